Background: an optimization exercise with open tools, aiming at small area and a short achievable clock period. Do not read the settings as production practice. RTL that was checked went through simulation tests only; none was proved equivalent to the original. Order is by start time. A run may have started before the one above it ended, and the first run may already hold edits. The series may have gaps, and a smaller design here may also do less where the tests do not look. The RTL of runs 2 to 5, 7, 8, 10, 11, 14 to 16, 18, 19, 25 and 30 was laid out without a check of its function. No driver is modelled on the clock port, so clocking that relies on it looks cheaper here than on a real chip. No activity file was given, so power comes from the tool's default toggle rates.

==> design/flow/design.v <==
`timescale 1ns / 1ps
module Parameterized_ALU#(parameter N = 16)(
    input clk,  
    input [N-1:0] A, 
    input [N-1:0] B,  
    input [3:0] ALU_Func,  
    output reg [N-1:0] ALU_out, 
    output reg Carry,  
    output  Arith, 
    output  Shift, 
    output  CMP, 
    output  Logic  
    );
    localparam [N-1:0] one = 1, two = 2,three = 3;  
    always@(posedge clk)
        begin
            Carry <= 1'b0;
            case(ALU_Func)
                4'b0000: {Carry,ALU_out} <= A + B;
                4'b0001: {Carry,ALU_out} <= A - B;
                4'b0010: ALU_out <= A * B;
                4'b0011: ALU_out <= (B == 0) ? {N{1'b1}} : A / B;  
                4'b0100: ALU_out <= A & B;
                4'b0101: ALU_out <= A | B;
                4'b0110: ALU_out <= ~(A & B);
                4'b0111: ALU_out <= ~(A | B);
                4'b1000: ALU_out <= A ^ B;
                4'b1001: ALU_out <= ~(A ^ B);
                4'b1010: begin
                            if (A == B) ALU_out <= one;
                            else ALU_out <= 'b0;
                         end
                4'b1011:  begin
                            if (A > B) ALU_out <= two;
                            else ALU_out <= 'b0;
                          end
                 4'b1100: begin
                            if (A < B) ALU_out <= three;
                            else ALU_out <= 'b0;
                          end
                 4'b1101: ALU_out <= A >> 1'b1;
                 4'b1110: ALU_out <= A << 1'b1;                               
                default: ALU_out <= 'b0;
            endcase
        end
    assign Arith = ({ALU_Func[3],ALU_Func[2]} == 2'b00 ); 
    assign Logic = ({ALU_Func[3],ALU_Func[2]} == 2'b01) || (ALU_Func == 4'b1000) || (ALU_Func == 4'b1001);
    assign CMP = (ALU_Func == 4'b1010) || (ALU_Func == 4'b1011) || (ALU_Func == 4'b1100);
    assign Shift = (ALU_Func == 4'b1101) || (ALU_Func == 4'b1110);
endmodule
==> design/flow/run.sh <==
#!/bin/bash
# synth_recipe.tcl (not shown) runs the flow's synth.tcl, then flattens the netlist and writes it again
# the make line also repeats each setting of config.mk as NAME=value (left out here)
make -C /OpenROAD-flow-scripts/flow DESIGN_CONFIG=/design/flow/config.mk WORK_HOME=/design/flow/orfs CLKGATE_MAP_FILE= SYNTH_SCRIPT=/design/flow/synth_recipe.tcl finish
==> design/flow/config.mk <==
export PLATFORM = sky130hd
export DESIGN_NAME = Parameterized_ALU
export DESIGN_NICKNAME = Parameterized_ALU
export VERILOG_FILES = /design/flow/design.v
export SDC_FILE = /design/flow/constraint.sdc
export NUM_CORES = 4
export LEC_CHECK = 0
export CAP_MARGIN = 20
export CORE_MARGIN = 2
export CORE_UTILIZATION = 40
export SLEW_MARGIN = 20
==> design/flow/constraint.sdc <==
create_clock -name core_clock -period 35.0 [get_ports {clk}]
set_input_delay 7.0000 -clock core_clock [delete_from_list [all_inputs] [get_ports {clk}]]
set_output_delay 7.0000 -clock core_clock [all_outputs]
set_load 0.01 [all_outputs]
==> metrics.csv, run 1 <==
stage,metric,value,unit
job,max cap viols,0,
logic_synthesis,synth cell count leaders,"ha_1 (236), nor2_1 (198), nand2_1 (192)",
logic_synthesis,sequential fraction of the synthesis area,0.0245,
logic_synthesis,share of the synthesized area in the top cell type,0.213,
worst_setup_path,Worst path most repeated cell,ha_1,
worst_setup_path,Worst setup SP type,input pin,
grt,largest net degree at the start of global routing,55,
floorplan,Starting Density,0.404,
drt,DRC,0,
clock_network,hold-fix buffers at CTS,0,
sta,Final Hold Fails,0,
placed_design,placed cell count,2409,
logic_synthesis,most common cell in the netlist,ha_1,
clock_network,Num Clock Sinks,17,
drt,routed length per placed instance,23.8,um
logic_synthesis,Mapped Cells,1922,
sta,Final period util,0.955,
logic_synthesis,Post-Syn Area,13900,um2
sta,sum of negative setup slack,0,ps
logic_synthesis,Seq cells post-synth,17,
sta,Worst-Margin Slew,1230,ps
grt,global route overflow,0,
grt,global route hottest layer,met2,
floorplan,die footprint,36200,um2
sta,Tmin final,33410,ps
logic_synthesis,syn nets,2277,
floorplan,die width,190,um
worst_setup_path,Crit path largest cell delay,570,ps
grt,met1 Usage GRT,0.398,
grt,global routing usage on met2,0.507,
drt,drt initial violations,1647,
grt,first-pass GRT wire length,87100,um
worst_setup_path,Slowest cell on crit path,or4_1,
floorplan,std cell rows,68,
clock_network,clock root buffer,clkbuf_16,
sta,Slew Limit Fails,0,
drt,Vias,14920,
logic_synthesis,Unique masters post-synth,84,
finish,layout cell share with drive strength beyond 1,0.0799,
drt,drt pass-1 iters,7,
sta,Max-slew headroom,0.175,
grt,met3 usage,0.0532,
finish,n_diodes,0,
logic_synthesis,fraction of registers with async set/reset,0,
power,maximum VDD drop,0.0000796,V
finish,"Core Util, Final",0.450,
placed_design,GPL Wtd Cong,1.02,
placed_design,post-DP HPWL,43400,um
sta,final worst slack,1590,ps
power,pwr dens,40.7,nW/um2
power,LEAKAGE,7.02,nW
finish,Finished Cell Area,15500,um2
placed_design,"Cell Area, Placed",15200,um2
sta,# setup viols final,0,
worst_setup_path,Worst setup EP type,flop,
finish,area delta synth->final,11.4,%
sta,top achievable clock speed,29.9,MHz
grt,vias in the first global route,14605,
clock_network,H-Tree Depth,1,
floorplan,overall die height,190,um
clock_network,TritonCTS clock tree,built,
drt,WL final,57500,um
placed_design,post-place setup slack,-387,ps
finish,final net count,2321,
logic_synthesis,leading area contributor after synthesis,ha_1,
worst_hold_path,min-delay worst type,in -> reg,
logic_synthesis,"EDFF count, synth",0,
run_status,run status,timing/DRC/antenna clean,
logic_synthesis,YS warnings,1,
drt,vias per std cell,6.17,
grt,gr usage total,0.315,
floorplan,IO Count,58,
sta,Fin Hold WS,7570,ps
logic_synthesis,Synth Flop Type,dfxtp_1,
worst_setup_path,critical path peak fanout,18,
clock_network,clock buffer depth,2,
placed_design,I/O Buffers,57,
logic_synthesis,largest cells by area after synthesis,"ha_1 (21%), fa_1 (12%), nor2_1 (5.4%)",
worst_setup_path,Crit Path Class,in -> reg,
drt,post-route ant nets,0,
power,total power draw,0.629,mW
floorplan,core area,34400,um2
finish,fin cells,2420,
clock_network,CTS buffer count,3,
grt,antenna violations before repair,1,
clock_network,"Reg clk slew, reported paths",70,ps
worst_setup_path,"Arr. time, crit path",33540,ps
worst_setup_path,Critical Path RT,35130,ps
logic_synthesis,"Avg Cell Area, Syn",7.22,um2
[per-layer routing]
metal,up-vias,part of all wire
met1,7047,0.41
met3,206,0.086
met2,718,0.44
met5,-,0.00028
li1,6947,-
met4,2,0.067
[registers in the layout, indices dropped and copies added, names as in the netlist]
name / cells
ALU_out: 16
Carry: 1
[area by class of cell]
| cell class | instances | area, um2 |
|---|---|---|
| Inverter | 189 | 712 |
| Sequential cell | 17 | 340 |
| Multi-Input combinational cell | 1626 | 12600 |
| Fill cell | 3580 | 18900 |
| Clock inverter | 1 | 5.00 |
| Tap cell | 455 | 569 |
| Timing Repair Buffer | 129 | 1110 |
| Clock buffer | 3 | 75.1 |
[cells by family (layout without fill, tap and decap cells)]
kind of cell,after synthesis,count (layout),synth area share
compound gates,547,547,0.261
xor+xnor,117,117,0.0739
fa+ha+maj,318,318,0.331
buf+inv,279,322,0.0763
simple gates,604,604,0.201
flops,17,17,0.0245
mux,40,40,0.0319
[path summary, 6_finish.rpt]
| path | cells after the start | end | from | slack (ps) |
|---|---|---|---|---|
| hold / removal | 5 | ALU_out[0] | ALU_Func[0] | 7570 |
| setup / recovery | 117 | ALU_out[0] | B[11] | 1590 |
[where the power goes]
part,internal [mW],switching [mW],leakage [nW]
Combinational,0.235,0.342,6.84
Sequential,0.0245,0.00160,0.143
Clock,0.0154,0.0102,0.0409
Total,0.275,0.354,7.02
[cell usage in the layout (no fill, tap or decap), types with 17 or more instances in the layout]
cell	instances
a21o_1	38
a21oi_1	138
a31oi_1	25
buf_4	71
clkdlybuf4s50_1	55
dfxtp_1	17
fa_1	82
ha_1	236
inv_1	182
mux2_2	29
nand2_1	192
nand2b_1	20
nand3_1	33
nor2_1	195
nor3_1	48
o211ai_1	23
o21a_1	24
o21ai_0	93
o21bai_1	18
xnor2_1	84
xor2_1	33
[repair_timing]
action                     4_1_cts  5_1_grt
setup buffers                    0        7
gates resized for setup          1       33
pin swaps                        0        4
setup endpoints to repair        1        2
[critical path, delay by kind of cell]
family          cells  cell delay, ps
compound gates     57           11420
fa+ha+maj          15            4680
buf+inv            12            2230
mux                 5            1940
simple gates       28            6170
==> inputs of run 2 (changes only) <==
==> design/flow/design.v (replaced) <==
`timescale 1ns / 1ps
module Parameterized_ALU#(parameter N = 16)(
    input clk,
    input [N-1:0] A,
    input [N-1:0] B,
    input [3:0] ALU_Func,
    output reg [N-1:0] ALU_out,
    output reg Carry,
    output  Arith,
    output  Shift,
    output  CMP,
    output  Logic
    );
    wire sub = ALU_Func[0] | ALU_Func[3];
    wire [15:0] bx = B ^ {16{sub}};
    wire [16:0] c;
    wire [15:0] s;
    assign c[0] = sub;
    genvar i;
    generate for (i = 0; i < 16; i = i + 1) begin : add
      assign s[i] = A[i] ^ bx[i] ^ c[i];
      assign c[i+1] = (A[i] & bx[i]) | (c[i] & (A[i] ^ bx[i]));
    end endgenerate
    wire lt = ~c[16];             
    wire eq = ~|(A ^ B);
    wire gt = ~lt & ~eq;
    wire [15:0] prod, quo;
    alu_mul u_mul(.A(A), .B(B), .P(prod));
    alu_div u_div(.A(A), .B(B), .Q(quo));
    always @(posedge clk) begin
        Carry <= 1'b0;
        case (ALU_Func)
            4'b0000: {Carry, ALU_out} <= {c[16], s};
            4'b0001: {Carry, ALU_out} <= {lt, s};
            4'b0010: ALU_out <= prod;
            4'b0011: ALU_out <= quo;
            4'b0100: ALU_out <= A & B;
            4'b0101: ALU_out <= A | B;
            4'b0110: ALU_out <= ~(A & B);
            4'b0111: ALU_out <= ~(A | B);
            4'b1000: ALU_out <= A ^ B;
            4'b1001: ALU_out <= ~(A ^ B);
            4'b1010: ALU_out <= {15'b0, eq};
            4'b1011: ALU_out <= {14'b0, gt, 1'b0};
            4'b1100: ALU_out <= {14'b0, lt, lt};
            4'b1101: ALU_out <= {1'b0, A[15:1]};
            4'b1110: ALU_out <= {A[14:0], 1'b0};
            default: ALU_out <= 16'b0;
        endcase
    end
    assign Arith = (ALU_Func[3:2] == 2'b00);
    assign Logic = (ALU_Func[3:2] == 2'b01) || (ALU_Func == 4'b1000) || (ALU_Func == 4'b1001);
    assign CMP   = (ALU_Func == 4'b1010) || (ALU_Func == 4'b1011) || (ALU_Func == 4'b1100);
    assign Shift = (ALU_Func == 4'b1101) || (ALU_Func == 4'b1110);
endmodule
module alu_mul(input [15:0] A, input [15:0] B, output [15:0] P);
  wire [15:0] acc [0:15];
  assign acc[0] = A & {16{B[0]}};
  genvar i, j;
  generate for (i = 1; i < 16; i = i + 1) begin : row
    wire [15:0] pp = (A & {16{B[i]}}) << i;
    wire [16:0] c;
    assign c[i] = 1'b0;
    assign acc[i][i-1:0] = acc[i-1][i-1:0];
    for (j = i; j < 16; j = j + 1) begin : col
      wire x = acc[i-1][j], y = pp[j];
      assign acc[i][j] = x ^ y ^ c[j];
      assign c[j+1] = (x & y) | (c[j] & (x ^ y));
    end
  end endgenerate
  assign P = acc[15];
endmodule
module alu_div(input [15:0] A, input [15:0] B, output [15:0] Q);
  wire [15:0] nB = ~B;
  wire [16:0] hiz;
  assign hiz[16] = 1'b1;
  assign hiz[15] = hiz[16] & nB[15];
  assign hiz[14] = hiz[15] & nB[14];
  assign hiz[13] = hiz[14] & nB[13];
  assign hiz[12] = hiz[13] & nB[12];
  assign hiz[11] = hiz[12] & nB[11];
  assign hiz[10] = hiz[11] & nB[10];
  assign hiz[9] = hiz[10] & nB[9];
  assign hiz[8] = hiz[9] & nB[8];
  assign hiz[7] = hiz[8] & nB[7];
  assign hiz[6] = hiz[7] & nB[6];
  assign hiz[5] = hiz[6] & nB[5];
  assign hiz[4] = hiz[5] & nB[4];
  assign hiz[3] = hiz[4] & nB[3];
  assign hiz[2] = hiz[3] & nB[2];
  assign hiz[1] = hiz[2] & nB[1];
  wire [0:0] s1_t, s1_d, s1_r, s1_g, s1_p;
  assign s1_t = A[15];
  assign s1_g = ~s1_t & B[0:0];
  assign s1_p = ~(s1_t ^ B[0:0]);
  wire [1:0] s1_c; assign s1_c[0] = 1'b0;
  assign s1_c[1] = s1_g[0];
  assign s1_d = s1_t ^ B[0:0] ^ s1_c[0:0];
  assign Q[15] = hiz[1] & ~s1_c[1];
  assign s1_r = Q[15] ? s1_d : s1_t;
  wire [1:0] s2_t, s2_d, s2_r, s2_g, s2_p;
  assign s2_t = {s1_r, A[14]};
  assign s2_g = ~s2_t & B[1:0];
  assign s2_p = ~(s2_t ^ B[1:0]);
  wire [2:0] s2_c; assign s2_c[0] = 1'b0;
  wire s2_n1_g = s2_g[1] | (s2_p[1] & s2_g[0]);
  wire s2_n1_p = s2_p[1] & s2_p[0];
  assign s2_c[1] = s2_g[0];
  assign s2_c[2] = s2_n1_g;
  assign s2_d = s2_t ^ B[1:0] ^ s2_c[1:0];
  assign Q[14] = hiz[2] & ~s2_c[2];
  assign s2_r = Q[14] ? s2_d : s2_t;
  wire [2:0] s3_t, s3_d, s3_r, s3_g, s3_p;
  assign s3_t = {s2_r, A[13]};
  assign s3_g = ~s3_t & B[2:0];
  assign s3_p = ~(s3_t ^ B[2:0]);
  wire [3:0] s3_c; assign s3_c[0] = 1'b0;
  wire s3_n1_g = s3_g[1] | (s3_p[1] & s3_g[0]);
  wire s3_n1_p = s3_p[1] & s3_p[0];
  wire s3_n2_g = s3_g[2] | (s3_p[2] & s3_n1_g);
  wire s3_n2_p = s3_p[2] & s3_n1_p;
  assign s3_c[1] = s3_g[0];
  assign s3_c[2] = s3_n1_g;
  assign s3_c[3] = s3_n2_g;
  assign s3_d = s3_t ^ B[2:0] ^ s3_c[2:0];
  assign Q[13] = hiz[3] & ~s3_c[3];
  assign s3_r = Q[13] ? s3_d : s3_t;
  wire [3:0] s4_t, s4_d, s4_r, s4_g, s4_p;
  assign s4_t = {s3_r, A[12]};
  assign s4_g = ~s4_t & B[3:0];
  assign s4_p = ~(s4_t ^ B[3:0]);
  wire [4:0] s4_c; assign s4_c[0] = 1'b0;
  wire s4_n1_g = s4_g[1] | (s4_p[1] & s4_g[0]);
  wire s4_n1_p = s4_p[1] & s4_p[0];
  wire s4_n2_g = s4_g[3] | (s4_p[3] & s4_g[2]);
  wire s4_n2_p = s4_p[3] & s4_p[2];
  wire s4_n3_g = s4_g[2] | (s4_p[2] & s4_n1_g);
  wire s4_n3_p = s4_p[2] & s4_n1_p;
  wire s4_n4_g = s4_n2_g | (s4_n2_p & s4_n1_g);
  wire s4_n4_p = s4_n2_p & s4_n1_p;
  assign s4_c[1] = s4_g[0];
  assign s4_c[2] = s4_n1_g;
  assign s4_c[3] = s4_n3_g;
  assign s4_c[4] = s4_n4_g;
  assign s4_d = s4_t ^ B[3:0] ^ s4_c[3:0];
  assign Q[12] = hiz[4] & ~s4_c[4];
  assign s4_r = Q[12] ? s4_d : s4_t;
  wire [4:0] s5_t, s5_d, s5_r, s5_g, s5_p;
  assign s5_t = {s4_r, A[11]};
  assign s5_g = ~s5_t & B[4:0];
  assign s5_p = ~(s5_t ^ B[4:0]);
  wire [5:0] s5_c; assign s5_c[0] = 1'b0;
  wire s5_n1_g = s5_g[1] | (s5_p[1] & s5_g[0]);
  wire s5_n1_p = s5_p[1] & s5_p[0];
  wire s5_n2_g = s5_g[3] | (s5_p[3] & s5_g[2]);
  wire s5_n2_p = s5_p[3] & s5_p[2];
  wire s5_n3_g = s5_g[2] | (s5_p[2] & s5_n1_g);
  wire s5_n3_p = s5_p[2] & s5_n1_p;
  wire s5_n4_g = s5_n2_g | (s5_n2_p & s5_n1_g);
  wire s5_n4_p = s5_n2_p & s5_n1_p;
  wire s5_n5_g = s5_g[4] | (s5_p[4] & s5_n4_g);
  wire s5_n5_p = s5_p[4] & s5_n4_p;
  assign s5_c[1] = s5_g[0];
  assign s5_c[2] = s5_n1_g;
  assign s5_c[3] = s5_n3_g;
  assign s5_c[4] = s5_n4_g;
  assign s5_c[5] = s5_n5_g;
  assign s5_d = s5_t ^ B[4:0] ^ s5_c[4:0];
  assign Q[11] = hiz[5] & ~s5_c[5];
  assign s5_r = Q[11] ? s5_d : s5_t;
  wire [5:0] s6_t, s6_d, s6_r, s6_g, s6_p;
  assign s6_t = {s5_r, A[10]};
  assign s6_g = ~s6_t & B[5:0];
  assign s6_p = ~(s6_t ^ B[5:0]);
  wire [6:0] s6_c; assign s6_c[0] = 1'b0;
  wire s6_n1_g = s6_g[1] | (s6_p[1] & s6_g[0]);
  wire s6_n1_p = s6_p[1] & s6_p[0];
  wire s6_n2_g = s6_g[3] | (s6_p[3] & s6_g[2]);
  wire s6_n2_p = s6_p[3] & s6_p[2];
  wire s6_n3_g = s6_g[5] | (s6_p[5] & s6_g[4]);
  wire s6_n3_p = s6_p[5] & s6_p[4];
  wire s6_n4_g = s6_g[2] | (s6_p[2] & s6_n1_g);
  wire s6_n4_p = s6_p[2] & s6_n1_p;
  wire s6_n5_g = s6_n2_g | (s6_n2_p & s6_n1_g);
  wire s6_n5_p = s6_n2_p & s6_n1_p;
  wire s6_n6_g = s6_g[4] | (s6_p[4] & s6_n5_g);
  wire s6_n6_p = s6_p[4] & s6_n5_p;
  wire s6_n7_g = s6_n3_g | (s6_n3_p & s6_n5_g);
  wire s6_n7_p = s6_n3_p & s6_n5_p;
  assign s6_c[1] = s6_g[0];
  assign s6_c[2] = s6_n1_g;
  assign s6_c[3] = s6_n4_g;
  assign s6_c[4] = s6_n5_g;
  assign s6_c[5] = s6_n6_g;
  assign s6_c[6] = s6_n7_g;
  assign s6_d = s6_t ^ B[5:0] ^ s6_c[5:0];
  assign Q[10] = hiz[6] & ~s6_c[6];
  assign s6_r = Q[10] ? s6_d : s6_t;
  wire [6:0] s7_t, s7_d, s7_r, s7_g, s7_p;
  assign s7_t = {s6_r, A[9]};
  assign s7_g = ~s7_t & B[6:0];
  assign s7_p = ~(s7_t ^ B[6:0]);
  wire [7:0] s7_c; assign s7_c[0] = 1'b0;
  wire s7_n1_g = s7_g[1] | (s7_p[1] & s7_g[0]);
  wire s7_n1_p = s7_p[1] & s7_p[0];
  wire s7_n2_g = s7_g[3] | (s7_p[3] & s7_g[2]);
  wire s7_n2_p = s7_p[3] & s7_p[2];
  wire s7_n3_g = s7_g[5] | (s7_p[5] & s7_g[4]);
  wire s7_n3_p = s7_p[5] & s7_p[4];
  wire s7_n4_g = s7_g[2] | (s7_p[2] & s7_n1_g);
  wire s7_n4_p = s7_p[2] & s7_n1_p;
  wire s7_n5_g = s7_n2_g | (s7_n2_p & s7_n1_g);
  wire s7_n5_p = s7_n2_p & s7_n1_p;
  wire s7_n6_g = s7_g[6] | (s7_p[6] & s7_n3_g);
  wire s7_n6_p = s7_p[6] & s7_n3_p;
  wire s7_n7_g = s7_g[4] | (s7_p[4] & s7_n5_g);
  wire s7_n7_p = s7_p[4] & s7_n5_p;
  wire s7_n8_g = s7_n3_g | (s7_n3_p & s7_n5_g);
  wire s7_n8_p = s7_n3_p & s7_n5_p;
  wire s7_n9_g = s7_n6_g | (s7_n6_p & s7_n5_g);
  wire s7_n9_p = s7_n6_p & s7_n5_p;
  assign s7_c[1] = s7_g[0];
  assign s7_c[2] = s7_n1_g;
  assign s7_c[3] = s7_n4_g;
  assign s7_c[4] = s7_n5_g;
  assign s7_c[5] = s7_n7_g;
  assign s7_c[6] = s7_n8_g;
  assign s7_c[7] = s7_n9_g;
  assign s7_d = s7_t ^ B[6:0] ^ s7_c[6:0];
  assign Q[9] = hiz[7] & ~s7_c[7];
  assign s7_r = Q[9] ? s7_d : s7_t;
  wire [7:0] s8_t, s8_d, s8_r, s8_g, s8_p;
  assign s8_t = {s7_r, A[8]};
  assign s8_g = ~s8_t & B[7:0];
  assign s8_p = ~(s8_t ^ B[7:0]);
  wire [8:0] s8_c; assign s8_c[0] = 1'b0;
  wire s8_n1_g = s8_g[1] | (s8_p[1] & s8_g[0]);
  wire s8_n1_p = s8_p[1] & s8_p[0];
  wire s8_n2_g = s8_g[3] | (s8_p[3] & s8_g[2]);
  wire s8_n2_p = s8_p[3] & s8_p[2];
  wire s8_n3_g = s8_g[5] | (s8_p[5] & s8_g[4]);
  wire s8_n3_p = s8_p[5] & s8_p[4];
  wire s8_n4_g = s8_g[7] | (s8_p[7] & s8_g[6]);
  wire s8_n4_p = s8_p[7] & s8_p[6];
  wire s8_n5_g = s8_g[2] | (s8_p[2] & s8_n1_g);
  wire s8_n5_p = s8_p[2] & s8_n1_p;
  wire s8_n6_g = s8_n2_g | (s8_n2_p & s8_n1_g);
  wire s8_n6_p = s8_n2_p & s8_n1_p;
  wire s8_n7_g = s8_g[6] | (s8_p[6] & s8_n3_g);
  wire s8_n7_p = s8_p[6] & s8_n3_p;
  wire s8_n8_g = s8_n4_g | (s8_n4_p & s8_n3_g);
  wire s8_n8_p = s8_n4_p & s8_n3_p;
  wire s8_n9_g = s8_g[4] | (s8_p[4] & s8_n6_g);
  wire s8_n9_p = s8_p[4] & s8_n6_p;
  wire s8_n10_g = s8_n3_g | (s8_n3_p & s8_n6_g);
  wire s8_n10_p = s8_n3_p & s8_n6_p;
  wire s8_n11_g = s8_n7_g | (s8_n7_p & s8_n6_g);
  wire s8_n11_p = s8_n7_p & s8_n6_p;
  wire s8_n12_g = s8_n8_g | (s8_n8_p & s8_n6_g);
  wire s8_n12_p = s8_n8_p & s8_n6_p;
  assign s8_c[1] = s8_g[0];
  assign s8_c[2] = s8_n1_g;
  assign s8_c[3] = s8_n5_g;
  assign s8_c[4] = s8_n6_g;
  assign s8_c[5] = s8_n9_g;
  assign s8_c[6] = s8_n10_g;
  assign s8_c[7] = s8_n11_g;
  assign s8_c[8] = s8_n12_g;
  assign s8_d = s8_t ^ B[7:0] ^ s8_c[7:0];
  assign Q[8] = hiz[8] & ~s8_c[8];
  assign s8_r = Q[8] ? s8_d : s8_t;
  wire [8:0] s9_t, s9_d, s9_r, s9_g, s9_p;
  assign s9_t = {s8_r, A[7]};
  assign s9_g = ~s9_t & B[8:0];
  assign s9_p = ~(s9_t ^ B[8:0]);
  wire [9:0] s9_c; assign s9_c[0] = 1'b0;
  wire s9_n1_g = s9_g[1] | (s9_p[1] & s9_g[0]);
  wire s9_n1_p = s9_p[1] & s9_p[0];
  wire s9_n2_g = s9_g[3] | (s9_p[3] & s9_g[2]);
  wire s9_n2_p = s9_p[3] & s9_p[2];
  wire s9_n3_g = s9_g[5] | (s9_p[5] & s9_g[4]);
  wire s9_n3_p = s9_p[5] & s9_p[4];
  wire s9_n4_g = s9_g[7] | (s9_p[7] & s9_g[6]);
  wire s9_n4_p = s9_p[7] & s9_p[6];
  wire s9_n5_g = s9_g[2] | (s9_p[2] & s9_n1_g);
  wire s9_n5_p = s9_p[2] & s9_n1_p;
  wire s9_n6_g = s9_n2_g | (s9_n2_p & s9_n1_g);
  wire s9_n6_p = s9_n2_p & s9_n1_p;
  wire s9_n7_g = s9_g[6] | (s9_p[6] & s9_n3_g);
  wire s9_n7_p = s9_p[6] & s9_n3_p;
  wire s9_n8_g = s9_n4_g | (s9_n4_p & s9_n3_g);
  wire s9_n8_p = s9_n4_p & s9_n3_p;
  wire s9_n9_g = s9_g[4] | (s9_p[4] & s9_n6_g);
  wire s9_n9_p = s9_p[4] & s9_n6_p;
  wire s9_n10_g = s9_n3_g | (s9_n3_p & s9_n6_g);
  wire s9_n10_p = s9_n3_p & s9_n6_p;
  wire s9_n11_g = s9_n7_g | (s9_n7_p & s9_n6_g);
  wire s9_n11_p = s9_n7_p & s9_n6_p;
  wire s9_n12_g = s9_n8_g | (s9_n8_p & s9_n6_g);
  wire s9_n12_p = s9_n8_p & s9_n6_p;
  wire s9_n13_g = s9_g[8] | (s9_p[8] & s9_n12_g);
  wire s9_n13_p = s9_p[8] & s9_n12_p;
  assign s9_c[1] = s9_g[0];
  assign s9_c[2] = s9_n1_g;
  assign s9_c[3] = s9_n5_g;
  assign s9_c[4] = s9_n6_g;
  assign s9_c[5] = s9_n9_g;
  assign s9_c[6] = s9_n10_g;
  assign s9_c[7] = s9_n11_g;
  assign s9_c[8] = s9_n12_g;
  assign s9_c[9] = s9_n13_g;
  assign s9_d = s9_t ^ B[8:0] ^ s9_c[8:0];
  assign Q[7] = hiz[9] & ~s9_c[9];
  assign s9_r = Q[7] ? s9_d : s9_t;
  wire [9:0] s10_t, s10_d, s10_r, s10_g, s10_p;
  assign s10_t = {s9_r, A[6]};
  assign s10_g = ~s10_t & B[9:0];
  assign s10_p = ~(s10_t ^ B[9:0]);
  wire [10:0] s10_c; assign s10_c[0] = 1'b0;
  wire s10_n1_g = s10_g[1] | (s10_p[1] & s10_g[0]);
  wire s10_n1_p = s10_p[1] & s10_p[0];
  wire s10_n2_g = s10_g[3] | (s10_p[3] & s10_g[2]);
  wire s10_n2_p = s10_p[3] & s10_p[2];
  wire s10_n3_g = s10_g[5] | (s10_p[5] & s10_g[4]);
  wire s10_n3_p = s10_p[5] & s10_p[4];
  wire s10_n4_g = s10_g[7] | (s10_p[7] & s10_g[6]);
  wire s10_n4_p = s10_p[7] & s10_p[6];
  wire s10_n5_g = s10_g[9] | (s10_p[9] & s10_g[8]);
  wire s10_n5_p = s10_p[9] & s10_p[8];
  wire s10_n6_g = s10_g[2] | (s10_p[2] & s10_n1_g);
  wire s10_n6_p = s10_p[2] & s10_n1_p;
  wire s10_n7_g = s10_n2_g | (s10_n2_p & s10_n1_g);
  wire s10_n7_p = s10_n2_p & s10_n1_p;
  wire s10_n8_g = s10_g[6] | (s10_p[6] & s10_n3_g);
  wire s10_n8_p = s10_p[6] & s10_n3_p;
  wire s10_n9_g = s10_n4_g | (s10_n4_p & s10_n3_g);
  wire s10_n9_p = s10_n4_p & s10_n3_p;
  wire s10_n10_g = s10_g[4] | (s10_p[4] & s10_n7_g);
  wire s10_n10_p = s10_p[4] & s10_n7_p;
  wire s10_n11_g = s10_n3_g | (s10_n3_p & s10_n7_g);
  wire s10_n11_p = s10_n3_p & s10_n7_p;
  wire s10_n12_g = s10_n8_g | (s10_n8_p & s10_n7_g);
  wire s10_n12_p = s10_n8_p & s10_n7_p;
  wire s10_n13_g = s10_n9_g | (s10_n9_p & s10_n7_g);
  wire s10_n13_p = s10_n9_p & s10_n7_p;
  wire s10_n14_g = s10_g[8] | (s10_p[8] & s10_n13_g);
  wire s10_n14_p = s10_p[8] & s10_n13_p;
  wire s10_n15_g = s10_n5_g | (s10_n5_p & s10_n13_g);
  wire s10_n15_p = s10_n5_p & s10_n13_p;
  assign s10_c[1] = s10_g[0];
  assign s10_c[2] = s10_n1_g;
  assign s10_c[3] = s10_n6_g;
  assign s10_c[4] = s10_n7_g;
  assign s10_c[5] = s10_n10_g;
  assign s10_c[6] = s10_n11_g;
  assign s10_c[7] = s10_n12_g;
  assign s10_c[8] = s10_n13_g;
  assign s10_c[9] = s10_n14_g;
  assign s10_c[10] = s10_n15_g;
  assign s10_d = s10_t ^ B[9:0] ^ s10_c[9:0];
  assign Q[6] = hiz[10] & ~s10_c[10];
  assign s10_r = Q[6] ? s10_d : s10_t;
  wire [10:0] s11_t, s11_d, s11_r, s11_g, s11_p;
  assign s11_t = {s10_r, A[5]};
  assign s11_g = ~s11_t & B[10:0];
  assign s11_p = ~(s11_t ^ B[10:0]);
  wire [11:0] s11_c; assign s11_c[0] = 1'b0;
  wire s11_n1_g = s11_g[1] | (s11_p[1] & s11_g[0]);
  wire s11_n1_p = s11_p[1] & s11_p[0];
  wire s11_n2_g = s11_g[3] | (s11_p[3] & s11_g[2]);
  wire s11_n2_p = s11_p[3] & s11_p[2];
  wire s11_n3_g = s11_g[5] | (s11_p[5] & s11_g[4]);
  wire s11_n3_p = s11_p[5] & s11_p[4];
  wire s11_n4_g = s11_g[7] | (s11_p[7] & s11_g[6]);
  wire s11_n4_p = s11_p[7] & s11_p[6];
  wire s11_n5_g = s11_g[9] | (s11_p[9] & s11_g[8]);
  wire s11_n5_p = s11_p[9] & s11_p[8];
  wire s11_n6_g = s11_g[2] | (s11_p[2] & s11_n1_g);
  wire s11_n6_p = s11_p[2] & s11_n1_p;
  wire s11_n7_g = s11_n2_g | (s11_n2_p & s11_n1_g);
  wire s11_n7_p = s11_n2_p & s11_n1_p;
  wire s11_n8_g = s11_g[6] | (s11_p[6] & s11_n3_g);
  wire s11_n8_p = s11_p[6] & s11_n3_p;
  wire s11_n9_g = s11_n4_g | (s11_n4_p & s11_n3_g);
  wire s11_n9_p = s11_n4_p & s11_n3_p;
  wire s11_n10_g = s11_g[10] | (s11_p[10] & s11_n5_g);
  wire s11_n10_p = s11_p[10] & s11_n5_p;
  wire s11_n11_g = s11_g[4] | (s11_p[4] & s11_n7_g);
  wire s11_n11_p = s11_p[4] & s11_n7_p;
  wire s11_n12_g = s11_n3_g | (s11_n3_p & s11_n7_g);
  wire s11_n12_p = s11_n3_p & s11_n7_p;
  wire s11_n13_g = s11_n8_g | (s11_n8_p & s11_n7_g);
  wire s11_n13_p = s11_n8_p & s11_n7_p;
  wire s11_n14_g = s11_n9_g | (s11_n9_p & s11_n7_g);
  wire s11_n14_p = s11_n9_p & s11_n7_p;
  wire s11_n15_g = s11_g[8] | (s11_p[8] & s11_n14_g);
  wire s11_n15_p = s11_p[8] & s11_n14_p;
  wire s11_n16_g = s11_n5_g | (s11_n5_p & s11_n14_g);
  wire s11_n16_p = s11_n5_p & s11_n14_p;
  wire s11_n17_g = s11_n10_g | (s11_n10_p & s11_n14_g);
  wire s11_n17_p = s11_n10_p & s11_n14_p;
  assign s11_c[1] = s11_g[0];
  assign s11_c[2] = s11_n1_g;
  assign s11_c[3] = s11_n6_g;
  assign s11_c[4] = s11_n7_g;
  assign s11_c[5] = s11_n11_g;
  assign s11_c[6] = s11_n12_g;
  assign s11_c[7] = s11_n13_g;
  assign s11_c[8] = s11_n14_g;
  assign s11_c[9] = s11_n15_g;
  assign s11_c[10] = s11_n16_g;
  assign s11_c[11] = s11_n17_g;
  assign s11_d = s11_t ^ B[10:0] ^ s11_c[10:0];
  assign Q[5] = hiz[11] & ~s11_c[11];
  assign s11_r = Q[5] ? s11_d : s11_t;
  wire [11:0] s12_t, s12_d, s12_r, s12_g, s12_p;
  assign s12_t = {s11_r, A[4]};
  assign s12_g = ~s12_t & B[11:0];
  assign s12_p = ~(s12_t ^ B[11:0]);
  wire [12:0] s12_c; assign s12_c[0] = 1'b0;
  wire s12_n1_g = s12_g[1] | (s12_p[1] & s12_g[0]);
  wire s12_n1_p = s12_p[1] & s12_p[0];
  wire s12_n2_g = s12_g[3] | (s12_p[3] & s12_g[2]);
  wire s12_n2_p = s12_p[3] & s12_p[2];
  wire s12_n3_g = s12_g[5] | (s12_p[5] & s12_g[4]);
  wire s12_n3_p = s12_p[5] & s12_p[4];
  wire s12_n4_g = s12_g[7] | (s12_p[7] & s12_g[6]);
  wire s12_n4_p = s12_p[7] & s12_p[6];
  wire s12_n5_g = s12_g[9] | (s12_p[9] & s12_g[8]);
  wire s12_n5_p = s12_p[9] & s12_p[8];
  wire s12_n6_g = s12_g[11] | (s12_p[11] & s12_g[10]);
  wire s12_n6_p = s12_p[11] & s12_p[10];
  wire s12_n7_g = s12_g[2] | (s12_p[2] & s12_n1_g);
  wire s12_n7_p = s12_p[2] & s12_n1_p;
  wire s12_n8_g = s12_n2_g | (s12_n2_p & s12_n1_g);
  wire s12_n8_p = s12_n2_p & s12_n1_p;
  wire s12_n9_g = s12_g[6] | (s12_p[6] & s12_n3_g);
  wire s12_n9_p = s12_p[6] & s12_n3_p;
  wire s12_n10_g = s12_n4_g | (s12_n4_p & s12_n3_g);
  wire s12_n10_p = s12_n4_p & s12_n3_p;
  wire s12_n11_g = s12_g[10] | (s12_p[10] & s12_n5_g);
  wire s12_n11_p = s12_p[10] & s12_n5_p;
  wire s12_n12_g = s12_n6_g | (s12_n6_p & s12_n5_g);
  wire s12_n12_p = s12_n6_p & s12_n5_p;
  wire s12_n13_g = s12_g[4] | (s12_p[4] & s12_n8_g);
  wire s12_n13_p = s12_p[4] & s12_n8_p;
  wire s12_n14_g = s12_n3_g | (s12_n3_p & s12_n8_g);
  wire s12_n14_p = s12_n3_p & s12_n8_p;
  wire s12_n15_g = s12_n9_g | (s12_n9_p & s12_n8_g);
  wire s12_n15_p = s12_n9_p & s12_n8_p;
  wire s12_n16_g = s12_n10_g | (s12_n10_p & s12_n8_g);
  wire s12_n16_p = s12_n10_p & s12_n8_p;
  wire s12_n17_g = s12_g[8] | (s12_p[8] & s12_n16_g);
  wire s12_n17_p = s12_p[8] & s12_n16_p;
  wire s12_n18_g = s12_n5_g | (s12_n5_p & s12_n16_g);
  wire s12_n18_p = s12_n5_p & s12_n16_p;
  wire s12_n19_g = s12_n11_g | (s12_n11_p & s12_n16_g);
  wire s12_n19_p = s12_n11_p & s12_n16_p;
  wire s12_n20_g = s12_n12_g | (s12_n12_p & s12_n16_g);
  wire s12_n20_p = s12_n12_p & s12_n16_p;
  assign s12_c[1] = s12_g[0];
  assign s12_c[2] = s12_n1_g;
  assign s12_c[3] = s12_n7_g;
  assign s12_c[4] = s12_n8_g;
  assign s12_c[5] = s12_n13_g;
  assign s12_c[6] = s12_n14_g;
  assign s12_c[7] = s12_n15_g;
  assign s12_c[8] = s12_n16_g;
  assign s12_c[9] = s12_n17_g;
  assign s12_c[10] = s12_n18_g;
  assign s12_c[11] = s12_n19_g;
  assign s12_c[12] = s12_n20_g;
  assign s12_d = s12_t ^ B[11:0] ^ s12_c[11:0];
  assign Q[4] = hiz[12] & ~s12_c[12];
  assign s12_r = Q[4] ? s12_d : s12_t;
  wire [12:0] s13_t, s13_d, s13_r, s13_g, s13_p;
  assign s13_t = {s12_r, A[3]};
  assign s13_g = ~s13_t & B[12:0];
  assign s13_p = ~(s13_t ^ B[12:0]);
  wire [13:0] s13_c; assign s13_c[0] = 1'b0;
  wire s13_n1_g = s13_g[1] | (s13_p[1] & s13_g[0]);
  wire s13_n1_p = s13_p[1] & s13_p[0];
  wire s13_n2_g = s13_g[3] | (s13_p[3] & s13_g[2]);
  wire s13_n2_p = s13_p[3] & s13_p[2];
  wire s13_n3_g = s13_g[5] | (s13_p[5] & s13_g[4]);
  wire s13_n3_p = s13_p[5] & s13_p[4];
  wire s13_n4_g = s13_g[7] | (s13_p[7] & s13_g[6]);
  wire s13_n4_p = s13_p[7] & s13_p[6];
  wire s13_n5_g = s13_g[9] | (s13_p[9] & s13_g[8]);
  wire s13_n5_p = s13_p[9] & s13_p[8];
  wire s13_n6_g = s13_g[11] | (s13_p[11] & s13_g[10]);
  wire s13_n6_p = s13_p[11] & s13_p[10];
  wire s13_n7_g = s13_g[2] | (s13_p[2] & s13_n1_g);
  wire s13_n7_p = s13_p[2] & s13_n1_p;
  wire s13_n8_g = s13_n2_g | (s13_n2_p & s13_n1_g);
  wire s13_n8_p = s13_n2_p & s13_n1_p;
  wire s13_n9_g = s13_g[6] | (s13_p[6] & s13_n3_g);
  wire s13_n9_p = s13_p[6] & s13_n3_p;
  wire s13_n10_g = s13_n4_g | (s13_n4_p & s13_n3_g);
  wire s13_n10_p = s13_n4_p & s13_n3_p;
  wire s13_n11_g = s13_g[10] | (s13_p[10] & s13_n5_g);
  wire s13_n11_p = s13_p[10] & s13_n5_p;
  wire s13_n12_g = s13_n6_g | (s13_n6_p & s13_n5_g);
  wire s13_n12_p = s13_n6_p & s13_n5_p;
  wire s13_n13_g = s13_g[4] | (s13_p[4] & s13_n8_g);
  wire s13_n13_p = s13_p[4] & s13_n8_p;
  wire s13_n14_g = s13_n3_g | (s13_n3_p & s13_n8_g);
  wire s13_n14_p = s13_n3_p & s13_n8_p;
  wire s13_n15_g = s13_n9_g | (s13_n9_p & s13_n8_g);
  wire s13_n15_p = s13_n9_p & s13_n8_p;
  wire s13_n16_g = s13_n10_g | (s13_n10_p & s13_n8_g);
  wire s13_n16_p = s13_n10_p & s13_n8_p;
  wire s13_n17_g = s13_g[12] | (s13_p[12] & s13_n12_g);
  wire s13_n17_p = s13_p[12] & s13_n12_p;
  wire s13_n18_g = s13_g[8] | (s13_p[8] & s13_n16_g);
  wire s13_n18_p = s13_p[8] & s13_n16_p;
  wire s13_n19_g = s13_n5_g | (s13_n5_p & s13_n16_g);
  wire s13_n19_p = s13_n5_p & s13_n16_p;
  wire s13_n20_g = s13_n11_g | (s13_n11_p & s13_n16_g);
  wire s13_n20_p = s13_n11_p & s13_n16_p;
  wire s13_n21_g = s13_n12_g | (s13_n12_p & s13_n16_g);
  wire s13_n21_p = s13_n12_p & s13_n16_p;
  wire s13_n22_g = s13_n17_g | (s13_n17_p & s13_n16_g);
  wire s13_n22_p = s13_n17_p & s13_n16_p;
  assign s13_c[1] = s13_g[0];
  assign s13_c[2] = s13_n1_g;
  assign s13_c[3] = s13_n7_g;
  assign s13_c[4] = s13_n8_g;
  assign s13_c[5] = s13_n13_g;
  assign s13_c[6] = s13_n14_g;
  assign s13_c[7] = s13_n15_g;
  assign s13_c[8] = s13_n16_g;
  assign s13_c[9] = s13_n18_g;
  assign s13_c[10] = s13_n19_g;
  assign s13_c[11] = s13_n20_g;
  assign s13_c[12] = s13_n21_g;
  assign s13_c[13] = s13_n22_g;
  assign s13_d = s13_t ^ B[12:0] ^ s13_c[12:0];
  assign Q[3] = hiz[13] & ~s13_c[13];
  assign s13_r = Q[3] ? s13_d : s13_t;
  wire [13:0] s14_t, s14_d, s14_r, s14_g, s14_p;
  assign s14_t = {s13_r, A[2]};
  assign s14_g = ~s14_t & B[13:0];
  assign s14_p = ~(s14_t ^ B[13:0]);
  wire [14:0] s14_c; assign s14_c[0] = 1'b0;
  wire s14_n1_g = s14_g[1] | (s14_p[1] & s14_g[0]);
  wire s14_n1_p = s14_p[1] & s14_p[0];
  wire s14_n2_g = s14_g[3] | (s14_p[3] & s14_g[2]);
  wire s14_n2_p = s14_p[3] & s14_p[2];
  wire s14_n3_g = s14_g[5] | (s14_p[5] & s14_g[4]);
  wire s14_n3_p = s14_p[5] & s14_p[4];
  wire s14_n4_g = s14_g[7] | (s14_p[7] & s14_g[6]);
  wire s14_n4_p = s14_p[7] & s14_p[6];
  wire s14_n5_g = s14_g[9] | (s14_p[9] & s14_g[8]);
  wire s14_n5_p = s14_p[9] & s14_p[8];
  wire s14_n6_g = s14_g[11] | (s14_p[11] & s14_g[10]);
  wire s14_n6_p = s14_p[11] & s14_p[10];
  wire s14_n7_g = s14_g[13] | (s14_p[13] & s14_g[12]);
  wire s14_n7_p = s14_p[13] & s14_p[12];
  wire s14_n8_g = s14_g[2] | (s14_p[2] & s14_n1_g);
  wire s14_n8_p = s14_p[2] & s14_n1_p;
  wire s14_n9_g = s14_n2_g | (s14_n2_p & s14_n1_g);
  wire s14_n9_p = s14_n2_p & s14_n1_p;
  wire s14_n10_g = s14_g[6] | (s14_p[6] & s14_n3_g);
  wire s14_n10_p = s14_p[6] & s14_n3_p;
  wire s14_n11_g = s14_n4_g | (s14_n4_p & s14_n3_g);
  wire s14_n11_p = s14_n4_p & s14_n3_p;
  wire s14_n12_g = s14_g[10] | (s14_p[10] & s14_n5_g);
  wire s14_n12_p = s14_p[10] & s14_n5_p;
  wire s14_n13_g = s14_n6_g | (s14_n6_p & s14_n5_g);
  wire s14_n13_p = s14_n6_p & s14_n5_p;
  wire s14_n14_g = s14_g[4] | (s14_p[4] & s14_n9_g);
  wire s14_n14_p = s14_p[4] & s14_n9_p;
  wire s14_n15_g = s14_n3_g | (s14_n3_p & s14_n9_g);
  wire s14_n15_p = s14_n3_p & s14_n9_p;
  wire s14_n16_g = s14_n10_g | (s14_n10_p & s14_n9_g);
  wire s14_n16_p = s14_n10_p & s14_n9_p;
  wire s14_n17_g = s14_n11_g | (s14_n11_p & s14_n9_g);
  wire s14_n17_p = s14_n11_p & s14_n9_p;
  wire s14_n18_g = s14_g[12] | (s14_p[12] & s14_n13_g);
  wire s14_n18_p = s14_p[12] & s14_n13_p;
  wire s14_n19_g = s14_n7_g | (s14_n7_p & s14_n13_g);
  wire s14_n19_p = s14_n7_p & s14_n13_p;
  wire s14_n20_g = s14_g[8] | (s14_p[8] & s14_n17_g);
  wire s14_n20_p = s14_p[8] & s14_n17_p;
  wire s14_n21_g = s14_n5_g | (s14_n5_p & s14_n17_g);
  wire s14_n21_p = s14_n5_p & s14_n17_p;
  wire s14_n22_g = s14_n12_g | (s14_n12_p & s14_n17_g);
  wire s14_n22_p = s14_n12_p & s14_n17_p;
  wire s14_n23_g = s14_n13_g | (s14_n13_p & s14_n17_g);
  wire s14_n23_p = s14_n13_p & s14_n17_p;
  wire s14_n24_g = s14_n18_g | (s14_n18_p & s14_n17_g);
  wire s14_n24_p = s14_n18_p & s14_n17_p;
  wire s14_n25_g = s14_n19_g | (s14_n19_p & s14_n17_g);
  wire s14_n25_p = s14_n19_p & s14_n17_p;
  assign s14_c[1] = s14_g[0];
  assign s14_c[2] = s14_n1_g;
  assign s14_c[3] = s14_n8_g;
  assign s14_c[4] = s14_n9_g;
  assign s14_c[5] = s14_n14_g;
  assign s14_c[6] = s14_n15_g;
  assign s14_c[7] = s14_n16_g;
  assign s14_c[8] = s14_n17_g;
  assign s14_c[9] = s14_n20_g;
  assign s14_c[10] = s14_n21_g;
  assign s14_c[11] = s14_n22_g;
  assign s14_c[12] = s14_n23_g;
  assign s14_c[13] = s14_n24_g;
  assign s14_c[14] = s14_n25_g;
  assign s14_d = s14_t ^ B[13:0] ^ s14_c[13:0];
  assign Q[2] = hiz[14] & ~s14_c[14];
  assign s14_r = Q[2] ? s14_d : s14_t;
  wire [14:0] s15_t, s15_d, s15_r, s15_g, s15_p;
  assign s15_t = {s14_r, A[1]};
  assign s15_g = ~s15_t & B[14:0];
  assign s15_p = ~(s15_t ^ B[14:0]);
  wire [15:0] s15_c; assign s15_c[0] = 1'b0;
  wire s15_n1_g = s15_g[1] | (s15_p[1] & s15_g[0]);
  wire s15_n1_p = s15_p[1] & s15_p[0];
  wire s15_n2_g = s15_g[3] | (s15_p[3] & s15_g[2]);
  wire s15_n2_p = s15_p[3] & s15_p[2];
  wire s15_n3_g = s15_g[5] | (s15_p[5] & s15_g[4]);
  wire s15_n3_p = s15_p[5] & s15_p[4];
  wire s15_n4_g = s15_g[7] | (s15_p[7] & s15_g[6]);
  wire s15_n4_p = s15_p[7] & s15_p[6];
  wire s15_n5_g = s15_g[9] | (s15_p[9] & s15_g[8]);
  wire s15_n5_p = s15_p[9] & s15_p[8];
  wire s15_n6_g = s15_g[11] | (s15_p[11] & s15_g[10]);
  wire s15_n6_p = s15_p[11] & s15_p[10];
  wire s15_n7_g = s15_g[13] | (s15_p[13] & s15_g[12]);
  wire s15_n7_p = s15_p[13] & s15_p[12];
  wire s15_n8_g = s15_g[2] | (s15_p[2] & s15_n1_g);
  wire s15_n8_p = s15_p[2] & s15_n1_p;
  wire s15_n9_g = s15_n2_g | (s15_n2_p & s15_n1_g);
  wire s15_n9_p = s15_n2_p & s15_n1_p;
  wire s15_n10_g = s15_g[6] | (s15_p[6] & s15_n3_g);
  wire s15_n10_p = s15_p[6] & s15_n3_p;
  wire s15_n11_g = s15_n4_g | (s15_n4_p & s15_n3_g);
  wire s15_n11_p = s15_n4_p & s15_n3_p;
  wire s15_n12_g = s15_g[10] | (s15_p[10] & s15_n5_g);
  wire s15_n12_p = s15_p[10] & s15_n5_p;
  wire s15_n13_g = s15_n6_g | (s15_n6_p & s15_n5_g);
  wire s15_n13_p = s15_n6_p & s15_n5_p;
  wire s15_n14_g = s15_g[14] | (s15_p[14] & s15_n7_g);
  wire s15_n14_p = s15_p[14] & s15_n7_p;
  wire s15_n15_g = s15_g[4] | (s15_p[4] & s15_n9_g);
  wire s15_n15_p = s15_p[4] & s15_n9_p;
  wire s15_n16_g = s15_n3_g | (s15_n3_p & s15_n9_g);
  wire s15_n16_p = s15_n3_p & s15_n9_p;
  wire s15_n17_g = s15_n10_g | (s15_n10_p & s15_n9_g);
  wire s15_n17_p = s15_n10_p & s15_n9_p;
  wire s15_n18_g = s15_n11_g | (s15_n11_p & s15_n9_g);
  wire s15_n18_p = s15_n11_p & s15_n9_p;
  wire s15_n19_g = s15_g[12] | (s15_p[12] & s15_n13_g);
  wire s15_n19_p = s15_p[12] & s15_n13_p;
  wire s15_n20_g = s15_n7_g | (s15_n7_p & s15_n13_g);
  wire s15_n20_p = s15_n7_p & s15_n13_p;
  wire s15_n21_g = s15_n14_g | (s15_n14_p & s15_n13_g);
  wire s15_n21_p = s15_n14_p & s15_n13_p;
  wire s15_n22_g = s15_g[8] | (s15_p[8] & s15_n18_g);
  wire s15_n22_p = s15_p[8] & s15_n18_p;
  wire s15_n23_g = s15_n5_g | (s15_n5_p & s15_n18_g);
  wire s15_n23_p = s15_n5_p & s15_n18_p;
  wire s15_n24_g = s15_n12_g | (s15_n12_p & s15_n18_g);
  wire s15_n24_p = s15_n12_p & s15_n18_p;
  wire s15_n25_g = s15_n13_g | (s15_n13_p & s15_n18_g);
  wire s15_n25_p = s15_n13_p & s15_n18_p;
  wire s15_n26_g = s15_n19_g | (s15_n19_p & s15_n18_g);
  wire s15_n26_p = s15_n19_p & s15_n18_p;
  wire s15_n27_g = s15_n20_g | (s15_n20_p & s15_n18_g);
  wire s15_n27_p = s15_n20_p & s15_n18_p;
  wire s15_n28_g = s15_n21_g | (s15_n21_p & s15_n18_g);
  wire s15_n28_p = s15_n21_p & s15_n18_p;
  assign s15_c[1] = s15_g[0];
  assign s15_c[2] = s15_n1_g;
  assign s15_c[3] = s15_n8_g;
  assign s15_c[4] = s15_n9_g;
  assign s15_c[5] = s15_n15_g;
  assign s15_c[6] = s15_n16_g;
  assign s15_c[7] = s15_n17_g;
  assign s15_c[8] = s15_n18_g;
  assign s15_c[9] = s15_n22_g;
  assign s15_c[10] = s15_n23_g;
  assign s15_c[11] = s15_n24_g;
  assign s15_c[12] = s15_n25_g;
  assign s15_c[13] = s15_n26_g;
  assign s15_c[14] = s15_n27_g;
  assign s15_c[15] = s15_n28_g;
  assign s15_d = s15_t ^ B[14:0] ^ s15_c[14:0];
  assign Q[1] = hiz[15] & ~s15_c[15];
  assign s15_r = Q[1] ? s15_d : s15_t;
  wire [15:0] s16_t, s16_d, s16_r, s16_g, s16_p;
  assign s16_t = {s15_r, A[0]};
  assign s16_g = ~s16_t & B[15:0];
  assign s16_p = ~(s16_t ^ B[15:0]);
  wire [16:0] s16_c; assign s16_c[0] = 1'b0;
  wire s16_n1_g = s16_g[1] | (s16_p[1] & s16_g[0]);
  wire s16_n1_p = s16_p[1] & s16_p[0];
  wire s16_n2_g = s16_g[3] | (s16_p[3] & s16_g[2]);
  wire s16_n2_p = s16_p[3] & s16_p[2];
  wire s16_n3_g = s16_g[5] | (s16_p[5] & s16_g[4]);
  wire s16_n3_p = s16_p[5] & s16_p[4];
  wire s16_n4_g = s16_g[7] | (s16_p[7] & s16_g[6]);
  wire s16_n4_p = s16_p[7] & s16_p[6];
  wire s16_n5_g = s16_g[9] | (s16_p[9] & s16_g[8]);
  wire s16_n5_p = s16_p[9] & s16_p[8];
  wire s16_n6_g = s16_g[11] | (s16_p[11] & s16_g[10]);
  wire s16_n6_p = s16_p[11] & s16_p[10];
  wire s16_n7_g = s16_g[13] | (s16_p[13] & s16_g[12]);
  wire s16_n7_p = s16_p[13] & s16_p[12];
  wire s16_n8_g = s16_g[15] | (s16_p[15] & s16_g[14]);
  wire s16_n8_p = s16_p[15] & s16_p[14];
  wire s16_n9_g = s16_g[2] | (s16_p[2] & s16_n1_g);
  wire s16_n9_p = s16_p[2] & s16_n1_p;
  wire s16_n10_g = s16_n2_g | (s16_n2_p & s16_n1_g);
  wire s16_n10_p = s16_n2_p & s16_n1_p;
  wire s16_n11_g = s16_g[6] | (s16_p[6] & s16_n3_g);
  wire s16_n11_p = s16_p[6] & s16_n3_p;
  wire s16_n12_g = s16_n4_g | (s16_n4_p & s16_n3_g);
  wire s16_n12_p = s16_n4_p & s16_n3_p;
  wire s16_n13_g = s16_g[10] | (s16_p[10] & s16_n5_g);
  wire s16_n13_p = s16_p[10] & s16_n5_p;
  wire s16_n14_g = s16_n6_g | (s16_n6_p & s16_n5_g);
  wire s16_n14_p = s16_n6_p & s16_n5_p;
  wire s16_n15_g = s16_g[14] | (s16_p[14] & s16_n7_g);
  wire s16_n15_p = s16_p[14] & s16_n7_p;
  wire s16_n16_g = s16_n8_g | (s16_n8_p & s16_n7_g);
  wire s16_n16_p = s16_n8_p & s16_n7_p;
  wire s16_n17_g = s16_g[4] | (s16_p[4] & s16_n10_g);
  wire s16_n17_p = s16_p[4] & s16_n10_p;
  wire s16_n18_g = s16_n3_g | (s16_n3_p & s16_n10_g);
  wire s16_n18_p = s16_n3_p & s16_n10_p;
  wire s16_n19_g = s16_n11_g | (s16_n11_p & s16_n10_g);
  wire s16_n19_p = s16_n11_p & s16_n10_p;
  wire s16_n20_g = s16_n12_g | (s16_n12_p & s16_n10_g);
  wire s16_n20_p = s16_n12_p & s16_n10_p;
  wire s16_n21_g = s16_g[12] | (s16_p[12] & s16_n14_g);
  wire s16_n21_p = s16_p[12] & s16_n14_p;
  wire s16_n22_g = s16_n7_g | (s16_n7_p & s16_n14_g);
  wire s16_n22_p = s16_n7_p & s16_n14_p;
  wire s16_n23_g = s16_n15_g | (s16_n15_p & s16_n14_g);
  wire s16_n23_p = s16_n15_p & s16_n14_p;
  wire s16_n24_g = s16_n16_g | (s16_n16_p & s16_n14_g);
  wire s16_n24_p = s16_n16_p & s16_n14_p;
  wire s16_n25_g = s16_g[8] | (s16_p[8] & s16_n20_g);
  wire s16_n25_p = s16_p[8] & s16_n20_p;
  wire s16_n26_g = s16_n5_g | (s16_n5_p & s16_n20_g);
  wire s16_n26_p = s16_n5_p & s16_n20_p;
  wire s16_n27_g = s16_n13_g | (s16_n13_p & s16_n20_g);
  wire s16_n27_p = s16_n13_p & s16_n20_p;
  wire s16_n28_g = s16_n14_g | (s16_n14_p & s16_n20_g);
  wire s16_n28_p = s16_n14_p & s16_n20_p;
  wire s16_n29_g = s16_n21_g | (s16_n21_p & s16_n20_g);
  wire s16_n29_p = s16_n21_p & s16_n20_p;
  wire s16_n30_g = s16_n22_g | (s16_n22_p & s16_n20_g);
  wire s16_n30_p = s16_n22_p & s16_n20_p;
  wire s16_n31_g = s16_n23_g | (s16_n23_p & s16_n20_g);
  wire s16_n31_p = s16_n23_p & s16_n20_p;
  wire s16_n32_g = s16_n24_g | (s16_n24_p & s16_n20_g);
  wire s16_n32_p = s16_n24_p & s16_n20_p;
  assign s16_c[1] = s16_g[0];
  assign s16_c[2] = s16_n1_g;
  assign s16_c[3] = s16_n9_g;
  assign s16_c[4] = s16_n10_g;
  assign s16_c[5] = s16_n17_g;
  assign s16_c[6] = s16_n18_g;
  assign s16_c[7] = s16_n19_g;
  assign s16_c[8] = s16_n20_g;
  assign s16_c[9] = s16_n25_g;
  assign s16_c[10] = s16_n26_g;
  assign s16_c[11] = s16_n27_g;
  assign s16_c[12] = s16_n28_g;
  assign s16_c[13] = s16_n29_g;
  assign s16_c[14] = s16_n30_g;
  assign s16_c[15] = s16_n31_g;
  assign s16_c[16] = s16_n32_g;
  assign s16_d = s16_t ^ B[15:0] ^ s16_c[15:0];
  assign Q[0] = hiz[16] & ~s16_c[16];
  assign s16_r = Q[0] ? s16_d : s16_t;
endmodule
--- a/design/flow/config.mk
+++ b/design/flow/config.mk
@@ -6,4 +6,5 @@
 export NUM_CORES = 4
 export LEC_CHECK = 0
+export ABC_AREA = 1
 export CAP_MARGIN = 20
 export CORE_MARGIN = 2
==> run 2 against run 1 <==
  * Die area down 15%
  * Worst hold slack worse by 150 ps
  * Setup slack better by 630 ps
  * Highest routed layer is now met4
  * Wire length down 35%
  * Critical path depth up 53
  * Fmax up 1.9%
  * Global-route usage down 6.9 points
  * Sequential share of layout area up 0.39 points
  * Non-clock buffer count down 25
  * Sequential cell count unchanged
==> metrics.csv, run 2 <==
stage,metric,value,unit,change
worst_setup_path,Slowest cell on crit path,clkdlybuf4s50_1,,
logic_synthesis,Seq cells post-synth,17,,unchanged
finish,"Core Util, Final",0.456,,+0.00664
worst_setup_path,critical path peak fanout,21,,+3
job,max cap viols,0,,unchanged
finish,layout cell share with drive strength beyond 1,0.105,,+0.0254
drt,vias per std cell,5.30,,-14%
finish,n_diodes,0,,unchanged
drt,WL final,37200,um,-35%
placed_design,post-place setup slack,-609,ps,-223 ps
worst_setup_path,Crit path largest cell delay,520,ps,-50 ps
floorplan,die width,175,um,-8.0%
sta,Tmin final,32780,ps,-627 ps
logic_synthesis,most common cell in the netlist,nand2_1,,
logic_synthesis,"EDFF count, synth",0,,unchanged
logic_synthesis,synth cell count leaders,"nand2_1 (353), inv_1 (259), ha_1 (180)",,
worst_setup_path,Crit Path Class,in -> reg,,
grt,largest net degree at the start of global routing,37,,-33%
logic_synthesis,Synth Flop Type,dfxtp_1,,
finish,fin cells,1999,,-17%
clock_network,"Reg clk slew, reported paths",60,ps,about the same
placed_design,GPL Wtd Cong,0.979,,-3.9%
clock_network,CTS buffer count,3,,unchanged
floorplan,overall die height,175,um,-8.0%
finish,most frequent cells in the layout,"nand2_1 (351), inv_1 (257), ha_1 (180), fa_1 (151), xor2_1 (58)",,
worst_setup_path,Critical Path RT,35180,ps,+50 ps
worst_setup_path,Worst setup SP type,input pin,,
logic_synthesis,syn nets,1920,,-16%
grt,first-pass GRT wire length,58700,um,-33%
run_status,run status,timing/DRC/antenna clean,,
worst_setup_path,"Buf+Inv Stages, Crit Path",24,,+12
finish,largest registers,"ALU_out: 16 flops, Carry: 1 flops",,
finish,"commonest non-fill, non-tap cell in the layout",nand2_1,,
floorplan,IO Count,58,,unchanged
worst_setup_path,"Arr. time, crit path",32960,ps,-580 ps
grt,gr usage total,0.246,,-0.0690
sta,Slew Limit Fails,0,,unchanged
logic_synthesis,YS warnings,2,,+1
logic_synthesis,"Avg Cell Area, Syn",7.55,um2,+4.5%
finish,Biggest register,ALU_out,,
floorplan,core area,28800,um2,-16%
sta,Worst-Margin Slew,891,ps,-338 ps
clock_network,Num Clock Sinks,17,,unchanged
drt,post-route ant nets,0,,unchanged
grt,antenna violations before repair,1,,unchanged
clock_network,H-Tree Depth,1,,unchanged
placed_design,placed cell count,1984,,-18%
logic_synthesis,Mapped Cells,1552,,-19%
drt,DRC,0,,unchanged
placed_design,post-DP HPWL,29600,um,-32%
logic_synthesis,Unique masters post-synth,54,,-36%
floorplan,Starting Density,0.407,,+0.00328
worst_setup_path,Worst path most repeated cell,nand2_1,,
finish,Finished Cell Area,13100,um2,-15%
sta,Final Hold Fails,0,,unchanged
logic_synthesis,sequential fraction of the synthesis area,0.0291,,+0.00453
floorplan,die footprint,30700,um2,-15%
grt,global route overflow,0,,unchanged
clock_network,TritonCTS clock tree,built,,
sta,# setup viols final,0,,unchanged
worst_setup_path,CP top delay family,compound AO/OA/AOI/OAI gates,,
drt,drt initial violations,892,,-46%
sta,top achievable clock speed,30.5,MHz,+1.9%
drt,drt pass-1 iters,5,,-2
finish,final net count,1984,,-15%
finish,# fillers,2965,,-17%
logic_synthesis,leading area contributor after synthesis,fa_1,,
drt,routed length per placed instance,18.6,um,-22%
sta,final worst slack,2220,ps,+627 ps
grt,vias in the first global route,10685,,-27%
drt,Vias,10587,,-29%
clock_network,clock root buffer,clkbuf_16,,
placed_design,"Cell Area, Placed",12800,um2,-16%
finish,max reg flops,16,,unchanged
logic_synthesis,largest cells by area after synthesis,"fa_1 (26%), ha_1 (19%), nand2_1 (11%)",,
finish,area delta synth->final,12.1,%,
worst_hold_path,min-delay worst type,in -> reg,,
floorplan,std cell rows,62,,-8.8%
sta,Final period util,0.937,,-0.0179
logic_synthesis,Post-Syn Area,11700,um2,-16%
placed_design,I/O Buffers,57,,unchanged
worst_setup_path,Worst setup EP type,flop,,
sta,Max-slew headroom,0.404,,+0.229
logic_synthesis,share of the synthesized area in the top cell type,0.258,,+0.0453
logic_synthesis,fraction of registers with async set/reset,0,,unchanged
clock_network,clock buffer depth,2,,unchanged
[run 2: logic make-up (layout without fill, tap and decap cells)]
family	after synthesis	in the layout	share of synthesized area
buffers and inverters	321	383	0.106
adders and majority gates	331	331	0.450
and+or+nand+nor	549	550	0.210
muxes	5	5	0.00427
DFF	17	17	0.0291
xor gates and xnor gates	98	98	0.0733
AOI/OAI and AO/OA	231	231	0.127
[run 2: metrics by stage]
step / setup TNS [ps] / hold slack (ps)
after detailed placement: -609 / 7690
after global routing: -38.2 / 7450
after CTS: 0 / 7420
final: 0 / 7420
after global placement: 0 / 7710
after floorplan: 0 / 7130
[run 2: worst paths after layout]
path / cells past startpoint / from / to / slack [ps]
setup / recovery: 170 / B[11] / ALU_out[0] / 2220
hold / removal: 5 / B[2] / ALU_out[15] / 7420
[run 2: cell type report]
type                    count  area [um2]  share of cell area
repair buffers            104         918              0.0699
clock buffers               4        78.8             0.00600
flip-flops and latches     17         340              0.0259
multi-input cells        1215       10300               0.782
inverters                 275        1050              0.0798
well taps                 384         480              0.0366
[run 2: routing by layer]
metal / global-route usage / vias to the layer above / wire [um]
li1: - / 5094 / -
met4: 0.0549 / 0 / 1160
met2: 0.401 / 344 / 16500
met1: 0.336 / 5085 / 16900
met3: 0.0466 / 64 / 2690
met5: 0 / - / 0
[run 2: repair_timing]
item                                    CTS  global route
gates cloned                              0             1
pin swaps                                 0             4
endpoints found under the setup margin    1             2
buffers inserted                          3             7
resized for setup                         4            34
hold buffers                              0             0
Power of run 2 is left out: the tool's default activity adds up to more than one toggle a clock period on the data nets, which glitch-free logic cannot reach.
--- run 3: outline of the changes from run 2 ---
design/flow/design.v: 780 -> 695 lines; modules unchanged: 1
  alu_mul: edited, 17 -> 356 lines, shown in part
  alu_div: edited, 708 -> 284 lines, not shown
==> module alu_mul, changes in run 3, first 57 of 371 lines <==
@@ -1,17 +1,356 @@
 module alu_mul(input [15:0] A, input [15:0] B, output [15:0] P);
-  wire [15:0] acc [0:15];
-  assign acc[0] = A & {16{B[0]}};
-  genvar i, j;
-  generate for (i = 1; i < 16; i = i + 1) begin : row
-    wire [15:0] pp = (A & {16{B[i]}}) << i;
-    wire [16:0] c;
-    assign c[i] = 1'b0;
-    assign acc[i][i-1:0] = acc[i-1][i-1:0];
-    for (j = i; j < 16; j = j + 1) begin : col
-      wire x = acc[i-1][j], y = pp[j];
-      assign acc[i][j] = x ^ y ^ c[j];
-      assign c[j+1] = (x & y) | (c[j] & (x ^ y));
-    end
+  wire pp0_0 = A[0] & B[0];
+  wire pp0_1 = A[1] & B[0];
+  wire pp0_2 = A[2] & B[0];
+  wire pp0_3 = A[3] & B[0];
+  wire pp0_4 = A[4] & B[0];
+  wire pp0_5 = A[5] & B[0];
+  wire pp0_6 = A[6] & B[0];
+  wire pp0_7 = A[7] & B[0];
+  wire pp0_8 = A[8] & B[0];
+  wire pp0_9 = A[9] & B[0];
+  wire pp0_10 = A[10] & B[0];
+  wire pp0_11 = A[11] & B[0];
+  wire pp0_12 = A[12] & B[0];
+  wire pp0_13 = A[13] & B[0];
+  wire pp0_14 = A[14] & B[0];
+  wire pp0_15 = A[15] & B[0];
+  wire pp1_0 = A[0] & B[1];
+  wire pp1_1 = A[1] & B[1];
+  wire pp1_2 = A[2] & B[1];
+  wire pp1_3 = A[3] & B[1];
+  wire pp1_4 = A[4] & B[1];
+  wire pp1_5 = A[5] & B[1];
+  wire pp1_6 = A[6] & B[1];
+  wire pp1_7 = A[7] & B[1];
+  wire pp1_8 = A[8] & B[1];
+  wire pp1_9 = A[9] & B[1];
+  wire pp1_10 = A[10] & B[1];
+  wire pp1_11 = A[11] & B[1];
+  wire pp1_12 = A[12] & B[1];
+  wire pp1_13 = A[13] & B[1];
+  wire pp1_14 = A[14] & B[1];
+  wire pp2_0 = A[0] & B[2];
+  wire pp2_1 = A[1] & B[2];
+  wire pp2_2 = A[2] & B[2];
+  wire pp2_3 = A[3] & B[2];
+  wire pp2_4 = A[4] & B[2];
+  wire pp2_5 = A[5] & B[2];
+  wire pp2_6 = A[6] & B[2];
+  wire pp2_7 = A[7] & B[2];
+  wire pp2_8 = A[8] & B[2];
+  wire pp2_9 = A[9] & B[2];
+  wire pp2_10 = A[10] & B[2];
==> run 3 against run 2 <==
  * Design area fell by 0.97%
  * Still clean
  * Critical path depth is 2 lower
  * Critical endpoint unchanged
  * Synthesized area rose by 3.0%
  * Sequential share of layout area is essentially flat
  * Critical path type unchanged
==> metrics.csv, run 3 <==
stage,metric,value,unit,change
placed_design,post-place setup slack,10140,ps,+10750 ps
floorplan,overall die height,178,um,+1.5%
drt,vias per std cell,5.25,,-0.92%
grt,antenna violations before repair,0,,-1
grt,global route overflow,0,,unchanged
drt,routed length per placed instance,17.0,um,-8.7%
logic_synthesis,Unique masters post-synth,54,,unchanged
finish,layout cell share with drive strength beyond 1,0.105,,-0.000482
sta,Final Hold Fails,0,,unchanged
floorplan,Starting Density,0.407,,about the same
run_status,run status,timing/DRC/antenna clean,,
sta,Worst-Margin Slew,1040,ps,+147 ps
clock_network,"Reg clk slew, reported paths",80,ps,+20 ps
worst_setup_path,Slowest cell on crit path,inv_1,,
floorplan,core area,29600,um2,+3.0%
finish,"commonest non-fill, non-tap cell in the layout",nand2_1,,
sta,top achievable clock speed,40.4,MHz,+32%
logic_synthesis,synth cell count leaders,"nand2_1 (605), inv_1 (320), nand3_1 (185)",,
logic_synthesis,largest cells by area after synthesis,"nand2_1 (19%), fa_1 (18%), inv_1 (10%)",,
drt,post-route ant nets,0,,unchanged
finish,max reg flops,16,,unchanged
clock_network,CTS buffer count,3,,unchanged
sta,Tmin final,24750,ps,-8040 ps
logic_synthesis,"EDFF count, synth",0,,unchanged
floorplan,IO Count,58,,unchanged
sta,sum of negative setup slack,0,ps,unchanged
sta,Max-slew headroom,0.290,,-0.113
placed_design,GPL Wtd Cong,0.976,,-0.32%
logic_synthesis,leading area contributor after synthesis,nand2_1,,
logic_synthesis,Mapped Cells,1954,,+26%
finish,Finished Cell Area,13000,um2,-0.97%
grt,gr usage total,0.260,,+0.0144
grt,vias in the first global route,11903,,+11%
power,LEAKAGE,6.96,nW,
drt,drt initial violations,754,,-15%
clock_network,TritonCTS clock tree,built,,
finish,n_diodes,0,,unchanged
drt,Vias,12363,,+17%
sta,Slew Limit Fails,0,,unchanged
placed_design,I/O Buffers,57,,unchanged
floorplan,die footprint,31600,um2,+3.0%
logic_synthesis,Synth Flop Type,dfxtp_1,,
finish,most frequent cells in the layout,"nand2_1 (605), inv_1 (320), nand3_1 (185), fa_1 (106), nor2_1 (105)",,
sta,unrepaired setup endpoints after global routing,false,,
finish,Biggest register,ALU_out,,
drt,WL final,40100,um,+7.7%
power,pwr dens,29.5,nW/um2,
worst_setup_path,"Arr. time, crit path",24870,ps,-8090 ps
power,total power draw,0.383,mW,
clock_network,post-cts sizing count,0,,-4
drt,DRC,0,,unchanged
worst_setup_path,worst setup path startpoint,B[9],,
clock_network,clock buffer depth,2,,unchanged
logic_synthesis,most common cell in the netlist,nand2_1,,
floorplan,die width,178,um,+1.5%
clock_network,Num Clock Sinks,17,,unchanged
finish,largest registers,"ALU_out: 16 flops, Carry: 1 flops",,
finish,final net count,2157,,+8.7%
grt,largest net degree at the start of global routing,45,,+22%
worst_hold_path,min-delay src,B[2],,
job,max cap viols,0,,unchanged
worst_setup_path,Crit Path Class,in -> reg,,
grt,first-pass GRT wire length,64600,um,+10%
clock_network,clock root buffer,clkbuf_16,,
logic_synthesis,"Avg Cell Area, Syn",6.18,um2,-18%
worst_setup_path,Worst setup EP type,flop,,
drt,drt pass-1 iters,5,,unchanged
clock_network,hold-fix buffers at CTS,0,,unchanged
worst_setup_path,Crit path largest cell delay,630,ps,+110 ps
worst_setup_path,Worst path most repeated cell,nand3_2,,
placed_design,"Cell Area, Placed",12900,um2,+0.74%
sta,# setup viols final,0,,unchanged
worst_setup_path,CP Capture Point,ALU_out[0],,
logic_synthesis,syn nets,2144,,+12%
worst_setup_path,critical path peak fanout,20,,-4.8%
logic_synthesis,sequential fraction of the synthesis area,0.0282,,-0.000859
worst_setup_path,Worst setup SP type,input pin,,
clock_network,"Setup Fix Bufs, Post-CTS",0,,-3
floorplan,std cell rows,63,,+1.6%
logic_synthesis,Seq cells post-synth,17,,unchanged
sta,Final period util,0.707,,-0.230
logic_synthesis,Post-Syn Area,12100,um2,+3.0%
logic_synthesis,share of the synthesized area in the top cell type,0.188,,-0.0699
sta,final worst slack,10250,ps,+8040 ps
power,maximum VDD drop,0.0000425,V,
worst_hold_path,min-delay worst type,in -> reg,,
logic_synthesis,YS warnings,1,,-1
clock_network,H-Tree Depth,1,,unchanged
logic_synthesis,fraction of registers with async set/reset,0,,unchanged
finish,area delta synth->final,7.73,%,
placed_design,post-DP HPWL,30100,um,+1.7%
worst_setup_path,Critical Path RT,35120,ps,-60 ps
-- run 3: cell count changes after synthesis, sizes merged, moves of 51 or more --
cell | previous run | this run
nor2 | 59 | 110
ha | 180 | 47
inv | 273 | 364
nand3 | 57 | 251
nand2 | 379 | 633
o21ai | 101 | 47
-- run 3: area by class of cell --
type	instances	area, um2
multi-input combinational	1483	9860
tap	390	488
timing repair buffer	94	833
fill	3152	16600
sequential	17	340
clock inverter	1	7.51
clock buffer	3	75.1
inverter	368	1400
-- run 3: cell families (layout without fill, tap and decap cells) --
group	count (synthesis)	after routing	synth area share
xor+xnor	140	140	0.105
fa+ha+maj	153	153	0.225
flops	17	17	0.0282
simple gates	1055	1055	0.413
buf+inv	454	466	0.155
compound gates	135	135	0.0733
-- run 3: worst min-delay path by stage --
stage	to	slack, ps	depth (start not counted)
after global routing	ALU_out[14]	7620	4
after detailed placement	ALU_out[12]	7740	1
final	ALU_out[14]	7590	4
after floorplan	ALU_out[14]	7150	2
after CTS	ALU_out[14]	7570	4
after global placement	ALU_out[2]	7740	1
-- run 3: where the power goes --
part / internal (mW) / total (mW) / switching (mW)
combinational: 0.133 / 0.329 / 0.196
clock: 0.0156 / 0.0282 / 0.0126
sequential: 0.0243 / 0.0262 / 0.00189
-- run 3: per-stage QoR --
step / std cells / utilization / hold WS, ps
final: 2356 / 0.439 / 7590
after global routing: 2356 / 0.439 / 7620
after CTS: 2356 / 0.439 / 7570
after detailed placement: 2352 / 0.436 / 7740
after global placement: 2352 / 0.436 / 7740
after floorplan: 1954 / - / 7150
-- run 3: metal layers --
metal | routed length, um | vias to the layer above | share of wire | track usage
li1 | - | 6075 | - | -
met1 | 17200 | 5747 | 0.43 | 0.345
met2 | 18800 | 468 | 0.47 | 0.449
met3 | 2870 | 73 | 0.072 | 0.0304
met4 | 1200 | 0 | 0.030 | 0.0618
met5 | 0 | - | 0 | 0
-- run 3: worst max-delay path, delay by kind of cell --
family	cells	cell delay, ps
XOR/XNOR	6	1360
buffers and inverters	11	2120
AO/OA/AOI/OAI	1	150
AND/OR/NAND/NOR	150	14190
==> run 4: too many edits to list; what changed since run 3 <==
design/flow/design.v: 695 -> 1119 lines; modules unchanged: 2
  alu_div: edited, 284 -> 708 lines, shown in part
==> module alu_div, changes in run 4, first 45 of 776 lines <==
@@ -23,5 +23,5 @@
   assign s1_p = ~s1_t | B[0:0];
   wire [1:0] s1_c; assign s1_c[0] = 1'b0;
-  assign s1_c[1] = s1_g[0] | (s1_p[0] & s1_c[0]);
+  assign s1_c[1] = s1_g[0];
   assign s1_d = s1_t ^ B[0:0] ^ s1_c[0:0];
   assign Q[15] = hiz[1] & ~s1_c[1];
@@ -32,6 +32,8 @@
   assign s2_p = ~s2_t | B[1:0];
   wire [2:0] s2_c; assign s2_c[0] = 1'b0;
-  assign s2_c[1] = s2_g[0] | (s2_p[0] & s2_c[0]);
-  assign s2_c[2] = s2_g[1] | (s2_p[1] & s2_c[1]);
+  wire s2_n1_g = s2_g[1] | (s2_p[1] & s2_g[0]);
+  wire s2_n1_p = s2_p[1] & s2_p[0];
+  assign s2_c[1] = s2_g[0];
+  assign s2_c[2] = s2_n1_g;
   assign s2_d = s2_t ^ B[1:0] ^ s2_c[1:0];
   assign Q[14] = hiz[2] & ~s2_c[2];
@@ -42,7 +44,11 @@
   assign s3_p = ~s3_t | B[2:0];
   wire [3:0] s3_c; assign s3_c[0] = 1'b0;
-  assign s3_c[1] = s3_g[0] | (s3_p[0] & s3_c[0]);
-  assign s3_c[2] = s3_g[1] | (s3_p[1] & s3_c[1]);
-  assign s3_c[3] = s3_g[2] | (s3_p[2] & s3_c[2]);
+  wire s3_n1_g = s3_g[1] | (s3_p[1] & s3_g[0]);
+  wire s3_n1_p = s3_p[1] & s3_p[0];
+  wire s3_n2_g = s3_g[2] | (s3_p[2] & s3_n1_g);
+  wire s3_n2_p = s3_p[2] & s3_n1_p;
+  assign s3_c[1] = s3_g[0];
+  assign s3_c[2] = s3_n1_g;
+  assign s3_c[3] = s3_n2_g;
   assign s3_d = s3_t ^ B[2:0] ^ s3_c[2:0];
   assign Q[13] = hiz[3] & ~s3_c[3];
@@ -53,8 +59,16 @@
   assign s4_p = ~s4_t | B[3:0];
   wire [4:0] s4_c; assign s4_c[0] = 1'b0;
-  assign s4_c[1] = s4_g[0] | (s4_p[0] & s4_c[0]);
-  assign s4_c[2] = s4_g[1] | (s4_p[1] & s4_c[1]);
-  assign s4_c[3] = s4_g[2] | (s4_p[2] & s4_c[2]);
-  assign s4_c[4] = s4_g[3] | (s4_p[3] & s4_c[3]);
+  wire s4_n1_g = s4_g[1] | (s4_p[1] & s4_g[0]);
+  wire s4_n1_p = s4_p[1] & s4_p[0];
+  wire s4_n2_g = s4_g[3] | (s4_p[3] & s4_g[2]);
+  wire s4_n2_p = s4_p[3] & s4_p[2];
+  wire s4_n3_g = s4_g[2] | (s4_p[2] & s4_n1_g);
==> run 4 against run 3 <==
  * Still clean
  * Die area grew 17%
  * Count of clock-buffer cells in the layout unchanged
  * Sequential share of layout area decreased by 0.37 points
  * Design area is 16% higher
  * Core utilization fell by 1.0 points
  * Fmax increased by 6.5%
  * Wire length increased by 30%
  * Synthesized cell count up 29%
  * First-iteration DRC count up 69%
  * Total power grew 12%
  * Highest routed layer unchanged
==> metrics.csv, run 4 <==
stage,metric,value,unit,change
logic_synthesis,Seq cells post-synth,17,,unchanged
floorplan,core area,35300,um2,+19%
worst_setup_path,CP Capture Point,ALU_out[0],,
job,max cap viols,0,,unchanged
logic_synthesis,Synth Flop Type,dfxtp_1,,
finish,final net count,2699,,+25%
worst_setup_path,"Arr. time, crit path",23370,ps,-1500 ps
clock_network,"Setup Fix Bufs, Post-CTS",0,,unchanged
worst_setup_path,Worst setup SP type,input pin,,
clock_network,H-Tree Depth,1,,unchanged
finish,max reg flops,16,,unchanged
clock_network,Num Clock Sinks,17,,unchanged
sta,Final Hold Fails,0,,unchanged
logic_synthesis,sequential fraction of the synthesis area,0.0239,,-0.00428
logic_synthesis,share of the synthesized area in the top cell type,0.230,,+0.0421
drt,vias per std cell,5.49,,+4.7%
sta,Fin Hold WS,7560,ps,-23.6 ps
finish,# fillers,3853,,+22%
clock_network,"Reg clk slew, reported paths",80,ps,about the same
logic_synthesis,"EDFF count, synth",0,,unchanged
clock_network,post-cts sizing count,0,,unchanged
logic_synthesis,synth cell count leaders,"nand2_1 (873), inv_1 (392), nand3_1 (354)",,
run_status,run status,timing/DRC/antenna clean,,
clock_network,CTS buffer count,3,,unchanged
finish,Multi-input gate area,11700,um2,+18%
grt,antenna violations before repair,0,,unchanged
sta,Final period util,0.664,,-0.0432
drt,post-route ant nets,0,,unchanged
grt,gr usage total,0.283,,+0.0233
grt,global route overflow,0,,unchanged
clock_network,TritonCTS clock tree,built,,
worst_setup_path,critical path peak fanout,22,,+10%
floorplan,overall die height,193,um,+8.4%
finish,FF/Latch Area,340,um2,unchanged
worst_setup_path,worst setup path startpoint,B[11],,
floorplan,Starting Density,0.403,,-0.00418
logic_synthesis,Post-Syn Area,14200,um2,+18%
logic_synthesis,YS warnings,1,,unchanged
worst_setup_path,Worst setup EP type,flop,,
finish,n_diodes,0,,unchanged
logic_synthesis,most common cell in the netlist,nand2_1,,
worst_setup_path,Crit path largest cell delay,760,ps,+130 ps
clock_network,clock root buffer,clkbuf_16,,
power,maximum VDD drop,0.0000288,V,-32%
sta,Max-slew headroom,0.287,,-0.00337
placed_design,GPL Wtd Cong,0.929,,-4.8%
sta,Tmin final,23230,ps,-1510 ps
power,LEAKAGE,8.45,nW,+21%
drt,Vias,16314,,+32%
logic_synthesis,syn nets,2704,,+26%
worst_setup_path,Critical Path RT,35140,ps,+20 ps
logic_synthesis,largest cells by area after synthesis,"nand2_1 (23%), fa_1 (15%), nand3_1 (12%)",,
drt,routed length per placed instance,17.6,um,+3.5%
sta,# setup viols final,0,,unchanged
finish,most frequent cells in the layout,"nand2_1 (873), inv_1 (392), nand3_1 (354), nor2_1 (126), fa_1 (106)",,
floorplan,die width,193,um,+8.4%
logic_synthesis,"Avg Cell Area, Syn",5.66,um2,-8.4%
clock_network,clock buffer depth,2,,unchanged
floorplan,std cell rows,69,,+9.5%
sta,top achievable clock speed,43.0,MHz,+6.5%
finish,"commonest non-fill, non-tap cell in the layout",nand2_1,,
logic_synthesis,Unique masters post-synth,55,,+1.9%
placed_design,post-DP HPWL,38300,um,+27%
worst_hold_path,min-delay worst type,in -> reg,,
worst_setup_path,Worst path most repeated cell,nand2_1,,
grt,first-pass GRT wire length,82600,um,+28%
grt,vias in the first global route,15298,,+29%
sta,sum of negative setup slack,0,ps,unchanged
drt,DRC,0,,unchanged
grt,largest net degree at the start of global routing,45,,unchanged
floorplan,IO Count,58,,unchanged
placed_design,I/O Buffers,57,,unchanged
finish,largest registers,"ALU_out: 16 flops, Carry: 1 flops",,
finish,layout cell share with drive strength beyond 1,0.0809,,-0.0238
finish,area delta synth->final,6.30,%,
logic_synthesis,fraction of registers with async set/reset,0,,unchanged
floorplan,die footprint,37100,um2,+17%
clock_network,hold-fix buffers at CTS,0,,unchanged
finish,Biggest register,ALU_out,,
drt,drt initial violations,1272,,+69%
sta,unrepaired setup endpoints after global routing,false,,
worst_setup_path,Slowest cell on crit path,clkdlybuf4s50_1,,
drt,WL final,52300,um,+30%
sta,Worst-Margin Slew,1040,ps,+4.92 ps
sta,Slew Limit Fails,0,,unchanged
worst_setup_path,Crit Path Class,in -> reg,,
logic_synthesis,Mapped Cells,2514,,+29%
logic_synthesis,leading area contributor after synthesis,nand2_1,,
power,pwr dens,28.4,nW/um2,-3.7%
drt,drt pass-1 iters,7,,+2
[run 4: kinds of logic (layout without fill, tap and decap cells)]
| kind of cell | Yosys count | count (layout) | share of synthesized area |
|---|---|---|---|
| adders and majority gates | 153 | 153 | 0.190 |
| AOI/OAI and AO/OA | 174 | 174 | 0.0860 |
| buffers and inverters | 536 | 530 | 0.156 |
| DFF | 17 | 17 | 0.0239 |
| xor gates and xnor gates | 63 | 63 | 0.0388 |
| and+or+nand+nor | 1571 | 1571 | 0.505 |
[run 4: worst max-delay path: cells and delay by family]
family,cells,cell delay (ps)
AO/OA/AOI/OAI,5,1950
buffers and inverters,9,1940
AND/OR/NAND/NOR,101,12400
[run 4: area by class of cell]
class | count | share of cell area
clock buffer | 3 | 0.00496
clock inverter | 1 | 0.000496
sequential | 17 | 0.0225
multi-input combinational | 1961 | 0.771
timing repair buffer | 91 | 0.0536
tap | 461 | 0.0381
inverter | 435 | 0.109
[run 4: power by group]
part           switching, mW  total [mW]  internal (mW)
clock network         0.0127      0.0283         0.0156
logic                  0.231       0.374          0.142
registers            0.00266      0.0270         0.0244
total                  0.247       0.429          0.182
[run 4: layer usage]
metal	share of wire	track usage	vias to the layer above
met5	0	0	-
met1	0.44	0.381	7594
met2	0.45	0.471	627
met4	0.031	0.0887	0
li1	-	-	7978
met3	0.076	0.0349	115
[run 4: worst min-delay path by stage]
stage           startpoint  slack [ps]           to  cells after the start
2_1_floorplan         A[4]        7210   ALU_out[5]                      4
3_3_place_gp   ALU_out[15]        7740  ALU_out[15]                      1
5_1_grt        ALU_Func[0]        7600        Carry                      3
4_1_cts        ALU_Func[0]        7540        Carry                      3
3_5_place_dp   ALU_out[12]        7740  ALU_out[12]                      1
6_report       ALU_Func[0]        7560        Carry                      3
[run 4: through the flow]
stage                     instance area [um2]  std cells  power, mW  setup WS (ps)   util
after floorplan                         14200       2514      0.289          16760      -
after global placement                  15000       2965      0.393          11940  0.426
after detailed placement                15000       2965      0.396          11570  0.426
after CTS                               15100       2969      0.428          11850  0.428
after global routing                    15100       2969      0.473           9760  0.428
final                                   15100       2969      0.429          11770  0.428
==> inputs of run 5 (changes only) <==
==> design/flow/design.v: back to that of run 3 <==
--- a/design/flow/config.mk
+++ b/design/flow/config.mk
@@ -9,4 +9,5 @@
 export CAP_MARGIN = 20
 export CORE_MARGIN = 2
-export CORE_UTILIZATION = 40
+export CORE_UTILIZATION = 65
+export PLACE_DENSITY = 0.8
 export SLEW_MARGIN = 20
==> run 5 against run 4 <==
  * Setup slack lost 1700 ps
  * Fmax shrank 6.8%
  * Still clean on timing, DRC and antenna
  * First-iteration DRC count shrank 11%
  * Die area shrank 47%
  * Synthesized area shrank 15%
  * Via count shrank 20%
  * Sequential share of layout area grew 0.42 points
  * Global-route usage grew 12 points
  * Cell count shrank 26%
  * Sequential power shrank 4%
  * Clock power shrank 7.1%
==> metrics.csv, run 5 <==
stage,metric,value,unit,change
sta,top achievable clock speed,40.1,MHz,-6.8%
finish,max reg flops,16,,unchanged
finish,most frequent cells in the layout,"nand2_1 (605), inv_1 (320), nand3_1 (185), fa_1 (106), nor2_1 (105)",,
logic_synthesis,share of the synthesized area in the top cell type,0.188,,-0.0421
logic_synthesis,Post-Syn Area,12100,um2,-15%
finish,"commonest non-fill, non-tap cell in the layout",nand2_1,,
clock_network,"Setup Fix Bufs, Post-CTS",0,,unchanged
drt,drt initial violations,1135,,-11%
grt,antenna violations before repair,0,,unchanged
power,pwr dens,30.3,nW/um2,+6.6%
drt,vias per std cell,5.96,,+8.4%
sta,# setup viols final,0,,unchanged
floorplan,die width,140,um,-27%
finish,layout cell share with drive strength beyond 1,0.102,,+0.0210
clock_network,post-cts sizing count,0,,unchanged
logic_synthesis,Seq cells post-synth,17,,unchanged
logic_synthesis,YS warnings,1,,unchanged
job,max cap viols,0,,unchanged
placed_design,I/O Buffers,57,,unchanged
worst_setup_path,Slowest cell on crit path,inv_1,,
grt,first-pass GRT wire length,63100,um,-24%
sta,sum of negative setup slack,0,ps,unchanged
floorplan,die footprint,19700,um2,-47%
drt,drt pass-1 iters,7,,unchanged
drt,WL final,39600,um,-24%
finish,final net count,2152,,-20%
floorplan,std cell rows,49,,-29%
finish,area delta synth->final,5.72,%,
grt,global route overflow,0,,unchanged
sta,Worst-Margin Slew,1030,ps,-8.04 ps
clock_network,Num Clock Sinks,17,,unchanged
worst_setup_path,Crit path largest cell delay,630,ps,-130 ps
clock_network,TritonCTS clock tree,built,,
worst_setup_path,"Arr. time, crit path",25060,ps,+1690 ps
worst_setup_path,Worst setup SP type,input pin,,
placed_design,GPL Wtd Cong,1.00,,+8.2%
logic_synthesis,most common cell in the netlist,nand2_1,,
sta,Final period util,0.713,,+0.0488
worst_setup_path,Worst setup EP type,flop,,
drt,Vias,13044,,-20%
worst_setup_path,Worst path most repeated cell,nand3_2,,
sta,Final Hold Fails,0,,unchanged
clock_network,clock buffer depth,2,,unchanged
logic_synthesis,synth cell count leaders,"nand2_1 (605), inv_1 (320), nand3_1 (185)",,
worst_setup_path,critical path peak fanout,29,,+32%
run_status,run status,timing/DRC/antenna clean,,
placed_design,"Cell Area, Placed",12700,um2,-16%
finish,n_diodes,0,,unchanged
worst_setup_path,Critical Path RT,35120,ps,-20 ps
logic_synthesis,syn nets,2144,,-21%
sta,Slew Limit Fails,0,,unchanged
drt,routed length per placed instance,18.1,um,+2.8%
placed_design,post-DP HPWL,28900,um,-25%
worst_setup_path,Crit Path Class,in -> reg,,
floorplan,IO Count,58,,unchanged
placed_design,placed cell count,2186,,-26%
logic_synthesis,"Avg Cell Area, Syn",6.18,um2,+9.1%
finish,largest registers,"ALU_out: 16 flops, Carry: 1 flops",,
power,maximum VDD drop,0.0000396,V,+37%
grt,vias in the first global route,12291,,-20%
grt,gr usage total,0.405,,+0.121
sta,unrepaired setup endpoints after global routing,false,,
finish,Finished Cell Area,12800,um2,-16%
logic_synthesis,Synth Flop Type,dfxtp_1,,
finish,fin cells,2190,,-26%
sta,Fin Hold WS,7310,ps,-251 ps
logic_synthesis,Mapped Cells,1954,,-22%
logic_synthesis,fraction of registers with async set/reset,0,,unchanged
power,LEAKAGE,6.94,nW,-18%
drt,post-route ant nets,0,,unchanged
clock_network,clock root buffer,clkbuf_16,,
logic_synthesis,leading area contributor after synthesis,nand2_1,,
sta,Max-slew headroom,0.308,,+0.0208
grt,largest net degree at the start of global routing,45,,unchanged
logic_synthesis,sequential fraction of the synthesis area,0.0282,,+0.00428
logic_synthesis,Unique masters post-synth,54,,-1.8%
clock_network,hold-fix buffers at CTS,0,,unchanged
power,total power draw,0.386,mW,-10%
clock_network,H-Tree Depth,1,,unchanged
sta,Tmin final,24940,ps,+1710 ps
clock_network,CTS buffer count,3,,unchanged
worst_hold_path,min-delay worst type,in -> reg,,
clock_network,"Reg clk slew, reported paths",60,ps,-20 ps
drt,DRC,0,,unchanged
floorplan,core area,18100,um2,-49%
floorplan,Starting Density,0.667,,+0.264
floorplan,overall die height,140,um,-27%
finish,Biggest register,ALU_out,,
logic_synthesis,"EDFF count, synth",0,,unchanged
logic_synthesis,largest cells by area after synthesis,"nand2_1 (19%), fa_1 (18%), inv_1 (10%)",,
## run 5: cell types whose count changed in the layout (fill, tap and decap cells not counted), sizes merged, moves of 7 or more
| cell | change |
|---|---|
| inv | -63 |
| nand3 | -139 |
| o21ai | -14 |
| xnor2 | +23 |
| o22ai | +16 |
| a21oi | -11 |
| o21bai | -13 |
| nor2 | -39 |
| a21boi | -7 |
| xor2 | +54 |
| nand4 | -65 |
| or2 | +13 |
| nand2 | -285 |
## run 5: worst paths after layout
| check | startpoint | end | slack (ps) | cells past startpoint |
|---|---|---|---|---|
| worst max-delay path | B[8] | ALU_out[0] | 10060 | 159 |
| worst min-delay path | B[2] | ALU_out[14] | 7310 | 4 |
## run 5: worst max-delay path: cells and delay by family
| kind | cells | cell delay, ps |
|---|---|---|
| and+or+nand+nor | 127 | 12110 |
| buffers and inverters | 19 | 2970 |
| AOI/OAI and AO/OA | 3 | 720 |
| xor gates and xnor gates | 10 | 2190 |
## run 5: cell families (layout without fill, tap and decap cells)
family	count (synthesis)	count (layout)	synth area share
flops	17	17	0.0282
xor+xnor	140	140	0.105
simple gates	1055	1055	0.413
compound gates	135	135	0.0733
buf+inv	454	461	0.155
fa+ha+maj	153	153	0.225
## run 5: routing by layer
metal | vias to the layer above | track usage | wire, um
met5 | - | 0 | 0
met2 | 822 | 0.669 | 17900
met1 | 5920 | 0.506 | 14700
li1 | 6069 | - | -
met4 | 0 | 0.232 | 2670
met3 | 233 | 0.0605 | 4260
## run 5: per-stage QoR
step	utilization	worst slack, ps
2_1_floorplan	-	13640
3_3_place_gp	0.701	10750
3_5_place_dp	0.701	10130
4_1_cts	0.706	10370
5_1_grt	0.706	7950
6_report	0.706	10060
## run 5: layout make-up
type	instances	area, um2
repair buffers	89	796
multi-input cells	1483	9860
well taps	229	287
fillers	1642	5330
inverters	368	1400
flip-flops and latches	17	340
clock buffers	4	78.8
## run 5: report_power, final
| part | switching (mW) | total [mW] | internal, mW |
|---|---|---|---|
| clock | 0.0107 | 0.0263 | 0.0156 |
| sequential | 0.00173 | 0.0260 | 0.0243 |
| combinational | 0.199 | 0.334 | 0.134 |
==> inputs of run 6 (changes only) <==
==> design/flow/design.v (replaced) <==
`timescale 1ns / 1ps
module Parameterized_ALU#(parameter N = 16)(
    input clk,
    input [N-1:0] A,
    input [N-1:0] B,
    input [3:0] ALU_Func,
    output reg [N-1:0] ALU_out,
    output reg Carry,
    output  Arith,
    output  Shift,
    output  CMP,
    output  Logic
    );
    wire sub = ALU_Func[0] | ALU_Func[3];
    wire [15:0] bx = B ^ {16{sub}};
    wire [16:0] c;
    wire [15:0] s;
    assign c[0] = sub;
    genvar i;
    generate for (i = 0; i < 16; i = i + 1) begin : add
      assign s[i] = A[i] ^ bx[i] ^ c[i];
      assign c[i+1] = (A[i] & bx[i]) | (c[i] & (A[i] ^ bx[i]));
    end endgenerate
    wire lt = ~c[16];             
    wire eq = ~|(A ^ B);
    wire gt = ~lt & ~eq;
    wire [15:0] md;
    alu_muldiv u_md(.A(A), .B(B), .div(ALU_Func[0]), .Y(md));
    always @(posedge clk) begin
        Carry <= 1'b0;
        case (ALU_Func)
            4'b0000: {Carry, ALU_out} <= {c[16], s};
            4'b0001: {Carry, ALU_out} <= {lt, s};
            4'b0010: ALU_out <= md;
            4'b0011: ALU_out <= md;
            4'b0100: ALU_out <= A & B;
            4'b0101: ALU_out <= A | B;
            4'b0110: ALU_out <= ~(A & B);
            4'b0111: ALU_out <= ~(A | B);
            4'b1000: ALU_out <= A ^ B;
            4'b1001: ALU_out <= ~(A ^ B);
            4'b1010: ALU_out <= {15'b0, eq};
            4'b1011: ALU_out <= {14'b0, gt, 1'b0};
            4'b1100: ALU_out <= {14'b0, lt, lt};
            4'b1101: ALU_out <= {1'b0, A[15:1]};
            4'b1110: ALU_out <= {A[14:0], 1'b0};
            default: ALU_out <= 16'b0;
        endcase
    end
    assign Arith = (ALU_Func[3:2] == 2'b00);
    assign Logic = (ALU_Func[3:2] == 2'b01) || (ALU_Func == 4'b1000) || (ALU_Func == 4'b1001);
    assign CMP   = (ALU_Func == 4'b1010) || (ALU_Func == 4'b1011) || (ALU_Func == 4'b1100);
    assign Shift = (ALU_Func == 4'b1101) || (ALU_Func == 4'b1110);
endmodule
module alu_muldiv(input [15:0] A, input [15:0] B, input div, output [15:0] Y);
  wire [15:0] y = div ? ~B : A;
  wire [15:0] q;
  wire [16:0] hiz;
  assign hiz[16] = 1'b1;
  genvar w;
  generate for (w = 15; w >= 1; w = w - 1) begin : hz
    assign hiz[w] = hiz[w+1] & ~B[w];
  end endgenerate
  wire [0:0] s1_t, s1_r;
  wire [1:0] s1_c;
  assign s1_c[0] = div;
  assign s1_t = div & A[15];
  generate for (w = 0; w < 1; w = w + 1) begin : c1
    assign s1_c[w+1] = (s1_t[w] & y[w]) | ((s1_t[w] | y[w]) & s1_c[w]);
  end endgenerate
  assign q[15] = hiz[1] & s1_c[1];
  wire ctl1 = div ? q[15] : B[15];
  assign s1_r = s1_t ^ ({1{ctl1}} & (y[0:0] ^ s1_c[0:0]));
  wire [1:0] s2_t, s2_r;
  wire [2:0] s2_c;
  assign s2_c[0] = div;
  assign s2_t = {s1_r, div & A[14]};
  generate for (w = 0; w < 2; w = w + 1) begin : c2
    assign s2_c[w+1] = (s2_t[w] & y[w]) | ((s2_t[w] | y[w]) & s2_c[w]);
  end endgenerate
  assign q[14] = hiz[2] & s2_c[2];
  wire ctl2 = div ? q[14] : B[14];
  assign s2_r = s2_t ^ ({2{ctl2}} & (y[1:0] ^ s2_c[1:0]));
  wire [2:0] s3_t, s3_r;
  wire [3:0] s3_c;
  assign s3_c[0] = div;
  assign s3_t = {s2_r, div & A[13]};
  generate for (w = 0; w < 3; w = w + 1) begin : c3
    assign s3_c[w+1] = (s3_t[w] & y[w]) | ((s3_t[w] | y[w]) & s3_c[w]);
  end endgenerate
  assign q[13] = hiz[3] & s3_c[3];
  wire ctl3 = div ? q[13] : B[13];
  assign s3_r = s3_t ^ ({3{ctl3}} & (y[2:0] ^ s3_c[2:0]));
  wire [3:0] s4_t, s4_r;
  wire [4:0] s4_c;
  assign s4_c[0] = div;
  assign s4_t = {s3_r, div & A[12]};
  generate for (w = 0; w < 4; w = w + 1) begin : c4
    assign s4_c[w+1] = (s4_t[w] & y[w]) | ((s4_t[w] | y[w]) & s4_c[w]);
  end endgenerate
  assign q[12] = hiz[4] & s4_c[4];
  wire ctl4 = div ? q[12] : B[12];
  assign s4_r = s4_t ^ ({4{ctl4}} & (y[3:0] ^ s4_c[3:0]));
  wire [4:0] s5_t, s5_r;
  wire [5:0] s5_c;
  assign s5_c[0] = div;
  assign s5_t = {s4_r, div & A[11]};
  generate for (w = 0; w < 5; w = w + 1) begin : c5
    assign s5_c[w+1] = (s5_t[w] & y[w]) | ((s5_t[w] | y[w]) & s5_c[w]);
  end endgenerate
  assign q[11] = hiz[5] & s5_c[5];
  wire ctl5 = div ? q[11] : B[11];
  assign s5_r = s5_t ^ ({5{ctl5}} & (y[4:0] ^ s5_c[4:0]));
  wire [5:0] s6_t, s6_r;
  wire [6:0] s6_c;
  assign s6_c[0] = div;
  assign s6_t = {s5_r, div & A[10]};
  generate for (w = 0; w < 6; w = w + 1) begin : c6
    assign s6_c[w+1] = (s6_t[w] & y[w]) | ((s6_t[w] | y[w]) & s6_c[w]);
  end endgenerate
  assign q[10] = hiz[6] & s6_c[6];
  wire ctl6 = div ? q[10] : B[10];
  assign s6_r = s6_t ^ ({6{ctl6}} & (y[5:0] ^ s6_c[5:0]));
  wire [6:0] s7_t, s7_r;
  wire [7:0] s7_c;
  assign s7_c[0] = div;
  assign s7_t = {s6_r, div & A[9]};
  generate for (w = 0; w < 7; w = w + 1) begin : c7
    assign s7_c[w+1] = (s7_t[w] & y[w]) | ((s7_t[w] | y[w]) & s7_c[w]);
  end endgenerate
  assign q[9] = hiz[7] & s7_c[7];
  wire ctl7 = div ? q[9] : B[9];
  assign s7_r = s7_t ^ ({7{ctl7}} & (y[6:0] ^ s7_c[6:0]));
  wire [7:0] s8_t, s8_r;
  wire [8:0] s8_c;
  assign s8_c[0] = div;
  assign s8_t = {s7_r, div & A[8]};
  generate for (w = 0; w < 8; w = w + 1) begin : c8
    assign s8_c[w+1] = (s8_t[w] & y[w]) | ((s8_t[w] | y[w]) & s8_c[w]);
  end endgenerate
  assign q[8] = hiz[8] & s8_c[8];
  wire ctl8 = div ? q[8] : B[8];
  assign s8_r = s8_t ^ ({8{ctl8}} & (y[7:0] ^ s8_c[7:0]));
  wire [8:0] s9_t, s9_r;
  wire [9:0] s9_c;
  assign s9_c[0] = div;
  assign s9_t = {s8_r, div & A[7]};
  generate for (w = 0; w < 9; w = w + 1) begin : c9
    assign s9_c[w+1] = (s9_t[w] & y[w]) | ((s9_t[w] | y[w]) & s9_c[w]);
  end endgenerate
  assign q[7] = hiz[9] & s9_c[9];
  wire ctl9 = div ? q[7] : B[7];
  assign s9_r = s9_t ^ ({9{ctl9}} & (y[8:0] ^ s9_c[8:0]));
  wire [9:0] s10_t, s10_r;
  wire [10:0] s10_c;
  assign s10_c[0] = div;
  assign s10_t = {s9_r, div & A[6]};
  generate for (w = 0; w < 10; w = w + 1) begin : c10
    assign s10_c[w+1] = (s10_t[w] & y[w]) | ((s10_t[w] | y[w]) & s10_c[w]);
  end endgenerate
  assign q[6] = hiz[10] & s10_c[10];
  wire ctl10 = div ? q[6] : B[6];
  assign s10_r = s10_t ^ ({10{ctl10}} & (y[9:0] ^ s10_c[9:0]));
  wire [10:0] s11_t, s11_r;
  wire [11:0] s11_c;
  assign s11_c[0] = div;
  assign s11_t = {s10_r, div & A[5]};
  generate for (w = 0; w < 11; w = w + 1) begin : c11
    assign s11_c[w+1] = (s11_t[w] & y[w]) | ((s11_t[w] | y[w]) & s11_c[w]);
  end endgenerate
  assign q[5] = hiz[11] & s11_c[11];
  wire ctl11 = div ? q[5] : B[5];
  assign s11_r = s11_t ^ ({11{ctl11}} & (y[10:0] ^ s11_c[10:0]));
  wire [11:0] s12_t, s12_r;
  wire [12:0] s12_c;
  assign s12_c[0] = div;
  assign s12_t = {s11_r, div & A[4]};
  generate for (w = 0; w < 12; w = w + 1) begin : c12
    assign s12_c[w+1] = (s12_t[w] & y[w]) | ((s12_t[w] | y[w]) & s12_c[w]);
  end endgenerate
  assign q[4] = hiz[12] & s12_c[12];
  wire ctl12 = div ? q[4] : B[4];
  assign s12_r = s12_t ^ ({12{ctl12}} & (y[11:0] ^ s12_c[11:0]));
  wire [12:0] s13_t, s13_r;
  wire [13:0] s13_c;
  assign s13_c[0] = div;
  assign s13_t = {s12_r, div & A[3]};
  generate for (w = 0; w < 13; w = w + 1) begin : c13
    assign s13_c[w+1] = (s13_t[w] & y[w]) | ((s13_t[w] | y[w]) & s13_c[w]);
  end endgenerate
  assign q[3] = hiz[13] & s13_c[13];
  wire ctl13 = div ? q[3] : B[3];
  assign s13_r = s13_t ^ ({13{ctl13}} & (y[12:0] ^ s13_c[12:0]));
  wire [13:0] s14_t, s14_r;
  wire [14:0] s14_c;
  assign s14_c[0] = div;
  assign s14_t = {s13_r, div & A[2]};
  generate for (w = 0; w < 14; w = w + 1) begin : c14
    assign s14_c[w+1] = (s14_t[w] & y[w]) | ((s14_t[w] | y[w]) & s14_c[w]);
  end endgenerate
  assign q[2] = hiz[14] & s14_c[14];
  wire ctl14 = div ? q[2] : B[2];
  assign s14_r = s14_t ^ ({14{ctl14}} & (y[13:0] ^ s14_c[13:0]));
  wire [14:0] s15_t, s15_r;
  wire [15:0] s15_c;
  assign s15_c[0] = div;
  assign s15_t = {s14_r, div & A[1]};
  generate for (w = 0; w < 15; w = w + 1) begin : c15
    assign s15_c[w+1] = (s15_t[w] & y[w]) | ((s15_t[w] | y[w]) & s15_c[w]);
  end endgenerate
  assign q[1] = hiz[15] & s15_c[15];
  wire ctl15 = div ? q[1] : B[1];
  assign s15_r = s15_t ^ ({15{ctl15}} & (y[14:0] ^ s15_c[14:0]));
  wire [15:0] s16_t, s16_r;
  wire [16:0] s16_c;
  assign s16_c[0] = div;
  assign s16_t = {s15_r, div & A[0]};
  generate for (w = 0; w < 16; w = w + 1) begin : c16
    assign s16_c[w+1] = (s16_t[w] & y[w]) | ((s16_t[w] | y[w]) & s16_c[w]);
  end endgenerate
  assign q[0] = hiz[16] & s16_c[16];
  wire ctl16 = div ? q[0] : B[0];
  assign s16_r = s16_t ^ ({16{ctl16}} & (y[15:0] ^ s16_c[15:0]));
  assign Y = div ? q : s16_r;
endmodule
--- a/design/flow/config.mk
+++ b/design/flow/config.mk
@@ -9,5 +9,4 @@
 export CAP_MARGIN = 20
 export CORE_MARGIN = 2
-export CORE_UTILIZATION = 65
-export PLACE_DENSITY = 0.8
+export CORE_UTILIZATION = 40
 export SLEW_MARGIN = 20
==> run 6 against run 5 <==
  * Still clean on timing, DRC and antenna
  * Global-route usage decreased by 17 points
  * Non-clock buffer count decreased by 13
  * Core utilization decreased by 28 points
  * Design area decreased by 13%
  * Die area increased by 41%
  * Sequential cell count unchanged
  * Wire length decreased by 15%
  * Critical endpoint is now ALU_out[7]
  * Largest power group unchanged
  * Highest routed layer unchanged
==> metrics.csv, run 6 <==
stage,metric,value,unit,change
logic_synthesis,most common cell in the netlist,nand2_1,,
sta,top achievable clock speed,35.7,MHz,-11%
clock_network,"Reg clk slew, reported paths",70,ps,about the same
logic_synthesis,Seq cells post-synth,17,,unchanged
worst_setup_path,Worst setup SP type,input pin,,
power,maximum VDD drop,0.0000261,V,-34%
logic_synthesis,synth cell count leaders,"nand2_1 (596), inv_1 (274), nor2_1 (188)",,
placed_design,GPL Wtd Cong,0.962,,-4.3%
logic_synthesis,"Avg Cell Area, Syn",5.67,um2,-8.2%
clock_network,post-cts sizing count,0,,unchanged
worst_setup_path,Crit path largest cell delay,530,ps,-100 ps
sta,Max-slew headroom,0.250,,-0.0572
sta,Tmin final,27990,ps,+3050 ps
logic_synthesis,sequential fraction of the synthesis area,0.0321,,+0.00391
clock_network,TritonCTS clock tree,built,,
clock_network,"Setup Fix Bufs, Post-CTS",0,,unchanged
placed_design,post-DP HPWL,26600,um,-7.8%
floorplan,Starting Density,0.407,,-0.261
logic_synthesis,Synth Flop Type,dfxtp_1,,
worst_setup_path,"Arr. time, crit path",28130,ps,+3070 ps
drt,drt pass-1 iters,6,,-1
worst_setup_path,Worst path most repeated cell,nand3_2,,
floorplan,die width,167,um,+19%
drt,WL final,33800,um,-15%
sta,Slew Limit Fails,0,,unchanged
logic_synthesis,Post-Syn Area,10600,um2,-12%
grt,antenna violations before repair,0,,unchanged
worst_setup_path,critical path peak fanout,58,,+100%
logic_synthesis,"EDFF count, synth",0,,unchanged
floorplan,die footprint,27800,um2,+41%
sta,Fin Hold WS,7670,ps,+363 ps
power,pwr dens,49.1,nW/um2,+62%
clock_network,clock root buffer,clkbuf_16,,
worst_setup_path,worst setup path startpoint,ALU_Func[0],,
logic_synthesis,leading area contributor after synthesis,nand2_1,,
finish,n_diodes,0,,unchanged
sta,Final Hold Fails,0,,unchanged
sta,unrepaired setup endpoints after global routing,false,,
worst_hold_path,min-delay worst type,in -> reg,,
finish,most frequent cells in the layout,"nand2_1 (596), inv_1 (274), nor2_1 (187), nand3_1 (161), xor2_1 (103)",,
grt,gr usage total,0.238,,-0.166
finish,area delta synth->final,5.28,%,
grt,vias in the first global route,10409,,-15%
logic_synthesis,Unique masters post-synth,53,,-1.9%
power,LEAKAGE,6.09,nW,-12%
sta,Worst-Margin Slew,1100,ps,+61.3 ps
clock_network,hold-fix buffers at CTS,0,,unchanged
clock_network,CTS buffer count,3,,unchanged
floorplan,IO Count,58,,unchanged
finish,Finished Cell Area,11200,um2,-13%
power,total power draw,0.548,mW,+42%
grt,largest net degree at the start of global routing,59,,+31%
finish,final net count,1976,,-8.2%
clock_network,clock buffer depth,2,,unchanged
sta,Final period util,0.800,,+0.0870
clock_network,H-Tree Depth,1,,unchanged
floorplan,std cell rows,59,,+20%
finish,# fillers,2844,,+73%
finish,"commonest non-fill, non-tap cell in the layout",nand2_1,,
worst_hold_path,min-delay src,A[0],,
worst_setup_path,Critical Path RT,35140,ps,+20 ps
finish,layout cell share with drive strength beyond 1,0.147,,+0.0450
worst_setup_path,Crit Path Class,in -> reg,,
sta,sum of negative setup slack,0,ps,unchanged
clock_network,Num Clock Sinks,17,,unchanged
sta,# setup viols final,0,,unchanged
drt,drt initial violations,1041,,-8.3%
worst_hold_path,WHS Endpoint,ALU_out[0],,
logic_synthesis,syn nets,1953,,-8.9%
finish,max reg flops,16,,unchanged
placed_design,I/O Buffers,57,,unchanged
grt,first-pass GRT wire length,54200,um,-14%
grt,global route overflow,0,,unchanged
logic_synthesis,Mapped Cells,1869,,-4.4%
logic_synthesis,share of the synthesized area in the top cell type,0.211,,+0.0229
drt,post-route ant nets,0,,unchanged
placed_design,placed cell count,2222,,+1.6%
job,max cap viols,0,,unchanged
logic_synthesis,largest cells by area after synthesis,"nand2_1 (21%), inv_1 (9.7%), nand3_2 (9.0%)",,
drt,vias per std cell,5.12,,-14%
finish,Biggest register,ALU_out,,
drt,Vias,11398,,-13%
placed_design,"Cell Area, Placed",11100,um2,-13%
logic_synthesis,YS warnings,1,,unchanged
worst_setup_path,Slowest cell on crit path,buf_4,,
finish,fin cells,2226,,+1.6%
floorplan,overall die height,167,um,+19%
drt,DRC,0,,unchanged
drt,routed length per placed instance,15.2,um,-16%
finish,largest registers,"ALU_out: 16 flops, Carry: 1 flops",,
run_status,run status,timing/DRC/antenna clean,,
worst_hold_path,worst hold stages,4,,unchanged
logic_synthesis,fraction of registers with async set/reset,0,,unchanged
floorplan,core area,26100,um2,+44%
worst_setup_path,Worst setup EP type,flop,,
## run 6: worst max path at each step
stage                       end  cells after the start
finish               ALU_out[7]                    212
floorplan           ALU_out[12]                    203
detailed placement   ALU_out[7]                    210
global route         ALU_out[7]                    206
CTS                  ALU_out[7]                    208
global placement     ALU_out[7]                    211
## run 6: area by class of cell
| class | instances | area [um2] | share of cell area |
|---|---|---|---|
| clock buffers | 3 | 75.1 | 0.00673 |
| clock inverters | 1 | 7.51 | 0.000673 |
| inverters | 304 | 1180 | 0.105 |
| multi-input cells | 1490 | 8430 | 0.755 |
| flip-flops and latches | 17 | 340 | 0.0305 |
| well taps | 335 | 419 | 0.0376 |
| repair buffers | 76 | 713 | 0.0639 |
## run 6: critical path: cells and delay by family
family                    cells  cell delay (ps)
and+or+nand+nor             192            16920
buffers and inverters        13             2360
xor gates and xnor gates      6             1670
AOI/OAI and AO/OA             1              120
## run 6: logic make-up after synthesis
| kind of cell | share of synthesized area |
|---|---|
| compound gates | 0.0728 |
| simple gates | 0.546 |
| fa+ha+maj | 0.0661 |
| buf+inv | 0.174 |
| flops | 0.0321 |
| xor+xnor | 0.109 |
## run 6: per-stage QoR
stage / worst slack, ps / util
5_1_grt: 4430 / 0.428
3_5_place_dp: 6830 / 0.425
2_1_floorplan: 11930 / -
6_report: 7010 / 0.428
3_3_place_gp: 7290 / 0.425
4_1_cts: 7060 / 0.428
## run 6: metal layers
metal	routed length [um]	vias to the layer above	part of all wire	global-route usage
li1	-	5839	-	-
met2	15300	342	0.45	0.404
met4	650	0	0.019	0.0513
met3	2110	50	0.063	0.0166
met1	15700	5167	0.47	0.331
met5	0	-	0	0
## run 6: power by group
part	internal (mW)	switching (mW)	total [mW]	leakage, nW
clock network	0.0156	0.0108	0.0263	0.0371
logic	0.168	0.327	0.496	5.91
registers	0.0236	0.00230	0.0259	0.142
total	0.207	0.340	0.548	6.09
==> inputs of run 7 (changes only) <==
--- a/design/flow/design.v
+++ b/design/flow/design.v
@@ -66,7 +66,7 @@
   assign s1_c[0] = div;
   assign s1_t = div & A[15];
-  generate for (w = 0; w < 1; w = w + 1) begin : c1
-    assign s1_c[w+1] = (s1_t[w] & y[w]) | ((s1_t[w] | y[w]) & s1_c[w]);
-  end endgenerate
+  wire [0:0] s1_g = s1_t & y[0:0];
+  wire [0:0] s1_p = s1_t | y[0:0];
+  assign s1_c[1] = (s1_g[0] | (s1_p[0] & div));
   assign q[15] = hiz[1] & s1_c[1];
   wire ctl1 = div ? q[15] : B[15];
@@ -76,7 +76,9 @@
   assign s2_c[0] = div;
   assign s2_t = {s1_r, div & A[14]};
-  generate for (w = 0; w < 2; w = w + 1) begin : c2
-    assign s2_c[w+1] = (s2_t[w] & y[w]) | ((s2_t[w] | y[w]) & s2_c[w]);
-  end endgenerate
+  wire [1:0] s2_g = s2_t & y[1:0];
+  wire [1:0] s2_p = s2_t | y[1:0];
+  wire s2_n1_g = s2_g[1] | (s2_p[1] & (s2_g[0] | (s2_p[0] & div)));
+  assign s2_c[1] = (s2_g[0] | (s2_p[0] & div));
+  assign s2_c[2] = s2_n1_g;
   assign q[14] = hiz[2] & s2_c[2];
   wire ctl2 = div ? q[14] : B[14];
@@ -86,7 +88,11 @@
   assign s3_c[0] = div;
   assign s3_t = {s2_r, div & A[13]};
-  generate for (w = 0; w < 3; w = w + 1) begin : c3
-    assign s3_c[w+1] = (s3_t[w] & y[w]) | ((s3_t[w] | y[w]) & s3_c[w]);
-  end endgenerate
+  wire [2:0] s3_g = s3_t & y[2:0];
+  wire [2:0] s3_p = s3_t | y[2:0];
+  wire s3_n1_g = s3_g[1] | (s3_p[1] & (s3_g[0] | (s3_p[0] & div)));
+  wire s3_n2_g = s3_g[2] | (s3_p[2] & s3_n1_g);
+  assign s3_c[1] = (s3_g[0] | (s3_p[0] & div));
+  assign s3_c[2] = s3_n1_g;
+  assign s3_c[3] = s3_n2_g;
   assign q[13] = hiz[3] & s3_c[3];
   wire ctl3 = div ? q[13] : B[13];
@@ -96,7 +102,15 @@
   assign s4_c[0] = div;
   assign s4_t = {s3_r, div & A[12]};
-  generate for (w = 0; w < 4; w = w + 1) begin : c4
-    assign s4_c[w+1] = (s4_t[w] & y[w]) | ((s4_t[w] | y[w]) & s4_c[w]);
-  end endgenerate
+  wire [3:0] s4_g = s4_t & y[3:0];
+  wire [3:0] s4_p = s4_t | y[3:0];
+  wire s4_n1_g = s4_g[1] | (s4_p[1] & (s4_g[0] | (s4_p[0] & div)));
+  wire s4_n2_g = s4_g[3] | (s4_p[3] & s4_g[2]);
+  wire s4_n2_p = s4_p[3] & s4_p[2];
+  wire s4_n3_g = s4_g[2] | (s4_p[2] & s4_n1_g);
+  wire s4_n4_g = s4_n2_g | (s4_n2_p & s4_n1_g);
+  assign s4_c[1] = (s4_g[0] | (s4_p[0] & div));
+  assign s4_c[2] = s4_n1_g;
+  assign s4_c[3] = s4_n3_g;
+  assign s4_c[4] = s4_n4_g;
   assign q[12] = hiz[4] & s4_c[4];
   wire ctl4 = div ? q[12] : B[12];
@@ -106,7 +120,17 @@
   assign s5_c[0] = div;
   assign s5_t = {s4_r, div & A[11]};
-  generate for (w = 0; w < 5; w = w + 1) begin : c5
-    assign s5_c[w+1] = (s5_t[w] & y[w]) | ((s5_t[w] | y[w]) & s5_c[w]);
-  end endgenerate
+  wire [4:0] s5_g = s5_t & y[4:0];
+  wire [4:0] s5_p = s5_t | y[4:0];
+  wire s5_n1_g = s5_g[1] | (s5_p[1] & (s5_g[0] | (s5_p[0] & div)));
+  wire s5_n2_g = s5_g[3] | (s5_p[3] & s5_g[2]);
+  wire s5_n2_p = s5_p[3] & s5_p[2];
+  wire s5_n3_g = s5_g[2] | (s5_p[2] & s5_n1_g);
+  wire s5_n4_g = s5_n2_g | (s5_n2_p & s5_n1_g);
+  wire s5_n5_g = s5_g[4] | (s5_p[4] & s5_n4_g);
+  assign s5_c[1] = (s5_g[0] | (s5_p[0] & div));
+  assign s5_c[2] = s5_n1_g;
+  assign s5_c[3] = s5_n3_g;
+  assign s5_c[4] = s5_n4_g;
+  assign s5_c[5] = s5_n5_g;
   assign q[11] = hiz[5] & s5_c[5];
   wire ctl5 = div ? q[11] : B[11];
@@ -116,7 +140,21 @@
   assign s6_c[0] = div;
   assign s6_t = {s5_r, div & A[10]};
-  generate for (w = 0; w < 6; w = w + 1) begin : c6
-    assign s6_c[w+1] = (s6_t[w] & y[w]) | ((s6_t[w] | y[w]) & s6_c[w]);
-  end endgenerate
+  wire [5:0] s6_g = s6_t & y[5:0];
+  wire [5:0] s6_p = s6_t | y[5:0];
+  wire s6_n1_g = s6_g[1] | (s6_p[1] & (s6_g[0] | (s6_p[0] & div)));
+  wire s6_n2_g = s6_g[3] | (s6_p[3] & s6_g[2]);
+  wire s6_n2_p = s6_p[3] & s6_p[2];
+  wire s6_n3_g = s6_g[5] | (s6_p[5] & s6_g[4]);
+  wire s6_n3_p = s6_p[5] & s6_p[4];
+  wire s6_n4_g = s6_g[2] | (s6_p[2] & s6_n1_g);
+  wire s6_n5_g = s6_n2_g | (s6_n2_p & s6_n1_g);
+  wire s6_n6_g = s6_g[4] | (s6_p[4] & s6_n5_g);
+  wire s6_n7_g = s6_n3_g | (s6_n3_p & s6_n5_g);
+  assign s6_c[1] = (s6_g[0] | (s6_p[0] & div));
+  assign s6_c[2] = s6_n1_g;
+  assign s6_c[3] = s6_n4_g;
+  assign s6_c[4] = s6_n5_g;
+  assign s6_c[5] = s6_n6_g;
+  assign s6_c[6] = s6_n7_g;
   assign q[10] = hiz[6] & s6_c[6];
   wire ctl6 = div ? q[10] : B[10];
@@ -126,7 +164,25 @@
   assign s7_c[0] = div;
   assign s7_t = {s6_r, div & A[9]};
-  generate for (w = 0; w < 7; w = w + 1) begin : c7
-    assign s7_c[w+1] = (s7_t[w] & y[w]) | ((s7_t[w] | y[w]) & s7_c[w]);
-  end endgenerate
+  wire [6:0] s7_g = s7_t & y[6:0];
+  wire [6:0] s7_p = s7_t | y[6:0];
+  wire s7_n1_g = s7_g[1] | (s7_p[1] & (s7_g[0] | (s7_p[0] & div)));
+  wire s7_n2_g = s7_g[3] | (s7_p[3] & s7_g[2]);
+  wire s7_n2_p = s7_p[3] & s7_p[2];
+  wire s7_n3_g = s7_g[5] | (s7_p[5] & s7_g[4]);
+  wire s7_n3_p = s7_p[5] & s7_p[4];
+  wire s7_n4_g = s7_g[2] | (s7_p[2] & s7_n1_g);
+  wire s7_n5_g = s7_n2_g | (s7_n2_p & s7_n1_g);
+  wire s7_n6_g = s7_g[6] | (s7_p[6] & s7_n3_g);
+  wire s7_n6_p = s7_p[6] & s7_n3_p;
+  wire s7_n7_g = s7_g[4] | (s7_p[4] & s7_n5_g);
+  wire s7_n8_g = s7_n3_g | (s7_n3_p & s7_n5_g);
+  wire s7_n9_g = s7_n6_g | (s7_n6_p & s7_n5_g);
+  assign s7_c[1] = (s7_g[0] | (s7_p[0] & div));
+  assign s7_c[2] = s7_n1_g;
+  assign s7_c[3] = s7_n4_g;
+  assign s7_c[4] = s7_n5_g;
+  assign s7_c[5] = s7_n7_g;
+  assign s7_c[6] = s7_n8_g;
+  assign s7_c[7] = s7_n9_g;
   assign q[9] = hiz[7] & s7_c[7];
   wire ctl7 = div ? q[9] : B[9];
@@ -136,7 +192,31 @@
   assign s8_c[0] = div;
   assign s8_t = {s7_r, div & A[8]};
-  generate for (w = 0; w < 8; w = w + 1) begin : c8
-    assign s8_c[w+1] = (s8_t[w] & y[w]) | ((s8_t[w] | y[w]) & s8_c[w]);
-  end endgenerate
+  wire [7:0] s8_g = s8_t & y[7:0];
+  wire [7:0] s8_p = s8_t | y[7:0];
+  wire s8_n1_g = s8_g[1] | (s8_p[1] & (s8_g[0] | (s8_p[0] & div)));
+  wire s8_n2_g = s8_g[3] | (s8_p[3] & s8_g[2]);
+  wire s8_n2_p = s8_p[3] & s8_p[2];
+  wire s8_n3_g = s8_g[5] | (s8_p[5] & s8_g[4]);
+  wire s8_n3_p = s8_p[5] & s8_p[4];
+  wire s8_n4_g = s8_g[7] | (s8_p[7] & s8_g[6]);
+  wire s8_n4_p = s8_p[7] & s8_p[6];
+  wire s8_n5_g = s8_g[2] | (s8_p[2] & s8_n1_g);
+  wire s8_n6_g = s8_n2_g | (s8_n2_p & s8_n1_g);
+  wire s8_n7_g = s8_g[6] | (s8_p[6] & s8_n3_g);
+  wire s8_n7_p = s8_p[6] & s8_n3_p;
+  wire s8_n8_g = s8_n4_g | (s8_n4_p & s8_n3_g);
+  wire s8_n8_p = s8_n4_p & s8_n3_p;
+  wire s8_n9_g = s8_g[4] | (s8_p[4] & s8_n6_g);
+  wire s8_n10_g = s8_n3_g | (s8_n3_p & s8_n6_g);
+  wire s8_n11_g = s8_n7_g | (s8_n7_p & s8_n6_g);
+  wire s8_n12_g = s8_n8_g | (s8_n8_p & s8_n6_g);
+  assign s8_c[1] = (s8_g[0] | (s8_p[0] & div));
+  assign s8_c[2] = s8_n1_g;
+  assign s8_c[3] = s8_n5_g;
+  assign s8_c[4] = s8_n6_g;
+  assign s8_c[5] = s8_n9_g;
+  assign s8_c[6] = s8_n10_g;
+  assign s8_c[7] = s8_n11_g;
+  assign s8_c[8] = s8_n12_g;
   assign q[8] = hiz[8] & s8_c[8];
   wire ctl8 = div ? q[8] : B[8];
@@ -146,7 +226,33 @@
   assign s9_c[0] = div;
   assign s9_t = {s8_r, div & A[7]};
-  generate for (w = 0; w < 9; w = w + 1) begin : c9
-    assign s9_c[w+1] = (s9_t[w] & y[w]) | ((s9_t[w] | y[w]) & s9_c[w]);
-  end endgenerate
+  wire [8:0] s9_g = s9_t & y[8:0];
+  wire [8:0] s9_p = s9_t | y[8:0];
+  wire s9_n1_g = s9_g[1] | (s9_p[1] & (s9_g[0] | (s9_p[0] & div)));
+  wire s9_n2_g = s9_g[3] | (s9_p[3] & s9_g[2]);
+  wire s9_n2_p = s9_p[3] & s9_p[2];
+  wire s9_n3_g = s9_g[5] | (s9_p[5] & s9_g[4]);
+  wire s9_n3_p = s9_p[5] & s9_p[4];
+  wire s9_n4_g = s9_g[7] | (s9_p[7] & s9_g[6]);
+  wire s9_n4_p = s9_p[7] & s9_p[6];
+  wire s9_n5_g = s9_g[2] | (s9_p[2] & s9_n1_g);
+  wire s9_n6_g = s9_n2_g | (s9_n2_p & s9_n1_g);
+  wire s9_n7_g = s9_g[6] | (s9_p[6] & s9_n3_g);
+  wire s9_n7_p = s9_p[6] & s9_n3_p;
+  wire s9_n8_g = s9_n4_g | (s9_n4_p & s9_n3_g);
+  wire s9_n8_p = s9_n4_p & s9_n3_p;
+  wire s9_n9_g = s9_g[4] | (s9_p[4] & s9_n6_g);
+  wire s9_n10_g = s9_n3_g | (s9_n3_p & s9_n6_g);
+  wire s9_n11_g = s9_n7_g | (s9_n7_p & s9_n6_g);
+  wire s9_n12_g = s9_n8_g | (s9_n8_p & s9_n6_g);
+  wire s9_n13_g = s9_g[8] | (s9_p[8] & s9_n12_g);
+  assign s9_c[1] = (s9_g[0] | (s9_p[0] & div));
+  assign s9_c[2] = s9_n1_g;
+  assign s9_c[3] = s9_n5_g;
+  assign s9_c[4] = s9_n6_g;
+  assign s9_c[5] = s9_n9_g;
+  assign s9_c[6] = s9_n10_g;
+  assign s9_c[7] = s9_n11_g;
+  assign s9_c[8] = s9_n12_g;
+  assign s9_c[9] = s9_n13_g;
   assign q[7] = hiz[9] & s9_c[9];
   wire ctl9 = div ? q[7] : B[7];
@@ -156,7 +262,37 @@
   assign s10_c[0] = div;
   assign s10_t = {s9_r, div & A[6]};
-  generate for (w = 0; w < 10; w = w + 1) begin : c10
-    assign s10_c[w+1] = (s10_t[w] & y[w]) | ((s10_t[w] | y[w]) & s10_c[w]);
-  end endgenerate
+  wire [9:0] s10_g = s10_t & y[9:0];
+  wire [9:0] s10_p = s10_t | y[9:0];
+  wire s10_n1_g = s10_g[1] | (s10_p[1] & (s10_g[0] | (s10_p[0] & div)));
+  wire s10_n2_g = s10_g[3] | (s10_p[3] & s10_g[2]);
+  wire s10_n2_p = s10_p[3] & s10_p[2];
+  wire s10_n3_g = s10_g[5] | (s10_p[5] & s10_g[4]);
+  wire s10_n3_p = s10_p[5] & s10_p[4];
+  wire s10_n4_g = s10_g[7] | (s10_p[7] & s10_g[6]);
+  wire s10_n4_p = s10_p[7] & s10_p[6];
+  wire s10_n5_g = s10_g[9] | (s10_p[9] & s10_g[8]);
+  wire s10_n5_p = s10_p[9] & s10_p[8];
+  wire s10_n6_g = s10_g[2] | (s10_p[2] & s10_n1_g);
+  wire s10_n7_g = s10_n2_g | (s10_n2_p & s10_n1_g);
+  wire s10_n8_g = s10_g[6] | (s10_p[6] & s10_n3_g);
+  wire s10_n8_p = s10_p[6] & s10_n3_p;
+  wire s10_n9_g = s10_n4_g | (s10_n4_p & s10_n3_g);
+  wire s10_n9_p = s10_n4_p & s10_n3_p;
+  wire s10_n10_g = s10_g[4] | (s10_p[4] & s10_n7_g);
+  wire s10_n11_g = s10_n3_g | (s10_n3_p & s10_n7_g);
+  wire s10_n12_g = s10_n8_g | (s10_n8_p & s10_n7_g);
+  wire s10_n13_g = s10_n9_g | (s10_n9_p & s10_n7_g);
+  wire s10_n14_g = s10_g[8] | (s10_p[8] & s10_n13_g);
+  wire s10_n15_g = s10_n5_g | (s10_n5_p & s10_n13_g);
+  assign s10_c[1] = (s10_g[0] | (s10_p[0] & div));
+  assign s10_c[2] = s10_n1_g;
+  assign s10_c[3] = s10_n6_g;
+  assign s10_c[4] = s10_n7_g;
+  assign s10_c[5] = s10_n10_g;
+  assign s10_c[6] = s10_n11_g;
+  assign s10_c[7] = s10_n12_g;
+  assign s10_c[8] = s10_n13_g;
+  assign s10_c[9] = s10_n14_g;
+  assign s10_c[10] = s10_n15_g;
   assign q[6] = hiz[10] & s10_c[10];
   wire ctl10 = div ? q[6] : B[6];
@@ -166,7 +302,41 @@
   assign s11_c[0] = div;
   assign s11_t = {s10_r, div & A[5]};
-  generate for (w = 0; w < 11; w = w + 1) begin : c11
-    assign s11_c[w+1] = (s11_t[w] & y[w]) | ((s11_t[w] | y[w]) & s11_c[w]);
-  end endgenerate
+  wire [10:0] s11_g = s11_t & y[10:0];
+  wire [10:0] s11_p = s11_t | y[10:0];
+  wire s11_n1_g = s11_g[1] | (s11_p[1] & (s11_g[0] | (s11_p[0] & div)));
+  wire s11_n2_g = s11_g[3] | (s11_p[3] & s11_g[2]);
+  wire s11_n2_p = s11_p[3] & s11_p[2];
+  wire s11_n3_g = s11_g[5] | (s11_p[5] & s11_g[4]);
+  wire s11_n3_p = s11_p[5] & s11_p[4];
+  wire s11_n4_g = s11_g[7] | (s11_p[7] & s11_g[6]);
+  wire s11_n4_p = s11_p[7] & s11_p[6];
+  wire s11_n5_g = s11_g[9] | (s11_p[9] & s11_g[8]);
+  wire s11_n5_p = s11_p[9] & s11_p[8];
+  wire s11_n6_g = s11_g[2] | (s11_p[2] & s11_n1_g);
+  wire s11_n7_g = s11_n2_g | (s11_n2_p & s11_n1_g);
+  wire s11_n8_g = s11_g[6] | (s11_p[6] & s11_n3_g);
+  wire s11_n8_p = s11_p[6] & s11_n3_p;
+  wire s11_n9_g = s11_n4_g | (s11_n4_p & s11_n3_g);
+  wire s11_n9_p = s11_n4_p & s11_n3_p;
+  wire s11_n10_g = s11_g[10] | (s11_p[10] & s11_n5_g);
+  wire s11_n10_p = s11_p[10] & s11_n5_p;
+  wire s11_n11_g = s11_g[4] | (s11_p[4] & s11_n7_g);
+  wire s11_n12_g = s11_n3_g | (s11_n3_p & s11_n7_g);
+  wire s11_n13_g = s11_n8_g | (s11_n8_p & s11_n7_g);
+  wire s11_n14_g = s11_n9_g | (s11_n9_p & s11_n7_g);
+  wire s11_n15_g = s11_g[8] | (s11_p[8] & s11_n14_g);
+  wire s11_n16_g = s11_n5_g | (s11_n5_p & s11_n14_g);
+  wire s11_n17_g = s11_n10_g | (s11_n10_p & s11_n14_g);
+  assign s11_c[1] = (s11_g[0] | (s11_p[0] & div));
+  assign s11_c[2] = s11_n1_g;
+  assign s11_c[3] = s11_n6_g;
+  assign s11_c[4] = s11_n7_g;
+  assign s11_c[5] = s11_n11_g;
+  assign s11_c[6] = s11_n12_g;
+  assign s11_c[7] = s11_n13_g;
+  assign s11_c[8] = s11_n14_g;
+  assign s11_c[9] = s11_n15_g;
+  assign s11_c[10] = s11_n16_g;
+  assign s11_c[11] = s11_n17_g;
   assign q[5] = hiz[11] & s11_c[11];
   wire ctl11 = div ? q[5] : B[5];
@@ -176,7 +346,47 @@
   assign s12_c[0] = div;
   assign s12_t = {s11_r, div & A[4]};
-  generate for (w = 0; w < 12; w = w + 1) begin : c12
-    assign s12_c[w+1] = (s12_t[w] & y[w]) | ((s12_t[w] | y[w]) & s12_c[w]);
-  end endgenerate
+  wire [11:0] s12_g = s12_t & y[11:0];
+  wire [11:0] s12_p = s12_t | y[11:0];
+  wire s12_n1_g = s12_g[1] | (s12_p[1] & (s12_g[0] | (s12_p[0] & div)));
+  wire s12_n2_g = s12_g[3] | (s12_p[3] & s12_g[2]);
+  wire s12_n2_p = s12_p[3] & s12_p[2];
+  wire s12_n3_g = s12_g[5] | (s12_p[5] & s12_g[4]);
+  wire s12_n3_p = s12_p[5] & s12_p[4];
+  wire s12_n4_g = s12_g[7] | (s12_p[7] & s12_g[6]);
+  wire s12_n4_p = s12_p[7] & s12_p[6];
+  wire s12_n5_g = s12_g[9] | (s12_p[9] & s12_g[8]);
+  wire s12_n5_p = s12_p[9] & s12_p[8];
+  wire s12_n6_g = s12_g[11] | (s12_p[11] & s12_g[10]);
+  wire s12_n6_p = s12_p[11] & s12_p[10];
+  wire s12_n7_g = s12_g[2] | (s12_p[2] & s12_n1_g);
+  wire s12_n8_g = s12_n2_g | (s12_n2_p & s12_n1_g);
+  wire s12_n9_g = s12_g[6] | (s12_p[6] & s12_n3_g);
+  wire s12_n9_p = s12_p[6] & s12_n3_p;
+  wire s12_n10_g = s12_n4_g | (s12_n4_p & s12_n3_g);
+  wire s12_n10_p = s12_n4_p & s12_n3_p;
+  wire s12_n11_g = s12_g[10] | (s12_p[10] & s12_n5_g);
+  wire s12_n11_p = s12_p[10] & s12_n5_p;
+  wire s12_n12_g = s12_n6_g | (s12_n6_p & s12_n5_g);
+  wire s12_n12_p = s12_n6_p & s12_n5_p;
+  wire s12_n13_g = s12_g[4] | (s12_p[4] & s12_n8_g);
+  wire s12_n14_g = s12_n3_g | (s12_n3_p & s12_n8_g);
+  wire s12_n15_g = s12_n9_g | (s12_n9_p & s12_n8_g);
+  wire s12_n16_g = s12_n10_g | (s12_n10_p & s12_n8_g);
+  wire s12_n17_g = s12_g[8] | (s12_p[8] & s12_n16_g);
+  wire s12_n18_g = s12_n5_g | (s12_n5_p & s12_n16_g);
+  wire s12_n19_g = s12_n11_g | (s12_n11_p & s12_n16_g);
+  wire s12_n20_g = s12_n12_g | (s12_n12_p & s12_n16_g);
+  assign s12_c[1] = (s12_g[0] | (s12_p[0] & div));
+  assign s12_c[2] = s12_n1_g;
+  assign s12_c[3] = s12_n7_g;
+  assign s12_c[4] = s12_n8_g;
+  assign s12_c[5] = s12_n13_g;
+  assign s12_c[6] = s12_n14_g;
+  assign s12_c[7] = s12_n15_g;
+  assign s12_c[8] = s12_n16_g;
+  assign s12_c[9] = s12_n17_g;
+  assign s12_c[10] = s12_n18_g;
+  assign s12_c[11] = s12_n19_g;
+  assign s12_c[12] = s12_n20_g;
   assign q[4] = hiz[12] & s12_c[12];
   wire ctl12 = div ? q[4] : B[4];
@@ -186,7 +396,51 @@
   assign s13_c[0] = div;
   assign s13_t = {s12_r, div & A[3]};
-  generate for (w = 0; w < 13; w = w + 1) begin : c13
-    assign s13_c[w+1] = (s13_t[w] & y[w]) | ((s13_t[w] | y[w]) & s13_c[w]);
-  end endgenerate
+  wire [12:0] s13_g = s13_t & y[12:0];
+  wire [12:0] s13_p = s13_t | y[12:0];
+  wire s13_n1_g = s13_g[1] | (s13_p[1] & (s13_g[0] | (s13_p[0] & div)));
+  wire s13_n2_g = s13_g[3] | (s13_p[3] & s13_g[2]);
+  wire s13_n2_p = s13_p[3] & s13_p[2];
+  wire s13_n3_g = s13_g[5] | (s13_p[5] & s13_g[4]);
+  wire s13_n3_p = s13_p[5] & s13_p[4];
+  wire s13_n4_g = s13_g[7] | (s13_p[7] & s13_g[6]);
+  wire s13_n4_p = s13_p[7] & s13_p[6];
+  wire s13_n5_g = s13_g[9] | (s13_p[9] & s13_g[8]);
+  wire s13_n5_p = s13_p[9] & s13_p[8];
+  wire s13_n6_g = s13_g[11] | (s13_p[11] & s13_g[10]);
+  wire s13_n6_p = s13_p[11] & s13_p[10];
+  wire s13_n7_g = s13_g[2] | (s13_p[2] & s13_n1_g);
+  wire s13_n8_g = s13_n2_g | (s13_n2_p & s13_n1_g);
+  wire s13_n9_g = s13_g[6] | (s13_p[6] & s13_n3_g);
+  wire s13_n9_p = s13_p[6] & s13_n3_p;
+  wire s13_n10_g = s13_n4_g | (s13_n4_p & s13_n3_g);
+  wire s13_n10_p = s13_n4_p & s13_n3_p;
+  wire s13_n11_g = s13_g[10] | (s13_p[10] & s13_n5_g);
+  wire s13_n11_p = s13_p[10] & s13_n5_p;
+  wire s13_n12_g = s13_n6_g | (s13_n6_p & s13_n5_g);
+  wire s13_n12_p = s13_n6_p & s13_n5_p;
+  wire s13_n13_g = s13_g[4] | (s13_p[4] & s13_n8_g);
+  wire s13_n14_g = s13_n3_g | (s13_n3_p & s13_n8_g);
+  wire s13_n15_g = s13_n9_g | (s13_n9_p & s13_n8_g);
+  wire s13_n16_g = s13_n10_g | (s13_n10_p & s13_n8_g);
+  wire s13_n17_g = s13_g[12] | (s13_p[12] & s13_n12_g);
+  wire s13_n17_p = s13_p[12] & s13_n12_p;
+  wire s13_n18_g = s13_g[8] | (s13_p[8] & s13_n16_g);
+  wire s13_n19_g = s13_n5_g | (s13_n5_p & s13_n16_g);
+  wire s13_n20_g = s13_n11_g | (s13_n11_p & s13_n16_g);
+  wire s13_n21_g = s13_n12_g | (s13_n12_p & s13_n16_g);
+  wire s13_n22_g = s13_n17_g | (s13_n17_p & s13_n16_g);
+  assign s13_c[1] = (s13_g[0] | (s13_p[0] & div));
+  assign s13_c[2] = s13_n1_g;
+  assign s13_c[3] = s13_n7_g;
+  assign s13_c[4] = s13_n8_g;
+  assign s13_c[5] = s13_n13_g;
+  assign s13_c[6] = s13_n14_g;
+  assign s13_c[7] = s13_n15_g;
+  assign s13_c[8] = s13_n16_g;
+  assign s13_c[9] = s13_n18_g;
+  assign s13_c[10] = s13_n19_g;
+  assign s13_c[11] = s13_n20_g;
+  assign s13_c[12] = s13_n21_g;
+  assign s13_c[13] = s13_n22_g;
   assign q[3] = hiz[13] & s13_c[13];
   wire ctl13 = div ? q[3] : B[3];
@@ -196,7 +450,57 @@
   assign s14_c[0] = div;
   assign s14_t = {s13_r, div & A[2]};
-  generate for (w = 0; w < 14; w = w + 1) begin : c14
-    assign s14_c[w+1] = (s14_t[w] & y[w]) | ((s14_t[w] | y[w]) & s14_c[w]);
-  end endgenerate
+  wire [13:0] s14_g = s14_t & y[13:0];
+  wire [13:0] s14_p = s14_t | y[13:0];
+  wire s14_n1_g = s14_g[1] | (s14_p[1] & (s14_g[0] | (s14_p[0] & div)));
+  wire s14_n2_g = s14_g[3] | (s14_p[3] & s14_g[2]);
+  wire s14_n2_p = s14_p[3] & s14_p[2];
+  wire s14_n3_g = s14_g[5] | (s14_p[5] & s14_g[4]);
+  wire s14_n3_p = s14_p[5] & s14_p[4];
+  wire s14_n4_g = s14_g[7] | (s14_p[7] & s14_g[6]);
+  wire s14_n4_p = s14_p[7] & s14_p[6];
+  wire s14_n5_g = s14_g[9] | (s14_p[9] & s14_g[8]);
+  wire s14_n5_p = s14_p[9] & s14_p[8];
+  wire s14_n6_g = s14_g[11] | (s14_p[11] & s14_g[10]);
+  wire s14_n6_p = s14_p[11] & s14_p[10];
+  wire s14_n7_g = s14_g[13] | (s14_p[13] & s14_g[12]);
+  wire s14_n7_p = s14_p[13] & s14_p[12];
+  wire s14_n8_g = s14_g[2] | (s14_p[2] & s14_n1_g);
+  wire s14_n9_g = s14_n2_g | (s14_n2_p & s14_n1_g);
+  wire s14_n10_g = s14_g[6] | (s14_p[6] & s14_n3_g);
+  wire s14_n10_p = s14_p[6] & s14_n3_p;
+  wire s14_n11_g = s14_n4_g | (s14_n4_p & s14_n3_g);
+  wire s14_n11_p = s14_n4_p & s14_n3_p;
+  wire s14_n12_g = s14_g[10] | (s14_p[10] & s14_n5_g);
+  wire s14_n12_p = s14_p[10] & s14_n5_p;
+  wire s14_n13_g = s14_n6_g | (s14_n6_p & s14_n5_g);
+  wire s14_n13_p = s14_n6_p & s14_n5_p;
+  wire s14_n14_g = s14_g[4] | (s14_p[4] & s14_n9_g);
+  wire s14_n15_g = s14_n3_g | (s14_n3_p & s14_n9_g);
+  wire s14_n16_g = s14_n10_g | (s14_n10_p & s14_n9_g);
+  wire s14_n17_g = s14_n11_g | (s14_n11_p & s14_n9_g);
+  wire s14_n18_g = s14_g[12] | (s14_p[12] & s14_n13_g);
+  wire s14_n18_p = s14_p[12] & s14_n13_p;
+  wire s14_n19_g = s14_n7_g | (s14_n7_p & s14_n13_g);
+  wire s14_n19_p = s14_n7_p & s14_n13_p;
+  wire s14_n20_g = s14_g[8] | (s14_p[8] & s14_n17_g);
+  wire s14_n21_g = s14_n5_g | (s14_n5_p & s14_n17_g);
+  wire s14_n22_g = s14_n12_g | (s14_n12_p & s14_n17_g);
+  wire s14_n23_g = s14_n13_g | (s14_n13_p & s14_n17_g);
+  wire s14_n24_g = s14_n18_g | (s14_n18_p & s14_n17_g);
+  wire s14_n25_g = s14_n19_g | (s14_n19_p & s14_n17_g);
+  assign s14_c[1] = (s14_g[0] | (s14_p[0] & div));
+  assign s14_c[2] = s14_n1_g;
+  assign s14_c[3] = s14_n8_g;
+  assign s14_c[4] = s14_n9_g;
+  assign s14_c[5] = s14_n14_g;
+  assign s14_c[6] = s14_n15_g;
+  assign s14_c[7] = s14_n16_g;
+  assign s14_c[8] = s14_n17_g;
+  assign s14_c[9] = s14_n20_g;
+  assign s14_c[10] = s14_n21_g;
+  assign s14_c[11] = s14_n22_g;
+  assign s14_c[12] = s14_n23_g;
+  assign s14_c[13] = s14_n24_g;
+  assign s14_c[14] = s14_n25_g;
   assign q[2] = hiz[14] & s14_c[14];
   wire ctl14 = div ? q[2] : B[2];
@@ -206,7 +510,63 @@
   assign s15_c[0] = div;
   assign s15_t = {s14_r, div & A[1]};
-  generate for (w = 0; w < 15; w = w + 1) begin : c15
-    assign s15_c[w+1] = (s15_t[w] & y[w]) | ((s15_t[w] | y[w]) & s15_c[w]);
-  end endgenerate
+  wire [14:0] s15_g = s15_t & y[14:0];
+  wire [14:0] s15_p = s15_t | y[14:0];
+  wire s15_n1_g = s15_g[1] | (s15_p[1] & (s15_g[0] | (s15_p[0] & div)));
+  wire s15_n2_g = s15_g[3] | (s15_p[3] & s15_g[2]);
+  wire s15_n2_p = s15_p[3] & s15_p[2];
+  wire s15_n3_g = s15_g[5] | (s15_p[5] & s15_g[4]);
+  wire s15_n3_p = s15_p[5] & s15_p[4];
+  wire s15_n4_g = s15_g[7] | (s15_p[7] & s15_g[6]);
+  wire s15_n4_p = s15_p[7] & s15_p[6];
+  wire s15_n5_g = s15_g[9] | (s15_p[9] & s15_g[8]);
+  wire s15_n5_p = s15_p[9] & s15_p[8];
+  wire s15_n6_g = s15_g[11] | (s15_p[11] & s15_g[10]);
+  wire s15_n6_p = s15_p[11] & s15_p[10];
+  wire s15_n7_g = s15_g[13] | (s15_p[13] & s15_g[12]);
+  wire s15_n7_p = s15_p[13] & s15_p[12];
+  wire s15_n8_g = s15_g[2] | (s15_p[2] & s15_n1_g);
+  wire s15_n9_g = s15_n2_g | (s15_n2_p & s15_n1_g);
+  wire s15_n10_g = s15_g[6] | (s15_p[6] & s15_n3_g);
+  wire s15_n10_p = s15_p[6] & s15_n3_p;
+  wire s15_n11_g = s15_n4_g | (s15_n4_p & s15_n3_g);
+  wire s15_n11_p = s15_n4_p & s15_n3_p;
+  wire s15_n12_g = s15_g[10] | (s15_p[10] & s15_n5_g);
+  wire s15_n12_p = s15_p[10] & s15_n5_p;
+  wire s15_n13_g = s15_n6_g | (s15_n6_p & s15_n5_g);
+  wire s15_n13_p = s15_n6_p & s15_n5_p;
+  wire s15_n14_g = s15_g[14] | (s15_p[14] & s15_n7_g);
+  wire s15_n14_p = s15_p[14] & s15_n7_p;
+  wire s15_n15_g = s15_g[4] | (s15_p[4] & s15_n9_g);
+  wire s15_n16_g = s15_n3_g | (s15_n3_p & s15_n9_g);
+  wire s15_n17_g = s15_n10_g | (s15_n10_p & s15_n9_g);
+  wire s15_n18_g = s15_n11_g | (s15_n11_p & s15_n9_g);
+  wire s15_n19_g = s15_g[12] | (s15_p[12] & s15_n13_g);
+  wire s15_n19_p = s15_p[12] & s15_n13_p;
+  wire s15_n20_g = s15_n7_g | (s15_n7_p & s15_n13_g);
+  wire s15_n20_p = s15_n7_p & s15_n13_p;
+  wire s15_n21_g = s15_n14_g | (s15_n14_p & s15_n13_g);
+  wire s15_n21_p = s15_n14_p & s15_n13_p;
+  wire s15_n22_g = s15_g[8] | (s15_p[8] & s15_n18_g);
+  wire s15_n23_g = s15_n5_g | (s15_n5_p & s15_n18_g);
+  wire s15_n24_g = s15_n12_g | (s15_n12_p & s15_n18_g);
+  wire s15_n25_g = s15_n13_g | (s15_n13_p & s15_n18_g);
+  wire s15_n26_g = s15_n19_g | (s15_n19_p & s15_n18_g);
+  wire s15_n27_g = s15_n20_g | (s15_n20_p & s15_n18_g);
+  wire s15_n28_g = s15_n21_g | (s15_n21_p & s15_n18_g);
+  assign s15_c[1] = (s15_g[0] | (s15_p[0] & div));
+  assign s15_c[2] = s15_n1_g;
+  assign s15_c[3] = s15_n8_g;
+  assign s15_c[4] = s15_n9_g;
+  assign s15_c[5] = s15_n15_g;
+  assign s15_c[6] = s15_n16_g;
+  assign s15_c[7] = s15_n17_g;
+  assign s15_c[8] = s15_n18_g;
+  assign s15_c[9] = s15_n22_g;
+  assign s15_c[10] = s15_n23_g;
+  assign s15_c[11] = s15_n24_g;
+  assign s15_c[12] = s15_n25_g;
+  assign s15_c[13] = s15_n26_g;
+  assign s15_c[14] = s15_n27_g;
+  assign s15_c[15] = s15_n28_g;
   assign q[1] = hiz[15] & s15_c[15];
   wire ctl15 = div ? q[1] : B[1];
@@ -216,7 +576,71 @@
   assign s16_c[0] = div;
   assign s16_t = {s15_r, div & A[0]};
-  generate for (w = 0; w < 16; w = w + 1) begin : c16
-    assign s16_c[w+1] = (s16_t[w] & y[w]) | ((s16_t[w] | y[w]) & s16_c[w]);
-  end endgenerate
+  wire [15:0] s16_g = s16_t & y[15:0];
+  wire [15:0] s16_p = s16_t | y[15:0];
+  wire s16_n1_g = s16_g[1] | (s16_p[1] & (s16_g[0] | (s16_p[0] & div)));
+  wire s16_n2_g = s16_g[3] | (s16_p[3] & s16_g[2]);
+  wire s16_n2_p = s16_p[3] & s16_p[2];
+  wire s16_n3_g = s16_g[5] | (s16_p[5] & s16_g[4]);
+  wire s16_n3_p = s16_p[5] & s16_p[4];
+  wire s16_n4_g = s16_g[7] | (s16_p[7] & s16_g[6]);
+  wire s16_n4_p = s16_p[7] & s16_p[6];
+  wire s16_n5_g = s16_g[9] | (s16_p[9] & s16_g[8]);
+  wire s16_n5_p = s16_p[9] & s16_p[8];
+  wire s16_n6_g = s16_g[11] | (s16_p[11] & s16_g[10]);
+  wire s16_n6_p = s16_p[11] & s16_p[10];
+  wire s16_n7_g = s16_g[13] | (s16_p[13] & s16_g[12]);
+  wire s16_n7_p = s16_p[13] & s16_p[12];
+  wire s16_n8_g = s16_g[15] | (s16_p[15] & s16_g[14]);
+  wire s16_n8_p = s16_p[15] & s16_p[14];
+  wire s16_n9_g = s16_g[2] | (s16_p[2] & s16_n1_g);
+  wire s16_n10_g = s16_n2_g | (s16_n2_p & s16_n1_g);
+  wire s16_n11_g = s16_g[6] | (s16_p[6] & s16_n3_g);
+  wire s16_n11_p = s16_p[6] & s16_n3_p;
+  wire s16_n12_g = s16_n4_g | (s16_n4_p & s16_n3_g);
+  wire s16_n12_p = s16_n4_p & s16_n3_p;
+  wire s16_n13_g = s16_g[10] | (s16_p[10] & s16_n5_g);
+  wire s16_n13_p = s16_p[10] & s16_n5_p;
+  wire s16_n14_g = s16_n6_g | (s16_n6_p & s16_n5_g);
+  wire s16_n14_p = s16_n6_p & s16_n5_p;
+  wire s16_n15_g = s16_g[14] | (s16_p[14] & s16_n7_g);
+  wire s16_n15_p = s16_p[14] & s16_n7_p;
+  wire s16_n16_g = s16_n8_g | (s16_n8_p & s16_n7_g);
+  wire s16_n16_p = s16_n8_p & s16_n7_p;
+  wire s16_n17_g = s16_g[4] | (s16_p[4] & s16_n10_g);
+  wire s16_n18_g = s16_n3_g | (s16_n3_p & s16_n10_g);
+  wire s16_n19_g = s16_n11_g | (s16_n11_p & s16_n10_g);
+  wire s16_n20_g = s16_n12_g | (s16_n12_p & s16_n10_g);
+  wire s16_n21_g = s16_g[12] | (s16_p[12] & s16_n14_g);
+  wire s16_n21_p = s16_p[12] & s16_n14_p;
+  wire s16_n22_g = s16_n7_g | (s16_n7_p & s16_n14_g);
+  wire s16_n22_p = s16_n7_p & s16_n14_p;
+  wire s16_n23_g = s16_n15_g | (s16_n15_p & s16_n14_g);
+  wire s16_n23_p = s16_n15_p & s16_n14_p;
+  wire s16_n24_g = s16_n16_g | (s16_n16_p & s16_n14_g);
+  wire s16_n24_p = s16_n16_p & s16_n14_p;
+  wire s16_n25_g = s16_g[8] | (s16_p[8] & s16_n20_g);
+  wire s16_n26_g = s16_n5_g | (s16_n5_p & s16_n20_g);
+  wire s16_n27_g = s16_n13_g | (s16_n13_p & s16_n20_g);
+  wire s16_n28_g = s16_n14_g | (s16_n14_p & s16_n20_g);
+  wire s16_n29_g = s16_n21_g | (s16_n21_p & s16_n20_g);
+  wire s16_n30_g = s16_n22_g | (s16_n22_p & s16_n20_g);
+  wire s16_n31_g = s16_n23_g | (s16_n23_p & s16_n20_g);
+  wire s16_n32_g = s16_n24_g | (s16_n24_p & s16_n20_g);
+  assign s16_c[1] = (s16_g[0] | (s16_p[0] & div));
+  assign s16_c[2] = s16_n1_g;
+  assign s16_c[3] = s16_n9_g;
+  assign s16_c[4] = s16_n10_g;
+  assign s16_c[5] = s16_n17_g;
+  assign s16_c[6] = s16_n18_g;
+  assign s16_c[7] = s16_n19_g;
+  assign s16_c[8] = s16_n20_g;
+  assign s16_c[9] = s16_n25_g;
+  assign s16_c[10] = s16_n26_g;
+  assign s16_c[11] = s16_n27_g;
+  assign s16_c[12] = s16_n28_g;
+  assign s16_c[13] = s16_n29_g;
+  assign s16_c[14] = s16_n30_g;
+  assign s16_c[15] = s16_n31_g;
+  assign s16_c[16] = s16_n32_g;
   assign q[0] = hiz[16] & s16_c[16];
   wire ctl16 = div ? q[0] : B[0];
==> run 7 against run 6 <==
  * Total power up 7.8%
  * Design area up 10%
  * Sequential cell count unchanged
  * Fmax up 12%
  * Clock power down 3%
  * Synthesized cell count up 24%
  * Critical endpoint is now ALU_out[8]
  * Critical path depth down 49
  * Non-clock buffer count up 8
  * Sequential power down 4%
==> metrics.csv, run 7 <==
stage,metric,value,unit,change
run_status,run status,timing/DRC/antenna clean,,
placed_design,GPL Wtd Cong,0.985,,+2.4%
placed_design,I/O Buffers,57,,unchanged
worst_setup_path,critical path peak fanout,60,,+3.4%
finish,Multi-input gate area,9250,um2,+9.8%
sta,Slew Limit Fails,0,,unchanged
logic_synthesis,Seq cells post-synth,17,,unchanged
drt,post-route ant nets,0,,unchanged
finish,largest registers,"ALU_out: 16 flops, Carry: 1 flops",,
clock_network,clock buffer depth,2,,unchanged
worst_setup_path,Crit Path Class,in -> reg,,
worst_setup_path,CP Capture Point,ALU_out[8],,
finish,area delta synth->final,6.53,%,
floorplan,die width,174,um,+4.4%
worst_setup_path,Levels on crit path,163,,-23%
finish,Biggest register,ALU_out,,
worst_setup_path,Worst setup SP type,input pin,,
finish,FF/Latch Area,340,um2,unchanged
grt,gr usage total,0.269,,+0.0307
floorplan,std cell rows,62,,+5.1%
logic_synthesis,Unique masters post-synth,57,,+7.5%
worst_setup_path,"Arr. time, crit path",25210,ps,-2920 ps
floorplan,core area,28600,um2,+9.8%
sta,Max-slew headroom,0.335,,+0.0850
drt,Vias,14347,,+26%
drt,drt initial violations,1199,,+15%
clock_network,hold-fix buffers at CTS,0,,unchanged
power,pwr dens,47.9,nW/um2,-2.4%
grt,first-pass GRT wire length,66500,um,+23%
logic_synthesis,"Avg Cell Area, Syn",5.00,um2,-12%
clock_network,CTS buffer count,3,,unchanged
sta,# setup viols final,0,,unchanged
logic_synthesis,most common cell in the netlist,nand2_1,,
logic_synthesis,synth cell count leaders,"nand2_1 (930), nand3_1 (347), inv_1 (337)",,
floorplan,die footprint,30300,um2,+8.9%
worst_setup_path,Critical Path RT,35190,ps,+50 ps
finish,Finished Cell Area,12300,um2,+10%
job,max cap viols,0,,unchanged
logic_synthesis,Post-Syn Area,11600,um2,+9.1%
floorplan,IO Count,58,,unchanged
placed_design,post-DP HPWL,32700,um,+23%
logic_synthesis,largest cells by area after synthesis,"nand2_1 (30%), nand3_1 (15%), inv_1 (11%)",,
clock_network,post-cts sizing count,0,,unchanged
sta,unrepaired setup endpoints after global routing,false,,
sta,Tmin final,25030,ps,-2960 ps
sta,sum of negative setup slack,0,ps,unchanged
floorplan,overall die height,174,um,+4.4%
worst_setup_path,"Buf+Inv Stages, Crit Path",11,,-2
finish,layout cell share with drive strength beyond 1,0.0688,,-0.0783
finish,"commonest non-fill, non-tap cell in the layout",nand2_1,,
finish,final net count,2412,,+22%
logic_synthesis,sequential fraction of the synthesis area,0.0294,,-0.00269
grt,largest net degree at the start of global routing,61,,+3.4%
finish,max reg flops,16,,unchanged
drt,routed length per placed instance,15.4,um,+1.7%
logic_synthesis,syn nets,2396,,+23%
logic_synthesis,leading area contributor after synthesis,nand2_1,,
grt,antenna violations before repair,2,,+2
finish,n_diodes,0,,unchanged
worst_setup_path,Slowest cell on crit path,nor2_4,,
placed_design,"Cell Area, Placed",12200,um2,+11%
sta,Final period util,0.715,,-0.0846
finish,# fillers,3190,,+12%
worst_hold_path,min-delay worst type,in -> reg,,
worst_setup_path,worst setup path startpoint,ALU_Func[0],,
power,maximum VDD drop,0.0000211,V,-19%
drt,drt pass-1 iters,6,,unchanged
clock_network,"Reg clk slew, reported paths",70,ps,about the same
sta,top achievable clock speed,40.0,MHz,+12%
logic_synthesis,Mapped Cells,2312,,+24%
drt,DRC,0,,unchanged
worst_setup_path,Crit path largest cell delay,540,ps,about the same
clock_network,H-Tree Depth,1,,unchanged
sta,Worst-Margin Slew,996,ps,-100 ps
finish,most frequent cells in the layout,"nand2_1 (930), nand3_1 (347), inv_1 (337), nor2_1 (158), xor2_1 (77)",,
logic_synthesis,Synth Flop Type,dfxtp_1,,
logic_synthesis,"EDFF count, synth",0,,unchanged
drt,WL final,41800,um,+24%
worst_setup_path,CP top delay family,simple AND/OR/NAND/NOR gates,,
drt,vias per std cell,5.29,,+3.4%
grt,vias in the first global route,12848,,+23%
logic_synthesis,fraction of registers with async set/reset,0,,unchanged
logic_synthesis,share of the synthesized area in the top cell type,0.302,,+0.0907
clock_network,TritonCTS clock tree,built,,
sta,Final Hold Fails,0,,unchanged
clock_network,clock root buffer,clkbuf_16,,
worst_setup_path,Worst setup EP type,flop,,
clock_network,"Setup Fix Bufs, Post-CTS",0,,unchanged
worst_setup_path,Worst path most repeated cell,nand2_1,,
power,LEAKAGE,7.40,nW,+21%
logic_synthesis,YS warnings,1,,unchanged
clock_network,Num Clock Sinks,17,,unchanged
grt,global route overflow,0,,unchanged
floorplan,Starting Density,0.404,,-0.00259
[run 7: cell types whose count changed after synthesis, sizes merged, moves of 13 or more]
cell,change
nor2,-21
nand3,+107
buf,+48
o21ai,-13
xor2,-34
nand2,+287
a21oi,+24
clkbuf,-33
inv,+71
[run 7: worst min path at each step]
| stage | startpoint | to | slack (ps) | depth (start not counted) |
|---|---|---|---|---|
| 3_5_place_dp | ALU_out[5] | ALU_out[5] | 7740 | 1 |
| 5_1_grt | ALU_Func[2] | ALU_out[0] | 7680 | 4 |
| 6_report | ALU_Func[2] | ALU_out[0] | 7630 | 4 |
| 3_3_place_gp | ALU_out[12] | ALU_out[12] | 7740 | 1 |
| 2_1_floorplan | A[7] | ALU_out[8] | 7220 | 4 |
| 4_1_cts | ALU_Func[2] | ALU_out[0] | 7630 | 4 |
[run 7: kinds of logic (layout without fill, tap and decap cells)]
kind of cell	count (synthesis)	count (layout)	synth area share
flops	17	17	0.0294
compound gates	158	158	0.0889
simple gates	1564	1564	0.584
buf+inv	444	459	0.172
fa+ha+maj	47	47	0.0606
xor+xnor	82	82	0.0647
[run 7: final cells by class]
type	instances	area share
Clock inverter	1	0.000609
Clock buffer	3	0.00609
Sequential cell	17	0.0276
Inverter	371	0.113
Tap cell	384	0.0390
Timing Repair Buffer	84	0.0627
Multi-Input combinational cell	1851	0.751
[run 7: metrics by stage]
| stage | total power [mW] | setup slack (ps) | cells | hold slack [ps] | util |
|---|---|---|---|---|---|
| after floorplan | 0.444 | 15030 | 2312 | 7220 | - |
| after global placement | 0.550 | 10370 | 2707 | 7740 | 0.428 |
| after detailed placement | 0.555 | 9920 | 2707 | 7740 | 0.428 |
| after CTS | 0.583 | 10160 | 2711 | 7630 | 0.431 |
| after global routing | 0.666 | 7490 | 2711 | 7680 | 0.431 |
| final | 0.591 | 9970 | 2711 | 7630 | 0.431 |
[run 7: report_power, final]
group | internal [mW] | switching, mW
Combinational | 0.170 | 0.370
Sequential | 0.0232 | 0.00157
Clock | 0.0155 | 0.0100
[run 7: layer usage]
metal / share of wire / track usage / wire [um]
met5: 0.00038 / 0 / 16
met4: 0.020 / 0.0564 / 848
met3: 0.084 / 0.0350 / 3500
met2: 0.44 / 0.446 / 18500
met1: 0.45 / 0.372 / 19000
==> inputs of run 8 (changes only) <==
==> design/flow/design.v (replaced) <==
`timescale 1ns / 1ps
module Parameterized_ALU#(parameter N = 16)(
    input clk,
    input [N-1:0] A,
    input [N-1:0] B,
    input [3:0] ALU_Func,
    output reg [N-1:0] ALU_out,
    output reg Carry,
    output  Arith,
    output  Shift,
    output  CMP,
    output  Logic
    );
    wire sub = ALU_Func[0] | ALU_Func[3];
    wire [15:0] bx = B ^ {16{sub}};
    wire [16:0] c;
    wire [15:0] s;
    assign c[0] = sub;
    genvar i;
    generate for (i = 0; i < 16; i = i + 1) begin : add
      assign s[i] = A[i] ^ bx[i] ^ c[i];
      assign c[i+1] = (A[i] & bx[i]) | (c[i] & (A[i] ^ bx[i]));
    end endgenerate
    wire lt = ~c[16];             
    wire eq = ~|(A ^ B);
    wire gt = ~lt & ~eq;
    wire [15:0] md;
    alu_muldiv u_md(.A(A), .B(B), .div(ALU_Func[0]), .Y(md));
    always @(posedge clk) begin
        Carry <= 1'b0;
        case (ALU_Func)
            4'b0000: {Carry, ALU_out} <= {c[16], s};
            4'b0001: {Carry, ALU_out} <= {lt, s};
            4'b0010: ALU_out <= md;
            4'b0011: ALU_out <= md;
            4'b0100: ALU_out <= A & B;
            4'b0101: ALU_out <= A | B;
            4'b0110: ALU_out <= ~(A & B);
            4'b0111: ALU_out <= ~(A | B);
            4'b1000: ALU_out <= A ^ B;
            4'b1001: ALU_out <= ~(A ^ B);
            4'b1010: ALU_out <= {15'b0, eq};
            4'b1011: ALU_out <= {14'b0, gt, 1'b0};
            4'b1100: ALU_out <= {14'b0, lt, lt};
            4'b1101: ALU_out <= {1'b0, A[15:1]};
            4'b1110: ALU_out <= {A[14:0], 1'b0};
            default: ALU_out <= 16'b0;
        endcase
    end
    assign Arith = (ALU_Func[3:2] == 2'b00);
    assign Logic = (ALU_Func[3:2] == 2'b01) || (ALU_Func == 4'b1000) || (ALU_Func == 4'b1001);
    assign CMP   = (ALU_Func == 4'b1010) || (ALU_Func == 4'b1011) || (ALU_Func == 4'b1100);
    assign Shift = (ALU_Func == 4'b1101) || (ALU_Func == 4'b1110);
endmodule
module alu_muldiv(input [15:0] A, input [15:0] B, input div, output [15:0] Y);
  wire [15:0] y = div ? ~B : A;
  wire [15:0] q;
  wire [16:0] hiz;
  assign hiz[16] = 1'b1;
  genvar w;
  generate for (w = 15; w >= 1; w = w - 1) begin : hz
    assign hiz[w] = hiz[w+1] & ~B[w];
  end endgenerate
  wire [0:0] s1_t, s1_r;
  wire [1:0] s1_c;
  assign s1_c[0] = div;
  assign s1_t = div & A[15];
  wire [0:0] s1_g = s1_t & y[0:0];
  wire [0:0] s1_p = s1_t | y[0:0];
  assign s1_c[1] = (s1_g[0] | (s1_p[0] & div));
  assign q[15] = hiz[1] & s1_c[1];
  wire ctl1 = div ? q[15] : B[15];
  assign s1_r = s1_t ^ ({1{ctl1}} & (y[0:0] ^ s1_c[0:0]));
  wire [1:0] s2_t, s2_r;
  wire [2:0] s2_c;
  assign s2_c[0] = div;
  assign s2_t = {s1_r, div & A[14]};
  wire [1:0] s2_g = s2_t & y[1:0];
  wire [1:0] s2_p = s2_t | y[1:0];
  wire s2_n1_g = s2_g[1] | (s2_p[1] & (s2_g[0] | (s2_p[0] & div)));
  assign s2_c[1] = (s2_g[0] | (s2_p[0] & div));
  assign s2_c[2] = s2_n1_g;
  assign q[14] = hiz[2] & s2_c[2];
  wire ctl2 = div ? q[14] : B[14];
  assign s2_r = s2_t ^ ({2{ctl2}} & (y[1:0] ^ s2_c[1:0]));
  wire [2:0] s3_t, s3_r;
  wire [3:0] s3_c;
  assign s3_c[0] = div;
  assign s3_t = {s2_r, div & A[13]};
  wire [2:0] s3_g = s3_t & y[2:0];
  wire [2:0] s3_p = s3_t | y[2:0];
  wire s3_n1_g = s3_g[1] | (s3_p[1] & (s3_g[0] | (s3_p[0] & div)));
  wire s3_n2_g = s3_g[2] | (s3_p[2] & s3_n1_g);
  assign s3_c[1] = (s3_g[0] | (s3_p[0] & div));
  assign s3_c[2] = s3_n1_g;
  assign s3_c[3] = s3_n2_g;
  assign q[13] = hiz[3] & s3_c[3];
  wire ctl3 = div ? q[13] : B[13];
  assign s3_r = s3_t ^ ({3{ctl3}} & (y[2:0] ^ s3_c[2:0]));
  wire [3:0] s4_t, s4_r;
  wire [4:0] s4_c;
  assign s4_c[0] = div;
  assign s4_t = {s3_r, div & A[12]};
  wire [3:0] s4_g = s4_t & y[3:0];
  wire [3:0] s4_p = s4_t | y[3:0];
  wire s4_n1_g = s4_g[1] | (s4_p[1] & (s4_g[0] | (s4_p[0] & div)));
  wire s4_n2_g = s4_g[3] | (s4_p[3] & s4_g[2]);
  wire s4_n2_p = s4_p[3] & s4_p[2];
  wire s4_n3_g = s4_n2_g | (s4_n2_p & s4_n1_g);
  wire s4_n4_g = s4_g[2] | (s4_p[2] & s4_n1_g);
  assign s4_c[1] = (s4_g[0] | (s4_p[0] & div));
  assign s4_c[2] = s4_n1_g;
  assign s4_c[3] = s4_n4_g;
  assign s4_c[4] = s4_n3_g;
  assign q[12] = hiz[4] & s4_c[4];
  wire ctl4 = div ? q[12] : B[12];
  assign s4_r = s4_t ^ ({4{ctl4}} & (y[3:0] ^ s4_c[3:0]));
  wire [4:0] s5_t, s5_r;
  wire [5:0] s5_c;
  assign s5_c[0] = div;
  assign s5_t = {s4_r, div & A[11]};
  wire [4:0] s5_g = s5_t & y[4:0];
  wire [4:0] s5_p = s5_t | y[4:0];
  wire s5_n1_g = s5_g[1] | (s5_p[1] & (s5_g[0] | (s5_p[0] & div)));
  wire s5_n2_g = s5_g[3] | (s5_p[3] & s5_g[2]);
  wire s5_n2_p = s5_p[3] & s5_p[2];
  wire s5_n3_g = s5_n2_g | (s5_n2_p & s5_n1_g);
  wire s5_n4_g = s5_g[2] | (s5_p[2] & s5_n1_g);
  wire s5_n5_g = s5_g[4] | (s5_p[4] & s5_n3_g);
  assign s5_c[1] = (s5_g[0] | (s5_p[0] & div));
  assign s5_c[2] = s5_n1_g;
  assign s5_c[3] = s5_n4_g;
  assign s5_c[4] = s5_n3_g;
  assign s5_c[5] = s5_n5_g;
  assign q[11] = hiz[5] & s5_c[5];
  wire ctl5 = div ? q[11] : B[11];
  assign s5_r = s5_t ^ ({5{ctl5}} & (y[4:0] ^ s5_c[4:0]));
  wire [5:0] s6_t, s6_r;
  wire [6:0] s6_c;
  assign s6_c[0] = div;
  assign s6_t = {s5_r, div & A[10]};
  wire [5:0] s6_g = s6_t & y[5:0];
  wire [5:0] s6_p = s6_t | y[5:0];
  wire s6_n1_g = s6_g[1] | (s6_p[1] & (s6_g[0] | (s6_p[0] & div)));
  wire s6_n2_g = s6_g[3] | (s6_p[3] & s6_g[2]);
  wire s6_n2_p = s6_p[3] & s6_p[2];
  wire s6_n3_g = s6_g[5] | (s6_p[5] & s6_g[4]);
  wire s6_n3_p = s6_p[5] & s6_p[4];
  wire s6_n4_g = s6_n2_g | (s6_n2_p & s6_n1_g);
  wire s6_n5_g = s6_n3_g | (s6_n3_p & s6_n4_g);
  wire s6_n6_g = s6_g[2] | (s6_p[2] & s6_n1_g);
  wire s6_n7_g = s6_g[4] | (s6_p[4] & s6_n4_g);
  assign s6_c[1] = (s6_g[0] | (s6_p[0] & div));
  assign s6_c[2] = s6_n1_g;
  assign s6_c[3] = s6_n6_g;
  assign s6_c[4] = s6_n4_g;
  assign s6_c[5] = s6_n7_g;
  assign s6_c[6] = s6_n5_g;
  assign q[10] = hiz[6] & s6_c[6];
  wire ctl6 = div ? q[10] : B[10];
  assign s6_r = s6_t ^ ({6{ctl6}} & (y[5:0] ^ s6_c[5:0]));
  wire [6:0] s7_t, s7_r;
  wire [7:0] s7_c;
  assign s7_c[0] = div;
  assign s7_t = {s6_r, div & A[9]};
  wire [6:0] s7_g = s7_t & y[6:0];
  wire [6:0] s7_p = s7_t | y[6:0];
  wire s7_n1_g = s7_g[1] | (s7_p[1] & (s7_g[0] | (s7_p[0] & div)));
  wire s7_n2_g = s7_g[3] | (s7_p[3] & s7_g[2]);
  wire s7_n2_p = s7_p[3] & s7_p[2];
  wire s7_n3_g = s7_g[5] | (s7_p[5] & s7_g[4]);
  wire s7_n3_p = s7_p[5] & s7_p[4];
  wire s7_n4_g = s7_n2_g | (s7_n2_p & s7_n1_g);
  wire s7_n5_g = s7_n3_g | (s7_n3_p & s7_n4_g);
  wire s7_n6_g = s7_g[2] | (s7_p[2] & s7_n1_g);
  wire s7_n7_g = s7_g[4] | (s7_p[4] & s7_n4_g);
  wire s7_n8_g = s7_g[6] | (s7_p[6] & s7_n5_g);
  assign s7_c[1] = (s7_g[0] | (s7_p[0] & div));
  assign s7_c[2] = s7_n1_g;
  assign s7_c[3] = s7_n6_g;
  assign s7_c[4] = s7_n4_g;
  assign s7_c[5] = s7_n7_g;
  assign s7_c[6] = s7_n5_g;
  assign s7_c[7] = s7_n8_g;
  assign q[9] = hiz[7] & s7_c[7];
  wire ctl7 = div ? q[9] : B[9];
  assign s7_r = s7_t ^ ({7{ctl7}} & (y[6:0] ^ s7_c[6:0]));
  wire [7:0] s8_t, s8_r;
  wire [8:0] s8_c;
  assign s8_c[0] = div;
  assign s8_t = {s7_r, div & A[8]};
  wire [7:0] s8_g = s8_t & y[7:0];
  wire [7:0] s8_p = s8_t | y[7:0];
  wire s8_n1_g = s8_g[1] | (s8_p[1] & (s8_g[0] | (s8_p[0] & div)));
  wire s8_n2_g = s8_g[3] | (s8_p[3] & s8_g[2]);
  wire s8_n2_p = s8_p[3] & s8_p[2];
  wire s8_n3_g = s8_g[5] | (s8_p[5] & s8_g[4]);
  wire s8_n3_p = s8_p[5] & s8_p[4];
  wire s8_n4_g = s8_g[7] | (s8_p[7] & s8_g[6]);
  wire s8_n4_p = s8_p[7] & s8_p[6];
  wire s8_n5_g = s8_n2_g | (s8_n2_p & s8_n1_g);
  wire s8_n6_g = s8_n4_g | (s8_n4_p & s8_n3_g);
  wire s8_n6_p = s8_n4_p & s8_n3_p;
  wire s8_n7_g = s8_n6_g | (s8_n6_p & s8_n5_g);
  wire s8_n8_g = s8_n3_g | (s8_n3_p & s8_n5_g);
  wire s8_n9_g = s8_g[2] | (s8_p[2] & s8_n1_g);
  wire s8_n10_g = s8_g[4] | (s8_p[4] & s8_n5_g);
  wire s8_n11_g = s8_g[6] | (s8_p[6] & s8_n8_g);
  assign s8_c[1] = (s8_g[0] | (s8_p[0] & div));
  assign s8_c[2] = s8_n1_g;
  assign s8_c[3] = s8_n9_g;
  assign s8_c[4] = s8_n5_g;
  assign s8_c[5] = s8_n10_g;
  assign s8_c[6] = s8_n8_g;
  assign s8_c[7] = s8_n11_g;
  assign s8_c[8] = s8_n7_g;
  assign q[8] = hiz[8] & s8_c[8];
  wire ctl8 = div ? q[8] : B[8];
  assign s8_r = s8_t ^ ({8{ctl8}} & (y[7:0] ^ s8_c[7:0]));
  wire [8:0] s9_t, s9_r;
  wire [9:0] s9_c;
  assign s9_c[0] = div;
  assign s9_t = {s8_r, div & A[7]};
  wire [8:0] s9_g = s9_t & y[8:0];
  wire [8:0] s9_p = s9_t | y[8:0];
  wire s9_n1_g = s9_g[1] | (s9_p[1] & (s9_g[0] | (s9_p[0] & div)));
  wire s9_n2_g = s9_g[3] | (s9_p[3] & s9_g[2]);
  wire s9_n2_p = s9_p[3] & s9_p[2];
  wire s9_n3_g = s9_g[5] | (s9_p[5] & s9_g[4]);
  wire s9_n3_p = s9_p[5] & s9_p[4];
  wire s9_n4_g = s9_g[7] | (s9_p[7] & s9_g[6]);
  wire s9_n4_p = s9_p[7] & s9_p[6];
  wire s9_n5_g = s9_n2_g | (s9_n2_p & s9_n1_g);
  wire s9_n6_g = s9_n4_g | (s9_n4_p & s9_n3_g);
  wire s9_n6_p = s9_n4_p & s9_n3_p;
  wire s9_n7_g = s9_n6_g | (s9_n6_p & s9_n5_g);
  wire s9_n8_g = s9_n3_g | (s9_n3_p & s9_n5_g);
  wire s9_n9_g = s9_g[2] | (s9_p[2] & s9_n1_g);
  wire s9_n10_g = s9_g[4] | (s9_p[4] & s9_n5_g);
  wire s9_n11_g = s9_g[6] | (s9_p[6] & s9_n8_g);
  wire s9_n12_g = s9_g[8] | (s9_p[8] & s9_n7_g);
  assign s9_c[1] = (s9_g[0] | (s9_p[0] & div));
  assign s9_c[2] = s9_n1_g;
  assign s9_c[3] = s9_n9_g;
  assign s9_c[4] = s9_n5_g;
  assign s9_c[5] = s9_n10_g;
  assign s9_c[6] = s9_n8_g;
  assign s9_c[7] = s9_n11_g;
  assign s9_c[8] = s9_n7_g;
  assign s9_c[9] = s9_n12_g;
  assign q[7] = hiz[9] & s9_c[9];
  wire ctl9 = div ? q[7] : B[7];
  assign s9_r = s9_t ^ ({9{ctl9}} & (y[8:0] ^ s9_c[8:0]));
  wire [9:0] s10_t, s10_r;
  wire [10:0] s10_c;
  assign s10_c[0] = div;
  assign s10_t = {s9_r, div & A[6]};
  wire [9:0] s10_g = s10_t & y[9:0];
  wire [9:0] s10_p = s10_t | y[9:0];
  wire s10_n1_g = s10_g[1] | (s10_p[1] & (s10_g[0] | (s10_p[0] & div)));
  wire s10_n2_g = s10_g[3] | (s10_p[3] & s10_g[2]);
  wire s10_n2_p = s10_p[3] & s10_p[2];
  wire s10_n3_g = s10_g[5] | (s10_p[5] & s10_g[4]);
  wire s10_n3_p = s10_p[5] & s10_p[4];
  wire s10_n4_g = s10_g[7] | (s10_p[7] & s10_g[6]);
  wire s10_n4_p = s10_p[7] & s10_p[6];
  wire s10_n5_g = s10_g[9] | (s10_p[9] & s10_g[8]);
  wire s10_n5_p = s10_p[9] & s10_p[8];
  wire s10_n6_g = s10_n2_g | (s10_n2_p & s10_n1_g);
  wire s10_n7_g = s10_n4_g | (s10_n4_p & s10_n3_g);
  wire s10_n7_p = s10_n4_p & s10_n3_p;
  wire s10_n8_g = s10_n7_g | (s10_n7_p & s10_n6_g);
  wire s10_n9_g = s10_n3_g | (s10_n3_p & s10_n6_g);
  wire s10_n10_g = s10_n5_g | (s10_n5_p & s10_n8_g);
  wire s10_n11_g = s10_g[2] | (s10_p[2] & s10_n1_g);
  wire s10_n12_g = s10_g[4] | (s10_p[4] & s10_n6_g);
  wire s10_n13_g = s10_g[6] | (s10_p[6] & s10_n9_g);
  wire s10_n14_g = s10_g[8] | (s10_p[8] & s10_n8_g);
  assign s10_c[1] = (s10_g[0] | (s10_p[0] & div));
  assign s10_c[2] = s10_n1_g;
  assign s10_c[3] = s10_n11_g;
  assign s10_c[4] = s10_n6_g;
  assign s10_c[5] = s10_n12_g;
  assign s10_c[6] = s10_n9_g;
  assign s10_c[7] = s10_n13_g;
  assign s10_c[8] = s10_n8_g;
  assign s10_c[9] = s10_n14_g;
  assign s10_c[10] = s10_n10_g;
  assign q[6] = hiz[10] & s10_c[10];
  wire ctl10 = div ? q[6] : B[6];
  assign s10_r = s10_t ^ ({10{ctl10}} & (y[9:0] ^ s10_c[9:0]));
  wire [10:0] s11_t, s11_r;
  wire [11:0] s11_c;
  assign s11_c[0] = div;
  assign s11_t = {s10_r, div & A[5]};
  wire [10:0] s11_g = s11_t & y[10:0];
  wire [10:0] s11_p = s11_t | y[10:0];
  wire s11_n1_g = s11_g[1] | (s11_p[1] & (s11_g[0] | (s11_p[0] & div)));
  wire s11_n2_g = s11_g[3] | (s11_p[3] & s11_g[2]);
  wire s11_n2_p = s11_p[3] & s11_p[2];
  wire s11_n3_g = s11_g[5] | (s11_p[5] & s11_g[4]);
  wire s11_n3_p = s11_p[5] & s11_p[4];
  wire s11_n4_g = s11_g[7] | (s11_p[7] & s11_g[6]);
  wire s11_n4_p = s11_p[7] & s11_p[6];
  wire s11_n5_g = s11_g[9] | (s11_p[9] & s11_g[8]);
  wire s11_n5_p = s11_p[9] & s11_p[8];
  wire s11_n6_g = s11_n2_g | (s11_n2_p & s11_n1_g);
  wire s11_n7_g = s11_n4_g | (s11_n4_p & s11_n3_g);
  wire s11_n7_p = s11_n4_p & s11_n3_p;
  wire s11_n8_g = s11_n7_g | (s11_n7_p & s11_n6_g);
  wire s11_n9_g = s11_n3_g | (s11_n3_p & s11_n6_g);
  wire s11_n10_g = s11_n5_g | (s11_n5_p & s11_n8_g);
  wire s11_n11_g = s11_g[2] | (s11_p[2] & s11_n1_g);
  wire s11_n12_g = s11_g[4] | (s11_p[4] & s11_n6_g);
  wire s11_n13_g = s11_g[6] | (s11_p[6] & s11_n9_g);
  wire s11_n14_g = s11_g[8] | (s11_p[8] & s11_n8_g);
  wire s11_n15_g = s11_g[10] | (s11_p[10] & s11_n10_g);
  assign s11_c[1] = (s11_g[0] | (s11_p[0] & div));
  assign s11_c[2] = s11_n1_g;
  assign s11_c[3] = s11_n11_g;
  assign s11_c[4] = s11_n6_g;
  assign s11_c[5] = s11_n12_g;
  assign s11_c[6] = s11_n9_g;
  assign s11_c[7] = s11_n13_g;
  assign s11_c[8] = s11_n8_g;
  assign s11_c[9] = s11_n14_g;
  assign s11_c[10] = s11_n10_g;
  assign s11_c[11] = s11_n15_g;
  assign q[5] = hiz[11] & s11_c[11];
  wire ctl11 = div ? q[5] : B[5];
  assign s11_r = s11_t ^ ({11{ctl11}} & (y[10:0] ^ s11_c[10:0]));
  wire [11:0] s12_t, s12_r;
  wire [12:0] s12_c;
  assign s12_c[0] = div;
  assign s12_t = {s11_r, div & A[4]};
  wire [11:0] s12_g = s12_t & y[11:0];
  wire [11:0] s12_p = s12_t | y[11:0];
  wire s12_n1_g = s12_g[1] | (s12_p[1] & (s12_g[0] | (s12_p[0] & div)));
  wire s12_n2_g = s12_g[3] | (s12_p[3] & s12_g[2]);
  wire s12_n2_p = s12_p[3] & s12_p[2];
  wire s12_n3_g = s12_g[5] | (s12_p[5] & s12_g[4]);
  wire s12_n3_p = s12_p[5] & s12_p[4];
  wire s12_n4_g = s12_g[7] | (s12_p[7] & s12_g[6]);
  wire s12_n4_p = s12_p[7] & s12_p[6];
  wire s12_n5_g = s12_g[9] | (s12_p[9] & s12_g[8]);
  wire s12_n5_p = s12_p[9] & s12_p[8];
  wire s12_n6_g = s12_g[11] | (s12_p[11] & s12_g[10]);
  wire s12_n6_p = s12_p[11] & s12_p[10];
  wire s12_n7_g = s12_n2_g | (s12_n2_p & s12_n1_g);
  wire s12_n8_g = s12_n4_g | (s12_n4_p & s12_n3_g);
  wire s12_n8_p = s12_n4_p & s12_n3_p;
  wire s12_n9_g = s12_n6_g | (s12_n6_p & s12_n5_g);
  wire s12_n9_p = s12_n6_p & s12_n5_p;
  wire s12_n10_g = s12_n8_g | (s12_n8_p & s12_n7_g);
  wire s12_n11_g = s12_n9_g | (s12_n9_p & s12_n10_g);
  wire s12_n12_g = s12_n3_g | (s12_n3_p & s12_n7_g);
  wire s12_n13_g = s12_n5_g | (s12_n5_p & s12_n10_g);
  wire s12_n14_g = s12_g[2] | (s12_p[2] & s12_n1_g);
  wire s12_n15_g = s12_g[4] | (s12_p[4] & s12_n7_g);
  wire s12_n16_g = s12_g[6] | (s12_p[6] & s12_n12_g);
  wire s12_n17_g = s12_g[8] | (s12_p[8] & s12_n10_g);
  wire s12_n18_g = s12_g[10] | (s12_p[10] & s12_n13_g);
  assign s12_c[1] = (s12_g[0] | (s12_p[0] & div));
  assign s12_c[2] = s12_n1_g;
  assign s12_c[3] = s12_n14_g;
  assign s12_c[4] = s12_n7_g;
  assign s12_c[5] = s12_n15_g;
  assign s12_c[6] = s12_n12_g;
  assign s12_c[7] = s12_n16_g;
  assign s12_c[8] = s12_n10_g;
  assign s12_c[9] = s12_n17_g;
  assign s12_c[10] = s12_n13_g;
  assign s12_c[11] = s12_n18_g;
  assign s12_c[12] = s12_n11_g;
  assign q[4] = hiz[12] & s12_c[12];
  wire ctl12 = div ? q[4] : B[4];
  assign s12_r = s12_t ^ ({12{ctl12}} & (y[11:0] ^ s12_c[11:0]));
  wire [12:0] s13_t, s13_r;
  wire [13:0] s13_c;
  assign s13_c[0] = div;
  assign s13_t = {s12_r, div & A[3]};
  wire [12:0] s13_g = s13_t & y[12:0];
  wire [12:0] s13_p = s13_t | y[12:0];
  wire s13_n1_g = s13_g[1] | (s13_p[1] & (s13_g[0] | (s13_p[0] & div)));
  wire s13_n2_g = s13_g[3] | (s13_p[3] & s13_g[2]);
  wire s13_n2_p = s13_p[3] & s13_p[2];
  wire s13_n3_g = s13_g[5] | (s13_p[5] & s13_g[4]);
  wire s13_n3_p = s13_p[5] & s13_p[4];
  wire s13_n4_g = s13_g[7] | (s13_p[7] & s13_g[6]);
  wire s13_n4_p = s13_p[7] & s13_p[6];
  wire s13_n5_g = s13_g[9] | (s13_p[9] & s13_g[8]);
  wire s13_n5_p = s13_p[9] & s13_p[8];
  wire s13_n6_g = s13_g[11] | (s13_p[11] & s13_g[10]);
  wire s13_n6_p = s13_p[11] & s13_p[10];
  wire s13_n7_g = s13_n2_g | (s13_n2_p & s13_n1_g);
  wire s13_n8_g = s13_n4_g | (s13_n4_p & s13_n3_g);
  wire s13_n8_p = s13_n4_p & s13_n3_p;
  wire s13_n9_g = s13_n6_g | (s13_n6_p & s13_n5_g);
  wire s13_n9_p = s13_n6_p & s13_n5_p;
  wire s13_n10_g = s13_n8_g | (s13_n8_p & s13_n7_g);
  wire s13_n11_g = s13_n9_g | (s13_n9_p & s13_n10_g);
  wire s13_n12_g = s13_n3_g | (s13_n3_p & s13_n7_g);
  wire s13_n13_g = s13_n5_g | (s13_n5_p & s13_n10_g);
  wire s13_n14_g = s13_g[2] | (s13_p[2] & s13_n1_g);
  wire s13_n15_g = s13_g[4] | (s13_p[4] & s13_n7_g);
  wire s13_n16_g = s13_g[6] | (s13_p[6] & s13_n12_g);
  wire s13_n17_g = s13_g[8] | (s13_p[8] & s13_n10_g);
  wire s13_n18_g = s13_g[10] | (s13_p[10] & s13_n13_g);
  wire s13_n19_g = s13_g[12] | (s13_p[12] & s13_n11_g);
  assign s13_c[1] = (s13_g[0] | (s13_p[0] & div));
  assign s13_c[2] = s13_n1_g;
  assign s13_c[3] = s13_n14_g;
  assign s13_c[4] = s13_n7_g;
  assign s13_c[5] = s13_n15_g;
  assign s13_c[6] = s13_n12_g;
  assign s13_c[7] = s13_n16_g;
  assign s13_c[8] = s13_n10_g;
  assign s13_c[9] = s13_n17_g;
  assign s13_c[10] = s13_n13_g;
  assign s13_c[11] = s13_n18_g;
  assign s13_c[12] = s13_n11_g;
  assign s13_c[13] = s13_n19_g;
  assign q[3] = hiz[13] & s13_c[13];
  wire ctl13 = div ? q[3] : B[3];
  assign s13_r = s13_t ^ ({13{ctl13}} & (y[12:0] ^ s13_c[12:0]));
  wire [13:0] s14_t, s14_r;
  wire [14:0] s14_c;
  assign s14_c[0] = div;
  assign s14_t = {s13_r, div & A[2]};
  wire [13:0] s14_g = s14_t & y[13:0];
  wire [13:0] s14_p = s14_t | y[13:0];
  wire s14_n1_g = s14_g[1] | (s14_p[1] & (s14_g[0] | (s14_p[0] & div)));
  wire s14_n2_g = s14_g[3] | (s14_p[3] & s14_g[2]);
  wire s14_n2_p = s14_p[3] & s14_p[2];
  wire s14_n3_g = s14_g[5] | (s14_p[5] & s14_g[4]);
  wire s14_n3_p = s14_p[5] & s14_p[4];
  wire s14_n4_g = s14_g[7] | (s14_p[7] & s14_g[6]);
  wire s14_n4_p = s14_p[7] & s14_p[6];
  wire s14_n5_g = s14_g[9] | (s14_p[9] & s14_g[8]);
  wire s14_n5_p = s14_p[9] & s14_p[8];
  wire s14_n6_g = s14_g[11] | (s14_p[11] & s14_g[10]);
  wire s14_n6_p = s14_p[11] & s14_p[10];
  wire s14_n7_g = s14_g[13] | (s14_p[13] & s14_g[12]);
  wire s14_n7_p = s14_p[13] & s14_p[12];
  wire s14_n8_g = s14_n2_g | (s14_n2_p & s14_n1_g);
  wire s14_n9_g = s14_n4_g | (s14_n4_p & s14_n3_g);
  wire s14_n9_p = s14_n4_p & s14_n3_p;
  wire s14_n10_g = s14_n6_g | (s14_n6_p & s14_n5_g);
  wire s14_n10_p = s14_n6_p & s14_n5_p;
  wire s14_n11_g = s14_n9_g | (s14_n9_p & s14_n8_g);
  wire s14_n12_g = s14_n10_g | (s14_n10_p & s14_n11_g);
  wire s14_n13_g = s14_n3_g | (s14_n3_p & s14_n8_g);
  wire s14_n14_g = s14_n5_g | (s14_n5_p & s14_n11_g);
  wire s14_n15_g = s14_n7_g | (s14_n7_p & s14_n12_g);
  wire s14_n16_g = s14_g[2] | (s14_p[2] & s14_n1_g);
  wire s14_n17_g = s14_g[4] | (s14_p[4] & s14_n8_g);
  wire s14_n18_g = s14_g[6] | (s14_p[6] & s14_n13_g);
  wire s14_n19_g = s14_g[8] | (s14_p[8] & s14_n11_g);
  wire s14_n20_g = s14_g[10] | (s14_p[10] & s14_n14_g);
  wire s14_n21_g = s14_g[12] | (s14_p[12] & s14_n12_g);
  assign s14_c[1] = (s14_g[0] | (s14_p[0] & div));
  assign s14_c[2] = s14_n1_g;
  assign s14_c[3] = s14_n16_g;
  assign s14_c[4] = s14_n8_g;
  assign s14_c[5] = s14_n17_g;
  assign s14_c[6] = s14_n13_g;
  assign s14_c[7] = s14_n18_g;
  assign s14_c[8] = s14_n11_g;
  assign s14_c[9] = s14_n19_g;
  assign s14_c[10] = s14_n14_g;
  assign s14_c[11] = s14_n20_g;
  assign s14_c[12] = s14_n12_g;
  assign s14_c[13] = s14_n21_g;
  assign s14_c[14] = s14_n15_g;
  assign q[2] = hiz[14] & s14_c[14];
  wire ctl14 = div ? q[2] : B[2];
  assign s14_r = s14_t ^ ({14{ctl14}} & (y[13:0] ^ s14_c[13:0]));
  wire [14:0] s15_t, s15_r;
  wire [15:0] s15_c;
  assign s15_c[0] = div;
  assign s15_t = {s14_r, div & A[1]};
  wire [14:0] s15_g = s15_t & y[14:0];
  wire [14:0] s15_p = s15_t | y[14:0];
  wire s15_n1_g = s15_g[1] | (s15_p[1] & (s15_g[0] | (s15_p[0] & div)));
  wire s15_n2_g = s15_g[3] | (s15_p[3] & s15_g[2]);
  wire s15_n2_p = s15_p[3] & s15_p[2];
  wire s15_n3_g = s15_g[5] | (s15_p[5] & s15_g[4]);
  wire s15_n3_p = s15_p[5] & s15_p[4];
  wire s15_n4_g = s15_g[7] | (s15_p[7] & s15_g[6]);
  wire s15_n4_p = s15_p[7] & s15_p[6];
  wire s15_n5_g = s15_g[9] | (s15_p[9] & s15_g[8]);
  wire s15_n5_p = s15_p[9] & s15_p[8];
  wire s15_n6_g = s15_g[11] | (s15_p[11] & s15_g[10]);
  wire s15_n6_p = s15_p[11] & s15_p[10];
  wire s15_n7_g = s15_g[13] | (s15_p[13] & s15_g[12]);
  wire s15_n7_p = s15_p[13] & s15_p[12];
  wire s15_n8_g = s15_n2_g | (s15_n2_p & s15_n1_g);
  wire s15_n9_g = s15_n4_g | (s15_n4_p & s15_n3_g);
  wire s15_n9_p = s15_n4_p & s15_n3_p;
  wire s15_n10_g = s15_n6_g | (s15_n6_p & s15_n5_g);
  wire s15_n10_p = s15_n6_p & s15_n5_p;
  wire s15_n11_g = s15_n9_g | (s15_n9_p & s15_n8_g);
  wire s15_n12_g = s15_n10_g | (s15_n10_p & s15_n11_g);
  wire s15_n13_g = s15_n3_g | (s15_n3_p & s15_n8_g);
  wire s15_n14_g = s15_n5_g | (s15_n5_p & s15_n11_g);
  wire s15_n15_g = s15_n7_g | (s15_n7_p & s15_n12_g);
  wire s15_n16_g = s15_g[2] | (s15_p[2] & s15_n1_g);
  wire s15_n17_g = s15_g[4] | (s15_p[4] & s15_n8_g);
  wire s15_n18_g = s15_g[6] | (s15_p[6] & s15_n13_g);
  wire s15_n19_g = s15_g[8] | (s15_p[8] & s15_n11_g);
  wire s15_n20_g = s15_g[10] | (s15_p[10] & s15_n14_g);
  wire s15_n21_g = s15_g[12] | (s15_p[12] & s15_n12_g);
  wire s15_n22_g = s15_g[14] | (s15_p[14] & s15_n15_g);
  assign s15_c[1] = (s15_g[0] | (s15_p[0] & div));
  assign s15_c[2] = s15_n1_g;
  assign s15_c[3] = s15_n16_g;
  assign s15_c[4] = s15_n8_g;
  assign s15_c[5] = s15_n17_g;
  assign s15_c[6] = s15_n13_g;
  assign s15_c[7] = s15_n18_g;
  assign s15_c[8] = s15_n11_g;
  assign s15_c[9] = s15_n19_g;
  assign s15_c[10] = s15_n14_g;
  assign s15_c[11] = s15_n20_g;
  assign s15_c[12] = s15_n12_g;
  assign s15_c[13] = s15_n21_g;
  assign s15_c[14] = s15_n15_g;
  assign s15_c[15] = s15_n22_g;
  assign q[1] = hiz[15] & s15_c[15];
  wire ctl15 = div ? q[1] : B[1];
  assign s15_r = s15_t ^ ({15{ctl15}} & (y[14:0] ^ s15_c[14:0]));
  wire [15:0] s16_t, s16_r;
  wire [16:0] s16_c;
  assign s16_c[0] = div;
  assign s16_t = {s15_r, div & A[0]};
  wire [15:0] s16_g = s16_t & y[15:0];
  wire [15:0] s16_p = s16_t | y[15:0];
  wire s16_n1_g = s16_g[1] | (s16_p[1] & (s16_g[0] | (s16_p[0] & div)));
  wire s16_n2_g = s16_g[3] | (s16_p[3] & s16_g[2]);
  wire s16_n2_p = s16_p[3] & s16_p[2];
  wire s16_n3_g = s16_g[5] | (s16_p[5] & s16_g[4]);
  wire s16_n3_p = s16_p[5] & s16_p[4];
  wire s16_n4_g = s16_g[7] | (s16_p[7] & s16_g[6]);
  wire s16_n4_p = s16_p[7] & s16_p[6];
  wire s16_n5_g = s16_g[9] | (s16_p[9] & s16_g[8]);
  wire s16_n5_p = s16_p[9] & s16_p[8];
  wire s16_n6_g = s16_g[11] | (s16_p[11] & s16_g[10]);
  wire s16_n6_p = s16_p[11] & s16_p[10];
  wire s16_n7_g = s16_g[13] | (s16_p[13] & s16_g[12]);
  wire s16_n7_p = s16_p[13] & s16_p[12];
  wire s16_n8_g = s16_g[15] | (s16_p[15] & s16_g[14]);
  wire s16_n8_p = s16_p[15] & s16_p[14];
  wire s16_n9_g = s16_n2_g | (s16_n2_p & s16_n1_g);
  wire s16_n10_g = s16_n4_g | (s16_n4_p & s16_n3_g);
  wire s16_n10_p = s16_n4_p & s16_n3_p;
  wire s16_n11_g = s16_n6_g | (s16_n6_p & s16_n5_g);
  wire s16_n11_p = s16_n6_p & s16_n5_p;
  wire s16_n12_g = s16_n8_g | (s16_n8_p & s16_n7_g);
  wire s16_n12_p = s16_n8_p & s16_n7_p;
  wire s16_n13_g = s16_n10_g | (s16_n10_p & s16_n9_g);
  wire s16_n14_g = s16_n12_g | (s16_n12_p & s16_n11_g);
  wire s16_n14_p = s16_n12_p & s16_n11_p;
  wire s16_n15_g = s16_n14_g | (s16_n14_p & s16_n13_g);
  wire s16_n16_g = s16_n11_g | (s16_n11_p & s16_n13_g);
  wire s16_n17_g = s16_n3_g | (s16_n3_p & s16_n9_g);
  wire s16_n18_g = s16_n5_g | (s16_n5_p & s16_n13_g);
  wire s16_n19_g = s16_n7_g | (s16_n7_p & s16_n16_g);
  wire s16_n20_g = s16_g[2] | (s16_p[2] & s16_n1_g);
  wire s16_n21_g = s16_g[4] | (s16_p[4] & s16_n9_g);
  wire s16_n22_g = s16_g[6] | (s16_p[6] & s16_n17_g);
  wire s16_n23_g = s16_g[8] | (s16_p[8] & s16_n13_g);
  wire s16_n24_g = s16_g[10] | (s16_p[10] & s16_n18_g);
  wire s16_n25_g = s16_g[12] | (s16_p[12] & s16_n16_g);
  wire s16_n26_g = s16_g[14] | (s16_p[14] & s16_n19_g);
  assign s16_c[1] = (s16_g[0] | (s16_p[0] & div));
  assign s16_c[2] = s16_n1_g;
  assign s16_c[3] = s16_n20_g;
  assign s16_c[4] = s16_n9_g;
  assign s16_c[5] = s16_n21_g;
  assign s16_c[6] = s16_n17_g;
  assign s16_c[7] = s16_n22_g;
  assign s16_c[8] = s16_n13_g;
  assign s16_c[9] = s16_n23_g;
  assign s16_c[10] = s16_n18_g;
  assign s16_c[11] = s16_n24_g;
  assign s16_c[12] = s16_n16_g;
  assign s16_c[13] = s16_n25_g;
  assign s16_c[14] = s16_n19_g;
  assign s16_c[15] = s16_n26_g;
  assign s16_c[16] = s16_n15_g;
  assign q[0] = hiz[16] & s16_c[16];
  wire ctl16 = div ? q[0] : B[0];
  assign s16_r = s16_t ^ ({16{ctl16}} & (y[15:0] ^ s16_c[15:0]));
  assign Y = div ? q : s16_r;
endmodule
==> run 8 against run 7 <==
  * Synthesized cell count down 8.1%
  * First-iteration DRC count stayed put
  * Critical path type unchanged
  * Design area is 5.0% lower
  * Wire length down 3.8%
  * Die area fell by 5.1%
  * Still clean on timing, DRC and antenna
  * Setup slack worse by 660 ps
  * Critical path depth decreased by 6
  * Sequential cell count is the same
==> metrics.csv, run 8 <==
stage,metric,value,unit,change
worst_setup_path,"Arr. time, crit path",25900,ps,+690 ps
drt,post-route ant nets,0,,unchanged
finish,most frequent cells in the layout,"nand2_1 (785), nand3_1 (316), inv_1 (290), nor2_1 (169), xor2_1 (100)",,
placed_design,GPL Wtd Cong,0.966,,-1.9%
drt,drt pass-1 iters,6,,unchanged
power,sw power,0.391,mW,+2.4%
sta,unrepaired setup endpoints after global routing,false,,
grt,largest net degree at the start of global routing,35,,-43%
logic_synthesis,fraction of registers with async set/reset,0,,unchanged
clock_network,clock root buffer,clkbuf_16,,
floorplan,die width,170,um,-2.6%
logic_synthesis,largest cells by area after synthesis,"nand2_1 (27%), nand3_1 (14%), inv_1 (9.9%)",,
power,total power draw,0.608,mW,+2.9%
worst_setup_path,critical path peak fanout,34,,-43%
power,pwr dens,51.9,nW/um2,+8.4%
placed_design,I/O Buffers,57,,unchanged
clock_network,CTS buffer count,3,,unchanged
run_status,run status,timing/DRC/antenna clean,,
clock_network,Num Clock Sinks,17,,unchanged
worst_setup_path,Crit path largest cell delay,640,ps,+100 ps
finish,Biggest register,ALU_out,,
worst_hold_path,min-delay src,A[0],,
logic_synthesis,sequential fraction of the synthesis area,0.0310,,+0.00162
drt,WL final,40200,um,-3.8%
sta,Final period util,0.734,,+0.0190
clock_network,post-cts sizing count,0,,unchanged
drt,DRC,0,,unchanged
power,switch share,0.643,,-0.00366
power,LEAKAGE,6.81,nW,-8.0%
logic_synthesis,Seq cells post-synth,17,,unchanged
job,max cap viols,0,,unchanged
sta,Worst-Margin Slew,973,ps,-22.9 ps
grt,gr usage total,0.275,,+0.00570
finish,n_diodes,0,,unchanged
floorplan,Starting Density,0.407,,+0.00268
clock_network,hold-fix buffers at CTS,0,,unchanged
worst_setup_path,Worst setup SP type,input pin,,
power,Reg power frac,0.042,,about the same
sta,# setup viols final,0,,unchanged
grt,antenna violations before repair,0,,-2
finish,"Core Util, Final",0.434,,+0.00386
finish,final net count,2229,,-7.6%
logic_synthesis,Post-Syn Area,11000,um2,-5.2%
logic_synthesis,"EDFF count, synth",0,,unchanged
sta,Tmin final,25690,ps,+664 ps
sta,Max-slew headroom,0.347,,+0.0116
power,internal power,0.217,mW,+4.0%
floorplan,IO Count,58,,unchanged
grt,vias in the first global route,11532,,-10%
finish,largest registers,"ALU_out: 16 flops, Carry: 1 flops",,
grt,first-pass GRT wire length,62400,um,-6.1%
worst_setup_path,worst setup path startpoint,ALU_Func[0],,
finish,layout cell share with drive strength beyond 1,0.0765,,+0.00773
logic_synthesis,"Avg Cell Area, Syn",5.16,um2,+3.2%
power,maximum VDD drop,0.0000238,V,+13%
finish,max reg flops,16,,unchanged
worst_setup_path,Slowest cell on crit path,a21oi_4,,
clock_network,"Setup Fix Bufs, Post-CTS",0,,unchanged
placed_design,post-DP HPWL,31800,um,-2.7%
power,combinational fraction of design power,0.916,,about the same
clock_network,clock buffer depth,2,,unchanged
sta,sum of negative setup slack,0,ps,unchanged
logic_synthesis,Unique masters post-synth,57,,unchanged
placed_design,post-place setup slack,9310,ps,-607 ps
grt,global route overflow,0,,unchanged
logic_synthesis,leading area contributor after synthesis,nand2_1,,
sta,Slew Limit Fails,0,,unchanged
drt,routed length per placed instance,16.2,um,+4.9%
worst_setup_path,Critical Path RT,35210,ps,+20 ps
floorplan,overall die height,170,um,-2.6%
worst_setup_path,Worst setup EP type,flop,,
logic_synthesis,synth cell count leaders,"nand2_1 (785), nand3_1 (316), inv_1 (290)",,
sta,final worst slack,9310,ps,-664 ps
sta,Fin Hold WS,7660,ps,+31.5 ps
sta,Final Hold Fails,0,,unchanged
drt,vias per std cell,5.34,,+0.94%
worst_setup_path,Worst path most repeated cell,nand2_1,,
clock_network,"Reg clk slew, reported paths",60,ps,about the same
logic_synthesis,Synth Flop Type,dfxtp_1,,
clock_network,TritonCTS clock tree,built,,
logic_synthesis,Mapped Cells,2124,,-8.1%
drt,drt initial violations,1199,,unchanged
floorplan,core area,27000,um2,-5.8%
finish,"commonest non-fill, non-tap cell in the layout",nand2_1,,
drt,Vias,13275,,-7.5%
finish,area delta synth->final,6.78,%,
logic_synthesis,share of the synthesized area in the top cell type,0.269,,-0.0330
sta,top achievable clock speed,38.9,MHz,-2.6%
logic_synthesis,syn nets,2208,,-7.8%
worst_setup_path,Crit Path Class,in -> reg,,
power,power share of the clock group,0.042,,about the same
logic_synthesis,YS warnings,1,,unchanged
clock_network,H-Tree Depth,1,,unchanged
floorplan,std cell rows,60,,-3.2%
worst_hold_path,min-delay worst type,in -> reg,,
logic_synthesis,most common cell in the netlist,nand2_1,,
floorplan,die footprint,28800,um2,-5.1%
[run 8: layer usage]
| metal | routed length [um] | vias up | global-route usage | share of wire |
|---|---|---|---|---|
| li1 | - | 6694 | - | - |
| met1 | 19000 | 6000 | 0.400 | 0.47 |
| met3 | 3350 | 52 | 0.0331 | 0.083 |
| met4 | 843 | 0 | 0.0598 | 0.021 |
| met2 | 17000 | 529 | 0.431 | 0.42 |
| met5 | 0 | - | 0 | 0 |
[run 8: layout make-up]
type | count | area (um2)
fillers | 2985 | 15200
multi-input cells | 1715 | 8880
inverters | 326 | 1220
repair buffers | 82 | 758
well taps | 341 | 427
flip-flops and latches | 17 | 340
clock buffers | 3 | 75.1
clock inverters | 1 | 5.00
[run 8: worst max-delay path, delay by kind of cell]
kind / cells / cell delay (ps)
xor gates and xnor gates: 3 / 870
AOI/OAI and AO/OA: 2 / 780
and+or+nand+nor: 145 / 15290
buffers and inverters: 7 / 1860
[run 8: metrics by stage]
step | instance area (um2) | instances
after global routing | 11700 | 2485
after detailed placement | 11600 | 2481
after floorplan | 11000 | 2124
after CTS | 11700 | 2485
after global placement | 11600 | 2481
final | 11700 | 2485
[run 8: cell families after synthesis]
family	Yosys count	synth area share
flip-flops	17	0.0310
adder cells (fa/ha/maj)	47	0.0639
AND/OR/NAND/NOR	1406	0.562
buffers and inverters	392	0.161
XOR/XNOR	115	0.0994
AO/OA/AOI/OAI	147	0.0834
[run 8: final timing paths]
| kind | to | slack [ps] | cells after the start |
|---|---|---|---|
| setup / recovery | ALU_out[8] | 9310 | 157 |
| hold / removal | ALU_out[0] | 7660 | 3 |
[run 8: power by group through the flow]
stage | logic (mW) | registers, mW | clock network [mW]
floorplan | 0.424 | 0.0273 | 0
detailed placement | 0.545 | 0.0259 | 0
finish | 0.557 | 0.0254 | 0.0257
CTS | 0.548 | 0.0255 | 0.0261
global placement | 0.541 | 0.0259 | 0
global route | 0.624 | 0.0257 | 0.0268
==> inputs of run 9 (changes only) <==
==> design/flow/design.v: back to that of run 6 <==
--- a/design/flow/config.mk
+++ b/design/flow/config.mk
@@ -10,3 +10,4 @@
 export CORE_MARGIN = 2
 export CORE_UTILIZATION = 40
+export GPL_TIMING_DRIVEN = 0
 export SLEW_MARGIN = 20
==> run 9 against run 8 <==
  * Still clean
  * Setup slack got worse by 2000 ps
  * Combinational power decreased by 7.5%
  * Design area decreased by 0.40%
  * Core utilization increased by 1.3 points
  * Synthesized cell count decreased by 12%
  * Worst hold slack got worse by 270 ps
  * Cell count decreased by 8.9%
  * Synthesized area decreased by 3.3%
  * Sequential share of layout area about the same
  * Critical path type unchanged
==> metrics.csv, run 9 <==
stage,metric,value,unit,change
run_status,run status,timing/DRC/antenna clean,,
worst_hold_path,WHS Endpoint,ALU_out[15],,
logic_synthesis,synth cell count leaders,"nand2_1 (596), inv_1 (274), nor2_1 (188)",,
grt,antenna violations before repair,0,,unchanged
clock_network,Num Clock Sinks,17,,unchanged
clock_network,clock buffer depth,2,,unchanged
logic_synthesis,Synth Area in Simple Gates,0.546,,-0.0156
logic_synthesis,"Avg Cell Area, Syn",5.67,um2,+9.9%
clock_network,"Reg clk slew, reported paths",60,ps,about the same
finish,most frequent cells in the layout,"nand2_1 (596), inv_1 (274), nor2_1 (188), nand3_1 (161), xor2_1 (103)",,
finish,Biggest register,ALU_out,,
worst_hold_path,worst hold stages,7,,+4
worst_setup_path,Slowest cell on crit path,clkdlybuf4s50_1,,
finish,area delta synth->final,10.0,%,
clock_network,CTS buffer count,3,,unchanged
logic_synthesis,complex-gate fraction of the synthesized area,0.0728,,-0.0106
sta,Worst-Margin Slew,1130,ps,+153 ps
worst_setup_path,Crit path largest cell delay,640,ps,about the same
worst_setup_path,Crit Path Class,in -> reg,,
logic_synthesis,syn nets,1953,,-12%
worst_hold_path,min-delay src,ALU_Func[0],,
finish,"commonest non-fill, non-tap cell in the layout",nand2_1,,
logic_synthesis,sequential fraction of the synthesis area,0.0321,,+0.00107
worst_hold_path,min-delay worst type,in -> reg,,
logic_synthesis,XOR/XNOR Fraction of Synth Area,0.109,,+0.00921
logic_synthesis,YS warnings,1,,unchanged
drt,drt pass-1 iters,5,,-1
worst_setup_path,"Arr. time, crit path",27780,ps,+1880 ps
logic_synthesis,leading area contributor after synthesis,nand2_1,,
finish,final net count,2014,,-9.6%
power,pwr dens,48.5,nW/um2,-6.6%
sta,# setup viols final,0,,unchanged
drt,DRC,0,,unchanged
sta,Final Hold Fails,0,,unchanged
sta,Slew Limit Fails,0,,unchanged
floorplan,Starting Density,0.407,,about the same
sta,top achievable clock speed,36.2,MHz,-7.1%
logic_synthesis,share of the synthesized area in the top cell type,0.211,,-0.0577
grt,largest net degree at the start of global routing,12,,-66%
logic_synthesis,mux contribution to synthesized area,0,,unchanged
grt,first-pass GRT wire length,54200,um,-13%
logic_synthesis,Post-Syn Area,10600,um2,-3.3%
floorplan,IO Count,58,,unchanged
clock_network,post-cts sizing count,0,,unchanged
grt,global route overflow,0,,unchanged
worst_setup_path,Worst setup SP type,input pin,,
sta,Max-slew headroom,0.230,,-0.117
finish,Finished Cell Area,11700,um2,-0.40%
clock_network,hold-fix buffers at CTS,0,,unchanged
job,max cap viols,0,,unchanged
logic_synthesis,"EDFF count, synth",0,,unchanged
clock_network,clock root buffer,clkbuf_16,,
logic_synthesis,Mapped Cells,1869,,-12%
clock_network,"Setup Fix Bufs, Post-CTS",0,,unchanged
worst_setup_path,"Buf+Inv Stages, Crit Path",14,,+7
placed_design,"Cell Area, Placed",11600,um2,-0.41%
logic_synthesis,largest family of logic cells by synthesized area,simple AND/OR/NAND/NOR gates,,
drt,drt initial violations,675,,-44%
drt,Vias,11407,,-14%
power,maximum VDD drop,0.0000364,V,+53%
drt,vias per std cell,5.04,,-5.7%
worst_setup_path,Critical Path RT,35130,ps,-80 ps
power,LEAKAGE,6.34,nW,-6.9%
floorplan,overall die height,167,um,-1.6%
clock_network,H-Tree Depth,1,,unchanged
floorplan,core area,26100,um2,-3.3%
grt,vias in the first global route,10465,,-9.3%
grt,gr usage total,0.238,,-0.0363
finish,max reg flops,16,,unchanged
floorplan,die footprint,27800,um2,-3.3%
drt,WL final,33800,um,-16%
placed_design,GPL Wtd Cong,0.989,,+2.4%
finish,n_diodes,0,,unchanged
finish,layout cell share with drive strength beyond 1,0.159,,+0.0821
sta,sum of negative setup slack,0,ps,unchanged
logic_synthesis,Unique masters post-synth,53,,-7.0%
sta,unrepaired setup endpoints after global routing,false,,
worst_setup_path,Worst path most repeated cell,nand3_2,,
sta,Tmin final,27650,ps,+1960 ps
placed_design,I/O Buffers,56,,-1.8%
logic_synthesis,largest cells by area after synthesis,"nand2_1 (21%), inv_1 (9.7%), nand3_2 (9.0%)",,
logic_synthesis,Seq cells post-synth,17,,unchanged
worst_setup_path,Levels on crit path,206,,+31%
logic_synthesis,Synth Flop Type,dfxtp_1,,
finish,largest registers,"ALU_out: 16 flops, Carry: 1 flops",,
logic_synthesis,most common cell in the netlist,nand2_1,,
clock_network,TritonCTS clock tree,built,,
drt,met2 WL post-DR,15600,um,-8.3%
sta,Final period util,0.790,,+0.0561
drt,Max Used Layer,met4,,
logic_synthesis,Adder-Cell Fraction of Synth Area,0.0661,,+0.00220
floorplan,die width,167,um,-1.6%
worst_setup_path,CP top delay family,simple AND/OR/NAND/NOR gates,,
worst_setup_path,Worst setup EP type,flop,,
drt,routed length per placed instance,14.9,um,-7.7%
worst_setup_path,critical path peak fanout,10,,-71%
drt,met3 routed WL,1640,um,-51%
logic_synthesis,fraction of registers with async set/reset,0,,unchanged
floorplan,std cell rows,59,,-1.7%
drt,post-route ant nets,0,,unchanged
placed_design,post-DP HPWL,28800,um,-9.6%
drt,DRT met1 WL,15900,um,-16%
run 9: cell count changes in the layout (fill, tap and decap cells not counted), sizes merged, moves of 4 or more:
| cell | before | now |
|---|---|---|
| a221oi | 4 | 0 |
| nand3 | 338 | 256 |
| xor2 | 110 | 114 |
| nor2 | 176 | 193 |
| or2 | 14 | 10 |
| buf | 25 | 15 |
| a21oi | 27 | 12 |
| nand2 | 839 | 702 |
| o21ai | 65 | 61 |
| a21boi | 4 | 0 |
| a211oi | 3 | 8 |
| inv | 317 | 292 |
| clkbuf | 3 | 46 |
run 9: logic make-up (layout without fill, tap and decap cells):
logic type               after synthesis  count (layout)
AND/OR/NAND/NOR                     1198            1198
adder cells (fa/ha/maj)               47              47
AO/OA/AOI/OAI                        123             123
flip-flops                            17              17
XOR/XNOR                             122             122
buffers and inverters                362             422
run 9: worst max path at each step:
| stage | from | to | slack [ps] |
|---|---|---|---|
| floorplan | ALU_Func[0] | ALU_out[12] | 11930 |
| global placement | B[10] | ALU_out[11] | 7390 |
| detailed placement | B[10] | ALU_out[7] | 7120 |
| CTS | B[10] | ALU_out[7] | 7360 |
| global route | B[10] | ALU_out[11] | 4970 |
| finish | B[10] | ALU_out[7] | 7350 |
run 9: layout make-up:
cell class              count  area [um2]
multi-input cells        1490        8410
well taps                 335         419
flip-flops and latches     17         340
clock buffers               3        75.1
clock inverters             1        7.51
inverters                 304        1180
repair buffers             56         561
fillers                  2866       14400
plain buffers              58         671
run 9: layer usage:
layer / GRT usage / vias up
li1: - / 5918
met1: 0.325 / 5189
met2: 0.411 / 255
met3: 0.0212 / 45
met4: 0.0469 / 0
met5: 0 / -
run 9: metrics by stage:
stage	setup WS [ps]	std cells	power (mW)	util	hold WS, ps
floorplan	11930	1869	0.428	-	7240
finish	7350	2264	0.566	0.447	7400
global placement	7390	2260	0.531	0.444	7650
detailed placement	7120	2260	0.540	0.444	7650
CTS	7360	2264	0.567	0.447	7380
global route	4970	2264	0.634	0.447	7390
run 9: where the power goes:
group          leakage (nW)  internal, mW  switching, mW  total [mW]
Clock                0.0371        0.0155        0.00898      0.0244
Combinational          6.16         0.180          0.335       0.515
Sequential            0.142        0.0237        0.00211      0.0258
==> inputs of run 10 (changes only) <==
==> design/flow/design.v: back to that of run 8 <==
==> run 10 against run 9 <==
  * Cell count up 12%
  * Sequential cell count unchanged
  * Design area up 3.3%
  * Global-route usage up 3.1 points
  * Sequential power down 5%
  * Synthesized area up 3.4%
==> metrics.csv, run 10 <==
stage,metric,value,unit,change
run_status,run status,timing/DRC/antenna clean,,
logic_synthesis,XOR/XNOR Fraction of Synth Area,0.0994,,-0.00921
power,maximum VDD drop,0.0000295,V,-19%
grt,antenna violations before repair,0,,unchanged
logic_synthesis,Seq cells post-synth,17,,unchanged
clock_network,post-cts sizing count,0,,unchanged
drt,drt pass-1 iters,5,,unchanged
power,pwr dens,50.4,nW/um2,+4.0%
drt,routed length per placed instance,15.6,um,+4.3%
sta,# setup viols final,0,,unchanged
logic_synthesis,"EDFF count, synth",0,,unchanged
sta,final worst slack,9980,ps,+2630 ps
clock_network,"Setup Fix Bufs, Post-CTS",0,,unchanged
floorplan,IO Count,58,,unchanged
logic_synthesis,Mapped Cells,2124,,+14%
clock_network,clock buffer depth,2,,unchanged
grt,global route overflow,0,,unchanged
finish,# fillers,3028,,+5.7%
sta,Fin Hold WS,7710,ps,+314 ps
finish,Multi-input gate area,8860,um2,+5.4%
finish,most frequent cells in the layout,"nand2_1 (785), nand3_1 (316), inv_1 (290), nor2_1 (170), xor2_1 (100)",,
logic_synthesis,synth cell count leaders,"nand2_1 (785), nand3_1 (316), inv_1 (290)",,
sta,sum of negative setup slack,0,ps,unchanged
logic_synthesis,Unique masters post-synth,57,,+7.5%
worst_setup_path,Worst setup EP type,flop,,
clock_network,"Reg clk slew, reported paths",60,ps,about the same
worst_setup_path,Crit path largest cell delay,640,ps,about the same
logic_synthesis,sequential fraction of the synthesis area,0.0310,,-0.00107
sta,Slew Limit Fails,0,,unchanged
worst_setup_path,Crit Path Class,in -> reg,,
floorplan,die width,170,um,+1.7%
drt,vias per std cell,5.23,,+3.7%
finish,final net count,2270,,+13%
logic_synthesis,largest cells by area after synthesis,"nand2_1 (27%), nand3_1 (14%), inv_1 (9.9%)",,
worst_setup_path,"Arr. time, crit path",25150,ps,-2630 ps
sta,Max-slew headroom,0.287,,+0.0576
drt,Vias,13202,,+16%
drt,post-route ant nets,0,,unchanged
placed_design,post-DP HPWL,33100,um,+15%
finish,n_diodes,0,,unchanged
finish,largest registers,"ALU_out: 16 flops, Carry: 1 flops",,
grt,gr usage total,0.269,,+0.0310
sta,Final Hold Fails,0,,unchanged
placed_design,GPL Wtd Cong,0.975,,-1.4%
logic_synthesis,complex-gate fraction of the synthesized area,0.0834,,+0.0106
finish,layout cell share with drive strength beyond 1,0.0870,,-0.0717
logic_synthesis,YS warnings,1,,unchanged
logic_synthesis,largest family of logic cells by synthesized area,simple AND/OR/NAND/NOR gates,,
floorplan,die footprint,28800,um2,+3.4%
sta,Worst-Margin Slew,1060,ps,-64.3 ps
logic_synthesis,syn nets,2208,,+13%
drt,WL final,39300,um,+16%
sta,Final period util,0.715,,-0.0751
finish,max reg flops,16,,unchanged
finish,area delta synth->final,9.82,%,
grt,first-pass GRT wire length,62300,um,+15%
clock_network,CTS buffer count,3,,unchanged
worst_setup_path,Worst path most repeated cell,nand2_1,,
logic_synthesis,most common cell in the netlist,nand2_1,,
finish,"commonest non-fill, non-tap cell in the layout",nand2_1,,
logic_synthesis,mux contribution to synthesized area,0,,unchanged
grt,vias in the first global route,11938,,+14%
floorplan,overall die height,170,um,+1.7%
floorplan,Starting Density,0.407,,about the same
logic_synthesis,share of the synthesized area in the top cell type,0.269,,+0.0577
power,LEAKAGE,6.99,nW,+10%
placed_design,post-place setup slack,9900,ps,+2770 ps
sta,top achievable clock speed,40.0,MHz,+11%
sta,Tmin final,25020,ps,-2630 ps
floorplan,std cell rows,60,,+1.7%
sta,unrepaired setup endpoints after global routing,false,,
logic_synthesis,Synth Flop Type,dfxtp_1,,
drt,DRC,0,,unchanged
drt,drt initial violations,1020,,+51%
logic_synthesis,"Avg Cell Area, Syn",5.16,um2,-9.0%
finish,Biggest register,ALU_out,,
logic_synthesis,Adder-Cell Fraction of Synth Area,0.0639,,-0.00220
worst_hold_path,min-delay worst type,in -> reg,,
logic_synthesis,leading area contributor after synthesis,nand2_1,,
worst_setup_path,Critical Path RT,35120,ps,about the same
clock_network,Num Clock Sinks,17,,unchanged
clock_network,H-Tree Depth,1,,unchanged
worst_hold_path,worst hold stages,3,,-4
worst_setup_path,critical path peak fanout,10,,unchanged
clock_network,hold-fix buffers at CTS,0,,unchanged
logic_synthesis,Synth Area in Simple Gates,0.562,,+0.0156
clock_network,TritonCTS clock tree,built,,
logic_synthesis,Post-Syn Area,11000,um2,+3.4%
worst_hold_path,WHS Endpoint,ALU_out[0],,
floorplan,core area,27000,um2,+3.4%
placed_design,I/O Buffers,57,,+1.8%
logic_synthesis,fraction of registers with async set/reset,0,,unchanged
clock_network,clock root buffer,clkbuf_16,,
worst_hold_path,min-delay src,A[0],,
finish,FF/Latch Area,340,um2,unchanged
worst_setup_path,Worst setup SP type,input pin,,
worst_setup_path,Slowest cell on crit path,clkdlybuf4s50_1,,
grt,largest net degree at the start of global routing,11,,-1
job,max cap viols,0,,unchanged
[run 10: how the worst max path moves through the flow]
stage / from / end / slack (ps) / cells after the start
6_report: B[15] / ALU_out[6] / 9980 / 164
5_1_grt: B[15] / ALU_out[7] / 7910 / 172
4_1_cts: B[15] / ALU_out[6] / 10140 / 164
3_5_place_dp: B[15] / ALU_out[6] / 9900 / 165
3_3_place_gp: B[15] / ALU_out[7] / 10130 / 165
2_1_floorplan: ALU_Func[0] / ALU_out[2] / 14880 / 160
[run 10: worst max-delay path, delay by kind of cell]
kind,cells,cell delay (ps)
buffers and inverters,15,2500
XOR/XNOR,3,850
AO/OA/AOI/OAI,4,410
AND/OR/NAND/NOR,142,14220
[run 10: kinds of logic (layout without fill, tap and decap cells)]
logic type      after synthesis  in the layout
compound gates              147            147
flops                        17             17
fa+ha+maj                    47             47
simple gates               1406           1406
xor+xnor                    115            115
buf+inv                     392            453
[run 10: layout make-up]
class / instances / share of cell area
multi-input combinational: 1715 / 0.736
inverter: 326 / 0.102
timing repair buffer: 57 / 0.0474
buffer: 66 / 0.0446
tap: 341 / 0.0354
sequential: 17 / 0.0283
clock buffer: 3 / 0.00623
clock inverter: 1 / 0.000416
[run 10: layer usage]
metal | vias to the layer above | wire (um) | track usage
li1 | 6772 | - | -
met1 | 6057 | 18600 | 0.373
met2 | 345 | 18200 | 0.472
met3 | 28 | 2170 | 0.0161
met4 | 0 | 391 | 0.0331
met5 | - | 0 | 0
[run 10: where the power goes]
part | leakage, nW | total, mW | switching, mW | internal (mW)
Clock | 0.0409 | 0.0246 | 0.00921 | 0.0154
Sequential | 0.142 | 0.0246 | 0.00102 | 0.0236
Combinational | 6.81 | 0.558 | 0.370 | 0.188
Total | 6.99 | 0.607 | 0.380 | 0.227
[run 10: through the flow]
stage          instance area, um2  std cells  total power [mW]  utilization
2_1_floorplan               11000       2124             0.451            -
3_3_place_gp                12000       2522             0.568        0.444
3_5_place_dp                12000       2522             0.578        0.444
4_1_cts                     12000       2526             0.604        0.447
5_1_grt                     12000       2526             0.680        0.447
6_report                    12000       2526             0.607        0.447
==> inputs of run 11 (changes only) <==
--- a/design/flow/design.v
+++ b/design/flow/design.v
@@ -54,5 +54,5 @@
 endmodule
 module alu_muldiv(input [15:0] A, input [15:0] B, input div, output [15:0] Y);
-  wire [15:0] y = div ? ~B : A;
+  wire [15:0] y = ~B;
   wire [15:0] q;
   wire [16:0] hiz;
@@ -64,63 +64,63 @@
   wire [0:0] s1_t, s1_r;
   wire [1:0] s1_c;
-  assign s1_c[0] = div;
-  assign s1_t = div & A[15];
+  assign s1_c[0] = 1'b1;
+  assign s1_t = A[15] | ~div;
   wire [0:0] s1_g = s1_t & y[0:0];
   wire [0:0] s1_p = s1_t | y[0:0];
-  assign s1_c[1] = (s1_g[0] | (s1_p[0] & div));
+  assign s1_c[1] = s1_p[0];
   assign q[15] = hiz[1] & s1_c[1];
-  wire ctl1 = div ? q[15] : B[15];
+  wire ctl1 = div ? q[15] : A[15];
   assign s1_r = s1_t ^ ({1{ctl1}} & (y[0:0] ^ s1_c[0:0]));
   wire [1:0] s2_t, s2_r;
   wire [2:0] s2_c;
-  assign s2_c[0] = div;
-  assign s2_t = {s1_r, div & A[14]};
+  assign s2_c[0] = 1'b1;
+  assign s2_t = {s1_r, A[14] | ~div};
   wire [1:0] s2_g = s2_t & y[1:0];
   wire [1:0] s2_p = s2_t | y[1:0];
-  wire s2_n1_g = s2_g[1] | (s2_p[1] & (s2_g[0] | (s2_p[0] & div)));
-  assign s2_c[1] = (s2_g[0] | (s2_p[0] & div));
+  wire s2_n1_g = s2_g[1] | (s2_p[1] & s2_p[0]);
+  assign s2_c[1] = s2_p[0];
   assign s2_c[2] = s2_n1_g;
   assign q[14] = hiz[2] & s2_c[2];
-  wire ctl2 = div ? q[14] : B[14];
+  wire ctl2 = div ? q[14] : A[14];
   assign s2_r = s2_t ^ ({2{ctl2}} & (y[1:0] ^ s2_c[1:0]));
   wire [2:0] s3_t, s3_r;
   wire [3:0] s3_c;
-  assign s3_c[0] = div;
-  assign s3_t = {s2_r, div & A[13]};
+  assign s3_c[0] = 1'b1;
+  assign s3_t = {s2_r, A[13] | ~div};
   wire [2:0] s3_g = s3_t & y[2:0];
   wire [2:0] s3_p = s3_t | y[2:0];
-  wire s3_n1_g = s3_g[1] | (s3_p[1] & (s3_g[0] | (s3_p[0] & div)));
+  wire s3_n1_g = s3_g[1] | (s3_p[1] & s3_p[0]);
   wire s3_n2_g = s3_g[2] | (s3_p[2] & s3_n1_g);
-  assign s3_c[1] = (s3_g[0] | (s3_p[0] & div));
+  assign s3_c[1] = s3_p[0];
   assign s3_c[2] = s3_n1_g;
   assign s3_c[3] = s3_n2_g;
   assign q[13] = hiz[3] & s3_c[3];
-  wire ctl3 = div ? q[13] : B[13];
+  wire ctl3 = div ? q[13] : A[13];
   assign s3_r = s3_t ^ ({3{ctl3}} & (y[2:0] ^ s3_c[2:0]));
   wire [3:0] s4_t, s4_r;
   wire [4:0] s4_c;
-  assign s4_c[0] = div;
-  assign s4_t = {s3_r, div & A[12]};
+  assign s4_c[0] = 1'b1;
+  assign s4_t = {s3_r, A[12] | ~div};
   wire [3:0] s4_g = s4_t & y[3:0];
   wire [3:0] s4_p = s4_t | y[3:0];
-  wire s4_n1_g = s4_g[1] | (s4_p[1] & (s4_g[0] | (s4_p[0] & div)));
+  wire s4_n1_g = s4_g[1] | (s4_p[1] & s4_p[0]);
   wire s4_n2_g = s4_g[3] | (s4_p[3] & s4_g[2]);
   wire s4_n2_p = s4_p[3] & s4_p[2];
   wire s4_n3_g = s4_n2_g | (s4_n2_p & s4_n1_g);
   wire s4_n4_g = s4_g[2] | (s4_p[2] & s4_n1_g);
-  assign s4_c[1] = (s4_g[0] | (s4_p[0] & div));
+  assign s4_c[1] = s4_p[0];
   assign s4_c[2] = s4_n1_g;
   assign s4_c[3] = s4_n4_g;
   assign s4_c[4] = s4_n3_g;
   assign q[12] = hiz[4] & s4_c[4];
-  wire ctl4 = div ? q[12] : B[12];
+  wire ctl4 = div ? q[12] : A[12];
   assign s4_r = s4_t ^ ({4{ctl4}} & (y[3:0] ^ s4_c[3:0]));
   wire [4:0] s5_t, s5_r;
   wire [5:0] s5_c;
-  assign s5_c[0] = div;
-  assign s5_t = {s4_r, div & A[11]};
+  assign s5_c[0] = 1'b1;
+  assign s5_t = {s4_r, A[11] | ~div};
   wire [4:0] s5_g = s5_t & y[4:0];
   wire [4:0] s5_p = s5_t | y[4:0];
-  wire s5_n1_g = s5_g[1] | (s5_p[1] & (s5_g[0] | (s5_p[0] & div)));
+  wire s5_n1_g = s5_g[1] | (s5_p[1] & s5_p[0]);
   wire s5_n2_g = s5_g[3] | (s5_p[3] & s5_g[2]);
   wire s5_n2_p = s5_p[3] & s5_p[2];
@@ -128,5 +128,5 @@
   wire s5_n4_g = s5_g[2] | (s5_p[2] & s5_n1_g);
   wire s5_n5_g = s5_g[4] | (s5_p[4] & s5_n3_g);
-  assign s5_c[1] = (s5_g[0] | (s5_p[0] & div));
+  assign s5_c[1] = s5_p[0];
   assign s5_c[2] = s5_n1_g;
   assign s5_c[3] = s5_n4_g;
@@ -134,13 +134,13 @@
   assign s5_c[5] = s5_n5_g;
   assign q[11] = hiz[5] & s5_c[5];
-  wire ctl5 = div ? q[11] : B[11];
+  wire ctl5 = div ? q[11] : A[11];
   assign s5_r = s5_t ^ ({5{ctl5}} & (y[4:0] ^ s5_c[4:0]));
   wire [5:0] s6_t, s6_r;
   wire [6:0] s6_c;
-  assign s6_c[0] = div;
-  assign s6_t = {s5_r, div & A[10]};
+  assign s6_c[0] = 1'b1;
+  assign s6_t = {s5_r, A[10] | ~div};
   wire [5:0] s6_g = s6_t & y[5:0];
   wire [5:0] s6_p = s6_t | y[5:0];
-  wire s6_n1_g = s6_g[1] | (s6_p[1] & (s6_g[0] | (s6_p[0] & div)));
+  wire s6_n1_g = s6_g[1] | (s6_p[1] & s6_p[0]);
   wire s6_n2_g = s6_g[3] | (s6_p[3] & s6_g[2]);
   wire s6_n2_p = s6_p[3] & s6_p[2];
@@ -151,5 +151,5 @@
   wire s6_n6_g = s6_g[2] | (s6_p[2] & s6_n1_g);
   wire s6_n7_g = s6_g[4] | (s6_p[4] & s6_n4_g);
-  assign s6_c[1] = (s6_g[0] | (s6_p[0] & div));
+  assign s6_c[1] = s6_p[0];
   assign s6_c[2] = s6_n1_g;
   assign s6_c[3] = s6_n6_g;
@@ -158,13 +158,13 @@
   assign s6_c[6] = s6_n5_g;
   assign q[10] = hiz[6] & s6_c[6];
-  wire ctl6 = div ? q[10] : B[10];
+  wire ctl6 = div ? q[10] : A[10];
   assign s6_r = s6_t ^ ({6{ctl6}} & (y[5:0] ^ s6_c[5:0]));
   wire [6:0] s7_t, s7_r;
   wire [7:0] s7_c;
-  assign s7_c[0] = div;
-  assign s7_t = {s6_r, div & A[9]};
+  assign s7_c[0] = 1'b1;
+  assign s7_t = {s6_r, A[9] | ~div};
   wire [6:0] s7_g = s7_t & y[6:0];
   wire [6:0] s7_p = s7_t | y[6:0];
-  wire s7_n1_g = s7_g[1] | (s7_p[1] & (s7_g[0] | (s7_p[0] & div)));
+  wire s7_n1_g = s7_g[1] | (s7_p[1] & s7_p[0]);
   wire s7_n2_g = s7_g[3] | (s7_p[3] & s7_g[2]);
   wire s7_n2_p = s7_p[3] & s7_p[2];
@@ -176,5 +176,5 @@
   wire s7_n7_g = s7_g[4] | (s7_p[4] & s7_n4_g);
   wire s7_n8_g = s7_g[6] | (s7_p[6] & s7_n5_g);
-  assign s7_c[1] = (s7_g[0] | (s7_p[0] & div));
+  assign s7_c[1] = s7_p[0];
   assign s7_c[2] = s7_n1_g;
   assign s7_c[3] = s7_n6_g;
@@ -184,13 +184,13 @@
   assign s7_c[7] = s7_n8_g;
   assign q[9] = hiz[7] & s7_c[7];
-  wire ctl7 = div ? q[9] : B[9];
+  wire ctl7 = div ? q[9] : A[9];
   assign s7_r = s7_t ^ ({7{ctl7}} & (y[6:0] ^ s7_c[6:0]));
   wire [7:0] s8_t, s8_r;
   wire [8:0] s8_c;
-  assign s8_c[0] = div;
-  assign s8_t = {s7_r, div & A[8]};
+  assign s8_c[0] = 1'b1;
+  assign s8_t = {s7_r, A[8] | ~div};
   wire [7:0] s8_g = s8_t & y[7:0];
   wire [7:0] s8_p = s8_t | y[7:0];
-  wire s8_n1_g = s8_g[1] | (s8_p[1] & (s8_g[0] | (s8_p[0] & div)));
+  wire s8_n1_g = s8_g[1] | (s8_p[1] & s8_p[0]);
   wire s8_n2_g = s8_g[3] | (s8_p[3] & s8_g[2]);
   wire s8_n2_p = s8_p[3] & s8_p[2];
@@ -207,5 +207,5 @@
   wire s8_n10_g = s8_g[4] | (s8_p[4] & s8_n5_g);
   wire s8_n11_g = s8_g[6] | (s8_p[6] & s8_n8_g);
-  assign s8_c[1] = (s8_g[0] | (s8_p[0] & div));
+  assign s8_c[1] = s8_p[0];
   assign s8_c[2] = s8_n1_g;
   assign s8_c[3] = s8_n9_g;
@@ -216,13 +216,13 @@
   assign s8_c[8] = s8_n7_g;
   assign q[8] = hiz[8] & s8_c[8];
-  wire ctl8 = div ? q[8] : B[8];
+  wire ctl8 = div ? q[8] : A[8];
   assign s8_r = s8_t ^ ({8{ctl8}} & (y[7:0] ^ s8_c[7:0]));
   wire [8:0] s9_t, s9_r;
   wire [9:0] s9_c;
-  assign s9_c[0] = div;
-  assign s9_t = {s8_r, div & A[7]};
+  assign s9_c[0] = 1'b1;
+  assign s9_t = {s8_r, A[7] | ~div};
   wire [8:0] s9_g = s9_t & y[8:0];
   wire [8:0] s9_p = s9_t | y[8:0];
-  wire s9_n1_g = s9_g[1] | (s9_p[1] & (s9_g[0] | (s9_p[0] & div)));
+  wire s9_n1_g = s9_g[1] | (s9_p[1] & s9_p[0]);
   wire s9_n2_g = s9_g[3] | (s9_p[3] & s9_g[2]);
   wire s9_n2_p = s9_p[3] & s9_p[2];
@@ -240,5 +240,5 @@
   wire s9_n11_g = s9_g[6] | (s9_p[6] & s9_n8_g);
   wire s9_n12_g = s9_g[8] | (s9_p[8] & s9_n7_g);
-  assign s9_c[1] = (s9_g[0] | (s9_p[0] & div));
+  assign s9_c[1] = s9_p[0];
   assign s9_c[2] = s9_n1_g;
   assign s9_c[3] = s9_n9_g;
@@ -250,13 +250,13 @@
   assign s9_c[9] = s9_n12_g;
   assign q[7] = hiz[9] & s9_c[9];
-  wire ctl9 = div ? q[7] : B[7];
+  wire ctl9 = div ? q[7] : A[7];
   assign s9_r = s9_t ^ ({9{ctl9}} & (y[8:0] ^ s9_c[8:0]));
   wire [9:0] s10_t, s10_r;
   wire [10:0] s10_c;
-  assign s10_c[0] = div;
-  assign s10_t = {s9_r, div & A[6]};
+  assign s10_c[0] = 1'b1;
+  assign s10_t = {s9_r, A[6] | ~div};
   wire [9:0] s10_g = s10_t & y[9:0];
   wire [9:0] s10_p = s10_t | y[9:0];
-  wire s10_n1_g = s10_g[1] | (s10_p[1] & (s10_g[0] | (s10_p[0] & div)));
+  wire s10_n1_g = s10_g[1] | (s10_p[1] & s10_p[0]);
   wire s10_n2_g = s10_g[3] | (s10_p[3] & s10_g[2]);
   wire s10_n2_p = s10_p[3] & s10_p[2];
@@ -277,5 +277,5 @@
   wire s10_n13_g = s10_g[6] | (s10_p[6] & s10_n9_g);
   wire s10_n14_g = s10_g[8] | (s10_p[8] & s10_n8_g);
-  assign s10_c[1] = (s10_g[0] | (s10_p[0] & div));
+  assign s10_c[1] = s10_p[0];
   assign s10_c[2] = s10_n1_g;
   assign s10_c[3] = s10_n11_g;
@@ -288,13 +288,13 @@
   assign s10_c[10] = s10_n10_g;
   assign q[6] = hiz[10] & s10_c[10];
-  wire ctl10 = div ? q[6] : B[6];
+  wire ctl10 = div ? q[6] : A[6];
   assign s10_r = s10_t ^ ({10{ctl10}} & (y[9:0] ^ s10_c[9:0]));
   wire [10:0] s11_t, s11_r;
   wire [11:0] s11_c;
-  assign s11_c[0] = div;
-  assign s11_t = {s10_r, div & A[5]};
+  assign s11_c[0] = 1'b1;
+  assign s11_t = {s10_r, A[5] | ~div};
   wire [10:0] s11_g = s11_t & y[10:0];
   wire [10:0] s11_p = s11_t | y[10:0];
-  wire s11_n1_g = s11_g[1] | (s11_p[1] & (s11_g[0] | (s11_p[0] & div)));
+  wire s11_n1_g = s11_g[1] | (s11_p[1] & s11_p[0]);
   wire s11_n2_g = s11_g[3] | (s11_p[3] & s11_g[2]);
   wire s11_n2_p = s11_p[3] & s11_p[2];
@@ -316,5 +316,5 @@
   wire s11_n14_g = s11_g[8] | (s11_p[8] & s11_n8_g);
   wire s11_n15_g = s11_g[10] | (s11_p[10] & s11_n10_g);
-  assign s11_c[1] = (s11_g[0] | (s11_p[0] & div));
+  assign s11_c[1] = s11_p[0];
   assign s11_c[2] = s11_n1_g;
   assign s11_c[3] = s11_n11_g;
@@ -328,13 +328,13 @@
   assign s11_c[11] = s11_n15_g;
   assign q[5] = hiz[11] & s11_c[11];
-  wire ctl11 = div ? q[5] : B[5];
+  wire ctl11 = div ? q[5] : A[5];
   assign s11_r = s11_t ^ ({11{ctl11}} & (y[10:0] ^ s11_c[10:0]));
   wire [11:0] s12_t, s12_r;
   wire [12:0] s12_c;
-  assign s12_c[0] = div;
-  assign s12_t = {s11_r, div & A[4]};
+  assign s12_c[0] = 1'b1;
+  assign s12_t = {s11_r, A[4] | ~div};
   wire [11:0] s12_g = s12_t & y[11:0];
   wire [11:0] s12_p = s12_t | y[11:0];
-  wire s12_n1_g = s12_g[1] | (s12_p[1] & (s12_g[0] | (s12_p[0] & div)));
+  wire s12_n1_g = s12_g[1] | (s12_p[1] & s12_p[0]);
   wire s12_n2_g = s12_g[3] | (s12_p[3] & s12_g[2]);
   wire s12_n2_p = s12_p[3] & s12_p[2];
@@ -361,5 +361,5 @@
   wire s12_n17_g = s12_g[8] | (s12_p[8] & s12_n10_g);
   wire s12_n18_g = s12_g[10] | (s12_p[10] & s12_n13_g);
-  assign s12_c[1] = (s12_g[0] | (s12_p[0] & div));
+  assign s12_c[1] = s12_p[0];
   assign s12_c[2] = s12_n1_g;
   assign s12_c[3] = s12_n14_g;
@@ -374,13 +374,13 @@
   assign s12_c[12] = s12_n11_g;
   assign q[4] = hiz[12] & s12_c[12];
-  wire ctl12 = div ? q[4] : B[4];
+  wire ctl12 = div ? q[4] : A[4];
   assign s12_r = s12_t ^ ({12{ctl12}} & (y[11:0] ^ s12_c[11:0]));
   wire [12:0] s13_t, s13_r;
   wire [13:0] s13_c;
-  assign s13_c[0] = div;
-  assign s13_t = {s12_r, div & A[3]};
+  assign s13_c[0] = 1'b1;
+  assign s13_t = {s12_r, A[3] | ~div};
   wire [12:0] s13_g = s13_t & y[12:0];
   wire [12:0] s13_p = s13_t | y[12:0];
-  wire s13_n1_g = s13_g[1] | (s13_p[1] & (s13_g[0] | (s13_p[0] & div)));
+  wire s13_n1_g = s13_g[1] | (s13_p[1] & s13_p[0]);
   wire s13_n2_g = s13_g[3] | (s13_p[3] & s13_g[2]);
   wire s13_n2_p = s13_p[3] & s13_p[2];
@@ -408,5 +408,5 @@
   wire s13_n18_g = s13_g[10] | (s13_p[10] & s13_n13_g);
   wire s13_n19_g = s13_g[12] | (s13_p[12] & s13_n11_g);
-  assign s13_c[1] = (s13_g[0] | (s13_p[0] & div));
+  assign s13_c[1] = s13_p[0];
   assign s13_c[2] = s13_n1_g;
   assign s13_c[3] = s13_n14_g;
@@ -422,13 +422,13 @@
   assign s13_c[13] = s13_n19_g;
   assign q[3] = hiz[13] & s13_c[13];
-  wire ctl13 = div ? q[3] : B[3];
+  wire ctl13 = div ? q[3] : A[3];
   assign s13_r = s13_t ^ ({13{ctl13}} & (y[12:0] ^ s13_c[12:0]));
   wire [13:0] s14_t, s14_r;
   wire [14:0] s14_c;
-  assign s14_c[0] = div;
-  assign s14_t = {s13_r, div & A[2]};
+  assign s14_c[0] = 1'b1;
+  assign s14_t = {s13_r, A[2] | ~div};
   wire [13:0] s14_g = s14_t & y[13:0];
   wire [13:0] s14_p = s14_t | y[13:0];
-  wire s14_n1_g = s14_g[1] | (s14_p[1] & (s14_g[0] | (s14_p[0] & div)));
+  wire s14_n1_g = s14_g[1] | (s14_p[1] & s14_p[0]);
   wire s14_n2_g = s14_g[3] | (s14_p[3] & s14_g[2]);
   wire s14_n2_p = s14_p[3] & s14_p[2];
@@ -459,5 +459,5 @@
   wire s14_n20_g = s14_g[10] | (s14_p[10] & s14_n14_g);
   wire s14_n21_g = s14_g[12] | (s14_p[12] & s14_n12_g);
-  assign s14_c[1] = (s14_g[0] | (s14_p[0] & div));
+  assign s14_c[1] = s14_p[0];
   assign s14_c[2] = s14_n1_g;
   assign s14_c[3] = s14_n16_g;
@@ -474,13 +474,13 @@
   assign s14_c[14] = s14_n15_g;
   assign q[2] = hiz[14] & s14_c[14];
-  wire ctl14 = div ? q[2] : B[2];
+  wire ctl14 = div ? q[2] : A[2];
   assign s14_r = s14_t ^ ({14{ctl14}} & (y[13:0] ^ s14_c[13:0]));
   wire [14:0] s15_t, s15_r;
   wire [15:0] s15_c;
-  assign s15_c[0] = div;
-  assign s15_t = {s14_r, div & A[1]};
+  assign s15_c[0] = 1'b1;
+  assign s15_t = {s14_r, A[1] | ~div};
   wire [14:0] s15_g = s15_t & y[14:0];
   wire [14:0] s15_p = s15_t | y[14:0];
-  wire s15_n1_g = s15_g[1] | (s15_p[1] & (s15_g[0] | (s15_p[0] & div)));
+  wire s15_n1_g = s15_g[1] | (s15_p[1] & s15_p[0]);
   wire s15_n2_g = s15_g[3] | (s15_p[3] & s15_g[2]);
   wire s15_n2_p = s15_p[3] & s15_p[2];
@@ -512,5 +512,5 @@
   wire s15_n21_g = s15_g[12] | (s15_p[12] & s15_n12_g);
   wire s15_n22_g = s15_g[14] | (s15_p[14] & s15_n15_g);
-  assign s15_c[1] = (s15_g[0] | (s15_p[0] & div));
+  assign s15_c[1] = s15_p[0];
   assign s15_c[2] = s15_n1_g;
   assign s15_c[3] = s15_n16_g;
@@ -528,13 +528,13 @@
   assign s15_c[15] = s15_n22_g;
   assign q[1] = hiz[15] & s15_c[15];
-  wire ctl15 = div ? q[1] : B[1];
+  wire ctl15 = div ? q[1] : A[1];
   assign s15_r = s15_t ^ ({15{ctl15}} & (y[14:0] ^ s15_c[14:0]));
   wire [15:0] s16_t, s16_r;
   wire [16:0] s16_c;
-  assign s16_c[0] = div;
-  assign s16_t = {s15_r, div & A[0]};
+  assign s16_c[0] = 1'b1;
+  assign s16_t = {s15_r, A[0] | ~div};
   wire [15:0] s16_g = s16_t & y[15:0];
   wire [15:0] s16_p = s16_t | y[15:0];
-  wire s16_n1_g = s16_g[1] | (s16_p[1] & (s16_g[0] | (s16_p[0] & div)));
+  wire s16_n1_g = s16_g[1] | (s16_p[1] & s16_p[0]);
   wire s16_n2_g = s16_g[3] | (s16_p[3] & s16_g[2]);
   wire s16_n2_p = s16_p[3] & s16_p[2];
@@ -573,5 +573,5 @@
   wire s16_n25_g = s16_g[12] | (s16_p[12] & s16_n16_g);
   wire s16_n26_g = s16_g[14] | (s16_p[14] & s16_n19_g);
-  assign s16_c[1] = (s16_g[0] | (s16_p[0] & div));
+  assign s16_c[1] = s16_p[0];
   assign s16_c[2] = s16_n1_g;
   assign s16_c[3] = s16_n20_g;
@@ -590,6 +590,6 @@
   assign s16_c[16] = s16_n15_g;
   assign q[0] = hiz[16] & s16_c[16];
-  wire ctl16 = div ? q[0] : B[0];
+  wire ctl16 = div ? q[0] : A[0];
   assign s16_r = s16_t ^ ({16{ctl16}} & (y[15:0] ^ s16_c[15:0]));
-  assign Y = div ? q : s16_r;
+  assign Y = div ? q : ~s16_r;
 endmodule
--- a/design/flow/config.mk
+++ b/design/flow/config.mk
@@ -10,4 +10,3 @@
 export CORE_MARGIN = 2
 export CORE_UTILIZATION = 40
-export GPL_TIMING_DRIVEN = 0
 export SLEW_MARGIN = 20
==> run 11 against run 10 <==
  * Global-route usage increased by 0.21 points
  * Cell count decreased by 2.8%
  * Synthesized cell count decreased by 0.61%
  * Largest power group unchanged
==> metrics.csv, run 11 <==
stage,metric,value,unit,change
logic_synthesis,syn nets,2195,,-0.59%
power,pwr dens,44.5,nW/um2,-12%
power,sw power,0.329,mW,-14%
power,switch share,0.634,,+0.00782
sta,top achievable clock speed,38.8,MHz,-3.0%
sta,Slew Limit Fails,0,,unchanged
finish,largest registers,"ALU_out: 16 flops, Carry: 1 flops",,
sta,Max-slew headroom,0.321,,+0.0333
worst_setup_path,Crit Path Class,in -> reg,,
logic_synthesis,sequential fraction of the synthesis area,0.0311,,+0.0000639
power,combinational fraction of design power,0.904,,-0.015
finish,fin cells,2456,,-2.8%
finish,area delta synth->final,6.39,%,
drt,WL final,39500,um,+0.43%
clock_network,hold-fix buffers at CTS,0,,unchanged
sta,Final Hold Fails,0,,unchanged
worst_setup_path,Worst setup SP type,input pin,,
finish,max reg flops,16,,unchanged
logic_synthesis,Seq cells post-synth,17,,unchanged
clock_network,clock buffer depth,2,,unchanged
logic_synthesis,most common cell in the netlist,nand2_1,,
clock_network,TritonCTS clock tree,built,,
logic_synthesis,Mapped Cells,2111,,-0.61%
job,max cap viols,0,,unchanged
power,internal power,0.190,mW,-16%
finish,n_diodes,0,,unchanged
sta,Worst-Margin Slew,1020,ps,-43.9 ps
power,Reg power frac,0.048,,+0.008
placed_design,I/O Buffers,57,,unchanged
floorplan,core area,26900,um2,-0.28%
logic_synthesis,Post-Syn Area,10900,um2,-0.21%
sta,# setup viols final,0,,unchanged
floorplan,std cell rows,60,,unchanged
finish,"commonest non-fill, non-tap cell in the layout",nand2_1,,
clock_network,Num Clock Sinks,17,,unchanged
placed_design,placed cell count,2452,,-2.8%
logic_synthesis,share of the synthesized area in the top cell type,0.263,,-0.00562
power,power share of the clock group,0.048,,+0.008
sta,unrepaired setup endpoints after global routing,false,,
sta,Tmin final,25790,ps,+761 ps
logic_synthesis,"Avg Cell Area, Syn",5.18,um2,+0.41%
grt,largest net degree at the start of global routing,46,,+35
finish,layout cell share with drive strength beyond 1,0.0832,,-0.00374
floorplan,overall die height,169,um,-0.10%
worst_hold_path,min-delay worst type,in -> reg,,
placed_design,post-DP HPWL,29700,um,-10%
drt,post-route ant nets,0,,unchanged
power,LEAKAGE,6.60,nW,-5.6%
logic_synthesis,Synth Flop Type,dfxtp_1,,
drt,drt pass-1 iters,8,,+3
finish,final net count,2200,,-3.1%
clock_network,CTS buffer count,3,,unchanged
clock_network,"Reg clk slew, reported paths",60,ps,about the same
grt,vias in the first global route,11953,,+0.13%
drt,Vias,13187,,-0.11%
power,maximum VDD drop,0.0000210,V,-29%
clock_network,"Setup Fix Bufs, Post-CTS",0,,unchanged
grt,antenna violations before repair,0,,unchanged
drt,routed length per placed instance,16.1,um,+3.3%
placed_design,GPL Wtd Cong,0.957,,-1.8%
grt,first-pass GRT wire length,62800,um,+0.84%
grt,global route overflow,0,,unchanged
run_status,run status,timing/DRC/antenna clean,,
floorplan,IO Count,58,,unchanged
floorplan,die width,169,um,-0.10%
worst_setup_path,Crit path largest cell delay,1060,ps,+420 ps
drt,DRC,0,,unchanged
logic_synthesis,Unique masters post-synth,53,,-7.0%
finish,most frequent cells in the layout,"nand2_1 (767), nand3_1 (345), inv_1 (267), nor2_1 (141), xor2_1 (99)",,
floorplan,die footprint,28700,um2,-0.20%
floorplan,Starting Density,0.407,,about the same
logic_synthesis,synth cell count leaders,"nand2_1 (767), nand3_1 (345), inv_1 (267)",,
worst_setup_path,Slowest cell on crit path,clkdlybuf4s50_1,,
drt,vias per std cell,5.37,,+2.7%
logic_synthesis,fraction of registers with async set/reset,0,,unchanged
finish,# fillers,2998,,-0.99%
worst_setup_path,Worst path most repeated cell,nand2_1,,
logic_synthesis,leading area contributor after synthesis,nand2_1,,
logic_synthesis,largest cells by area after synthesis,"nand2_1 (26%), nand3_1 (16%), inv_1 (9.2%)",,
logic_synthesis,YS warnings,1,,unchanged
drt,drt initial violations,1267,,+24%
worst_setup_path,Worst setup EP type,flop,,
worst_setup_path,"Arr. time, crit path",25950,ps,+800 ps
worst_setup_path,critical path peak fanout,32,,+22
worst_setup_path,Critical Path RT,35170,ps,+50 ps
logic_synthesis,"EDFF count, synth",0,,unchanged
clock_network,clock root buffer,clkbuf_16,,
finish,Biggest register,ALU_out,,
clock_network,H-Tree Depth,1,,unchanged
sta,sum of negative setup slack,0,ps,unchanged
sta,Final period util,0.737,,+0.0217
clock_network,post-cts sizing count,0,,unchanged
grt,gr usage total,0.271,,+0.00211
==> run 11: worst max-delay path, delay by kind of cell <==
kind | cells | cell delay, ps
simple gates | 147 | 16420
xor+xnor | 3 | 880
buf+inv | 9 | 1500
==> run 11: per-stage QoR <==
| stage | instance area [um2] | hold slack (ps) | util | power (mW) | setup slack [ps] |
|---|---|---|---|---|---|
| after detailed placement | 11600 | 7740 | 0.430 | 0.486 | 9240 |
| after floorplan | 10900 | 7120 | - | 0.385 | 14870 |
| after global routing | 11600 | 7710 | 0.433 | 0.582 | 6990 |
| after global placement | 11600 | 7740 | 0.430 | 0.485 | 9790 |
| final | 11600 | 7680 | 0.433 | 0.518 | 9210 |
| after CTS | 11600 | 7660 | 0.433 | 0.513 | 9470 |
==> run 11: worst paths after layout <==
check	start	endpoint	slack [ps]	cells past startpoint
worst max-delay path	ALU_Func[0]	ALU_out[9]	9210	159
worst min-delay path	A[13]	ALU_out[14]	7680	5
==> run 11: power by group through the flow <==
stage                     logic (mW)  clock network (mW)  registers [mW]
after floorplan                0.359                   0          0.0268
after global placement         0.460                   0          0.0252
after detailed placement       0.461                   0          0.0253
after CTS                      0.463              0.0248          0.0248
after global routing           0.531              0.0259          0.0251
final                          0.469              0.0247          0.0249
==> run 11: area by class of cell <==
class                      instances  area (um2)  share of cell area
clock buffer                       4        78.8             0.00677
inverter                         309        1160              0.0996
multi-input combinational       1706        8900               0.765
sequential                        17         340              0.0292
tap                              341         427              0.0367
timing repair buffer              79         736              0.0632
==> run 11: kinds of logic after synthesis <==
logic type | share of synthesized area
and+or+nand+nor | 0.569
buffers and inverters | 0.156
AOI/OAI and AO/OA | 0.0860
xor gates and xnor gates | 0.0937
adders and majority gates | 0.0640
DFF | 0.0311
==> run 11: layer usage <==
metal | GRT usage | up-vias | wire length [um]
li1 | - | 6668 | -
met1 | 0.374 | 5907 | 17700
met2 | 0.447 | 531 | 17200
met3 | 0.0373 | 81 | 3630
met4 | 0.0658 | 0 | 973
met5 | 0 | - | 0
==> inputs of run 12 (changes only) <==
==> design/flow/design.v (replaced) <==
`timescale 1ns / 1ps
module Parameterized_ALU#(parameter N = 16)(
    input clk,
    input [N-1:0] A,
    input [N-1:0] B,
    input [3:0] ALU_Func,
    output reg [N-1:0] ALU_out,
    output reg Carry,
    output  Arith,
    output  Shift,
    output  CMP,
    output  Logic
    );
    wire sub = ALU_Func[0] | ALU_Func[3];
    wire [15:0] bx = B ^ {16{sub}};
    wire [16:0] c;
    wire [15:0] s;
    assign c[0] = sub;
    genvar i;
    generate for (i = 0; i < 16; i = i + 1) begin : add
      assign s[i] = A[i] ^ bx[i] ^ c[i];
      assign c[i+1] = (A[i] & bx[i]) | (c[i] & (A[i] ^ bx[i]));
    end endgenerate
    wire lt = ~c[16];             
    wire eq = ~|(A ^ B);
    wire gt = ~lt & ~eq;
    wire [15:0] md;
    alu_muldiv u_md(.A(A), .B(B), .div(ALU_Func[0]), .Y(md));
    always @(posedge clk) begin
        Carry <= 1'b0;
        case (ALU_Func)
            4'b0000: {Carry, ALU_out} <= {c[16], s};
            4'b0001: {Carry, ALU_out} <= {lt, s};
            4'b0010: ALU_out <= md;
            4'b0011: ALU_out <= md;
            4'b0100: ALU_out <= A & B;
            4'b0101: ALU_out <= A | B;
            4'b0110: ALU_out <= ~(A & B);
            4'b0111: ALU_out <= ~(A | B);
            4'b1000: ALU_out <= A ^ B;
            4'b1001: ALU_out <= ~(A ^ B);
            4'b1010: ALU_out <= {15'b0, eq};
            4'b1011: ALU_out <= {14'b0, gt, 1'b0};
            4'b1100: ALU_out <= {14'b0, lt, lt};
            4'b1101: ALU_out <= {1'b0, A[15:1]};
            4'b1110: ALU_out <= {A[14:0], 1'b0};
            default: ALU_out <= 16'b0;
        endcase
    end
    assign Arith = (ALU_Func[3:2] == 2'b00);
    assign Logic = (ALU_Func[3:2] == 2'b01) || (ALU_Func == 4'b1000) || (ALU_Func == 4'b1001);
    assign CMP   = (ALU_Func == 4'b1010) || (ALU_Func == 4'b1011) || (ALU_Func == 4'b1100);
    assign Shift = (ALU_Func == 4'b1101) || (ALU_Func == 4'b1110);
endmodule
module alu_muldiv(input [15:0] A, input [15:0] B, input div, output [15:0] Y);
  wire [15:0] y = ~B;
  wire [15:0] q;
  wire [16:0] hiz;
  assign hiz[16] = 1'b1;
  genvar w;
  generate for (w = 15; w >= 1; w = w - 1) begin : hz
    assign hiz[w] = hiz[w+1] & ~B[w];
  end endgenerate
  wire [0:0] s1_t, s1_r;
  wire [1:0] s1_c;
  assign s1_c[0] = 1'b1;
  assign s1_t = A[15] | ~div;
  generate for (w = 0; w < 1; w = w + 1) begin : c1
    assign s1_c[w+1] = (s1_t[w] & y[w]) | ((s1_t[w] | y[w]) & s1_c[w]);
  end endgenerate
  assign q[15] = hiz[1] & s1_c[1];
  wire ctl1 = div ? q[15] : A[15];
  assign s1_r = s1_t ^ ({1{ctl1}} & (y[0:0] ^ s1_c[0:0]));
  wire [1:0] s2_t, s2_r;
  wire [2:0] s2_c;
  assign s2_c[0] = 1'b1;
  assign s2_t = {s1_r, A[14] | ~div};
  generate for (w = 0; w < 2; w = w + 1) begin : c2
    assign s2_c[w+1] = (s2_t[w] & y[w]) | ((s2_t[w] | y[w]) & s2_c[w]);
  end endgenerate
  assign q[14] = hiz[2] & s2_c[2];
  wire ctl2 = div ? q[14] : A[14];
  assign s2_r = s2_t ^ ({2{ctl2}} & (y[1:0] ^ s2_c[1:0]));
  wire [2:0] s3_t, s3_r;
  wire [3:0] s3_c;
  assign s3_c[0] = 1'b1;
  assign s3_t = {s2_r, A[13] | ~div};
  generate for (w = 0; w < 3; w = w + 1) begin : c3
    assign s3_c[w+1] = (s3_t[w] & y[w]) | ((s3_t[w] | y[w]) & s3_c[w]);
  end endgenerate
  assign q[13] = hiz[3] & s3_c[3];
  wire ctl3 = div ? q[13] : A[13];
  assign s3_r = s3_t ^ ({3{ctl3}} & (y[2:0] ^ s3_c[2:0]));
  wire [3:0] s4_t, s4_r;
  wire [4:0] s4_c;
  assign s4_c[0] = 1'b1;
  assign s4_t = {s3_r, A[12] | ~div};
  generate for (w = 0; w < 4; w = w + 1) begin : c4
    assign s4_c[w+1] = (s4_t[w] & y[w]) | ((s4_t[w] | y[w]) & s4_c[w]);
  end endgenerate
  assign q[12] = hiz[4] & s4_c[4];
  wire ctl4 = div ? q[12] : A[12];
  assign s4_r = s4_t ^ ({4{ctl4}} & (y[3:0] ^ s4_c[3:0]));
  wire [4:0] s5_t, s5_r;
  wire [5:0] s5_c;
  assign s5_c[0] = 1'b1;
  assign s5_t = {s4_r, A[11] | ~div};
  generate for (w = 0; w < 5; w = w + 1) begin : c5
    assign s5_c[w+1] = (s5_t[w] & y[w]) | ((s5_t[w] | y[w]) & s5_c[w]);
  end endgenerate
  assign q[11] = hiz[5] & s5_c[5];
  wire ctl5 = div ? q[11] : A[11];
  assign s5_r = s5_t ^ ({5{ctl5}} & (y[4:0] ^ s5_c[4:0]));
  wire [5:0] s6_t, s6_r;
  wire [6:0] s6_c;
  assign s6_c[0] = 1'b1;
  assign s6_t = {s5_r, A[10] | ~div};
  generate for (w = 0; w < 6; w = w + 1) begin : c6
    assign s6_c[w+1] = (s6_t[w] & y[w]) | ((s6_t[w] | y[w]) & s6_c[w]);
  end endgenerate
  assign q[10] = hiz[6] & s6_c[6];
  wire ctl6 = div ? q[10] : A[10];
  assign s6_r = s6_t ^ ({6{ctl6}} & (y[5:0] ^ s6_c[5:0]));
  wire [6:0] s7_t, s7_r;
  wire [7:0] s7_c;
  assign s7_c[0] = 1'b1;
  assign s7_t = {s6_r, A[9] | ~div};
  generate for (w = 0; w < 7; w = w + 1) begin : c7
    assign s7_c[w+1] = (s7_t[w] & y[w]) | ((s7_t[w] | y[w]) & s7_c[w]);
  end endgenerate
  assign q[9] = hiz[7] & s7_c[7];
  wire ctl7 = div ? q[9] : A[9];
  assign s7_r = s7_t ^ ({7{ctl7}} & (y[6:0] ^ s7_c[6:0]));
  wire [7:0] s8_t, s8_r;
  wire [8:0] s8_c;
  assign s8_c[0] = 1'b1;
  assign s8_t = {s7_r, A[8] | ~div};
  generate for (w = 0; w < 8; w = w + 1) begin : c8
    assign s8_c[w+1] = (s8_t[w] & y[w]) | ((s8_t[w] | y[w]) & s8_c[w]);
  end endgenerate
  assign q[8] = hiz[8] & s8_c[8];
  wire ctl8 = div ? q[8] : A[8];
  assign s8_r = s8_t ^ ({8{ctl8}} & (y[7:0] ^ s8_c[7:0]));
  wire [8:0] s9_t, s9_r;
  wire [9:0] s9_c;
  assign s9_c[0] = 1'b1;
  assign s9_t = {s8_r, A[7] | ~div};
  generate for (w = 0; w < 9; w = w + 1) begin : c9
    assign s9_c[w+1] = (s9_t[w] & y[w]) | ((s9_t[w] | y[w]) & s9_c[w]);
  end endgenerate
  assign q[7] = hiz[9] & s9_c[9];
  wire ctl9 = div ? q[7] : A[7];
  assign s9_r = s9_t ^ ({9{ctl9}} & (y[8:0] ^ s9_c[8:0]));
  wire [9:0] s10_t, s10_r;
  wire [10:0] s10_c;
  assign s10_c[0] = 1'b1;
  assign s10_t = {s9_r, A[6] | ~div};
  generate for (w = 0; w < 10; w = w + 1) begin : c10
    assign s10_c[w+1] = (s10_t[w] & y[w]) | ((s10_t[w] | y[w]) & s10_c[w]);
  end endgenerate
  assign q[6] = hiz[10] & s10_c[10];
  wire ctl10 = div ? q[6] : A[6];
  assign s10_r = s10_t ^ ({10{ctl10}} & (y[9:0] ^ s10_c[9:0]));
  wire [10:0] s11_t, s11_r;
  wire [11:0] s11_c;
  assign s11_c[0] = 1'b1;
  assign s11_t = {s10_r, A[5] | ~div};
  generate for (w = 0; w < 11; w = w + 1) begin : c11
    assign s11_c[w+1] = (s11_t[w] & y[w]) | ((s11_t[w] | y[w]) & s11_c[w]);
  end endgenerate
  assign q[5] = hiz[11] & s11_c[11];
  wire ctl11 = div ? q[5] : A[5];
  assign s11_r = s11_t ^ ({11{ctl11}} & (y[10:0] ^ s11_c[10:0]));
  wire [11:0] s12_t, s12_r;
  wire [12:0] s12_c;
  assign s12_c[0] = 1'b1;
  assign s12_t = {s11_r, A[4] | ~div};
  generate for (w = 0; w < 12; w = w + 1) begin : c12
    assign s12_c[w+1] = (s12_t[w] & y[w]) | ((s12_t[w] | y[w]) & s12_c[w]);
  end endgenerate
  assign q[4] = hiz[12] & s12_c[12];
  wire ctl12 = div ? q[4] : A[4];
  assign s12_r = s12_t ^ ({12{ctl12}} & (y[11:0] ^ s12_c[11:0]));
  wire [12:0] s13_t, s13_r;
  wire [13:0] s13_c;
  assign s13_c[0] = 1'b1;
  assign s13_t = {s12_r, A[3] | ~div};
  generate for (w = 0; w < 13; w = w + 1) begin : c13
    assign s13_c[w+1] = (s13_t[w] & y[w]) | ((s13_t[w] | y[w]) & s13_c[w]);
  end endgenerate
  assign q[3] = hiz[13] & s13_c[13];
  wire ctl13 = div ? q[3] : A[3];
  assign s13_r = s13_t ^ ({13{ctl13}} & (y[12:0] ^ s13_c[12:0]));
  wire [13:0] s14_t, s14_r;
  wire [14:0] s14_c;
  assign s14_c[0] = 1'b1;
  assign s14_t = {s13_r, A[2] | ~div};
  generate for (w = 0; w < 14; w = w + 1) begin : c14
    assign s14_c[w+1] = (s14_t[w] & y[w]) | ((s14_t[w] | y[w]) & s14_c[w]);
  end endgenerate
  assign q[2] = hiz[14] & s14_c[14];
  wire ctl14 = div ? q[2] : A[2];
  assign s14_r = s14_t ^ ({14{ctl14}} & (y[13:0] ^ s14_c[13:0]));
  wire [14:0] s15_t, s15_r;
  wire [15:0] s15_c;
  assign s15_c[0] = 1'b1;
  assign s15_t = {s14_r, A[1] | ~div};
  generate for (w = 0; w < 15; w = w + 1) begin : c15
    assign s15_c[w+1] = (s15_t[w] & y[w]) | ((s15_t[w] | y[w]) & s15_c[w]);
  end endgenerate
  assign q[1] = hiz[15] & s15_c[15];
  wire ctl15 = div ? q[1] : A[1];
  assign s15_r = s15_t ^ ({15{ctl15}} & (y[14:0] ^ s15_c[14:0]));
  wire [15:0] s16_t, s16_r;
  wire [16:0] s16_c;
  assign s16_c[0] = 1'b1;
  assign s16_t = {s15_r, A[0] | ~div};
  generate for (w = 0; w < 16; w = w + 1) begin : c16
    assign s16_c[w+1] = (s16_t[w] & y[w]) | ((s16_t[w] | y[w]) & s16_c[w]);
  end endgenerate
  assign q[0] = hiz[16] & s16_c[16];
  wire ctl16 = div ? q[0] : A[0];
  assign s16_r = s16_t ^ ({16{ctl16}} & (y[15:0] ^ s16_c[15:0]));
  assign Y = div ? q : ~s16_r;
endmodule
==> run 12 against run 11 <==
  * Setup slack got worse by 2600 ps
  * Core utilization increased by 0.63 points
  * Critical path depth increased by 48
  * Synthesized cell count decreased by 19%
  * Critical endpoint unchanged
==> metrics.csv, run 12 <==
stage,metric,value,unit,change
finish,n_diodes,0,,unchanged
clock_network,hold-fix buffers at CTS,0,,unchanged
worst_setup_path,Worst path most repeated cell,nand3_2,,
floorplan,overall die height,159,um,-6.2%
finish,"commonest non-fill, non-tap cell in the layout",nand2_1,,
logic_synthesis,XOR/XNOR Fraction of Synth Area,0.129,,+0.0354
worst_setup_path,"Buf+Inv Stages, Crit Path",9,,unchanged
floorplan,Starting Density,0.408,,+0.000668
power,maximum VDD drop,0.0000282,V,+35%
sta,Final Hold Fails,0,,unchanged
sta,Final period util,0.811,,+0.0746
floorplan,die width,159,um,-6.2%
logic_synthesis,Seq cells post-synth,17,,unchanged
grt,first-pass GRT wire length,50200,um,-20%
logic_synthesis,Synth Flop Type,dfxtp_1,,
logic_synthesis,mux contribution to synthesized area,0.00104,,+0.00104
logic_synthesis,fraction of registers with async set/reset,0,,unchanged
clock_network,H-Tree Depth,1,,unchanged
logic_synthesis,Synth Area in Simple Gates,0.548,,-0.0206
floorplan,core area,23500,um2,-12%
logic_synthesis,most common cell in the netlist,nand2_1,,
logic_synthesis,largest family of logic cells by synthesized area,simple AND/OR/NAND/NOR gates,,
sta,Max-slew headroom,0.365,,+0.0445
finish,Finished Cell Area,10300,um2,-11%
finish,largest registers,"ALU_out: 16 flops, Carry: 1 flops",,
power,LEAKAGE,5.56,nW,-16%
logic_synthesis,Adder-Cell Fraction of Synth Area,0.0730,,+0.00895
sta,top achievable clock speed,35.2,MHz,-9.2%
clock_network,Num Clock Sinks,17,,unchanged
sta,Worst-Margin Slew,928,ps,-89.7 ps
worst_setup_path,CP top delay family,simple AND/OR/NAND/NOR gates,,
finish,most frequent cells in the layout,"nand2_1 (582), inv_1 (240), nand3_1 (208), nor2_1 (116), xor2_1 (115)",,
sta,unrepaired setup endpoints after global routing,false,,
worst_setup_path,critical path peak fanout,33,,+3.1%
clock_network,clock root buffer,clkbuf_16,,
worst_setup_path,Critical Path RT,35140,ps,-30 ps
worst_setup_path,Worst setup EP type,flop,,
clock_network,"Setup Fix Bufs, Post-CTS",0,,unchanged
sta,sum of negative setup slack,0,ps,unchanged
drt,WL final,31200,um,-21%
finish,layout cell share with drive strength beyond 1,0.122,,+0.0392
grt,global route overflow,0,,unchanged
drt,routed length per placed instance,15.3,um,-4.9%
finish,# fillers,2595,,-13%
clock_network,"Reg clk slew, reported paths",60,ps,about the same
finish,FF/Latch Area,340,um2,unchanged
placed_design,post-place setup slack,6560,ps,-2680 ps
logic_synthesis,Unique masters post-synth,44,,-17%
finish,final net count,1809,,-18%
logic_synthesis,leading area contributor after synthesis,nand2_1,,
grt,antenna violations before repair,0,,unchanged
floorplan,die footprint,25300,um2,-12%
clock_network,TritonCTS clock tree,built,,
finish,area delta synth->final,7.77,%,
placed_design,I/O Buffers,57,,unchanged
finish,Multi-input gate area,7830,um2,-12%
run_status,run status,timing/DRC/antenna clean,,
worst_setup_path,Crit Path Class,in -> reg,,
grt,largest net degree at the start of global routing,47,,+2.2%
finish,Biggest register,ALU_out,,
clock_network,CTS buffer count,3,,unchanged
placed_design,post-DP HPWL,23100,um,-22%
job,max cap viols,0,,unchanged
clock_network,clock buffer depth,2,,unchanged
sta,Tmin final,28400,ps,+2610 ps
drt,drt initial violations,698,,-45%
floorplan,IO Count,58,,unchanged
logic_synthesis,YS warnings,1,,unchanged
worst_setup_path,Slowest cell on crit path,nand2_1,,
worst_hold_path,min-delay worst type,in -> reg,,
logic_synthesis,largest cells by area after synthesis,"nand2_1 (23%), nand3_2 (11%), nand3_1 (11%)",,
logic_synthesis,"EDFF count, synth",0,,unchanged
sta,# setup viols final,0,,unchanged
sta,final worst slack,6600,ps,-2610 ps
finish,max reg flops,16,,unchanged
drt,Vias,10430,,-21%
drt,drt pass-1 iters,5,,-3
logic_synthesis,syn nets,1798,,-18%
clock_network,post-cts sizing count,0,,unchanged
logic_synthesis,complex-gate fraction of the synthesized area,0.0633,,-0.0227
placed_design,GPL Wtd Cong,0.970,,+1.3%
floorplan,std cell rows,56,,-6.7%
sta,Slew Limit Fails,0,,unchanged
placed_design,"Cell Area, Placed",10300,um2,-11%
finish,fin cells,2043,,-17%
power,total power draw,0.557,mW,+7.3%
logic_synthesis,Mapped Cells,1714,,-19%
grt,vias in the first global route,9424,,-21%
worst_setup_path,Crit path largest cell delay,630,ps,-430 ps
logic_synthesis,"Avg Cell Area, Syn",5.60,um2,+8.1%
worst_setup_path,"Arr. time, crit path",28530,ps,+2580 ps
logic_synthesis,Post-Syn Area,9600,um2,-12%
logic_synthesis,share of the synthesized area in the top cell type,0.228,,-0.0356
grt,gr usage total,0.242,,-0.0289
placed_design,placed cell count,2039,,-17%
logic_synthesis,sequential fraction of the synthesis area,0.0354,,+0.00435
drt,DRC,0,,unchanged
drt,post-route ant nets,0,,unchanged
worst_setup_path,Worst setup SP type,input pin,,
logic_synthesis,synth cell count leaders,"nand2_1 (582), inv_1 (240), nand3_1 (208)",,
drt,vias per std cell,5.11,,-4.9%
power,pwr dens,53.8,nW/um2,+21%
## run 12: area by class of cell
cell class	instances	share of cell area
timing repair buffer	78	0.0704
clock buffer	3	0.00726
multi-input combinational	1367	0.757
tap	319	0.0386
clock inverter	1	0.000484
inverter	258	0.0938
sequential	17	0.0329
## run 12: final timing paths
kind | startpoint | endpoint | cells past startpoint
min | ALU_Func[0] | Carry | 4
max | B[0] | ALU_out[9] | 207
## run 12: through the flow
step | hold slack [ps] | util
2_1_floorplan | 7240 | -
3_3_place_gp | 7740 | 0.436
3_5_place_dp | 7740 | 0.436
4_1_cts | 7610 | 0.439
5_1_grt | 7670 | 0.439
6_report | 7610 | 0.439
## run 12: kinds of logic (layout without fill, tap and decap cells)
logic type,Yosys count,count (layout)
simple gates,1091,1091
buf+inv,330,340
xor+xnor,138,138
compound gates,90,90
fa+ha+maj,47,47
mux,1,1
flops,17,17
## run 12: where the power goes
group          total [mW]  switching [mW]  internal (mW)  leakage (nW)
Combinational       0.507           0.332          0.174          5.38
Sequential         0.0251         0.00122         0.0238         0.142
Clock              0.0249         0.00955         0.0154        0.0409
## run 12: metal layers
metal | vias up | GRT usage | part of all wire
li1 | 5403 | - | -
met1 | 4681 | 0.328 | 0.45
met2 | 304 | 0.422 | 0.46
met3 | 42 | 0.0170 | 0.066
met4 | 0 | 0.0579 | 0.022
met5 | - | 0 | 0
==> inputs of run 13 (changes only) <==
--- a/design/flow/config.mk
+++ b/design/flow/config.mk
@@ -10,3 +10,4 @@
 export CORE_MARGIN = 2
 export CORE_UTILIZATION = 40
+export GPL_TIMING_DRIVEN = 0
 export SLEW_MARGIN = 20
==> run 13 against run 12 <==
  * Wire length increased by 3.4%
  * Cell count increased by 2.5%
  * Total power increased by 2.5%
  * Core utilization increased by 1.3 points
  * Design area increased by 2.9%
  * Worst hold slack improved by 21 ps
  * Sequential share of layout area decreased by 0.094 points
  * Largest power group unchanged
  * Critical path type unchanged
  * Via count increased by 3.8%
  * Synthesized cell count unchanged
==> metrics.csv, run 13 <==
stage,metric,value,unit,change
run_status,run status,timing/DRC/antenna clean,,
drt,post-route ant nets,0,,unchanged
clock_network,Num Clock Sinks,17,,unchanged
power,maximum VDD drop,0.0000464,V,+64%
worst_setup_path,"Arr. time, crit path",28300,ps,-230 ps
clock_network,"Reg clk slew, reported paths",60,ps,about the same
finish,layout cell share with drive strength beyond 1,0.136,,+0.0139
sta,top achievable clock speed,35.5,MHz,+0.75%
logic_synthesis,largest cells by area after synthesis,"nand2_1 (23%), nand3_2 (11%), nand3_1 (11%)",,
finish,n_diodes,0,,unchanged
sta,Max-slew headroom,0.380,,+0.0147
sta,sum of negative setup slack,0,ps,unchanged
finish,final net count,1860,,+2.8%
logic_synthesis,"Avg Cell Area, Syn",5.60,um2,unchanged
sta,# setup viols final,0,,unchanged
logic_synthesis,"EDFF count, synth",0,,unchanged
worst_setup_path,Worst path most repeated cell,nand3_2,,
placed_design,GPL Wtd Cong,0.923,,-4.8%
drt,DRC,0,,unchanged
floorplan,IO Count,58,,unchanged
worst_hold_path,min-delay worst type,in -> reg,,
grt,vias in the first global route,9882,,+4.9%
placed_design,post-DP HPWL,26400,um,+14%
logic_synthesis,Unique masters post-synth,44,,unchanged
sta,unrepaired setup endpoints after global routing,false,,
logic_synthesis,Mapped Cells,1714,,unchanged
sta,Worst-Margin Slew,927,ps,-1.49 ps
clock_network,H-Tree Depth,1,,unchanged
logic_synthesis,largest family of logic cells by synthesized area,simple AND/OR/NAND/NOR gates,,
worst_setup_path,Crit path largest cell delay,590,ps,-40 ps
clock_network,hold-fix buffers at CTS,0,,unchanged
drt,Vias,10824,,+3.8%
drt,drt pass-1 iters,5,,unchanged
floorplan,die footprint,25300,um2,unchanged
logic_synthesis,sequential fraction of the synthesis area,0.0354,,unchanged
logic_synthesis,Post-Syn Area,9600,um2,unchanged
logic_synthesis,syn nets,1798,,unchanged
sta,Slew Limit Fails,0,,unchanged
worst_setup_path,Critical Path RT,35120,ps,-20 ps
grt,first-pass GRT wire length,52000,um,+3.6%
finish,area delta synth->final,10.9,%,
logic_synthesis,leading area contributor after synthesis,nand2_1,,
logic_synthesis,synth cell count leaders,"nand2_1 (582), inv_1 (240), nand3_1 (208)",,
power,LEAKAGE,5.74,nW,+3.2%
drt,routed length per placed instance,15.4,um,+0.92%
floorplan,Starting Density,0.408,,unchanged
sta,Tmin final,28190,ps,-210 ps
sta,Final Hold Fails,0,,unchanged
logic_synthesis,mux contribution to synthesized area,0.00104,,unchanged
sta,Final period util,0.805,,-0.00600
finish,largest registers,"ALU_out: 16 flops, Carry: 1 flops",,
logic_synthesis,XOR/XNOR Fraction of Synth Area,0.129,,unchanged
finish,max reg flops,16,,unchanged
floorplan,die width,159,um,unchanged
worst_setup_path,Crit Path Class,in -> reg,,
clock_network,post-cts sizing count,0,,unchanged
finish,# fillers,2662,,+2.6%
logic_synthesis,fraction of registers with async set/reset,0,,unchanged
clock_network,clock buffer depth,2,,unchanged
logic_synthesis,most common cell in the netlist,nand2_1,,
logic_synthesis,complex-gate fraction of the synthesized area,0.0633,,unchanged
worst_setup_path,Worst setup EP type,flop,,
clock_network,"Setup Fix Bufs, Post-CTS",0,,unchanged
drt,drt initial violations,832,,+19%
drt,WL final,32300,um,+3.4%
drt,vias per std cell,5.17,,+1.3%
grt,largest net degree at the start of global routing,11,,-77%
power,pwr dens,53.6,nW/um2,-0.42%
floorplan,overall die height,159,um,unchanged
logic_synthesis,Adder-Cell Fraction of Synth Area,0.0730,,unchanged
logic_synthesis,Synth Area in Simple Gates,0.548,,unchanged
grt,global route overflow,0,,unchanged
grt,gr usage total,0.252,,+0.00952
worst_setup_path,critical path peak fanout,10,,-70%
clock_network,TritonCTS clock tree,built,,
worst_setup_path,Slowest cell on crit path,clkdlybuf4s50_1,,
logic_synthesis,share of the synthesized area in the top cell type,0.228,,unchanged
finish,"commonest non-fill, non-tap cell in the layout",nand2_1,,
logic_synthesis,Seq cells post-synth,17,,unchanged
placed_design,I/O Buffers,57,,unchanged
floorplan,std cell rows,56,,unchanged
sta,Fin Hold WS,7630,ps,+20.5 ps
logic_synthesis,Synth Flop Type,dfxtp_1,,
job,max cap viols,0,,unchanged
grt,antenna violations before repair,0,,unchanged
finish,Biggest register,ALU_out,,
worst_setup_path,Worst setup SP type,input pin,,
logic_synthesis,YS warnings,1,,unchanged
clock_network,clock root buffer,clkbuf_16,,
clock_network,CTS buffer count,3,,unchanged
floorplan,core area,23500,um2,unchanged
finish,most frequent cells in the layout,"nand2_1 (582), inv_1 (240), nand3_1 (208), nor2_1 (118), xor2_1 (115)",,
run 13: cell counts after synthesis:
No cell type changed its count.
run 13: final cells by class:
type                            instances  area, um2  share of cell area
Multi-Input combinational cell       1367       7820               0.734
Buffer                                 72        467              0.0438
Inverter                              258        971              0.0912
Timing Repair Buffer                   57        571              0.0536
Clock buffer                            3       75.1             0.00705
Tap cell                              319        399              0.0375
Clock inverter                          1       5.00            0.000470
Sequential cell                        17        340              0.0320
run 13: logic make-up (layout without fill, tap and decap cells):
kind of cell | Yosys count | count (layout)
xor gates and xnor gates | 138 | 138
DFF | 17 | 17
adders and majority gates | 47 | 47
muxes | 1 | 1
and+or+nand+nor | 1091 | 1091
buffers and inverters | 330 | 391
AOI/OAI and AO/OA | 90 | 90
run 13: metal layers:
layer / vias to the layer above / share of wire / track usage
met3: 36 / 0.067 / 0.0436
met2: 289 / 0.46 / 0.433
met4: 0 / 0.014 / 0.0388
met5: - / 0 / 0
li1: 5497 / - / -
met1: 5002 / 0.46 / 0.337
run 13: power by group:
| part | switching (mW) | internal, mW | leakage, nW | total, mW |
|---|---|---|---|---|
| Sequential | 0.00114 | 0.0238 | 0.142 | 0.0250 |
| Clock | 0.00883 | 0.0153 | 0.0409 | 0.0242 |
| Combinational | 0.336 | 0.185 | 5.56 | 0.521 |
| Total | 0.346 | 0.224 | 5.74 | 0.570 |
run 13: worst paths after layout:
kind                     from  cells past startpoint    endpoint  slack (ps)
hold / removal    ALU_Func[2]                      4  ALU_out[0]        7630
setup / recovery        B[14]                    201  ALU_out[6]        6810
run 13: worst max-delay path, delay by kind of cell:
kind            cells  cell delay (ps)
buf+inv            15             2180
compound gates      1              210
simple gates      176            16630
xor+xnor            9             2220
run 13: per-stage QoR:
stage	util	power, mW	std cells	cell area (um2)	setup WS [ps]
2_1_floorplan	-	0.438	1714	9600	11710
3_3_place_gp	0.449	0.538	2090	10600	6790
3_5_place_dp	0.449	0.546	2090	10600	6630
4_1_cts	0.452	0.572	2094	10700	6850
5_1_grt	0.452	0.640	2094	10700	4260
6_report	0.452	0.570	2094	10700	6810
==> inputs of run 14 (changes only) <==
--- a/design/flow/design.v
+++ b/design/flow/design.v
@@ -12,26 +12,20 @@
     output  Logic
     );
-    wire sub = ALU_Func[0] | ALU_Func[3];
-    wire [15:0] bx = B ^ {16{sub}};
-    wire [16:0] c;
-    wire [15:0] s;
-    assign c[0] = sub;
-    genvar i;
-    generate for (i = 0; i < 16; i = i + 1) begin : add
-      assign s[i] = A[i] ^ bx[i] ^ c[i];
-      assign c[i+1] = (A[i] & bx[i]) | (c[i] & (A[i] ^ bx[i]));
-    end endgenerate
-    wire lt = ~c[16];             
+    wire div  = ALU_Func[0];
+    wire arr  = (ALU_Func[3:1] == 3'b001);
+    wire addm = (ALU_Func == 4'b0000);
+    wire [15:0] q, r;
+    wire c;
+    alu_muldiv u_md(.A(A), .B(B), .div(div), .arr(arr), .addm(addm), .Q(q), .R(r), .C(c));
+    wire lt = ~c;
     wire eq = ~|(A ^ B);
     wire gt = ~lt & ~eq;
-    wire [15:0] md;
-    alu_muldiv u_md(.A(A), .B(B), .div(ALU_Func[0]), .Y(md));
     always @(posedge clk) begin
         Carry <= 1'b0;
         case (ALU_Func)
-            4'b0000: {Carry, ALU_out} <= {c[16], s};
-            4'b0001: {Carry, ALU_out} <= {lt, s};
-            4'b0010: ALU_out <= md;
-            4'b0011: ALU_out <= md;
+            4'b0000: {Carry, ALU_out} <= {~c, ~r};
+            4'b0001: {Carry, ALU_out} <= {~c, r};
+            4'b0010: ALU_out <= ~r;
+            4'b0011: ALU_out <= q;
             4'b0100: ALU_out <= A & B;
             4'b0101: ALU_out <= A | B;
@@ -53,5 +47,5 @@
     assign Shift = (ALU_Func == 4'b1101) || (ALU_Func == 4'b1110);
 endmodule
-module alu_muldiv(input [15:0] A, input [15:0] B, input div, output [15:0] Y);
+module alu_muldiv(input [15:0] A, input [15:0] B, input div, input arr, input addm, output [15:0] Q, output [15:0] R, output C);
   wire [15:0] y = ~B;
   wire [15:0] q;
@@ -215,11 +209,13 @@
   wire [16:0] s16_c;
   assign s16_c[0] = 1'b1;
-  assign s16_t = {s15_r, A[0] | ~div};
+  assign s16_t = arr ? {s15_r, A[0] | ~div} : (A ^ {16{addm}});
   generate for (w = 0; w < 16; w = w + 1) begin : c16
     assign s16_c[w+1] = (s16_t[w] & y[w]) | ((s16_t[w] | y[w]) & s16_c[w]);
   end endgenerate
   assign q[0] = hiz[16] & s16_c[16];
-  wire ctl16 = div ? q[0] : A[0];
+  wire ctl16 = (div & arr) ? q[0] : (A[0] | ~arr);
   assign s16_r = s16_t ^ ({16{ctl16}} & (y[15:0] ^ s16_c[15:0]));
-  assign Y = div ? q : ~s16_r;
+  assign Q = q;
+  assign R = s16_r;
+  assign C = s16_c[16];
 endmodule
--- a/design/flow/config.mk
+++ b/design/flow/config.mk
@@ -10,4 +10,3 @@
 export CORE_MARGIN = 2
 export CORE_UTILIZATION = 40
-export GPL_TIMING_DRIVEN = 0
 export SLEW_MARGIN = 20
==> run 14 against run 13 <==
  * First-iteration DRC count shrank 18%
  * Sequential cell count unchanged
  * Worst hold slack worse by 74 ps
  * Highest routed layer unchanged
==> metrics.csv, run 14 <==
stage,metric,value,unit,change
logic_synthesis,"EDFF count, synth",0,,unchanged
worst_hold_path,min-delay worst type,in -> reg,,
logic_synthesis,syn nets,1876,,+4.3%
drt,vias per std cell,5.26,,+1.7%
grt,antenna violations before repair,0,,unchanged
sta,# setup viols final,0,,unchanged
sta,Max-slew headroom,0.392,,+0.0124
drt,DRC,0,,unchanged
clock_network,clock root buffer,clkbuf_16,,
logic_synthesis,leading area contributor after synthesis,nand2_1,,
power,LEAKAGE,5.55,nW,-3.3%
logic_synthesis,largest cells by area after synthesis,"nand2_1 (21%), nand3_1 (12%), inv_1 (8.6%)",,
worst_setup_path,Worst path most repeated cell,nand3_2,,
clock_network,clock buffer depth,2,,unchanged
worst_setup_path,Worst setup EP type,flop,,
grt,global route overflow,0,,unchanged
logic_synthesis,most common cell in the netlist,nand2_1,,
floorplan,std cell rows,58,,+3.6%
floorplan,die width,164,um,+3.4%
sta,Slew Limit Fails,0,,unchanged
sta,Tmin final,29910,ps,+1720 ps
worst_setup_path,Critical Path RT,35180,ps,+60 ps
drt,WL final,32100,um,-0.80%
job,max cap viols,0,,unchanged
drt,post-route ant nets,0,,unchanged
logic_synthesis,synth cell count leaders,"nand2_1 (564), nand3_1 (241), inv_1 (236)",,
clock_network,H-Tree Depth,1,,unchanged
finish,max reg flops,16,,unchanged
drt,drt pass-1 iters,6,,+1
sta,Final Hold Fails,0,,unchanged
clock_network,post-cts sizing count,0,,unchanged
floorplan,die footprint,27000,um2,+7.0%
sta,sum of negative setup slack,0,ps,unchanged
sta,Worst-Margin Slew,911,ps,-15.2 ps
grt,vias in the first global route,10225,,+3.5%
placed_design,post-DP HPWL,24300,um,-8.2%
finish,largest registers,"ALU_out: 16 flops, Carry: 1 flops",,
clock_network,Num Clock Sinks,17,,unchanged
drt,drt initial violations,680,,-18%
worst_setup_path,"Arr. time, crit path",30090,ps,+1790 ps
power,maximum VDD drop,0.0000214,V,-54%
logic_synthesis,sequential fraction of the synthesis area,0.0331,,-0.00236
clock_network,CTS buffer count,3,,unchanged
logic_synthesis,YS warnings,1,,unchanged
floorplan,IO Count,58,,unchanged
logic_synthesis,Mapped Cells,1807,,+5.4%
logic_synthesis,"Avg Cell Area, Syn",5.69,um2,+1.6%
run_status,run status,timing/DRC/antenna clean,,
floorplan,core area,25200,um2,+7.0%
finish,final net count,1885,,+1.3%
finish,area delta synth->final,2.97,%,
floorplan,Starting Density,0.408,,+0.000685
floorplan,overall die height,164,um,+3.4%
placed_design,I/O Buffers,57,,unchanged
worst_setup_path,Crit path largest cell delay,870,ps,+280 ps
drt,routed length per placed instance,14.9,um,-3.2%
worst_setup_path,Slowest cell on crit path,clkdlybuf4s50_1,,
logic_synthesis,Seq cells post-synth,17,,unchanged
placed_design,GPL Wtd Cong,0.922,,-0.13%
drt,Vias,11280,,+4.2%
clock_network,hold-fix buffers at CTS,0,,unchanged
finish,n_diodes,0,,unchanged
clock_network,"Setup Fix Bufs, Post-CTS",0,,unchanged
finish,Biggest register,ALU_out,,
finish,"commonest non-fill, non-tap cell in the layout",nand2_1,,
worst_setup_path,critical path peak fanout,48,,+38
grt,gr usage total,0.236,,-0.0158
power,pwr dens,41.1,nW/um2,-23%
sta,Final period util,0.854,,+0.0492
finish,layout cell share with drive strength beyond 1,0.140,,+0.00361
logic_synthesis,Post-Syn Area,10300,um2,+7.1%
logic_synthesis,fraction of registers with async set/reset,0,,unchanged
clock_network,"Reg clk slew, reported paths",50,ps,about the same
finish,most frequent cells in the layout,"nand2_1 (564), nand3_1 (241), inv_1 (236), nor2_1 (127), xor2_1 (89)",,
sta,top achievable clock speed,33.4,MHz,-5.8%
logic_synthesis,share of the synthesized area in the top cell type,0.206,,-0.0217
worst_setup_path,Crit Path Class,in -> reg,,
logic_synthesis,Unique masters post-synth,56,,+27%
logic_synthesis,Synth Flop Type,dfxtp_1,,
worst_setup_path,Worst setup SP type,input pin,,
grt,largest net degree at the start of global routing,51,,+40
clock_network,TritonCTS clock tree,built,,
sta,unrepaired setup endpoints after global routing,false,,
grt,first-pass GRT wire length,51600,um,-0.62%
finish,"Core Util, Final",0.421,,-0.0318
==> run 14: cell count changes after synthesis, sizes merged, moves of 9 or more <==
cell,before,now
o21ai,30,54
nor2,121,134
xor2,119,93
xnor2,19,10
fa,15,0
clkbuf,18,54
nand3,315,327
or2,4,13
buf,54,16
nor3,2,11
o22ai,14,32
a21oi,6,25
nand2,634,650
==> run 14: area by class of cell <==
class	instances	area, um2
Clock buffer	3	75.1
Clock inverter	1	5.00
Inverter	268	1040
Tap cell	330	413
Multi-Input combinational cell	1450	8010
Sequential cell	17	340
Timing Repair Buffer	76	703
Fill cell	2772	14600
==> run 14: logic make-up after synthesis <==
logic type	after synthesis	synth area share
compound gates	160	0.103
xor+xnor	103	0.0906
fa+ha+maj	32	0.0389
buf+inv	340	0.188
flops	17	0.0331
simple gates	1155	0.546
==> run 14: routing by layer <==
| metal | GRT usage | vias to the layer above | routed length, um |
|---|---|---|---|
| li1 | - | 5768 | - |
| met4 | 0.0351 | 0 | 344 |
| met5 | 0 | - | 0 |
| met1 | 0.320 | 5164 | 14800 |
| met2 | 0.406 | 322 | 14600 |
| met3 | 0.0303 | 26 | 2260 |
==> run 14: where the power goes <==
group / total [mW] / switching, mW / internal (mW)
sequential: 0.0235 / 0.000728 / 0.0228
clock: 0.0230 / 0.00772 / 0.0153
combinational: 0.389 / 0.256 / 0.133
==> run 14: final timing paths <==
| check | start | end | cells after the start |
|---|---|---|---|
| max | B[9] | ALU_out[2] | 223 |
| min | B[0] | ALU_out[0] | 4 |
==> run 14: stage by stage <==
step	total power [mW]	area, um2	cells	setup WS [ps]	hold slack, ps
6_report	0.435	10600	2145	5090	7560
5_1_grt	0.485	10600	2145	2240	7590
4_1_cts	0.435	10600	2145	5130	7530
3_5_place_dp	0.410	10500	2141	4950	7730
3_3_place_gp	0.404	10500	2141	5370	7740
2_1_floorplan	0.337	10300	1807	10500	7250
==> run 14: critical path: cells and delay by family <==
family / cells / cell delay [ps]
AO/OA/AOI/OAI: 5 / 1100
buffers and inverters: 7 / 2060
XOR/XNOR: 2 / 530
AND/OR/NAND/NOR: 209 / 19300
==> inputs of run 15 (changes only) <==
--- a/design/flow/design.v
+++ b/design/flow/design.v
@@ -12,20 +12,26 @@
     output  Logic
     );
-    wire div  = ALU_Func[0];
-    wire arr  = (ALU_Func[3:1] == 3'b001);
-    wire addm = (ALU_Func == 4'b0000);
-    wire [15:0] q, r;
-    wire c;
-    alu_muldiv u_md(.A(A), .B(B), .div(div), .arr(arr), .addm(addm), .Q(q), .R(r), .C(c));
-    wire lt = ~c;
+    wire sub = ALU_Func[0] | ALU_Func[3];
+    wire [15:0] bx = B ^ {16{sub}};
+    wire [16:0] c;
+    wire [15:0] s;
+    assign c[0] = sub;
+    genvar i;
+    generate for (i = 0; i < 16; i = i + 1) begin : add
+      assign s[i] = A[i] ^ bx[i] ^ c[i];
+      assign c[i+1] = (A[i] & bx[i]) | (c[i] & (A[i] ^ bx[i]));
+    end endgenerate
+    wire lt = ~c[16];             
     wire eq = ~|(A ^ B);
     wire gt = ~lt & ~eq;
+    wire [15:0] md;
+    alu_muldiv u_md(.A(A), .B(B), .div(ALU_Func[0]), .Y(md));
     always @(posedge clk) begin
         Carry <= 1'b0;
         case (ALU_Func)
-            4'b0000: {Carry, ALU_out} <= {~c, ~r};
-            4'b0001: {Carry, ALU_out} <= {~c, r};
-            4'b0010: ALU_out <= ~r;
-            4'b0011: ALU_out <= q;
+            4'b0000: {Carry, ALU_out} <= {c[16], s};
+            4'b0001: {Carry, ALU_out} <= {lt, s};
+            4'b0010: ALU_out <= md;
+            4'b0011: ALU_out <= md;
             4'b0100: ALU_out <= A & B;
             4'b0101: ALU_out <= A | B;
@@ -47,5 +53,5 @@
     assign Shift = (ALU_Func == 4'b1101) || (ALU_Func == 4'b1110);
 endmodule
-module alu_muldiv(input [15:0] A, input [15:0] B, input div, input arr, input addm, output [15:0] Q, output [15:0] R, output C);
+module alu_muldiv(input [15:0] A, input [15:0] B, input div, output [15:0] Y);
   wire [15:0] y = ~B;
   wire [15:0] q;
@@ -209,13 +215,11 @@
   wire [16:0] s16_c;
   assign s16_c[0] = 1'b1;
-  assign s16_t = arr ? {s15_r, A[0] | ~div} : (A ^ {16{addm}});
+  assign s16_t = {s15_r, A[0] | ~div};
   generate for (w = 0; w < 16; w = w + 1) begin : c16
     assign s16_c[w+1] = (s16_t[w] & y[w]) | ((s16_t[w] | y[w]) & s16_c[w]);
   end endgenerate
   assign q[0] = hiz[16] & s16_c[16];
-  wire ctl16 = (div & arr) ? q[0] : (A[0] | ~arr);
+  wire ctl16 = A[0];
   assign s16_r = s16_t ^ ({16{ctl16}} & (y[15:0] ^ s16_c[15:0]));
-  assign Q = q;
-  assign R = s16_r;
-  assign C = s16_c[16];
+  assign Y = div ? q : ~s16_r;
 endmodule
==> run 15 against run 14 <==
  * Synthesized cell count fell by 3.0%
  * Critical endpoint is now ALU_out[11]
  * Die area decreased by 0.67%
  * Non-clock buffer count up 5
  * Critical path type unchanged
  * Setup slack improved by 2800 ps
  * Sequential power increased by 3%
  * Clock power increased by 11%
  * Core utilization grew 0.76 points
  * Largest power group unchanged
==> metrics.csv, run 15 <==
stage,metric,value,unit,change
run_status,run status,timing/DRC/antenna clean,,
sta,top achievable clock speed,36.9,MHz,+10%
finish,Biggest register,ALU_out,,
worst_setup_path,Slowest cell on crit path,clkdlybuf4s50_1,,
drt,DRC,0,,unchanged
clock_network,"Setup Fix Bufs, Post-CTS",0,,unchanged
sta,Worst-Margin Slew,1180,ps,+271 ps
worst_hold_path,min-delay worst type,in -> reg,,
finish,n_diodes,0,,unchanged
power,Reg power frac,0.052,,-0.002
floorplan,die width,164,um,-0.33%
finish,max reg flops,16,,unchanged
placed_design,post-DP HPWL,25600,um,+5.6%
logic_synthesis,syn nets,1836,,-2.1%
drt,post-route ant nets,0,,unchanged
sta,final worst slack,7900,ps,+2810 ps
sta,Slew Limit Fails,0,,unchanged
power,combinational fraction of design power,0.893,,about the same
worst_setup_path,Worst path most repeated cell,nand3_2,,
placed_design,post-place setup slack,8020,ps,+3070 ps
power,LEAKAGE,5.65,nW,+1.8%
logic_synthesis,Seq cells post-synth,17,,unchanged
placed_design,GPL Wtd Cong,0.935,,+1.4%
clock_network,clock root buffer,clkbuf_16,,
logic_synthesis,Post-Syn Area,10200,um2,-0.68%
finish,largest registers,"ALU_out: 16 flops, Carry: 1 flops",,
grt,vias in the first global route,10156,,-0.67%
finish,# fillers,2784,,+0.43%
logic_synthesis,fraction of registers with async set/reset,0,,unchanged
logic_synthesis,"Avg Cell Area, Syn",5.83,um2,+2.4%
power,sw power,0.286,mW,+8.4%
logic_synthesis,YS warnings,1,,unchanged
grt,global route overflow,0,,unchanged
power,internal power,0.177,mW,+3.3%
drt,drt initial violations,880,,+29%
finish,layout cell share with drive strength beyond 1,0.159,,+0.0187
logic_synthesis,leading area contributor after synthesis,nand2_1,,
sta,Final period util,0.774,,-0.0802
worst_setup_path,Worst setup SP type,input pin,,
worst_setup_path,critical path peak fanout,23,,-52%
worst_setup_path,"Arr. time, crit path",27230,ps,-2860 ps
power,pwr dens,43.1,nW/um2,+4.8%
logic_synthesis,share of the synthesized area in the top cell type,0.191,,-0.0151
clock_network,post-cts sizing count,0,,unchanged
floorplan,IO Count,58,,unchanged
grt,gr usage total,0.254,,+0.0183
grt,largest net degree at the start of global routing,41,,-20%
worst_setup_path,Worst setup EP type,flop,,
clock_network,H-Tree Depth,1,,unchanged
finish,final net count,1856,,-1.5%
placed_design,I/O Buffers,57,,unchanged
drt,Vias,10921,,-3.2%
logic_synthesis,Mapped Cells,1752,,-3.0%
clock_network,Num Clock Sinks,17,,unchanged
clock_network,TritonCTS clock tree,built,,
clock_network,clock buffer depth,2,,unchanged
drt,routed length per placed instance,16.1,um,+8.0%
worst_setup_path,Crit path largest cell delay,1170,ps,+300 ps
floorplan,overall die height,164,um,-0.33%
logic_synthesis,most common cell in the netlist,nand2_1,,
sta,Final Hold Fails,0,,unchanged
finish,most frequent cells in the layout,"nand2_1 (519), inv_1 (238), nor2_1 (158), nand3_1 (120), nand3_2 (111)",,
sta,Max-slew headroom,0.209,,-0.183
logic_synthesis,Unique masters post-synth,55,,-1.8%
logic_synthesis,Synth Flop Type,dfxtp_1,,
power,maximum VDD drop,0.0000247,V,+16%
finish,"Core Util, Final",0.428,,+0.00764
floorplan,std cell rows,58,,unchanged
sta,sum of negative setup slack,0,ps,unchanged
power,power share of the clock group,0.055,,+0.002
clock_network,CTS buffer count,3,,unchanged
worst_setup_path,Critical Path RT,35130,ps,-50 ps
drt,vias per std cell,5.20,,-1.2%
grt,first-pass GRT wire length,53900,um,+4.4%
sta,# setup viols final,0,,unchanged
logic_synthesis,"EDFF count, synth",0,,unchanged
sta,unrepaired setup endpoints after global routing,false,,
clock_network,"Reg clk slew, reported paths",70,ps,+20 ps
grt,antenna violations before repair,0,,unchanged
logic_synthesis,largest cells by area after synthesis,"nand2_1 (19%), nand3_2 (11%), inv_1 (8.7%)",,
floorplan,Starting Density,0.407,,-0.00161
drt,drt pass-1 iters,7,,+1
logic_synthesis,sequential fraction of the synthesis area,0.0333,,+0.000227
worst_hold_path,worst hold stages,5,,+1
power,switch share,0.619,,+0.0114
worst_setup_path,Crit Path Class,in -> reg,,
finish,"commonest non-fill, non-tap cell in the layout",nand2_1,,
sta,Tmin final,27100,ps,-2810 ps
clock_network,hold-fix buffers at CTS,0,,unchanged
drt,WL final,33900,um,+5.8%
finish,area delta synth->final,5.25,%,
floorplan,core area,25100,um2,-0.29%
logic_synthesis,synth cell count leaders,"nand2_1 (519), inv_1 (238), nor2_1 (159)",,
floorplan,die footprint,26800,um2,-0.67%
job,max cap viols,0,,unchanged
## run 15: per-layer routing
layer	vias to the layer above	GRT usage	wire (um)
met5	-	0	0
met4	0	0.0602	788
met3	59	0.0505	2670
met2	346	0.414	15100
met1	4971	0.345	15300
li1	5545	-	-
## run 15: area by class of cell
class | count | area [um2] | share of cell area
timing repair buffer | 81 | 751 | 0.0698
tap | 330 | 413 | 0.0384
sequential | 17 | 340 | 0.0316
multi-input combinational | 1394 | 8110 | 0.755
inverter | 275 | 1060 | 0.0982
clock buffer | 4 | 78.8 | 0.00733
## run 15: worst max-delay path, delay by kind of cell
family | cells | cell delay, ps
buffers and inverters | 9 | 2320
and+or+nand+nor | 168 | 15120
AOI/OAI and AO/OA | 6 | 780
xor gates and xnor gates | 8 | 2020
## run 15: final timing paths
kind | startpoint | end | slack [ps]
worst min-delay path | ALU_Func[0] | ALU_out[0] | 7660
worst max-delay path | B[1] | ALU_out[11] | 7900
## run 15: power by group through the flow
stage	Clock, mW	Sequential [mW]	Combinational (mW)
after floorplan	0	0.0267	0.312
after global placement	0	0.0247	0.403
after detailed placement	0	0.0247	0.405
after CTS	0.0250	0.0243	0.407
after global routing	0.0258	0.0246	0.461
final	0.0255	0.0243	0.413
## run 15: kinds of logic after synthesis
group                      Yosys count  share of synthesized area
xor gates and xnor gates           117                      0.105
buffers and inverters              341                      0.173
and+or+nand+nor                   1071                      0.525
AOI/OAI and AO/OA                  159                     0.0949
DFF                                 17                     0.0333
adders and majority gates           47                     0.0686
## run 15: per-stage QoR
step | total power, mW | cell area [um2] | hold WS, ps | std cells
2_1_floorplan | 0.338 | 10200 | 7140 | 1752
3_3_place_gp | 0.427 | 10700 | 7730 | 2097
3_5_place_dp | 0.430 | 10700 | 7730 | 2097
4_1_cts | 0.457 | 10800 | 7660 | 2101
5_1_grt | 0.512 | 10800 | 7700 | 2101
6_report | 0.463 | 10800 | 7660 | 2101
==> inputs of run 16 (changes only) <==
--- a/design/flow/design.v
+++ b/design/flow/design.v
@@ -186,7 +186,45 @@
   assign s13_c[0] = 1'b1;
   assign s13_t = {s12_r, A[3] | ~div};
-  generate for (w = 0; w < 13; w = w + 1) begin : c13
-    assign s13_c[w+1] = (s13_t[w] & y[w]) | ((s13_t[w] | y[w]) & s13_c[w]);
-  end endgenerate
+  wire [12:0] s13_g = s13_t & y[12:0];
+  wire [12:0] s13_p = s13_t | y[12:0];
+  wire s13_n1_g = s13_g[1] | (s13_p[1] & s13_p[0]);
+  wire s13_n2_g = s13_g[3] | (s13_p[3] & s13_g[2]);
+  wire s13_n2_p = s13_p[3] & s13_p[2];
+  wire s13_n3_g = s13_g[5] | (s13_p[5] & s13_g[4]);
+  wire s13_n3_p = s13_p[5] & s13_p[4];
+  wire s13_n4_g = s13_g[7] | (s13_p[7] & s13_g[6]);
+  wire s13_n4_p = s13_p[7] & s13_p[6];
+  wire s13_n5_g = s13_g[9] | (s13_p[9] & s13_g[8]);
+  wire s13_n5_p = s13_p[9] & s13_p[8];
+  wire s13_n6_g = s13_g[11] | (s13_p[11] & s13_g[10]);
+  wire s13_n6_p = s13_p[11] & s13_p[10];
+  wire s13_n7_g = s13_n2_g | (s13_n2_p & s13_n1_g);
+  wire s13_n8_g = s13_n4_g | (s13_n4_p & s13_n3_g);
+  wire s13_n8_p = s13_n4_p & s13_n3_p;
+  wire s13_n9_g = s13_n6_g | (s13_n6_p & s13_n5_g);
+  wire s13_n9_p = s13_n6_p & s13_n5_p;
+  wire s13_n10_g = s13_n8_g | (s13_n8_p & s13_n7_g);
+  wire s13_n11_g = s13_n9_g | (s13_n9_p & s13_n10_g);
+  wire s13_n12_g = s13_n3_g | (s13_n3_p & s13_n7_g);
+  wire s13_n13_g = s13_n5_g | (s13_n5_p & s13_n10_g);
+  wire s13_n14_g = s13_g[2] | (s13_p[2] & s13_n1_g);
+  wire s13_n15_g = s13_g[4] | (s13_p[4] & s13_n7_g);
+  wire s13_n16_g = s13_g[6] | (s13_p[6] & s13_n12_g);
+  wire s13_n17_g = s13_g[8] | (s13_p[8] & s13_n10_g);
+  wire s13_n18_g = s13_g[10] | (s13_p[10] & s13_n13_g);
+  wire s13_n19_g = s13_g[12] | (s13_p[12] & s13_n11_g);
+  assign s13_c[1] = s13_p[0];
+  assign s13_c[2] = s13_n1_g;
+  assign s13_c[3] = s13_n14_g;
+  assign s13_c[4] = s13_n7_g;
+  assign s13_c[5] = s13_n15_g;
+  assign s13_c[6] = s13_n12_g;
+  assign s13_c[7] = s13_n16_g;
+  assign s13_c[8] = s13_n10_g;
+  assign s13_c[9] = s13_n17_g;
+  assign s13_c[10] = s13_n13_g;
+  assign s13_c[11] = s13_n18_g;
+  assign s13_c[12] = s13_n11_g;
+  assign s13_c[13] = s13_n19_g;
   assign q[3] = hiz[13] & s13_c[13];
   wire ctl13 = div ? q[3] : A[3];
@@ -196,7 +234,49 @@
   assign s14_c[0] = 1'b1;
   assign s14_t = {s13_r, A[2] | ~div};
-  generate for (w = 0; w < 14; w = w + 1) begin : c14
-    assign s14_c[w+1] = (s14_t[w] & y[w]) | ((s14_t[w] | y[w]) & s14_c[w]);
-  end endgenerate
+  wire [13:0] s14_g = s14_t & y[13:0];
+  wire [13:0] s14_p = s14_t | y[13:0];
+  wire s14_n1_g = s14_g[1] | (s14_p[1] & s14_p[0]);
+  wire s14_n2_g = s14_g[3] | (s14_p[3] & s14_g[2]);
+  wire s14_n2_p = s14_p[3] & s14_p[2];
+  wire s14_n3_g = s14_g[5] | (s14_p[5] & s14_g[4]);
+  wire s14_n3_p = s14_p[5] & s14_p[4];
+  wire s14_n4_g = s14_g[7] | (s14_p[7] & s14_g[6]);
+  wire s14_n4_p = s14_p[7] & s14_p[6];
+  wire s14_n5_g = s14_g[9] | (s14_p[9] & s14_g[8]);
+  wire s14_n5_p = s14_p[9] & s14_p[8];
+  wire s14_n6_g = s14_g[11] | (s14_p[11] & s14_g[10]);
+  wire s14_n6_p = s14_p[11] & s14_p[10];
+  wire s14_n7_g = s14_g[13] | (s14_p[13] & s14_g[12]);
+  wire s14_n7_p = s14_p[13] & s14_p[12];
+  wire s14_n8_g = s14_n2_g | (s14_n2_p & s14_n1_g);
+  wire s14_n9_g = s14_n4_g | (s14_n4_p & s14_n3_g);
+  wire s14_n9_p = s14_n4_p & s14_n3_p;
+  wire s14_n10_g = s14_n6_g | (s14_n6_p & s14_n5_g);
+  wire s14_n10_p = s14_n6_p & s14_n5_p;
+  wire s14_n11_g = s14_n9_g | (s14_n9_p & s14_n8_g);
+  wire s14_n12_g = s14_n10_g | (s14_n10_p & s14_n11_g);
+  wire s14_n13_g = s14_n3_g | (s14_n3_p & s14_n8_g);
+  wire s14_n14_g = s14_n5_g | (s14_n5_p & s14_n11_g);
+  wire s14_n15_g = s14_n7_g | (s14_n7_p & s14_n12_g);
+  wire s14_n16_g = s14_g[2] | (s14_p[2] & s14_n1_g);
+  wire s14_n17_g = s14_g[4] | (s14_p[4] & s14_n8_g);
+  wire s14_n18_g = s14_g[6] | (s14_p[6] & s14_n13_g);
+  wire s14_n19_g = s14_g[8] | (s14_p[8] & s14_n11_g);
+  wire s14_n20_g = s14_g[10] | (s14_p[10] & s14_n14_g);
+  wire s14_n21_g = s14_g[12] | (s14_p[12] & s14_n12_g);
+  assign s14_c[1] = s14_p[0];
+  assign s14_c[2] = s14_n1_g;
+  assign s14_c[3] = s14_n16_g;
+  assign s14_c[4] = s14_n8_g;
+  assign s14_c[5] = s14_n17_g;
+  assign s14_c[6] = s14_n13_g;
+  assign s14_c[7] = s14_n18_g;
+  assign s14_c[8] = s14_n11_g;
+  assign s14_c[9] = s14_n19_g;
+  assign s14_c[10] = s14_n14_g;
+  assign s14_c[11] = s14_n20_g;
+  assign s14_c[12] = s14_n12_g;
+  assign s14_c[13] = s14_n21_g;
+  assign s14_c[14] = s14_n15_g;
   assign q[2] = hiz[14] & s14_c[14];
   wire ctl14 = div ? q[2] : A[2];
@@ -206,7 +286,51 @@
   assign s15_c[0] = 1'b1;
   assign s15_t = {s14_r, A[1] | ~div};
-  generate for (w = 0; w < 15; w = w + 1) begin : c15
-    assign s15_c[w+1] = (s15_t[w] & y[w]) | ((s15_t[w] | y[w]) & s15_c[w]);
-  end endgenerate
+  wire [14:0] s15_g = s15_t & y[14:0];
+  wire [14:0] s15_p = s15_t | y[14:0];
+  wire s15_n1_g = s15_g[1] | (s15_p[1] & s15_p[0]);
+  wire s15_n2_g = s15_g[3] | (s15_p[3] & s15_g[2]);
+  wire s15_n2_p = s15_p[3] & s15_p[2];
+  wire s15_n3_g = s15_g[5] | (s15_p[5] & s15_g[4]);
+  wire s15_n3_p = s15_p[5] & s15_p[4];
+  wire s15_n4_g = s15_g[7] | (s15_p[7] & s15_g[6]);
+  wire s15_n4_p = s15_p[7] & s15_p[6];
+  wire s15_n5_g = s15_g[9] | (s15_p[9] & s15_g[8]);
+  wire s15_n5_p = s15_p[9] & s15_p[8];
+  wire s15_n6_g = s15_g[11] | (s15_p[11] & s15_g[10]);
+  wire s15_n6_p = s15_p[11] & s15_p[10];
+  wire s15_n7_g = s15_g[13] | (s15_p[13] & s15_g[12]);
+  wire s15_n7_p = s15_p[13] & s15_p[12];
+  wire s15_n8_g = s15_n2_g | (s15_n2_p & s15_n1_g);
+  wire s15_n9_g = s15_n4_g | (s15_n4_p & s15_n3_g);
+  wire s15_n9_p = s15_n4_p & s15_n3_p;
+  wire s15_n10_g = s15_n6_g | (s15_n6_p & s15_n5_g);
+  wire s15_n10_p = s15_n6_p & s15_n5_p;
+  wire s15_n11_g = s15_n9_g | (s15_n9_p & s15_n8_g);
+  wire s15_n12_g = s15_n10_g | (s15_n10_p & s15_n11_g);
+  wire s15_n13_g = s15_n3_g | (s15_n3_p & s15_n8_g);
+  wire s15_n14_g = s15_n5_g | (s15_n5_p & s15_n11_g);
+  wire s15_n15_g = s15_n7_g | (s15_n7_p & s15_n12_g);
+  wire s15_n16_g = s15_g[2] | (s15_p[2] & s15_n1_g);
+  wire s15_n17_g = s15_g[4] | (s15_p[4] & s15_n8_g);
+  wire s15_n18_g = s15_g[6] | (s15_p[6] & s15_n13_g);
+  wire s15_n19_g = s15_g[8] | (s15_p[8] & s15_n11_g);
+  wire s15_n20_g = s15_g[10] | (s15_p[10] & s15_n14_g);
+  wire s15_n21_g = s15_g[12] | (s15_p[12] & s15_n12_g);
+  wire s15_n22_g = s15_g[14] | (s15_p[14] & s15_n15_g);
+  assign s15_c[1] = s15_p[0];
+  assign s15_c[2] = s15_n1_g;
+  assign s15_c[3] = s15_n16_g;
+  assign s15_c[4] = s15_n8_g;
+  assign s15_c[5] = s15_n17_g;
+  assign s15_c[6] = s15_n13_g;
+  assign s15_c[7] = s15_n18_g;
+  assign s15_c[8] = s15_n11_g;
+  assign s15_c[9] = s15_n19_g;
+  assign s15_c[10] = s15_n14_g;
+  assign s15_c[11] = s15_n20_g;
+  assign s15_c[12] = s15_n12_g;
+  assign s15_c[13] = s15_n21_g;
+  assign s15_c[14] = s15_n15_g;
+  assign s15_c[15] = s15_n22_g;
   assign q[1] = hiz[15] & s15_c[15];
   wire ctl15 = div ? q[1] : A[1];
@@ -216,7 +340,59 @@
   assign s16_c[0] = 1'b1;
   assign s16_t = {s15_r, A[0] | ~div};
-  generate for (w = 0; w < 16; w = w + 1) begin : c16
-    assign s16_c[w+1] = (s16_t[w] & y[w]) | ((s16_t[w] | y[w]) & s16_c[w]);
-  end endgenerate
+  wire [15:0] s16_g = s16_t & y[15:0];
+  wire [15:0] s16_p = s16_t | y[15:0];
+  wire s16_n1_g = s16_g[1] | (s16_p[1] & s16_p[0]);
+  wire s16_n2_g = s16_g[3] | (s16_p[3] & s16_g[2]);
+  wire s16_n2_p = s16_p[3] & s16_p[2];
+  wire s16_n3_g = s16_g[5] | (s16_p[5] & s16_g[4]);
+  wire s16_n3_p = s16_p[5] & s16_p[4];
+  wire s16_n4_g = s16_g[7] | (s16_p[7] & s16_g[6]);
+  wire s16_n4_p = s16_p[7] & s16_p[6];
+  wire s16_n5_g = s16_g[9] | (s16_p[9] & s16_g[8]);
+  wire s16_n5_p = s16_p[9] & s16_p[8];
+  wire s16_n6_g = s16_g[11] | (s16_p[11] & s16_g[10]);
+  wire s16_n6_p = s16_p[11] & s16_p[10];
+  wire s16_n7_g = s16_g[13] | (s16_p[13] & s16_g[12]);
+  wire s16_n7_p = s16_p[13] & s16_p[12];
+  wire s16_n8_g = s16_g[15] | (s16_p[15] & s16_g[14]);
+  wire s16_n8_p = s16_p[15] & s16_p[14];
+  wire s16_n9_g = s16_n2_g | (s16_n2_p & s16_n1_g);
+  wire s16_n10_g = s16_n4_g | (s16_n4_p & s16_n3_g);
+  wire s16_n10_p = s16_n4_p & s16_n3_p;
+  wire s16_n11_g = s16_n6_g | (s16_n6_p & s16_n5_g);
+  wire s16_n11_p = s16_n6_p & s16_n5_p;
+  wire s16_n12_g = s16_n8_g | (s16_n8_p & s16_n7_g);
+  wire s16_n12_p = s16_n8_p & s16_n7_p;
+  wire s16_n13_g = s16_n10_g | (s16_n10_p & s16_n9_g);
+  wire s16_n14_g = s16_n12_g | (s16_n12_p & s16_n11_g);
+  wire s16_n14_p = s16_n12_p & s16_n11_p;
+  wire s16_n15_g = s16_n14_g | (s16_n14_p & s16_n13_g);
+  wire s16_n16_g = s16_n11_g | (s16_n11_p & s16_n13_g);
+  wire s16_n17_g = s16_n3_g | (s16_n3_p & s16_n9_g);
+  wire s16_n18_g = s16_n5_g | (s16_n5_p & s16_n13_g);
+  wire s16_n19_g = s16_n7_g | (s16_n7_p & s16_n16_g);
+  wire s16_n20_g = s16_g[2] | (s16_p[2] & s16_n1_g);
+  wire s16_n21_g = s16_g[4] | (s16_p[4] & s16_n9_g);
+  wire s16_n22_g = s16_g[6] | (s16_p[6] & s16_n17_g);
+  wire s16_n23_g = s16_g[8] | (s16_p[8] & s16_n13_g);
+  wire s16_n24_g = s16_g[10] | (s16_p[10] & s16_n18_g);
+  wire s16_n25_g = s16_g[12] | (s16_p[12] & s16_n16_g);
+  wire s16_n26_g = s16_g[14] | (s16_p[14] & s16_n19_g);
+  assign s16_c[1] = s16_p[0];
+  assign s16_c[2] = s16_n1_g;
+  assign s16_c[3] = s16_n20_g;
+  assign s16_c[4] = s16_n9_g;
+  assign s16_c[5] = s16_n21_g;
+  assign s16_c[6] = s16_n17_g;
+  assign s16_c[7] = s16_n22_g;
+  assign s16_c[8] = s16_n13_g;
+  assign s16_c[9] = s16_n23_g;
+  assign s16_c[10] = s16_n18_g;
+  assign s16_c[11] = s16_n24_g;
+  assign s16_c[12] = s16_n16_g;
+  assign s16_c[13] = s16_n25_g;
+  assign s16_c[14] = s16_n19_g;
+  assign s16_c[15] = s16_n26_g;
+  assign s16_c[16] = s16_n15_g;
   assign q[0] = hiz[16] & s16_c[16];
   wire ctl16 = A[0];
==> run 16 against run 15 <==
  * Critical endpoint unchanged
  * Combinational power up 23%
  * Sequential cell count unchanged
  * Largest cell class unchanged
  * Non-clock buffer count unchanged
==> metrics.csv, run 16 <==
stage,metric,value,unit,change
finish,max reg flops,16,,unchanged
sta,top achievable clock speed,38.4,MHz,+4.1%
grt,vias in the first global route,10255,,+0.97%
sta,Worst-Margin Slew,823,ps,-359 ps
logic_synthesis,Unique masters post-synth,55,,unchanged
logic_synthesis,synth cell count leaders,"nand2_1 (596), nand3_1 (224), inv_1 (218)",,
floorplan,core area,25300,um2,+0.58%
worst_setup_path,critical path peak fanout,24,,+4.3%
sta,# setup viols final,0,,unchanged
clock_network,TritonCTS clock tree,built,,
floorplan,IO Count,58,,unchanged
worst_setup_path,Crit path largest cell delay,900,ps,-270 ps
power,Reg power frac,0.044,,-0.008
finish,n_diodes,0,,unchanged
power,sw power,0.351,mW,+22%
clock_network,"Reg clk slew, reported paths",60,ps,about the same
power,switch share,0.628,,+0.00922
worst_setup_path,"Arr. time, crit path",26200,ps,-1030 ps
logic_synthesis,syn nets,1899,,+3.4%
logic_synthesis,sequential fraction of the synthesis area,0.0330,,-0.000359
finish,area delta synth->final,4.79,%,
clock_network,clock buffer depth,2,,unchanged
logic_synthesis,fraction of registers with async set/reset,0,,unchanged
placed_design,I/O Buffers,57,,unchanged
floorplan,die footprint,27100,um2,+1.1%
placed_design,placed cell count,2148,,+2.4%
floorplan,Starting Density,0.409,,+0.00207
finish,final net count,1907,,+2.7%
sta,sum of negative setup slack,0,ps,unchanged
power,pwr dens,51.6,nW/um2,+20%
power,LEAKAGE,5.70,nW,+0.92%
floorplan,die width,165,um,+0.53%
sta,Final Hold Fails,0,,unchanged
power,internal power,0.208,mW,+18%
logic_synthesis,share of the synthesized area in the top cell type,0.217,,+0.0259
placed_design,GPL Wtd Cong,0.935,,about the same
finish,Biggest register,ALU_out,,
finish,FF/Latch Area,340,um2,unchanged
placed_design,post-DP HPWL,25900,um,+1.3%
logic_synthesis,largest cells by area after synthesis,"nand2_1 (22%), nand3_1 (11%), xor2_1 (8.3%)",,
logic_synthesis,leading area contributor after synthesis,nand2_1,,
grt,first-pass GRT wire length,53900,um,unchanged
grt,largest net degree at the start of global routing,47,,+15%
worst_setup_path,Worst setup EP type,flop,,
clock_network,post-cts sizing count,0,,unchanged
grt,antenna violations before repair,0,,unchanged
power,power share of the clock group,0.044,,-0.011
finish,fin cells,2152,,+2.4%
worst_setup_path,Worst path most repeated cell,nand2_1,,
run_status,run status,timing/DRC/antenna clean,,
finish,"commonest non-fill, non-tap cell in the layout",nand2_1,,
clock_network,H-Tree Depth,1,,unchanged
logic_synthesis,most common cell in the netlist,nand2_1,,
logic_synthesis,"EDFF count, synth",0,,unchanged
finish,# fillers,2787,,+0.11%
grt,gr usage total,0.251,,-0.00323
floorplan,std cell rows,58,,unchanged
job,max cap viols,0,,unchanged
grt,global route overflow,0,,unchanged
drt,Vias,11403,,+4.4%
drt,routed length per placed instance,16.0,um,-1.1%
drt,post-route ant nets,0,,unchanged
logic_synthesis,Mapped Cells,1815,,+3.6%
drt,drt pass-1 iters,8,,+1
clock_network,CTS buffer count,3,,unchanged
sta,Tmin final,26030,ps,-1070 ps
worst_setup_path,Slowest cell on crit path,clkdlybuf4s50_1,,
worst_setup_path,Critical Path RT,35170,ps,+40 ps
drt,WL final,34300,um,+1.3%
logic_synthesis,Seq cells post-synth,17,,unchanged
drt,DRC,0,,unchanged
drt,drt initial violations,879,,-0.11%
logic_synthesis,"Avg Cell Area, Syn",5.69,um2,-2.4%
sta,Final period util,0.744,,-0.0306
floorplan,overall die height,165,um,+0.53%
power,maximum VDD drop,0.0000262,V,+6.0%
finish,most frequent cells in the layout,"nand2_1 (596), nand3_1 (224), inv_1 (218), nor2_1 (115), xor2_1 (98)",,
finish,largest registers,"ALU_out: 16 flops, Carry: 1 flops",,
logic_synthesis,YS warnings,1,,unchanged
clock_network,"Setup Fix Bufs, Post-CTS",0,,unchanged
worst_setup_path,Crit Path Class,in -> reg,,
logic_synthesis,Post-Syn Area,10300,um2,+1.1%
logic_synthesis,Synth Flop Type,dfxtp_1,,
drt,vias per std cell,5.30,,+1.9%
finish,layout cell share with drive strength beyond 1,0.136,,-0.0231
worst_hold_path,min-delay worst type,in -> reg,,
sta,Max-slew headroom,0.451,,+0.242
clock_network,hold-fix buffers at CTS,0,,unchanged
sta,Slew Limit Fails,0,,unchanged
worst_setup_path,Worst setup SP type,input pin,,
finish,Multi-input gate area,8320,um2,+2.6%
sta,unrepaired setup endpoints after global routing,false,,
clock_network,clock root buffer,clkbuf_16,,
power,combinational fraction of design power,0.913,,+0.020
clock_network,Num Clock Sinks,17,,unchanged
-- run 16: changes by cell type in the layout (fill, tap and decap cells not counted), sizes merged, moves of 7 or more --
cell   delta
nor3     -17
nand3    +65
nand2    +93
inv      -32
a21oi    -20
or2      -10
a31oi     +7
o21ai     -7
nor2     -35
-- run 16: cell type report --
class | instances | share of cell area
Inverter | 241 | 0.0846
Sequential cell | 17 | 0.0314
Timing Repair Buffer | 81 | 0.0694
Multi-Input combinational cell | 1479 | 0.769
Clock buffer | 4 | 0.00728
Tap cell | 330 | 0.0382
-- run 16: stage by stage --
step	cell area, um2	hold WS, ps	total power, mW	util	worst slack [ps]
finish	10800	7680	0.558	0.429	8970
global route	10800	7740	0.623	0.429	6710
CTS	10800	7680	0.554	0.428	9150
detailed placement	10700	7740	0.527	0.425	8940
global placement	10700	7730	0.526	0.425	9200
floorplan	10300	7120	0.426	-	13350
-- run 16: power by group through the flow --
stage	Clock [mW]	Combinational, mW	Sequential (mW)
floorplan	0	0.399	0.0269
global placement	0	0.501	0.0249
detailed placement	0	0.503	0.0249
CTS	0.0247	0.504	0.0245
global route	0.0253	0.573	0.0248
finish	0.0244	0.510	0.0244
-- run 16: worst max-delay path, delay by kind of cell --
kind | cells | cell delay, ps
compound gates | 2 | 320
xor+xnor | 6 | 1570
buf+inv | 9 | 1730
simple gates | 164 | 15450
-- run 16: worst paths after layout --
| check | cells past startpoint | slack, ps | endpoint | startpoint |
|---|---|---|---|---|
| max | 181 | 8970 | ALU_out[11] | ALU_Func[0] |
| min | 5 | 7680 | ALU_out[0] | ALU_Func[2] |
-- run 16: cells by family after synthesis --
family                   count (synthesis)  synth area share
AO/OA/AOI/OAI                          148            0.0915
XOR/XNOR                               117             0.104
adder cells (fa/ha/maj)                 47            0.0678
buffers and inverters                  319             0.161
flip-flops                              17            0.0330
AND/OR/NAND/NOR                       1167             0.542
-- run 16: per-layer routing --
metal | part of all wire | global-route usage | routed length, um | vias up
met2 | 0.46 | 0.431 | 15700 | 422
li1 | - | - | - | 5790
met5 | 0 | 0 | 0 | -
met1 | 0.45 | 0.338 | 15400 | 5146
met4 | 0.015 | 0.0486 | 529 | 0
met3 | 0.079 | 0.0334 | 2720 | 45
==> inputs of run 17 (changes only) <==
==> design/flow/design.v: back to that of run 12 <==
==> design/flow/flow/run.sh (new file) <==
#!/bin/bash
set -euo pipefail
export SETUP_SLACK_MARGIN=8
bash standard.sh > standard.log 2>&1
==> design/flow/standard.sh (new file) <==
#!/bin/bash
# synth_recipe.tcl (not shown) runs the flow's synth.tcl, then flattens the netlist and writes it again
# the make line also repeats each setting of config.mk as NAME=value (left out here)
make -C /OpenROAD-flow-scripts/flow DESIGN_CONFIG=/design/flow/config.mk WORK_HOME=/design/flow/orfs CLKGATE_MAP_FILE= SYNTH_SCRIPT=/design/flow/synth_recipe.tcl "${@:-finish}"
removed: design/flow/run.sh
==> run 17 against run 16 <==
  * Still clean on timing, DRC and antenna
  * Cell count increased by 1.7%
  * Non-clock buffer count up 130
  * Sequential power up 3%
  * Setup slack gained 27 ps
  * Combinational power rose by 24%
  * Total power rose by 22%
  * Die area is 6.9% lower
  * Core utilization up 12 points
  * Critical path depth increased by 30
  * Critical endpoint is now ALU_out[4]
  * Largest cell class unchanged
  * Largest power group unchanged
==> metrics.csv, run 17 <==
stage,metric,value,unit,change
logic_synthesis,Mapped Cells,1714,,-5.6%
clock_network,hold-fix buffers at CTS,0,,unchanged
finish,final net count,1955,,+2.5%
drt,post-route ant nets,0,,unchanged
finish,Biggest register,ALU_out,,
logic_synthesis,leading area contributor after synthesis,nand2_1,,
drt,Vias,11512,,+0.96%
logic_synthesis,"Avg Cell Area, Syn",5.60,um2,-1.6%
grt,largest net degree at the start of global routing,47,,unchanged
logic_synthesis,most common cell in the netlist,nand2_1,,
grt,vias in the first global route,9433,,-8.0%
logic_synthesis,share of the synthesized area in the top cell type,0.228,,+0.0109
worst_setup_path,Crit path largest cell delay,240,ps,-660 ps
power,pwr dens,52.5,nW/um2,+1.7%
drt,drt pass-1 iters,5,,-3
logic_synthesis,YS warnings,1,,unchanged
grt,gr usage total,0.242,,-0.00877
worst_setup_path,worst setup path startpoint,B[5],,
clock_network,CTS buffer count,3,,unchanged
sta,sum of negative setup slack,0,ps,unchanged
finish,max reg flops,16,,unchanged
logic_synthesis,Post-Syn Area,9600,um2,-7.0%
logic_synthesis,Synth Flop Type,dfxtp_1,,
grt,antenna violations before repair,0,,unchanged
sta,Slew Limit Fails,0,,unchanged
clock_network,"Reg clk slew, reported paths",60,ps,about the same
worst_hold_path,min-delay worst type,in -> reg,,
worst_setup_path,Worst setup EP type,flop,,
finish,largest registers,"ALU_out: 16 flops, Carry: 1 flops",,
worst_setup_path,Crit Path Class,in -> reg,,
sta,unrepaired setup endpoints after global routing,false,,
worst_setup_path,Worst path most repeated cell,nand3_2,,
sta,Final period util,0.743,,-0.000771
floorplan,die footprint,25300,um2,-6.9%
grt,global route overflow,0,,unchanged
logic_synthesis,"EDFF count, synth",0,,unchanged
floorplan,overall die height,159,um,-3.5%
worst_setup_path,"Arr. time, crit path",26090,ps,-110 ps
floorplan,std cell rows,56,,-3.4%
floorplan,IO Count,58,,unchanged
power,total power draw,0.682,mW,+22%
logic_synthesis,synth cell count leaders,"nand2_1 (582), inv_1 (240), nand3_1 (208)",,
sta,top achievable clock speed,38.5,MHz,+0.10%
clock_network,clock root buffer,clkbuf_16,,
clock_network,H-Tree Depth,1,,unchanged
worst_setup_path,Slowest cell on crit path,xnor2_2,,
worst_setup_path,critical path peak fanout,15,,-38%
clock_network,Num Clock Sinks,17,,unchanged
run_status,run status,timing/DRC/antenna clean,,
worst_setup_path,Critical Path RT,35090,ps,-80 ps
logic_synthesis,Unique masters post-synth,44,,-20%
sta,Worst-Margin Slew,1110,ps,+289 ps
sta,# setup viols final,0,,unchanged
sta,Final Hold Fails,0,,unchanged
logic_synthesis,largest cells by area after synthesis,"nand2_1 (23%), nand3_2 (11%), nand3_1 (11%)",,
floorplan,die width,159,um,-3.5%
floorplan,core area,23500,um2,-6.8%
placed_design,post-DP HPWL,23100,um,-11%
logic_synthesis,fraction of registers with async set/reset,0,,unchanged
placed_design,"Cell Area, Placed",10300,um2,-4.4%
finish,most frequent cells in the layout,"nand2_1 (485), inv_1 (230), nand3_1 (179), buf_4 (137), nand2_2 (115)",,
power,maximum VDD drop,0.0000450,V,+72%
floorplan,Starting Density,0.408,,-0.00115
sta,Tmin final,26000,ps,-27.0 ps
clock_network,TritonCTS clock tree,built,,
finish,layout cell share with drive strength beyond 1,0.286,,+0.150
placed_design,GPL Wtd Cong,0.970,,+3.7%
logic_synthesis,Seq cells post-synth,17,,unchanged
finish,n_diodes,0,,unchanged
finish,"commonest non-fill, non-tap cell in the layout",nand2_1,,
finish,area delta synth->final,35.4,%,
drt,vias per std cell,5.26,,-0.75%
worst_setup_path,Worst setup SP type,input pin,,
sta,Max-slew headroom,0.240,,-0.211
drt,WL final,36300,um,+5.7%
clock_network,clock buffer depth,2,,unchanged
grt,first-pass GRT wire length,50100,um,-7.0%
finish,Finished Cell Area,13000,um2,+20%
drt,DRC,0,,unchanged
job,max cap viols,0,,unchanged
logic_synthesis,sequential fraction of the synthesis area,0.0354,,+0.00250
logic_synthesis,syn nets,1798,,-5.3%
drt,drt initial violations,896,,+1.9%
placed_design,I/O Buffers,57,,unchanged
worst_setup_path,CP Capture Point,ALU_out[4],,
power,LEAKAGE,6.74,nW,+18%
drt,routed length per placed instance,16.6,um,+3.9%
run 17: cell count changes after synthesis, moves of 16 or more:
cell and change:
xor2_1 +17, inv_1 +22, nand2_2 -44, buf_2 +20
nand3_1 -16, nand3_2 +34, clkbuf_8 -18
run 17: repair_timing:
action | in CTS | in global routing
hold endpoints to repair | 0 | 0
gates resized for setup | 28 | 352
setup buffers | 0 | 126
endpoints found under the setup margin | 16 | 16
pin swaps | 0 | 125
gates cloned | 0 | 20
run 17: kinds of logic after synthesis:
group	synth area share
multiplexers	0.00104
XOR/XNOR	0.129
flip-flops	0.0354
AO/OA/AOI/OAI	0.0633
buffers and inverters	0.150
AND/OR/NAND/NOR	0.548
adder cells (fa/ha/maj)	0.0730
run 17: cell type report:
cell class | count | area [um2]
Multi-Input combinational cell | 1377 | 9070
Clock buffer | 3 | 75.1
Timing Repair Buffer | 211 | 2000
Clock inverter | 1 | 5.00
Fill cell | 2335 | 10500
Timing Repair inverter | 3 | 31.3
Inverter | 258 | 1080
Tap cell | 319 | 399
Sequential cell | 17 | 340
run 17: report_power, final:
group | total, mW | switching [mW] | internal, mW
clock network | 0.0251 | 0.00967 | 0.0154
registers | 0.0251 | 0.00123 | 0.0238
logic | 0.632 | 0.397 | 0.236
total | 0.682 | 0.407 | 0.275
run 17: worst min path at each step:
stage,start,to,slack [ps],cells after the start
2_1_floorplan,ALU_Func[1],Carry,7240,3
3_3_place_gp,ALU_out[13],ALU_out[13],7740,1
3_5_place_dp,ALU_out[13],ALU_out[13],7740,1
4_1_cts,B[15],ALU_out[15],7540,4
5_1_grt,B[15],ALU_out[15],7270,4
6_report,B[15],ALU_out[15],7250,4
run 17: critical path: cells and delay by family:
family                    cells  cell delay [ps]
xor gates and xnor gates      6             1180
buffers and inverters        11             1170
and+or+nand+nor             194            16620
run 17: metal layers:
layer / vias up / global-route usage / wire [um]
li1: 5696 / - / -
met1: 5322 / 0.331 / 15500
met2: 414 / 0.421 / 17000
met3: 80 / 0.0110 / 2230
met4: 0 / 0.0599 / 1580
met5: - / 0 / 0
run 17: metrics by stage:
stage	cells	worst slack, ps	hold WS [ps]	util
floorplan	1714	11710	7240	-
global placement	2039	6930	7740	0.436
detailed placement	2039	6560	7740	0.436
CTS	2043	8060	7540	0.443
global route	2189	7420	7270	0.552
finish	2189	9000	7250	0.552
==> inputs of run 18 (changes only) <==
==> design/flow/design.v: back to that of run 16 <==
==> design/flow/flow/run.sh (replaced) <==
#!/bin/bash
set -euo pipefail
export SETUP_SLACK_MARGIN=10
bash standard.sh > standard.log 2>&1
==> run 18 against run 17 <==
  * Still clean on timing, DRC and antenna
  * Synthesized cell count increased by 5.9%
  * Non-clock buffer count decreased by 22
  * Setup slack improved by 1700 ps
  * Critical endpoint is now ALU_out[11]
  * Largest power group unchanged
  * Highest routed layer unchanged
==> metrics.csv, run 18 <==
stage,metric,value,unit,change
placed_design,GPL Wtd Cong,0.935,,-3.6%
worst_setup_path,"Arr. time, crit path",24450,ps,-1640 ps
power,total power draw,0.736,mW,+7.9%
logic_synthesis,syn nets,1899,,+5.6%
clock_network,hold-fix buffers at CTS,0,,unchanged
finish,fin cells,2274,,+3.9%
drt,post-route ant nets,0,,unchanged
logic_synthesis,Unique masters post-synth,55,,+25%
drt,WL final,39800,um,+9.8%
finish,FF/Latch Area,340,um2,unchanged
sta,# setup viols final,0,,unchanged
floorplan,die width,165,um,+3.6%
run_status,run status,timing/DRC/antenna clean,,
logic_synthesis,"Avg Cell Area, Syn",5.69,um2,+1.6%
worst_setup_path,Crit Path Class,in -> reg,,
placed_design,placed cell count,2148,,+5.3%
clock_network,H-Tree Depth,1,,unchanged
logic_synthesis,"EDFF count, synth",0,,unchanged
placed_design,post-place setup slack,8940,ps,+2380 ps
logic_synthesis,most common cell in the netlist,nand2_1,,
logic_synthesis,YS warnings,1,,unchanged
finish,final net count,2029,,+3.8%
worst_setup_path,Critical Path RT,35190,ps,+100 ps
worst_hold_path,min-delay worst type,in -> reg,,
clock_network,clock buffer depth,2,,unchanged
grt,antenna violations before repair,0,,unchanged
grt,first-pass GRT wire length,54400,um,+8.5%
drt,routed length per placed instance,17.5,um,+5.7%
floorplan,core area,25300,um2,+7.3%
power,switch share,0.604,,+0.00648
clock_network,Num Clock Sinks,17,,unchanged
drt,DRC,0,,unchanged
finish,# fillers,2527,,+8.2%
finish,layout cell share with drive strength beyond 1,0.306,,+0.0200
job,max cap viols,0,,unchanged
worst_setup_path,Worst path most repeated cell,nand2_2,,
drt,vias per std cell,5.46,,+3.9%
sta,Final period util,0.693,,-0.0498
drt,drt initial violations,1116,,+25%
finish,most frequent cells in the layout,"nand2_1 (484), inv_1 (207), nand3_1 (181), nand2_2 (158), buf_4 (110)",,
finish,max reg flops,16,,unchanged
floorplan,die footprint,27100,um2,+7.4%
logic_synthesis,Mapped Cells,1815,,+5.9%
finish,Multi-input gate area,10000,um2,+10%
grt,vias in the first global route,10330,,+9.5%
finish,"commonest non-fill, non-tap cell in the layout",nand2_1,,
worst_setup_path,Worst setup SP type,input pin,,
power,power share of the clock group,0.033,,-0.004
clock_network,"Reg clk slew, reported paths",60,ps,about the same
logic_synthesis,synth cell count leaders,"nand2_1 (596), nand3_1 (224), inv_1 (218)",,
grt,largest net degree at the start of global routing,47,,unchanged
grt,global route overflow,0,,unchanged
clock_network,clock root buffer,clkbuf_16,,
logic_synthesis,Post-Syn Area,10300,um2,+7.6%
worst_setup_path,CP top delay family,simple AND/OR/NAND/NOR gates,,
power,maximum VDD drop,0.0000294,V,-35%
worst_setup_path,Worst setup EP type,flop,,
finish,Biggest register,ALU_out,,
worst_setup_path,Slowest cell on crit path,xnor2_1,,
sta,Tmin final,24260,ps,-1740 ps
power,LEAKAGE,6.86,nW,+1.8%
drt,Vias,12425,,+7.9%
power,internal power,0.292,mW,+6.1%
power,Reg power frac,0.033,,-0.004
logic_synthesis,sequential fraction of the synthesis area,0.0330,,-0.00250
sta,Slew Limit Fails,0,,unchanged
logic_synthesis,fraction of registers with async set/reset,0,,unchanged
power,pwr dens,54.3,nW/um2,+3.4%
sta,top achievable clock speed,41.2,MHz,+7.2%
logic_synthesis,Synth Flop Type,dfxtp_1,,
clock_network,CTS buffer count,3,,unchanged
worst_setup_path,critical path peak fanout,29,,+14
sta,final worst slack,10740,ps,+1740 ps
sta,sum of negative setup slack,0,ps,unchanged
power,combinational fraction of design power,0.934,,+0.007
floorplan,std cell rows,58,,+3.6%
finish,area delta synth->final,31.4,%,
sta,Worst-Margin Slew,884,ps,-227 ps
finish,largest registers,"ALU_out: 16 flops, Carry: 1 flops",,
logic_synthesis,share of the synthesized area in the top cell type,0.217,,-0.0109
drt,drt pass-1 iters,7,,+2
worst_setup_path,Crit path largest cell delay,340,ps,+100 ps
logic_synthesis,leading area contributor after synthesis,nand2_1,,
floorplan,IO Count,58,,unchanged
floorplan,Starting Density,0.409,,+0.00115
logic_synthesis,Seq cells post-synth,17,,unchanged
floorplan,overall die height,165,um,+3.6%
placed_design,I/O Buffers,57,,unchanged
placed_design,post-DP HPWL,25900,um,+12%
clock_network,TritonCTS clock tree,built,,
power,sw power,0.444,mW,+9.1%
finish,n_diodes,0,,unchanged
sta,unrepaired setup endpoints after global routing,true,,
sta,Final Hold Fails,0,,unchanged
grt,gr usage total,0.254,,+0.0111
worst_setup_path,"Buf+Inv Stages, Crit Path",14,,+3
logic_synthesis,largest cells by area after synthesis,"nand2_1 (22%), nand3_1 (11%), xor2_1 (8.3%)",,
sta,Max-slew headroom,0.410,,+0.170
run 18: changes by cell type in the layout (fill, tap and decap cells not counted), moves of 16 or more:
cell,change
xor2_1,-16
nand2_4,+21
nand3_2,-16
nand2_2,+43
inv_1,-23
buf_4,-27
run 18: tightest hold or removal path: stages:
cell      delay, ps
clkbuf_4        270
xor2_1          130
nor2_1          100
run 18: per-layer routing:
| layer | global-route usage | vias up | wire length, um |
|---|---|---|---|
| met5 | 0 | - | 0 |
| met4 | 0.0494 | 0 | 843 |
| met3 | 0.0342 | 72 | 2810 |
| met2 | 0.438 | 497 | 19200 |
| met1 | 0.338 | 5804 | 17000 |
| li1 | - | 6052 | - |
run 18: final cells by class:
cell class / count / share of cell area
Multi-Input combinational cell: 1493 / 0.737
Tap cell: 330 / 0.0304
Timing Repair Buffer: 189 / 0.133
Inverter: 241 / 0.0681
Sequential cell: 17 / 0.0251
Clock buffer: 4 / 0.00581
run 18: logic make-up after synthesis:
| logic type | count (synthesis) | share of synthesized area |
|---|---|---|
| flops | 17 | 0.0330 |
| simple gates | 1167 | 0.542 |
| buf+inv | 319 | 0.161 |
| fa+ha+maj | 47 | 0.0678 |
| xor+xnor | 117 | 0.104 |
| compound gates | 148 | 0.0915 |
run 18: path summary, 6_finish.rpt:
kind                         from          end  slack [ps]  cells past startpoint
worst max-delay path         B[2]  ALU_out[11]       10740                    181
worst min-delay path  ALU_Func[0]        Carry        7280                      3
run 18: timing repair:
action,4_1_cts,5_1_grt
pin swaps,3,128
gates cloned,0,20
endpoints found under the setup margin,15,16
setup buffers,5,97
resized for setup,22,403
hold endpoints to repair,0,0
run 18: power groups by stage:
stage	clock network (mW)	registers [mW]	logic, mW
after floorplan	0	0.0269	0.399
after global placement	0	0.0249	0.501
after detailed placement	0	0.0249	0.503
after CTS	0.0247	0.0245	0.508
after global routing	0.0253	0.0248	0.750
final	0.0245	0.0244	0.687
run 18: stage by stage:
| step | util | cell area, um2 | hold slack (ps) |
|---|---|---|---|
| 3_3_place_gp | 0.425 | 10700 | 7730 |
| 6_report | 0.537 | 13600 | 7280 |
| 3_5_place_dp | 0.425 | 10700 | 7740 |
| 4_1_cts | 0.433 | 10900 | 7420 |
| 5_1_grt | 0.537 | 13600 | 7300 |
| 2_1_floorplan | - | 10300 | 7120 |
==> inputs of run 19 (changes only) <==
--- a/design/flow/design.v
+++ b/design/flow/design.v
@@ -186,45 +186,7 @@
   assign s13_c[0] = 1'b1;
   assign s13_t = {s12_r, A[3] | ~div};
-  wire [12:0] s13_g = s13_t & y[12:0];
-  wire [12:0] s13_p = s13_t | y[12:0];
-  wire s13_n1_g = s13_g[1] | (s13_p[1] & s13_p[0]);
-  wire s13_n2_g = s13_g[3] | (s13_p[3] & s13_g[2]);
-  wire s13_n2_p = s13_p[3] & s13_p[2];
-  wire s13_n3_g = s13_g[5] | (s13_p[5] & s13_g[4]);
-  wire s13_n3_p = s13_p[5] & s13_p[4];
-  wire s13_n4_g = s13_g[7] | (s13_p[7] & s13_g[6]);
-  wire s13_n4_p = s13_p[7] & s13_p[6];
-  wire s13_n5_g = s13_g[9] | (s13_p[9] & s13_g[8]);
-  wire s13_n5_p = s13_p[9] & s13_p[8];
-  wire s13_n6_g = s13_g[11] | (s13_p[11] & s13_g[10]);
-  wire s13_n6_p = s13_p[11] & s13_p[10];
-  wire s13_n7_g = s13_n2_g | (s13_n2_p & s13_n1_g);
-  wire s13_n8_g = s13_n4_g | (s13_n4_p & s13_n3_g);
-  wire s13_n8_p = s13_n4_p & s13_n3_p;
-  wire s13_n9_g = s13_n6_g | (s13_n6_p & s13_n5_g);
-  wire s13_n9_p = s13_n6_p & s13_n5_p;
-  wire s13_n10_g = s13_n8_g | (s13_n8_p & s13_n7_g);
-  wire s13_n11_g = s13_n9_g | (s13_n9_p & s13_n10_g);
-  wire s13_n12_g = s13_n3_g | (s13_n3_p & s13_n7_g);
-  wire s13_n13_g = s13_n5_g | (s13_n5_p & s13_n10_g);
-  wire s13_n14_g = s13_g[2] | (s13_p[2] & s13_n1_g);
-  wire s13_n15_g = s13_g[4] | (s13_p[4] & s13_n7_g);
-  wire s13_n16_g = s13_g[6] | (s13_p[6] & s13_n12_g);
-  wire s13_n17_g = s13_g[8] | (s13_p[8] & s13_n10_g);
-  wire s13_n18_g = s13_g[10] | (s13_p[10] & s13_n13_g);
-  wire s13_n19_g = s13_g[12] | (s13_p[12] & s13_n11_g);
-  assign s13_c[1] = s13_p[0];
-  assign s13_c[2] = s13_n1_g;
-  assign s13_c[3] = s13_n14_g;
-  assign s13_c[4] = s13_n7_g;
-  assign s13_c[5] = s13_n15_g;
-  assign s13_c[6] = s13_n12_g;
-  assign s13_c[7] = s13_n16_g;
-  assign s13_c[8] = s13_n10_g;
-  assign s13_c[9] = s13_n17_g;
-  assign s13_c[10] = s13_n13_g;
-  assign s13_c[11] = s13_n18_g;
-  assign s13_c[12] = s13_n11_g;
-  assign s13_c[13] = s13_n19_g;
+  generate for (w = 0; w < 13; w = w + 1) begin : c13
+    assign s13_c[w+1] = (s13_t[w] & y[w]) | ((s13_t[w] | y[w]) & s13_c[w]);
+  end endgenerate
   assign q[3] = hiz[13] & s13_c[13];
   wire ctl13 = div ? q[3] : A[3];
@@ -234,49 +196,7 @@
   assign s14_c[0] = 1'b1;
   assign s14_t = {s13_r, A[2] | ~div};
-  wire [13:0] s14_g = s14_t & y[13:0];
-  wire [13:0] s14_p = s14_t | y[13:0];
-  wire s14_n1_g = s14_g[1] | (s14_p[1] & s14_p[0]);
-  wire s14_n2_g = s14_g[3] | (s14_p[3] & s14_g[2]);
-  wire s14_n2_p = s14_p[3] & s14_p[2];
-  wire s14_n3_g = s14_g[5] | (s14_p[5] & s14_g[4]);
-  wire s14_n3_p = s14_p[5] & s14_p[4];
-  wire s14_n4_g = s14_g[7] | (s14_p[7] & s14_g[6]);
-  wire s14_n4_p = s14_p[7] & s14_p[6];
-  wire s14_n5_g = s14_g[9] | (s14_p[9] & s14_g[8]);
-  wire s14_n5_p = s14_p[9] & s14_p[8];
-  wire s14_n6_g = s14_g[11] | (s14_p[11] & s14_g[10]);
-  wire s14_n6_p = s14_p[11] & s14_p[10];
-  wire s14_n7_g = s14_g[13] | (s14_p[13] & s14_g[12]);
-  wire s14_n7_p = s14_p[13] & s14_p[12];
-  wire s14_n8_g = s14_n2_g | (s14_n2_p & s14_n1_g);
-  wire s14_n9_g = s14_n4_g | (s14_n4_p & s14_n3_g);
-  wire s14_n9_p = s14_n4_p & s14_n3_p;
-  wire s14_n10_g = s14_n6_g | (s14_n6_p & s14_n5_g);
-  wire s14_n10_p = s14_n6_p & s14_n5_p;
-  wire s14_n11_g = s14_n9_g | (s14_n9_p & s14_n8_g);
-  wire s14_n12_g = s14_n10_g | (s14_n10_p & s14_n11_g);
-  wire s14_n13_g = s14_n3_g | (s14_n3_p & s14_n8_g);
-  wire s14_n14_g = s14_n5_g | (s14_n5_p & s14_n11_g);
-  wire s14_n15_g = s14_n7_g | (s14_n7_p & s14_n12_g);
-  wire s14_n16_g = s14_g[2] | (s14_p[2] & s14_n1_g);
-  wire s14_n17_g = s14_g[4] | (s14_p[4] & s14_n8_g);
-  wire s14_n18_g = s14_g[6] | (s14_p[6] & s14_n13_g);
-  wire s14_n19_g = s14_g[8] | (s14_p[8] & s14_n11_g);
-  wire s14_n20_g = s14_g[10] | (s14_p[10] & s14_n14_g);
-  wire s14_n21_g = s14_g[12] | (s14_p[12] & s14_n12_g);
-  assign s14_c[1] = s14_p[0];
-  assign s14_c[2] = s14_n1_g;
-  assign s14_c[3] = s14_n16_g;
-  assign s14_c[4] = s14_n8_g;
-  assign s14_c[5] = s14_n17_g;
-  assign s14_c[6] = s14_n13_g;
-  assign s14_c[7] = s14_n18_g;
-  assign s14_c[8] = s14_n11_g;
-  assign s14_c[9] = s14_n19_g;
-  assign s14_c[10] = s14_n14_g;
-  assign s14_c[11] = s14_n20_g;
-  assign s14_c[12] = s14_n12_g;
-  assign s14_c[13] = s14_n21_g;
-  assign s14_c[14] = s14_n15_g;
+  generate for (w = 0; w < 14; w = w + 1) begin : c14
+    assign s14_c[w+1] = (s14_t[w] & y[w]) | ((s14_t[w] | y[w]) & s14_c[w]);
+  end endgenerate
   assign q[2] = hiz[14] & s14_c[14];
   wire ctl14 = div ? q[2] : A[2];
==> design/flow/run.sh (new file) <==
#!/bin/bash
# synth_recipe.tcl (not shown) runs the flow's synth.tcl, then flattens the netlist and writes it again
# the make line also repeats each setting of config.mk as NAME=value (left out here)
make -C /OpenROAD-flow-scripts/flow DESIGN_CONFIG=/design/flow/config.mk WORK_HOME=/design/flow/orfs CLKGATE_MAP_FILE= SYNTH_SCRIPT=/design/flow/synth_recipe.tcl finish
removed: design/flow/flow/run.sh
removed: design/flow/standard.sh
==> run 19 against run 18 <==
  * Setup slack lost 2900 ps
  * Die area is 6.3% lower
  * Worst hold slack better by 340 ps
  * Critical path depth up 17
  * Still clean on timing, DRC and antenna
  * Global-route usage down 0.95 points
  * Synthesized cell count down 3.5%
  * Sequential power hardly changed
  * Count of clock-buffer cells in the layout fell by 1
  * Core utilization decreased by 9.6 points
  * Wire length shrank 20%
  * Largest cell class unchanged
==> metrics.csv, run 19 <==
stage,metric,value,unit,change
finish,max reg flops,16,,unchanged
sta,top achievable clock speed,36.8,MHz,-11%
finish,n_diodes,0,,unchanged
clock_network,CTS buffer count,3,,unchanged
floorplan,die width,159,um,-3.2%
worst_setup_path,Crit Path Class,in -> reg,,
floorplan,Starting Density,0.409,,about the same
grt,gr usage total,0.244,,-0.00950
drt,Max Used Layer,met4,,
finish,layout cell share with drive strength beyond 1,0.113,,-0.193
power,maximum VDD drop,0.0000300,V,+2.0%
logic_synthesis,YS warnings,1,,unchanged
clock_network,"Reg clk slew, reported paths",70,ps,about the same
finish,FF/Latch Area,340,um2,unchanged
logic_synthesis,"EDFF count, synth",0,,unchanged
worst_setup_path,worst setup path startpoint,B[7],,
finish,Finished Cell Area,10400,um2,-23%
drt,drt pass-1 iters,5,,-2
logic_synthesis,leading area contributor after synthesis,nand2_1,,
placed_design,I/O Buffers,57,,unchanged
sta,sum of negative setup slack,0,ps,unchanged
sta,Final period util,0.777,,+0.0838
sta,Slew Limit Fails,0,,unchanged
sta,final worst slack,7810,ps,-2930 ps
sta,Max-slew headroom,0.362,,-0.0477
clock_network,hold-fix buffers at CTS,0,,unchanged
sta,Worst-Margin Slew,956,ps,+71.4 ps
sta,# setup viols final,0,,unchanged
grt,first-pass GRT wire length,51000,um,-6.2%
logic_synthesis,Seq cells post-synth,17,,unchanged
drt,routed length per placed instance,15.3,um,-13%
sta,Tmin final,27190,ps,+2930 ps
worst_setup_path,critical path peak fanout,29,,unchanged
logic_synthesis,"Avg Cell Area, Syn",5.51,um2,-3.1%
worst_setup_path,Crit path largest cell delay,890,ps,+550 ps
sta,Final Hold Fails,0,,unchanged
grt,antenna violations before repair,0,,unchanged
finish,fin cells,2073,,-8.8%
placed_design,"Cell Area, Placed",10300,um2,-3.8%
finish,# fillers,2556,,+1.1%
grt,global route overflow,0,,unchanged
worst_setup_path,Worst setup SP type,input pin,,
drt,met2 WL post-DR,14300,um,-25%
worst_setup_path,"Buf+Inv Stages, Crit Path",5,,-9
logic_synthesis,most common cell in the netlist,nand2_1,,
clock_network,TritonCTS clock tree,built,,
clock_network,H-Tree Depth,1,,unchanged
placed_design,post-DP HPWL,23700,um,-8.8%
logic_synthesis,Post-Syn Area,9660,um2,-6.5%
finish,most frequent cells in the layout,"nand2_1 (590), inv_1 (221), nand3_1 (220), nor2_1 (119), xor2_1 (100)",,
worst_setup_path,CP top delay family,simple AND/OR/NAND/NOR gates,,
logic_synthesis,Mapped Cells,1751,,-3.5%
placed_design,post-place setup slack,7720,ps,-1220 ps
drt,WL final,31700,um,-20%
power,LEAKAGE,5.50,nW,-20%
drt,DRT met1 WL,14600,um,-14%
power,total power draw,0.539,mW,-27%
worst_hold_path,min-delay worst type,in -> reg,,
clock_network,clock buffer depth,2,,unchanged
clock_network,post-cts sizing count,0,,-100%
logic_synthesis,synth cell count leaders,"nand2_1 (590), inv_1 (221), nand3_1 (220)",,
logic_synthesis,Synth Flop Type,dfxtp_1,,
floorplan,core area,23600,um2,-6.5%
logic_synthesis,Unique masters post-synth,48,,-13%
floorplan,die footprint,25400,um2,-6.3%
finish,largest registers,"ALU_out: 16 flops, Carry: 1 flops",,
logic_synthesis,sequential fraction of the synthesis area,0.0352,,+0.00229
clock_network,"Setup Fix Bufs, Post-CTS",0,,-5
drt,post-route ant nets,0,,unchanged
floorplan,std cell rows,56,,-3.4%
logic_synthesis,share of the synthesized area in the top cell type,0.229,,+0.0127
worst_setup_path,Slowest cell on crit path,inv_1,,
placed_design,placed cell count,2069,,-3.7%
worst_setup_path,Worst path most repeated cell,nand2_1,,
logic_synthesis,largest cells by area after synthesis,"nand2_1 (23%), nand3_1 (11%), xor2_1 (9.1%)",,
grt,largest net degree at the start of global routing,45,,-4.3%
drt,DRC,0,,unchanged
floorplan,IO Count,58,,unchanged
power,pwr dens,51.8,nW/um2,-4.6%
finish,"commonest non-fill, non-tap cell in the layout",nand2_1,,
finish,final net count,1839,,-9.4%
worst_setup_path,"Arr. time, crit path",27380,ps,+2930 ps
sta,unrepaired setup endpoints after global routing,false,,
worst_setup_path,Worst setup EP type,flop,,
placed_design,GPL Wtd Cong,0.905,,-3.2%
logic_synthesis,fraction of registers with async set/reset,0,,unchanged
drt,met3 routed WL,2090,um,-25%
logic_synthesis,syn nets,1835,,-3.4%
drt,Vias,10869,,-13%
grt,vias in the first global route,9731,,-5.8%
job,max cap viols,0,,unchanged
clock_network,clock root buffer,clkbuf_16,,
run_status,run status,timing/DRC/antenna clean,,
drt,drt initial violations,879,,-21%
drt,vias per std cell,5.24,,-4.0%
finish,area delta synth->final,7.86,%,
worst_setup_path,Critical Path RT,35190,ps,about the same
worst_hold_path,min-delay src,ALU_Func[0],,
finish,Biggest register,ALU_out,,
finish,Multi-input gate area,7990,um2,-20%
floorplan,overall die height,159,um,-3.2%
clock_network,Num Clock Sinks,17,,unchanged
run 19: cell count changes after synthesis, moves of 5 or more:
cell / change
nand3_2: +12
clkbuf_8: -18
clkbuf_1: +5
a31oi_1: -5
nor2_2: -6
o21ai_0: -7
buf_4: -8
nand2_1: -6
nand2_2: -36
buf_6: -18
buf_2: +40
run 19: worst paths after layout:
kind,cells past startpoint,slack (ps),endpoint
max,198,7810,ALU_out[11]
min,4,7620,Carry
run 19: layer usage:
| metal | vias to the layer above | track usage |
|---|---|---|
| li1 | 5581 | - |
| met1 | 4884 | 0.337 |
| met4 | 0 | 0.0603 |
| met3 | 47 | 0.0185 |
| met5 | - | 0 |
| met2 | 357 | 0.412 |
run 19: area by class of cell:
| type | instances | share of cell area |
|---|---|---|
| multi-input cells | 1420 | 0.767 |
| inverters | 237 | 0.0854 |
| repair buffers | 76 | 0.0685 |
| well taps | 319 | 0.0383 |
| flip-flops and latches | 17 | 0.0327 |
| clock buffers | 3 | 0.00721 |
| clock inverters | 1 | 0.000480 |
run 19: kinds of logic after synthesis:
logic type | share of synthesized area
DFF | 0.0352
and+or+nand+nor | 0.553
xor gates and xnor gates | 0.114
buffers and inverters | 0.137
adders and majority gates | 0.0726
AOI/OAI and AO/OA | 0.0873
run 19: where the power goes:
| group | switching [mW] | total [mW] | leakage, nW | internal, mW |
|---|---|---|---|---|
| clock network | 0.00961 | 0.0250 | 0.0409 | 0.0154 |
| registers | 0.00102 | 0.0245 | 0.142 | 0.0234 |
| logic | 0.322 | 0.490 | 5.31 | 0.168 |
| total | 0.333 | 0.539 | 5.50 | 0.206 |
run 19: metrics by stage:
stage / hold slack (ps) / utilization
final: 7620 / 0.441
after global routing: 7690 / 0.441
after CTS: 7620 / 0.441
after detailed placement: 7730 / 0.438
after global placement: 7740 / 0.438
after floorplan: 7160 / -
==> inputs of run 20 (changes only) <==
--- a/design/flow/design.v
+++ b/design/flow/design.v
@@ -166,7 +166,37 @@
   assign s11_c[0] = 1'b1;
   assign s11_t = {s10_r, A[5] | ~div};
-  generate for (w = 0; w < 11; w = w + 1) begin : c11
-    assign s11_c[w+1] = (s11_t[w] & y[w]) | ((s11_t[w] | y[w]) & s11_c[w]);
-  end endgenerate
+  wire [10:0] s11_g = s11_t & y[10:0];
+  wire [10:0] s11_p = s11_t | y[10:0];
+  wire s11_n1_g = s11_g[1] | (s11_p[1] & s11_p[0]);
+  wire s11_n2_g = s11_g[3] | (s11_p[3] & s11_g[2]);
+  wire s11_n2_p = s11_p[3] & s11_p[2];
+  wire s11_n3_g = s11_g[5] | (s11_p[5] & s11_g[4]);
+  wire s11_n3_p = s11_p[5] & s11_p[4];
+  wire s11_n4_g = s11_g[7] | (s11_p[7] & s11_g[6]);
+  wire s11_n4_p = s11_p[7] & s11_p[6];
+  wire s11_n5_g = s11_g[9] | (s11_p[9] & s11_g[8]);
+  wire s11_n5_p = s11_p[9] & s11_p[8];
+  wire s11_n6_g = s11_n2_g | (s11_n2_p & s11_n1_g);
+  wire s11_n7_g = s11_n4_g | (s11_n4_p & s11_n3_g);
+  wire s11_n7_p = s11_n4_p & s11_n3_p;
+  wire s11_n8_g = s11_n7_g | (s11_n7_p & s11_n6_g);
+  wire s11_n9_g = s11_n3_g | (s11_n3_p & s11_n6_g);
+  wire s11_n10_g = s11_n5_g | (s11_n5_p & s11_n8_g);
+  wire s11_n11_g = s11_g[2] | (s11_p[2] & s11_n1_g);
+  wire s11_n12_g = s11_g[4] | (s11_p[4] & s11_n6_g);
+  wire s11_n13_g = s11_g[6] | (s11_p[6] & s11_n9_g);
+  wire s11_n14_g = s11_g[8] | (s11_p[8] & s11_n8_g);
+  wire s11_n15_g = s11_g[10] | (s11_p[10] & s11_n10_g);
+  assign s11_c[1] = s11_p[0];
+  assign s11_c[2] = s11_n1_g;
+  assign s11_c[3] = s11_n11_g;
+  assign s11_c[4] = s11_n6_g;
+  assign s11_c[5] = s11_n12_g;
+  assign s11_c[6] = s11_n9_g;
+  assign s11_c[7] = s11_n13_g;
+  assign s11_c[8] = s11_n8_g;
+  assign s11_c[9] = s11_n14_g;
+  assign s11_c[10] = s11_n10_g;
+  assign s11_c[11] = s11_n15_g;
   assign q[5] = hiz[11] & s11_c[11];
   wire ctl11 = div ? q[5] : A[5];
@@ -176,7 +206,43 @@
   assign s12_c[0] = 1'b1;
   assign s12_t = {s11_r, A[4] | ~div};
-  generate for (w = 0; w < 12; w = w + 1) begin : c12
-    assign s12_c[w+1] = (s12_t[w] & y[w]) | ((s12_t[w] | y[w]) & s12_c[w]);
-  end endgenerate
+  wire [11:0] s12_g = s12_t & y[11:0];
+  wire [11:0] s12_p = s12_t | y[11:0];
+  wire s12_n1_g = s12_g[1] | (s12_p[1] & s12_p[0]);
+  wire s12_n2_g = s12_g[3] | (s12_p[3] & s12_g[2]);
+  wire s12_n2_p = s12_p[3] & s12_p[2];
+  wire s12_n3_g = s12_g[5] | (s12_p[5] & s12_g[4]);
+  wire s12_n3_p = s12_p[5] & s12_p[4];
+  wire s12_n4_g = s12_g[7] | (s12_p[7] & s12_g[6]);
+  wire s12_n4_p = s12_p[7] & s12_p[6];
+  wire s12_n5_g = s12_g[9] | (s12_p[9] & s12_g[8]);
+  wire s12_n5_p = s12_p[9] & s12_p[8];
+  wire s12_n6_g = s12_g[11] | (s12_p[11] & s12_g[10]);
+  wire s12_n6_p = s12_p[11] & s12_p[10];
+  wire s12_n7_g = s12_n2_g | (s12_n2_p & s12_n1_g);
+  wire s12_n8_g = s12_n4_g | (s12_n4_p & s12_n3_g);
+  wire s12_n8_p = s12_n4_p & s12_n3_p;
+  wire s12_n9_g = s12_n6_g | (s12_n6_p & s12_n5_g);
+  wire s12_n9_p = s12_n6_p & s12_n5_p;
+  wire s12_n10_g = s12_n8_g | (s12_n8_p & s12_n7_g);
+  wire s12_n11_g = s12_n9_g | (s12_n9_p & s12_n10_g);
+  wire s12_n12_g = s12_n3_g | (s12_n3_p & s12_n7_g);
+  wire s12_n13_g = s12_n5_g | (s12_n5_p & s12_n10_g);
+  wire s12_n14_g = s12_g[2] | (s12_p[2] & s12_n1_g);
+  wire s12_n15_g = s12_g[4] | (s12_p[4] & s12_n7_g);
+  wire s12_n16_g = s12_g[6] | (s12_p[6] & s12_n12_g);
+  wire s12_n17_g = s12_g[8] | (s12_p[8] & s12_n10_g);
+  wire s12_n18_g = s12_g[10] | (s12_p[10] & s12_n13_g);
+  assign s12_c[1] = s12_p[0];
+  assign s12_c[2] = s12_n1_g;
+  assign s12_c[3] = s12_n14_g;
+  assign s12_c[4] = s12_n7_g;
+  assign s12_c[5] = s12_n15_g;
+  assign s12_c[6] = s12_n12_g;
+  assign s12_c[7] = s12_n16_g;
+  assign s12_c[8] = s12_n10_g;
+  assign s12_c[9] = s12_n17_g;
+  assign s12_c[10] = s12_n13_g;
+  assign s12_c[11] = s12_n18_g;
+  assign s12_c[12] = s12_n11_g;
   assign q[4] = hiz[12] & s12_c[12];
   wire ctl12 = div ? q[4] : A[4];
@@ -186,7 +252,45 @@
   assign s13_c[0] = 1'b1;
   assign s13_t = {s12_r, A[3] | ~div};
-  generate for (w = 0; w < 13; w = w + 1) begin : c13
-    assign s13_c[w+1] = (s13_t[w] & y[w]) | ((s13_t[w] | y[w]) & s13_c[w]);
-  end endgenerate
+  wire [12:0] s13_g = s13_t & y[12:0];
+  wire [12:0] s13_p = s13_t | y[12:0];
+  wire s13_n1_g = s13_g[1] | (s13_p[1] & s13_p[0]);
+  wire s13_n2_g = s13_g[3] | (s13_p[3] & s13_g[2]);
+  wire s13_n2_p = s13_p[3] & s13_p[2];
+  wire s13_n3_g = s13_g[5] | (s13_p[5] & s13_g[4]);
+  wire s13_n3_p = s13_p[5] & s13_p[4];
+  wire s13_n4_g = s13_g[7] | (s13_p[7] & s13_g[6]);
+  wire s13_n4_p = s13_p[7] & s13_p[6];
+  wire s13_n5_g = s13_g[9] | (s13_p[9] & s13_g[8]);
+  wire s13_n5_p = s13_p[9] & s13_p[8];
+  wire s13_n6_g = s13_g[11] | (s13_p[11] & s13_g[10]);
+  wire s13_n6_p = s13_p[11] & s13_p[10];
+  wire s13_n7_g = s13_n2_g | (s13_n2_p & s13_n1_g);
+  wire s13_n8_g = s13_n4_g | (s13_n4_p & s13_n3_g);
+  wire s13_n8_p = s13_n4_p & s13_n3_p;
+  wire s13_n9_g = s13_n6_g | (s13_n6_p & s13_n5_g);
+  wire s13_n9_p = s13_n6_p & s13_n5_p;
+  wire s13_n10_g = s13_n8_g | (s13_n8_p & s13_n7_g);
+  wire s13_n11_g = s13_n9_g | (s13_n9_p & s13_n10_g);
+  wire s13_n12_g = s13_n3_g | (s13_n3_p & s13_n7_g);
+  wire s13_n13_g = s13_n5_g | (s13_n5_p & s13_n10_g);
+  wire s13_n14_g = s13_g[2] | (s13_p[2] & s13_n1_g);
+  wire s13_n15_g = s13_g[4] | (s13_p[4] & s13_n7_g);
+  wire s13_n16_g = s13_g[6] | (s13_p[6] & s13_n12_g);
+  wire s13_n17_g = s13_g[8] | (s13_p[8] & s13_n10_g);
+  wire s13_n18_g = s13_g[10] | (s13_p[10] & s13_n13_g);
+  wire s13_n19_g = s13_g[12] | (s13_p[12] & s13_n11_g);
+  assign s13_c[1] = s13_p[0];
+  assign s13_c[2] = s13_n1_g;
+  assign s13_c[3] = s13_n14_g;
+  assign s13_c[4] = s13_n7_g;
+  assign s13_c[5] = s13_n15_g;
+  assign s13_c[6] = s13_n12_g;
+  assign s13_c[7] = s13_n16_g;
+  assign s13_c[8] = s13_n10_g;
+  assign s13_c[9] = s13_n17_g;
+  assign s13_c[10] = s13_n13_g;
+  assign s13_c[11] = s13_n18_g;
+  assign s13_c[12] = s13_n11_g;
+  assign s13_c[13] = s13_n19_g;
   assign q[3] = hiz[13] & s13_c[13];
   wire ctl13 = div ? q[3] : A[3];
@@ -196,7 +300,49 @@
   assign s14_c[0] = 1'b1;
   assign s14_t = {s13_r, A[2] | ~div};
-  generate for (w = 0; w < 14; w = w + 1) begin : c14
-    assign s14_c[w+1] = (s14_t[w] & y[w]) | ((s14_t[w] | y[w]) & s14_c[w]);
-  end endgenerate
+  wire [13:0] s14_g = s14_t & y[13:0];
+  wire [13:0] s14_p = s14_t | y[13:0];
+  wire s14_n1_g = s14_g[1] | (s14_p[1] & s14_p[0]);
+  wire s14_n2_g = s14_g[3] | (s14_p[3] & s14_g[2]);
+  wire s14_n2_p = s14_p[3] & s14_p[2];
+  wire s14_n3_g = s14_g[5] | (s14_p[5] & s14_g[4]);
+  wire s14_n3_p = s14_p[5] & s14_p[4];
+  wire s14_n4_g = s14_g[7] | (s14_p[7] & s14_g[6]);
+  wire s14_n4_p = s14_p[7] & s14_p[6];
+  wire s14_n5_g = s14_g[9] | (s14_p[9] & s14_g[8]);
+  wire s14_n5_p = s14_p[9] & s14_p[8];
+  wire s14_n6_g = s14_g[11] | (s14_p[11] & s14_g[10]);
+  wire s14_n6_p = s14_p[11] & s14_p[10];
+  wire s14_n7_g = s14_g[13] | (s14_p[13] & s14_g[12]);
+  wire s14_n7_p = s14_p[13] & s14_p[12];
+  wire s14_n8_g = s14_n2_g | (s14_n2_p & s14_n1_g);
+  wire s14_n9_g = s14_n4_g | (s14_n4_p & s14_n3_g);
+  wire s14_n9_p = s14_n4_p & s14_n3_p;
+  wire s14_n10_g = s14_n6_g | (s14_n6_p & s14_n5_g);
+  wire s14_n10_p = s14_n6_p & s14_n5_p;
+  wire s14_n11_g = s14_n9_g | (s14_n9_p & s14_n8_g);
+  wire s14_n12_g = s14_n10_g | (s14_n10_p & s14_n11_g);
+  wire s14_n13_g = s14_n3_g | (s14_n3_p & s14_n8_g);
+  wire s14_n14_g = s14_n5_g | (s14_n5_p & s14_n11_g);
+  wire s14_n15_g = s14_n7_g | (s14_n7_p & s14_n12_g);
+  wire s14_n16_g = s14_g[2] | (s14_p[2] & s14_n1_g);
+  wire s14_n17_g = s14_g[4] | (s14_p[4] & s14_n8_g);
+  wire s14_n18_g = s14_g[6] | (s14_p[6] & s14_n13_g);
+  wire s14_n19_g = s14_g[8] | (s14_p[8] & s14_n11_g);
+  wire s14_n20_g = s14_g[10] | (s14_p[10] & s14_n14_g);
+  wire s14_n21_g = s14_g[12] | (s14_p[12] & s14_n12_g);
+  assign s14_c[1] = s14_p[0];
+  assign s14_c[2] = s14_n1_g;
+  assign s14_c[3] = s14_n16_g;
+  assign s14_c[4] = s14_n8_g;
+  assign s14_c[5] = s14_n17_g;
+  assign s14_c[6] = s14_n13_g;
+  assign s14_c[7] = s14_n18_g;
+  assign s14_c[8] = s14_n11_g;
+  assign s14_c[9] = s14_n19_g;
+  assign s14_c[10] = s14_n14_g;
+  assign s14_c[11] = s14_n20_g;
+  assign s14_c[12] = s14_n12_g;
+  assign s14_c[13] = s14_n21_g;
+  assign s14_c[14] = s14_n15_g;
   assign q[2] = hiz[14] & s14_c[14];
   wire ctl14 = div ? q[2] : A[2];
==> run 20 against run 19 <==
  * Synthesized cell count rose by 5.6%
  * Fmax rose by 5.9%
  * Combinational power fell by 2%
==> metrics.csv, run 20 <==
stage,metric,value,unit,change
worst_setup_path,Worst path most repeated cell,nand2_1,,
finish,Biggest register,ALU_out,,
grt,global route overflow,0,,unchanged
finish,final net count,1944,,+5.7%
finish,layout cell share with drive strength beyond 1,0.122,,+0.00869
clock_network,clock root buffer,clkbuf_16,,
clock_network,post-cts sizing count,0,,unchanged
logic_synthesis,syn nets,1933,,+5.3%
finish,Multi-input gate area,8430,um2,+5.4%
clock_network,TritonCTS clock tree,built,,
power,pwr dens,48.6,nW/um2,-6.1%
worst_setup_path,Crit Path Class,in -> reg,,
floorplan,IO Count,58,,unchanged
placed_design,post-place setup slack,9270,ps,+1550 ps
finish,most frequent cells in the layout,"nand2_1 (638), nand3_1 (238), inv_1 (191), nor2_1 (118), xor2_1 (98)",,
floorplan,std cell rows,58,,+3.6%
grt,gr usage total,0.263,,+0.0192
drt,Vias,11751,,+8.1%
logic_synthesis,"EDFF count, synth",0,,unchanged
clock_network,"Reg clk slew, reported paths",70,ps,about the same
sta,Slew Limit Fails,0,,unchanged
drt,post-route ant nets,0,,unchanged
power,total power draw,0.530,mW,-1.8%
logic_synthesis,Unique masters post-synth,60,,+25%
placed_design,I/O Buffers,57,,unchanged
sta,Final period util,0.734,,-0.0431
clock_network,"Setup Fix Bufs, Post-CTS",0,,unchanged
logic_synthesis,largest cells by area after synthesis,"nand2_1 (23%), nand3_1 (12%), xor2_1 (8.3%)",,
grt,antenna violations before repair,1,,+1
clock_network,clock buffer depth,2,,unchanged
finish,# fillers,2827,,+11%
logic_synthesis,fraction of registers with async set/reset,0,,unchanged
clock_network,CTS buffer count,3,,unchanged
job,max cap viols,0,,unchanged
drt,vias per std cell,5.37,,+2.4%
logic_synthesis,Post-Syn Area,10300,um2,+6.8%
worst_setup_path,critical path peak fanout,33,,+14%
sta,Tmin final,25690,ps,-1510 ps
drt,met3 routed WL,2610,um,+25%
run_status,run status,timing/DRC/antenna clean,,
sta,top achievable clock speed,38.9,MHz,+5.9%
finish,Finished Cell Area,10900,um2,+4.6%
clock_network,H-Tree Depth,1,,unchanged
logic_synthesis,share of the synthesized area in the top cell type,0.232,,+0.00286
sta,sum of negative setup slack,0,ps,unchanged
finish,n_diodes,0,,unchanged
logic_synthesis,Synth Flop Type,dfxtp_1,,
clock_network,Num Clock Sinks,17,,unchanged
worst_hold_path,min-delay worst type,in -> reg,,
logic_synthesis,YS warnings,1,,unchanged
finish,max reg flops,16,,unchanged
logic_synthesis,Seq cells post-synth,17,,unchanged
power,maximum VDD drop,0.0000247,V,-18%
worst_setup_path,Critical Path RT,35150,ps,-40 ps
floorplan,overall die height,165,um,+3.3%
worst_setup_path,Crit path largest cell delay,480,ps,-410 ps
sta,Worst-Margin Slew,1170,ps,+215 ps
drt,DRC,0,,unchanged
grt,vias in the first global route,10812,,+11%
sta,final worst slack,9310,ps,+1510 ps
sta,unrepaired setup endpoints after global routing,false,,
drt,drt pass-1 iters,6,,+1
worst_setup_path,"Arr. time, crit path",25840,ps,-1540 ps
worst_setup_path,Worst setup EP type,flop,,
sta,# setup viols final,0,,unchanged
grt,largest net degree at the start of global routing,46,,+2.2%
placed_design,post-DP HPWL,26900,um,+14%
logic_synthesis,leading area contributor after synthesis,nand2_1,,
placed_design,"Cell Area, Placed",10800,um2,+4.7%
clock_network,hold-fix buffers at CTS,0,,unchanged
finish,"commonest non-fill, non-tap cell in the layout",nand2_1,,
floorplan,die width,165,um,+3.3%
finish,FF/Latch Area,340,um2,unchanged
floorplan,die footprint,27100,um2,+6.6%
drt,drt initial violations,826,,-6.0%
sta,Fin Hold WS,7620,ps,+3.11 ps
worst_setup_path,Slowest cell on crit path,nand2_2,,
drt,Max Used Layer,met4,,
drt,met2 WL post-DR,16100,um,+12%
finish,largest registers,"ALU_out: 16 flops, Carry: 1 flops",,
floorplan,core area,25300,um2,+7.0%
power,LEAKAGE,5.75,nW,+4.6%
sta,Final Hold Fails,0,,unchanged
logic_synthesis,synth cell count leaders,"nand2_1 (638), nand3_1 (238), inv_1 (191)",,
drt,DRT met1 WL,15800,um,+8.2%
sta,Max-slew headroom,0.217,,-0.145
drt,routed length per placed instance,16.3,um,+6.2%
drt,WL final,35600,um,+12%
logic_synthesis,sequential fraction of the synthesis area,0.0330,,-0.00224
worst_setup_path,Worst setup SP type,input pin,,
placed_design,GPL Wtd Cong,0.940,,+3.9%
grt,first-pass GRT wire length,56500,um,+11%
floorplan,Starting Density,0.408,,-0.000573
logic_synthesis,most common cell in the netlist,nand2_1,,
logic_synthesis,"Avg Cell Area, Syn",5.58,um2,+1.1%
logic_synthesis,Mapped Cells,1849,,+5.6%
finish,area delta synth->final,5.69,%,
run 20: cell types whose count changed after synthesis, moves of 8 or more:
cell and change:
nand2_1 +48, buf_2 -32, nand3_2 -32, inv_1 -30
inv_2 +21, nand2_2 +18, nand3_1 +18, buf_6 +16
o21ai_1 +14, buf_4 +8
run 20: area by class of cell:
class | count | area share
clock buffer | 3 | 0.00689
clock inverter | 1 | 0.000689
inverter | 238 | 0.0834
multi-input combinational | 1522 | 0.773
sequential | 17 | 0.0312
tap | 330 | 0.0379
timing repair buffer | 78 | 0.0668
run 20: logic make-up (layout without fill, tap and decap cells):
logic type | Yosys count | count (layout) | share of synthesized area
adder cells (fa/ha/maj) | 47 | 47 | 0.0679
AO/OA/AOI/OAI | 163 | 163 | 0.100
buffers and inverters | 310 | 320 | 0.150
XOR/XNOR | 116 | 116 | 0.105
AND/OR/NAND/NOR | 1196 | 1196 | 0.543
flip-flops | 17 | 17 | 0.0330
run 20: per-stage QoR:
stage | util | cells
after global placement | 0.428 | 2185
after global routing | 0.432 | 2189
final | 0.432 | 2189
after floorplan | - | 1849
after CTS | 0.432 | 2189
after detailed placement | 0.428 | 2185
run 20: per-layer routing:
metal,track usage,up-vias
li1,-,5927
met4,0.0787,0
met5,0,-
met1,0.352,5326
met3,0.0311,76
met2,0.444,422
run 20: path summary, 6_finish.rpt:
check         from           to  cells after the start
min    ALU_Func[0]        Carry                      4
max           B[0]  ALU_out[10]                    169
run 20: report_power, final:
part | internal, mW | leakage [nW] | total (mW) | switching, mW
registers | 0.0233 | 0.142 | 0.0244 | 0.00115
clock network | 0.0155 | 0.0371 | 0.0261 | 0.0106
logic | 0.159 | 5.57 | 0.479 | 0.320
run 20: worst max-delay path: cells and delay by family:
kind | cells | cell delay (ps)
compound gates | 4 | 670
xor+xnor | 9 | 2420
buf+inv | 10 | 1600
simple gates | 146 | 14040
==> inputs of run 21 (changes only) <==
==> design/flow/flow/run.sh (new file) <==
#!/bin/bash
# The standard layout, with the port buffers made of sky130_fd_sc_hd__buf_1 cells
# (the standard flow picks clkdlybuf4s50_1). Every port still gets its buffer.
set -euo pipefail
export BUFFER_PORTS_ARGS="-buffer_cell sky130_fd_sc_hd__buf_1"
bash standard.sh > standard.log 2>&1
==> design/flow/standard.sh (new file) <==
#!/bin/bash
# synth_recipe.tcl (not shown) runs the flow's synth.tcl, then flattens the netlist and writes it again
# the make line also repeats each setting of config.mk as NAME=value (left out here)
make -C /OpenROAD-flow-scripts/flow DESIGN_CONFIG=/design/flow/config.mk WORK_HOME=/design/flow/orfs CLKGATE_MAP_FILE= SYNTH_SCRIPT=/design/flow/synth_recipe.tcl "${@:-finish}"
removed: design/flow/run.sh
==> run 21 against run 20 <==
  * First-iteration DRC count up 5.9%
  * Highest routed layer unchanged
  * Still clean on timing, DRC and antenna
  * Setup slack better by 370 ps
  * Design area down 3.3%
  * Worst hold slack worse by 360 ps
  * Critical path type unchanged
  * Synthesized area unchanged
  * Via count about the same
  * Largest power group unchanged
  * Cell count unchanged
  * Total power down 1.9%
  * Wire length down 1.8%
  * Clock power up 2%
==> metrics.csv, run 21 <==
stage,metric,value,unit,change
drt,Vias,11744,,-0.060%
logic_synthesis,Post-Syn Area,10300,um2,unchanged
finish,area delta synth->final,2.23,%,
finish,fin cells,2189,,unchanged
logic_synthesis,syn nets,1933,,unchanged
worst_setup_path,Slowest cell on crit path,clkbuf_2,,
clock_network,post-cts sizing count,0,,unchanged
clock_network,TritonCTS clock tree,built,,
worst_setup_path,Worst setup EP type,flop,,
placed_design,placed cell count,2185,,unchanged
logic_synthesis,Synth Flop Type,dfxtp_1,,
grt,gr usage total,0.258,,-0.00473
clock_network,"Reg clk slew, reported paths",70,ps,about the same
worst_setup_path,CP Capture Point,ALU_out[14],,
worst_setup_path,Crit path largest cell delay,660,ps,+180 ps
drt,post-route ant nets,0,,unchanged
job,max cap viols,0,,unchanged
drt,routed length per placed instance,16.0,um,-1.8%
logic_synthesis,leading area contributor after synthesis,nand2_1,,
floorplan,die width,165,um,unchanged
sta,Final period util,0.723,,-0.0105
grt,antenna violations before repair,0,,-1
worst_setup_path,critical path peak fanout,33,,unchanged
logic_synthesis,Mapped Cells,1849,,unchanged
grt,first-pass GRT wire length,55300,um,-2.0%
sta,Worst-Margin Slew,1090,ps,-84.7 ps
sta,Tmin final,25320,ps,-367 ps
finish,"Core Util, Final",0.418,,-0.0141
logic_synthesis,YS warnings,1,,unchanged
worst_setup_path,Critical Path RT,35150,ps,about the same
placed_design,GPL Wtd Cong,0.930,,-1.0%
clock_network,hold-fix buffers at CTS,0,,unchanged
logic_synthesis,Unique masters post-synth,60,,unchanged
logic_synthesis,sequential fraction of the synthesis area,0.0330,,unchanged
drt,vias per std cell,5.37,,about the same
power,maximum VDD drop,0.0000201,V,-19%
logic_synthesis,"Avg Cell Area, Syn",5.58,um2,unchanged
logic_synthesis,Seq cells post-synth,17,,unchanged
power,pwr dens,49.3,nW/um2,+1.4%
worst_setup_path,Worst path most repeated cell,nand2_1,,
drt,WL final,35000,um,-1.8%
worst_hold_path,min-delay worst type,in -> reg,,
clock_network,clock buffer depth,2,,unchanged
clock_network,"Setup Fix Bufs, Post-CTS",0,,unchanged
grt,vias in the first global route,10743,,-0.64%
floorplan,core area,25300,um2,unchanged
clock_network,H-Tree Depth,1,,unchanged
run_status,run status,timing/DRC/antenna clean,,
placed_design,post-DP HPWL,26600,um,-1.1%
finish,largest registers,"ALU_out: 16 flops, Carry: 1 flops",,
drt,drt pass-1 iters,6,,unchanged
finish,Biggest register,ALU_out,,
sta,Final Hold Fails,0,,unchanged
worst_setup_path,"Arr. time, crit path",25470,ps,-370 ps
floorplan,std cell rows,58,,unchanged
clock_network,clock root buffer,clkbuf_16,,
power,LEAKAGE,5.61,nW,-2.5%
sta,# setup viols final,0,,unchanged
finish,n_diodes,0,,unchanged
finish,layout cell share with drive strength beyond 1,0.122,,+0.000538
floorplan,IO Count,58,,unchanged
logic_synthesis,share of the synthesized area in the top cell type,0.232,,unchanged
finish,most frequent cells in the layout,"nand2_1 (638), nand3_1 (238), inv_1 (191), nor2_1 (119), xor2_1 (98)",,
logic_synthesis,most common cell in the netlist,nand2_1,,
clock_network,Num Clock Sinks,17,,unchanged
sta,unrepaired setup endpoints after global routing,false,,
logic_synthesis,fraction of registers with async set/reset,0,,unchanged
floorplan,overall die height,165,um,unchanged
logic_synthesis,largest cells by area after synthesis,"nand2_1 (23%), nand3_1 (12%), xor2_1 (8.3%)",,
floorplan,die footprint,27100,um2,unchanged
placed_design,I/O Buffers,57,,unchanged
worst_setup_path,Crit Path Class,in -> reg,,
drt,drt initial violations,875,,+5.9%
sta,top achievable clock speed,39.5,MHz,+1.4%
worst_setup_path,worst setup path startpoint,B[0],,
worst_hold_path,worst hold stages,3,,-1
worst_setup_path,Worst setup SP type,input pin,,
floorplan,Starting Density,0.408,,unchanged
grt,largest net degree at the start of global routing,46,,unchanged
drt,DRC,0,,unchanged
sta,Max-slew headroom,0.273,,+0.0562
grt,global route overflow,0,,unchanged
sta,Slew Limit Fails,0,,unchanged
logic_synthesis,"EDFF count, synth",0,,unchanged
sta,Fin Hold WS,7260,ps,-358 ps
finish,"commonest non-fill, non-tap cell in the layout",nand2_1,,
finish,final net count,1944,,unchanged
logic_synthesis,synth cell count leaders,"nand2_1 (638), nand3_1 (238), inv_1 (191)",,
clock_network,CTS buffer count,3,,unchanged
finish,max reg flops,16,,unchanged
sta,sum of negative setup slack,0,ps,unchanged
## run 21: worst min path at each step
| stage | from | end | slack, ps |
|---|---|---|---|
| detailed placement | ALU_out[7] | ALU_out[7] | 7390 |
| floorplan | ALU_Func[1] | Carry | 7210 |
| finish | ALU_Func[3] | ALU_out[0] | 7260 |
| CTS | ALU_Func[3] | ALU_out[0] | 7260 |
| global route | ALU_Func[3] | ALU_out[0] | 7300 |
| global placement | ALU_out[4] | ALU_out[4] | 7390 |
## run 21: cells by family after synthesis
kind of cell    after synthesis  synth area share
simple gates               1196             0.543
buf+inv                     310             0.150
compound gates              163             0.100
xor+xnor                    116             0.105
fa+ha+maj                    47            0.0679
flops                        17            0.0330
## run 21: layout make-up
type / count / area (um2)
clock inverters: 1 / 7.51
multi-input cells: 1522 / 8420
clock buffers: 3 / 75.1
inverters: 238 / 910
fillers: 2833 / 14700
well taps: 330 / 413
repair buffers: 78 / 374
flip-flops and latches: 17 / 340
## run 21: worst max-delay path, delay by kind of cell
family	cells	cell delay, ps
and+or+nand+nor	155	14890
xor gates and xnor gates	6	1690
buffers and inverters	7	1150
AOI/OAI and AO/OA	3	670
## run 21: where the power goes
group | internal [mW] | switching [mW] | leakage (nW)
Clock | 0.0156 | 0.0110 | 0.0371
Sequential | 0.0233 | 0.00122 | 0.142
Combinational | 0.152 | 0.317 | 5.43
## run 21: layer usage
| layer | global-route usage | wire [um] | part of all wire | vias to the layer above |
|---|---|---|---|---|
| met3 | 0.0450 | 3150 | 0.090 | 81 |
| met2 | 0.432 | 15500 | 0.44 | 420 |
| li1 | - | - | - | 5935 |
| met1 | 0.339 | 15100 | 0.43 | 5308 |
| met5 | 0 | 0 | 0 | - |
| met4 | 0.0771 | 1140 | 0.033 | 0 |
## run 21: metrics by stage
stage | setup WS (ps) | power (mW) | cell area [um2]
2_1_floorplan | 14000 | 0.398 | 10300
3_3_place_gp | 9980 | 0.486 | 10500
3_5_place_dp | 9560 | 0.487 | 10500
4_1_cts | 9830 | 0.516 | 10500
5_1_grt | 7310 | 0.582 | 10500
6_report | 9680 | 0.520 | 10500
==> inputs of run 22 (changes only) <==
==> design/flow/flow/run.sh (replaced) <==
#!/bin/bash
# The standard layout, with the port buffers made of sky130_fd_sc_hd__buf_2 cells
# (the standard flow picks clkdlybuf4s50_1). Every port still gets its buffer.
set -euo pipefail
export BUFFER_PORTS_ARGS="-buffer_cell sky130_fd_sc_hd__buf_2"
bash standard.sh > standard.log 2>&1
==> run 22 against run 21 <==
  * Still clean
  * First-iteration DRC count increased by 20%
  * Sequential share of layout area about the same
  * Sequential cell count unchanged
  * Die area unchanged
  * Core utilization about the same
  * Wire length increased by 1.2%
  * Via count decreased by 0.61%
  * Sequential power about the same
  * Global-route usage increased by 0.36 points
  * Critical path depth unchanged
  * Critical endpoint unchanged
  * Largest power group unchanged
==> metrics.csv, run 22 <==
stage,metric,value,unit,change
logic_synthesis,most common cell in the netlist,nand2_1,,
logic_synthesis,Post-Syn Area,10300,um2,unchanged
drt,drt initial violations,1053,,+20%
worst_setup_path,Worst setup SP type,input pin,,
finish,# fillers,2877,,+1.6%
drt,vias per std cell,5.35,,-0.20%
logic_synthesis,syn nets,1933,,unchanged
logic_synthesis,leading area contributor after synthesis,nand2_1,,
worst_hold_path,worst hold stages,4,,+1
logic_synthesis,largest cells by area after synthesis,"nand2_1 (23%), nand3_1 (12%), xor2_1 (8.3%)",,
logic_synthesis,XOR/XNOR Fraction of Synth Area,0.105,,unchanged
clock_network,clock root buffer,clkbuf_16,,
finish,largest registers,"ALU_out: 16 flops, Carry: 1 flops",,
grt,global route overflow,0,,unchanged
power,LEAKAGE,5.73,nW,+2.2%
worst_setup_path,Critical Path RT,35160,ps,about the same
drt,routed length per placed instance,16.2,um,+1.6%
finish,n_diodes,0,,unchanged
drt,DRC,0,,unchanged
placed_design,placed cell count,2176,,-0.41%
sta,final worst slack,9780,ps,+100 ps
drt,drt pass-1 iters,7,,+1
power,maximum VDD drop,0.0000222,V,+10%
finish,layout cell share with drive strength beyond 1,0.148,,+0.0255
grt,gr usage total,0.262,,+0.00362
placed_design,post-DP HPWL,27000,um,+1.7%
logic_synthesis,Adder-Cell Fraction of Synth Area,0.0679,,unchanged
sta,sum of negative setup slack,0,ps,unchanged
logic_synthesis,Unique masters post-synth,60,,unchanged
logic_synthesis,Synth Area in Simple Gates,0.543,,unchanged
logic_synthesis,Mapped Cells,1849,,unchanged
logic_synthesis,Synth Flop Type,dfxtp_1,,
finish,Finished Cell Area,10500,um2,about the same
worst_setup_path,Crit path largest cell delay,590,ps,-70 ps
sta,Fin Hold WS,7220,ps,-47.8 ps
sta,unrepaired setup endpoints after global routing,false,,
logic_synthesis,largest family of logic cells by synthesized area,simple AND/OR/NAND/NOR gates,,
grt,largest net degree at the start of global routing,46,,unchanged
finish,Biggest register,ALU_out,,
power,pwr dens,50.0,nW/um2,+1.4%
finish,"Core Util, Final",0.418,,about the same
worst_setup_path,Worst path most repeated cell,nand2_1,,
worst_setup_path,"Buf+Inv Stages, Crit Path",8,,+1
logic_synthesis,synth cell count leaders,"nand2_1 (638), nand3_1 (238), inv_1 (191)",,
clock_network,"Reg clk slew, reported paths",60,ps,about the same
finish,fin cells,2180,,-0.41%
floorplan,Starting Density,0.408,,unchanged
clock_network,"Setup Fix Bufs, Post-CTS",0,,unchanged
logic_synthesis,"EDFF count, synth",0,,unchanged
clock_network,TritonCTS clock tree,built,,
placed_design,"Cell Area, Placed",10500,um2,about the same
worst_setup_path,critical path peak fanout,33,,unchanged
grt,first-pass GRT wire length,56000,um,+1.2%
sta,Tmin final,25220,ps,-100 ps
worst_setup_path,CP top delay family,simple AND/OR/NAND/NOR gates,,
finish,final net count,1935,,-0.46%
floorplan,IO Count,58,,unchanged
placed_design,GPL Wtd Cong,0.995,,+7.0%
grt,vias in the first global route,10600,,-1.3%
finish,"commonest non-fill, non-tap cell in the layout",nand2_1,,
job,max cap viols,0,,unchanged
placed_design,post-place setup slack,9780,ps,+221 ps
grt,antenna violations before repair,0,,unchanged
drt,WL final,35400,um,+1.2%
sta,Max-slew headroom,0.473,,+0.200
worst_setup_path,Slowest cell on crit path,buf_2,,
sta,Slew Limit Fails,0,,unchanged
worst_setup_path,Worst setup EP type,flop,,
sta,Final Hold Fails,0,,unchanged
sta,top achievable clock speed,39.7,MHz,+0.40%
clock_network,Num Clock Sinks,17,,unchanged
placed_design,I/O Buffers,57,,unchanged
drt,Vias,11672,,-0.61%
logic_synthesis,sequential fraction of the synthesis area,0.0330,,unchanged
drt,post-route ant nets,0,,unchanged
finish,area delta synth->final,2.24,%,about the same
floorplan,die footprint,27100,um2,unchanged
worst_setup_path,Crit Path Class,in -> reg,,
power,total power draw,0.527,mW,+1.4%
worst_setup_path,Levels on crit path,171,,unchanged
logic_synthesis,mux contribution to synthesized area,0,,unchanged
logic_synthesis,"Avg Cell Area, Syn",5.58,um2,unchanged
worst_hold_path,min-delay worst type,in -> reg,,
floorplan,die width,165,um,unchanged
worst_setup_path,"Arr. time, crit path",25380,ps,-90 ps
clock_network,H-Tree Depth,1,,unchanged
finish,Multi-input gate area,8420,um2,unchanged
floorplan,core area,25300,um2,unchanged
sta,# setup viols final,0,,unchanged
finish,max reg flops,16,,unchanged
clock_network,post-cts sizing count,0,,unchanged
run_status,run status,timing/DRC/antenna clean,,
logic_synthesis,share of the synthesized area in the top cell type,0.232,,unchanged
floorplan,std cell rows,58,,unchanged
clock_network,CTS buffer count,3,,unchanged
logic_synthesis,YS warnings,1,,unchanged
sta,Final period util,0.721,,-0.00286
clock_network,hold-fix buffers at CTS,0,,unchanged
floorplan,overall die height,165,um,unchanged
finish,most frequent cells in the layout,"nand2_1 (638), nand3_1 (238), inv_1 (191), nor2_1 (119), xor2_1 (98)",,
logic_synthesis,fraction of registers with async set/reset,0,,unchanged
sta,Worst-Margin Slew,789,ps,-297 ps
logic_synthesis,complex-gate fraction of the synthesized area,0.100,,unchanged
logic_synthesis,Seq cells post-synth,17,,unchanged
finish,FF/Latch Area,340,um2,unchanged
clock_network,clock buffer depth,2,,unchanged
-- run 22: layer usage --
metal	routed length, um	up-vias	global-route usage
li1	-	5907	-
met1	15300	5240	0.353
met2	16200	468	0.447
met3	3020	57	0.0284
met4	894	0	0.0660
met5	0	-	0
-- run 22: layout make-up --
class	instances	area share
Clock inverter	1	0.000712
Clock buffer	3	0.00712
Inverter	238	0.0863
Multi-Input combinational cell	1522	0.799
Sequential cell	17	0.0323
Timing Repair Buffer	69	0.0356
Tap cell	330	0.0392
-- run 22: where the power goes --
| part | internal (mW) | total [mW] | leakage, nW | switching, mW |
|---|---|---|---|---|
| combinational | 0.152 | 0.477 | 5.55 | 0.324 |
| clock | 0.0155 | 0.0259 | 0.0371 | 0.0104 |
| sequential | 0.0233 | 0.0244 | 0.142 | 0.00110 |
| total | 0.191 | 0.527 | 5.73 | 0.336 |
-- run 22: kinds of logic after synthesis --
logic type,after synthesis
adders and majority gates,47
DFF,17
buffers and inverters,310
xor gates and xnor gates,116
AOI/OAI and AO/OA,163
and+or+nand+nor,1196
-- run 22: tightest hold or removal path, delay by kind of cell --
| family | cells | cell delay [ps] |
|---|---|---|
| buffers and inverters | 1 | 140 |
| AOI/OAI and AO/OA | 1 | 80 |
| adders and majority gates | 1 | 180 |
| and+or+nand+nor | 1 | 50 |
-- run 22: final timing paths --
kind | startpoint | slack, ps | to
hold / removal | A[13] | 7220 | ALU_out[13]
setup / recovery | B[0] | 9780 | ALU_out[14]
==> inputs of run 23 (changes only) <==
==> design/flow/flow/run.sh (replaced) <==
#!/bin/bash
# The standard layout, with the port buffers made of sky130_fd_sc_hd__buf_2 cells
# (the standard flow picks clkdlybuf4s50_1; every port still gets its buffer), and one more
# timing repair after clock tree synthesis (flow/resize_cts.tcl).
set -euo pipefail
export BUFFER_PORTS_ARGS="-buffer_cell sky130_fd_sc_hd__buf_2"
bash standard.sh cts > standard_cts.log 2>&1
openroad -no_init -exit flow/resize_cts.tcl > resize_cts.log 2>&1
touch orfs/results/sky130hd/Parameterized_ALU/base/4_cts.sdc
bash standard.sh > standard.log 2>&1
==> design/flow/flow/resize_cts.tcl (new file) <==
# After clock tree synthesis: size up and buffer the slowest paths a little further than
# the standard flow's flow does (about 1 ns more setup slack at the design's clock period), then
# legalise the placement again. Registers keep their cell types (sizing only).
set results orfs/results/sky130hd/Parameterized_ALU/base
read_liberty $::env(FLOW_HOME)/platforms/sky130hd/lib/sky130_fd_sc_hd__tt_025C_1v80.lib
read_db $results/4_cts.odb
read_sdc $results/4_cts.sdc
source $::env(FLOW_HOME)/platforms/sky130hd/setRC.tcl
set_dont_use [list sky130_fd_sc_hd__probe_p_8 sky130_fd_sc_hd__probec_p_8 sky130_fd_sc_hd__lpflow_*]
estimate_parasitics -placement
set ws [expr [sta::worst_slack_cmd max] * 1e9]
puts "worst setup slack before: $ws ns"
report_design_area
repair_timing -setup -setup_margin [expr $ws + 1.0] -sequence "unbuffer,sizeup,swap,buffer" -repair_tns 100
detailed_placement
check_placement -verbose
estimate_parasitics -placement
puts "worst setup slack after: [expr [sta::worst_slack_cmd max] * 1e9] ns"
report_design_area
write_db $results/4_cts.odb
==> run 23 against run 22 <==
  * Still clean
  * Sequential cell count is the same
  * Worst hold slack is essentially flat
  * Via count rose by 0.35%
  * Global-route usage increased by 0.14 points
  * Clock power about the same
  * Wire length increased by 0.31%
  * Design area is 1.7% higher
  * Total power is 1.7% higher
  * Sequential share of layout area down 0.053 points
  * Largest power group unchanged
==> metrics.csv, run 23 <==
stage,metric,value,unit,change
clock_network,post-cts sizing count,0,,unchanged
logic_synthesis,largest cells by area after synthesis,"nand2_1 (23%), nand3_1 (12%), xor2_1 (8.3%)",,
sta,Max-slew headroom,0.466,,-0.00714
worst_setup_path,Crit Path Class,in -> reg,,
finish,layout cell share with drive strength beyond 1,0.152,,+0.00486
sta,Tmin final,24120,ps,-1100 ps
sta,Slew Limit Fails,0,,unchanged
logic_synthesis,sequential fraction of the synthesis area,0.0330,,unchanged
power,pwr dens,50.0,nW/um2,about the same
grt,vias in the first global route,10651,,+0.48%
logic_synthesis,leading area contributor after synthesis,nand2_1,,
drt,Vias,11713,,+0.35%
finish,fin cells,2180,,unchanged
drt,vias per std cell,5.37,,+0.35%
floorplan,std cell rows,58,,unchanged
logic_synthesis,synth cell count leaders,"nand2_1 (638), nand3_1 (238), inv_1 (191)",,
worst_setup_path,Critical Path RT,35160,ps,about the same
worst_hold_path,worst hold stages,4,,unchanged
clock_network,CTS buffer count,3,,unchanged
logic_synthesis,Unique masters post-synth,60,,unchanged
sta,sum of negative setup slack,0,ps,unchanged
floorplan,overall die height,165,um,unchanged
placed_design,I/O Buffers,57,,unchanged
logic_synthesis,fraction of registers with async set/reset,0,,unchanged
logic_synthesis,share of the synthesized area in the top cell type,0.232,,unchanged
worst_hold_path,min-delay src,A[13],,
worst_setup_path,critical path peak fanout,29,,-12%
logic_synthesis,"EDFF count, synth",0,,unchanged
clock_network,Num Clock Sinks,17,,unchanged
worst_setup_path,"Arr. time, crit path",24280,ps,-1100 ps
logic_synthesis,Post-Syn Area,10300,um2,unchanged
worst_setup_path,Worst setup EP type,flop,,
finish,n_diodes,0,,unchanged
floorplan,die width,165,um,unchanged
worst_setup_path,Slowest cell on crit path,buf_4,,
logic_synthesis,Synth Flop Type,dfxtp_1,,
sta,Final period util,0.689,,-0.0315
finish,Biggest register,ALU_out,,
finish,largest registers,"ALU_out: 16 flops, Carry: 1 flops",,
finish,area delta synth->final,3.97,%,
drt,routed length per placed instance,16.3,um,+0.31%
floorplan,die footprint,27100,um2,unchanged
finish,most frequent cells in the layout,"nand2_1 (638), nand3_1 (237), inv_1 (191), nor2_1 (119), xor2_1 (92)",,
floorplan,IO Count,58,,unchanged
sta,Final Hold Fails,0,,unchanged
clock_network,clock root buffer,clkbuf_16,,
finish,"commonest non-fill, non-tap cell in the layout",nand2_1,,
logic_synthesis,Seq cells post-synth,17,,unchanged
floorplan,core area,25300,um2,unchanged
logic_synthesis,Mapped Cells,1849,,unchanged
grt,largest net degree at the start of global routing,46,,unchanged
sta,# setup viols final,0,,unchanged
placed_design,post-DP HPWL,27000,um,unchanged
drt,DRC,0,,unchanged
logic_synthesis,syn nets,1933,,unchanged
finish,"Core Util, Final",0.425,,+0.00704
clock_network,hold-fix buffers at CTS,0,,unchanged
grt,first-pass GRT wire length,56300,um,+0.47%
drt,drt initial violations,979,,-7.0%
logic_synthesis,YS warnings,1,,unchanged
power,LEAKAGE,5.77,nW,+0.77%
sta,Fin Hold WS,7220,ps,-0.0800 ps
clock_network,"Setup Fix Bufs, Post-CTS",0,,unchanged
run_status,run status,timing/DRC/antenna clean,,
clock_network,H-Tree Depth,1,,unchanged
drt,WL final,35500,um,+0.31%
clock_network,clock buffer depth,2,,unchanged
sta,Worst-Margin Slew,796,ps,+6.65 ps
worst_setup_path,Crit path largest cell delay,260,ps,-330 ps
worst_hold_path,min-delay worst type,in -> reg,,
grt,global route overflow,0,,unchanged
placed_design,GPL Wtd Cong,0.995,,unchanged
worst_hold_path,WHS Endpoint,ALU_out[13],,
drt,post-route ant nets,0,,unchanged
logic_synthesis,"Avg Cell Area, Syn",5.58,um2,unchanged
sta,top achievable clock speed,41.5,MHz,+4.6%
power,maximum VDD drop,0.0000223,V,+0.23%
worst_setup_path,Worst setup SP type,input pin,,
clock_network,TritonCTS clock tree,built,,
finish,final net count,1935,,unchanged
placed_design,placed cell count,2176,,unchanged
logic_synthesis,most common cell in the netlist,nand2_1,,
worst_setup_path,Worst path most repeated cell,nand2_1,,
worst_setup_path,worst setup path startpoint,B[3],,
finish,max reg flops,16,,unchanged
sta,unrepaired setup endpoints after global routing,false,,
floorplan,Starting Density,0.408,,unchanged
grt,gr usage total,0.263,,+0.00137
clock_network,"Reg clk slew, reported paths",60,ps,about the same
grt,antenna violations before repair,0,,unchanged
drt,drt pass-1 iters,5,,-2
job,max cap viols,0,,unchanged
## run 23: layer usage
layer / share of wire / GRT usage / routed length, um / vias to the layer above
li1: - / - / - / 5903
met1: 0.43 / 0.350 / 15400 / 5301
met2: 0.46 / 0.453 / 16400 / 459
met3: 0.082 / 0.0324 / 2920 / 50
met4: 0.022 / 0.0628 / 796 / 0
met5: 0 / 0 / 0 / -
## run 23: layout make-up
cell class | count | area [um2]
inverters | 238 | 943
fillers | 2865 | 14500
flip-flops and latches | 17 | 340
clock buffers | 3 | 75.1
multi-input cells | 1522 | 8550
well taps | 330 | 413
repair buffers | 69 | 395
clock inverters | 1 | 7.51
## run 23: worst max-delay path by stage
stage,to,cells after the start
6_report,ALU_out[14],177
5_1_grt,ALU_out[14],175
2_1_floorplan,ALU_out[15],172
3_3_place_gp,ALU_out[14],168
4_1_cts,ALU_out[14],169
3_5_place_dp,ALU_out[14],169
## run 23: kinds of logic (layout without fill, tap and decap cells)
| group | after synthesis | in the layout | synth area share |
|---|---|---|---|
| compound gates | 163 | 163 | 0.100 |
| xor+xnor | 116 | 116 | 0.105 |
| fa+ha+maj | 47 | 47 | 0.0679 |
| buf+inv | 310 | 311 | 0.150 |
| flops | 17 | 17 | 0.0330 |
| simple gates | 1196 | 1196 | 0.543 |
## run 23: report_power, final
part | internal, mW | switching [mW] | leakage (nW)
Combinational | 0.156 | 0.330 | 5.59
Clock | 0.0155 | 0.0104 | 0.0371
Sequential | 0.0233 | 0.00111 | 0.142
## run 23: metrics by stage
step	power, mW	setup slack, ps	instance area [um2]
finish	0.536	10880	10700
global route	0.594	8580	10700
CTS	0.522	10040	10500
detailed placement	0.493	9780	10500
global placement	0.491	10100	10500
floorplan	0.398	14000	10300
## run 23: worst max-delay path: cells and delay by family
kind                   cells  cell delay, ps
XOR/XNOR                   6            1290
AND/OR/NAND/NOR          161           14650
AO/OA/AOI/OAI              1              90
buffers and inverters      9            1120
==> inputs of run 24 (changes only) <==
--- a/design/flow/flow/resize_cts.tcl
+++ b/design/flow/flow/resize_cts.tcl
@@ -1,4 +1,4 @@
 # After clock tree synthesis: size up and buffer the slowest paths a little further than
-# the standard flow's flow does (about 1 ns more setup slack at the design's clock period), then
+# the standard flow's flow does (about 1.6 ns more setup slack at the design's clock period), then
 # legalise the placement again. Registers keep their cell types (sizing only).
 set results orfs/results/sky130hd/Parameterized_ALU/base
@@ -12,5 +12,5 @@
 puts "worst setup slack before: $ws ns"
 report_design_area
-repair_timing -setup -setup_margin [expr $ws + 1.0] -sequence "unbuffer,sizeup,swap,buffer" -repair_tns 100
+repair_timing -setup -setup_margin [expr $ws + 1.6] -sequence "unbuffer,sizeup,swap,buffer" -repair_tns 100
 detailed_placement
 check_placement -verbose
==> run 24 against run 23 <==
  * Still clean
  * Count of clock-buffer cells in the layout is the same
  * Sequential power about the same
  * Total power increased by 2.3%
  * Critical endpoint is now ALU_out[11]
  * Largest power group unchanged
==> metrics.csv, run 24 <==
stage,metric,value,unit,change
run_status,run status,timing/DRC/antenna clean,,
power,switch share,0.630,,-0.00619
drt,Vias,11766,,+0.45%
floorplan,die footprint,27100,um2,unchanged
sta,Tmin final,23550,ps,-567 ps
sta,# setup viols final,0,,unchanged
finish,# fillers,2827,,-1.3%
clock_network,TritonCTS clock tree,built,,
power,pwr dens,49.6,nW/um2,-0.77%
worst_setup_path,Crit Path Class,in -> reg,,
job,max cap viols,0,,unchanged
logic_synthesis,sequential fraction of the synthesis area,0.0330,,unchanged
finish,Finished Cell Area,11100,um2,+3.1%
clock_network,clock buffer depth,2,,unchanged
floorplan,core area,25300,um2,unchanged
sta,Worst-Margin Slew,794,ps,-1.90 ps
power,sw power,0.346,mW,+1.4%
finish,"commonest non-fill, non-tap cell in the layout",nand2_1,,
clock_network,post-cts sizing count,0,,unchanged
floorplan,std cell rows,58,,unchanged
logic_synthesis,syn nets,1933,,unchanged
floorplan,IO Count,58,,unchanged
finish,most frequent cells in the layout,"nand2_1 (633), nand3_1 (234), inv_1 (191), nor2_1 (116), xor2_1 (86)",,
drt,post-route ant nets,0,,unchanged
grt,antenna violations before repair,0,,unchanged
power,maximum VDD drop,0.0000223,V,+0.40%
drt,WL final,35500,um,+0.22%
finish,n_diodes,0,,unchanged
clock_network,clock root buffer,clkbuf_16,,
grt,global route hottest layer,met2,,
finish,max reg flops,16,,unchanged
logic_synthesis,Seq cells post-synth,17,,unchanged
finish,layout cell share with drive strength beyond 1,0.167,,+0.0149
logic_synthesis,Post-Syn Area,10300,um2,unchanged
worst_setup_path,Worst path most repeated cell,nand2_1,,
logic_synthesis,"Avg Cell Area, Syn",5.58,um2,unchanged
sta,unrepaired setup endpoints after global routing,false,,
power,Reg power frac,0.044,,about the same
logic_synthesis,Synth Flop Type,dfxtp_1,,
clock_network,H-Tree Depth,1,,unchanged
worst_setup_path,CP top delay family,simple AND/OR/NAND/NOR gates,,
placed_design,post-DP HPWL,27000,um,unchanged
placed_design,GPL Wtd Cong,0.995,,unchanged
finish,Biggest register,ALU_out,,
worst_setup_path,"Arr. time, crit path",23760,ps,-520 ps
worst_setup_path,Worst setup SP type,input pin,,
worst_setup_path,critical path peak fanout,28,,-3.4%
floorplan,overall die height,165,um,unchanged
logic_synthesis,Mapped Cells,1849,,unchanged
power,total power draw,0.549,mW,+2.3%
clock_network,hold-fix buffers at CTS,0,,unchanged
logic_synthesis,share of the synthesized area in the top cell type,0.232,,unchanged
logic_synthesis,"EDFF count, synth",0,,unchanged
logic_synthesis,largest cells by area after synthesis,"nand2_1 (23%), nand3_1 (12%), xor2_1 (8.3%)",,
sta,Final period util,0.673,,-0.0162
finish,FF/Latch Area,340,um2,unchanged
finish,largest registers,"ALU_out: 16 flops, Carry: 1 flops",,
sta,Final Hold Fails,0,,unchanged
sta,sum of negative setup slack,0,ps,unchanged
logic_synthesis,leading area contributor after synthesis,nand2_1,,
logic_synthesis,YS warnings,1,,unchanged
finish,area delta synth->final,7.23,%,
grt,gr usage total,0.265,,+0.00137
finish,final net count,1944,,+0.47%
grt,global route overflow,0,,unchanged
clock_network,"Setup Fix Bufs, Post-CTS",0,,unchanged
power,LEAKAGE,5.89,nW,+2.0%
grt,met1 Usage GRT,0.353,,+0.00297
worst_setup_path,Slowest cell on crit path,buf_8,,
drt,drt pass-1 iters,5,,unchanged
grt,met3 usage,0.0309,,-0.00151
clock_network,Num Clock Sinks,17,,unchanged
worst_setup_path,Crit path largest cell delay,270,ps,about the same
drt,DRC,0,,unchanged
sta,Fin Hold WS,7220,ps,+6.62 ps
power,power share of the clock group,0.048,,about the same
drt,vias per std cell,5.38,,about the same
floorplan,die width,165,um,unchanged
clock_network,"Reg clk slew, reported paths",60,ps,about the same
sta,top achievable clock speed,42.5,MHz,+2.4%
grt,global routing usage on met2,0.454,,about the same
finish,Multi-input gate area,8710,um2,+1.9%
power,combinational fraction of design power,0.908,,+0.002
logic_synthesis,fraction of registers with async set/reset,0,,unchanged
worst_hold_path,min-delay worst type,in -> reg,,
logic_synthesis,most common cell in the netlist,nand2_1,,
grt,largest net degree at the start of global routing,46,,unchanged
placed_design,"Cell Area, Placed",10500,um2,unchanged
clock_network,CTS buffer count,3,,unchanged
placed_design,I/O Buffers,57,,unchanged
worst_setup_path,Worst setup EP type,flop,,
floorplan,Starting Density,0.408,,unchanged
power,internal power,0.203,mW,+4.1%
sta,Slew Limit Fails,0,,unchanged
logic_synthesis,synth cell count leaders,"nand2_1 (638), nand3_1 (238), inv_1 (191)",,
drt,routed length per placed instance,16.2,um,-0.19%
logic_synthesis,Unique masters post-synth,60,,unchanged
drt,drt initial violations,953,,-2.7%
grt,vias in the first global route,10769,,+1.1%
sta,Max-slew headroom,0.467,,+0.00128
worst_setup_path,Critical Path RT,35210,ps,+50 ps
worst_setup_path,"Buf+Inv Stages, Crit Path",9,,unchanged
grt,first-pass GRT wire length,56700,um,+0.67%
-- run 24: cell counts after synthesis --
No cell type changed its count.
-- run 24: through the flow --
step / std cells / utilization / setup WS, ps
6_report: 2189 / 0.438 / 11450
3_3_place_gp: 2176 / 0.414 / 10100
4_1_cts: 2180 / 0.418 / 10040
2_1_floorplan: 1849 / - / 14000
3_5_place_dp: 2176 / 0.414 / 9780
5_1_grt: 2189 / 0.438 / 9190
-- run 24: tightest hold or removal path, cell delays in order --
cell	delay, ps
buf_2	150
ha_1	180
a211oi_1	80
nand2_1	60
-- run 24: worst paths after layout --
check	startpoint	depth (start not counted)	endpoint
setup / recovery	B[2]	175	ALU_out[11]
hold / removal	A[13]	4	ALU_out[13]
-- run 24: cells by family after synthesis --
family,Yosys count,share of synthesized area
AOI/OAI and AO/OA,163,0.100
xor gates and xnor gates,116,0.105
adders and majority gates,47,0.0679
buffers and inverters,310,0.150
DFF,17,0.0330
and+or+nand+nor,1196,0.543
-- run 24: layout make-up --
cell class              count  area share
multi-input cells        1522       0.787
repair buffers             78      0.0470
clock inverters             1    0.000679
well taps                 330      0.0373
inverters                 238      0.0901
flip-flops and latches     17      0.0308
clock buffers               3     0.00679
-- run 24: metal layers --
metal  wire [um]  up-vias
met5           0        -
met4         918        0
met3        2680       57
met2       16300      433
met1       15600     5361
li1            -     5915
-- run 24: power by group through the flow --
stage,Combinational [mW],Clock (mW),Sequential (mW)
floorplan,0.371,0,0.0267
global placement,0.466,0,0.0248
detailed placement,0.468,0,0.0248
CTS,0.471,0.0265,0.0244
global route,0.556,0.0272,0.0246
finish,0.498,0.0261,0.0244
==> inputs of run 25 (changes only) <==
--- a/design/flow/design.v
+++ b/design/flow/design.v
@@ -12,26 +12,21 @@
     output  Logic
     );
-    wire sub = ALU_Func[0] | ALU_Func[3];
-    wire [15:0] bx = B ^ {16{sub}};
-    wire [16:0] c;
-    wire [15:0] s;
-    assign c[0] = sub;
-    genvar i;
-    generate for (i = 0; i < 16; i = i + 1) begin : add
-      assign s[i] = A[i] ^ bx[i] ^ c[i];
-      assign c[i+1] = (A[i] & bx[i]) | (c[i] & (A[i] ^ bx[i]));
-    end endgenerate
-    wire lt = ~c[16];             
+    wire arr  = (ALU_Func[3:1] == 3'b001);
+    wire divm = arr & ALU_Func[0];
+    wire mulm = arr & ~ALU_Func[0];
+    wire addm = (ALU_Func == 4'b0000);
+    wire [15:0] q, r;
+    wire c;
+    alu_muldiv u_md(.A(A), .B(B), .divm(divm), .mulm(mulm), .addm(addm), .Q(q), .R(r), .C(c));
+    wire lt = ~c;
     wire eq = ~|(A ^ B);
-    wire gt = ~lt & ~eq;
-    wire [15:0] md;
-    alu_muldiv u_md(.A(A), .B(B), .div(ALU_Func[0]), .Y(md));
+    wire gt = c & ~eq;
     always @(posedge clk) begin
         Carry <= 1'b0;
         case (ALU_Func)
-            4'b0000: {Carry, ALU_out} <= {c[16], s};
-            4'b0001: {Carry, ALU_out} <= {lt, s};
-            4'b0010: ALU_out <= md;
-            4'b0011: ALU_out <= md;
+            4'b0000: {Carry, ALU_out} <= {~c, ~r};
+            4'b0001: {Carry, ALU_out} <= {~c, r};
+            4'b0010: ALU_out <= ~r;
+            4'b0011: ALU_out <= q;
             4'b0100: ALU_out <= A & B;
             4'b0101: ALU_out <= A | B;
@@ -53,5 +48,5 @@
     assign Shift = (ALU_Func == 4'b1101) || (ALU_Func == 4'b1110);
 endmodule
-module alu_muldiv(input [15:0] A, input [15:0] B, input div, output [15:0] Y);
+module alu_muldiv(input [15:0] A, input [15:0] B, input divm, input mulm, input addm, output [15:0] Q, output [15:0] R, output C);
   wire [15:0] y = ~B;
   wire [15:0] q;
@@ -65,191 +60,125 @@
   wire [1:0] s1_c;
   assign s1_c[0] = 1'b1;
-  assign s1_t = A[15] | ~div;
+  assign s1_t = (A[15] ^ addm) | mulm;
   generate for (w = 0; w < 1; w = w + 1) begin : c1
     assign s1_c[w+1] = (s1_t[w] & y[w]) | ((s1_t[w] | y[w]) & s1_c[w]);
   end endgenerate
   assign q[15] = hiz[1] & s1_c[1];
-  wire ctl1 = div ? q[15] : A[15];
+  wire ctl1 = (divm & q[15]) | (mulm & A[15]);
   assign s1_r = s1_t ^ ({1{ctl1}} & (y[0:0] ^ s1_c[0:0]));
   wire [1:0] s2_t, s2_r;
   wire [2:0] s2_c;
   assign s2_c[0] = 1'b1;
-  assign s2_t = {s1_r, A[14] | ~div};
+  assign s2_t = {s1_r, (A[14] ^ addm) | mulm};
   generate for (w = 0; w < 2; w = w + 1) begin : c2
     assign s2_c[w+1] = (s2_t[w] & y[w]) | ((s2_t[w] | y[w]) & s2_c[w]);
   end endgenerate
   assign q[14] = hiz[2] & s2_c[2];
-  wire ctl2 = div ? q[14] : A[14];
+  wire ctl2 = (divm & q[14]) | (mulm & A[14]);
   assign s2_r = s2_t ^ ({2{ctl2}} & (y[1:0] ^ s2_c[1:0]));
   wire [2:0] s3_t, s3_r;
   wire [3:0] s3_c;
   assign s3_c[0] = 1'b1;
-  assign s3_t = {s2_r, A[13] | ~div};
+  assign s3_t = {s2_r, (A[13] ^ addm) | mulm};
   generate for (w = 0; w < 3; w = w + 1) begin : c3
     assign s3_c[w+1] = (s3_t[w] & y[w]) | ((s3_t[w] | y[w]) & s3_c[w]);
   end endgenerate
   assign q[13] = hiz[3] & s3_c[3];
-  wire ctl3 = div ? q[13] : A[13];
+  wire ctl3 = (divm & q[13]) | (mulm & A[13]);
   assign s3_r = s3_t ^ ({3{ctl3}} & (y[2:0] ^ s3_c[2:0]));
   wire [3:0] s4_t, s4_r;
   wire [4:0] s4_c;
   assign s4_c[0] = 1'b1;
-  assign s4_t = {s3_r, A[12] | ~div};
+  assign s4_t = {s3_r, (A[12] ^ addm) | mulm};
   generate for (w = 0; w < 4; w = w + 1) begin : c4
     assign s4_c[w+1] = (s4_t[w] & y[w]) | ((s4_t[w] | y[w]) & s4_c[w]);
   end endgenerate
   assign q[12] = hiz[4] & s4_c[4];
-  wire ctl4 = div ? q[12] : A[12];
+  wire ctl4 = (divm & q[12]) | (mulm & A[12]);
   assign s4_r = s4_t ^ ({4{ctl4}} & (y[3:0] ^ s4_c[3:0]));
   wire [4:0] s5_t, s5_r;
   wire [5:0] s5_c;
   assign s5_c[0] = 1'b1;
-  assign s5_t = {s4_r, A[11] | ~div};
+  assign s5_t = {s4_r, (A[11] ^ addm) | mulm};
   generate for (w = 0; w < 5; w = w + 1) begin : c5
     assign s5_c[w+1] = (s5_t[w] & y[w]) | ((s5_t[w] | y[w]) & s5_c[w]);
   end endgenerate
   assign q[11] = hiz[5] & s5_c[5];
-  wire ctl5 = div ? q[11] : A[11];
+  wire ctl5 = (divm & q[11]) | (mulm & A[11]);
   assign s5_r = s5_t ^ ({5{ctl5}} & (y[4:0] ^ s5_c[4:0]));
   wire [5:0] s6_t, s6_r;
   wire [6:0] s6_c;
   assign s6_c[0] = 1'b1;
-  assign s6_t = {s5_r, A[10] | ~div};
+  assign s6_t = {s5_r, (A[10] ^ addm) | mulm};
   generate for (w = 0; w < 6; w = w + 1) begin : c6
     assign s6_c[w+1] = (s6_t[w] & y[w]) | ((s6_t[w] | y[w]) & s6_c[w]);
   end endgenerate
   assign q[10] = hiz[6] & s6_c[6];
-  wire ctl6 = div ? q[10] : A[10];
+  wire ctl6 = (divm & q[10]) | (mulm & A[10]);
   assign s6_r = s6_t ^ ({6{ctl6}} & (y[5:0] ^ s6_c[5:0]));
   wire [6:0] s7_t, s7_r;
   wire [7:0] s7_c;
   assign s7_c[0] = 1'b1;
-  assign s7_t = {s6_r, A[9] | ~div};
+  assign s7_t = {s6_r, (A[9] ^ addm) | mulm};
   generate for (w = 0; w < 7; w = w + 1) begin : c7
     assign s7_c[w+1] = (s7_t[w] & y[w]) | ((s7_t[w] | y[w]) & s7_c[w]);
   end endgenerate
   assign q[9] = hiz[7] & s7_c[7];
-  wire ctl7 = div ? q[9] : A[9];
+  wire ctl7 = (divm & q[9]) | (mulm & A[9]);
   assign s7_r = s7_t ^ ({7{ctl7}} & (y[6:0] ^ s7_c[6:0]));
   wire [7:0] s8_t, s8_r;
   wire [8:0] s8_c;
   assign s8_c[0] = 1'b1;
-  assign s8_t = {s7_r, A[8] | ~div};
+  assign s8_t = {s7_r, (A[8] ^ addm) | mulm};
   generate for (w = 0; w < 8; w = w + 1) begin : c8
     assign s8_c[w+1] = (s8_t[w] & y[w]) | ((s8_t[w] | y[w]) & s8_c[w]);
   end endgenerate
   assign q[8] = hiz[8] & s8_c[8];
-  wire ctl8 = div ? q[8] : A[8];
+  wire ctl8 = (divm & q[8]) | (mulm & A[8]);
   assign s8_r = s8_t ^ ({8{ctl8}} & (y[7:0] ^ s8_c[7:0]));
   wire [8:0] s9_t, s9_r;
   wire [9:0] s9_c;
   assign s9_c[0] = 1'b1;
-  assign s9_t = {s8_r, A[7] | ~div};
+  assign s9_t = {s8_r, (A[7] ^ addm) | mulm};
   generate for (w = 0; w < 9; w = w + 1) begin : c9
     assign s9_c[w+1] = (s9_t[w] & y[w]) | ((s9_t[w] | y[w]) & s9_c[w]);
   end endgenerate
   assign q[7] = hiz[9] & s9_c[9];
-  wire ctl9 = div ? q[7] : A[7];
+  wire ctl9 = (divm & q[7]) | (mulm & A[7]);
   assign s9_r = s9_t ^ ({9{ctl9}} & (y[8:0] ^ s9_c[8:0]));
   wire [9:0] s10_t, s10_r;
   wire [10:0] s10_c;
   assign s10_c[0] = 1'b1;
-  assign s10_t = {s9_r, A[6] | ~div};
+  assign s10_t = {s9_r, (A[6] ^ addm) | mulm};
   generate for (w = 0; w < 10; w = w + 1) begin : c10
     assign s10_c[w+1] = (s10_t[w] & y[w]) | ((s10_t[w] | y[w]) & s10_c[w]);
   end endgenerate
   assign q[6] = hiz[10] & s10_c[10];
-  wire ctl10 = div ? q[6] : A[6];
+  wire ctl10 = (divm & q[6]) | (mulm & A[6]);
   assign s10_r = s10_t ^ ({10{ctl10}} & (y[9:0] ^ s10_c[9:0]));
   wire [10:0] s11_t, s11_r;
   wire [11:0] s11_c;
   assign s11_c[0] = 1'b1;
-  assign s11_t = {s10_r, A[5] | ~div};
-  wire [10:0] s11_g = s11_t & y[10:0];
-  wire [10:0] s11_p = s11_t | y[10:0];
-  wire s11_n1_g = s11_g[1] | (s11_p[1] & s11_p[0]);
-  wire s11_n2_g = s11_g[3] | (s11_p[3] & s11_g[2]);
-  wire s11_n2_p = s11_p[3] & s11_p[2];
-  wire s11_n3_g = s11_g[5] | (s11_p[5] & s11_g[4]);
-  wire s11_n3_p = s11_p[5] & s11_p[4];
-  wire s11_n4_g = s11_g[7] | (s11_p[7] & s11_g[6]);
-  wire s11_n4_p = s11_p[7] & s11_p[6];
-  wire s11_n5_g = s11_g[9] | (s11_p[9] & s11_g[8]);
-  wire s11_n5_p = s11_p[9] & s11_p[8];
-  wire s11_n6_g = s11_n2_g | (s11_n2_p & s11_n1_g);
-  wire s11_n7_g = s11_n4_g | (s11_n4_p & s11_n3_g);
-  wire s11_n7_p = s11_n4_p & s11_n3_p;
-  wire s11_n8_g = s11_n7_g | (s11_n7_p & s11_n6_g);
-  wire s11_n9_g = s11_n3_g | (s11_n3_p & s11_n6_g);
-  wire s11_n10_g = s11_n5_g | (s11_n5_p & s11_n8_g);
-  wire s11_n11_g = s11_g[2] | (s11_p[2] & s11_n1_g);
-  wire s11_n12_g = s11_g[4] | (s11_p[4] & s11_n6_g);
-  wire s11_n13_g = s11_g[6] | (s11_p[6] & s11_n9_g);
-  wire s11_n14_g = s11_g[8] | (s11_p[8] & s11_n8_g);
-  wire s11_n15_g = s11_g[10] | (s11_p[10] & s11_n10_g);
-  assign s11_c[1] = s11_p[0];
-  assign s11_c[2] = s11_n1_g;
-  assign s11_c[3] = s11_n11_g;
-  assign s11_c[4] = s11_n6_g;
-  assign s11_c[5] = s11_n12_g;
-  assign s11_c[6] = s11_n9_g;
-  assign s11_c[7] = s11_n13_g;
-  assign s11_c[8] = s11_n8_g;
-  assign s11_c[9] = s11_n14_g;
-  assign s11_c[10] = s11_n10_g;
-  assign s11_c[11] = s11_n15_g;
+  assign s11_t = {s10_r, (A[5] ^ addm) | mulm};
+  generate for (w = 0; w < 11; w = w + 1) begin : c11
+    assign s11_c[w+1] = (s11_t[w] & y[w]) | ((s11_t[w] | y[w]) & s11_c[w]);
+  end endgenerate
   assign q[5] = hiz[11] & s11_c[11];
-  wire ctl11 = div ? q[5] : A[5];
+  wire ctl11 = (divm & q[5]) | (mulm & A[5]);
   assign s11_r = s11_t ^ ({11{ctl11}} & (y[10:0] ^ s11_c[10:0]));
   wire [11:0] s12_t, s12_r;
   wire [12:0] s12_c;
   assign s12_c[0] = 1'b1;
-  assign s12_t = {s11_r, A[4] | ~div};
-  wire [11:0] s12_g = s12_t & y[11:0];
-  wire [11:0] s12_p = s12_t | y[11:0];
-  wire s12_n1_g = s12_g[1] | (s12_p[1] & s12_p[0]);
-  wire s12_n2_g = s12_g[3] | (s12_p[3] & s12_g[2]);
-  wire s12_n2_p = s12_p[3] & s12_p[2];
-  wire s12_n3_g = s12_g[5] | (s12_p[5] & s12_g[4]);
-  wire s12_n3_p = s12_p[5] & s12_p[4];
-  wire s12_n4_g = s12_g[7] | (s12_p[7] & s12_g[6]);
-  wire s12_n4_p = s12_p[7] & s12_p[6];
-  wire s12_n5_g = s12_g[9] | (s12_p[9] & s12_g[8]);
-  wire s12_n5_p = s12_p[9] & s12_p[8];
-  wire s12_n6_g = s12_g[11] | (s12_p[11] & s12_g[10]);
-  wire s12_n6_p = s12_p[11] & s12_p[10];
-  wire s12_n7_g = s12_n2_g | (s12_n2_p & s12_n1_g);
-  wire s12_n8_g = s12_n4_g | (s12_n4_p & s12_n3_g);
-  wire s12_n8_p = s12_n4_p & s12_n3_p;
-  wire s12_n9_g = s12_n6_g | (s12_n6_p & s12_n5_g);
-  wire s12_n9_p = s12_n6_p & s12_n5_p;
-  wire s12_n10_g = s12_n8_g | (s12_n8_p & s12_n7_g);
-  wire s12_n11_g = s12_n9_g | (s12_n9_p & s12_n10_g);
-  wire s12_n12_g = s12_n3_g | (s12_n3_p & s12_n7_g);
-  wire s12_n13_g = s12_n5_g | (s12_n5_p & s12_n10_g);
-  wire s12_n14_g = s12_g[2] | (s12_p[2] & s12_n1_g);
-  wire s12_n15_g = s12_g[4] | (s12_p[4] & s12_n7_g);
-  wire s12_n16_g = s12_g[6] | (s12_p[6] & s12_n12_g);
-  wire s12_n17_g = s12_g[8] | (s12_p[8] & s12_n10_g);
-  wire s12_n18_g = s12_g[10] | (s12_p[10] & s12_n13_g);
-  assign s12_c[1] = s12_p[0];
-  assign s12_c[2] = s12_n1_g;
-  assign s12_c[3] = s12_n14_g;
-  assign s12_c[4] = s12_n7_g;
-  assign s12_c[5] = s12_n15_g;
-  assign s12_c[6] = s12_n12_g;
-  assign s12_c[7] = s12_n16_g;
-  assign s12_c[8] = s12_n10_g;
-  assign s12_c[9] = s12_n17_g;
-  assign s12_c[10] = s12_n13_g;
-  assign s12_c[11] = s12_n18_g;
-  assign s12_c[12] = s12_n11_g;
+  assign s12_t = {s11_r, (A[4] ^ addm) | mulm};
+  generate for (w = 0; w < 12; w = w + 1) begin : c12
+    assign s12_c[w+1] = (s12_t[w] & y[w]) | ((s12_t[w] | y[w]) & s12_c[w]);
+  end endgenerate
   assign q[4] = hiz[12] & s12_c[12];
-  wire ctl12 = div ? q[4] : A[4];
+  wire ctl12 = (divm & q[4]) | (mulm & A[4]);
   assign s12_r = s12_t ^ ({12{ctl12}} & (y[11:0] ^ s12_c[11:0]));
   wire [12:0] s13_t, s13_r;
   wire [13:0] s13_c;
   assign s13_c[0] = 1'b1;
-  assign s13_t = {s12_r, A[3] | ~div};
+  assign s13_t = {s12_r, (A[3] ^ addm) | mulm};
   wire [12:0] s13_g = s13_t & y[12:0];
   wire [12:0] s13_p = s13_t | y[12:0];
@@ -294,10 +223,10 @@
   assign s13_c[13] = s13_n19_g;
   assign q[3] = hiz[13] & s13_c[13];
-  wire ctl13 = div ? q[3] : A[3];
+  wire ctl13 = (divm & q[3]) | (mulm & A[3]);
   assign s13_r = s13_t ^ ({13{ctl13}} & (y[12:0] ^ s13_c[12:0]));
   wire [13:0] s14_t, s14_r;
   wire [14:0] s14_c;
   assign s14_c[0] = 1'b1;
-  assign s14_t = {s13_r, A[2] | ~div};
+  assign s14_t = {s13_r, (A[2] ^ addm) | mulm};
   wire [13:0] s14_g = s14_t & y[13:0];
   wire [13:0] s14_p = s14_t | y[13:0];
@@ -346,10 +275,10 @@
   assign s14_c[14] = s14_n15_g;
   assign q[2] = hiz[14] & s14_c[14];
-  wire ctl14 = div ? q[2] : A[2];
+  wire ctl14 = (divm & q[2]) | (mulm & A[2]);
   assign s14_r = s14_t ^ ({14{ctl14}} & (y[13:0] ^ s14_c[13:0]));
   wire [14:0] s15_t, s15_r;
   wire [15:0] s15_c;
   assign s15_c[0] = 1'b1;
-  assign s15_t = {s14_r, A[1] | ~div};
+  assign s15_t = {s14_r, (A[1] ^ addm) | mulm};
   wire [14:0] s15_g = s15_t & y[14:0];
   wire [14:0] s15_p = s15_t | y[14:0];
@@ -400,10 +329,10 @@
   assign s15_c[15] = s15_n22_g;
   assign q[1] = hiz[15] & s15_c[15];
-  wire ctl15 = div ? q[1] : A[1];
+  wire ctl15 = (divm & q[1]) | (mulm & A[1]);
   assign s15_r = s15_t ^ ({15{ctl15}} & (y[14:0] ^ s15_c[14:0]));
   wire [15:0] s16_t, s16_r;
   wire [16:0] s16_c;
   assign s16_c[0] = 1'b1;
-  assign s16_t = {s15_r, A[0] | ~div};
+  assign s16_t = {s15_r, (A[0] ^ addm) | mulm};
   wire [15:0] s16_g = s16_t & y[15:0];
   wire [15:0] s16_p = s16_t | y[15:0];
@@ -462,6 +391,8 @@
   assign s16_c[16] = s16_n15_g;
   assign q[0] = hiz[16] & s16_c[16];
-  wire ctl16 = A[0];
+  wire ctl16 = A[0] | ~mulm;
   assign s16_r = s16_t ^ ({16{ctl16}} & (y[15:0] ^ s16_c[15:0]));
-  assign Y = div ? q : ~s16_r;
+  assign Q = q;
+  assign R = s16_r;
+  assign C = s16_c[16];
 endmodule
--- a/design/flow/flow/resize_cts.tcl
+++ b/design/flow/flow/resize_cts.tcl
@@ -1,4 +1,4 @@
 # After clock tree synthesis: size up and buffer the slowest paths a little further than
-# the standard flow's flow does (about 1.6 ns more setup slack at the design's clock period), then
+# the standard flow's flow does (about 1 ns more setup slack at the design's clock period), then
 # legalise the placement again. Registers keep their cell types (sizing only).
 set results orfs/results/sky130hd/Parameterized_ALU/base
@@ -12,5 +12,5 @@
 puts "worst setup slack before: $ws ns"
 report_design_area
-repair_timing -setup -setup_margin [expr $ws + 1.6] -sequence "unbuffer,sizeup,swap,buffer" -repair_tns 100
+repair_timing -setup -setup_margin [expr $ws + 1.0] -sequence "unbuffer,sizeup,swap,buffer" -repair_tns 100
 detailed_placement
 check_placement -verbose
==> run 25 against run 24 <==
  * Sequential cell count unchanged
  * Critical path depth increased by 11
  * Non-clock buffer count decreased by 7
  * Count of clock-buffer cells in the layout increased by 1
  * Worst hold slack improved by 19 ps
  * Core utilization decreased by 1.7 points
  * Setup slack got worse by 830 ps
  * Sequential power decreased by 3%
  * Largest cell class unchanged
  * Largest power group unchanged
  * Synthesized area decreased by 4.2%
==> metrics.csv, run 25 <==
stage,metric,value,unit,change
worst_setup_path,Slowest cell on crit path,buf_2,,
logic_synthesis,syn nets,1890,,-2.2%
sta,Final period util,0.696,,+0.0236
clock_network,H-Tree Depth,1,,unchanged
finish,FF/Latch Area,340,um2,unchanged
grt,gr usage total,0.241,,-0.0239
logic_synthesis,leading area contributor after synthesis,nand2_1,,
drt,Vias,11402,,-3.1%
logic_synthesis,"Avg Cell Area, Syn",5.43,um2,-2.7%
job,max cap viols,0,,unchanged
worst_setup_path,Crit Path Class,in -> reg,,
worst_setup_path,"Arr. time, crit path",24510,ps,+750 ps
finish,fin cells,2151,,-1.7%
clock_network,clock buffer depth,2,,unchanged
finish,layout cell share with drive strength beyond 1,0.149,,-0.0179
finish,n_diodes,0,,unchanged
clock_network,CTS buffer count,3,,unchanged
grt,first-pass GRT wire length,51200,um,-9.7%
logic_synthesis,Seq cells post-synth,17,,unchanged
power,total power draw,0.241,mW,-56%
sta,# setup viols final,0,,unchanged
finish,Finished Cell Area,10200,um2,-7.4%
logic_synthesis,Mapped Cells,1821,,-1.5%
grt,vias in the first global route,10103,,-6.2%
clock_network,post-cts sizing count,0,,unchanged
logic_synthesis,synth cell count leaders,"nand2_1 (638), nand3_1 (267), inv_1 (204)",,
floorplan,overall die height,161,um,-2.1%
sta,unrepaired setup endpoints after global routing,false,,
clock_network,"Setup Fix Bufs, Post-CTS",0,,unchanged
grt,global route hottest layer,met2,,
worst_setup_path,Crit path largest cell delay,290,ps,+20 ps
logic_synthesis,Synth Flop Type,dfxtp_1,,
logic_synthesis,YS warnings,1,,unchanged
logic_synthesis,Post-Syn Area,9880,um2,-4.2%
finish,most frequent cells in the layout,"nand2_1 (638), nand3_1 (267), inv_1 (204), nor2_1 (118), xor2_1 (87)",,
floorplan,IO Count,58,,unchanged
finish,max reg flops,16,,unchanged
drt,WL final,32100,um,-9.6%
sta,Max-slew headroom,0.250,,-0.217
clock_network,clock root buffer,clkbuf_16,,
sta,Slew Limit Fails,0,,unchanged
logic_synthesis,most common cell in the netlist,nand2_1,,
floorplan,die footprint,26000,um2,-4.1%
finish,largest registers,"ALU_out: 16 flops, Carry: 1 flops",,
drt,post-route ant nets,0,,unchanged
logic_synthesis,sequential fraction of the synthesis area,0.0344,,+0.00144
grt,met3 usage,0.0288,,-0.00213
grt,met1 Usage GRT,0.336,,-0.0174
power,maximum VDD drop,0.0000277,V,+24%
finish,Multi-input gate area,8050,um2,-7.5%
grt,largest net degree at the start of global routing,38,,-17%
floorplan,std cell rows,57,,-1.7%
finish,Biggest register,ALU_out,,
finish,# fillers,2639,,-6.7%
worst_hold_path,min-delay worst type,in -> reg,,
placed_design,"Cell Area, Placed",10000,um2,-4.1%
sta,top achievable clock speed,41.0,MHz,-3.4%
worst_setup_path,Critical Path RT,35130,ps,-80 ps
placed_design,post-DP HPWL,24100,um,-11%
grt,global route overflow,0,,unchanged
floorplan,Starting Density,0.406,,-0.00200
clock_network,Num Clock Sinks,17,,unchanged
power,pwr dens,23.5,nW/um2,-53%
floorplan,die width,161,um,-2.1%
clock_network,"Reg clk slew, reported paths",50,ps,about the same
finish,area delta synth->final,3.57,%,
sta,Worst-Margin Slew,1110,ps,+315 ps
worst_setup_path,Worst setup SP type,input pin,,
clock_network,hold-fix buffers at CTS,0,,unchanged
floorplan,core area,24300,um2,-3.7%
grt,global routing usage on met2,0.389,,-0.0648
drt,DRC,0,,unchanged
finish,final net count,1897,,-2.4%
clock_network,TritonCTS clock tree,built,,
placed_design,GPL Wtd Cong,0.932,,-6.3%
drt,vias per std cell,5.30,,-1.4%
logic_synthesis,"EDFF count, synth",0,,unchanged
drt,drt pass-1 iters,6,,+1
run_status,run status,timing/DRC/antenna clean,,
placed_design,I/O Buffers,57,,unchanged
drt,drt initial violations,952,,-0.10%
sta,sum of negative setup slack,0,ps,unchanged
logic_synthesis,largest cells by area after synthesis,"nand2_1 (24%), nand3_1 (14%), xor2_1 (7.9%)",,
logic_synthesis,share of the synthesized area in the top cell type,0.242,,+0.0101
placed_design,placed cell count,2145,,-1.4%
drt,routed length per placed instance,14.9,um,-8.0%
logic_synthesis,Unique masters post-synth,57,,-5.0%
finish,"commonest non-fill, non-tap cell in the layout",nand2_1,,
sta,Tmin final,24380,ps,+826 ps
logic_synthesis,fraction of registers with async set/reset,0,,unchanged
worst_setup_path,Worst setup EP type,flop,,
worst_setup_path,Worst path most repeated cell,nand2_1,,
sta,Final Hold Fails,0,,unchanged
power,LEAKAGE,5.51,nW,-6.4%
grt,antenna violations before repair,0,,unchanged
worst_setup_path,critical path peak fanout,28,,unchanged
-- run 25: cell types whose count changed after synthesis, moves of 8 or more --
cell	change
o2111ai_1	+10
nand2_2	-10
fa_1	-15
inv_1	+13
o21ai_1	-15
o22ai_1	+8
nand3_1	+29
xor2_1	-9
o21ai_0	-11
nand3_2	+17
-- run 25: critical path, delay by kind of cell --
kind	cells	cell delay, ps
xor gates and xnor gates	2	400
and+or+nand+nor	180	16420
AOI/OAI and AO/OA	1	90
buffers and inverters	3	490
-- run 25: area by class of cell --
| class | instances | share of cell area |
|---|---|---|
| clock buffer | 4 | 0.00770 |
| inverter | 250 | 0.0931 |
| multi-input combinational | 1485 | 0.787 |
| sequential | 17 | 0.0332 |
| tap | 324 | 0.0396 |
| timing repair buffer | 71 | 0.0397 |
-- run 25: final timing paths --
kind	startpoint	to	slack, ps	cells past startpoint
worst min-delay path	B[15]	ALU_out[15]	7240	5
worst max-delay path	B[8]	ALU_out[15]	10620	186
-- run 25: metal layers --
layer	share of wire	up-vias
met5	0	-
met2	0.44	465
met1	0.45	5061
li1	-	5820
met4	0.025	0
met3	0.087	56
-- run 25: cell families after synthesis --
family          count (synthesis)  share of synthesized area
xor+xnor                      108                      0.100
simple gates                 1215                      0.580
flops                          17                     0.0344
fa+ha+maj                      32                     0.0405
buf+inv                       319                      0.159
compound gates                130                     0.0862
-- run 25: report_power, final --
group          switching (mW)  internal (mW)
registers            0.000780         0.0228
clock network         0.00789         0.0155
logic                   0.132         0.0622
total                   0.141          0.100
-- run 25: per-stage QoR --
step	setup slack (ps)	utilization	hold WS [ps]
final	10620	0.421	7240
after global routing	8060	0.421	7280
after CTS	9730	0.416	7240
after detailed placement	9520	0.413	7390
after global placement	9920	0.413	7390
after floorplan	13300	-	7280
==> inputs of run 26 (changes only) <==
--- a/design/flow/design.v
+++ b/design/flow/design.v
@@ -161,7 +161,37 @@
   assign s11_c[0] = 1'b1;
   assign s11_t = {s10_r, (A[5] ^ addm) | mulm};
-  generate for (w = 0; w < 11; w = w + 1) begin : c11
-    assign s11_c[w+1] = (s11_t[w] & y[w]) | ((s11_t[w] | y[w]) & s11_c[w]);
-  end endgenerate
+  wire [10:0] s11_g = s11_t & y[10:0];
+  wire [10:0] s11_p = s11_t | y[10:0];
+  wire s11_n1_g = s11_g[1] | (s11_p[1] & s11_p[0]);
+  wire s11_n2_g = s11_g[3] | (s11_p[3] & s11_g[2]);
+  wire s11_n2_p = s11_p[3] & s11_p[2];
+  wire s11_n3_g = s11_g[5] | (s11_p[5] & s11_g[4]);
+  wire s11_n3_p = s11_p[5] & s11_p[4];
+  wire s11_n4_g = s11_g[7] | (s11_p[7] & s11_g[6]);
+  wire s11_n4_p = s11_p[7] & s11_p[6];
+  wire s11_n5_g = s11_g[9] | (s11_p[9] & s11_g[8]);
+  wire s11_n5_p = s11_p[9] & s11_p[8];
+  wire s11_n6_g = s11_n2_g | (s11_n2_p & s11_n1_g);
+  wire s11_n7_g = s11_n4_g | (s11_n4_p & s11_n3_g);
+  wire s11_n7_p = s11_n4_p & s11_n3_p;
+  wire s11_n8_g = s11_n7_g | (s11_n7_p & s11_n6_g);
+  wire s11_n9_g = s11_n3_g | (s11_n3_p & s11_n6_g);
+  wire s11_n10_g = s11_n5_g | (s11_n5_p & s11_n8_g);
+  wire s11_n11_g = s11_g[2] | (s11_p[2] & s11_n1_g);
+  wire s11_n12_g = s11_g[4] | (s11_p[4] & s11_n6_g);
+  wire s11_n13_g = s11_g[6] | (s11_p[6] & s11_n9_g);
+  wire s11_n14_g = s11_g[8] | (s11_p[8] & s11_n8_g);
+  wire s11_n15_g = s11_g[10] | (s11_p[10] & s11_n10_g);
+  assign s11_c[1] = s11_p[0];
+  assign s11_c[2] = s11_n1_g;
+  assign s11_c[3] = s11_n11_g;
+  assign s11_c[4] = s11_n6_g;
+  assign s11_c[5] = s11_n12_g;
+  assign s11_c[6] = s11_n9_g;
+  assign s11_c[7] = s11_n13_g;
+  assign s11_c[8] = s11_n8_g;
+  assign s11_c[9] = s11_n14_g;
+  assign s11_c[10] = s11_n10_g;
+  assign s11_c[11] = s11_n15_g;
   assign q[5] = hiz[11] & s11_c[11];
   wire ctl11 = (divm & q[5]) | (mulm & A[5]);
@@ -171,7 +201,43 @@
   assign s12_c[0] = 1'b1;
   assign s12_t = {s11_r, (A[4] ^ addm) | mulm};
-  generate for (w = 0; w < 12; w = w + 1) begin : c12
-    assign s12_c[w+1] = (s12_t[w] & y[w]) | ((s12_t[w] | y[w]) & s12_c[w]);
-  end endgenerate
+  wire [11:0] s12_g = s12_t & y[11:0];
+  wire [11:0] s12_p = s12_t | y[11:0];
+  wire s12_n1_g = s12_g[1] | (s12_p[1] & s12_p[0]);
+  wire s12_n2_g = s12_g[3] | (s12_p[3] & s12_g[2]);
+  wire s12_n2_p = s12_p[3] & s12_p[2];
+  wire s12_n3_g = s12_g[5] | (s12_p[5] & s12_g[4]);
+  wire s12_n3_p = s12_p[5] & s12_p[4];
+  wire s12_n4_g = s12_g[7] | (s12_p[7] & s12_g[6]);
+  wire s12_n4_p = s12_p[7] & s12_p[6];
+  wire s12_n5_g = s12_g[9] | (s12_p[9] & s12_g[8]);
+  wire s12_n5_p = s12_p[9] & s12_p[8];
+  wire s12_n6_g = s12_g[11] | (s12_p[11] & s12_g[10]);
+  wire s12_n6_p = s12_p[11] & s12_p[10];
+  wire s12_n7_g = s12_n2_g | (s12_n2_p & s12_n1_g);
+  wire s12_n8_g = s12_n4_g | (s12_n4_p & s12_n3_g);
+  wire s12_n8_p = s12_n4_p & s12_n3_p;
+  wire s12_n9_g = s12_n6_g | (s12_n6_p & s12_n5_g);
+  wire s12_n9_p = s12_n6_p & s12_n5_p;
+  wire s12_n10_g = s12_n8_g | (s12_n8_p & s12_n7_g);
+  wire s12_n11_g = s12_n9_g | (s12_n9_p & s12_n10_g);
+  wire s12_n12_g = s12_n3_g | (s12_n3_p & s12_n7_g);
+  wire s12_n13_g = s12_n5_g | (s12_n5_p & s12_n10_g);
+  wire s12_n14_g = s12_g[2] | (s12_p[2] & s12_n1_g);
+  wire s12_n15_g = s12_g[4] | (s12_p[4] & s12_n7_g);
+  wire s12_n16_g = s12_g[6] | (s12_p[6] & s12_n12_g);
+  wire s12_n17_g = s12_g[8] | (s12_p[8] & s12_n10_g);
+  wire s12_n18_g = s12_g[10] | (s12_p[10] & s12_n13_g);
+  assign s12_c[1] = s12_p[0];
+  assign s12_c[2] = s12_n1_g;
+  assign s12_c[3] = s12_n14_g;
+  assign s12_c[4] = s12_n7_g;
+  assign s12_c[5] = s12_n15_g;
+  assign s12_c[6] = s12_n12_g;
+  assign s12_c[7] = s12_n16_g;
+  assign s12_c[8] = s12_n10_g;
+  assign s12_c[9] = s12_n17_g;
+  assign s12_c[10] = s12_n13_g;
+  assign s12_c[11] = s12_n18_g;
+  assign s12_c[12] = s12_n11_g;
   assign q[4] = hiz[12] & s12_c[12];
   wire ctl12 = (divm & q[4]) | (mulm & A[4]);
==> run 26 against run 25 <==
  * Wire length up 5.2%
  * Worst hold slack improved by 21 ps
  * Critical path depth down 22
  * Setup slack better by 590 ps
  * Combinational power up 4%
  * Sequential share of layout area decreased by 0.085 points
  * Cell count is 2.8% higher
  * First-iteration DRC count is 13% higher
  * Non-clock buffer count rose by 3
  * Global-route usage is 1.6 points higher
  * Critical path type unchanged
  * Critical endpoint is now ALU_out[8]
==> metrics.csv, run 26 <==
stage,metric,value,unit,change
floorplan,Starting Density,0.405,,-0.00154
worst_setup_path,Critical Path RT,35080,ps,-50 ps
clock_network,post-cts sizing count,0,,unchanged
drt,DRC,0,,unchanged
drt,routed length per placed instance,15.3,um,+2.3%
worst_setup_path,"Arr. time, crit path",23860,ps,-650 ps
drt,WL final,33800,um,+5.2%
logic_synthesis,sequential fraction of the synthesis area,0.0348,,+0.000335
clock_network,"Reg clk slew, reported paths",50,ps,about the same
floorplan,std cell rows,57,,unchanged
job,max cap viols,0,,unchanged
floorplan,die width,160,um,-0.47%
finish,Biggest register,ALU_out,,
grt,gr usage total,0.257,,+0.0159
logic_synthesis,share of the synthesized area in the top cell type,0.261,,+0.0185
finish,fin cells,2212,,+2.8%
run_status,run status,timing/DRC/antenna clean,,
power,maximum VDD drop,0.0000317,V,+15%
finish,max reg flops,16,,unchanged
sta,sum of negative setup slack,0,ps,unchanged
placed_design,post-place setup slack,10210,ps,+690 ps
logic_synthesis,leading area contributor after synthesis,nand2_1,,
worst_setup_path,worst setup path startpoint,B[1],,
floorplan,IO Count,58,,unchanged
sta,Fin Hold WS,7260,ps,+21.1 ps
sta,Tmin final,23780,ps,-594 ps
logic_synthesis,synth cell count leaders,"nand2_1 (680), nand3_1 (294), inv_1 (208)",,
worst_setup_path,Crit path largest cell delay,530,ps,+240 ps
finish,n_diodes,0,,unchanged
power,internal power,0.103,mW,+2.9%
clock_network,CTS buffer count,3,,unchanged
worst_setup_path,critical path peak fanout,27,,-3.6%
logic_synthesis,YS warnings,1,,unchanged
logic_synthesis,"EDFF count, synth",0,,unchanged
clock_network,"Setup Fix Bufs, Post-CTS",0,,unchanged
power,sw power,0.145,mW,+3.2%
logic_synthesis,most common cell in the netlist,nand2_1,,
grt,first-pass GRT wire length,54000,um,+5.5%
placed_design,placed cell count,2204,,+2.8%
worst_hold_path,min-delay src,ALU_Func[1],,
drt,post-route ant nets,0,,unchanged
finish,layout cell share with drive strength beyond 1,0.150,,+0.000469
grt,vias in the first global route,10536,,+4.3%
floorplan,core area,24200,um2,-0.59%
floorplan,overall die height,160,um,-0.47%
power,combinational fraction of design power,0.815,,+0.010
logic_synthesis,"Avg Cell Area, Syn",5.21,um2,-4.1%
sta,Slew Limit Fails,0,,unchanged
sta,Worst-Margin Slew,1190,ps,+81.5 ps
logic_synthesis,Synth Flop Type,dfxtp_1,,
logic_synthesis,largest cells by area after synthesis,"nand2_1 (26%), nand3_1 (15%), inv_1 (8.0%)",,
floorplan,die footprint,25700,um2,-0.94%
clock_network,Num Clock Sinks,17,,unchanged
finish,"commonest non-fill, non-tap cell in the layout",nand2_1,,
clock_network,clock buffer depth,2,,unchanged
grt,antenna violations before repair,0,,unchanged
worst_hold_path,min-delay worst type,in -> reg,,
sta,unrepaired setup endpoints after global routing,false,,
worst_setup_path,Worst setup SP type,input pin,,
grt,largest net degree at the start of global routing,33,,-13%
power,LEAKAGE,5.74,nW,+4.1%
sta,final worst slack,11220,ps,+594 ps
clock_network,clock root buffer,clkbuf_16,,
sta,Max-slew headroom,0.195,,-0.0551
sta,Final period util,0.679,,-0.0170
drt,drt initial violations,1078,,+13%
drt,Vias,11766,,+3.2%
worst_setup_path,Worst path most repeated cell,nand2_1,,
clock_network,hold-fix buffers at CTS,0,,unchanged
grt,global route overflow,0,,unchanged
logic_synthesis,fraction of registers with async set/reset,0,,unchanged
worst_setup_path,Worst setup EP type,flop,,
clock_network,TritonCTS clock tree,built,,
sta,Final Hold Fails,0,,unchanged
logic_synthesis,Seq cells post-synth,17,,unchanged
finish,largest registers,"ALU_out: 16 flops, Carry: 1 flops",,
drt,drt pass-1 iters,6,,unchanged
logic_synthesis,syn nets,1949,,+3.1%
logic_synthesis,Mapped Cells,1880,,+3.2%
finish,final net count,1958,,+3.2%
clock_network,H-Tree Depth,1,,unchanged
logic_synthesis,Post-Syn Area,9790,um2,-0.96%
power,switch share,0.584,,+0.000734
placed_design,post-DP HPWL,25800,um,+6.8%
power,pwr dens,23.6,nW/um2,+0.42%
logic_synthesis,Unique masters post-synth,53,,-7.0%
sta,# setup viols final,0,,unchanged
finish,area delta synth->final,7.32,%,
sta,top achievable clock speed,42.0,MHz,+2.5%
placed_design,GPL Wtd Cong,0.910,,-2.4%
drt,vias per std cell,5.32,,+0.35%
power,power share of the clock group,0.091,,-0.006
placed_design,I/O Buffers,57,,unchanged
power,Reg power frac,0.095,,-0.003
worst_setup_path,Crit Path Class,in -> reg,,
worst_setup_path,Slowest cell on crit path,buf_2,,
finish,most frequent cells in the layout,"nand2_1 (677), nand3_1 (293), inv_1 (206), nor2_1 (108), xor2_1 (80)",,
[run 26: worst max-delay path: cells and delay by family]
| family | cells | cell delay (ps) |
|---|---|---|
| and+or+nand+nor | 145 | 13180 |
| xor gates and xnor gates | 7 | 1540 |
| buffers and inverters | 10 | 1470 |
| AOI/OAI and AO/OA | 2 | 560 |
[run 26: layer usage]
layer / wire length [um] / vias up / global-route usage
met4: 886 / 0 / 0.0667
met5: 0 / - / 0
met3: 3030 / 71 / 0.0354
met2: 15300 / 450 / 0.434
li1: - / 5997 / -
met1: 14600 / 5248 / 0.344
[run 26: layout make-up]
cell class,instances,area [um2]
Clock buffer,4,78.8
Sequential cell,17,340
Timing Repair Buffer,74,428
Fill cell,2637,13700
Tap cell,324,405
Multi-Input combinational cell,1532,8250
Inverter,261,1000
[run 26: cells by family after synthesis]
family | count (synthesis) | share of synthesized area
AOI/OAI and AO/OA | 141 | 0.0928
buffers and inverters | 331 | 0.139
muxes | 1 | 0.00102
adders and majority gates | 32 | 0.0409
xor gates and xnor gates | 104 | 0.101
DFF | 17 | 0.0348
and+or+nand+nor | 1254 | 0.591
[run 26: final timing paths]
path	to	slack (ps)	cells after the start
hold / removal	ALU_out[0]	7260	5
setup / recovery	ALU_out[8]	11220	164
[run 26: power by group through the flow]
stage / clock [mW] / combinational (mW) / sequential, mW
detailed placement: 0 / 0.196 / 0.0240
floorplan: 0 / 0.151 / 0.0260
global placement: 0 / 0.194 / 0.0240
global route: 0.0237 / 0.228 / 0.0238
finish: 0.0225 / 0.202 / 0.0236
CTS: 0.0228 / 0.197 / 0.0236
[run 26: metrics by stage]
step / util / total power, mW / instance area (um2)
floorplan: - / 0.177 / 9790
global placement: 0.422 / 0.218 / 10200
detailed placement: 0.422 / 0.220 / 10200
CTS: 0.425 / 0.243 / 10300
global route: 0.435 / 0.275 / 10500
finish: 0.435 / 0.248 / 10500
==> inputs of run 27 (changes only) <==
--- a/design/flow/design.v
+++ b/design/flow/design.v
@@ -22,25 +22,38 @@
     wire eq = ~|(A ^ B);
     wire gt = c & ~eq;
-    always @(posedge clk) begin
-        Carry <= 1'b0;
+    reg [3:0] tt;
+    always @* begin
         case (ALU_Func)
-            4'b0000: {Carry, ALU_out} <= {~c, ~r};
-            4'b0001: {Carry, ALU_out} <= {~c, r};
-            4'b0010: ALU_out <= ~r;
-            4'b0011: ALU_out <= q;
-            4'b0100: ALU_out <= A & B;
-            4'b0101: ALU_out <= A | B;
-            4'b0110: ALU_out <= ~(A & B);
-            4'b0111: ALU_out <= ~(A | B);
-            4'b1000: ALU_out <= A ^ B;
-            4'b1001: ALU_out <= ~(A ^ B);
-            4'b1010: ALU_out <= {15'b0, eq};
-            4'b1011: ALU_out <= {14'b0, gt, 1'b0};
-            4'b1100: ALU_out <= {14'b0, lt, lt};
-            4'b1101: ALU_out <= {1'b0, A[15:1]};
-            4'b1110: ALU_out <= {A[14:0], 1'b0};
-            default: ALU_out <= 16'b0;
+            4'b0100: tt = 4'b1000;   
+            4'b0101: tt = 4'b1110;   
+            4'b0110: tt = 4'b0111;   
+            4'b0111: tt = 4'b0001;   
+            4'b1000: tt = 4'b0110;   
+            4'b1001: tt = 4'b1001;   
+            default: tt = 4'b0000;
         endcase
     end
+    wire [15:0] lg;
+    genvar gi;
+    generate for (gi = 0; gi < 16; gi = gi + 1) begin : lut
+        assign lg[gi] = tt[{A[gi], B[gi]}];
+    end endgenerate
+    wire sel_r  = (ALU_Func[3:2] == 2'b00) & ~divm;      
+    wire inv_r  = ~ALU_Func[0];                          
+    wire f_eq   = (ALU_Func == 4'b1010);
+    wire f_gt   = (ALU_Func == 4'b1011);
+    wire f_lt   = (ALU_Func == 4'b1100);
+    wire f_shr  = (ALU_Func == 4'b1101);
+    wire f_shl  = (ALU_Func == 4'b1110);
+    wire f_cy   = (ALU_Func[3:1] == 3'b000);              
+    always @(posedge clk) begin
+        Carry <= f_cy & ~c;
+        ALU_out <= ({16{sel_r}} & (r ^ {16{inv_r}}))
+                 | ({16{divm}} & q)
+                 | lg
+                 | ({16{f_shr}} & {1'b0, A[15:1]})
+                 | ({16{f_shl}} & {A[14:0], 1'b0})
+                 | {14'b0, (f_gt & gt) | (f_lt & lt), (f_eq & eq) | (f_lt & lt)};
+    end
     assign Arith = (ALU_Func[3:2] == 2'b00);
     assign Logic = (ALU_Func[3:2] == 2'b01) || (ALU_Func == 4'b1000) || (ALU_Func == 4'b1001);
==> run 27 against run 26 <==
  * Sequential power hardly changed
  * Setup slack worse by 450 ps
  * Synthesized area is 3.1% higher
  * Count of clock-buffer cells in the layout is 1 lower
  * Design area is 2.4% lower
  * Critical path depth is 13 higher
  * Critical endpoint is now ALU_out[9]
  * Highest routed layer is now met5
  * Core utilization is 2.4 points lower
  * Total power is 2.4% higher
  * Non-clock buffer count is 4 lower
  * Sequential cell count stayed put
  * First-iteration DRC count is 14% lower
  * Critical path type unchanged
==> metrics.csv, run 27 <==
stage,metric,value,unit,change
clock_network,TritonCTS clock tree,built,,
floorplan,core area,25000,um2,+3.3%
logic_synthesis,YS warnings,1,,unchanged
finish,area delta synth->final,1.60,%,
logic_synthesis,leading area contributor after synthesis,nand2_1,,
clock_network,CTS buffer count,3,,unchanged
grt,largest net degree at the start of global routing,43,,+30%
run_status,run status,timing/DRC/antenna clean,,
finish,final net count,1845,,-5.8%
finish,Biggest register,ALU_out,,
floorplan,die width,163,um,+1.5%
placed_design,post-DP HPWL,24800,um,-3.8%
clock_network,post-cts sizing count,0,,unchanged
logic_synthesis,Unique masters post-synth,61,,+15%
floorplan,IO Count,58,,unchanged
power,maximum VDD drop,0.0000170,V,-46%
power,LEAKAGE,5.43,nW,-5.5%
logic_synthesis,Seq cells post-synth,17,,unchanged
placed_design,I/O Buffers,57,,unchanged
drt,DRC,0,,unchanged
worst_setup_path,Crit Path Class,in -> reg,,
sta,unrepaired setup endpoints after global routing,false,,
worst_hold_path,min-delay src,ALU_Func[1],,
logic_synthesis,Post-Syn Area,10100,um2,+3.1%
worst_hold_path,WHS Endpoint,Carry,,
logic_synthesis,largest cells by area after synthesis,"nand2_1 (22%), nand3_1 (12%), xor2_1 (10%)",,
worst_setup_path,"Arr. time, crit path",24350,ps,+490 ps
sta,sum of negative setup slack,0,ps,unchanged
grt,gr usage total,0.241,,-0.0159
job,max cap viols,0,,unchanged
logic_synthesis,share of the synthesized area in the top cell type,0.217,,-0.0435
logic_synthesis,synth cell count leaders,"nand2_1 (584), nand3_1 (238), inv_1 (207)",,
grt,first-pass GRT wire length,51500,um,-4.7%
grt,vias in the first global route,9997,,-5.1%
worst_setup_path,Worst path most repeated cell,nand2_1,,
sta,Final Hold Fails,0,,unchanged
worst_setup_path,Slowest cell on crit path,o211ai_1,,
drt,Vias,11243,,-4.4%
grt,antenna violations before repair,3,,+3
clock_network,clock buffer depth,2,,unchanged
sta,Worst-Margin Slew,915,ps,-276 ps
worst_setup_path,CP top delay family,simple AND/OR/NAND/NOR gates,,
sta,Tmin final,24240,ps,+454 ps
finish,layout cell share with drive strength beyond 1,0.194,,+0.0438
worst_hold_path,worst hold stages,2,,-3
power,pwr dens,24.8,nW/um2,+5.0%
clock_network,"Setup Fix Bufs, Post-CTS",0,,unchanged
clock_network,"Reg clk slew, reported paths",70,ps,+20 ps
sta,top achievable clock speed,41.3,MHz,-1.9%
drt,drt initial violations,922,,-14%
sta,Slew Limit Fails,0,,unchanged
drt,vias per std cell,5.26,,-1.1%
logic_synthesis,most common cell in the netlist,nand2_1,,
power,total power draw,0.254,mW,+2.4%
drt,post-route ant nets,0,,unchanged
placed_design,GPL Wtd Cong,0.915,,+0.59%
logic_synthesis,Mapped Cells,1803,,-4.1%
finish,max reg flops,16,,unchanged
sta,# setup viols final,0,,unchanged
worst_setup_path,critical path peak fanout,31,,+15%
drt,routed length per placed instance,15.3,um,-0.21%
worst_setup_path,Worst setup SP type,input pin,,
logic_synthesis,"EDFF count, synth",0,,unchanged
finish,largest registers,"ALU_out: 16 flops, Carry: 1 flops",,
logic_synthesis,syn nets,1840,,-5.6%
logic_synthesis,fraction of registers with async set/reset,0,,unchanged
logic_synthesis,Synth Flop Type,dfxtp_1,,
sta,Max-slew headroom,0.387,,+0.191
logic_synthesis,sequential fraction of the synthesis area,0.0337,,-0.00103
worst_setup_path,Worst setup EP type,flop,,
worst_hold_path,min-delay worst type,in -> reg,,
sta,Final period util,0.692,,+0.0130
finish,"commonest non-fill, non-tap cell in the layout",nand2_1,,
worst_setup_path,Critical Path RT,35110,ps,+30 ps
worst_setup_path,"Buf+Inv Stages, Crit Path",11,,+1
worst_setup_path,Crit path largest cell delay,460,ps,-70 ps
clock_network,Num Clock Sinks,17,,unchanged
floorplan,die footprint,26500,um2,+3.0%
finish,most frequent cells in the layout,"nand2_1 (583), nand3_1 (238), inv_1 (206), nor2_1 (116), nand2_2 (115)",,
finish,"Core Util, Final",0.411,,-0.0240
floorplan,std cell rows,58,,+1.8%
drt,drt pass-1 iters,5,,-1
clock_network,clock root buffer,clkbuf_16,,
floorplan,overall die height,163,um,+1.5%
logic_synthesis,"Avg Cell Area, Syn",5.59,um2,+7.5%
clock_network,H-Tree Depth,1,,unchanged
grt,global route overflow,0,,unchanged
drt,WL final,32600,um,-3.6%
clock_network,hold-fix buffers at CTS,0,,unchanged
floorplan,Starting Density,0.404,,-0.000785
run 27: cell type report:
type	instances	area, um2
well taps	330	413
diodes	1	2.50
inverters	237	920
flip-flops and latches	17	340
clock inverters	1	5.00
clock buffers	3	75.1
multi-input cells	1479	8100
repair buffers	70	395
fillers	2785	14700
run 27: report_power, final:
group | leakage (nW) | switching (mW) | internal (mW)
logic | 5.24 | 0.140 | 0.0656
registers | 0.142 | 0.000887 | 0.0228
clock network | 0.0409 | 0.00930 | 0.0154
total | 5.43 | 0.151 | 0.104
run 27: worst max path at each step:
stage | to | cells past startpoint | from
CTS | ALU_out[9] | 171 | B[3]
global placement | ALU_out[9] | 167 | B[3]
detailed placement | ALU_out[9] | 171 | B[3]
finish | ALU_out[9] | 177 | ALU_Func[0]
global route | ALU_out[9] | 178 | ALU_Func[0]
floorplan | ALU_out[1] | 168 | ALU_Func[0]
run 27: logic make-up (layout without fill, tap and decap cells):
family	count (synthesis)	after routing	share of synthesized area
AND/OR/NAND/NOR	1222	1222	0.594
buffers and inverters	307	311	0.173
XOR/XNOR	134	134	0.125
AO/OA/AOI/OAI	123	123	0.0749
flip-flops	17	17	0.0337
other	0	1	0
run 27: per-layer routing:
layer  routed length (um)  part of all wire  global-route usage
met1                14900              0.46               0.334
met4                  864             0.026              0.0619
met2                14500              0.44               0.397
met3                 2380             0.073              0.0267
met5                   11           0.00034                   0
run 27: through the flow:
stage | setup slack [ps] | hold WS, ps | instances | cell area (um2)
floorplan | 13860 | 7160 | 1803 | 10100
global placement | 10050 | 7340 | 2132 | 10000
detailed placement | 9710 | 7340 | 2132 | 10000
CTS | 9940 | 7070 | 2136 | 10100
global route | 8510 | 7090 | 2137 | 10200
finish | 10760 | 7080 | 2138 | 10200
==> inputs of run 28 (changes only) <==
--- a/design/flow/config.mk
+++ b/design/flow/config.mk
@@ -9,4 +9,5 @@
 export CAP_MARGIN = 20
 export CORE_MARGIN = 2
-export CORE_UTILIZATION = 40
+export CORE_UTILIZATION = 60
+export PLACE_DENSITY = 0.75
 export SLEW_MARGIN = 20
==> run 28 against run 27 <==
  * Still clean on timing, DRC and antenna
  * Die area down 33%
  * Via count up 0.76%
  * Global-route usage up 10 points
  * Non-clock buffer count up 2
  * Design area down 1.1%
  * Fmax up 1.2%
  * Synthesized area unchanged
  * Largest cell class unchanged
==> metrics.csv, run 28 <==
stage,metric,value,unit,change
worst_hold_path,min-delay worst type,in -> reg,,
finish,final net count,1847,,+0.11%
worst_setup_path,critical path peak fanout,28,,-9.7%
drt,post-route ant nets,0,,unchanged
finish,Biggest register,ALU_out,,
logic_synthesis,Seq cells post-synth,17,,unchanged
clock_network,TritonCTS clock tree,built,,
clock_network,hold-fix buffers at CTS,0,,unchanged
floorplan,std cell rows,47,,-19%
drt,Vias,11328,,+0.76%
logic_synthesis,"EDFF count, synth",0,,unchanged
floorplan,die footprint,17900,um2,-33%
logic_synthesis,share of the synthesized area in the top cell type,0.217,,unchanged
logic_synthesis,Mapped Cells,1803,,unchanged
logic_synthesis,synth cell count leaders,"nand2_1 (584), nand3_1 (238), inv_1 (207)",,
clock_network,clock root buffer,clkbuf_16,,
floorplan,IO Count,58,,unchanged
grt,vias in the first global route,10192,,+2.0%
worst_setup_path,Crit Path Class,in -> reg,,
sta,Slew Limit Fails,0,,unchanged
grt,antenna violations before repair,0,,-3
logic_synthesis,syn nets,1840,,unchanged
logic_synthesis,largest cells by area after synthesis,"nand2_1 (22%), nand3_1 (12%), xor2_1 (10%)",,
finish,"commonest non-fill, non-tap cell in the layout",nand2_1,,
worst_setup_path,Critical Path RT,35070,ps,-40 ps
finish,layout cell share with drive strength beyond 1,0.196,,+0.00200
clock_network,H-Tree Depth,1,,unchanged
floorplan,core area,16500,um2,-34%
logic_synthesis,"Avg Cell Area, Syn",5.59,um2,unchanged
logic_synthesis,Unique masters post-synth,61,,unchanged
sta,unrepaired setup endpoints after global routing,false,,
finish,n_diodes,0,,-1
power,pwr dens,25.3,nW/um2,+1.7%
finish,largest registers,"ALU_out: 16 flops, Carry: 1 flops",,
drt,drt initial violations,965,,+4.7%
logic_synthesis,leading area contributor after synthesis,nand2_1,,
grt,global route overflow,0,,unchanged
sta,Tmin final,23950,ps,-290 ps
clock_network,post-cts sizing count,0,,unchanged
logic_synthesis,most common cell in the netlist,nand2_1,,
clock_network,Num Clock Sinks,17,,unchanged
grt,first-pass GRT wire length,50300,um,-2.4%
clock_network,"Setup Fix Bufs, Post-CTS",0,,unchanged
placed_design,GPL Wtd Cong,1.01,,+9.9%
power,LEAKAGE,5.44,nW,+0.27%
worst_setup_path,worst setup path startpoint,B[3],,
finish,area delta synth->final,0.459,%,
sta,Final period util,0.684,,-0.00828
floorplan,Starting Density,0.610,,+0.206
sta,# setup viols final,0,,unchanged
logic_synthesis,sequential fraction of the synthesis area,0.0337,,unchanged
sta,top achievable clock speed,41.8,MHz,+1.2%
clock_network,"Reg clk slew, reported paths",70,ps,about the same
power,total power draw,0.256,mW,+0.56%
sta,Worst-Margin Slew,1040,ps,+124 ps
clock_network,clock buffer depth,2,,unchanged
clock_network,CTS buffer count,3,,unchanged
drt,routed length per placed instance,15.4,um,+1.1%
drt,vias per std cell,5.58,,+6.2%
logic_synthesis,Synth Flop Type,dfxtp_1,,
worst_setup_path,Worst setup SP type,input pin,,
worst_setup_path,Worst setup EP type,flop,,
worst_setup_path,Worst path most repeated cell,nand2_1,,
floorplan,die width,134,um,-18%
logic_synthesis,YS warnings,1,,unchanged
worst_setup_path,Slowest cell on crit path,o21ai_0,,
sta,Max-slew headroom,0.298,,-0.0888
sta,Final Hold Fails,0,,unchanged
worst_setup_path,"Arr. time, crit path",24020,ps,-330 ps
logic_synthesis,fraction of registers with async set/reset,0,,unchanged
placed_design,post-DP HPWL,23500,um,-5.1%
grt,largest net degree at the start of global routing,43,,unchanged
drt,WL final,31300,um,-4.1%
logic_synthesis,Post-Syn Area,10100,um2,unchanged
run_status,run status,timing/DRC/antenna clean,,
drt,drt pass-1 iters,8,,+3
floorplan,overall die height,134,um,-18%
drt,DRC,0,,unchanged
grt,gr usage total,0.346,,+0.105
finish,max reg flops,16,,unchanged
power,maximum VDD drop,0.0000184,V,+8.4%
worst_hold_path,WHS Endpoint,Carry,,
job,max cap viols,0,,unchanged
sta,sum of negative setup slack,0,ps,unchanged
worst_hold_path,worst hold stages,2,,unchanged
finish,most frequent cells in the layout,"nand2_1 (583), nand3_1 (238), inv_1 (206), nor2_1 (116)",,
placed_design,I/O Buffers,57,,unchanged
worst_setup_path,Crit path largest cell delay,390,ps,-70 ps
worst_hold_path,min-delay src,ALU_Func[1],,
run 28: kinds of logic after synthesis:
| logic type | Yosys count | synth area share |
|---|---|---|
| flip-flops | 17 | 0.0337 |
| XOR/XNOR | 134 | 0.125 |
| AO/OA/AOI/OAI | 123 | 0.0749 |
| buffers and inverters | 307 | 0.173 |
| AND/OR/NAND/NOR | 1222 | 0.594 |
run 28: layout make-up:
cell class                 count  area (um2)
timing repair buffer          72         412
multi-input combinational   1479        8100
fill                        1704        6390
clock buffer                   3        75.1
clock inverter                 1        5.00
sequential                    17         340
inverter                     237         923
tap                          220         275
run 28: where the power goes:
part	internal [mW]	switching (mW)
registers	0.0228	0.00111
logic	0.0659	0.140
clock network	0.0154	0.0104
run 28: how the worst max path moves through the flow:
| stage | end | slack, ps |
|---|---|---|
| 3_5_place_dp | ALU_out[12] | 10100 |
| 6_report | ALU_out[4] | 11050 |
| 3_3_place_gp | ALU_out[9] | 10480 |
| 2_1_floorplan | ALU_out[1] | 13860 |
| 4_1_cts | ALU_out[12] | 10310 |
| 5_1_grt | ALU_out[4] | 9040 |
run 28: critical path, delay by kind of cell:
family	cells	cell delay, ps
simple gates	145	13430
xor+xnor	7	1540
buf+inv	9	1160
compound gates	3	780
run 28: metrics by stage:
step                      hold WS (ps)  setup WS [ps]  instances   util  instance area (um2)
after detailed placement          7340          10100       2024  0.600                 9920
final                             7070          11050       2029  0.613                10100
after global routing              7080           9040       2029  0.613                10100
after CTS                         7070          10310       2028  0.605                10000
after floorplan                   7160          13860       1803      -                10100
after global placement            7340          10480       2024  0.600                 9920
run 28: routing by layer:
layer	vias up	GRT usage	part of all wire
li1	5697	-	-
met5	-	0	0
met1	5045	0.465	0.43
met3	101	0.0495	0.092
met2	485	0.562	0.44
met4	0	0.129	0.040
==> inputs of run 29 (changes only) <==
--- a/design/flow/flow/resize_cts.tcl
+++ b/design/flow/flow/resize_cts.tcl
@@ -1,4 +1,4 @@
 # After clock tree synthesis: size up and buffer the slowest paths a little further than
-# the standard flow's flow does (about 1 ns more setup slack at the design's clock period), then
+# the standard flow's flow does (about 1.3 ns more setup slack at the design's clock period), then
 # legalise the placement again. Registers keep their cell types (sizing only).
 set results orfs/results/sky130hd/Parameterized_ALU/base
@@ -12,5 +12,5 @@
 puts "worst setup slack before: $ws ns"
 report_design_area
-repair_timing -setup -setup_margin [expr $ws + 1.0] -sequence "unbuffer,sizeup,swap,buffer" -repair_tns 100
+repair_timing -setup -setup_margin [expr $ws + 1.3] -sequence "unbuffer,sizeup,swap,buffer" -repair_tns 100
 detailed_placement
 check_placement -verbose
==> run 29 against run 28 <==
  * First-iteration DRC count grew 6.3%
  * Critical path type unchanged
  * Wire length grew 1.1%
  * Sequential power is essentially flat
  * Largest cell class unchanged
  * Critical endpoint is now ALU_out[9]
  * Still clean
==> metrics.csv, run 29 <==
stage,metric,value,unit,change
sta,top achievable clock speed,42.2,MHz,+1.1%
worst_setup_path,Critical Path RT,35130,ps,+60 ps
worst_setup_path,Worst setup EP type,flop,,
finish,most frequent cells in the layout,"nand2_1 (577), nand3_1 (235), inv_1 (206), nand2_2 (119), nor2_1 (114)",,
clock_network,"Setup Fix Bufs, Post-CTS",0,,unchanged
drt,vias per std cell,5.57,,-0.25%
drt,routed length per placed instance,15.5,um,+0.57%
logic_synthesis,Mapped Cells,1803,,unchanged
sta,Max-slew headroom,0.398,,+0.0998
drt,DRC,0,,unchanged
grt,first-pass GRT wire length,50900,um,+1.3%
logic_synthesis,share of the synthesized area in the top cell type,0.217,,unchanged
worst_setup_path,Worst setup SP type,input pin,,
clock_network,Num Clock Sinks,17,,unchanged
logic_synthesis,YS warnings,1,,unchanged
drt,drt pass-1 iters,8,,unchanged
sta,Tmin final,23670,ps,-272 ps
logic_synthesis,Post-Syn Area,10100,um2,unchanged
finish,max reg flops,16,,unchanged
logic_synthesis,leading area contributor after synthesis,nand2_1,,
power,maximum VDD drop,0.0000188,V,+2.1%
clock_network,clock root buffer,clkbuf_16,,
logic_synthesis,Seq cells post-synth,17,,unchanged
sta,# setup viols final,0,,unchanged
sta,Fin Hold WS,7040,ps,-28.9 ps
power,switch share,0.591,,-0.00190
clock_network,post-cts sizing count,0,,unchanged
finish,largest registers,"ALU_out: 16 flops, Carry: 1 flops",,
worst_setup_path,"Arr. time, crit path",23810,ps,-210 ps
worst_setup_path,critical path peak fanout,28,,unchanged
finish,area delta synth->final,2.53,%,
sta,Worst-Margin Slew,891,ps,-148 ps
sta,Final Hold Fails,0,,unchanged
worst_setup_path,Crit path largest cell delay,360,ps,-30 ps
drt,WL final,31600,um,+1.1%
clock_network,hold-fix buffers at CTS,0,,unchanged
floorplan,die width,134,um,unchanged
finish,layout cell share with drive strength beyond 1,0.208,,+0.0121
worst_setup_path,Worst path most repeated cell,nand2_2,,
floorplan,Starting Density,0.610,,unchanged
sta,unrepaired setup endpoints after global routing,false,,
drt,post-route ant nets,0,,unchanged
power,sw power,0.154,mW,+1.6%
power,power share of the clock group,0.101,,about the same
clock_network,"Reg clk slew, reported paths",70,ps,about the same
worst_hold_path,min-delay worst type,in -> reg,,
sta,sum of negative setup slack,0,ps,unchanged
clock_network,clock buffer depth,2,,unchanged
job,max cap viols,0,,unchanged
worst_setup_path,worst setup path startpoint,B[3],,
power,pwr dens,25.2,nW/um2,-0.13%
floorplan,overall die height,134,um,unchanged
logic_synthesis,syn nets,1840,,unchanged
floorplan,core area,16500,um2,unchanged
grt,antenna violations before repair,0,,unchanged
finish,Finished Cell Area,10300,um2,+2.1%
grt,gr usage total,0.351,,+0.00485
logic_synthesis,sequential fraction of the synthesis area,0.0337,,unchanged
worst_setup_path,CP Capture Point,ALU_out[9],,
power,internal power,0.107,mW,+2.4%
worst_setup_path,Slowest cell on crit path,o211ai_1,,
logic_synthesis,most common cell in the netlist,nand2_1,,
logic_synthesis,synth cell count leaders,"nand2_1 (584), nand3_1 (238), inv_1 (207)",,
floorplan,IO Count,58,,unchanged
logic_synthesis,fraction of registers with async set/reset,0,,unchanged
clock_network,H-Tree Depth,1,,unchanged
drt,Vias,11355,,+0.24%
clock_network,CTS buffer count,3,,unchanged
clock_network,TritonCTS clock tree,built,,
grt,largest net degree at the start of global routing,43,,unchanged
worst_setup_path,Crit Path Class,in -> reg,,
finish,"commonest non-fill, non-tap cell in the layout",nand2_1,,
power,Reg power frac,0.092,,about the same
grt,global route overflow,0,,unchanged
logic_synthesis,Synth Flop Type,dfxtp_1,,
placed_design,I/O Buffers,57,,unchanged
floorplan,die footprint,17900,um2,unchanged
run_status,run status,timing/DRC/antenna clean,,
finish,# fillers,1672,,-1.9%
placed_design,"Cell Area, Placed",9920,um2,unchanged
power,LEAKAGE,5.53,nW,+1.6%
logic_synthesis,largest cells by area after synthesis,"nand2_1 (22%), nand3_1 (12%), xor2_1 (10%)",,
placed_design,GPL Wtd Cong,1.01,,unchanged
finish,n_diodes,0,,unchanged
finish,Biggest register,ALU_out,,
drt,drt initial violations,1026,,+6.3%
logic_synthesis,"EDFF count, synth",0,,unchanged
sta,Final period util,0.676,,-0.00778
logic_synthesis,"Avg Cell Area, Syn",5.59,um2,unchanged
power,combinational fraction of design power,0.808,,+0.002
grt,vias in the first global route,10323,,+1.3%
logic_synthesis,Unique masters post-synth,61,,unchanged
finish,final net count,1857,,+0.54%
placed_design,post-DP HPWL,23500,um,unchanged
floorplan,std cell rows,47,,unchanged
sta,Slew Limit Fails,0,,unchanged
run 29: cell types whose count changed in the layout (fill, tap and decap cells not counted), sizes merged:
| cell | before | now |
|---|---|---|
| buf | 71 | 81 |
run 29: area by class of cell:
type                       count  area, um2  area share
clock buffer                   3       75.1     0.00726
sequential                    17        340      0.0329
clock inverter                 1       5.00    0.000484
timing repair buffer          82        515      0.0498
tap                          220        275      0.0266
inverter                     237        928      0.0898
multi-input combinational   1479       8200       0.793
run 29: worst min-delay path by stage:
| stage | from | endpoint | cells after the start |
|---|---|---|---|
| floorplan | A[4] | ALU_out[4] | 2 |
| global placement | ALU_Func[1] | Carry | 2 |
| detailed placement | ALU_Func[1] | Carry | 2 |
| CTS | ALU_Func[1] | Carry | 2 |
| global route | ALU_Func[1] | Carry | 2 |
| finish | ALU_Func[1] | Carry | 2 |
run 29: cell families (layout without fill, tap and decap cells):
| family | count (synthesis) | after routing | share of synthesized area |
|---|---|---|---|
| flip-flops | 17 | 17 | 0.0337 |
| buffers and inverters | 307 | 323 | 0.173 |
| AO/OA/AOI/OAI | 123 | 123 | 0.0749 |
| AND/OR/NAND/NOR | 1222 | 1222 | 0.594 |
| XOR/XNOR | 134 | 134 | 0.125 |
run 29: metrics by stage:
stage / util / total power [mW] / worst slack, ps / std cells
6_report: 0.626 / 0.261 / 11330 / 2039
4_1_cts: 0.605 / 0.251 / 10310 / 2028
3_5_place_dp: 0.600 / 0.224 / 10100 / 2024
5_1_grt: 0.626 / 0.286 / 9330 / 2039
2_1_floorplan: - / 0.188 / 13860 / 1803
3_3_place_gp: 0.600 / 0.222 / 10480 / 2024
run 29: critical path, delay by kind of cell:
kind | cells | cell delay, ps
and+or+nand+nor | 167 | 14740
buffers and inverters | 8 | 880
xor gates and xnor gates | 4 | 790
AOI/OAI and AO/OA | 1 | 360
run 29: power groups by stage:
stage                     logic [mW]  clock network (mW)  registers, mW
final                          0.211              0.0263         0.0239
after global routing           0.235              0.0264         0.0241
after CTS                      0.201              0.0256         0.0239
after detailed placement       0.200                   0         0.0243
after global placement         0.198                   0         0.0243
after floorplan                0.162                   0         0.0259
run 29: per-layer routing:
layer	share of wire	GRT usage
met1	0.42	0.470
met2	0.44	0.567
met3	0.10	0.0491
met4	0.041	0.142
met5	0	0
==> inputs of run 30 (changes only) <==
--- a/design/flow/design.v
+++ b/design/flow/design.v
@@ -50,5 +50,5 @@
         Carry <= f_cy & ~c;
         ALU_out <= ({16{sel_r}} & (r ^ {16{inv_r}}))
-                 | ({16{divm}} & q)
+                 | q
                  | lg
                  | ({16{f_shr}} & {1'b0, A[15:1]})
@@ -65,5 +65,5 @@
   wire [15:0] q;
   wire [16:0] hiz;
-  assign hiz[16] = 1'b1;
+  assign hiz[16] = divm;   
   genvar w;
   generate for (w = 15; w >= 1; w = w - 1) begin : hz
@@ -78,5 +78,5 @@
   end endgenerate
   assign q[15] = hiz[1] & s1_c[1];
-  wire ctl1 = (divm & q[15]) | (mulm & A[15]);
+  wire ctl1 = q[15] | (mulm & A[15]);
   assign s1_r = s1_t ^ ({1{ctl1}} & (y[0:0] ^ s1_c[0:0]));
   wire [1:0] s2_t, s2_r;
@@ -88,5 +88,5 @@
   end endgenerate
   assign q[14] = hiz[2] & s2_c[2];
-  wire ctl2 = (divm & q[14]) | (mulm & A[14]);
+  wire ctl2 = q[14] | (mulm & A[14]);
   assign s2_r = s2_t ^ ({2{ctl2}} & (y[1:0] ^ s2_c[1:0]));
   wire [2:0] s3_t, s3_r;
@@ -98,5 +98,5 @@
   end endgenerate
   assign q[13] = hiz[3] & s3_c[3];
-  wire ctl3 = (divm & q[13]) | (mulm & A[13]);
+  wire ctl3 = q[13] | (mulm & A[13]);
   assign s3_r = s3_t ^ ({3{ctl3}} & (y[2:0] ^ s3_c[2:0]));
   wire [3:0] s4_t, s4_r;
@@ -108,5 +108,5 @@
   end endgenerate
   assign q[12] = hiz[4] & s4_c[4];
-  wire ctl4 = (divm & q[12]) | (mulm & A[12]);
+  wire ctl4 = q[12] | (mulm & A[12]);
   assign s4_r = s4_t ^ ({4{ctl4}} & (y[3:0] ^ s4_c[3:0]));
   wire [4:0] s5_t, s5_r;
@@ -118,5 +118,5 @@
   end endgenerate
   assign q[11] = hiz[5] & s5_c[5];
-  wire ctl5 = (divm & q[11]) | (mulm & A[11]);
+  wire ctl5 = q[11] | (mulm & A[11]);
   assign s5_r = s5_t ^ ({5{ctl5}} & (y[4:0] ^ s5_c[4:0]));
   wire [5:0] s6_t, s6_r;
@@ -128,5 +128,5 @@
   end endgenerate
   assign q[10] = hiz[6] & s6_c[6];
-  wire ctl6 = (divm & q[10]) | (mulm & A[10]);
+  wire ctl6 = q[10] | (mulm & A[10]);
   assign s6_r = s6_t ^ ({6{ctl6}} & (y[5:0] ^ s6_c[5:0]));
   wire [6:0] s7_t, s7_r;
@@ -138,5 +138,5 @@
   end endgenerate
   assign q[9] = hiz[7] & s7_c[7];
-  wire ctl7 = (divm & q[9]) | (mulm & A[9]);
+  wire ctl7 = q[9] | (mulm & A[9]);
   assign s7_r = s7_t ^ ({7{ctl7}} & (y[6:0] ^ s7_c[6:0]));
   wire [7:0] s8_t, s8_r;
@@ -148,5 +148,5 @@
   end endgenerate
   assign q[8] = hiz[8] & s8_c[8];
-  wire ctl8 = (divm & q[8]) | (mulm & A[8]);
+  wire ctl8 = q[8] | (mulm & A[8]);
   assign s8_r = s8_t ^ ({8{ctl8}} & (y[7:0] ^ s8_c[7:0]));
   wire [8:0] s9_t, s9_r;
@@ -158,5 +158,5 @@
   end endgenerate
   assign q[7] = hiz[9] & s9_c[9];
-  wire ctl9 = (divm & q[7]) | (mulm & A[7]);
+  wire ctl9 = q[7] | (mulm & A[7]);
   assign s9_r = s9_t ^ ({9{ctl9}} & (y[8:0] ^ s9_c[8:0]));
   wire [9:0] s10_t, s10_r;
@@ -168,5 +168,5 @@
   end endgenerate
   assign q[6] = hiz[10] & s10_c[10];
-  wire ctl10 = (divm & q[6]) | (mulm & A[6]);
+  wire ctl10 = q[6] | (mulm & A[6]);
   assign s10_r = s10_t ^ ({10{ctl10}} & (y[9:0] ^ s10_c[9:0]));
   wire [10:0] s11_t, s11_r;
@@ -208,5 +208,5 @@
   assign s11_c[11] = s11_n15_g;
   assign q[5] = hiz[11] & s11_c[11];
-  wire ctl11 = (divm & q[5]) | (mulm & A[5]);
+  wire ctl11 = q[5] | (mulm & A[5]);
   assign s11_r = s11_t ^ ({11{ctl11}} & (y[10:0] ^ s11_c[10:0]));
   wire [11:0] s12_t, s12_r;
@@ -254,5 +254,5 @@
   assign s12_c[12] = s12_n11_g;
   assign q[4] = hiz[12] & s12_c[12];
-  wire ctl12 = (divm & q[4]) | (mulm & A[4]);
+  wire ctl12 = q[4] | (mulm & A[4]);
   assign s12_r = s12_t ^ ({12{ctl12}} & (y[11:0] ^ s12_c[11:0]));
   wire [12:0] s13_t, s13_r;
@@ -302,5 +302,5 @@
   assign s13_c[13] = s13_n19_g;
   assign q[3] = hiz[13] & s13_c[13];
-  wire ctl13 = (divm & q[3]) | (mulm & A[3]);
+  wire ctl13 = q[3] | (mulm & A[3]);
   assign s13_r = s13_t ^ ({13{ctl13}} & (y[12:0] ^ s13_c[12:0]));
   wire [13:0] s14_t, s14_r;
@@ -354,5 +354,5 @@
   assign s14_c[14] = s14_n15_g;
   assign q[2] = hiz[14] & s14_c[14];
-  wire ctl14 = (divm & q[2]) | (mulm & A[2]);
+  wire ctl14 = q[2] | (mulm & A[2]);
   assign s14_r = s14_t ^ ({14{ctl14}} & (y[13:0] ^ s14_c[13:0]));
   wire [14:0] s15_t, s15_r;
@@ -408,5 +408,5 @@
   assign s15_c[15] = s15_n22_g;
   assign q[1] = hiz[15] & s15_c[15];
-  wire ctl15 = (divm & q[1]) | (mulm & A[1]);
+  wire ctl15 = q[1] | (mulm & A[1]);
   assign s15_r = s15_t ^ ({15{ctl15}} & (y[14:0] ^ s15_c[14:0]));
   wire [15:0] s16_t, s16_r;
--- a/design/flow/flow/resize_cts.tcl
+++ b/design/flow/flow/resize_cts.tcl
@@ -1,4 +1,4 @@
 # After clock tree synthesis: size up and buffer the slowest paths a little further than
-# the standard flow's flow does (about 1.3 ns more setup slack at the design's clock period), then
+# the standard flow's flow does (about 1 ns more setup slack at the design's clock period), then
 # legalise the placement again. Registers keep their cell types (sizing only).
 set results orfs/results/sky130hd/Parameterized_ALU/base
@@ -12,5 +12,5 @@
 puts "worst setup slack before: $ws ns"
 report_design_area
-repair_timing -setup -setup_margin [expr $ws + 1.3] -sequence "unbuffer,sizeup,swap,buffer" -repair_tns 100
+repair_timing -setup -setup_margin [expr $ws + 1.0] -sequence "unbuffer,sizeup,swap,buffer" -repair_tns 100
 detailed_placement
 check_placement -verbose
--- a/design/flow/config.mk
+++ b/design/flow/config.mk
@@ -9,5 +9,4 @@
 export CAP_MARGIN = 20
 export CORE_MARGIN = 2
-export CORE_UTILIZATION = 60
-export PLACE_DENSITY = 0.75
+export CORE_UTILIZATION = 40
 export SLEW_MARGIN = 20
==> run 30 against run 29 <==
  * Via count fell by 0.52%
  * Setup slack got worse by 390 ps
  * Largest cell class unchanged
  * Highest routed layer unchanged
  * Combinational power rose by 3%
  * Still clean
  * Synthesized area rose by 0.65%
  * Sequential cell count did not move
  * Die area rose by 49%
  * Synthesized cell count rose by 0.83%
==> metrics.csv, run 30 <==
stage,metric,value,unit,change
sta,Tmin final,24070,ps,+391 ps
power,Reg power frac,0.090,,-0.002
finish,"Core Util, Final",0.420,,-0.206
worst_setup_path,Crit path largest cell delay,500,ps,+140 ps
finish,largest registers,"ALU_out: 16 flops, Carry: 1 flops",,
clock_network,"Setup Fix Bufs, Post-CTS",0,,unchanged
sta,top achievable clock speed,41.6,MHz,-1.6%
drt,WL final,32000,um,+1.2%
logic_synthesis,"Avg Cell Area, Syn",5.58,um2,-0.19%
finish,# fillers,2758,,+65%
worst_setup_path,Slowest cell on crit path,inv_1,,
worst_setup_path,CP Capture Point,ALU_out[5],,
power,pwr dens,25.4,nW/um2,+0.89%
sta,Slew Limit Fails,0,,unchanged
finish,"commonest non-fill, non-tap cell in the layout",nand2_1,,
sta,final worst slack,10930,ps,-391 ps
clock_network,hold-fix buffers at CTS,0,,unchanged
clock_network,clock buffer depth,2,,unchanged
power,internal power,0.110,mW,+3.0%
clock_network,TritonCTS clock tree,built,,
grt,first-pass GRT wire length,51500,um,+1.2%
logic_synthesis,"EDFF count, synth",0,,unchanged
finish,Finished Cell Area,10500,um2,+1.7%
power,combinational fraction of design power,0.814,,+0.006
placed_design,I/O Buffers,57,,unchanged
power,LEAKAGE,5.68,nW,+2.9%
placed_design,post-DP HPWL,24300,um,+3.5%
floorplan,die footprint,26700,um2,+49%
sta,Final Hold Fails,0,,unchanged
floorplan,std cell rows,58,,+23%
placed_design,post-place setup slack,9880,ps,-212 ps
worst_setup_path,Worst path most repeated cell,nand2_2,,
sta,Final period util,0.688,,+0.0112
worst_setup_path,Worst setup SP type,input pin,,
logic_synthesis,fraction of registers with async set/reset,0,,unchanged
floorplan,die width,163,um,+22%
sta,sum of negative setup slack,0,ps,unchanged
floorplan,overall die height,163,um,+22%
worst_setup_path,Crit Path Class,in -> reg,,
logic_synthesis,synth cell count leaders,"nand2_1 (595), nand3_1 (263), inv_1 (231)",,
job,max cap viols,0,,unchanged
grt,largest net degree at the start of global routing,31,,-28%
finish,n_diodes,0,,unchanged
logic_synthesis,largest cells by area after synthesis,"nand2_1 (22%), nand3_1 (13%), xor2_1 (11%)",,
floorplan,IO Count,58,,unchanged
placed_design,GPL Wtd Cong,0.958,,-4.8%
grt,gr usage total,0.239,,-0.111
grt,vias in the first global route,10301,,-0.21%
logic_synthesis,syn nets,1855,,+0.82%
worst_setup_path,Critical Path RT,35080,ps,-50 ps
sta,Worst-Margin Slew,833,ps,-57.9 ps
drt,vias per std cell,5.22,,-6.2%
finish,max reg flops,16,,unchanged
drt,drt pass-1 iters,6,,-2
worst_setup_path,worst setup path startpoint,B[9],,
worst_setup_path,Worst setup EP type,flop,,
worst_hold_path,min-delay worst type,in -> reg,,
finish,area delta synth->final,3.57,%,
power,switch share,0.590,,-0.00169
clock_network,CTS buffer count,3,,unchanged
clock_network,"Reg clk slew, reported paths",70,ps,about the same
logic_synthesis,leading area contributor after synthesis,nand2_1,,
logic_synthesis,share of the synthesized area in the top cell type,0.220,,+0.00267
drt,drt initial violations,869,,-15%
power,power share of the clock group,0.097,,-0.004
clock_network,H-Tree Depth,1,,unchanged
logic_synthesis,most common cell in the netlist,nand2_1,,
finish,layout cell share with drive strength beyond 1,0.195,,-0.0125
logic_synthesis,Seq cells post-synth,17,,unchanged
drt,DRC,0,,unchanged
sta,Max-slew headroom,0.444,,+0.0464
sta,# setup viols final,0,,unchanged
finish,most frequent cells in the layout,"nand2_1 (587), nand3_1 (259), inv_1 (229), xor2_1 (122), nand2_2 (107)",,
floorplan,Starting Density,0.405,,-0.205
logic_synthesis,sequential fraction of the synthesis area,0.0335,,-0.000216
drt,routed length per placed instance,14.8,um,-4.6%
logic_synthesis,Unique masters post-synth,65,,+6.6%
drt,post-route ant nets,0,,unchanged
grt,global route overflow,0,,unchanged
worst_setup_path,"Arr. time, crit path",24140,ps,+330 ps
power,sw power,0.158,mW,+2.3%
drt,Vias,11296,,-0.52%
grt,antenna violations before repair,1,,+1
sta,unrepaired setup endpoints after global routing,false,,
logic_synthesis,Post-Syn Area,10200,um2,+0.65%
placed_design,"Cell Area, Placed",10100,um2,+1.5%
logic_synthesis,Mapped Cells,1818,,+0.83%
finish,Biggest register,ALU_out,,
run_status,run status,timing/DRC/antenna clean,,
logic_synthesis,Synth Flop Type,dfxtp_1,,
clock_network,clock root buffer,clkbuf_16,,
clock_network,post-cts sizing count,0,,unchanged
logic_synthesis,YS warnings,1,,unchanged
power,maximum VDD drop,0.0000188,V,-0.21%
clock_network,Num Clock Sinks,17,,unchanged
floorplan,core area,25000,um2,+52%
worst_setup_path,critical path peak fanout,28,,unchanged
finish,final net count,1871,,+0.75%
## run 30: final cells by class
class | instances | area, um2 | share of cell area
multi-input cells | 1476 | 8230 | 0.783
inverters | 252 | 953 | 0.0907
repair buffers | 84 | 497 | 0.0472
well taps | 330 | 413 | 0.0393
flip-flops and latches | 17 | 340 | 0.0324
clock buffers | 4 | 78.8 | 0.00750
## run 30: power by group through the flow
stage | clock (mW) | sequential [mW] | combinational [mW]
finish | 0.0259 | 0.0240 | 0.218
global route | 0.0269 | 0.0243 | 0.245
CTS | 0.0258 | 0.0239 | 0.208
detailed placement | 0 | 0.0243 | 0.207
global placement | 0 | 0.0243 | 0.206
floorplan | 0 | 0.0260 | 0.167
## run 30: cells by family after synthesis
group / after synthesis / synth area share
AOI/OAI and AO/OA: 130 / 0.0775
xor gates and xnor gates: 143 / 0.129
DFF: 17 / 0.0335
buffers and inverters: 325 / 0.181
and+or+nand+nor: 1203 / 0.579
## run 30: worst min path at each step
stage / depth (start not counted) / from / endpoint / slack [ps]
CTS: 2 / ALU_Func[1] / Carry / 7050
global route: 2 / ALU_Func[1] / Carry / 7030
finish: 2 / ALU_Func[1] / Carry / 7030
global placement: 2 / ALU_Func[1] / Carry / 7320
detailed placement: 2 / ALU_Func[1] / Carry / 7330
floorplan: 2 / A[4] / ALU_out[4] / 7160
## run 30: routing by layer
metal  track usage  part of all wire  routed length (um)  up-vias
li1              -                 -                   -     5766
met1         0.324              0.46               14900     5120
met2         0.406              0.45               14500      354
met3        0.0218             0.059                1880       56
met4        0.0644             0.026                 822        0
met5             0                 0                   0        -
## run 30: through the flow
stage,power (mW),hold slack (ps),cells
final,0.268,7030,2163
after global routing,0.297,7030,2163
after CTS,0.258,7050,2149
after detailed placement,0.231,7330,2145
after global placement,0.230,7320,2145
after floorplan,0.193,7160,1818
## run 30: critical path, delay by kind of cell
family                 cells  cell delay (ps)
AO/OA/AOI/OAI              7             1140
XOR/XNOR                   4             1070
buffers and inverters      6             1070
AND/OR/NAND/NOR          153            13750

afterwards: timing with drivers on the ports:
How much do the figures lean on ideal ports? The routed layouts below were timed once more, with nothing changed but the port constraints. Step 1 (the two cells are an assumption about what drives the block):
set clk [get_ports {clk}]
set_driving_cell -lib_cell sky130_fd_sc_hd__clkbuf_16 $clk
set_driving_cell -lib_cell sky130_fd_sc_hd__buf_2 [delete_from_list [all_inputs] $clk]
Step 2 adds t to the input delays and takes it off the output delays; t is the mean of the earliest and latest rising clock arrival at the registers after step 1. Input paths then give back, and output paths get back, about the clock's delay inside the block. Three values: no drivers, after step 1, after step 2; two values: the first two.
| run | t (ns) | slack for setup (ns) | worst hold slack (ns) | worst slew at a driven data input, ns |
|---|---|---|---|---|
| run 1 | 0.296 | 1.589 / 1.596 / 1.300 | 7.574 / 7.556 / 7.752 | 0.08 |
| run 2 | 0.300 | 2.216 / 2.237 / 1.936 | 7.420 / 7.403 / 7.703 | 0.04 |
| run 3 | 0.315 | 10.254 / 10.273 / 9.958 | 7.585 / 7.562 / 7.758 | 0.04 |
| run 4 | 0.312 | 11.765 / 11.752 / 11.440 | 7.562 / 7.543 / 7.765 | 0.07 |
| run 5 | 0.304 | 10.058 / 10.076 / 9.771 | 7.310 / 7.290 / 7.595 | 0.04 |
| run 6 | 0.301 | 7.012 / 7.025 / 6.724 | 7.673 / 7.663 / 7.760 | 0.04 |
| run 7 | 0.293 | 9.974 / 9.979 / 9.685 | 7.630 / 7.624 / 7.751 | 0.05 |
| run 8 | 0.297 | 9.309 / 9.320 / 9.022 | 7.662 / 7.656 / 7.757 | 0.05 |
| run 9 | 0.290 | 7.345 / 7.348 / 7.058 | 7.396 / 7.397 / 7.687 | 0.04 |
| run 10 | 0.294 | 9.975 / 9.987 / 9.692 | 7.711 / 7.696 / 7.753 | 0.04 |
| run 11 | 0.283 | 9.215 / 9.218 / 8.935 | 7.680 / 7.686 / 7.752 | 0.04 |
| run 12 | 0.291 | 6.605 / 6.619 / 6.328 | 7.609 / 7.596 / 7.755 | 0.04 |
| run 13 | 0.283 | 6.815 / 6.825 / 6.541 | 7.630 / 7.621 / 7.752 | 0.04 |
| run 14 | 0.282 | 5.093 / 5.104 / 4.822 | 7.555 / 7.538 / 7.748 | 0.03 |
| run 15 | 0.295 | 7.900 / 7.907 / 7.612 | 7.664 / 7.646 / 7.750 | 0.04 |
| run 16 | 0.289 | 8.970 / 8.980 / 8.691 | 7.683 / 7.673 / 7.750 | 0.03 |
| run 17 | 0.296 | 8.997 / 9.016 / 8.720 | 7.249 / 7.237 / 7.533 | 0.04 |
| run 18 | 0.291 | 10.739 / 10.748 / 10.457 | 7.276 / 7.267 / 7.558 | 0.03 |
| run 19 | 0.292 | 7.805 / 7.819 / 7.527 | 7.619 / 7.604 / 7.749 | 0.04 |
| run 20 | 0.300 | 9.313 / 9.319 / 9.019 | 7.622 / 7.606 / 7.753 | 0.04 |
| run 21 | 0.308 | 9.680 / 9.701 / 9.393 | 7.264 / 7.245 / 7.403 | 0.04 |
| run 22 | 0.303 | 9.780 / 9.791 / 9.487 | 7.216 / 7.202 / 7.415 | 0.03 |
| run 23 | 0.303 | 10.883 / 10.899 / 10.595 | 7.216 / 7.203 / 7.416 | 0.04 |
| run 24 | 0.304 | 11.450 / 11.462 / 11.158 | 7.223 / 7.208 / 7.415 | 0.05 |
| run 25 | 0.282 | 10.623 / 10.630 / 10.348 | 7.242 / 7.232 / 7.411 | 0.06 |
| run 26 | 0.273 | 11.218 / 11.220 / 10.947 | 7.263 / 7.252 / 7.407 | 0.06 |
| run 27 | 0.283 | 10.764 / 10.765 / 10.481 | 7.075 / 7.067 / 7.351 | 0.06 |
| run 28 | 0.287 | 11.054 / 11.062 / 10.775 | 7.066 / 7.058 / 7.345 | 0.05 |
| run 29 | 0.288 | 11.326 / 11.335 / 11.046 | 7.037 / 7.031 / 7.319 | 0.05 |
| run 30 | 0.292 | 10.934 / 10.933 / 10.641 | 7.028 / 7.016 / 7.309 | 0.05 |
After both steps every run listed still meets setup and hold. For run 4, which loses most, drivers alone change the setup slack by -0.013 ns; drivers and shift together by -0.325 ns.
